Source: an optimization exercise on an open RTL-to-GDS flow (aim: small area, a short achievable clock period and few clock cycles). Production flows keep margins and buffers that such runs may drop. Where RTL was checked, it was by simulation tests only, not by an equivalence proof against the original. Runs are listed by start time; runs that overlapped did not see each other's results, and the first one shown may already differ from the original design. Some runs may be left out. An edit can pass the tests and still lose a function that they never use. Function not checked in runs 5 to 8, 10, 14, 15, 17, 20, 24 to 26, 32, 34, 35, 37 and 40 to 46: the RTL went through the layout flow alone.

==> flow/design.v <==
module cpu(clk,reset,read_data,datapath_out,mem_cmd,mem_addr);
input clk, reset; 
input [15:0] read_data;
output [15:0] datapath_out;
reg load_ir;
output reg [1:0] mem_cmd;
output reg [8:0] mem_addr;
reg reset_pc;
reg load_pc;
reg addr_sel;
reg load_addr;
reg [2:0] nsel;
wire [2:0] opcode;
wire [1:0] op;
wire [1:0] ALUop;
wire [15:0] sximm5;
wire [15:0] sximm8;
wire [1:0] shift;
wire [2:0] readnum;
wire [2:0] writenum;
wire [15:0] mdata;
wire [8:0] next_pc;
reg [8:0] add;
wire [8:0] PC;
wire N,V,Z;
wire [8:0] data;
wire [15:0] instruct_out;
reg [4:0] present_state;
reg write, loada, loadb, asel, bsel, loadc, loads;
reg [1:0] vsel;
	assign mdata = read_data;
	vDFFE #(16) instruction_register(clk, load_ir, read_data, instruct_out);  
	instruction_decoder Dut(instruct_out, nsel, opcode, op, ALUop, sximm5, sximm8, shift, readnum, writenum);  
	always_ff @(posedge clk) begin
		if(reset) begin  
			present_state = 5'b11110;
		end
		else 
		case(present_state)
		5'b11110 : 		present_state = 5'b11111;
		5'b11111 : 		present_state = 5'b11101;
		5'b11101 :		present_state = 5'b11011;
		5'b11011 :	present_state = 5'b00001;
		5'b00001 : if(opcode == 3'b110 & op == 2'b10) begin  
			  present_state = 5'b00010;
			  end
			  else if(opcode == 3'b110 &op == 2'b00) begin   
			  present_state = 5'b00110;
			  end
			  else if( opcode == 3'b101 & op !== 2'b11) begin  
			  present_state = 5'b00100;
			  end
			  else if( opcode == 3'b101 & op == 2'b11) begin  
			  present_state = 5'b00110;
			  end
			  else if( opcode == 3'b011 | opcode == 3'b100) begin
			  present_state = 5'b10111;
			  end
			  else if( opcode == 3'b111) begin
			  present_state = 5'b00101;
			  end
			  else begin  
			  present_state = 5'b11111;
			  end
		5'b00010 : present_state = 5'b11111;  
		5'b00100 :	present_state = 5'b01000;  
		5'b10111 :	present_state = 5'b01111;
		5'b01111 :	present_state = 5'b10100;
		5'b10100 : 	present_state = 5'b10011;
		5'b10011 :	if(opcode == 3'b100) begin  
				present_state = 5'b01001;
				end
				else begin  
				present_state = 5'b00111;
				end
		5'b00111 :	present_state = 5'b10010;
		5'b01001 :		present_state = 5'b01010;
		5'b01010 :		present_state = 5'b01011;
		5'b01011 :		present_state = 5'b11111;
		5'b00110 :	present_state = 5'b01100;  
		5'b01100 :	present_state = 5'b11000;  
		5'b11000 : 	present_state = 5'b00011;  
		5'b01000 :	if(op == 2'b01) begin  
				present_state = 5'b11100;
				end
				else begin  
				present_state = 5'b10000;
				end
		5'b10000 : 	present_state = 5'b00011;  
		5'b11100 :		present_state = 5'b11111;  
		5'b00011 : 	present_state = 5'b11111;  
		5'b10010 : 		present_state = 5'b11111;
		5'b00101 :		present_state = 5'b00101;
		default : present_state = 5'b11110;
		endcase
		case(present_state)
		5'b11110	 :	begin  
				write <= 1'b0;
				loada <= 1'b0;
				loadb <= 1'b0;
				asel <= 1'b0;
				bsel <= 1'b0;
				loadc <= 1'b0;
				loads <= 1'b0;
				vsel <= 2'b10;
				nsel <= 3'b000;
				reset_pc <= 1'b1;
				load_pc <= 1'b1;
				addr_sel <= 1'b0;
				mem_cmd <= 2'b00;
				load_ir <= 1'b0;
				load_addr <= 1'b0;
				end
		5'b11111	 :	begin  
				write <= 1'b0;
				loada <= 1'b0;
				loadb <= 1'b0;
				asel <= 1'b0;
				bsel <= 1'b0;
				loadc <= 1'b0;
				loads <= 1'b0;
				vsel <= 2'b10;
				nsel <= 3'b000;
				reset_pc <= 1'b0;
				load_pc <= 1'b0;
				addr_sel <= 1'b1;
				mem_cmd <= 2'b01;
				load_ir <= 1'b0;
				load_addr <= 1'b0;
				end
		5'b11101	 :	begin  
				write <= 1'b0;
				loada <= 1'b0;
				loadb <= 1'b0;
				asel <= 1'b0;
				bsel <= 1'b0;
				loadc <= 1'b0;
				loads <= 1'b0;
				vsel <= 2'b10;
				nsel <= 3'b000;
				reset_pc <= 1'b0;
				load_pc <= 1'b0;
				addr_sel <= 1'b1;
				mem_cmd <= 2'b01;
				load_ir <= 1'b1;
				load_addr <= 1'b0;
				end
		5'b11011	 :	begin  
				write <= 1'b0;
				loada <= 1'b0;
				loadb <= 1'b0;
				asel <= 1'b0;
				bsel <= 1'b0;
				loadc <= 1'b0;
				loads <= 1'b0;
				vsel <= 2'b10;
				nsel <= 3'b000;
				reset_pc <= 1'b0;
				load_pc <= 1'b1;
				addr_sel <= 1'b0;
				mem_cmd <= 2'b00;
				load_ir <= 1'b0;
				load_addr <= 1'b0;
				end
		5'b00001 :	begin  
				write <= 1'b0;
				loada <= 1'b0;
				loadb <= 1'b0;
				asel <= 1'b0;
				bsel <= 1'b0;
				loadc <= 1'b0;
				loads <= 1'b0;
				vsel <= 2'b10;
				nsel <= 3'b000;
				reset_pc <= 1'b0;
				load_pc <= 1'b0;
				addr_sel <= 1'b0;
				mem_cmd <= 2'b00;
				load_ir <= 1'b0;
				load_addr <= 1'b0;
				end
		5'b00010 :	begin  
				write <= 1'b1;
				loada <= 1'b0;
				loadb <= 1'b0;
				asel <= 1'b0;
				bsel <= 1'b0;
				loadc <= 1'b0;
				loads <= 1'b0;
				vsel <= 2'b10;
				nsel <= 3'b001;
				reset_pc <= 1'b0;
				load_pc <= 1'b0;
				addr_sel <= 1'b0;
				mem_cmd <= 2'b00;
				load_ir <= 1'b0;
				load_addr <= 1'b0;
				end
		5'b00100 :	begin  
				write <= 1'b0;
				loada <= 1'b1;
				loadb <= 1'b0;
				asel <= 1'b0;
				bsel <= 1'b0;
				loadc <= 1'b0;
				loads <= 1'b0;
				vsel <= 2'b10;
				nsel <= 3'b001;
				reset_pc <= 1'b0;
				load_pc <= 1'b0;
				addr_sel <= 1'b0;
				mem_cmd <= 2'b00;
				load_ir <= 1'b0;
				load_addr <= 1'b0;
				end
		5'b00110 :	begin  
				write <= 1'b0;
				loada <= 1'b1;
				loadb <= 1'b0;
				asel <= 1'b1;
				bsel <= 1'b0;
				loadc <= 1'b0;
				loads <= 1'b0;
				vsel <= 2'b10;
				nsel <= 3'b001;
				reset_pc <= 1'b0;
				load_pc <= 1'b0;
				addr_sel <= 1'b0;
				mem_cmd <= 2'b00;
				load_ir <= 1'b0;
				load_addr <= 1'b0;
				end
		5'b10111 :	begin  
				write <= 1'b0;
				loada <= 1'b1;
				loadb <= 1'b0;
				asel <= 1'b0;
				bsel <= 1'b0;
				loadc <= 1'b0;
				loads <= 1'b0;
				vsel <= 2'b10;
				nsel <= 3'b001;
				reset_pc <= 1'b0;
				load_pc <= 1'b0;
				addr_sel <= 1'b0;
				mem_cmd <= 2'b00;
				load_ir <= 1'b0;
				load_addr <= 1'b0;
				end
		5'b01000 :	begin  
				write <= 1'b0;
				loada <= 1'b0;
				loadb <= 1'b1;
				asel <= 1'b0;
				bsel <= 1'b0;
				loadc <= 1'b0;
				loads <= 1'b0;
				vsel <= 2'b10;
				nsel <= 3'b010;
				reset_pc <= 1'b0;
				load_pc <= 1'b0;
				addr_sel <= 1'b0;
				mem_cmd <= 2'b00;
				load_ir <= 1'b0;
				load_addr <= 1'b0;
				end
		5'b01111 :	begin  
				write <= 1'b0;
				loada <= 1'b0;
				loadb <= 1'b1;
				asel <= 1'b0;
				bsel <= 1'b1;
				loadc <= 1'b0;
				loads <= 1'b0;
				vsel <= 2'b10;
				nsel <= 3'b010;
				reset_pc <= 1'b0;
				load_pc <= 1'b0;
				addr_sel <= 1'b0;
				mem_cmd <= 2'b00;
				load_ir <= 1'b0;
				load_addr <= 1'b0;
				end
		5'b01100 :	begin  
				write <= 1'b0;
				loada <= 1'b0;
				loadb <= 1'b1;
				asel <= 1'b1;
				bsel <= 1'b0;
				loadc <= 1'b0;
				loads <= 1'b0;
				vsel <= 2'b10;
				nsel <= 3'b010;
				reset_pc <= 1'b0;
				load_pc <= 1'b0;
				addr_sel <= 1'b0;
				mem_cmd <= 2'b00;
				load_ir <= 1'b0;
				load_addr <= 1'b0;
				end
		5'b10000 :		begin  
				write <= 1'b0;
				loada <= 1'b0;
				loadb <= 1'b0;
				asel <= 1'b0;
				bsel <= 1'b0;
				loadc <= 1'b1;
				loads <= 1'b0;
				vsel <= 2'b10;
				nsel <= 3'b000;
				reset_pc <= 1'b0;
				load_pc <= 1'b0;
				addr_sel <= 1'b0;
				mem_cmd <= 2'b00;
				load_ir <= 1'b0;
				load_addr <= 1'b0;
				end
		5'b11000 :		begin  
				write <= 1'b0;
				loada <= 1'b0;
				loadb <= 1'b0;
				asel <= 1'b1;
				bsel <= 1'b0;
				loadc <= 1'b1;
				loads <= 1'b0;
				vsel <= 2'b10;
				nsel <= 3'b000;
				reset_pc <= 1'b0;
				load_pc <= 1'b0;
				addr_sel <= 1'b0;
				mem_cmd <= 2'b00;
				load_ir <= 1'b0;
				load_addr <= 1'b0;
				end
		5'b11100 :		begin  
				write <= 1'b0;
				loada <= 1'b0;
				loadb <= 1'b0;
				asel <= 1'b0;
				bsel <= 1'b0;
				loadc <= 1'b1;
				loads <= 1'b1;
				vsel <= 2'b10;
				nsel <= 3'b000;
				reset_pc <= 1'b0;
				load_pc <= 1'b0;
				addr_sel <= 1'b0;
				mem_cmd <= 2'b00;
				load_ir <= 1'b0;
				load_addr <= 1'b0;
				end
		5'b10100 :		begin  
				write <= 1'b0;
				loada <= 1'b0;
				loadb <= 1'b0;
				asel <= 1'b0;
				bsel <= 1'b1;
				loadc <= 1'b1;
				loads <= 1'b0;
				vsel <= 2'b10;
				nsel <= 3'b000;
				reset_pc <= 1'b0;
				load_pc <= 1'b0;
				addr_sel <= 1'b0;
				mem_cmd <= 2'b00;
				load_ir <= 1'b0;
				load_addr <= 1'b0;
				end
		5'b10011 :		begin  
				write <= 1'b0;
				loada <= 1'b0;
				loadb <= 1'b0;
				asel <= 1'b0;
				bsel <= 1'b0;
				loadc <= 1'b0;
				loads <= 1'b0;
				vsel <= 2'b10;
				nsel <= 3'b100;
				reset_pc <= 1'b0;
				load_pc <= 1'b0;
				addr_sel <= 1'b0;
				mem_cmd <= 2'b00;
				load_ir <= 1'b0;
				load_addr <= 1'b1;
				end
		5'b10010 :		begin  
				write <= 1'b1;
				loada <= 1'b0;
				loadb <= 1'b0;
				asel <= 1'b0;
				bsel <= 1'b0;
				loadc <= 1'b0;
				loads <= 1'b0;
				vsel <= 2'b11;
				nsel <= 3'b100;
				reset_pc <= 1'b0;
				load_pc <= 1'b0;
				addr_sel <= 1'b0;
				mem_cmd <= 2'b01;
				load_ir <= 1'b0;
				load_addr <= 1'b0;
				end
		5'b00111 :	begin  
				write <= 1'b0;
				loada <= 1'b0;
				loadb <= 1'b0;
				asel <= 1'b0;
				bsel <= 1'b0;
				loadc <= 1'b0;
				loads <= 1'b0;
				vsel <= 2'b10;
				nsel <= 3'b100;
				reset_pc <= 1'b0;
				load_pc <= 1'b0;
				addr_sel <= 1'b0;
				mem_cmd <= 2'b01;
				load_ir <= 1'b0;
				load_addr <= 1'b0;
				end
		5'b01001 :	begin  
				write <= 1'b0;
				loada <= 1'b0;
				loadb <= 1'b1;
				asel <= 1'b0;
				bsel <= 1'b0;
				loadc <= 1'b0;
				loads <= 1'b0;
				vsel <= 2'b10;
				nsel <= 3'b100;
				reset_pc <= 1'b0;
				load_pc <= 1'b0;
				addr_sel <= 1'b0;
				mem_cmd <= 2'b00;
				load_ir <= 1'b0;
				load_addr <= 1'b0;
				end
		5'b01010 :	begin  
				write <= 1'b0;
				loada <= 1'b0;
				loadb <= 1'b0;
				asel <= 1'b1;
				bsel <= 1'b0;
				loadc <= 1'b1;
				loads <= 1'b0;
				vsel <= 2'b10;
				nsel <= 3'b000;
				reset_pc <= 1'b0;
				load_pc <= 1'b0;
				addr_sel <= 1'b0;
				mem_cmd <= 2'b00;
				load_ir <= 1'b0;
				load_addr <= 1'b0;
				end
		5'b01011 :	begin  
				write <= 1'b0;
				loada <= 1'b0;
				loadb <= 1'b0;
				asel <= 1'b0;
				bsel <= 1'b0;
				loadc <= 1'b0;
				loads <= 1'b0;
				vsel <= 2'b10;
				nsel <= 3'b000;
				reset_pc <= 1'b0;
				load_pc <= 1'b0;
				addr_sel <= 1'b0;
				mem_cmd <= 2'b10;
				load_ir <= 1'b0;
				load_addr <= 1'b0;
				end
		5'b00101 :	begin  
				write <= 1'b0;
				loada <= 1'b0;
				loadb <= 1'b0;
				asel <= 1'b0;
				bsel <= 1'b0;
				loadc <= 1'b0;
				loads <= 1'b0;
				vsel <= 2'b10;
				nsel <= 3'b000;
				reset_pc <= 1'b0;
				load_pc <= 1'b0;
				addr_sel <= 1'b0;
				mem_cmd <= 2'b00;
				load_ir <= 1'b0;
				load_addr <= 1'b0;
				end
		5'b00011 :	begin  
				write <= 1'b1;
				loada <= 1'b0;
				loadb <= 1'b0;
				asel <= 1'b0;
				bsel <= 1'b0;
				loadc <= 1'b0;
				loads <= 1'b0;
				vsel <= 2'b00;
				nsel <= 3'b100;
				reset_pc <= 1'b0;
				load_pc <= 1'b0;
				addr_sel <= 1'b0;
				mem_cmd <= 2'b00;
				load_ir <= 1'b0;
				load_addr <= 1'b0;
				end
		default :	begin  
				write <= 1'b0;
				loada <= 1'b0;
				loadb <= 1'b0;
				asel <= 1'b0;
				bsel <= 1'b0;
				loadc <= 1'b0;
				loads <= 1'b0;
				vsel <= 2'b00;
				nsel <= 3'b000;
				reset_pc <= 1'b1;
				load_pc <= 1'b0;
				addr_sel <= 1'b0;
				mem_cmd <= 2'b00;
				load_ir <= 1'b0;
				load_addr <= 1'b0;
				end
		endcase
	end
	datapath DP(clk, readnum, vsel, loada, loadb, shift, asel, bsel, ALUop, loadc, loads,
 	writenum, write, mdata, sximm8, sximm5, PC, datapath_out, N, V, Z );  
	assign next_pc = reset_pc ? 9'b000000000 : add;
	vDFFE_PC #(9) program_counter(clk,load_pc,next_pc,PC);
	always_comb begin
	add = PC + 1'b1;
	end
	assign mem_addr = addr_sel ? PC : data;
	vDFFE_DA #(9) data_address(clk, load_addr, datapath_out[8:0], data);
endmodule
module vDFFE(clk, en, in, out);  
	parameter n = 1;
	input clk, en;
	input [n-1:0] in;
	output reg [n-1:0] out;
	wire [n-1:0] next_state;
	assign next_state = en ? in : out;
	always @(posedge clk)
		out <= next_state;
endmodule
module vDFFE_PC(clk, en, in, out);  
	parameter n = 1;
	input clk, en;
	input [n-1:0] in;
	output reg [n-1:0] out;
	wire [n-1:0] next_state;
	assign next_state = en ? in : out;
	always @(posedge clk)
		out <= next_state;
endmodule
module vDFFE_DA(clk, en, in, out);  
	parameter n = 1;
	input clk, en;
	input [n-1:0] in;
	output reg [n-1:0] out;
	wire [n-1:0] next_state;
	assign next_state = en ? in : out;
	always @(posedge clk)
		out <= next_state;
endmodule
module datapath(clk, readnum, vsel, loada, loadb, shift, asel, bsel, ALUop, loadc, loads,
 	writenum, write, mdata, sximm8, sximm5, PC, C, N, V, Z );
	input write, loada, loadb, asel, bsel, loadc, loads, clk;
	input [1:0] vsel;
	input [2:0] readnum, writenum;
	input [1:0] shift, ALUop;
	input [15:0] mdata;
	input [15:0] sximm8;
	input [7:0] PC;
	input [15:0] sximm5;
	output [15:0] C;  
	output reg N,V,Z;
	reg [15:0] data_in;
	wire [15:0] data_out;
	reg oppsign;
	reg diff;
	wire [15:0] regA;
	wire [15:0] in;
	wire [15:0] sout;
	wire [15:0] Ain;
	wire [15:0] Bin;
	wire Z_in;
	wire [15:0] out;   
	always_comb begin
	case(vsel)
	2'b00 : data_in = C;
 	2'b01 : data_in = {8'b00000000,PC};
	2'b10 : data_in = sximm8;
	2'b11 : data_in = mdata;
	default : data_in = 16'b0000000000000000;
	endcase
	end
	regfile REGFILE(data_in,writenum,write,readnum,clk,data_out);  
	vDFFE1 #(16) A(clk,loada,data_out,regA);  
	vDFFE1 #(16) B(clk,loadb,data_out,in);    
	shifter U1(in,shift,sout);  
	assign Ain = asel ? 16'b0000000000000000 : regA;  
	assign Bin = bsel ? sximm5 : sout;  
	ALU U2(Ain,Bin,ALUop,out,Zin);  
	vDFFE1 #(16) D(clk,loadc,out,C);  
	vDFFE2 status(clk,loads,Zin,Z);  
	always @(posedge clk) begin
	if(ALUop == 2'b01 & loads == 1) begin
	if(out[15] == 1'b1) begin
	N = 1'b1;
	end 
	else begin
	N = 1'b0;
	end 
	if(Ain[15] != Bin[15])begin  
		oppsign = 1'b1;
    end else begin
		oppsign = 1'b0;
	end
	if(out[15] == Bin[15])begin  
		diff = 1'b1;
    end else begin
		diff = 1'b0;
	end
    if(oppsign && diff)begin  
		V = 1'b1;
    end else begin
		V = 1'b0;
	end
	end
	else begin
	end
	end
endmodule
module vDFFE1(clk, en, in, out);  
	parameter n = 1;
	input clk, en;
	input [n-1:0] in;
	output reg [n-1:0] out;
	wire [n-1:0] next_state;
	assign next_state = en ? in : out;
	always @(posedge clk)
		out <= next_state;
endmodule
module vDFFE2(clk, en, in, out);  
	parameter n = 1;
	input clk, en;
	input [n-1:0] in;
	output reg [n-1:0] out;
	wire [n-1:0] next_state;
	assign next_state = en ? in : out;
	always @(posedge clk)
		out <= next_state;
endmodule
module instruction_decoder(in, nsel, opcode, op, ALUop, sximm5, sximm8, shift, readnum, writenum);
input [15:0] in;
input [2:0] nsel;
output reg [2:0] opcode;
output reg [1:0] op;
output reg [1:0] ALUop;
output reg [15:0] sximm5;
output reg [15:0] sximm8;
output reg [1:0] shift;
output reg [2:0] readnum;
output reg [2:0] writenum;
reg [4:0] imm5;
reg [7:0] imm8;
reg [2:0] Rm;
reg [2:0] Rd;
reg [2:0] Rn;
always_comb begin
	imm5 = in[4:0];
	imm8 = in[7:0];
	Rm = in[2:0];
	Rd = in[7:5];
	Rn = in[10:8];
    	sximm5 = { {11{imm5[4]}}, imm5};
    	sximm8 = { {8{imm8[7]}}, imm8};
    	case(nsel)
    	3'b001: begin
		readnum = Rn;
		writenum = Rn;
		end
	3'b010: begin
		readnum = Rm;
		writenum = Rm;
		end
	3'b100: begin
		readnum = Rd;
		writenum = Rd;
		end
	default: begin
		readnum = 3'b000;
		writenum =3'b000;
		end
   	endcase
	ALUop = in[12:11];
	shift = (in[15:13] == 3'b100) ? 2'b00 : in[4:3];  
	opcode = in[15:13];
	op = in[12:11];
end
endmodule
module ALU(Ain,Bin,ALUop,out,Z);
input [15:0] Ain, Bin;  
input [1:0] ALUop;  
output reg [15:0] out;	 
output reg Z;	 
	always_comb begin
		if( ALUop == 2'b00 ) begin  
			out = Ain + Bin;
		end
		else if ( ALUop == 2'b01 ) begin    
			out = Ain - Bin;
		end
		else if ( ALUop == 2'b10 ) begin  
			out = Ain & Bin;
		end
		else begin
			out = ~Bin;  
		end
		if( out == 16'b0 ) begin  
			Z = 1'b1;
		end
		else begin
			Z = 1'b0;  
		end
	end
endmodule
module regfile(data_in,writenum,write,readnum,clk,data_out);
input [15:0] data_in;
input [2:0] writenum, readnum;
input write, clk;
output reg [15:0] data_out;
wire [7:0] decoder_1;
wire [7:0] decoder_2;
wire [7:0] regload;
reg [15:0] R0, R1, R2, R3, R4, R5, R6, R7;
	Dec3_8 dut_dec1(writenum, decoder_1);
	assign regload[0] = decoder_1[0] & write;
	assign regload[1] = decoder_1[1] & write;
	assign regload[2] = decoder_1[2] & write;
	assign regload[3] = decoder_1[3] & write;
	assign regload[4] = decoder_1[4] & write;
	assign regload[5] = decoder_1[5] & write;
	assign regload[6] = decoder_1[6] & write;
	assign regload[7] = decoder_1[7] & write;
	vDFFE_0 #(16) dut_0(clk, regload[0], data_in, R0);
	vDFFE_1 #(16) dut_1(clk, regload[1], data_in, R1);
	vDFFE_2 #(16) dut_2(clk, regload[2], data_in, R2);
	vDFFE_3 #(16) dut_3(clk, regload[3], data_in, R3);
	vDFFE_4 #(16) dut_4(clk, regload[4], data_in, R4);
	vDFFE_5 #(16) dut_5(clk, regload[5], data_in, R5);
	vDFFE_6 #(16) dut_6(clk, regload[6], data_in, R6);
	vDFFE_7 #(16) dut_7(clk, regload[7], data_in, R7);	
	Dec3_8 dut_dec2(readnum, decoder_2);
	always_comb begin
	case(decoder_2)
	8'b00000001 : data_out = R0;
	8'b00000010 : data_out = R1;
	8'b00000100 : data_out = R2;
	8'b00001000 : data_out = R3;
	8'b00010000 : data_out = R4;
	8'b00100000 : data_out = R5;
	8'b01000000 : data_out = R6;	
	8'b10000000 : data_out = R7;
	default : data_out = 16'b0000000000000000;
	endcase
	end
endmodule
module Dec3_8(in, out);  
	input [2:0] in;
	output [7:0] out;
	wire [7:0] out = 1 << in;
endmodule
module vDFFE_0(clk, en, in, out);  
	parameter n = 1;
	input clk, en;
	input [n-1:0] in;
	output reg [n-1:0] out;
	wire [n-1:0] next_state;
	assign next_state = en ? in : out;
	always @(posedge clk)
		out <= next_state;
endmodule
module vDFFE_1(clk, en, in, out);
	parameter n = 1;
	input clk, en;
	input [n-1:0] in;
	output reg [n-1:0] out;
	wire [n-1:0] next_state;
	assign next_state = en ? in : out;
	always @(posedge clk)
		out <= next_state;
endmodule
module vDFFE_2(clk, en, in, out);
	parameter n = 1;
	input clk, en;
	input [n-1:0] in;
	output reg [n-1:0] out;
	wire [n-1:0] next_state;
	assign next_state = en ? in : out;
	always @(posedge clk)
		out <= next_state;
endmodule
module vDFFE_3(clk, en, in, out);
	parameter n = 1;
	input clk, en;
	input [n-1:0] in;
	output reg [n-1:0] out;
	wire [n-1:0] next_state;
	assign next_state = en ? in : out;
	always @(posedge clk)
		out <= next_state;
endmodule
module vDFFE_4(clk, en, in, out);
	parameter n = 1;
	input clk, en;
	input [n-1:0] in;
	output reg [n-1:0] out;
	wire [n-1:0] next_state;
	assign next_state = en ? in : out;
	always @(posedge clk)
		out <= next_state;
endmodule
module vDFFE_5(clk, en, in, out);
	parameter n = 1;
	input clk, en;
	input [n-1:0] in;
	output reg [n-1:0] out;
	wire [n-1:0] next_state;
	assign next_state = en ? in : out;
	always @(posedge clk)
		out <= next_state;
endmodule
module vDFFE_6(clk, en, in, out);
	parameter n = 1;
	input clk, en;
	input [n-1:0] in;
	output reg [n-1:0] out;
	wire [n-1:0] next_state;
	assign next_state = en ? in : out;
	always @(posedge clk)
		out <= next_state;
endmodule
module vDFFE_7(clk, en, in, out);
	parameter n = 1;
	input clk, en;
	input [n-1:0] in;
	output reg [n-1:0] out;
	wire [n-1:0] next_state;
	assign next_state = en ? in : out;
	always @(posedge clk)
		out <= next_state;
endmodule
module shifter(in,shift,sout);
input [15:0] in;
input [1:0] shift;
output reg [15:0] sout;
	always_comb begin
		case(shift)  
	2'b00 : sout = in;  
	2'b01 : begin  
		sout = in << 1;
		sout[0] = 1'b0;
		end
	2'b10 : begin  
		sout = in >> 1;
		sout[15] = 1'b0;
		end
	2'b11 : begin	 
		sout = in >> 1;
		sout[15] = in[15];
		end
	default : sout = 16'b0000000000000000;
	endcase
	end
endmodule
==> flow/run.sh <==
#!/bin/bash
# synth_recipe.tcl (not shown) runs the flow's synth.tcl, then flattens the netlist and writes it again
# the make line also repeats each setting of config.mk as NAME=value (left out here)
make -C /OpenROAD-flow-scripts/flow DESIGN_CONFIG=/design/flow/config.mk WORK_HOME=/design/flow/orfs CLKGATE_MAP_FILE= SYNTH_SCRIPT=/design/flow/synth_recipe.tcl finish
==> flow/config.mk <==
export PLATFORM = sky130hd
export DESIGN_NAME = cpu
export DESIGN_NICKNAME = cpu
export VERILOG_FILES = /design/flow/design.v
export SDC_FILE = /design/flow/constraint.sdc
export NUM_CORES = 4
export LEC_CHECK = 0
export CAP_MARGIN = 20
export CORE_MARGIN = 2
export CORE_UTILIZATION = 40
export SLEW_MARGIN = 20
==> flow/constraint.sdc <==
create_clock -name core_clock -period 6.0 [get_ports {clk}]
set_input_delay 1.2000 -clock core_clock [delete_from_list [all_inputs] [get_ports {clk}]]
set_output_delay 1.2000 -clock core_clock [all_outputs]
set_load 0.01 [all_outputs]
==> out/qor.txt, run 1 <==
Run status -> no timing/DRC/antenna violations
Drt via density -> 5.84
Clk Latency, worst-skew pair -> 540 ps
R2R cell count -> 16
Clock sinks -> 233
Antenna violations before repair -> 0
Pins over their slew limit -> 0
TritonCTS clock tree -> yes
DRT Pass-1 Iters -> 5
Top delay family on crit path -> compound AO/OA/AOI/OAI gates
Crit Path Class -> reg2reg
Largest fanout on the critical path -> 30
Sequential cell area -> 6770 um2
Post-synthesis sequential element count -> 233
Setup TNS -> 0 ps
Antenna-violating nets left -> 0
Bufs and invs on worst path -> 2
Maximum clock rate -> 192 MHz
Max stage delay on crit path -> 710 ps
Final net count -> 1063
Die W -> 175 um
Routed via count -> 8210
Crit path depth -> 16
R2r endpoint -> DP.D.out[7]$_DFFE_PP_
Vias in the first global route -> 7823
DP HPWL -> 21.4 mm
Clk root buf -> clkbuf_16
Post-synth EDFFs -> 210
Final hold vios -> 0
Worst Hold End -> data_address.out[3]$_DFFE_PP_
Avg Inst Size Synth -> 12.1 um2
IO buf count -> 44
Largest net degree at the start of global routing -> 56
Clock slew at reported path FFs -> 70 ps
CTS Buf Count -> 25
Most common cell after layout, fill and taps aside -> edfxtp_1
Max Root-Sink Buffers -> 3
Crit path DAT -> 5480 ps
Post-synthesis sequential area ratio -> 57.7%
Grt total ovfl -> 0
Post-synth cell types -> 80
Hold Path Class -> reg2reg
FF-to-FF Start -> instruction_register.out[14]$_DFFE_PP_
Tcrit/Tclk final -> 86.7%
Total Routed Length -> 30.7 mm
Global-route usage over all layers -> 20.0%
# IOs -> 45
Element type at the critical path end -> register
Row cnt -> 62
Syn Inst Count -> 973
DIE HEIGHT -> 175 um
Post CTS Setup Buffer Count -> 0
First-pass GRT wire length -> 47.2 mm
Core Footprint -> 28800 um2
Final setup fails -> 0
Data required time at the worst endpoint -> 6280 ps
Yosys warns -> 22
Worst rel slew slack -> 26.0%
Setup Skew -> 14.4 ps
Drt initial violations -> 805
WL/cell -> 21.8 um
WHS Path Cells -> 0
Starting Density -> 40.7%
Post-synthesis async set-or-reset flop share -> 0%
Area of the multi-input gates -> 4560 um2
Hold wc startpoint -> DP.D.out[3]$_DFFE_PP_
GP Congestion -> 0.899
H-tree depth -> 1
Slowest cell on crit path -> ha_1
DRC errors left -> 0
CP Cell Sequence -> or3b_1, and2_1, inv_1, ha_1, nor2b_1, nor3_1, a21oi_1, inv_1, ha_1, o21bai_1, a211oi_1, nor2_1, o41a_1, a221oi_1, xnor2_1, mux2i_1
Most frequent cells in the layout -> 210 x edfxtp_1, 73 x nand2_1, 52 x nor2_1
RSZ-0062 raised after global routing -> no
Mapped cell area -> 11700 um2
Post-layout min period -> 5200 ps
Worst Setup Start Kind -> register
Share of layout cells above drive strength 1 -> 8.41%
Die area -> 30700 um2
Layout filler cell count -> 2560
Ys flop type -> edfxtp_1
Post-CTS sizing -> 0
# hold bufs at CTS -> 0
Mapped Nets -> 1033
Area growth from synthesis to layout -> 13.8%
MaxCap Viol Count -> 0
Worst Tran Pin Value -> 1110 ps
Reg2Reg Setup Slack -> 800 ps
cells in the mapped netlist (13+ instances only):
cell type / number / area, um2
nor2_1: 52 / 195
a221oi_1: 25 / 219
nor3_1: 18 / 90.1
clkbuf_1: 34 / 128
mux2_2: 15 / 169
xnor2_1: 14 / 123
and2_1: 14 / 87.6
ha_1: 40 / 500
nor2b_1: 39 / 244
mux2i_1: 16 / 160
dfxtp_1: 23 / 460
nand2_1: 73 / 274
edfxtp_1: 210 / 6310
inv_1: 46 / 173
a21oi_1: 47 / 235
a22o_1: 13 / 114
nand3_1: 26 / 130
a22oi_1: 32 / 240
o21ai_0: 29 / 145
cell families (layout without fill, tap and decap cells):
group | Yosys count | after routing | share of synthesized area [%]
compound gates | 246 | 246 | 15.0
xor+xnor | 19 | 19 | 1.42
fa+ha+maj | 42 | 42 | 4.61
buf+inv | 102 | 151 | 3.47
flops | 233 | 233 | 57.7
mux | 41 | 41 | 4.63
other cells | 0 | 1 | 0
simple gates | 290 | 290 | 13.1
metrics by stage:
stage / instances / setup slack (ps) / hold slack [ps] / util (%) / area, um2
final: 1407 / 798 / 501 / 46.4 / 13300
after CTS: 1406 / 817 / 505 / 46.4 / 13300
after floorplan: 973 / 1590 / 516 / - / 11700
after global routing: 1406 / 394 / 523 / 46.4 / 13300
after global placement: 1360 / 977 / 488 / 43.5 / 12500
after detailed placement: 1360 / 833 / 491 / 43.5 / 12500
worst reg2reg max path, stage by stage (launching register included):
cell,delay [ps]
edfxtp_1,470
or3b_1,480
and2_1,350
inv_1,200
ha_1,710
nor2b_1,220
nor3_1,60
a21oi_1,350
inv_1,140
ha_1,330
o21bai_1,100
a211oi_1,480
nor2_1,110
o41a_1,370
a221oi_1,340
xnor2_1,150
mux2i_1,80
layout make-up:
type,count,area share [%]
clock buffer,38,5.51
inverter,50,1.41
sequential,233,50.7
timing repair buffer,55,3.92
clock inverter,8,0.685
tap,384,3.60
antenna,1,0.0188
multi-input combinational,638,34.1
routing by layer:
metal  up-vias  global-route usage [%]  wire, um
met1      4114                    28.6     14000
met3        47                    3.18      1860
met5         -                       0         0
met2       264                    31.9     14200
li1       3785                       -         -
met4         0                    5.00       691
worst max-delay path by stage:
stage	start	end
2_1_floorplan	instruction_register.out[14]$_DFFE_PP_	DP.D.out[7]$_DFFE_PP_
3_3_place_gp	instruction_register.out[14]$_DFFE_PP_	DP.D.out[7]$_DFFE_PP_
3_5_place_dp	instruction_register.out[14]$_DFFE_PP_	DP.D.out[7]$_DFFE_PP_
4_1_cts	instruction_register.out[14]$_DFFE_PP_	DP.D.out[7]$_DFFE_PP_
5_1_grt	instruction_register.out[14]$_DFFE_PP_	DP.D.out[7]$_DFFE_PP_
6_report	instruction_register.out[14]$_DFFE_PP_	DP.D.out[7]$_DFFE_PP_
Testbench counts, summed over its fixed seeds: cycles 57,209.
Power of run 1 is not shown: the default activity estimate is doubtful for this run.
==> run 2: changes to the inputs <==
==> flow/design.v (replaced) <==
module cpu(clk, reset, read_data, datapath_out, mem_cmd, mem_addr);
  input clk, reset;
  input [15:0] read_data;
  output [15:0] datapath_out;
  output reg [1:0] mem_cmd;
  output reg [8:0] mem_addr;
  reg [15:0] R [0:7];
  reg [15:0] ir;
  reg        irv;       
  reg        inflight;  
  reg        ldwb;      
  reg [2:0]  ld_rd;
  reg        halted;
  reg [8:0]  pc;        
  wire [2:0] opcode = ir[15:13];
  wire [1:0] op     = ir[12:11];
  wire [2:0] rn     = ir[10:8];
  wire [2:0] rd     = ir[7:5];
  wire [1:0] sh     = ir[4:3];
  wire [2:0] rm     = ir[2:0];
  wire exec   = irv & ~ldwb & ~halted;
  wire is_ldr = opcode == 3'b011;
  wire is_str = opcode == 3'b100;
  wire is_hlt = opcode == 3'b111;
  wire memop  = exec & (is_ldr | is_str);
  wire [15:0] ra = R[rn];
  wire [15:0] rb = R[(ir[14] | ir[13]) ? rm : rd];
  reg [15:0] sb;
  always_comb begin
    case (sh)
      2'b00: sb = rb;
      2'b01: sb = {rb[14:0], 1'b0};
      2'b10: sb = {1'b0, rb[15:1]};
      default: sb = {rb[15], rb[15:1]};
    endcase
  end
  reg [15:0] res;
  reg        wr;
  reg [2:0]  wnum;
  always_comb begin
    res  = 16'b0;
    wr   = 1'b0;
    wnum = rd;
    if (opcode == 3'b110) begin
      if (op == 2'b10) begin
        res = {{8{ir[7]}}, ir[7:0]};
        wr = 1'b1;
        wnum = rn;
      end else if (op == 2'b00) begin
        res = sb;
        wr = 1'b1;
      end
    end else if (opcode == 3'b101) begin
      case (op)
        2'b00: begin res = ra + sb; wr = 1'b1; end
        2'b10: begin res = ra & sb; wr = 1'b1; end
        2'b11: begin res = ~sb;     wr = 1'b1; end
        default: ;
      endcase
    end
  end
  wire [8:0] addr = ra[8:0] + {{4{ir[4]}}, ir[4:0]};
  wire fetch = ~memop & ~halted & ~(pc[8] & (inflight | irv));
  assign datapath_out = rb;
  always_comb begin
    if (memop) begin
      mem_cmd  = is_str ? 2'b10 : 2'b01;
      mem_addr = addr;
    end else begin
      mem_cmd  = fetch ? 2'b01 : 2'b00;
      mem_addr = pc;
    end
  end
  wire        we    = ldwb | (exec & wr);
  wire [2:0]  waddr = ldwb ? ld_rd : wnum;
  wire [15:0] wdata = ldwb ? read_data : res;
  always_ff @(posedge clk) begin
    if (we) R[waddr] <= wdata;
  end
  always_ff @(posedge clk) begin
    if (~irv | exec) ir <= read_data;
    ld_rd <= rd;
  end
  always_ff @(posedge clk) begin
    if (reset) begin
      pc       <= 9'd0;
      irv      <= 1'b0;
      inflight <= 1'b0;
      ldwb     <= 1'b0;
      halted   <= 1'b0;
    end else begin
      if (fetch) pc <= pc + 9'd1;
      inflight <= fetch;
      if (~irv | exec) irv <= inflight;
      ldwb <= memop & is_ldr;
      if (exec & is_hlt) halted <= 1'b1;
    end
  end
endmodule
==> run 2 against run 1 <==
Compared with the run above:
- cell count is 15% lower
- setup slack worse by 480 ps
- die area is 18% lower
- non-clock buffer count is 20 higher
- via count is 12% lower
- utilization is 0.63 points higher
- global-route usage is 3.1 points higher
- sequential share of layout area is 8.2 points lower
- synthesized area is 18% lower
==> out/qor.txt, run 2 <==
Yosys warns -> 1 (-95%)
Cell taking the most area after synthesis -> edfxtp_1
Core Footprint -> 23500 um2 (-18%)
Drt via density -> 6.03 (+3.3%)
Reg2Reg Setup Slack -> 580 ps (-220 ps)
Worst Hold End -> irv$_SDFFE_PP0N_
Avg Inst Size Synth -> 11.6 um2 (-3.8%)
Synth top cells by count -> 144 x edfxtp_1, 55 x and3_1, 54 x nand2_1, 49 x a211oi_1, 49 x nor2_1
WL/cell -> 24.1 um (+10%)
Syn Inst Count -> 830 (-15%)
Antenna-violating nets left -> 0 (unchanged)
Area growth from synthesis to layout -> 15.0%
Die area -> 25300 um2 (-18%)
Routed via count -> 7231 (-12%)
Die W -> 159 um (-9.2%)
Clock sinks -> 163 (-30%)
Max Root-Sink Buffers -> 2 (-1)
Drt initial violations -> 699 (-13%)
RSZ-0062 raised after global routing -> no
Most frequent cells in the layout -> 144 x edfxtp_1, 55 x and3_1, 53 x nand2_1
Post-synthesis async set-or-reset flop share -> 0% (unchanged)
R2R cell count -> 17 (+1)
Final setup fails -> 0 (unchanged)
# hold bufs at CTS -> 0 (unchanged)
Hold Path Class -> reg2reg
TritonCTS clock tree -> yes
Setup Skew -> 11.0 ps (-3.38 ps)
Ys flop type -> edfxtp_1
Top Registers -> R (128), ir (16), pc (9)
Clk Latency, worst-skew pair -> 440 ps (-100 ps)
Hold wc startpoint -> inflight$_SDFF_PP0_
Worst Tran Pin Value -> 856 ps (-254 ps)
Post-synthesis sequential element count -> 163 (-30%)
MaxCap Viol Count -> 0 (unchanged)
DRT Pass-1 Iters -> 5 (unchanged)
Sequential cell area -> 4710 um2 (-30%)
CTS Buf Count -> 17 (-32%)
Crit Path Class -> reg2out
Starting Density -> 40.9% (+0.12 points)
Yosys top cell area share -> 44.9% (-8.8 points)
Row cnt -> 56 (-9.7%)
Worst rel slew slack -> 42.9% (+17 points)
Largest Register -> R
Post-CTS sizing -> 0 (unchanged)
Run status -> no timing/DRC/antenna violations
Count leader, synth -> edfxtp_1
Share of layout cells above drive strength 1 -> 15.3% (+6.9 points)
Mapped cell area -> 9620 um2 (-18%)
Post-synthesis sequential area ratio -> 48.9% (-8.8 points)
Antenna fix cells -> 0 (-1)
Antenna violations before repair -> 0 (unchanged)
Pins over their slew limit -> 0 (unchanged)
Post CTS Setup Buffer Count -> 0 (unchanged)
Post-synth cell types -> 67 (-16%)
Clk root buf -> clkbuf_16
Top cells by area, synth -> edfxtp_1 45%, mux4_2 8.0%, dfxtp_1 4.0%
Post-layout min period -> 5680 ps (+475 ps)
Post-synth EDFFs -> 144 (-31%)
Area of the multi-input gates -> 4590 um2 (+0.69%)
Crit path DAT -> 4480 ps (-1000 ps)
Total Routed Length -> 28.9 mm (-5.9%)
Final hold vios -> 0 (unchanged)
R2r endpoint -> R[0][12]$_DFFE_PP_
Largest net degree at the start of global routing -> 50 (-11%)
Final instance area -> 11100 um2 (-17%)
DRC errors left -> 0 (unchanged)
Tcrit/Tclk final -> 94.6% (+7.9 points)
IO buf count -> 44 (unchanged)
Maximum clock rate -> 176 MHz (-8.4%)
Setup TNS -> 0 ps (unchanged)
Final net count -> 913 (-14%)
DP HPWL -> 20.3 mm (-5.3%)
WHS Path Cells -> 2 (+2)
Global-route usage over all layers -> 23.1% (+3.1 points)
Layout filler cell count -> 2153 (-16%)
Mapped Nets -> 875 (-15%)
Largest fanout on the critical path -> 12 (-60%)
Most common cell after layout, fill and taps aside -> edfxtp_1
Element type at the critical path end -> output pin
Vias in the first global route -> 7091 (-9.4%)
FF-to-FF Start -> ir[14]$_DFFE_PN_
Clock slew at reported path FFs -> 70 ps (about the same)
# IOs -> 45 (unchanged)
First-pass GRT wire length -> 43.9 mm (-6.9%)
DIE HEIGHT -> 159 um (-9.2%)
DP Area -> 10500 um2 (-16%)
Data required time at the worst endpoint -> 4800 ps (-1480 ps)
GP Congestion -> 1.03 (+14%)
Grt total ovfl -> 0 (unchanged)
H-tree depth -> 4 (+3)
Max reg flops -> 128
Worst Setup Start Kind -> register
[run 2: cell count changes after synthesis, sizes merged, moves of 14 or more]
cell    previous run  this run
a22oi             32         4
nor2b             39         3
a221oi            26         4
and3               6        55
mux4               9        34
a211oi             9        49
ha                40        25
nand3             26         5
edfxtp           210       144
inv               48        34
nand2             73        54
[run 2: kinds of logic after synthesis]
family | count (synthesis) | synth area share (%)
simple gates | 223 | 12.0
compound gates | 218 | 15.6
flops | 163 | 48.9
buf+inv | 90 | 3.73
mux | 85 | 13.7
fa+ha+maj | 27 | 3.67
xor+xnor | 24 | 2.33
[run 2: per-layer routing]
layer / up-vias / GRT usage (%) / wire (um) / part of all wire, %
met4: 0 / 8.43 / 797 / 2.8
li1: 3317 / - / - / -
met1: 3568 / 31.4 / 12600 / 43
met5: - / 0 / 0 / 0
met2: 297 / 37.5 / 13600 / 47
met3: 49 / 3.91 / 1890 / 6.5
[run 2: layout make-up]
cell class,instances,area share (%)
well taps,319,3.61
clock buffers,17,3.85
repair buffers,75,6.08
multi-input cells,577,41.5
clock inverters,15,1.31
flip-flops and latches,163,42.5
inverters,34,1.15
[run 2: worst max path at each step]
stage	from	endpoint	cells after the start
final	register	mem_addr[7]	13
after global routing	register	mem_addr[7]	13
after CTS	register	mem_addr[7]	13
after detailed placement	ir[14]$_DFFE_PN_	R[0][12]$_DFFE_PP_	17
after global placement	ir[14]$_DFFE_PN_	R[0][12]$_DFFE_PP_	17
after floorplan	register	mem_addr[8]	16
[run 2: through the flow]
| stage | hold slack, ps | instances | utilization [%] | setup WS (ps) |
|---|---|---|---|---|
| 2_1_floorplan | 346 | 830 | - | 1200 |
| 3_3_place_gp | 436 | 1168 | 44.6 | 761 |
| 3_5_place_dp | 443 | 1168 | 44.6 | 641 |
| 4_1_cts | 445 | 1200 | 47.0 | 348 |
| 5_1_grt | 485 | 1200 | 47.0 | 60.7 |
| 6_report | 443 | 1200 | 47.0 | 322 |
[run 2: critical path, cell delays in order (launching register included)]
cell             delay (ps)
dfxtp_2                 600
mux4_2                  550
mux2i_1                 490
inv_1                   210
ha_1                    320
a21o_1                  180
a21oi_1                 220
o21bai_1                 90
a21oi_1                 220
o21bai_1                110
a21oi_1                 180
xor2_1                   90
o21ai_0                 200
clkdlybuf4s50_1         570
Testbench counts for the RTL of run 2, summed over its fixed seeds: cycles 9,740.
Power of run 2 is not shown: the default activity estimate is doubtful for this run.
==> run 3: changes to the inputs <==
--- a/flow/config.mk
+++ b/flow/config.mk
@@ -5,7 +5,9 @@
 export SDC_FILE = /design/flow/constraint.sdc
 export NUM_CORES = 4
 export LEC_CHECK = 0
+export ABC_CLOCK_PERIOD_IN_PS = 3000
 export CAP_MARGIN = 20
 export CORE_MARGIN = 2
 export CORE_UTILIZATION = 40
+export SETUP_SLACK_MARGIN = 2.0
 export SLEW_MARGIN = 20
==> run 3 against run 2 <==
Compared with the run above:
- fmax up 25%
- die area unchanged
- via count up 14%
==> out/qor.txt, run 3 <==
Run status -> no timing/DRC/antenna violations
Die W -> 159 um (unchanged)
Tcrit/Tclk final -> 75.9% (-19 points)
Top Registers -> R (128), ir (16), pc (9)
Final setup fails -> 0 (unchanged)
Share of layout cells above drive strength 1 -> 42.1% (+27 points)
Clock sinks -> 163 (unchanged)
Reg2Reg Setup Slack -> 1470 ps (+890 ps)
Crit Path Class -> reg2out
Syn Inst Count -> 830 (unchanged)
Setup TNS -> 0 ps (unchanged)
# IOs -> 45 (unchanged)
Most common cell after layout, fill and taps aside -> edfxtp_1
Grt total ovfl -> 0 (unchanged)
DP HPWL -> 20.2 mm (-0.25%)
Post-synthesis sequential element count -> 163 (unchanged)
DRT Pass-1 Iters -> 6 (+1)
Clk Latency, worst-skew pair -> 450 ps (about the same)
Largest Register -> R
First-pass GRT wire length -> 47.6 mm (+8.5%)
FF-to-FF Start -> ir[13]$_DFFE_PN_
Cell taking the most area after synthesis -> edfxtp_1
Row cnt -> 56 (unchanged)
Routed via count -> 8237 (+14%)
R2r endpoint -> R[4][14]$_DFFE_PP_
Most frequent cells in the layout -> 144 x edfxtp_1, 84 x buf_4, 53 x and3_1
Crit path DAT -> 3350 ps (-1130 ps)
Worst setup margin -> 1450 ps (+1120 ps)
Drt via density -> 6.27 (+4.0%)
DIE HEIGHT -> 159 um (unchanged)
Synth top cells by count -> 144 x edfxtp_1, 55 x and3_1, 54 x nand2_1, 49 x a211oi_1, 49 x nor2_1
WL/cell -> 25.6 um (+6.2%)
Worst Setup Start Kind -> register
MaxCap Viol Count -> 0 (unchanged)
Yosys warns -> 1 (unchanged)
Worst rel slew slack -> 41.0% (-1.9 points)
Drt initial violations -> 1168 (+67%)
IO buf count -> 44 (unchanged)
Final hold vios -> 0 (unchanged)
Worst Tran Pin Value -> 886 ps (+29.8 ps)
R2R cell count -> 18 (+1)
Post-layout min period -> 4550 ps (-1120 ps)
Total Routed Length -> 33.6 mm (+16%)
DRC errors left -> 0 (unchanged)
Ys flop type -> edfxtp_1
Avg Inst Size Synth -> 11.6 um2 (unchanged)
Post-synthesis sequential area ratio -> 48.9% (unchanged)
Antenna violations before repair -> 0 (unchanged)
Die area -> 25300 um2 (unchanged)
Data required time at the worst endpoint -> 4800 ps (about the same)
Post-synth cell types -> 67 (unchanged)
Hold wc startpoint -> inflight$_SDFF_PP0_
Clk root buf -> clkbuf_16
Setup Skew -> 12.9 ps (+1.92 ps)
Count leader, synth -> edfxtp_1
Element type at the critical path end -> output pin
Global-route usage over all layers -> 25.0% (+1.9 points)
WHS Path Cells -> 2 (unchanged)
Largest fanout on the critical path -> 16 (+4)
CTS Buf Count -> 17 (unchanged)
Post-synthesis async set-or-reset flop share -> 0% (unchanged)
Maximum clock rate -> 220 MHz (+25%)
Clock slew at reported path FFs -> 70 ps (about the same)
Max Root-Sink Buffers -> 2 (unchanged)
Worst Hold End -> irv$_SDFFE_PP0N_
Antenna-violating nets left -> 0 (unchanged)
Top cells by area, synth -> edfxtp_1 45%, mux4_2 8.0%, dfxtp_1 4.0%
H-tree depth -> 4 (unchanged)
Mapped Nets -> 875 (unchanged)
Post-synth EDFFs -> 144 (unchanged)
Max reg flops -> 128 (unchanged)
Antenna fix cells -> 0 (unchanged)
Pins over their slew limit -> 0 (unchanged)
DP Worst Slack -> 836 ps (+194 ps)
Hold Path Class -> reg2reg
Final net count -> 1027 (+12%)
# hold bufs at CTS -> 0 (unchanged)
Core Footprint -> 23500 um2 (unchanged)
Area growth from synthesis to layout -> 38.6%
GP Congestion -> 0.968 (-5.8%)
RSZ-0062 raised after global routing -> yes
Vias in the first global route -> 7654 (+7.9%)
TritonCTS clock tree -> yes
Mapped cell area -> 9620 um2 (unchanged)
Starting Density -> 40.9% (unchanged)
Yosys top cell area share -> 44.9% (unchanged)
Largest net degree at the start of global routing -> 30 (-40%)
==> run 3: cells by family after synthesis <==
| group | after synthesis | synth area share [%] |
|---|---|---|
| and+or+nand+nor | 223 | 12.0 |
| adders and majority gates | 27 | 3.67 |
| AOI/OAI and AO/OA | 218 | 15.6 |
| muxes | 85 | 13.7 |
| DFF | 163 | 48.9 |
| buffers and inverters | 90 | 3.73 |
| xor gates and xnor gates | 24 | 2.33 |
==> run 3: through the flow <==
stage | std cells | hold slack, ps | utilization (%) | cell area, um2
after detailed placement | 1162 | 437 | 45.0 | 10600
after CTS | 1271 | 456 | 53.6 | 12600
final | 1314 | 454 | 56.6 | 13300
after global routing | 1314 | 486 | 56.6 | 13300
after floorplan | 830 | 346 | - | 9890
after global placement | 1162 | 439 | 45.0 | 10600
==> run 3: worst max-delay path, stage by stage (launching register included) <==
cell	delay [ps]
dfxtp_4	390
buf_12	130
buf_12	100
buf_12	170
mux4_2	520
mux2_2	380
ha_1	350
a21o_1	180
a31oi_1	150
xnor3_1	260
o21ai_2	110
buf_2	130
==> run 3: what timing repair did <==
action | 4_1_cts | 5_1_grt
cloned | 5 | 4
setup buffers | 72 | 39
pin swaps | 74 | 57
hold endpoints to repair | 0 | 0
gates resized for setup | 233 | 89
endpoints found under the setup margin | 146 | 137
==> run 3: layout make-up <==
| type | instances | area (um2) |
|---|---|---|
| Clock inverter | 15 | 166 |
| Fill cell | 1897 | 10200 |
| Clock buffer | 17 | 425 |
| Tap cell | 319 | 399 |
| Multi-Input combinational cell | 582 | 5610 |
| Inverter | 34 | 138 |
| Timing Repair Buffer | 184 | 1880 |
| Sequential cell | 163 | 4710 |
==> run 3: worst max-delay path by stage <==
| stage | start | to | cells past startpoint |
|---|---|---|---|
| floorplan | ir[13]$_DFFE_PN_ | R[0][12]$_DFFE_PP_ | 19 |
| CTS | ir[13]$_DFFE_PN_ | R[3][15]$_DFFE_PP_ | 17 |
| global route | register | mem_addr[7] | 15 |
| global placement | ir[13]$_DFFE_PN_ | R[0][6]$_DFFE_PP_ | 17 |
| detailed placement | ir[13]$_DFFE_PN_ | R[0][15]$_DFFE_PP_ | 16 |
| finish | register | mem_addr[8] | 11 |
==> run 3: layer usage <==
layer / global-route usage [%] / wire length, um / share of wire [%] / vias up
met4: 9.59 / 1450 / 4.3 / 0
met2: 39.1 / 15400 / 46 / 509
li1: - / - / - / 3557
met1: 34.6 / 13700 / 41 / 4072
met5: 0 / 0 / 0 / -
met3: 4.69 / 3100 / 9.2 / 99
Power of run 3 is not shown: the default activity estimate is doubtful for this run.
==> run 4: changes to the inputs <==
--- a/flow/config.mk
+++ b/flow/config.mk
@@ -9,5 +9,4 @@
 export CAP_MARGIN = 20
 export CORE_MARGIN = 2
 export CORE_UTILIZATION = 40
-export SETUP_SLACK_MARGIN = 2.0
 export SLEW_MARGIN = 20
==> run 4 against run 3 <==
Compared with the run above:
- cell area fell by 17%
- synthesized area unchanged
- sequential share of layout area rose by 7.2 points
- still clean
- clock-buffer cell count unchanged
==> out/qor.txt, run 4 <==
H-tree depth -> 4 (unchanged)
Setup TNS -> 0 ps (unchanged)
Die area -> 25300 um2 (unchanged)
Post-layout min period -> 5680 ps (+1120 ps)
First-pass GRT wire length -> 43.9 mm (-7.8%)
Share of layout cells above drive strength 1 -> 15.3% (-27 points)
Maximum clock rate -> 176 MHz (-20%)
GP Congestion -> 1.03 (+6.2%)
Tcrit/Tclk final -> 94.6% (+19 points)
Avg Inst Size Synth -> 11.6 um2 (unchanged)
Most common cell after layout, fill and taps aside -> edfxtp_1
Area growth from synthesis to layout -> 15.0%
Post-CTS sizing -> 0 (-100%)
Final hold vios -> 0 (unchanged)
DP HPWL -> 20.3 mm (+0.25%)
Element type at the critical path end -> output pin
Critical Path Sink -> mem_addr[7]
Run status -> no timing/DRC/antenna violations
Worst rel slew slack -> 42.9% (+1.9 points)
# hold bufs at CTS -> 0 (unchanged)
Post-synthesis sequential area ratio -> 48.9% (unchanged)
Drt via density -> 6.03 (-3.9%)
TritonCTS clock tree -> yes
CP Cell Sequence -> mux4_2, mux2i_1, inv_1, ha_1, a21o_1, a21oi_1, o21bai_1, a21oi_1, o21bai_1, a21oi_1, xor2_1, o21ai_0, clkdlybuf4s50_1
Worst Setup Start Kind -> register
MaxCap Viol Count -> 0 (unchanged)
WL/cell -> 24.1 um (-5.9%)
Pins over their slew limit -> 0 (unchanged)
Vias in the first global route -> 7091 (-7.4%)
Routed via count -> 7231 (-12%)
DRT Pass-1 Iters -> 5 (-1)
Final net count -> 913 (-11%)
Post-synthesis sequential element count -> 163 (unchanged)
CTS Buf Count -> 17 (unchanged)
Post-synthesis async set-or-reset flop share -> 0% (unchanged)
Layout filler cell count -> 2153 (+13%)
Synth top cells by count -> 144 x edfxtp_1, 55 x and3_1, 54 x nand2_1, 49 x a211oi_1, 49 x nor2_1
Hold Path Class -> reg2reg
Slowest cell on crit path -> dfxtp_2
Count leader, synth -> edfxtp_1
Reg2Reg Setup Slack -> 580 ps (-890 ps)
Max Root-Sink Buffers -> 2 (unchanged)
R2r endpoint -> R[0][12]$_DFFE_PP_
Antenna fix cells -> 0 (unchanged)
# IOs -> 45 (unchanged)
Die W -> 159 um (unchanged)
Clock sinks -> 163 (unchanged)
Post CTS Setup Buffer Count -> 0 (-100%)
Largest Register -> R
Antenna-violating nets left -> 0 (unchanged)
Syn Inst Count -> 830 (unchanged)
R2R cell count -> 17 (-1)
Hold wc startpoint -> inflight$_SDFF_PP0_
Largest net degree at the start of global routing -> 50 (+67%)
Drt initial violations -> 699 (-40%)
Top Registers -> R (128), ir (16), pc (9)
Bufs and invs on worst path -> 2 (-2)
Most frequent cells in the layout -> 144 x edfxtp_1, 55 x and3_1, 53 x nand2_1
Crit path depth -> 13 (+2)
FF-to-FF Start -> ir[14]$_DFFE_PN_
Post-synth EDFFs -> 144 (unchanged)
Final setup fails -> 0 (unchanged)
Top cells by area, synth -> edfxtp_1 45%, mux4_2 8.0%, dfxtp_1 4.0%
CP dominant cell by count -> a21oi_1
Total Routed Length -> 28.9 mm (-14%)
Row cnt -> 56 (unchanged)
Global-route usage over all layers -> 23.1% (-1.9 points)
Yosys top cell area share -> 44.9% (unchanged)
Setup Skew -> 11.0 ps (-1.92 ps)
Cell taking the most area after synthesis -> edfxtp_1
Post-synth cell types -> 67 (unchanged)
Largest fanout on the critical path -> 12 (-4)
DRC errors left -> 0 (unchanged)
Grt total ovfl -> 0 (unchanged)
Clk Latency, worst-skew pair -> 440 ps (about the same)
Crit Path Class -> reg2out
Clk root buf -> clkbuf_16
IO buf count -> 44 (unchanged)
Clock slew at reported path FFs -> 70 ps (about the same)
Mapped cell area -> 9620 um2 (unchanged)
Core Footprint -> 23500 um2 (unchanged)
Worst Tran Pin Value -> 856 ps (-29.8 ps)
RSZ-0062 raised after global routing -> no
DIE HEIGHT -> 159 um (unchanged)
Crit path DAT -> 4480 ps (+1130 ps)
Max stage delay on crit path -> 600 ps (+80 ps)
Ys flop type -> edfxtp_1
Starting Density -> 40.9% (unchanged)
Antenna violations before repair -> 0 (unchanged)
Max reg flops -> 128 (unchanged)
Mapped Nets -> 875 (unchanged)
Top delay family on crit path -> compound AO/OA/AOI/OAI gates
Data required time at the worst endpoint -> 4800 ps (about the same)
Yosys warns -> 1 (unchanged)
==> run 4: cell counts after synthesis <==
No cell type changed its count.
==> run 4: how the worst min path moves through the flow <==
| stage | endpoint | slack, ps | cells past startpoint |
|---|---|---|---|
| after global placement | irv$_SDFFE_PP0N_ | 440 | 2 |
| after detailed placement | irv$_SDFFE_PP0N_ | 440 | 2 |
| final | irv$_SDFFE_PP0N_ | 440 | 2 |
| after global routing | irv$_SDFFE_PP0N_ | 480 | 2 |
| after floorplan | ld_rd[2]$_DFF_P_ | 350 | 0 |
| after CTS | irv$_SDFFE_PP0N_ | 450 | 2 |
==> run 4: metal layers <==
metal / GRT usage [%] / vias to the layer above / share of wire [%]
li1: - / 3317 / -
met1: 31.4 / 3568 / 43
met2: 37.5 / 297 / 47
met3: 3.91 / 49 / 6.5
met4: 8.43 / 0 / 2.8
met5: 0 / - / 0
==> run 4: kinds of logic after synthesis <==
group,after synthesis,synth area share (%)
buffers and inverters,90,3.73
AO/OA/AOI/OAI,218,15.6
AND/OR/NAND/NOR,223,12.0
adder cells (fa/ha/maj),27,3.67
multiplexers,85,13.7
XOR/XNOR,24,2.33
flip-flops,163,48.9
==> run 4: metrics by stage <==
| stage | utilization, % | cell area (um2) | setup WS (ps) | hold slack (ps) | std cells |
|---|---|---|---|---|---|
| 6_report | 47.0 | 11100 | 322 | 443 | 1200 |
| 5_1_grt | 47.0 | 11100 | 60.7 | 485 | 1200 |
| 4_1_cts | 47.0 | 11100 | 348 | 445 | 1200 |
| 3_5_place_dp | 44.6 | 10500 | 641 | 443 | 1168 |
| 3_3_place_gp | 44.6 | 10500 | 761 | 436 | 1168 |
| 2_1_floorplan | - | 9620 | 1200 | 346 | 830 |
==> run 4: worst reg2reg max path: stages (launching register included) <==
cell       delay [ps]
edfxtp_1          560
o21ai_2           690
buf_4             300
and3_1            170
a211oi_1           40
or4_1             730
nand2_1           130
o21ai_0           140
inv_1             120
ha_1              280
a211o_1           300
o221a_2           260
o31a_1            130
o21ai_0           280
xnor2_1           160
nand2_1            70
a221o_1           300
a2bb2oi_1         470
==> run 4: cell type report <==
class	count	area, um2	area share, %
repair buffers	75	673	6.08
flip-flops and latches	163	4710	42.5
clock inverters	15	145	1.31
well taps	319	399	3.61
multi-input cells	577	4590	41.5
clock buffers	17	425	3.85
inverters	34	128	1.15
Power of run 4 is not shown: the default activity estimate is doubtful for this run.
==> run 5: changes to the inputs <==
==> flow/design.v (replaced) <==
module cpu(clk, reset, read_data, datapath_out, mem_cmd, mem_addr);
  input clk, reset;
  input [15:0] read_data;
  output [15:0] datapath_out;
  output reg [1:0] mem_cmd;
  output reg [8:0] mem_addr;
  reg [15:0] R [0:7];
  reg [15:0] ir;
  reg [15:0] A, B;
  reg [8:0]  ma;
  reg        irv;       
  reg        inflight;  
  reg        ldwb;      
  reg [2:0]  ld_rd;
  reg        halted;
  reg [8:0]  pc;        
  wire [2:0] opcode = ir[15:13];
  wire [1:0] op     = ir[12:11];
  wire [1:0] sh     = ir[4:3];
  wire exec   = irv & ~ldwb & ~halted;
  wire is_ldr = opcode == 3'b011;
  wire is_str = opcode == 3'b100;
  wire is_hlt = opcode == 3'b111;
  wire memop  = exec & (is_ldr | is_str);
  reg [15:0] sb;
  always_comb begin
    case (sh)
      2'b00: sb = B;
      2'b01: sb = {B[14:0], 1'b0};
      2'b10: sb = {1'b0, B[15:1]};
      default: sb = {B[15], B[15:1]};
    endcase
  end
  wire [15:0] sum;
  pfx_add #(16) add16 (.a(A), .b(sb), .s(sum));
  reg [15:0] res;
  reg        wr;
  always_comb begin
    res = 16'b0;
    wr  = 1'b0;
    if (opcode == 3'b110) begin
      if (op == 2'b10) begin
        res = {{8{ir[7]}}, ir[7:0]};
        wr = 1'b1;
      end else if (op == 2'b00) begin
        res = sb;
        wr = 1'b1;
      end
    end else if (opcode == 3'b101) begin
      case (op)
        2'b00: begin res = sum;    wr = 1'b1; end
        2'b10: begin res = A & sb; wr = 1'b1; end
        2'b11: begin res = ~sb;    wr = 1'b1; end
        default: ;
      endcase
    end
  end
  wire [2:0] wnum = (opcode == 3'b110 && op == 2'b10) ? ir[10:8] : ir[7:5];
  wire        we    = ldwb | (exec & wr);
  wire [2:0]  waddr = ldwb ? ld_rd : wnum;
  wire [15:0] wdata = ldwb ? read_data : res;
  always_ff @(posedge clk) begin
    if (we) R[waddr] <= wdata;
  end
  wire fetch = ~memop & ~halted & ~(pc[8] & (inflight | irv));
  assign datapath_out = B;
  always_comb begin
    if (memop) begin
      mem_cmd  = is_str ? 2'b10 : 2'b01;
      mem_addr = ma;
    end else begin
      mem_cmd  = fetch ? 2'b01 : 2'b00;
      mem_addr = pc;
    end
  end
  wire load = ~irv | exec;
  wire [15:0] dw = load ? read_data : ir;
  wire [2:0] sela = dw[10:8];
  wire [2:0] selb = (dw[14] | dw[13]) ? dw[2:0] : dw[7:5];  
  wire [8:0] imm5 = {{4{dw[4]}}, dw[4:0]};
  wire hita = we & (waddr == sela);
  wire hitb = we & (waddr == selb);
  wire [15:0] ra = R[sela];
  wire [15:0] rb = R[selb];
  wire [8:0] ma_r, ma_w;
  pfx_add #(9) addr_r (.a(ra[8:0]),    .b(imm5), .s(ma_r));
  pfx_add #(9) addr_w (.a(wdata[8:0]), .b(imm5), .s(ma_w));
  always_ff @(posedge clk) begin
    ir    <= dw;
    A     <= hita ? wdata : ra;
    B     <= hitb ? wdata : rb;
    ma    <= hita ? ma_w : ma_r;
    ld_rd <= wnum;
  end
  always_ff @(posedge clk) begin
    if (reset) begin
      pc       <= 9'd0;
      irv      <= 1'b0;
      inflight <= 1'b0;
      ldwb     <= 1'b0;
      halted   <= 1'b0;
    end else begin
      if (fetch) pc <= pc + 9'd1;
      inflight <= fetch;
      if (load) irv <= inflight;
      ldwb <= memop & is_ldr;
      if (exec & is_hlt) halted <= 1'b1;
    end
  end
endmodule
module pfx_add #(parameter W = 16) (a, b, s);
  input  [W-1:0] a, b;
  output [W-1:0] s;
  localparam L = $clog2(W);
  wire [W-1:0] g [0:L];
  wire [W-1:0] p [0:L];
  assign g[0] = a & b;
  assign p[0] = a ^ b;
  genvar k, i;
  generate
    for (k = 0; k < L; k = k + 1) begin : lvl
      for (i = 0; i < W; i = i + 1) begin : bit_
        if (i >= (1 << k)) begin : c
          assign g[k+1][i] = g[k][i] | (p[k][i] & g[k][i-(1<<k)]);
          assign p[k+1][i] = p[k][i] & p[k][i-(1<<k)];
        end else begin : n
          assign g[k+1][i] = g[k][i];
          assign p[k+1][i] = p[k][i];
        end
      end
    end
  endgenerate
  assign s = p[0] ^ {g[L][W-2:0], 1'b0};
endmodule
--- a/flow/config.mk
+++ b/flow/config.mk
@@ -5,7 +5,6 @@
 export SDC_FILE = /design/flow/constraint.sdc
 export NUM_CORES = 4
 export LEC_CHECK = 0
-export ABC_CLOCK_PERIOD_IN_PS = 3000
 export CAP_MARGIN = 20
 export CORE_MARGIN = 2
 export CORE_UTILIZATION = 40
==> run 5 against run 4 <==
Compared with the run above:
- still clean
- sequential cell count grew 25
- sequential share of layout area shrank 0.49 points
- hold slack lost 0.98 ps
- non-clock buffer count is the same
- clock skew grew 1.0 ps
- first-iteration DRC count shrank 18%
- utilization shrank 0.53 points
- critical path type is now reg2reg
- critical endpoint is now ma[8]$_DFF_P_
==> out/qor.txt, run 5 <==
GRT met3 Usage -> 3.11% (-0.79 points)
WL/cell -> 22.0 um (-8.8%)
Pins over their slew limit -> 0 (unchanged)
Total Routed Length -> 27.8 mm (-3.6%)
Avg Inst Size Synth -> 12.1 um2 (+4.6%)
Worst Hold End -> irv$_SDFFE_PP0N_
First-pass GRT wire length -> 42.4 mm (-3.5%)
Crit Path Class -> reg2reg
Data required time at the worst endpoint -> 6370 ps (+1570 ps)
Syn Inst Count -> 872 (+5.1%)
Max reg flops -> 128 (unchanged)
Yosys warns -> 3 (+2)
MaxCap Viol Count -> 0 (unchanged)
Maximum clock rate -> 184 MHz (+4.6%)
Antenna violations before repair -> 0 (unchanged)
Largest fanout on the critical path -> 16 (+4)
Clk root buf -> clkbuf_16
GP Congestion -> 0.894 (-13%)
Post-synthesis sequential element count -> 188 (+15%)
WHS Path Cells -> 2 (unchanged)
Crit path DAT -> 5800 ps (+1320 ps)
Top delay family on crit path -> compound AO/OA/AOI/OAI gates
RSZ-0062 raised after global routing -> no
TritonCTS clock tree -> yes
DP HPWL -> 19.5 mm (-3.8%)
Largest Register -> R
IO buf count -> 44 (unchanged)
Final net count -> 974 (+6.7%)
DIE HEIGHT -> 167 um (+4.7%)
R2R cell count -> 18 (+1)
Post-layout min period -> 5430 ps (-252 ps)
Element type at the critical path end -> register
Clk Latency, worst-skew pair -> 430 ps (about the same)
Final setup fails -> 0 (unchanged)
Global routing's busiest layer -> met2
Share of layout cells above drive strength 1 -> 20.0% (+4.7 points)
Worst Setup Start Kind -> register
Antenna-violating nets left -> 0 (unchanged)
Row cnt -> 59 (+5.4%)
Mapped cell area -> 10600 um2 (+9.9%)
Area growth from synthesis to layout -> 14.2%
Mapped Nets -> 926 (+5.8%)
Bufs and invs on worst path -> 0 (-2)
Drt via density -> 5.83 (-3.2%)
R2r endpoint -> ma[8]$_DFF_P_
Largest net degree at the start of global routing -> 44 (-12%)
Post-synth EDFFs -> 131 (-9.0%)
Yosys top cell area share -> 37.2% (-7.7 points)
Most common cell after layout, fill and taps aside -> edfxtp_1
Setup TNS -> 0 ps (unchanged)
Routed via count -> 7396 (+2.3%)
Grt total ovfl -> 0 (unchanged)
Die area -> 27800 um2 (+9.7%)
Post-synthesis sequential area ratio -> 48.0% (-0.91 points)
Die W -> 167 um (+4.7%)
Antenna fix cells -> 0 (unchanged)
Hold wc startpoint -> inflight$_SDFF_PP0_
Worst Tran Pin Value -> 917 ps (+60.9 ps)
H-tree depth -> 4 (unchanged)
Cell taking the most area after synthesis -> edfxtp_1
# IOs -> 45 (unchanged)
DRT Pass-1 Iters -> 7 (+2)
Tcrit/Tclk final -> 90.4% (-4.2 points)
Reg2Reg Setup Slack -> 570 ps (about the same)
CTS Buf Count -> 17 (unchanged)
Clock slew at reported path FFs -> 80 ps (about the same)
Drt initial violations -> 574 (-18%)
Count leader, synth -> edfxtp_1
Post-CTS sizing -> 0 (unchanged)
Slowest cell on crit path -> dfxtp_2
CP dominant cell by count -> o21ai_0
Global-route usage over all layers -> 20.1% (-3.0 points)
Synth top cells by count -> 131 x edfxtp_1, 100 x nand2_1, 62 x mux4_2, 57 x dfxtp_1, 56 x a21oi_1
Worst rel slew slack -> 38.9% (-4.0 points)
Setup Skew -> 12.0 ps (+1.00 ps)
Clock sinks -> 188 (+15%)
CP Cell Sequence -> mux4_1, mux2_2, mux2i_1, o21ai_0, ha_1, a21o_1, a21oi_1, o21ai_0, and3_1, o31ai_1, a221o_1, a22o_1, ha_1, a21oi_1, o21ai_0, a2111oi_0, a31oi_1, nand4b_1
Post-synth cell types -> 71 (+6.0%)
GR Util met1 -> 28.8% (-2.6 points)
Final hold vios -> 0 (unchanged)
DRC errors left -> 0 (unchanged)
Hold Path Class -> reg2reg
# hold bufs at CTS -> 0 (unchanged)
Post CTS Setup Buffer Count -> 0 (unchanged)
Core Footprint -> 26000 um2 (+10%)
Starting Density -> 40.7% (-0.17 points)
GR Util met2 -> 31.3% (-6.1 points)
Max stage delay on crit path -> 670 ps (+70 ps)
Run status -> no timing/DRC/antenna violations
Post-synthesis async set-or-reset flop share -> 0% (unchanged)
Ys flop type -> edfxtp_1
Vias in the first global route -> 7064 (-0.38%)
Top cells by area, synth -> edfxtp_1 37%, mux4_2 13%, dfxtp_1 11%
Top Registers -> R (128), A (16), ir (16)
Most frequent cells in the layout -> 131 x edfxtp_1, 100 x nand2_1, 62 x mux4_2
Max Root-Sink Buffers -> 2 (unchanged)
run 5: changes by cell type in the layout (fill, tap and decap cells not counted), sizes merged, moves of 6 or more:
| cell | delta |
|---|---|
| and3 | -50 |
| nand2 | +46 |
| a211oi | -44 |
| dfxtp | +38 |
| mux4 | +30 |
| a21oi | +16 |
| mux2 | +15 |
| edfxtp | -13 |
| nor2b | +10 |
| or4 | -10 |
| ha | +8 |
| and2 | -7 |
| a21o | +6 |
| xnor2 | +6 |
run 5: layer usage:
layer	wire, um	share of wire (%)
met4	748	2.7
met2	12800	46
met5	0	0
met1	12700	45
met3	1650	5.9
run 5: final cells by class:
type,count,area (um2)
fill,2344,13900
timing repair buffer,75,686
inverter,35,131
clock inverter,15,160
tap,335,419
multi-input combinational,603,5180
sequential,188,5080
clock buffer,17,425
run 5: worst reg2reg max path, stage by stage (launching register included):
cell       delay, ps
dfxtp_2          670
mux4_1           620
mux2_2           320
mux2i_1          130
o21ai_0          230
ha_1             350
a21o_1           180
a21oi_1          250
o21ai_0          250
and3_1           270
o31ai_1          250
a221o_1          190
a22o_1           420
ha_1             350
a21oi_1          190
o21ai_0          140
a2111oi_0        370
a31oi_1           80
nand4b_1         120
run 5: metrics by stage:
stage / hold WS, ps / utilization [%] / worst slack, ps / std cells / area, um2
floorplan: 422 / - / 1080 / 872 / 10600
global placement: 433 / 44.2 / 689 / 1236 / 11500
detailed placement: 435 / 44.2 / 631 / 1236 / 11500
CTS: 444 / 46.5 / 613 / 1268 / 12100
global route: 465 / 46.5 / 263 / 1268 / 12100
finish: 442 / 46.5 / 575 / 1268 / 12100
run 5: how the worst max path moves through the flow:
stage	slack, ps	start	cells past startpoint	endpoint
after floorplan	1080	register	23	ma[8]$_DFF_P_
after global placement	690	register	18	ma[8]$_DFF_P_
after detailed placement	630	register	18	ma[8]$_DFF_P_
after CTS	610	register	18	ma[8]$_DFF_P_
after global routing	260	register	18	ma[8]$_DFF_P_
final	570	register	18	ma[8]$_DFF_P_
run 5: cells by family (layout without fill, tap and decap cells):
logic type / after synthesis / in the layout / synth area share [%]
adder cells (fa/ha/maj): 36 / 36 / 4.47
XOR/XNOR: 27 / 27 / 2.24
AND/OR/NAND/NOR: 219 / 219 / 9.54
AO/OA/AOI/OAI: 186 / 186 / 11.3
buffers and inverters: 81 / 142 / 3.51
flip-flops: 188 / 188 / 48.0
multiplexers: 135 / 135 / 20.9
Power of run 5 is not shown: the default activity estimate is doubtful for this run.
==> run 6: changes to the inputs <==
--- a/flow/config.mk
+++ b/flow/config.mk
@@ -8,4 +8,5 @@
 export CAP_MARGIN = 20
 export CORE_MARGIN = 2
 export CORE_UTILIZATION = 40
+export SETUP_SLACK_MARGIN = 3.0
 export SLEW_MARGIN = 20
==> run 6 against run 5 <==
Compared with the run above:
- clock-buffer cell count is the same
- highest routed layer unchanged
- critical endpoint unchanged
- sequential cell count is the same
- first-iteration DRC count grew 6.4%
- fmax grew 22%
- critical path type unchanged
- critical path depth grew 4
- still clean on timing, DRC and antenna
- hold slack gained 7.3 ps
- largest cell class unchanged
- via count grew 9.2%
- die area is the same
- clock skew grew 5.0 ps
- non-clock buffer count grew 117
- synthesized area is the same
- synthesized cell count is the same
==> out/qor.txt, run 6 <==
Run status -> no timing/DRC/antenna violations
Global-route usage over all layers -> 22.3% (+2.2 points)
Post-synthesis sequential area ratio -> 48.0% (unchanged)
WL/cell -> 22.5 um (+2.3%)
Clock slew at reported path FFs -> 70 ps (about the same)
Final hold vios -> 0 (unchanged)
WHS Path Cells -> 2 (unchanged)
Die area -> 27800 um2 (unchanged)
Ys flop type -> edfxtp_1
Starting Density -> 40.7% (unchanged)
Clk root buf -> clkbuf_16
Post-synthesis async set-or-reset flop share -> 0% (unchanged)
Worst Tran Pin Value -> 780 ps (-136 ps)
First-pass GRT wire length -> 47.1 mm (+11%)
Worst Hold End -> irv$_SDFFE_PP0N_
Finished Core Util -> 54.8% (+8.3 points)
Yosys warns -> 3 (unchanged)
Pins over their slew limit -> 0 (unchanged)
R2R cell count -> 22 (+4)
DIE HEIGHT -> 167 um (unchanged)
Antenna violations before repair -> 0 (unchanged)
Most common cell after layout, fill and taps aside -> edfxtp_1
Area growth from synthesis to layout -> 34.6%
Largest fanout on the critical path -> 7 (-9)
Hold Path Class -> reg2reg
RSZ-0062 raised after global routing -> yes
Crit Path Class -> reg2reg
Final net count -> 1091 (+12%)
Share of layout cells above drive strength 1 -> 41.8% (+22 points)
Vias in the first global route -> 7944 (+12%)
Total Routed Length -> 31.1 mm (+12%)
Antenna-violating nets left -> 0 (unchanged)
Clock sinks -> 188 (unchanged)
Syn Inst Count -> 872 (unchanged)
Clk Latency, worst-skew pair -> 450 ps (+20 ps)
CP Cell Sequence -> buf_12, mux4_2, mux2_4, mux2i_1, o21ai_2, ha_4, nor2b_4, o21a_1, nor2_1, xnor2_1, o31ai_1, o32a_1, o21ai_4, ha_4, inv_1, o21bai_2, a21oi_4, o21ai_2, buf_4, nor2_1, a31oi_1, nand4b_1
Slowest cell on crit path -> mux4_2
Row cnt -> 59 (unchanged)
Worst Setup Start Kind -> register
Reg2Reg Setup Slack -> 1550 ps (+970 ps)
Cell taking the most area after synthesis -> edfxtp_1
CTS Buf Count -> 17 (unchanged)
R2r endpoint -> ma[8]$_DFF_P_
Drt initial violations -> 611 (+6.4%)
Max Root-Sink Buffers -> 2 (unchanged)
DP HPWL -> 20.1 mm (+2.9%)
Core Footprint -> 26000 um2 (unchanged)
Post-layout min period -> 4450 ps (-975 ps)
Final setup fails -> 0 (unchanged)
Worst rel slew slack -> 47.6% (+8.7 points)
Maximum clock rate -> 225 MHz (+22%)
Tcrit/Tclk final -> 74.2% (-16 points)
Most frequent cells in the layout -> 131 x edfxtp_1, 96 x nand2_1, 83 x buf_4
Mapped cell area -> 10600 um2 (unchanged)
Setup TNS -> 0 ps (unchanged)
IO buf count -> 44 (unchanged)
Die W -> 167 um (unchanged)
Top cells by area, synth -> edfxtp_1 37%, mux4_2 13%, dfxtp_1 11%
Yosys top cell area share -> 37.2% (unchanged)
# IOs -> 45 (unchanged)
GP Congestion -> 0.813 (-9.0%)
Post-synthesis sequential element count -> 188 (unchanged)
Count leader, synth -> edfxtp_1
Post-synth cell types -> 71 (unchanged)
# hold bufs at CTS -> 0 (unchanged)
Max stage delay on crit path -> 490 ps (-180 ps)
MaxCap Viol Count -> 0 (unchanged)
Hold wc startpoint -> inflight$_SDFF_PP0_
Grt total ovfl -> 0 (unchanged)
Setup Skew -> 17.0 ps (+5.01 ps)
Routed via count -> 8074 (+9.2%)
DRT Pass-1 Iters -> 4 (-3)
Antenna fix cells -> 0 (unchanged)
Drt via density -> 5.83 (about the same)
Largest Register -> R
DRC errors left -> 0 (unchanged)
Hold slack -> 449 ps (+7.33 ps)
Element type at the critical path end -> register
Largest net degree at the start of global routing -> 37 (-16%)
Crit path DAT -> 4760 ps (-1040 ps)
Mapped Nets -> 926 (unchanged)
Avg Inst Size Synth -> 12.1 um2 (unchanged)
Max reg flops -> 128 (unchanged)
H-tree depth -> 4 (unchanged)
Post-synth EDFFs -> 131 (unchanged)
Synth top cells by count -> 131 x edfxtp_1, 100 x nand2_1, 62 x mux4_2, 57 x dfxtp_1, 56 x a21oi_1
TritonCTS clock tree -> yes
Data required time at the worst endpoint -> 6310 ps (-60 ps)
Top Registers -> R (128), A (16), ir (16)
[run 6: repair_timing]
action | CTS | global route
setup endpoints to repair | 306 | 215
resized for setup | 233 | 98
gates cloned | 2 | 0
pin swaps | 51 | 42
setup buffers | 85 | 32
[run 6: worst max path at each step]
stage                          to  cells past startpoint
global placement    ma[8]$_DFF_P_                     16
floorplan           ma[7]$_DFF_P_                     22
global route        ma[8]$_DFF_P_                     22
detailed placement  ma[8]$_DFF_P_                     16
finish              ma[8]$_DFF_P_                     22
CTS                 ma[8]$_DFF_P_                     21
[run 6: area by class of cell]
type,count,area [um2]
Inverter,35,136
Sequential cell,188,5100
Tap cell,335,419
Clock inverter,15,188
Fill cell,2106,11800
Clock buffer,17,425
Timing Repair Buffer,192,1950
Multi-Input combinational cell,603,6020
[run 6: critical path, delay by kind of cell, from the launching register on]
family                   cells  cell delay (ps)
flip-flops                   1              460
adder cells (fa/ha/maj)      2              600
buffers and inverters        3              330
AO/OA/AOI/OAI                9             1480
XOR/XNOR                     1              120
AND/OR/NAND/NOR              4              360
multiplexers                 3              990
[run 6: cells by family (layout without fill, tap and decap cells)]
| logic type | Yosys count | after routing | synth area share, % |
|---|---|---|---|
| buffers and inverters | 81 | 259 | 3.51 |
| xor gates and xnor gates | 27 | 27 | 2.24 |
| muxes | 135 | 135 | 20.9 |
| DFF | 188 | 188 | 48.0 |
| AOI/OAI and AO/OA | 186 | 186 | 11.3 |
| and+or+nand+nor | 219 | 219 | 9.54 |
| adders and majority gates | 36 | 36 | 4.47 |
[run 6: layer usage]
metal	vias to the layer above	track usage, %	routed length (um)
met4	0	6.15	617
met1	4104	30.5	13300
met2	271	36.3	15000
met5	-	0	0
met3	38	4.61	2130
li1	3661	-	-
[run 6: stage by stage]
step / instance area, um2 / instances / setup slack (ps)
6_report: 14200 / 1385 / 1550
5_1_grt: 14200 / 1385 / 1330
4_1_cts: 13600 / 1353 / 1550
3_5_place_dp: 11700 / 1234 / 879
3_3_place_gp: 11700 / 1234 / 944
2_1_floorplan: 10800 / 872 / 1640
Power of run 6 is not shown: the default activity estimate is doubtful for this run.
==> run 7: changes to the inputs <==
--- a/flow/design.v
+++ b/flow/design.v
@@ -14,12 +14,14 @@
   reg [2:0]  ld_rd;
   reg        halted;
   reg [8:0]  pc;        
+  reg [8:0]  pcm;       
+  reg        mab;       
   wire [2:0] opcode = ir[15:13];
   wire [1:0] op     = ir[12:11];
   wire [1:0] sh     = ir[4:3];
-  wire exec   = irv & ~ldwb & ~halted;
   wire is_ldr = opcode == 3'b011;
   wire is_str = opcode == 3'b100;
+  wire exec   = irv & ~ldwb & ~halted & ~(mab & (is_ldr | is_str));
   wire is_hlt = opcode == 3'b111;
   wire memop  = exec & (is_ldr | is_str);
   reg [15:0] sb;
@@ -62,34 +64,38 @@
   always_ff @(posedge clk) begin
     if (we) R[waddr] <= wdata;
   end
-  wire fetch = ~memop & ~halted & ~(pc[8] & (inflight | irv));
+  wire load = ~irv | exec;
+  wire refetch = inflight & ~load & ~halted;
+  wire fetch = ~memop & ~halted & ~refetch & ~(pc[8] & (inflight | irv));
   assign datapath_out = B;
   always_comb begin
     if (memop) begin
       mem_cmd  = is_str ? 2'b10 : 2'b01;
       mem_addr = ma;
     end else begin
-      mem_cmd  = fetch ? 2'b01 : 2'b00;
-      mem_addr = pc;
+      mem_cmd  = (fetch | refetch) ? 2'b01 : 2'b00;
+      mem_addr = refetch ? pcm : pc;
     end
   end
-  wire load = ~irv | exec;
   wire [15:0] dw = load ? read_data : ir;
   wire [2:0] sela = dw[10:8];
   wire [2:0] selb = (dw[14] | dw[13]) ? dw[2:0] : dw[7:5];  
   wire [8:0] imm5 = {{4{dw[4]}}, dw[4:0]};
   wire hita = we & (waddr == sela);
+  wire hitxa = exec & wr & (wnum == sela);
+  wire hitla = ldwb & (ld_rd == sela);
   wire hitb = we & (waddr == selb);
   wire [15:0] ra = R[sela];
   wire [15:0] rb = R[selb];
   wire [8:0] ma_r, ma_w;
   pfx_add #(9) addr_r (.a(ra[8:0]),    .b(imm5), .s(ma_r));
-  pfx_add #(9) addr_w (.a(wdata[8:0]), .b(imm5), .s(ma_w));
+  pfx_add #(9) addr_w (.a(read_data[8:0]), .b(imm5), .s(ma_w));
   always_ff @(posedge clk) begin
     ir    <= dw;
     A     <= hita ? wdata : ra;
     B     <= hitb ? wdata : rb;
-    ma    <= hita ? ma_w : ma_r;
+    ma    <= hitla ? ma_w : ma_r;
+    mab   <= hitxa;
     ld_rd <= wnum;
   end
   always_ff @(posedge clk) begin
@@ -100,8 +106,11 @@
       ldwb     <= 1'b0;
       halted   <= 1'b0;
     end else begin
-      if (fetch) pc <= pc + 9'd1;
-      inflight <= fetch;
+      if (fetch) begin
+        pc  <= pc + 9'd1;
+        pcm <= pc;
+      end
+      inflight <= fetch | refetch;
       if (load) irv <= inflight;
       ldwb <= memop & is_ldr;
       if (exec & is_hlt) halted <= 1'b1;
--- a/flow/config.mk
+++ b/flow/config.mk
@@ -8,5 +8,5 @@
 export CAP_MARGIN = 20
 export CORE_MARGIN = 2
 export CORE_UTILIZATION = 40
-export SETUP_SLACK_MARGIN = 3.0
+export SETUP_SLACK_MARGIN = 2.5
 export SLEW_MARGIN = 20
==> run 7 against run 6 <==
Compared with the run above:
- first-iteration DRC count is 25% higher
- non-clock buffer count down 25
- cell area rose by 3.2%
- global-route usage is 0.49 points higher
- critical endpoint is now A[13]$_DFF_P_
- highest routed layer unchanged
==> out/qor.txt, run 7 <==
Max reg flops -> 128 (unchanged)
Crit Path Class -> reg2reg
Avg Inst Size Synth -> 11.0 um2 (-9.2%)
R2R cell count -> 17 (-23%)
Final net count -> 1215 (+11%)
Count leader, synth -> edfxtp_1
Crit path DAT -> 4340 ps (-420 ps)
Largest fanout on the critical path -> 7 (unchanged)
Post-synthesis sequential area ratio -> 47.5% (-0.46 points)
Drt initial violations -> 766 (+25%)
Post-layout min period -> 4020 ps (-432 ps)
GR Util met1 -> 30.4% (-0.11 points)
DRT Pass-1 Iters -> 5 (+1)
Die area -> 29600 um2 (+6.6%)
Largest Register -> R
Post-synth cell types -> 68 (-4.2%)
Worst Tran Pin Value -> 1190 ps (+408 ps)
GP Congestion -> 0.909 (+12%)
Top cells by area, synth -> edfxtp_1 37%, dfxtp_1 10%, mux4_2 6.4%
DP Area -> 12300 um2 (+5.4%)
# IOs -> 45 (unchanged)
Met3 wire length -> 2.40 mm (+13%)
Largest net degree at the start of global routing -> 38 (+2.7%)
Post-synth EDFFs -> 140 (+6.9%)
Ys flop type -> edfxtp_1
Syn Inst Count -> 1025 (+18%)
Row cnt -> 61 (+3.4%)
Max Root-Sink Buffers -> 2 (unchanged)
Met2 wire length -> 16.4 mm (+9.1%)
Clk root buf -> clkbuf_16
Post-synthesis sequential element count -> 198 (+5.3%)
Data required time at the worst endpoint -> 6320 ps (about the same)
Top Registers -> R (128), A (16), ir (16)
Drt via density -> 5.78 (-0.78%)
Die W -> 172 um (+3.2%)
Core Footprint -> 27800 um2 (+6.9%)
Mapped Nets -> 1082 (+17%)
DIE HEIGHT -> 172 um (+3.2%)
RSZ-0062 raised after global routing -> yes
Antenna-violating nets left -> 0 (unchanged)
Setup TNS -> 0 ps (unchanged)
Cell taking the most area after synthesis -> edfxtp_1
Vias in the first global route -> 8419 (+6.0%)
Starting Density -> 40.6% (-0.065 points)
Clock sinks -> 198 (+5.3%)
M1 WL -> 14.6 mm (+9.6%)
Critical Path Sink -> A[13]$_DFF_P_
Total Routed Length -> 34.4 mm (+10%)
Yosys warns -> 3 (unchanged)
H-tree depth -> 4 (unchanged)
Worst Setup Start Kind -> register
Yosys top cell area share -> 37.2% (+0.044 points)
Share of layout cells above drive strength 1 -> 34.8% (-7.0 points)
Setup Skew -> 12.7 ps (-4.27 ps)
Routed via count -> 8965 (+11%)
CTS Buf Count -> 17 (unchanged)
Maximum clock rate -> 249 MHz (+11%)
Final hold vios -> 0 (unchanged)
Run status -> no timing/DRC/antenna violations
Global routing's busiest layer -> met2
Most common cell after layout, fill and taps aside -> edfxtp_1
DRC errors left -> 0 (unchanged)
First-pass GRT wire length -> 50.4 mm (+6.9%)
Clk Latency, worst-skew pair -> 440 ps (about the same)
Global-route usage over all layers -> 22.8% (+0.49 points)
Most frequent cells in the layout -> 140 x edfxtp_1, 133 x nand2_1, 71 x buf_4
Hold Path Class -> reg2reg
Post-synthesis async set-or-reset flop share -> 0% (unchanged)
GRT met3 Usage -> 4.33% (-0.28 points)
GR Util met2 -> 37.6% (+1.2 points)
MaxCap Viol Count -> 0 (unchanged)
Top Metal Used -> met4
R2r endpoint -> A[13]$_DFF_P_
WHS Path Cells -> 0 (-2)
Final instance area -> 14700 um2 (+3.2%)
DP HPWL -> 21.8 mm (+8.7%)
Reg2Reg Setup Slack -> 1980 ps (+430 ps)
Synth top cells by count -> 140 x edfxtp_1, 139 x nand2_1, 64 x o21ai_0, 58 x dfxtp_1, 58 x mux2i_1
Tcrit/Tclk final -> 67.0% (-7.2 points)
Element type at the critical path end -> register
TritonCTS clock tree -> yes
Final setup fails -> 0 (unchanged)
Worst rel slew slack -> 20.7% (-27 points)
Pins over their slew limit -> 0 (unchanged)
Layout filler cell count -> 2389 (+13%)
Antenna violations before repair -> 1 (+1)
# hold bufs at CTS -> 0 (unchanged)
Grt total ovfl -> 0 (unchanged)
Area growth from synthesis to layout -> 30.1%
Mapped cell area -> 11300 um2 (+6.7%)
Clock slew at reported path FFs -> 80 ps (about the same)
WL/cell -> 22.2 um (-1.3%)
IO buf count -> 44 (unchanged)
[run 7: changes by cell type after synthesis, moves of 11 or more]
cell,previous run,this run
nand3_1,8,51
nand2_1,100,139
mux4_2,62,32
mux2i_1,30,58
o21ai_0,39,64
a221oi_1,3,14
clkbuf_1,21,32
xnor2_1,17,28
[run 7: critical path, stage by stage, from the launching register on]
cell	delay, ps
dfxtp_4	420
buf_12	150
mux4_2	530
mux2i_4	230
inv_2	90
o21ai_2	130
o21a_1	160
inv_2	50
ha_4	240
a211oi_4	260
o211ai_1	220
a41oi_2	250
buf_6	160
buf_6	100
a211o_1	160
a21oi_4	70
o32a_4	440
a21o_1	220
[run 7: layout make-up]
cell class,instances,area (um2),area share [%]
Clock inverter,14,151,1.03
Timing Repair Buffer,167,1670,11.4
Multi-Input combinational cell,747,6450,44.0
Tap cell,378,473,3.22
Clock buffer,18,429,2.92
Sequential cell,198,5380,36.6
Inverter,27,123,0.835
Antenna cell,1,2.50,0.0170
[run 7: kinds of logic (layout without fill, tap and decap cells)]
family          Yosys count  count (layout)  synth area share [%]
other cells               0               1                     0
buf+inv                  83             226                  3.06
simple gates            307             308                  12.4
xor+xnor                 42              42                  3.26
fa+ha+maj                39              39                  4.52
flops                   198             198                  47.5
mux                     146             146                  17.2
compound gates          210             212                  12.0
[run 7: how the worst min path moves through the flow]
| stage | from | to | slack [ps] |
|---|---|---|---|
| finish | pc[5]$_SDFFE_PP0P_ | pcm[5]$_DFFE_PP_ | 520 |
| global route | pc[5]$_SDFFE_PP0P_ | pcm[5]$_DFFE_PP_ | 530 |
| CTS | pc[8]$_SDFFE_PP0P_ | pcm[8]$_DFFE_PP_ | 510 |
| detailed placement | inflight$_SDFF_PP0_ | irv$_SDFFE_PP0N_ | 470 |
| global placement | pc[8]$_SDFFE_PP0P_ | pcm[8]$_DFFE_PP_ | 490 |
| floorplan | inflight$_SDFF_PP0_ | irv$_SDFFE_PP0N_ | 450 |
[run 7: per-stage QoR]
step	instances	util (%)	setup WS (ps)	hold WS, ps
global placement	1420	44.4	1100	486
CTS	1508	49.7	2080	506
finish	1550	52.9	1980	517
global route	1549	52.8	1830	534
detailed placement	1420	44.4	968	475
floorplan	1025	-	1860	451
[run 7: timing repair]
item / CTS / global route
buffers inserted: 51 / 38
setup endpoints to repair: 172 / 161
gates resized for setup: 188 / 140
cloned: 5 / 3
pin swaps: 35 / 63
Power of run 7 is not shown: the default activity estimate is doubtful for this run.
==> run 8: changes to the inputs <==
--- a/flow/config.mk
+++ b/flow/config.mk
@@ -8,5 +8,4 @@
 export CAP_MARGIN = 20
 export CORE_MARGIN = 2
 export CORE_UTILIZATION = 40
-export SETUP_SLACK_MARGIN = 2.5
 export SLEW_MARGIN = 20
==> run 8 against run 7 <==
Compared with the run above:
- setup slack worse by 1100 ps
- via count is 7.4% lower
- sequential cell count stayed put
- non-clock buffer count is 94 lower
- sequential share of layout area is 5.2 points higher
- first-iteration DRC count is 10% lower
- synthesized area stayed put
- clock skew is 5.1 ps higher
- fmax is 22% lower
- critical path type unchanged
- largest cell class unchanged
- highest routed layer unchanged
==> out/qor.txt, run 8 <==
DP HPWL -> 21.5 mm (-1.7%)
Clk Latency, worst-skew pair -> 460 ps (+20 ps)
Final setup fails -> 0 (unchanged)
Post-synthesis async set-or-reset flop share -> 0% (unchanged)
Post-synth cell types -> 68 (unchanged)
Total Routed Length -> 31.2 mm (-9.1%)
Met2 wire length -> 14.4 mm (-12%)
Hold slack -> 488 ps (-29.0 ps)
Setup Skew -> 17.8 ps (+5.09 ps)
Core Footprint -> 27800 um2 (unchanged)
Tcrit/Tclk final -> 85.9% (+19 points)
Mapped Nets -> 1082 (unchanged)
Top cells by area, synth -> edfxtp_1 37%, dfxtp_1 10%, mux4_2 6.4%
Setup TNS -> 0 ps (unchanged)
Antenna violations before repair -> 0 (-1)
FF-to-FF Start -> ir[13]$_DFF_P_
IO buf count -> 44 (unchanged)
Die area -> 29600 um2 (unchanged)
Clock sinks -> 198 (unchanged)
Drt via density -> 5.72 (-1.1%)
Row cnt -> 61 (unchanged)
H-tree depth -> 4 (unchanged)
Data required time at the worst endpoint -> 6320 ps (about the same)
Post CTS Setup Buffer Count -> 0 (-100%)
Syn Inst Count -> 1025 (unchanged)
Worst Tran Pin Value -> 953 ps (-235 ps)
DIE HEIGHT -> 172 um (unchanged)
Global-route usage over all layers -> 21.6% (-1.2 points)
Final Non-Filler Cells -> 1452 (-6.3%)
Clock slew at reported path FFs -> 70 ps (about the same)
Sequential cell area -> 5370 um2 (-0.26%)
Run status -> no timing/DRC/antenna violations
Drt initial violations -> 686 (-10%)
Count leader, synth -> edfxtp_1
Post-synthesis sequential element count -> 198 (unchanged)
Critical Path Sink -> ma[8]$_DFF_P_
# hold bufs at CTS -> 0 (unchanged)
RSZ-0062 raised after global routing -> no
Largest fanout on the critical path -> 23 (+16)
Starting Density -> 40.6% (unchanged)
MaxCap Viol Count -> 0 (unchanged)
Share of layout cells above drive strength 1 -> 16.1% (-19 points)
Final net count -> 1118 (-8.0%)
Met3 wire length -> 1.71 mm (-29%)
Maximum clock rate -> 194 MHz (-22%)
Worst setup path startpoint -> ir[13]$_DFF_P_
Reg2Reg Setup Slack -> 850 ps (-1140 ps)
Post-synthesis sequential area ratio -> 47.5% (unchanged)
Ys flop type -> edfxtp_1
Largest Register -> R
Area of the multi-input gates -> 5630 um2 (-13%)
DRC errors left -> 0 (unchanged)
Die W -> 172 um (unchanged)
DRT Pass-1 Iters -> 5 (unchanged)
Hold Path Class -> reg2reg
Top Registers -> R (128), A (16), ir (16)
R2r endpoint -> ma[8]$_DFF_P_
Final hold vios -> 0 (unchanged)
Finished Core Util -> 46.2% (-6.7 points)
TritonCTS clock tree -> yes
Worst rel slew slack -> 36.1% (+15 points)
Antenna-violating nets left -> 0 (unchanged)
# IOs -> 45 (unchanged)
Routed via count -> 8302 (-7.4%)
Top Metal Used -> met4
Synth top cells by count -> 140 x edfxtp_1, 139 x nand2_1, 64 x o21ai_0, 58 x dfxtp_1, 58 x mux2i_1
Yosys top cell area share -> 37.2% (unchanged)
Antenna fix cells -> 0 (-1)
Most frequent cells in the layout -> 140 x edfxtp_1, 139 x nand2_1, 64 x o21ai_0
R2R cell count -> 18 (+1)
Area growth from synthesis to layout -> 13.6%
CTS Buf Count -> 17 (unchanged)
Grt total ovfl -> 0 (unchanged)
Largest net degree at the start of global routing -> 46 (+21%)
Vias in the first global route -> 7990 (-5.1%)
Layout filler cell count -> 2599 (+8.8%)
Crit path DAT -> 5470 ps (+1130 ps)
Post-synth EDFFs -> 140 (unchanged)
Mapped cell area -> 11300 um2 (unchanged)
Crit Path Class -> reg2reg
WL/cell -> 21.5 um (-3.0%)
Clk root buf -> clkbuf_16
Element type at the critical path end -> register
Most common cell after layout, fill and taps aside -> edfxtp_1
Post-CTS sizing -> 0 (-100%)
Worst Setup Start Kind -> register
GP Congestion -> 0.923 (+1.5%)
Cell taking the most area after synthesis -> edfxtp_1
Max reg flops -> 128 (unchanged)
Dpl cells -> 1420 (unchanged)
Pins over their slew limit -> 0 (unchanged)
Yosys warns -> 3 (unchanged)
Max Root-Sink Buffers -> 2 (unchanged)
First-pass GRT wire length -> 47.4 mm (-5.9%)
M1 WL -> 14.1 mm (-3.5%)
Post-layout min period -> 5150 ps (+1140 ps)
Avg Inst Size Synth -> 11.0 um2 (unchanged)
-- run 8: cell type report --
cell class | instances | share of cell area (%)
Clock buffer | 17 | 3.32
Clock inverter | 15 | 1.35
Inverter | 27 | 0.790
Multi-Input combinational cell | 744 | 43.9
Sequential cell | 198 | 41.8
Tap cell | 378 | 3.69
Timing Repair Buffer | 73 | 5.13
-- run 8: critical path, stage by stage, from the launching register on --
cell,delay [ps]
dfxtp_1,590
and4bb_1,310
o31ai_4,500
mux2i_2,600
inv_2,370
nand3_1,160
nand2_1,50
o21ai_0,320
ha_1,240
inv_1,60
fa_1,420
inv_1,70
a21oi_1,60
o21bai_1,190
nand3_1,120
a31oi_1,260
or3b_2,470
mux2i_1,130
a2111oi_0,80
-- run 8: how the worst min path moves through the flow --
stage | depth (start not counted) | to | slack [ps] | from
finish | 2 | irv$_SDFFE_PP0N_ | 490 | inflight$_SDFF_PP0_
global route | 2 | irv$_SDFFE_PP0N_ | 530 | inflight$_SDFF_PP0_
CTS | 2 | irv$_SDFFE_PP0N_ | 500 | inflight$_SDFF_PP0_
detailed placement | 2 | irv$_SDFFE_PP0N_ | 480 | inflight$_SDFF_PP0_
global placement | 2 | irv$_SDFFE_PP0N_ | 470 | inflight$_SDFF_PP0_
floorplan | 2 | irv$_SDFFE_PP0N_ | 450 | inflight$_SDFF_PP0_
-- run 8: cells by family (layout without fill, tap and decap cells) --
logic type,Yosys count,in the layout,share of synthesized area (%)
muxes,146,146,17.2
xor gates and xnor gates,42,42,3.26
and+or+nand+nor,307,307,12.4
buffers and inverters,83,132,3.06
AOI/OAI and AO/OA,210,210,12.0
adders and majority gates,39,39,4.52
DFF,198,198,47.5
-- run 8: metal layers --
metal | up-vias | track usage, %
met5 | - | 0
met4 | 0 | 8.00
met3 | 61 | 3.27
met2 | 306 | 34.8
met1 | 4033 | 29.7
li1 | 3902 | -
-- run 8: through the flow --
| step | setup WS (ps) | area [um2] |
|---|---|---|
| after floorplan | 1360 | 11300 |
| after global placement | 784 | 12200 |
| after detailed placement | 661 | 12200 |
| after CTS | 857 | 12800 |
| after global routing | 444 | 12800 |
| final | 845 | 12800 |
Power of run 8 is not shown: the default activity estimate is doubtful for this run.
==> run 9: changes to the inputs <==
--- a/flow/design.v
+++ b/flow/design.v
@@ -120,7 +120,7 @@
 module pfx_add #(parameter W = 16) (a, b, s);
   input  [W-1:0] a, b;
   output [W-1:0] s;
-  localparam L = $clog2(W);
+  parameter L = 4;  
   wire [W-1:0] g [0:L];
   wire [W-1:0] p [0:L];
   assign g[0] = a & b;
--- a/flow/config.mk
+++ b/flow/config.mk
@@ -8,4 +8,5 @@
 export CAP_MARGIN = 20
 export CORE_MARGIN = 2
 export CORE_UTILIZATION = 40
+export SETUP_SLACK_MARGIN = 2.5
 export SLEW_MARGIN = 20
==> run 9 against run 8 <==
Compared with the run above:
- via count is 8.0% higher
- wire length grew 10%
- fmax grew 28%
- cell count up 6.7%
- critical path depth down 1
- cell area up 14%
- sequential share of layout area down 5.2 points
- setup slack better by 1100 ps
- global-route usage increased by 1.2 points
==> out/qor.txt, run 9 <==
Run status -> no timing/DRC/antenna violations
Core Footprint -> 27800 um2 (unchanged)
Clk root buf -> clkbuf_16
Die area -> 29600 um2 (unchanged)
Mapped Nets -> 1082 (unchanged)
Compound-Gate Fraction of Synth Area -> 12.0% (unchanged)
Avg Inst Size Synth -> 11.0 um2 (unchanged)
TritonCTS clock tree -> yes
Post-synthesis simple-gate area fraction -> 12.4% (unchanged)
DP Worst Slack -> 968 ps (+307 ps)
Post-synth cell types -> 68 (unchanged)
Pins over their slew limit -> 0 (unchanged)
Cell taking the most area after synthesis -> edfxtp_1
Final setup fails -> 0 (unchanged)
Vias in the first global route -> 8419 (+5.4%)
Largest net degree at the start of global routing -> 38 (-17%)
Largest fanout on the critical path -> 7 (-70%)
Element type at the critical path end -> register
First-pass GRT wire length -> 50.4 mm (+6.3%)
Setup Skew -> 12.7 ps (-5.09 ps)
Worst Setup Start Kind -> register
Syn Inst Count -> 1025 (unchanged)
Grt total ovfl -> 0 (unchanged)
Layout filler cell count -> 2389 (-8.1%)
Adder-Cell Fraction of Synth Area -> 4.52% (unchanged)
Global-route usage over all layers -> 22.8% (+1.2 points)
Mapped cell area -> 11300 um2 (unchanged)
Total Routed Length -> 34.4 mm (+10%)
Worst rel slew slack -> 20.7% (-15 points)
Main combinational cell family by area after synthesis -> multiplexers
Max Root-Sink Buffers -> 2 (unchanged)
Proportion of synthesized area in mux cells -> 17.2% (unchanged)
Final net count -> 1215 (+8.7%)
Worst Tran Pin Value -> 1190 ps (+235 ps)
DP HPWL -> 21.8 mm (+1.7%)
IO buf count -> 44 (unchanged)
Sequential cell area -> 5380 um2 (+0.26%)
Xor and xnor fraction of the mapped netlist area -> 3.26% (unchanged)
Area of the multi-input gates -> 6450 um2 (+15%)
Maximum clock rate -> 249 MHz (+28%)
Reg2Reg Setup Slack -> 1980 ps (+1140 ps)
H-tree depth -> 4 (unchanged)
Setup TNS -> 0 ps (unchanged)
Drt initial violations -> 766 (+12%)
Yosys warns -> 3 (unchanged)
RSZ-0062 raised after global routing -> yes
Clock sinks -> 198 (unchanged)
Synth top cells by count -> 140 x edfxtp_1, 139 x nand2_1, 64 x o21ai_0, 58 x dfxtp_1, 58 x mux2i_1
Largest Register -> R
Antenna violations before repair -> 1 (+1)
Post-synthesis sequential element count -> 198 (unchanged)
Share of layout cells above drive strength 1 -> 34.8% (+19 points)
Hold Path Class -> reg2reg
Row cnt -> 61 (unchanged)
Antenna-violating nets left -> 0 (unchanged)
Final hold vios -> 0 (unchanged)
Most frequent cells in the layout -> 140 x edfxtp_1, 133 x nand2_1, 71 x buf_4
Starting Density -> 40.6% (unchanged)
Post-synthesis async set-or-reset flop share -> 0% (unchanged)
# hold bufs at CTS -> 0 (unchanged)
Yosys top cell area share -> 37.2% (unchanged)
DRT Pass-1 Iters -> 5 (unchanged)
Post-layout min period -> 4020 ps (-1140 ps)
GP Congestion -> 0.909 (-1.5%)
Worst setup margin -> 1980 ps (+1140 ps)
Die W -> 172 um (unchanged)
Area growth from synthesis to layout -> 30.1%
Clk Latency, worst-skew pair -> 440 ps (-20 ps)
Crit Path Class -> reg2reg
Top Registers -> R (128), A (16), ir (16)
Tcrit/Tclk final -> 67.0% (-19 points)
Ys flop type -> edfxtp_1
DIE HEIGHT -> 172 um (unchanged)
Post-synthesis sequential area ratio -> 47.5% (unchanged)
Data required time at the worst endpoint -> 6320 ps (about the same)
WL/cell -> 22.2 um (+3.1%)
MaxCap Viol Count -> 0 (unchanged)
Drt via density -> 5.78 (+1.2%)
Most common cell after layout, fill and taps aside -> edfxtp_1
Count leader, synth -> edfxtp_1
Crit path DAT -> 4340 ps (-1130 ps)
Top cells by area, synth -> edfxtp_1 37%, dfxtp_1 10%, mux4_2 6.4%
Post-synth EDFFs -> 140 (unchanged)
DRC errors left -> 0 (unchanged)
Max reg flops -> 128 (unchanged)
Clock slew at reported path FFs -> 80 ps (about the same)
Routed via count -> 8965 (+8.0%)
# IOs -> 45 (unchanged)
CTS Buf Count -> 17 (unchanged)
run 9: final timing paths:
kind,startpoint,end,cells past startpoint
setup / recovery,register,A[13]$_DFF_P_,17
setup reg to reg,register,A[13]$_DFF_P_,17
hold reg to reg,pc[5]$_SDFFE_PP0P_,pcm[5]$_DFFE_PP_,0
hold / removal,pc[5]$_SDFFE_PP0P_,pcm[5]$_DFFE_PP_,0
run 9: worst max-delay path, stage by stage (launching register included):
cell      delay, ps
dfxtp_4         420
buf_12          150
mux4_2          530
mux2i_4         230
inv_2            90
o21ai_2         130
o21a_1          160
inv_2            50
ha_4            240
a211oi_4        260
o211ai_1        220
a41oi_2         250
buf_6           160
buf_6           100
a211o_1         160
a21oi_4          70
o32a_4          440
a21o_1          220
run 9: stage by stage:
stage | instance area (um2) | utilization, % | std cells | hold WS [ps]
3_3_place_gp | 12300 | 44.4 | 1420 | 486
4_1_cts | 13800 | 49.7 | 1508 | 506
6_report | 14700 | 52.9 | 1550 | 517
5_1_grt | 14700 | 52.8 | 1549 | 534
2_1_floorplan | 11500 | - | 1025 | 451
3_5_place_dp | 12300 | 44.4 | 1420 | 475
run 9: cell families (layout without fill, tap and decap cells):
kind of cell / Yosys count / in the layout
simple gates: 307 / 308
compound gates: 210 / 212
flops: 198 / 198
mux: 146 / 146
buf+inv: 83 / 226
xor+xnor: 42 / 42
fa+ha+maj: 39 / 39
other cells: 0 / 1
run 9: cell type report:
class / count / share of cell area, %
inverter: 27 / 0.835
sequential: 198 / 36.6
timing repair buffer: 167 / 11.4
antenna: 1 / 0.0170
clock buffer: 18 / 2.92
clock inverter: 14 / 1.03
tap: 378 / 3.22
multi-input combinational: 747 / 44.0
run 9: layer usage:
| metal | GRT usage [%] | part of all wire, % |
|---|---|---|
| met5 | 0 | 0 |
| met4 | 7.60 | 2.7 |
| met3 | 4.33 | 7.0 |
| met2 | 37.6 | 48 |
| met1 | 30.4 | 43 |
run 9: repair_timing:
action | CTS | global route
setup endpoints to repair | 172 | 161
gates resized for setup | 188 | 140
pin swaps | 35 | 63
buffers inserted | 51 | 38
cloned | 5 | 3
Testbench counts for the RTL of run 9, summed over its fixed seeds: cycles 9,868.
Power of run 9 is not shown: the default activity estimate is doubtful for this run.
==> run 10: changes to the inputs <==
--- a/flow/design.v
+++ b/flow/design.v
@@ -5,24 +5,27 @@
   output reg [1:0] mem_cmd;
   output reg [8:0] mem_addr;
   reg [15:0] R [0:7];
+  reg [15:0] w1;        
+  reg [2:0]  w1b;       
+  reg        v1;        
   reg [15:0] ir;
+  reg        irv;       
   reg [15:0] A, B;
   reg [8:0]  ma;
-  reg        irv;       
+  reg        mab;       
   reg        inflight;  
   reg        ldwb;      
   reg [2:0]  ld_rd;
   reg        halted;
   reg [8:0]  pc;        
   reg [8:0]  pcm;       
-  reg        mab;       
   wire [2:0] opcode = ir[15:13];
   wire [1:0] op     = ir[12:11];
   wire [1:0] sh     = ir[4:3];
   wire is_ldr = opcode == 3'b011;
   wire is_str = opcode == 3'b100;
+  wire is_hlt = opcode == 3'b111;
   wire exec   = irv & ~ldwb & ~halted & ~(mab & (is_ldr | is_str));
-  wire is_hlt = opcode == 3'b111;
   wire memop  = exec & (is_ldr | is_str);
   reg [15:0] sb;
   always_comb begin
@@ -58,15 +61,17 @@
     end
   end
   wire [2:0] wnum = (opcode == 3'b110 && op == 2'b10) ? ir[10:8] : ir[7:5];
-  wire        we    = ldwb | (exec & wr);
+  wire        wx    = exec & wr;
+  wire        we    = ldwb | wx;
   wire [2:0]  waddr = ldwb ? ld_rd : wnum;
   wire [15:0] wdata = ldwb ? read_data : res;
   always_ff @(posedge clk) begin
     if (we) R[waddr] <= wdata;
   end
-  wire load = ~irv | exec;
-  wire refetch = inflight & ~load & ~halted;
-  wire fetch = ~memop & ~halted & ~refetch & ~(pc[8] & (inflight | irv));
+  wire adv  = ~irv | exec;    
+  wire take = ~v1 | adv;      
+  wire refetch = inflight & ~take & ~halted;
+  wire fetch = ~memop & ~halted & ~refetch & ~(pc[8] & (inflight | v1 | irv));
   assign datapath_out = B;
   always_comb begin
     if (memop) begin
@@ -77,30 +82,44 @@
       mem_addr = refetch ? pcm : pc;
     end
   end
-  wire [15:0] dw = load ? read_data : ir;
-  wire [2:0] sela = dw[10:8];
-  wire [2:0] selb = (dw[14] | dw[13]) ? dw[2:0] : dw[7:5];  
-  wire [8:0] imm5 = {{4{dw[4]}}, dw[4:0]};
-  wire hita = we & (waddr == sela);
-  wire hitxa = exec & wr & (wnum == sela);
+  wire [2:0] sela = w1[10:8];
+  wire [2:0] selb = w1b;
+  wire hitxa = wx & (wnum == sela);
+  wire hitxb = wx & (wnum == selb);
   wire hitla = ldwb & (ld_rd == sela);
-  wire hitb = we & (waddr == selb);
+  wire hitlb = ldwb & (ld_rd == selb);
   wire [15:0] ra = R[sela];
   wire [15:0] rb = R[selb];
-  wire [8:0] ma_r, ma_w;
-  pfx_add #(9) addr_r (.a(ra[8:0]),    .b(imm5), .s(ma_r));
-  pfx_add #(9) addr_w (.a(read_data[8:0]), .b(imm5), .s(ma_w));
+  wire [8:0] ma_r;
+  pfx_add #(9) addr_r (.a(ra[8:0]), .b({{4{w1[4]}}, w1[4:0]}), .s(ma_r));
+  wire [2:0] irb = (ir[14] | ir[13]) ? ir[2:0] : ir[7:5];
+  wire hla = ldwb & (ld_rd == ir[10:8]);
+  wire hlb = ldwb & (ld_rd == irb);
+  wire [8:0] ma_h;
+  pfx_add #(9) addr_h (.a(hla ? read_data[8:0] : A[8:0]), .b({{4{ir[4]}}, ir[4:0]}), .s(ma_h));
   always_ff @(posedge clk) begin
-    ir    <= dw;
-    A     <= hita ? wdata : ra;
-    B     <= hitb ? wdata : rb;
-    ma    <= hitla ? ma_w : ma_r;
-    mab   <= hitxa;
+    if (adv) begin
+      ir  <= w1;
+      A   <= hitxa ? res : (hitla ? read_data : ra);
+      B   <= hitxb ? res : (hitlb ? read_data : rb);
+      ma  <= ma_r;
+      mab <= hitxa | hitla;
+    end else begin
+      if (hla) A <= read_data;
+      if (hlb) B <= read_data;
+      if (hla | mab) ma <= ma_h;
+      mab <= 1'b0;
+    end
+    if (take) begin
+      w1  <= read_data;
+      w1b <= (read_data[14] | read_data[13]) ? read_data[2:0] : read_data[7:5];
+    end
     ld_rd <= wnum;
   end
   always_ff @(posedge clk) begin
     if (reset) begin
       pc       <= 9'd0;
+      v1       <= 1'b0;
       irv      <= 1'b0;
       inflight <= 1'b0;
       ldwb     <= 1'b0;
@@ -111,7 +130,8 @@
         pcm <= pc;
       end
       inflight <= fetch | refetch;
-      if (load) irv <= inflight;
+      if (take) v1 <= inflight;
+      if (adv) irv <= v1;
       ldwb <= memop & is_ldr;
       if (exec & is_hlt) halted <= 1'b1;
     end
--- a/flow/config.mk
+++ b/flow/config.mk
@@ -8,5 +8,4 @@
 export CAP_MARGIN = 20
 export CORE_MARGIN = 2
 export CORE_UTILIZATION = 40
-export SETUP_SLACK_MARGIN = 2.5
 export SLEW_MARGIN = 20
==> run 10 against run 9 <==
Compared with the run above:
- first-iteration DRC count down 3.8%
- non-clock buffer count down 101
- cell area up 5.1%
- synthesized area up 21%
- largest cell class is now sequential cells
- cell count up 1.5%
- die area up 20%
- critical path depth down 10
- clock-buffer cell count up 14
- sequential share of layout area up 7.9 points
- still clean
- utilization down 6.8 points
- fmax down 22%
==> out/qor.txt, run 10 <==
Run status -> no timing/DRC/antenna violations
DIE HEIGHT -> 189 um (+9.8%)
Cell taking the most area after synthesis -> edfxtp_1
Global-route usage over all layers -> 20.2% (-2.6 points)
Maximum clock rate -> 195 MHz (-22%)
Synth top cells by count -> 213 x edfxtp_1, 86 x nor2_1, 70 x a21oi_1, 68 x mux2i_1, 64 x mux4_2
Row cnt -> 67 (+9.8%)
Post-layout min period -> 5130 ps (+1110 ps)
Worst Tran Pin Value -> 1050 ps (-143 ps)
Core Footprint -> 33500 um2 (+21%)
Post-synthesis async set-or-reset flop share -> 0% (unchanged)
Mapped Nets -> 1131 (+4.5%)
Tcrit/Tclk final -> 85.4% (+18 points)
WL/cell -> 22.9 um (+3.1%)
Mapped cell area -> 13700 um2 (+21%)
Total Routed Length -> 36.0 mm (+4.7%)
GP Congestion -> 0.911 (+0.21%)
Post CTS Setup Buffer Count -> 0 (-100%)
Max reg flops -> 128 (unchanged)
Bufs and invs on worst path -> 1 (-4)
Post-synthesis sequential area ratio -> 50.4% (+2.8 points)
Slowest cell on crit path -> nand4_1
Worst rel slew slack -> 30.3% (+9.6 points)
Die area -> 35600 um2 (+20%)
Antenna violations before repair -> 0 (-1)
Post-synth EDFFs -> 213 (+52%)
Worst setup margin -> 874 ps (-1110 ps)
Final hold vios -> 0 (unchanged)
Layout filler cell count -> 3027 (+27%)
Post-synth cell types -> 81 (+19%)
# IOs -> 45 (unchanged)
Ys flop type -> edfxtp_1
FF-to-FF Start -> ir[3]$_DFFE_PN_
Largest fanout on the critical path -> 12 (+5)
Worst Hold End -> ir[6]$_DFFE_PN_
Clock slew at reported path FFs -> 60 ps (-20 ps)
DRT Pass-1 Iters -> 5 (unchanged)
Reg2Reg Setup Slack -> 1760 ps (-220 ps)
R2r endpoint -> R[5][14]$_DFFE_PP_
Clock sinks -> 237 (+20%)
Largest Register -> R
Final setup fails -> 0 (unchanged)
Drt initial violations -> 737 (-3.8%)
Routed via count -> 9243 (+3.1%)
Post-CTS sizing -> 0 (-100%)
Top delay family on crit path -> simple AND/OR/NAND/NOR gates
Area growth from synthesis to layout -> 13.0%
H-tree depth -> 1 (-3)
Yosys warns -> 3 (unchanged)
Share of layout cells above drive strength 1 -> 17.7% (-17 points)
Crit Path Class -> reg2out
Starting Density -> 40.7% (+0.089 points)
Yosys top cell area share -> 46.8% (+9.6 points)
Most frequent cells in the layout -> 213 x edfxtp_1, 86 x nor2_1, 70 x a21oi_1
Pins over their slew limit -> 0 (unchanged)
Crit path DAT -> 3930 ps (-410 ps)
Top cells by area, synth -> edfxtp_1 47%, mux4_2 11%, mux2i_1 5.0%
Clk Latency, worst-skew pair -> 550 ps (+110 ps)
Data required time at the worst endpoint -> 4800 ps (-1520 ps)
TritonCTS clock tree -> yes
First-pass GRT wire length -> 55.1 mm (+9.4%)
Hold Path Class -> reg2reg
Die W -> 189 um (+9.8%)
DP HPWL -> 25.3 mm (+16%)
CP Cell Sequence -> or3b_1, a21bo_2, a21boi_2, nand4_1, mux2i_1, a21oi_1, clkdlybuf4s50_1
Worst Setup Start Kind -> register
Max stage delay on crit path -> 690 ps (+160 ps)
Element type at the critical path end -> output pin
WHS Path Cells -> 0 (unchanged)
Antenna fix cells -> 0 (-1)
Finished Core Util -> 46.0% (-6.8 points)
CTS Buf Count -> 26 (+9)
Largest net degree at the start of global routing -> 37 (-2.6%)
DP Worst Slack -> 1420 ps (+451 ps)
IO buf count -> 44 (unchanged)
Max Root-Sink Buffers -> 3 (+1)
Clk root buf -> clkbuf_16
Setup Skew -> 16.1 ps (+3.33 ps)
R2R cell count -> 10 (-7)
Avg Inst Size Synth -> 12.7 um2 (+15%)
Count leader, synth -> edfxtp_1
RSZ-0062 raised after global routing -> no
Syn Inst Count -> 1075 (+4.9%)
Most common cell after layout, fill and taps aside -> edfxtp_1
DRC errors left -> 0 (unchanged)
Vias in the first global route -> 9085 (+7.9%)
Antenna-violating nets left -> 0 (unchanged)
Hold wc startpoint -> w1[6]$_DFFE_PP_
# hold bufs at CTS -> 0 (unchanged)
Drt via density -> 5.88 (+1.6%)
Setup TNS -> 0 ps (unchanged)
Final net count -> 1162 (-4.4%)
Grt total ovfl -> 0 (unchanged)
Post-synthesis sequential element count -> 237 (+20%)
MaxCap Viol Count -> 0 (unchanged)
[run 10: layout make-up]
type	instances	area (um2)	area share [%]
Sequential cell	237	6880	44.6
Multi-Input combinational cell	731	6320	41.0
Clock buffer	32	683	4.43
Timing Repair Buffer	66	606	3.92
Tap cell	448	561	3.63
Clock inverter	15	211	1.37
Inverter	44	165	1.07
[run 10: logic make-up (layout without fill, tap and decap cells)]
| logic type | Yosys count | in the layout | synth area share, % |
|---|---|---|---|
| simple gates | 250 | 250 | 9.03 |
| flops | 237 | 237 | 50.4 |
| compound gates | 234 | 234 | 12.4 |
| mux | 173 | 173 | 18.9 |
| buf+inv | 107 | 157 | 3.37 |
| fa+ha+maj | 38 | 38 | 3.65 |
| xor+xnor | 36 | 36 | 2.31 |
[run 10: stage by stage]
step,instances,hold slack (ps),instance area [um2]
after floorplan,1075,400,13700
after global placement,1526,405,14500
after detailed placement,1526,406,14500
after CTS,1573,422,15400
after global routing,1573,433,15400
final,1573,420,15400
[run 10: worst max-delay path by stage]
stage                      from           to  slack [ps]  cells past startpoint
2_1_floorplan  ir[14]$_DFFE_PN_  mem_addr[2]        2580                      9
3_3_place_gp   ir[13]$_DFFE_PN_  mem_addr[0]        1520                      7
3_5_place_dp   ir[13]$_DFFE_PN_  mem_addr[0]        1420                      7
4_1_cts        ir[13]$_DFFE_PN_  mem_addr[0]         850                      7
5_1_grt        ir[13]$_DFFE_PN_  mem_addr[0]         670                      7
6_report       ir[13]$_DFFE_PN_  mem_addr[0]         870                      7
[run 10: per-layer routing]
metal | GRT usage, % | vias up | wire, um
met5 | 0 | - | 0
met4 | 5.26 | 0 | 799
met3 | 2.98 | 53 | 2410
met2 | 33.0 | 337 | 16800
met1 | 28.4 | 4587 | 15900
li1 | - | 4266 | -
Power of run 10 is not shown: the default activity estimate is doubtful for this run.
==> run 11: changes to the inputs <==
--- a/flow/design.v
+++ b/flow/design.v
@@ -88,8 +88,18 @@
   wire hitxb = wx & (wnum == selb);
   wire hitla = ldwb & (ld_rd == sela);
   wire hitlb = ldwb & (ld_rd == selb);
-  wire [15:0] ra = R[sela];
-  wire [15:0] rb = R[selb];
+  wire [7:0] oha = 8'b1 << sela;
+  wire [7:0] ohb = 8'b1 << selb;
+  reg [15:0] ra, rb;
+  integer k;
+  always_comb begin
+    ra = 16'b0;
+    rb = 16'b0;
+    for (k = 0; k < 8; k = k + 1) begin
+      ra = ra | ({16{oha[k]}} & R[k]);
+      rb = rb | ({16{ohb[k]}} & R[k]);
+    end
+  end
   wire [8:0] ma_r;
   pfx_add #(9) addr_r (.a(ra[8:0]), .b({{4{w1[4]}}, w1[4:0]}), .s(ma_r));
   wire [2:0] irb = (ir[14] | ir[13]) ? ir[2:0] : ir[7:5];
--- a/flow/config.mk
+++ b/flow/config.mk
@@ -8,4 +8,5 @@
 export CAP_MARGIN = 20
 export CORE_MARGIN = 2
 export CORE_UTILIZATION = 40
+export SETUP_SLACK_MARGIN = 3.0
 export SLEW_MARGIN = 20
==> run 11 against run 10 <==
Compared with the run above:
- highest routed layer unchanged
- still clean on timing, DRC and antenna
- non-clock buffer count up 120
- synthesized cell count up 4.0%
- sequential cell count down 6
- cell area up 8.6%
- first-iteration DRC count up 58%
==> out/qor.txt, run 11 <==
Run status -> no timing/DRC/antenna violations
Bufs and invs on worst path -> 3 (+2)
Most common cell after layout, fill and taps aside -> edfxtp_1
Pins over their slew limit -> 0 (unchanged)
Largest net degree at the start of global routing -> 38 (+2.7%)
Worst rel slew slack -> 50.1% (+20 points)
DRC errors left -> 0 (unchanged)
GP Congestion -> 0.896 (-1.7%)
Grt total ovfl -> 0 (unchanged)
Maximum clock rate -> 287 MHz (+47%)
DRT Pass-1 Iters -> 6 (+1)
Area growth from synthesis to layout -> 28.7%
Hold Path Class -> reg2reg
Worst setup path startpoint -> ir[15]$_DFFE_PN_
CP Cell Sequence -> and3b_2, o21ai_4, a21oi_4, buf_12, buf_16, mux2i_1, o21ai_1, buf_2
Mapped Nets -> 1174 (+3.8%)
FF-to-FF Start -> ir[3]$_DFFE_PN_
Largest Register -> R
TritonCTS clock tree -> yes
Cell taking the most area after synthesis -> edfxtp_1
Hold slack -> 425 ps (+4.68 ps)
Die area -> 34000 um2 (-4.5%)
Post-synth EDFFs -> 213 (unchanged)
First-pass GRT wire length -> 62.5 mm (+13%)
DIE HEIGHT -> 184 um (-2.3%)
# hold bufs at CTS -> 0 (unchanged)
Worst Tran Pin Value -> 746 ps (-299 ps)
Post-layout min period -> 3480 ps (-1640 ps)
H-tree depth -> 1 (unchanged)
Finished Core Util -> 51.9% (+5.9 points)
Vias in the first global route -> 10000 (+10%)
Share of layout cells above drive strength 1 -> 31.9% (+14 points)
WL/cell -> 24.6 um (+7.4%)
Top cells by area, synth -> edfxtp_1 49%, mux2i_1 4.4%, mux4_2 4.2%
Post-synthesis async set-or-reset flop share -> 0% (unchanged)
Mapped cell area -> 13000 um2 (-4.6%)
Worst Setup Start Kind -> register
Die W -> 184 um (-2.3%)
Crit path DAT -> 2280 ps (-1650 ps)
Setup Skew -> 19.1 ps (+3.02 ps)
Global-route usage over all layers -> 24.5% (+4.3 points)
Starting Density -> 40.3% (-0.39 points)
Most frequent cells in the layout -> 213 x edfxtp_1, 104 x buf_4, 90 x nand2_1
Antenna fix cells -> 0 (unchanged)
Hold wc startpoint -> w1[15]$_DFFE_PP_
Ys flop type -> edfxtp_1
Synth top cells by count -> 213 x edfxtp_1, 101 x nor2_1, 95 x nand2_1, 77 x a21oi_1, 60 x o21ai_0
Largest fanout on the critical path -> 6 (-6)
Top delay family on crit path -> flip-flops
Antenna violations before repair -> 1 (+1)
Final setup fails -> 0 (unchanged)
Yosys warns -> 3 (unchanged)
Total Routed Length -> 42.5 mm (+18%)
Post-synth cell types -> 80 (-1.2%)
Max reg flops -> 128 (unchanged)
Syn Inst Count -> 1118 (+4.0%)
CTS Buf Count -> 26 (unchanged)
Max Root-Sink Buffers -> 3 (unchanged)
Final net count -> 1325 (+14%)
Antenna-violating nets left -> 0 (unchanged)
DP HPWL -> 27.1 mm (+6.9%)
Core Footprint -> 32300 um2 (-3.7%)
Final hold vios -> 0 (unchanged)
Element type at the critical path end -> output pin
Post-synthesis sequential area ratio -> 51.9% (+1.5 points)
Data required time at the worst endpoint -> 4800 ps (about the same)
Setup TNS -> 0 ps (unchanged)
Tcrit/Tclk final -> 58.1% (-27 points)
Clock slew at reported path FFs -> 60 ps (about the same)
IO buf count -> 44 (unchanged)
Row cnt -> 66 (-1.5%)
Clk root buf -> clkbuf_16
Post-synthesis sequential element count -> 231 (-2.5%)
RSZ-0062 raised after global routing -> yes
Clk Latency, worst-skew pair -> 540 ps (about the same)
# IOs -> 45 (unchanged)
Layout filler cell count -> 2732 (-9.7%)
Slowest cell on crit path -> edfxtp_1
Count leader, synth -> edfxtp_1
Yosys top cell area share -> 49.1% (+2.3 points)
Drt via density -> 6.06 (+3.1%)
Routed via count -> 10500 (+13%)
Clock sinks -> 231 (-2.5%)
Max stage delay on crit path -> 510 ps (-180 ps)
Crit Path Class -> reg2out
Drt initial violations -> 1167 (+58%)
Avg Inst Size Synth -> 11.6 um2 (-8.3%)
MaxCap Viol Count -> 0 (unchanged)
-- run 11: layout make-up --
type	count	area [um2]	share of cell area [%]
clock buffer	36	782	4.67
clock inverter	11	85.1	0.508
inverter	31	134	0.799
multi-input combinational	793	6680	39.9
sequential	231	6760	40.3
tap	442	553	3.30
timing repair buffer	186	1770	10.5
-- run 11: through the flow --
step / setup WS, ps / std cells / cell area [um2]
floorplan: 2940 / 1118 / 13100
global placement: 1980 / 1563 / 14000
detailed placement: 1940 / 1564 / 14000
CTS: 2510 / 1694 / 16200
global route: 2450 / 1730 / 16800
finish: 2520 / 1730 / 16800
-- run 11: cells by family (layout without fill, tap and decap cells) --
logic type                 after synthesis  count (layout)  synth area share, %
AOI/OAI and AO/OA                      304             304                 16.0
DFF                                    231             231                 51.9
and+or+nand+nor                        283             283                 9.94
muxes                                  120             120                 12.0
xor gates and xnor gates                48              48                 3.23
adders and majority gates               38              38                 3.82
buffers and inverters                   94             264                 3.15
-- run 11: worst paths after layout --
check	to	slack, ps	cells past startpoint
worst max-delay path	mem_addr[0]	2520	8
worst min-delay path	ir[15]$_DFFE_PN_	420	0
worst max register to register	R[0][14]$_DFFE_PP_	2680	14
worst min register to register	ir[15]$_DFFE_PN_	420	0
-- run 11: routing by layer --
metal	vias to the layer above	global-route usage [%]	wire length, um
li1	4646	-	-
met1	5107	31.9	16600
met2	594	40.9	19900
met3	137	4.64	4100
met4	0	8.67	1820
met5	-	0	0
-- run 11: what timing repair did --
action | 4_1_cts | 5_1_grt
gates resized for setup | 224 | 66
pin swaps | 53 | 50
gates cloned | 4 | 0
setup buffers | 79 | 36
setup endpoints to repair | 246 | 272
Testbench counts for the RTL of run 11, summed over its fixed seeds: cycles 9,896.
Power of run 11 is not shown: the default activity estimate is doubtful for this run.
==> run 12: changes to the inputs <==
--- a/flow/config.mk
+++ b/flow/config.mk
@@ -8,5 +8,7 @@
 export CAP_MARGIN = 20
 export CORE_MARGIN = 2
 export CORE_UTILIZATION = 40
-export SETUP_SLACK_MARGIN = 3.0
+export CTS_BUF_LIST = sky130_fd_sc_hd__clkbuf_8
+export CTS_CLUSTER_SIZE = 40
+export SETUP_SLACK_MARGIN = 2.5
 export SLEW_MARGIN = 20
==> run 12 against run 11 <==
Compared with the run above:
- non-clock buffer count shrank 58
- cell count shrank 2.0%
- utilization shrank 3.9 points
- sequential cell count is the same
- fmax shrank 1.5%
- cell area shrank 7.4%
- sequential share of layout area grew 3.2 points
- register-to-register slack lost 120 ps
- critical path depth grew 1
==> out/qor.txt, run 12 <==
Run status -> no timing/DRC/antenna violations
Largest Register -> R
WL/cell -> 24.4 um (-0.58%)
Final setup fails -> 0 (unchanged)
Yosys top cell area share -> 49.1% (unchanged)
GP Congestion -> 0.918 (+2.5%)
DIE HEIGHT -> 184 um (unchanged)
Post-layout min period -> 3540 ps (+51.3 ps)
Post-synth EDFFs -> 213 (unchanged)
RSZ-0062 raised after global routing -> yes
Clock slew at reported path FFs -> 70 ps (about the same)
TritonCTS clock tree -> yes
Mapped Nets -> 1174 (unchanged)
Setup TNS -> 0 ps (unchanged)
Mapped cell area -> 13000 um2 (unchanged)
Final hold vios -> 0 (unchanged)
DP Worst Slack -> 1760 ps (-182 ps)
Ys flop type -> edfxtp_1
Post-synth cell types -> 80 (unchanged)
Synth top cells by count -> 213 x edfxtp_1, 101 x nor2_1, 95 x nand2_1, 77 x a21oi_1, 60 x o21ai_0
Count leader, synth -> edfxtp_1
Adder-Cell Fraction of Synth Area -> 3.82% (unchanged)
Maximum clock rate -> 283 MHz (-1.5%)
Main combinational cell family by area after synthesis -> compound AO/OA/AOI/OAI gates
Slowest cell on crit path -> edfxtp_1
Bufs and invs on worst path -> 4 (+1)
Top delay family on crit path -> buffers and inverters
First-pass GRT wire length -> 61.6 mm (-1.3%)
Tcrit/Tclk final -> 58.9% (+0.86 points)
Clk root buf -> clkbuf_8
Final net count -> 1281 (-3.3%)
Worst setup margin -> 2460 ps (-51.3 ps)
DRC errors left -> 0 (unchanged)
Starting Density -> 40.3% (unchanged)
CTS Buf Count -> 39 (+50%)
Crit path DAT -> 2340 ps (+60 ps)
Post-synthesis sequential element count -> 231 (unchanged)
Data required time at the worst endpoint -> 4800 ps (about the same)
Clk Latency, worst-skew pair -> 560 ps (+20 ps)
Max reg flops -> 128 (unchanged)
Largest net degree at the start of global routing -> 43 (+13%)
Post-synthesis simple-gate area fraction -> 9.94% (unchanged)
Row cnt -> 66 (unchanged)
Avg Inst Size Synth -> 11.6 um2 (unchanged)
Most common cell after layout, fill and taps aside -> edfxtp_1
Antenna violations before repair -> 0 (-1)
Largest fanout on the critical path -> 7 (+1)
Die W -> 184 um (unchanged)
CP Cell Sequence -> nor3b_4, buf_4, nor2_4, nor3_4, buf_6, buf_12, nand2_1, o21ai_1, clkbuf_2
Share of layout cells above drive strength 1 -> 22.5% (-9.4 points)
Antenna-violating nets left -> 0 (unchanged)
Grt total ovfl -> 0 (unchanged)
Post-synthesis async set-or-reset flop share -> 0% (unchanged)
Area growth from synthesis to layout -> 19.2%
Syn Inst Count -> 1118 (unchanged)
Total Routed Length -> 41.4 mm (-2.5%)
Cell taking the most area after synthesis -> edfxtp_1
# IOs -> 45 (unchanged)
Drt via density -> 6.12 (+0.97%)
# hold bufs at CTS -> 0 (unchanged)
Most frequent cells in the layout -> 213 x edfxtp_1, 95 x nand2_1, 93 x nor2_1
Xor and xnor fraction of the mapped netlist area -> 3.23% (unchanged)
Top cells by area, synth -> edfxtp_1 49%, mux2i_1 4.4%, mux4_2 4.2%
Vias in the first global route -> 9997 (-0.35%)
MaxCap Viol Count -> 0 (unchanged)
Hold Path Class -> reg2reg
IO buf count -> 44 (unchanged)
Global-route usage over all layers -> 24.2% (-0.31 points)
DP HPWL -> 27.8 mm (+2.7%)
Core Footprint -> 32300 um2 (unchanged)
Element type at the critical path end -> output pin
Drt initial violations -> 1242 (+6.4%)
Pins over their slew limit -> 0 (unchanged)
Setup Skew -> 34.5 ps (+15.4 ps)
DRT Pass-1 Iters -> 5 (-1)
Crit Path Class -> reg2out
Worst Setup Start Kind -> register
Routed via count -> 10400 (-1.0%)
Worst Tran Pin Value -> 1030 ps (+285 ps)
Max stage delay on crit path -> 530 ps (+20 ps)
Post-synthesis sequential area ratio -> 51.9% (unchanged)
Clock sinks -> 231 (unchanged)
Max Root-Sink Buffers -> 3 (unchanged)
Compound-Gate Fraction of Synth Area -> 16.0% (unchanged)
Proportion of synthesized area in mux cells -> 12.0% (unchanged)
H-tree depth -> 2 (+1)
Yosys warns -> 3 (unchanged)
Die area -> 34000 um2 (unchanged)
Worst rel slew slack -> 30.5% (-20 points)
[run 12: per-layer routing]
| layer | track usage, % | wire length (um) |
|---|---|---|
| met1 | 31.3 | 16500 |
| met2 | 39.5 | 19500 |
| met3 | 4.66 | 3660 |
| met4 | 10.6 | 1780 |
| met5 | 0 | 0 |
[run 12: timing repair]
item / in CTS / in global routing
pin swaps: 10 / 11
endpoints found under the hold margin: 0 / 0
endpoints found under the setup margin: 145 / 111
resized for setup: 75 / 67
setup buffers: 40 / 17
gates cloned: 1 / 2
[run 12: final timing paths]
kind,startpoint,endpoint,slack (ps),depth (start not counted)
min reg2reg,w1[11]$_DFFE_PP_,ir[11]$_DFFE_PN_,400,0
max,ir[13]$_DFFE_PN_,mem_addr[7],2460,9
min,w1[11]$_DFFE_PP_,ir[11]$_DFFE_PN_,400,0
max reg2reg,w1[9]$_DFFE_PP_,ma[7]$_DFFE_PP_,2560,12
[run 12: cell type report]
| class | instances | area [um2] |
|---|---|---|
| well taps | 442 | 553 |
| inverters | 31 | 120 |
| multi-input cells | 794 | 6230 |
| repair buffers | 128 | 1120 |
| flip-flops and latches | 231 | 6760 |
| clock inverters | 28 | 166 |
| fillers | 2893 | 16800 |
| diodes | 1 | 2.50 |
| clock buffers | 41 | 564 |
[run 12: cells by family (layout without fill, tap and decap cells)]
family / Yosys count / after routing
AO/OA/AOI/OAI: 304 / 305
AND/OR/NAND/NOR: 283 / 283
flip-flops: 231 / 231
multiplexers: 120 / 120
buffers and inverters: 94 / 228
XOR/XNOR: 48 / 48
adder cells (fa/ha/maj): 38 / 38
other: 0 / 1
[run 12: worst register-to-register path: cells and delay by family (launching register included)]
family,cells,cell delay (ps)
muxes,1,260
adders and majority gates,1,350
AOI/OAI and AO/OA,3,630
and+or+nand+nor,4,960
DFF,1,490
xor gates and xnor gates,1,130
buffers and inverters,2,390
[run 12: through the flow]
step	instance area [um2]	hold slack, ps	instances	util (%)
detailed placement	13900	405	1566	43.1
CTS	15100	411	1676	46.8
global route	15500	421	1695	48.0
finish	15500	402	1696	48.1
floorplan	13000	400	1118	-
global placement	13900	403	1566	43.1
Power of run 12 is not shown: the default activity estimate is doubtful for this run.
==> run 13: changes to the inputs <==
--- a/flow/config.mk
+++ b/flow/config.mk
@@ -8,7 +8,5 @@
 export CAP_MARGIN = 20
 export CORE_MARGIN = 2
 export CORE_UTILIZATION = 40
-export CTS_BUF_LIST = sky130_fd_sc_hd__clkbuf_8
-export CTS_CLUSTER_SIZE = 40
-export SETUP_SLACK_MARGIN = 2.5
+export SETUP_SLACK_MARGIN = 2.2
 export SLEW_MARGIN = 20
==> run 13 against run 12 <==
Compared with the run above:
- still clean
- sequential cell count did not move
- sequential share of layout area rose by 0.76 points
- utilization fell by 0.83 points
- cell count fell by 2.5%
- synthesized area did not move
- first-iteration DRC count fell by 11%
- register-to-register slack got worse by 270 ps
- critical path depth rose by 3
- fmax fell by 4.6%
- global-route usage fell by 0.34 points
- critical endpoint is now R[2][6]$_DFFE_PP_
==> out/qor.txt, run 13 <==
Run status -> no timing/DRC/antenna violations
H-tree depth -> 1 (-1)
Drt initial violations -> 1109 (-11%)
Element type at the critical path end -> register
Final setup fails -> 0 (unchanged)
Pins over their slew limit -> 0 (unchanged)
MaxCap Viol Count -> 0 (unchanged)
DRT Pass-1 Iters -> 5 (unchanged)
Max reg flops -> 128 (unchanged)
Hold Path Class -> reg2reg
Hold wc startpoint -> w1[13]$_DFFE_PP_
Worst setup path startpoint -> ir[3]$_DFFE_PN_
Worst rel slew slack -> 32.1% (+1.5 points)
CTS Buf Count -> 26 (-33%)
Clk Latency, worst-skew pair -> 550 ps (about the same)
Avg Inst Size Synth -> 11.6 um2 (unchanged)
Post-synthesis async set-or-reset flop share -> 0% (unchanged)
Clock slew at reported path FFs -> 70 ps (about the same)
Post-layout min period -> 3710 ps (+171 ps)
Antenna fix cells -> 0 (-1)
Global-route usage over all layers -> 23.8% (-0.34 points)
Layout filler cell count -> 2906 (+0.45%)
RSZ-0062 raised after global routing -> yes
Syn Inst Count -> 1118 (unchanged)
Largest net degree at the start of global routing -> 43 (unchanged)
Cell taking the most area after synthesis -> edfxtp_1
Post-synth EDFFs -> 213 (unchanged)
TritonCTS clock tree -> yes
Die area -> 34000 um2 (unchanged)
Share of layout cells above drive strength 1 -> 17.6% (-4.9 points)
First-pass GRT wire length -> 61.0 mm (-1.1%)
Data required time at the worst endpoint -> 6360 ps (+1560 ps)
Final hold vios -> 0 (unchanged)
Ys flop type -> edfxtp_1
Top cells by area, synth -> edfxtp_1 49%, mux2i_1 4.4%, mux4_2 4.2%
Worst Tran Pin Value -> 1010 ps (-22.8 ps)
Core Footprint -> 32300 um2 (unchanged)
DP HPWL -> 27.8 mm (unchanged)
WL/cell -> 24.6 um (+0.62%)
Most common cell after layout, fill and taps aside -> edfxtp_1
Worst Setup Start Kind -> register
Crit path DAT -> 4070 ps (+1730 ps)
Post-synth cell types -> 80 (unchanged)
Largest Register -> R
Clock sinks -> 231 (unchanged)
Antenna violations before repair -> 0 (unchanged)
Final net count -> 1248 (-2.6%)
Clk root buf -> clkbuf_16
Routed via count -> 10200 (-2.0%)
Maximum clock rate -> 270 MHz (-4.6%)
Antenna-violating nets left -> 0 (unchanged)
# hold bufs at CTS -> 0 (unchanged)
IO buf count -> 44 (unchanged)
Post-synthesis sequential element count -> 231 (unchanged)
Setup Skew -> 23.2 ps (-11.3 ps)
DIE HEIGHT -> 184 um (unchanged)
Max Root-Sink Buffers -> 3 (unchanged)
Total Routed Length -> 40.6 mm (-1.9%)
Sequential cell area -> 6760 um2 (unchanged)
FF-to-FF Start -> ir[3]$_DFFE_PN_
Largest fanout on the critical path -> 8 (+1)
Post-synthesis sequential area ratio -> 51.9% (unchanged)
Setup TNS -> 0 ps (unchanged)
GP Congestion -> 0.918 (unchanged)
Starting Density -> 40.3% (unchanged)
DRC errors left -> 0 (unchanged)
Drt via density -> 6.15 (+0.45%)
Die W -> 184 um (unchanged)
# IOs -> 45 (unchanged)
Crit Path Class -> reg2reg
Yosys warns -> 3 (unchanged)
Grt total ovfl -> 0 (unchanged)
Synth top cells by count -> 213 x edfxtp_1, 101 x nor2_1, 95 x nand2_1, 77 x a21oi_1, 60 x o21ai_0
Mapped Nets -> 1174 (unchanged)
Vias in the first global route -> 9766 (-2.3%)
Row cnt -> 66 (unchanged)
Count leader, synth -> edfxtp_1
Area of the multi-input gates -> 6020 um2 (-3.4%)
Tcrit/Tclk final -> 61.8% (+2.8 points)
Mapped cell area -> 13000 um2 (unchanged)
Area growth from synthesis to layout -> 17.1%
Most frequent cells in the layout -> 213 x edfxtp_1, 96 x nor2_1, 95 x nand2_1
Yosys top cell area share -> 49.1% (unchanged)
run 13: worst paths after layout:
kind                            end  slack (ps)  depth (start not counted)
setup / recovery  R[2][6]$_DFFE_PP_        2290                         12
hold / removal     ir[13]$_DFFE_PN_         410                          0
setup reg to reg  R[2][6]$_DFFE_PP_        2290                         12
hold reg to reg    ir[13]$_DFFE_PN_         410                          0
run 13: area by class of cell:
class / instances / area share, %
sequential: 231 / 44.3
multi-input combinational: 794 / 39.5
timing repair buffer: 108 / 6.29
clock buffer: 31 / 4.39
tap: 442 / 3.63
clock inverter: 17 / 1.13
inverter: 31 / 0.788
run 13: metrics by stage:
| stage | util, % | area [um2] | hold WS [ps] | instances | setup slack, ps |
|---|---|---|---|---|---|
| finish | 47.2 | 15200 | 407 | 1654 | 2290 |
| global route | 47.2 | 15200 | 427 | 1654 | 2190 |
| CTS | 46.6 | 15100 | 411 | 1642 | 2080 |
| detailed placement | 43.1 | 13900 | 405 | 1566 | 1760 |
| global placement | 43.1 | 13900 | 403 | 1566 | 1820 |
| floorplan | - | 13000 | 400 | 1118 | 2630 |
run 13: layer usage:
layer,track usage [%],routed length [um]
met1,31.1,16200
met2,39.8,19400
met4,8.83,1520
met3,4.27,3500
met5,0,0
run 13: what timing repair did:
action,4_1_cts,5_1_grt
gates cloned,1,0
buffers inserted,27,12
resized for setup,15,28
pin swaps,4,6
setup endpoints to repair,109,96
run 13: cell families (layout without fill, tap and decap cells):
| family | Yosys count | after routing | share of synthesized area [%] |
|---|---|---|---|
| AOI/OAI and AO/OA | 304 | 305 | 16.0 |
| and+or+nand+nor | 283 | 283 | 9.94 |
| DFF | 231 | 231 | 51.9 |
| muxes | 120 | 120 | 12.0 |
| buffers and inverters | 94 | 187 | 3.15 |
| xor gates and xnor gates | 48 | 48 | 3.23 |
| adders and majority gates | 38 | 38 | 3.82 |
run 13: worst max-delay path, stage by stage, from the launching register on:
cell	delay [ps]
edfxtp_1	500
buf_4	210
nor2_1	150
a22o_1	200
ha_1	210
inv_1	70
fa_1	440
nand3b_1	200
nand2_1	120
a31oi_1	110
xor2_1	160
o21ai_0	730
mux2_2	410
Power of run 13 is not shown: the default activity estimate is doubtful for this run.
==> run 14: changes to the inputs <==
==> flow/design.v (replaced) <==
module cpu(clk, reset, read_data, datapath_out, mem_cmd, mem_addr);
  input clk, reset;
  input [15:0] read_data;
  output [15:0] datapath_out;
  output reg [1:0] mem_cmd;
  output [8:0] mem_addr;
  reg [15:0] R [0:7];
  reg [15:0] w1;        
  reg [2:0]  w1b;       
  reg        v1;        
  reg [15:0] ir;
  reg        irv;       
  reg [15:0] A, B;
  reg [8:0]  ma;
  reg        mab;       
  reg        inflight;  
  reg        ldwb;      
  reg [2:0]  ld_rd;
  reg        halted;
  reg [8:0]  pc;        
  reg [8:0]  pcm;       
  reg        ex;        
  reg        mo;        
  reg        fe;        
  reg        rf;        
  wire [2:0] opcode = ir[15:13];
  wire [1:0] op     = ir[12:11];
  wire [1:0] sh     = ir[4:3];
  wire is_ldr = opcode == 3'b011;
  wire is_str = opcode == 3'b100;
  wire is_hlt = opcode == 3'b111;
  reg [15:0] sb;
  always_comb begin
    case (sh)
      2'b00: sb = B;
      2'b01: sb = {B[14:0], 1'b0};
      2'b10: sb = {1'b0, B[15:1]};
      default: sb = {B[15], B[15:1]};
    endcase
  end
  wire [15:0] sum;
  pfx_add #(16) add16 (.a(A), .b(sb), .s(sum));
  reg [15:0] res;
  always_comb begin
    res = 16'b0;
    if (opcode == 3'b110) begin
      if (op == 2'b10) res = {{8{ir[7]}}, ir[7:0]};
      else             res = sb;
    end else begin
      case (op)
        2'b00:   res = sum;
        2'b10:   res = A & sb;
        default: res = ~sb;
      endcase
    end
  end
  function automatic writes(input [15:0] w);
    writes = (w[15:13] == 3'b110 && (w[12:11] == 2'b10 || w[12:11] == 2'b00)) ||
             (w[15:13] == 3'b101 && w[12:11] != 2'b01);
  endfunction
  function automatic [2:0] wreg(input [15:0] w);
    wreg = (w[15:13] == 3'b110 && w[12:11] == 2'b10) ? w[10:8] : w[7:5];
  endfunction
  function automatic is_mem(input [15:0] w);
    is_mem = w[15:13] == 3'b011 || w[15:13] == 3'b100;
  endfunction
  wire [2:0]  wnum  = wreg(ir);
  wire        wx    = ex & writes(ir);
  wire [15:0] wdata = ldwb ? read_data : res;
  wire       we    = ldwb | wx;
  wire [2:0] waddr = ldwb ? ld_rd : wnum;
  always_ff @(posedge clk) begin
    if (we) R[waddr] <= wdata;
  end
  assign datapath_out = B;
  assign mem_addr = mo ? ma : (rf ? pcm : pc);
  wire adv  = ~irv | ex;      
  wire take = ~v1 | adv;      
  wire [2:0] sela = w1[10:8];
  wire [2:0] selb = w1b;
  wire hitxa = wx & (wnum == sela);
  wire hitxb = wx & (wnum == selb);
  wire hitla = ldwb & (ld_rd == sela);
  wire hitlb = ldwb & (ld_rd == selb);
  wire [7:0] oha = 8'b1 << sela;
  wire [7:0] ohb = 8'b1 << selb;
  reg [15:0] ra, rb;
  integer j;
  always_comb begin
    ra = 16'b0;
    rb = 16'b0;
    for (j = 0; j < 8; j = j + 1) begin
      ra = ra | ({16{oha[j]}} & R[j]);
      rb = rb | ({16{ohb[j]}} & R[j]);
    end
  end
  wire [8:0] ma_r, ma_h;
  pfx_add #(9) addr_r (.a(ra[8:0]), .b({{4{w1[4]}}, w1[4:0]}), .s(ma_r));
  pfx_add #(9) addr_h (.a(A[8:0]),  .b({{4{ir[4]}}, ir[4:0]}), .s(ma_h));
  wire [2:0] irb = (ir[14] | ir[13]) ? ir[2:0] : ir[7:5];
  wire hla = ldwb & (ld_rd == ir[10:8]);
  wire hlb = ldwb & (ld_rd == irb);
  always_ff @(posedge clk) begin
    if (adv) begin
      ir <= w1;
      A  <= hitxa ? res : (hitla ? read_data : ra);
      B  <= hitxb ? res : (hitlb ? read_data : rb);
      ma <= ma_r;
    end else begin
      if (hla) A <= read_data;
      if (hlb) B <= read_data;
      if (mab) ma <= ma_h;
    end
    if (take) begin
      w1  <= read_data;
      w1b <= (read_data[14] | read_data[13]) ? read_data[2:0] : read_data[7:5];
    end
    ld_rd <= wnum;
  end
  wire [15:0] ir_n   = adv ? w1 : ir;
  wire irv_n    = adv ? v1 : irv;
  wire v1_n     = take ? inflight : v1;
  wire inf_n    = fe | rf;
  wire ldwb_n   = mo & is_ldr;
  wire halted_n = halted | (ex & is_hlt);
  wire mab_n    = adv ? (hitxa | hitla) : hla;
  wire mem_n    = is_mem(ir_n);
  wire ex_n     = irv_n & ~ldwb_n & ~halted_n & ~(mab_n & mem_n);
  wire mo_n     = ex_n & mem_n;
  wire [8:0] pc_n  = fe ? pc + 9'd1 : pc;
  wire take_n   = ~v1_n | ~irv_n | ex_n;
  wire rf_n     = inf_n & ~take_n & ~halted_n;
  wire fe_n     = ~mo_n & ~halted_n & ~rf_n & ~(pc_n[8] & (inf_n | v1_n | irv_n));
  always_ff @(posedge clk) begin
    mab <= mab_n;
    if (reset) begin
      pc       <= 9'd0;
      v1       <= 1'b0;
      irv      <= 1'b0;
      inflight <= 1'b0;
      ldwb     <= 1'b0;
      halted   <= 1'b0;
      ex       <= 1'b0;
      mo       <= 1'b0;
      fe       <= 1'b1;
      rf       <= 1'b0;
      mem_cmd  <= 2'b01;
    end else begin
      if (fe) begin
        pc  <= pc + 9'd1;
        pcm <= pc;
      end
      v1       <= v1_n;
      irv      <= irv_n;
      inflight <= inf_n;
      ldwb     <= ldwb_n;
      halted   <= halted_n;
      ex       <= ex_n;
      mo       <= mo_n;
      fe       <= fe_n;
      rf       <= rf_n;
      mem_cmd  <= mo_n ? (str_op(ir_n) ? 2'b10 : 2'b01) : ((fe_n | rf_n) ? 2'b01 : 2'b00);
    end
  end
  function automatic str_op(input [15:0] w);
    str_op = w[15:13] == 3'b100;
  endfunction
endmodule
module pfx_add #(parameter W = 16) (a, b, s);
  input  [W-1:0] a, b;
  output [W-1:0] s;
  parameter L = 4;  
  wire [W-1:0] g [0:L];
  wire [W-1:0] p [0:L];
  assign g[0] = a & b;
  assign p[0] = a ^ b;
  genvar k, i;
  generate
    for (k = 0; k < L; k = k + 1) begin : lvl
      for (i = 0; i < W; i = i + 1) begin : bit_
        if (i >= (1 << k)) begin : c
          assign g[k+1][i] = g[k][i] | (p[k][i] & g[k][i-(1<<k)]);
          assign p[k+1][i] = p[k][i] & p[k][i-(1<<k)];
        end else begin : n
          assign g[k+1][i] = g[k][i];
          assign p[k+1][i] = p[k][i];
        end
      end
    end
  endgenerate
  assign s = p[0] ^ {g[L][W-2:0], 1'b0};
endmodule
--- a/flow/config.mk
+++ b/flow/config.mk
@@ -8,5 +8,5 @@
 export CAP_MARGIN = 20
 export CORE_MARGIN = 2
 export CORE_UTILIZATION = 40
-export SETUP_SLACK_MARGIN = 2.2
+export SETUP_SLACK_MARGIN = 2.5
 export SLEW_MARGIN = 20
==> run 14 against run 13 <==
Compared with the run above:
- fmax increased by 5.3%
- non-clock buffer count decreased by 6
- setup slack improved by 190 ps
- largest cell class unchanged
- clock skew decreased by 4.3 ps
- still clean on timing, DRC and antenna
- wire length decreased by 2.1%
==> out/qor.txt, run 14 <==
Run status -> no timing/DRC/antenna violations
Core Footprint -> 34300 um2 (+6.2%)
WL/cell -> 22.9 um (-6.9%)
Yosys warns -> 3 (unchanged)
WHS Path Cells -> 0 (unchanged)
Worst rel slew slack -> 40.5% (+8.4 points)
Top cells by area, synth -> edfxtp_1 46%, mux2i_1 4.6%, mux4_2 4.2%
Post-synthesis sequential element count -> 237 (+2.6%)
MaxCap Viol Count -> 0 (unchanged)
Drt initial violations -> 1215 (+9.6%)
Die W -> 190 um (+3.0%)
# hold bufs at CTS -> 0 (unchanged)
Crit Path Class -> reg2reg
Drt via density -> 5.98 (-2.8%)
Post-layout min period -> 3520 ps (-188 ps)
Most frequent cells in the layout -> 210 x edfxtp_1, 96 x nand2_1, 87 x nor2_1
Crit path DAT -> 3850 ps (-220 ps)
Bufs and invs on worst path -> 4 (+2)
Antenna violations before repair -> 0 (unchanged)
Antenna fix cells -> 0 (unchanged)
Row cnt -> 68 (+3.0%)
Tcrit/Tclk final -> 58.6% (-3.1 points)
Hold Path Class -> reg2reg
First-pass GRT wire length -> 60.2 mm (-1.2%)
Die area -> 36100 um2 (+6.0%)
Area growth from synthesis to layout -> 17.4%
Avg Inst Size Synth -> 11.4 um2 (-2.2%)
Starting Density -> 40.3% (about the same)
DP HPWL -> 27.5 mm (-1.0%)
Worst Setup Start Kind -> register
H-tree depth -> 1 (unchanged)
Top delay family on crit path -> simple AND/OR/NAND/NOR gates
Total Routed Length -> 39.8 mm (-2.1%)
Clk Latency, worst-skew pair -> 540 ps (about the same)
Final setup fails -> 0 (unchanged)
R2R cell count -> 15 (+3)
GP Congestion -> 0.928 (+1.0%)
Mapped cell area -> 13800 um2 (+6.1%)
Routed via count -> 10400 (+2.3%)
Clk root buf -> clkbuf_16
Cell taking the most area after synthesis -> edfxtp_1
Post-synthesis sequential area ratio -> 49.5% (-2.3 points)
Vias in the first global route -> 9952 (+1.9%)
Data required time at the worst endpoint -> 6330 ps (-30 ps)
CTS Buf Count -> 27 (+3.8%)
Yosys top cell area share -> 45.6% (-3.5 points)
Element type at the critical path end -> register
Slowest cell on crit path -> or4b_1
Share of layout cells above drive strength 1 -> 19.0% (+1.4 points)
Crit path depth -> 15 (+3)
Max Root-Sink Buffers -> 3 (unchanged)
CP Cell Sequence -> buf_12, buf_4, buf_4, mux2i_1, nor2_1, a21oi_2, inv_1, ha_2, or4b_1, a2111oi_2, and4_1, nor4_1, o211ai_1, nand2_2, a221oi_1
# IOs -> 45 (unchanged)
Largest Register -> R
Final net count -> 1321 (+5.8%)
CP dominant cell by count -> buf_4
RSZ-0062 raised after global routing -> yes
Mapped Nets -> 1269 (+8.1%)
TritonCTS clock tree -> yes
Maximum clock rate -> 284 MHz (+5.3%)
Largest fanout on the critical path -> 9 (+1)
Clock slew at reported path FFs -> 60 ps (about the same)
Post-synth EDFFs -> 210 (-1.4%)
Global-route usage over all layers -> 21.7% (-2.2 points)
Ys flop type -> edfxtp_1
Grt total ovfl -> 0 (unchanged)
Final hold vios -> 0 (unchanged)
Max stage delay on crit path -> 570 ps (-160 ps)
Synth top cells by count -> 210 x edfxtp_1, 97 x nand2_1, 89 x nor2_1, 73 x a21oi_1, 66 x o21ai_0
Post-synth cell types -> 85 (+6.3%)
Pins over their slew limit -> 0 (unchanged)
Clock sinks -> 237 (+2.6%)
Setup Skew -> 18.9 ps (-4.32 ps)
Largest net degree at the start of global routing -> 50 (+16%)
Max reg flops -> 128 (unchanged)
Most common cell after layout, fill and taps aside -> edfxtp_1
Worst Tran Pin Value -> 890 ps (-119 ps)
Setup TNS -> 0 ps (unchanged)
Antenna-violating nets left -> 0 (unchanged)
DRC errors left -> 0 (unchanged)
DRT Pass-1 Iters -> 5 (unchanged)
Count leader, synth -> edfxtp_1
IO buf count -> 44 (unchanged)
Syn Inst Count -> 1213 (+8.5%)
DIE HEIGHT -> 190 um (+3.0%)
Post-synthesis async set-or-reset flop share -> 0% (unchanged)
==> run 14: cell count changes in the layout (fill, tap and decap cells not counted), moves of 10 or more <==
| cell | previous run | this run |
|---|---|---|
| xnor2_1 | 27 | 40 |
| nor2b_1 | 7 | 20 |
| o21ai_0 | 58 | 46 |
| nand3_1 | 11 | 23 |
| buf_4 | 61 | 47 |
| o21ai_1 | 3 | 15 |
| clkdlybuf4s50_1 | 34 | 44 |
| a221oi_1 | 33 | 16 |
==> run 14: per-layer routing <==
layer  global-route usage (%)  vias to the layer above  share of wire, %
met5                        0                        -                 0
met4                     7.51                        0               3.5
met3                     3.01                       83               7.0
met2                     35.9                      458                47
met1                     29.2                     5093                43
li1                         -                     4767                 -
==> run 14: path summary, 6_finish.rpt <==
path | startpoint | end | slack (ps)
worst max register to register | ir[3]$_DFFE_PN_ | A[13]$_DFFE_PP_ | 2480
worst min register to register | w1[6]$_DFFE_PN_ | ir[6]$_DFFE_PN_ | 410
worst min-delay path | w1[6]$_DFFE_PN_ | ir[6]$_DFFE_PN_ | 410
worst max-delay path | ir[3]$_DFFE_PN_ | A[13]$_DFFE_PP_ | 2480
==> run 14: repair_timing <==
| item | CTS | global route |
|---|---|---|
| setup buffers | 20 | 13 |
| gates resized for setup | 37 | 49 |
| endpoints found under the setup margin | 157 | 139 |
| pin swaps | 9 | 24 |
==> run 14: area by class of cell <==
cell class,count,area (um2)
multi-input combinational,862,6730
clock inverter,20,289
tap,455,569
sequential,237,6850
inverter,35,135
fill,3067,18100
clock buffer,29,683
timing repair buffer,102,971
==> run 14: kinds of logic after synthesis <==
family | count (synthesis) | share of synthesized area [%]
muxes | 129 | 12.1
AOI/OAI and AO/OA | 315 | 15.8
adders and majority gates | 39 | 3.68
buffers and inverters | 114 | 3.69
xor gates and xnor gates | 57 | 3.61
and+or+nand+nor | 322 | 11.6
DFF | 237 | 49.5
==> run 14: through the flow <==
step / cell area [um2] / util [%] / hold slack (ps) / worst slack, ps / std cells
floorplan: 13800 / - / 400 / 2530 / 1213
detailed placement: 14700 / 42.9 / 405 / 1570 / 1658
global placement: 14700 / 42.8 / 401 / 1760 / 1656
CTS: 16000 / 46.6 / 413 / 2460 / 1727
global route: 16200 / 47.3 / 426 / 2330 / 1740
finish: 16200 / 47.3 / 412 / 2480 / 1740
Power of run 14 is not shown: the default activity estimate is doubtful for this run.
==> run 15: changes to the inputs <==
--- a/flow/design.v
+++ b/flow/design.v
@@ -23,6 +23,8 @@
   reg        mo;        
   reg        fe;        
   reg        rf;        
+  reg [8:0]  fa;        
+  reg [7:0]  wen;       
   wire [2:0] opcode = ir[15:13];
   wire [1:0] op     = ir[12:11];
   wire [1:0] sh     = ir[4:3];
@@ -67,13 +69,13 @@
   wire [2:0]  wnum  = wreg(ir);
   wire        wx    = ex & writes(ir);
   wire [15:0] wdata = ldwb ? read_data : res;
-  wire       we    = ldwb | wx;
-  wire [2:0] waddr = ldwb ? ld_rd : wnum;
+  integer k;
   always_ff @(posedge clk) begin
-    if (we) R[waddr] <= wdata;
+    for (k = 0; k < 8; k = k + 1)
+      if (wen[k]) R[k] <= wdata;
   end
   assign datapath_out = B;
-  assign mem_addr = mo ? ma : (rf ? pcm : pc);
+  assign mem_addr = mo ? ma : fa;
   wire adv  = ~irv | ex;      
   wire take = ~v1 | adv;      
   wire [2:0] sela = w1[10:8];
@@ -128,9 +130,12 @@
   wire ex_n     = irv_n & ~ldwb_n & ~halted_n & ~(mab_n & mem_n);
   wire mo_n     = ex_n & mem_n;
   wire [8:0] pc_n  = fe ? pc + 9'd1 : pc;
+  wire [8:0] pcm_n = fe ? pc : pcm;
   wire take_n   = ~v1_n | ~irv_n | ex_n;
   wire rf_n     = inf_n & ~take_n & ~halted_n;
   wire fe_n     = ~mo_n & ~halted_n & ~rf_n & ~(pc_n[8] & (inf_n | v1_n | irv_n));
+  wire [2:0] wnum_n = wreg(ir_n);
+  wire wx_n     = ex_n & writes(ir_n);
   always_ff @(posedge clk) begin
     mab <= mab_n;
     if (reset) begin
@@ -144,12 +149,12 @@
       mo       <= 1'b0;
       fe       <= 1'b1;
       rf       <= 1'b0;
+      fa       <= 9'd0;
       mem_cmd  <= 2'b01;
+      wen      <= 8'b0;
     end else begin
-      if (fe) begin
-        pc  <= pc + 9'd1;
-        pcm <= pc;
-      end
+      pc       <= pc_n;
+      pcm      <= pcm_n;
       v1       <= v1_n;
       irv      <= irv_n;
       inflight <= inf_n;
@@ -159,7 +164,10 @@
       mo       <= mo_n;
       fe       <= fe_n;
       rf       <= rf_n;
+      fa       <= rf_n ? pcm_n : pc_n;
       mem_cmd  <= mo_n ? (str_op(ir_n) ? 2'b10 : 2'b01) : ((fe_n | rf_n) ? 2'b01 : 2'b00);
+      for (k = 0; k < 8; k = k + 1)
+        wen[k] <= (wx_n & (wnum_n == k)) | (ldwb_n & (wnum == k));
     end
   end
   function automatic str_op(input [15:0] w);
==> run 15 against run 14 <==
Compared with the run above:
- wire length up 12%
- global-route usage up 2.2 points
- setup slack worse by 27 ps
- hold slack better by 52 ps
- utilization up 0.85 points
- first-iteration DRC count down 1.5%
- synthesized cell count up 6.3%
- still clean
- via count up 7.9%
- clock skew down 6.7 ps
==> out/qor.txt, run 15 <==
Critical Path Sink -> R[4][15]$_DFFE_PP_
Most frequent cells in the layout -> 202 x edfxtp_1, 107 x nand2_1, 83 x nor2_1
Pins over their slew limit -> 0 (unchanged)
Largest net degree at the start of global routing -> 51 (+2.0%)
RSZ-0062 raised after global routing -> yes
CTS Buf Count -> 29 (+7.4%)
First-pass GRT wire length -> 66.7 mm (+11%)
Tcrit/Tclk final -> 59.1% (+0.45 points)
Largest Register -> R
Hold Path Class -> reg2reg
Antenna violations before repair -> 1 (+1)
Final instance area -> 16700 um2 (+3.1%)
Post-synth cell types -> 86 (+1.2%)
Largest fanout on the critical path -> 8 (-1)
Run status -> no timing/DRC/antenna violations
Top delay family on crit path -> compound AO/OA/AOI/OAI gates
Max reg flops -> 128 (unchanged)
Clock slew at reported path FFs -> 60 ps (about the same)
Routed via count -> 11200 (+7.9%)
# IOs -> 45 (unchanged)
Drt via density -> 6.16 (+3.1%)
DRT Pass-1 Iters -> 6 (+1)
Post-layout min period -> 3550 ps (+26.8 ps)
Post-synthesis sequential element count -> 254 (+7.2%)
R2r endpoint -> R[4][15]$_DFFE_PP_
Total Routed Length -> 44.6 mm (+12%)
Max stage delay on crit path -> 530 ps (-40 ps)
Die area -> 37000 um2 (+2.6%)
Cell taking the most area after synthesis -> edfxtp_1
MaxCap Viol Count -> 0 (unchanged)
Synth top cells by count -> 202 x edfxtp_1, 108 x nand2_1, 89 x a21oi_1, 89 x nor2_1, 66 x o21ai_0
Setup TNS -> 0 ps (unchanged)
Yosys top cell area share -> 42.7% (-2.9 points)
Ys flop type -> edfxtp_1
Drt initial violations -> 1197 (-1.5%)
Vias in the first global route -> 10800 (+8.7%)
Mapped cell area -> 14200 um2 (+2.7%)
DRC errors left -> 0 (unchanged)
Final net count -> 1400 (+6.0%)
CP Cell Sequence -> buf_12, buf_6, mux2i_1, o21ai_2, ha_1, a211oi_2, o211ai_1, nand4_1, a21oi_2, or4_4, a221oi_4, o31ai_4
Count leader, synth -> edfxtp_1
Setup Skew -> 12.2 ps (-6.74 ps)
Yosys warns -> 4 (+1)
Worst Setup Start Kind -> register
Final hold vios -> 0 (unchanged)
Slowest cell on crit path -> edfxtp_1
Most common cell after layout, fill and taps aside -> edfxtp_1
Final setup fails -> 0 (unchanged)
Area growth from synthesis to layout -> 17.8%
Post-synthesis async set-or-reset flop share -> 0% (unchanged)
Antenna-violating nets left -> 0 (unchanged)
Avg Inst Size Synth -> 11.0 um2 (-3.4%)
Worst Tran Pin Value -> 1180 ps (+286 ps)
Data required time at the worst endpoint -> 6270 ps (-60 ps)
DP HPWL -> 29.7 mm (+7.8%)
Crit path depth -> 12 (-3)
Clock sinks -> 254 (+7.2%)
GP Congestion -> 0.941 (+1.5%)
Element type at the critical path end -> register
Clk Latency, worst-skew pair -> 560 ps (+20 ps)
Syn Inst Count -> 1290 (+6.3%)
R2R cell count -> 12 (-3)
Antenna fix cells -> 0 (unchanged)
Bufs and invs on worst path -> 2 (-2)
Crit path DAT -> 3820 ps (-30 ps)
DIE HEIGHT -> 192 um (+1.3%)
Max Root-Sink Buffers -> 3 (unchanged)
Mapped Nets -> 1346 (+6.1%)
Die W -> 192 um (+1.3%)
Worst rel slew slack -> 21.5% (-19 points)
Top cells by area, synth -> edfxtp_1 43%, dfxtp_1 7.3%, mux2_2 3.8%
Post-synthesis sequential area ratio -> 50.1% (+0.54 points)
WL/cell -> 24.5 um (+7.2%)
Post-synth EDFFs -> 202 (-3.8%)
IO buf count -> 44 (unchanged)
H-tree depth -> 1 (unchanged)
Global-route usage over all layers -> 23.9% (+2.2 points)
Starting Density -> 40.9% (+0.58 points)
Grt total ovfl -> 0 (unchanged)
TritonCTS clock tree -> yes
Share of layout cells above drive strength 1 -> 18.9% (-0.11 points)
Worst setup path startpoint -> ir[3]$_DFFE_PN_
FF-to-FF Start -> ir[3]$_DFFE_PN_
Core Footprint -> 34700 um2 (+1.2%)
Row cnt -> 68 (unchanged)
Crit Path Class -> reg2reg
DP Area -> 15100 um2 (+2.3%)
Clk root buf -> clkbuf_16
Maximum clock rate -> 282 MHz (-0.76%)
Reg2Reg Setup Slack -> 2450 ps (-30 ps)
==> run 15: cell types whose count changed in the layout (fill, tap and decap cells not counted), moves of 12 or more <==
cell      change
nand3_1      +12
dfxtp_1      +25
mux2i_1      -12
a221oi_1     +16
a31o_2       +12
a21oi_1      +15
==> run 15: worst min path at each step <==
stage          depth (start not counted)             endpoint  slack, ps       startpoint
3_5_place_dp                           0      ir[0]$_DFFE_PN_        450  w1[0]$_DFFE_PN_
4_1_cts                                0      ir[0]$_DFFE_PN_        460  w1[0]$_DFFE_PN_
6_report                               0      ir[0]$_DFFE_PN_        460  w1[0]$_DFFE_PN_
5_1_grt                                0      ir[0]$_DFFE_PN_        490  w1[0]$_DFFE_PN_
2_1_floorplan                          2        ir[7]$_DFF_P_        430  w1[7]$_DFFE_PN_
3_3_place_gp                           2  inflight$_SDFF_PP0_        450    rf$_SDFF_PP0_
==> run 15: per-stage QoR <==
step / setup WS (ps) / std cells / util (%) / hold WS (ps)
finish: 2450 / 1822 / 48.2 / 464
global route: 2380 / 1822 / 48.2 / 490
CTS: 2440 / 1802 / 47.0 / 457
detailed placement: 1420 / 1733 / 43.4 / 445
global placement: 1600 / 1733 / 43.4 / 446
floorplan: 2530 / 1290 / - / 425
==> run 15: cell families after synthesis <==
group	after synthesis	synth area share [%]
flops	254	50.1
compound gates	362	17.4
buf+inv	126	3.62
mux	120	10.7
fa+ha+maj	39	3.58
simple gates	332	11.1
xor+xnor	57	3.52
==> run 15: final cells by class <==
| type | instances | area, um2 |
|---|---|---|
| Clock inverter | 18 | 190 |
| Sequential cell | 254 | 7110 |
| Tap cell | 455 | 569 |
| Inverter | 45 | 178 |
| Fill cell | 3189 | 18000 |
| Multi-Input combinational cell | 910 | 6930 |
| Clock buffer | 36 | 762 |
| Timing Repair Buffer | 104 | 982 |
==> run 15: timing repair <==
item / CTS / global route
pin swaps: 7 / 20
gates cloned: 1 / 0
setup endpoints to repair: 142 / 115
resized for setup: 51 / 62
hold buffers: 0 / 0
buffers inserted: 14 / 20
==> run 15: routing by layer <==
layer  GRT usage, %  vias to the layer above  routed length, um
li1               -                     5073                  -
met5              0                        -                  0
met1           31.7                     5511              18200
met3           4.04                      110               3750
met4           9.37                        0               1950
met2           39.1                      532              20700
Power of run 15 is not shown: the default activity estimate is doubtful for this run.
==> run 16: changes to the inputs <==
==> flow/design.v: back to that of run 11 <==
==> run 16 against run 15 <==
Compared with the run above:
- synthesized area shrank 8.3%
- hold slack lost 56 ps
- non-clock buffer count grew 12
- utilization shrank 0.32 points
- highest routed layer unchanged
- global-route usage grew 0.10 points
- synthesized cell count shrank 13%
- die area shrank 8.1%
- still clean
- sequential cell count shrank 23
- clock skew grew 7.4 ps
- critical path depth shrank 5
==> out/qor.txt, run 16 <==
Post-layout min period -> 3460 ps (-80.8 ps)
Tcrit/Tclk final -> 57.7% (-1.3 points)
Clk Latency, worst-skew pair -> 540 ps (-20 ps)
Post-synth EDFFs -> 213 (+5.4%)
Setup TNS -> 0 ps (unchanged)
Yosys warns -> 3 (-1)
DP Area -> 13900 um2 (-7.5%)
Cell taking the most area after synthesis -> edfxtp_1
Run status -> no timing/DRC/antenna violations
Count leader, synth -> edfxtp_1
Clock sinks -> 231 (-9.1%)
Share of layout cells above drive strength 1 -> 21.2% (+2.4 points)
Largest fanout on the critical path -> 7 (-1)
Finished Core Util -> 47.8% (-0.32 points)
Post-synthesis simple-gate area fraction -> 9.94% (-1.1 points)
GR Util met1 -> 31.4% (-0.29 points)
Data required time at the worst endpoint -> 4800 ps (-1470 ps)
Worst rel slew slack -> 32.7% (+11 points)
Setup Skew -> 19.6 ps (+7.44 ps)
DRT Pass-1 Iters -> 5 (-1)
Largest net degree at the start of global routing -> 43 (-16%)
Total Routed Length -> 40.8 mm (-8.5%)
Largest Register -> R
DRC errors left -> 0 (unchanged)
CP Cell Sequence -> and3b_2, o21ai_4, a21oi_4, buf_12, mux2i_1, o21ai_1, buf_2
WL/cell -> 24.6 um (+0.33%)
Pins over their slew limit -> 0 (unchanged)
Most common cell after layout, fill and taps aside -> edfxtp_1
Compound-Gate Fraction of Synth Area -> 16.0% (-1.4 points)
Die W -> 184 um (-4.1%)
Drt via density -> 6.10 (-1.0%)
Synth top cells by count -> 213 x edfxtp_1, 101 x nor2_1, 95 x nand2_1, 77 x a21oi_1, 60 x o21ai_0
# IOs -> 45 (unchanged)
RSZ-0062 raised after global routing -> yes
Antenna fix cells -> 0 (unchanged)
Post-synthesis async set-or-reset flop share -> 0% (unchanged)
GP Congestion -> 0.918 (-2.4%)
Row cnt -> 66 (-2.9%)
Adder-Cell Fraction of Synth Area -> 3.82% (+0.25 points)
Crit path DAT -> 2260 ps (-1560 ps)
Main combinational cell family by area after synthesis -> compound AO/OA/AOI/OAI gates
WHS Path Cells -> 0 (unchanged)
Proportion of synthesized area in mux cells -> 12.0% (+1.2 points)
Max Root-Sink Buffers -> 3 (unchanged)
Worst Hold End -> ir[14]$_DFFE_PN_
Drt initial violations -> 1224 (+2.3%)
Final Non-Filler Cells -> 1662 (-8.8%)
R2R cell count -> 15 (+3)
Top cells by area, synth -> edfxtp_1 49%, mux2i_1 4.4%, mux4_2 4.2%
Worst Setup Start Kind -> register
Most frequent cells in the layout -> 213 x edfxtp_1, 95 x nand2_1, 92 x nor2_1
Final setup fails -> 0 (unchanged)
Area growth from synthesis to layout -> 18.7%
TritonCTS clock tree -> yes
Grt total ovfl -> 0 (unchanged)
Post-synth cell types -> 80 (-7.0%)
Hold Path Class -> reg2reg
Vias in the first global route -> 9858 (-8.9%)
IO buf count -> 44 (unchanged)
Mapped Nets -> 1174 (-13%)
Final hold vios -> 0 (unchanged)
Global routing's busiest layer -> met2
GR Util met2 -> 39.5% (+0.48 points)
Max stage delay on crit path -> 530 ps (about the same)
First-pass GRT wire length -> 61.2 mm (-8.3%)
Crit Path Class -> reg2out
Final net count -> 1256 (-10%)
CTS Buf Count -> 26 (-10%)
Mapped cell area -> 13000 um2 (-8.3%)
Syn Inst Count -> 1118 (-13%)
Maximum clock rate -> 289 MHz (+2.3%)
Die area -> 34000 um2 (-8.1%)
Final instance area -> 15400 um2 (-7.6%)
Worst Tran Pin Value -> 999 ps (-176 ps)
Clock slew at reported path FFs -> 60 ps (about the same)
Post-synthesis sequential area ratio -> 51.9% (+1.8 points)
Antenna violations before repair -> 0 (-1)
Avg Inst Size Synth -> 11.6 um2 (+5.9%)
Core Footprint -> 32300 um2 (-7.0%)
DIE HEIGHT -> 184 um (-4.1%)
FF-to-FF Start -> w1[10]$_DFFE_PP_
Antenna-violating nets left -> 0 (unchanged)
Clk root buf -> clkbuf_16
Dpl cells -> 1566 (-9.6%)
# hold bufs at CTS -> 0 (unchanged)
H-tree depth -> 1 (unchanged)
Yosys top cell area share -> 49.1% (+6.4 points)
Element type at the critical path end -> output pin
Hold wc startpoint -> w1[14]$_DFFE_PP_
Global-route usage over all layers -> 24.0% (+0.10 points)
Routed via count -> 10100 (-9.7%)
DP HPWL -> 27.8 mm (-6.3%)
Slowest cell on crit path -> edfxtp_1
Ys flop type -> edfxtp_1
Reg2Reg Setup Slack -> 2540 ps (+80 ps)
Max reg flops -> 128 (unchanged)
R2r endpoint -> ma[8]$_DFFE_PP_
Starting Density -> 40.3% (-0.56 points)
Xor and xnor fraction of the mapped netlist area -> 3.23% (-0.29 points)
MaxCap Viol Count -> 0 (unchanged)
GRT met3 Usage -> 4.27% (+0.23 points)
Post-synthesis sequential element count -> 231 (-9.1%)
run 16: what timing repair did:
item,in CTS,in global routing
gates cloned,1,0
pin swaps,9,11
gates resized for setup,70,59
endpoints found under the setup margin,146,116
buffers inserted,38,9
run 16: final cells by class:
class,instances,area [um2]
Clock buffer,31,669
Clock inverter,17,173
Fill cell,2888,16800
Inverter,31,120
Multi-Input combinational cell,794,6190
Sequential cell,231,6760
Tap cell,442,553
Timing Repair Buffer,116,985
run 16: worst max path at each step:
| stage | start | to | slack [ps] | cells past startpoint |
|---|---|---|---|---|
| 4_1_cts | ir[13]$_DFFE_PN_ | mem_addr[7] | 2330 | 7 |
| 5_1_grt | w1[10]$_DFFE_PP_ | ma[6]$_DFFE_PP_ | 2390 | 15 |
| 3_3_place_gp | ir[3]$_DFFE_PN_ | R[3][9]$_DFFE_PP_ | 1820 | 12 |
| 3_5_place_dp | ir[3]$_DFFE_PN_ | R[3][9]$_DFFE_PP_ | 1760 | 12 |
| 2_1_floorplan | ldwb$_SDFF_PP0_ | B[0]$_DFFE_PP_ | 2630 | 4 |
| 6_report | ir[13]$_DFFE_PN_ | mem_addr[7] | 2540 | 7 |
run 16: worst max-delay path: cells and delay by family (launching register included):
family,cells,cell delay [ps]
flip-flops,1,530
buffers and inverters,2,310
AO/OA/AOI/OAI,3,460
AND/OR/NAND/NOR,1,300
multiplexers,1,110
run 16: per-layer routing:
layer	vias up	part of all wire [%]
li1	4512	-
met1	5024	41
met2	484	47
met3	115	8.4
met4	0	3.9
met5	-	0
run 16: kinds of logic after synthesis:
kind of cell             count (synthesis)
AO/OA/AOI/OAI                          304
XOR/XNOR                                48
adder cells (fa/ha/maj)                 38
buffers and inverters                   94
flip-flops                             231
multiplexers                           120
AND/OR/NAND/NOR                        283
run 16: metrics by stage:
stage / setup WS [ps] / hold WS [ps]
after floorplan: 2630 / 400
after global placement: 1820 / 403
after detailed placement: 1760 / 405
after CTS: 2330 / 411
after global routing: 2390 / 427
final: 2540 / 408
Testbench counts for the RTL of run 16, summed over its fixed seeds: cycles 9,896.
Power of run 16 is not shown: the default activity estimate is doubtful for this run.
==> run 17: changes to the inputs <==
--- a/flow/design.v
+++ b/flow/design.v
@@ -18,7 +18,6 @@
   reg [2:0]  ld_rd;
   reg        halted;
   reg [8:0]  pc;        
-  reg [8:0]  pcm;       
   wire [2:0] opcode = ir[15:13];
   wire [1:0] op     = ir[12:11];
   wire [1:0] sh     = ir[4:3];
@@ -70,21 +69,22 @@
   end
   wire adv  = ~irv | exec;    
   wire take = ~v1 | adv;      
-  wire refetch = inflight & ~take & ~halted;
-  wire fetch = ~memop & ~halted & ~refetch & ~(pc[8] & (inflight | v1 | irv));
+  wire stall_n;
+  wire fetch = ~memop & ~halted & ~stall_n & ~(pc[8] & (inflight | v1 | irv));
   assign datapath_out = B;
   always_comb begin
     if (memop) begin
       mem_cmd  = is_str ? 2'b10 : 2'b01;
       mem_addr = ma;
     end else begin
-      mem_cmd  = (fetch | refetch) ? 2'b01 : 2'b00;
-      mem_addr = refetch ? pcm : pc;
+      mem_cmd  = fetch ? 2'b01 : 2'b00;
+      mem_addr = pc;
     end
   end
   wire [2:0] sela = w1[10:8];
   wire [2:0] selb = w1b;
   wire hitxa = wx & (wnum == sela);
+  assign stall_n = v1 & inflight & hitxa & (w1[15:13] == 3'b011 || w1[15:13] == 3'b100);
   wire hitxb = wx & (wnum == selb);
   wire hitla = ldwb & (ld_rd == sela);
   wire hitlb = ldwb & (ld_rd == selb);
@@ -135,11 +135,8 @@
       ldwb     <= 1'b0;
       halted   <= 1'b0;
     end else begin
-      if (fetch) begin
-        pc  <= pc + 9'd1;
-        pcm <= pc;
-      end
-      inflight <= fetch | refetch;
+      if (fetch) pc <= pc + 9'd1;
+      inflight <= fetch;
       if (take) v1 <= inflight;
       if (adv) irv <= v1;
       ldwb <= memop & is_ldr;
==> run 17 against run 16 <==
Compared with the run above:
- clock skew fell by 7.2 ps
- first-iteration DRC count fell by 2.6%
- synthesized area rose by 0.86%
- critical path type unchanged
- highest routed layer unchanged
- wire length rose by 3.2%
- hold slack improved by 12 ps
- via count rose by 2.5%
- setup slack got worse by 150 ps
- register-to-register slack got worse by 70 ps
- fmax fell by 4.2%
- sequential cell count fell by 9
==> out/qor.txt, run 17 <==
Hold Path Class -> reg2reg
DRC errors left -> 0 (unchanged)
# hold bufs at CTS -> 0 (unchanged)
RSZ-0062 raised after global routing -> yes
WL/cell -> 25.2 um (+2.6%)
Grt total ovfl -> 0 (unchanged)
Clock sinks -> 222 (-3.9%)
Post-synthesis sequential area ratio -> 49.4% (-2.5 points)
Most common cell after layout, fill and taps aside -> edfxtp_1
Post-layout min period -> 3620 ps (+153 ps)
Starting Density -> 40.5% (+0.14 points)
Maximum clock rate -> 276 MHz (-4.2%)
Post-synthesis sequential element count -> 222 (-3.9%)
Largest net degree at the start of global routing -> 45 (+4.7%)
Element type at the critical path end -> output pin
Largest Register -> R
Global-route usage over all layers -> 24.3% (+0.34 points)
Clk Latency, worst-skew pair -> 540 ps (about the same)
GP Congestion -> 0.894 (-2.7%)
Yosys top cell area share -> 46.6% (-2.5 points)
DRT Pass-1 Iters -> 6 (+1)
Crit path DAT -> 2420 ps (+160 ps)
Final setup fails -> 0 (unchanged)
Setup Skew -> 12.4 ps (-7.23 ps)
Clock slew at reported path FFs -> 60 ps (about the same)
Mapped Nets -> 1207 (+2.8%)
Synth top cells by count -> 204 x edfxtp_1, 103 x nor2_1, 70 x mux2_2, 70 x nand2_1, 63 x o21ai_0
Bufs and invs on worst path -> 2 (unchanged)
Syn Inst Count -> 1151 (+3.0%)
Post-synth EDFFs -> 204 (-4.2%)
Setup TNS -> 0 ps (unchanged)
Routed via count -> 10400 (+2.5%)
Data required time at the worst endpoint -> 4800 ps (about the same)
Top delay family on crit path -> simple AND/OR/NAND/NOR gates
Ys flop type -> edfxtp_1
Final net count -> 1269 (+1.0%)
Core Footprint -> 32500 um2 (+0.51%)
Dpl cells -> 1597 (+2.0%)
Share of layout cells above drive strength 1 -> 19.4% (-1.8 points)
Max reg flops -> 128 (unchanged)
Max Root-Sink Buffers -> 3 (unchanged)
Antenna fix cells -> 0 (unchanged)
Pins over their slew limit -> 0 (unchanged)
Yosys warns -> 3 (unchanged)
Most frequent cells in the layout -> 204 x edfxtp_1, 98 x nor2_1, 70 x mux2_2
Count leader, synth -> edfxtp_1
Antenna violations before repair -> 0 (unchanged)
Worst rel slew slack -> 22.0% (-11 points)
Clk root buf -> clkbuf_16
CTS Buf Count -> 25 (-3.8%)
Slowest cell on crit path -> edfxtp_1
Run status -> no timing/DRC/antenna violations
MaxCap Viol Count -> 0 (unchanged)
TritonCTS clock tree -> yes
Row cnt -> 66 (unchanged)
Antenna-violating nets left -> 0 (unchanged)
# IOs -> 45 (unchanged)
Worst Tran Pin Value -> 1170 ps (+166 ps)
Area growth from synthesis to layout -> 17.0%
Avg Inst Size Synth -> 11.4 um2 (-2.0%)
DIE HEIGHT -> 185 um (+0.42%)
Final hold vios -> 0 (unchanged)
Vias in the first global route -> 10000 (+1.5%)
Drt initial violations -> 1192 (-2.6%)
Die area -> 34300 um2 (+0.85%)
Tcrit/Tclk final -> 60.3% (+2.5 points)
Mapped cell area -> 13100 um2 (+0.86%)
Largest fanout on the critical path -> 4 (-3)
Final instance area -> 15400 um2 (-0.57%)
Post-synthesis async set-or-reset flop share -> 0% (unchanged)
Die W -> 185 um (+0.42%)
Final Non-Filler Cells -> 1672 (+0.60%)
Cell taking the most area after synthesis -> edfxtp_1
Worst Setup Start Kind -> register
DP HPWL -> 28.8 mm (+3.7%)
First-pass GRT wire length -> 62.1 mm (+1.5%)
IO buf count -> 44 (unchanged)
H-tree depth -> 1 (unchanged)
Drt via density -> 6.21 (+1.9%)
Total Routed Length -> 42.2 mm (+3.2%)
Post-synth cell types -> 81 (+1.3%)
Max stage delay on crit path -> 430 ps (-100 ps)
CP Cell Sequence -> buf_6, nand3b_4, nor2_4, mux2i_2, nand4_1, o21ai_2, nand2_1, clkbuf_2
DP Area -> 14000 um2 (+0.73%)
Crit Path Class -> reg2out
Top cells by area, synth -> edfxtp_1 47%, mux2_2 6.0%, mux2i_1 3.9%
-- run 17: cell types whose count changed in the layout (fill, tap and decap cells not counted), moves of 10 or more --
cell | before | now
nand2_1 | 95 | 69
a21oi_1 | 65 | 52
a221o_1 | 5 | 16
mux2_2 | 36 | 70
mux4_2 | 24 | 12
and2_1 | 2 | 14
buf_4 | 64 | 47
a221oi_1 | 30 | 44
o21ai_0 | 43 | 53
-- run 17: worst register-to-register path, stage by stage (launching register included) --
cell	delay [ps]
edfxtp_1	460
buf_6	220
buf_4	240
inv_1	120
nor2_1	350
a221oi_1	170
o22ai_1	590
ha_1	390
nor2_1	100
o21bai_1	230
o41ai_2	130
xnor2_1	140
mux2i_1	90
-- run 17: what timing repair did --
item | in CTS | in global routing
gates resized for setup | 41 | 36
cloned | 0 | 1
buffers inserted | 26 | 4
endpoints found under the setup margin | 157 | 126
pin swaps | 6 | 6
-- run 17: path summary, 6_finish.rpt --
path | cells after the start | end | slack [ps] | from
max | 8 | mem_cmd[0] | 2380 | ir[13]$_DFFE_PN_
min | 0 | ir[5]$_DFFE_PN_ | 420 | w1[5]$_DFFE_PP_
max reg2reg | 12 | ma[8]$_DFFE_PP_ | 2470 | w1[10]$_DFFE_PP_
min reg2reg | 0 | ir[5]$_DFFE_PN_ | 420 | w1[5]$_DFFE_PP_
-- run 17: area by class of cell --
class | count | area, um2
timing repair buffer | 102 | 917
multi-input combinational | 826 | 6390
tap | 442 | 553
sequential | 222 | 6490
clock buffer | 25 | 626
clock inverter | 19 | 254
inverter | 36 | 136
fill | 2916 | 17100
-- run 17: logic make-up after synthesis --
family | count (synthesis) | synth area share, %
xor gates and xnor gates | 39 | 2.60
AOI/OAI and AO/OA | 326 | 17.9
buffers and inverters | 103 | 3.43
DFF | 222 | 49.4
adders and majority gates | 38 | 3.79
muxes | 136 | 12.3
and+or+nand+nor | 287 | 10.6
-- run 17: metal layers --
metal | vias up | part of all wire (%) | wire length (um) | GRT usage (%)
met1 | 5081 | 42 | 17500 | 33.4
li1 | 4633 | - | - | -
met2 | 557 | 45 | 19000 | 38.6
met4 | 0 | 4.6 | 1950 | 10.8
met5 | - | 0 | 0 | 0
met3 | 119 | 8.8 | 3690 | 3.11
-- run 17: stage by stage --
step           utilization (%)  setup WS [ps]  hold WS [ps]
2_1_floorplan                -           2660           400
3_3_place_gp              43.2           1940           403
3_5_place_dp              43.2           1870           408
4_1_cts                   46.9           2360           423
5_1_grt                   47.3           2320           427
6_report                  47.3           2380           420
Power of run 17 is not shown: the default activity estimate is doubtful for this run.
==> run 18: changes to the inputs <==
--- a/flow/design.v
+++ b/flow/design.v
@@ -9,6 +9,9 @@
   reg [2:0]  w1b;       
   reg        v1;        
   reg [15:0] ir;
+  reg        wd;        
+  reg [2:0]  wn;        
+  reg        mo;        
   reg        irv;       
   reg [15:0] A, B;
   reg [8:0]  ma;
@@ -25,7 +28,7 @@
   wire is_str = opcode == 3'b100;
   wire is_hlt = opcode == 3'b111;
   wire exec   = irv & ~ldwb & ~halted & ~(mab & (is_ldr | is_str));
-  wire memop  = exec & (is_ldr | is_str);
+  wire memop  = mo;
   reg [15:0] sb;
   always_comb begin
     case (sh)
@@ -38,28 +41,18 @@
   wire [15:0] sum;
   pfx_add #(16) add16 (.a(A), .b(sb), .s(sum));
   reg [15:0] res;
-  reg        wr;
   always_comb begin
-    res = 16'b0;
-    wr  = 1'b0;
-    if (opcode == 3'b110) begin
-      if (op == 2'b10) begin
-        res = {{8{ir[7]}}, ir[7:0]};
-        wr = 1'b1;
-      end else if (op == 2'b00) begin
-        res = sb;
-        wr = 1'b1;
-      end
-    end else if (opcode == 3'b101) begin
+    if (opcode == 3'b110)
+      res = (op == 2'b10) ? {{8{ir[7]}}, ir[7:0]} : sb;
+    else
       case (op)
-        2'b00: begin res = sum;    wr = 1'b1; end
-        2'b10: begin res = A & sb; wr = 1'b1; end
-        2'b11: begin res = ~sb;    wr = 1'b1; end
-        default: ;
+        2'b00:   res = sum;
+        2'b10:   res = A & sb;
+        default: res = ~sb;
       endcase
-    end
   end
-  wire [2:0] wnum = (opcode == 3'b110 && op == 2'b10) ? ir[10:8] : ir[7:5];
+  wire       wr   = wd;
+  wire [2:0] wnum = wn;
   wire        wx    = exec & wr;
   wire        we    = ldwb | wx;
   wire [2:0]  waddr = ldwb ? ld_rd : wnum;
@@ -110,6 +103,9 @@
   always_ff @(posedge clk) begin
     if (adv) begin
       ir  <= w1;
+      wd  <= (w1[15:13] == 3'b110 && (w1[12:11] == 2'b10 || w1[12:11] == 2'b00)) ||
+             (w1[15:13] == 3'b101 && w1[12:11] != 2'b01);
+      wn  <= (w1[15:13] == 3'b110 && w1[12:11] == 2'b10) ? w1[10:8] : w1[7:5];
       A   <= hitxa ? res : (hitla ? read_data : ra);
       B   <= hitxb ? res : (hitlb ? read_data : rb);
       ma  <= ma_r;
@@ -134,7 +130,11 @@
       inflight <= 1'b0;
       ldwb     <= 1'b0;
       halted   <= 1'b0;
+      mo       <= 1'b0;
     end else begin
+      mo <= (adv ? v1 : irv) & ~(memop & is_ldr) & ~(halted | (exec & is_hlt)) &
+            ~(adv & (hitxa | hitla)) &
+            (adv ? (w1[15:13] == 3'b011 || w1[15:13] == 3'b100) : (is_ldr | is_str));
       if (fetch) pc <= pc + 9'd1;
       inflight <= fetch;
       if (take) v1 <= inflight;
==> run 18 against run 17 <==
Compared with the run above:
- still clean
- synthesized area rose by 0.91%
- highest routed layer unchanged
- wire length fell by 8.6%
- fmax rose by 3.5%
- cell count fell by 1.4%
==> out/qor.txt, run 18 <==
Largest net degree at the start of global routing -> 53 (+18%)
Post-synthesis async set-or-reset flop share -> 0% (unchanged)
Final net count -> 1245 (-1.9%)
Routed via count -> 9963 (-4.1%)
Yosys warns -> 3 (unchanged)
Grt total ovfl -> 0 (unchanged)
Final hold vios -> 0 (unchanged)
Mapped cell area -> 13300 um2 (+0.91%)
RSZ-0062 raised after global routing -> yes
Die area -> 34600 um2 (+0.89%)
Count leader, synth -> edfxtp_1
MaxCap Viol Count -> 0 (unchanged)
Global-route usage over all layers -> 22.2% (-2.2 points)
Top delay family on crit path -> compound AO/OA/AOI/OAI gates
IO buf count -> 44 (unchanged)
Worst Tran Pin Value -> 974 ps (-192 ps)
Post-layout min period -> 3500 ps (-121 ps)
Run status -> no timing/DRC/antenna violations
CP Cell Sequence -> buf_4, mux2i_1, nor2_1, a21oi_2, inv_1, ha_1, a21o_1, a221o_1, a21o_1, a311oi_4, mux2i_4, o31ai_4, buf_6
Vias in the first global route -> 9603 (-4.0%)
Drt initial violations -> 1055 (-11%)
TritonCTS clock tree -> yes
Row cnt -> 66 (unchanged)
FF-to-FF Start -> ir[3]$_DFFE_PN_
GP Congestion -> 0.872 (-2.5%)
Cell taking the most area after synthesis -> edfxtp_1
Bufs and invs on worst path -> 3 (+1)
DRC errors left -> 0 (unchanged)
Max Root-Sink Buffers -> 3 (unchanged)
Post-synthesis sequential element count -> 227 (+2.3%)
Antenna fix cells -> 0 (unchanged)
Tcrit/Tclk final -> 58.3% (-2.0 points)
Setup TNS -> 0 ps (unchanged)
Syn Inst Count -> 1127 (-2.1%)
Core Footprint -> 32600 um2 (+0.51%)
Area of the multi-input gates -> 6630 um2 (+3.8%)
Data required time at the worst endpoint -> 6270 ps (+1470 ps)
Setup Skew -> 13.1 ps (+0.709 ps)
Max stage delay on crit path -> 440 ps (about the same)
Antenna-violating nets left -> 0 (unchanged)
Most common cell after layout, fill and taps aside -> edfxtp_1
DIE HEIGHT -> 186 um (+0.45%)
# IOs -> 45 (unchanged)
Layout filler cell count -> 2867 (-1.7%)
Largest fanout on the critical path -> 8 (+4)
Avg Inst Size Synth -> 11.8 um2 (+3.1%)
Max reg flops -> 128 (unchanged)
Slowest cell on crit path -> a311oi_4
Mapped Nets -> 1183 (-2.0%)
DRT Pass-1 Iters -> 5 (-1)
Top cells by area, synth -> edfxtp_1 47%, mux4_2 5.1%, mux2_2 4.8%
Worst Setup Start Kind -> register
Synth top cells by count -> 208 x edfxtp_1, 88 x nand2_1, 86 x nor2_1, 61 x a21oi_1, 58 x mux2i_1
Crit path DAT -> 3770 ps (+1350 ps)
Worst rel slew slack -> 34.9% (+13 points)
Area growth from synthesis to layout -> 19.1%
Post-synth EDFFs -> 208 (+2.0%)
Final setup fails -> 0 (unchanged)
Pins over their slew limit -> 0 (unchanged)
Worst setup path startpoint -> ir[3]$_DFFE_PN_
Total Routed Length -> 38.5 mm (-8.6%)
Starting Density -> 40.6% (+0.16 points)
CTS Buf Count -> 25 (unchanged)
Hold slack -> 449 ps (+28.6 ps)
Largest Register -> R
WL/cell -> 23.4 um (-7.4%)
Antenna violations before repair -> 0 (unchanged)
First-pass GRT wire length -> 57.6 mm (-7.1%)
Hold wc startpoint -> w1[6]$_DFFE_PP_
Most frequent cells in the layout -> 208 x edfxtp_1, 88 x nand2_1, 77 x nor2_1
Share of layout cells above drive strength 1 -> 20.6% (+1.2 points)
Finished Core Util -> 48.4% (+1.0 points)
Clk root buf -> clkbuf_16
Clock slew at reported path FFs -> 60 ps (about the same)
CP dominant cell by count -> a21o_1
Clk Latency, worst-skew pair -> 530 ps (about the same)
Yosys top cell area share -> 47.1% (+0.48 points)
Crit Path Class -> reg2reg
Clock sinks -> 227 (+2.3%)
Drt via density -> 6.04 (-2.8%)
Sequential cell area -> 6630 um2 (+2.2%)
Post-synthesis sequential area ratio -> 50.0% (+0.61 points)
Maximum clock rate -> 286 MHz (+3.5%)
DP HPWL -> 26.8 mm (-7.2%)
Element type at the critical path end -> register
H-tree depth -> 1 (unchanged)
Post-synth cell types -> 78 (-3.7%)
Ys flop type -> edfxtp_1
Die W -> 186 um (+0.45%)
# hold bufs at CTS -> 0 (unchanged)
Hold Path Class -> reg2reg
[run 18: changes by cell type after synthesis, sizes merged, moves of 6 or more]
cell    before  now
a221oi      45    9
mux2        72   56
inv         35   27
mux2i       52   58
xor2        14   22
mux4        12   30
xnor2       25   38
a21oi       55   61
nor2       103   86
nand2       70   88
clkbuf      31   37
o21ai       65   54
[run 18: cell type report]
type	count	area share, %
Multi-Input combinational cell	804	42.0
Inverter	28	0.666
Sequential cell	227	42.0
Clock inverter	16	1.46
Tap cell	442	3.50
Timing Repair Buffer	103	6.30
Clock buffer	29	4.06
[run 18: repair_timing]
item / CTS / global route
resized for setup: 45 / 51
cloned: 0 / 1
buffers inserted: 26 / 9
pin swaps: 8 / 4
setup endpoints to repair: 142 / 101
[run 18: per-layer routing]
layer | track usage, % | vias to the layer above | share of wire [%]
li1 | - | 4500 | -
met1 | 30.1 | 4951 | 42
met2 | 36.8 | 425 | 47
met3 | 2.76 | 87 | 7.1
met4 | 7.72 | 0 | 3.8
met5 | 0 | - | 0
[run 18: worst paths after layout]
| path | end | slack, ps | depth (start not counted) |
|---|---|---|---|
| worst max-delay path | R[6][15]$_DFFE_PP_ | 2500 | 13 |
| worst min-delay path | ir[6]$_DFFE_PN_ | 450 | 0 |
| worst max register to register | R[6][15]$_DFFE_PP_ | 2500 | 13 |
| worst min register to register | ir[6]$_DFFE_PN_ | 450 | 0 |
[run 18: cell families after synthesis]
kind of cell	count (synthesis)	share of synthesized area [%]
mux	144	14.2
simple gates	278	9.92
compound gates	283	15.1
flops	227	50.0
xor+xnor	61	4.13
fa+ha+maj	38	3.76
buf+inv	96	2.88
[run 18: metrics by stage]
| stage | std cells | instance area (um2) | worst slack, ps |
|---|---|---|---|
| 2_1_floorplan | 1127 | 13300 | 2510 |
| 4_1_cts | 1639 | 15500 | 2360 |
| 5_1_grt | 1649 | 15800 | 2390 |
| 3_5_place_dp | 1568 | 14200 | 1570 |
| 3_3_place_gp | 1567 | 14200 | 1650 |
| 6_report | 1649 | 15800 | 2500 |
Testbench counts for the RTL of run 18, summed over its fixed seeds: cycles 9,896.
Power of run 18 is not shown: the default activity estimate is doubtful for this run.
==> run 19: changes to the inputs <==
==> flow/design.v: back to that of run 11 <==
--- a/flow/config.mk
+++ b/flow/config.mk
@@ -8,5 +8,8 @@
 export CAP_MARGIN = 20
 export CORE_MARGIN = 2
 export CORE_UTILIZATION = 40
+export CTS_CLUSTER_DIAMETER = 150
+export CTS_CLUSTER_SIZE = 22
 export SETUP_SLACK_MARGIN = 2.5
 export SLEW_MARGIN = 20
+export TNS_END_PERCENT = 10
==> run 19 against run 18 <==
Compared with the run above:
- critical path depth fell by 6
- sequential share of layout area rose by 3.3 points
- fmax fell by 4.5%
- highest routed layer unchanged
- synthesized cell count fell by 0.80%
- setup slack got worse by 170 ps
- clock skew rose by 23 ps
- hold slack got worse by 33 ps
- synthesized area fell by 1.8%
- cell area fell by 5.5%
- register-to-register slack got worse by 130 ps
- utilization fell by 2.2 points
- first-iteration DRC count rose by 21%
- critical endpoint is now mem_addr[7]
==> out/qor.txt, run 19 <==
Maximum clock rate -> 273 MHz (-4.5%)
R2r endpoint -> R[6][7]$_DFFE_PP_
Global-route usage over all layers -> 23.7% (+1.5 points)
Hold wc startpoint -> w1[13]$_DFFE_PP_
FF-to-FF Start -> ir[3]$_DFFE_PN_
First-pass GRT wire length -> 60.5 mm (+5.0%)
Clk root buf -> clkbuf_16
Share of layout cells above drive strength 1 -> 18.3% (-2.4 points)
MaxCap Viol Count -> 0 (unchanged)
Starting Density -> 40.3% (-0.31 points)
Largest Register -> R
Setup Skew -> 36.1 ps (+23.0 ps)
Final setup fails -> 0 (unchanged)
Routed via count -> 10000 (+0.52%)
Ys flop type -> edfxtp_1
Most frequent cells in the layout -> 213 x edfxtp_1, 95 x nand2_1, 93 x nor2_1
CP Cell Sequence -> and3b_2, o21ai_4, a21oi_4, buf_12, mux2i_1, o21ai_0, dlygate4sd2_1
Clock slew at reported path FFs -> 100 ps (+40 ps)
DIE HEIGHT -> 184 um (-0.86%)
Post-synth cell types -> 80 (+2.6%)
CTS Buf Count -> 14 (-44%)
WHS Path Cells -> 0 (unchanged)
Count leader, synth -> edfxtp_1
Worst rel slew slack -> 30.8% (-4.2 points)
Worst Hold End -> ir[13]$_DFFE_PN_
Pins over their slew limit -> 0 (unchanged)
# hold bufs at CTS -> 0 (unchanged)
Clock sinks -> 231 (+1.8%)
Worst Tran Pin Value -> 1030 ps (+54.0 ps)
Bufs and invs on worst path -> 2 (-1)
Run status -> no timing/DRC/antenna violations
Antenna fix cells -> 0 (unchanged)
Drt initial violations -> 1273 (+21%)
Crit path DAT -> 2460 ps (-1310 ps)
Max stage delay on crit path -> 550 ps (+110 ps)
Yosys top cell area share -> 49.1% (+2.0 points)
Clk Latency, worst-skew pair -> 500 ps (-30 ps)
DRC errors left -> 0 (unchanged)
Mapped cell area -> 13000 um2 (-1.8%)
Post-synthesis async set-or-reset flop share -> 0% (unchanged)
Crit Path Class -> reg2out
Post-synthesis sequential element count -> 231 (+1.8%)
Largest fanout on the critical path -> 7 (-1)
Tcrit/Tclk final -> 61.0% (+2.8 points)
Antenna-violating nets left -> 0 (unchanged)
Largest net degree at the start of global routing -> 43 (-19%)
Post-layout min period -> 3660 ps (+166 ps)
Final net count -> 1241 (-0.32%)
Slowest cell on crit path -> edfxtp_1
Element type at the critical path end -> output pin
Die W -> 184 um (-0.86%)
Final hold vios -> 0 (unchanged)
Crit path depth -> 7 (-6)
Post-synthesis sequential area ratio -> 51.9% (+1.9 points)
Max Root-Sink Buffers -> 3 (unchanged)
DP HPWL -> 27.8 mm (+3.8%)
Drt via density -> 6.14 (+1.7%)
# IOs -> 45 (unchanged)
Cell taking the most area after synthesis -> edfxtp_1
Vias in the first global route -> 9686 (+0.86%)
Total Routed Length -> 40.4 mm (+4.9%)
Data required time at the worst endpoint -> 4800 ps (-1470 ps)
Dpl cells -> 1566 (-0.13%)
Reg2Reg Setup Slack -> 2370 ps (-130 ps)
Core Footprint -> 32300 um2 (-1.0%)
Synth top cells by count -> 213 x edfxtp_1, 101 x nor2_1, 95 x nand2_1, 77 x a21oi_1, 60 x o21ai_0
Grt total ovfl -> 0 (unchanged)
Top delay family on crit path -> flip-flops
Worst Setup Start Kind -> register
H-tree depth -> 1 (unchanged)
Yosys warns -> 3 (unchanged)
Top cells by area, synth -> edfxtp_1 49%, mux2i_1 4.4%, mux4_2 4.2%
Post-synth EDFFs -> 213 (+2.4%)
Die area -> 34000 um2 (-1.7%)
Setup TNS -> 0 ps (unchanged)
TritonCTS clock tree -> yes
Hold Path Class -> reg2reg
Most common cell after layout, fill and taps aside -> edfxtp_1
Antenna violations before repair -> 0 (unchanged)
WL/cell -> 24.8 um (+6.1%)
Row cnt -> 66 (unchanged)
Final Non-Filler Cells -> 1630 (-1.2%)
Max reg flops -> 128 (unchanged)
Syn Inst Count -> 1118 (-0.80%)
RSZ-0062 raised after global routing -> yes
Layout filler cell count -> 2914 (+1.6%)
Area growth from synthesis to layout -> 14.5%
Avg Inst Size Synth -> 11.6 um2 (-0.97%)
GP Congestion -> 0.918 (+5.3%)
R2R cell count -> 12 (-1)
IO buf count -> 44 (unchanged)
Mapped Nets -> 1174 (-0.76%)
DRT Pass-1 Iters -> 5 (unchanged)
-- run 19: cell types whose count changed after synthesis, sizes merged, moves of 7 or more --
| cell | delta |
|---|---|
| o21ai | +8 |
| a211oi | -8 |
| a2bb2oi | -7 |
| nor2 | +17 |
| clkbuf | -9 |
| mux2 | -18 |
| nand2 | +9 |
| a21oi | +17 |
| xnor2 | -11 |
| a221o | -10 |
| a221oi | +25 |
-- run 19: layout make-up --
| cell class | instances | area [um2] | share of cell area [%] |
|---|---|---|---|
| tap | 442 | 553 | 3.71 |
| timing repair buffer | 113 | 953 | 6.39 |
| clock inverter | 1 | 16.3 | 0.109 |
| sequential | 231 | 6760 | 45.3 |
| clock buffer | 18 | 387 | 2.59 |
| inverter | 31 | 123 | 0.822 |
| multi-input combinational | 794 | 6120 | 41.1 |
-- run 19: per-stage QoR --
step / setup slack [ps] / instance area [um2] / utilization (%) / hold slack (ps)
2_1_floorplan: 2630 / 13000 / - / 400
3_3_place_gp: 1820 / 13900 / 43.1 / 403
3_5_place_dp: 1760 / 13900 / 43.1 / 405
4_1_cts: 2280 / 14600 / 45.3 / 418
5_1_grt: 2280 / 14900 / 46.2 / 434
6_report: 2340 / 14900 / 46.2 / 415
-- run 19: metal layers --
metal / routed length (um) / vias to the layer above / track usage, % / share of wire [%]
met3: 3360 / 119 / 3.69 / 8.3
met4: 1690 / 0 / 9.31 / 4.2
met2: 19100 / 489 / 39.1 / 47
met5: 0 / - / 0 / 0
li1: - / 4461 / - / -
met1: 16300 / 4946 / 31.2 / 40
-- run 19: kinds of logic after synthesis --
group	after synthesis	share of synthesized area, %
AND/OR/NAND/NOR	283	9.94
XOR/XNOR	48	3.23
adder cells (fa/ha/maj)	38	3.82
flip-flops	231	51.9
multiplexers	120	12.0
buffers and inverters	94	3.15
AO/OA/AOI/OAI	304	16.0
-- run 19: worst max path at each step --
stage                          start                 end  slack [ps]
floorplan            ldwb$_SDFF_PP0_      B[0]$_DFFE_PP_        2630
global placement     ir[3]$_DFFE_PN_   R[3][9]$_DFFE_PP_        1820
detailed placement   ir[3]$_DFFE_PN_   R[3][9]$_DFFE_PP_        1760
CTS                  ir[3]$_DFFE_PN_  R[2][12]$_DFFE_PP_        2280
global route        ir[14]$_DFFE_PN_         mem_addr[7]        2280
finish              ir[14]$_DFFE_PN_         mem_addr[7]        2340
-- run 19: timing repair --
item | in CTS | in global routing
buffers inserted | 31 | 13
setup endpoints to repair | 147 | 131
hold endpoints to repair | 0 | 0
cloned | 1 | 0
pin swaps | 7 | 4
gates resized for setup | 55 | 49
Testbench counts for the RTL of run 19, summed over its fixed seeds: cycles 9,896.
Power of run 19 is not shown: the default activity estimate is doubtful for this run.
==> run 20: changes to the inputs <==
--- a/flow/design.v
+++ b/flow/design.v
@@ -18,24 +18,14 @@
   reg [2:0]  ld_rd;
   reg        halted;
   reg [8:0]  pc;        
-  reg [8:0]  pcm;       
   wire [2:0] opcode = ir[15:13];
   wire [1:0] op     = ir[12:11];
-  wire [1:0] sh     = ir[4:3];
   wire is_ldr = opcode == 3'b011;
   wire is_str = opcode == 3'b100;
   wire is_hlt = opcode == 3'b111;
   wire exec   = irv & ~ldwb & ~halted & ~(mab & (is_ldr | is_str));
   wire memop  = exec & (is_ldr | is_str);
-  reg [15:0] sb;
-  always_comb begin
-    case (sh)
-      2'b00: sb = B;
-      2'b01: sb = {B[14:0], 1'b0};
-      2'b10: sb = {1'b0, B[15:1]};
-      default: sb = {B[15], B[15:1]};
-    endcase
-  end
+  wire [15:0] sb = B;
   wire [15:0] sum;
   pfx_add #(16) add16 (.a(A), .b(sb), .s(sum));
   reg [15:0] res;
@@ -70,21 +60,22 @@
   end
   wire adv  = ~irv | exec;    
   wire take = ~v1 | adv;      
-  wire refetch = inflight & ~take & ~halted;
-  wire fetch = ~memop & ~halted & ~refetch & ~(pc[8] & (inflight | v1 | irv));
+  wire stall_n;
+  wire fetch = ~memop & ~halted & ~stall_n & ~(pc[8] & (inflight | v1 | irv));
   assign datapath_out = B;
   always_comb begin
     if (memop) begin
       mem_cmd  = is_str ? 2'b10 : 2'b01;
       mem_addr = ma;
     end else begin
-      mem_cmd  = (fetch | refetch) ? 2'b01 : 2'b00;
-      mem_addr = refetch ? pcm : pc;
+      mem_cmd  = fetch ? 2'b01 : 2'b00;
+      mem_addr = pc;
     end
   end
   wire [2:0] sela = w1[10:8];
   wire [2:0] selb = w1b;
   wire hitxa = wx & (wnum == sela);
+  assign stall_n = v1 & inflight & hitxa & (w1[15:13] == 3'b011 || w1[15:13] == 3'b100);
   wire hitxb = wx & (wnum == selb);
   wire hitla = ldwb & (ld_rd == sela);
   wire hitlb = ldwb & (ld_rd == selb);
@@ -107,16 +98,18 @@
   wire hlb = ldwb & (ld_rd == irb);
   wire [8:0] ma_h;
   pfx_add #(9) addr_h (.a(hla ? read_data[8:0] : A[8:0]), .b({{4{ir[4]}}, ir[4:0]}), .s(ma_h));
+  wire [1:0] shd = (w1[15:13] == 3'b100) ? 2'b00 : w1[4:3];
+  wire [1:0] shx = (ir[15:13] == 3'b100) ? 2'b00 : ir[4:3];
   always_ff @(posedge clk) begin
     if (adv) begin
       ir  <= w1;
       A   <= hitxa ? res : (hitla ? read_data : ra);
-      B   <= hitxb ? res : (hitlb ? read_data : rb);
+      B   <= hitxb ? shf(res, shd) : (hitlb ? shf(read_data, shd) : shf(rb, shd));
       ma  <= ma_r;
       mab <= hitxa | hitla;
     end else begin
       if (hla) A <= read_data;
-      if (hlb) B <= read_data;
+      if (hlb) B <= shf(read_data, shx);
       if (hla | mab) ma <= ma_h;
       mab <= 1'b0;
     end
@@ -135,17 +128,22 @@
       ldwb     <= 1'b0;
       halted   <= 1'b0;
     end else begin
-      if (fetch) begin
-        pc  <= pc + 9'd1;
-        pcm <= pc;
-      end
-      inflight <= fetch | refetch;
+      if (fetch) pc <= pc + 9'd1;
+      inflight <= fetch;
       if (take) v1 <= inflight;
       if (adv) irv <= v1;
       ldwb <= memop & is_ldr;
       if (exec & is_hlt) halted <= 1'b1;
     end
   end
+  function automatic [15:0] shf(input [15:0] v, input [1:0] s);
+    case (s)
+      2'b00:   shf = v;
+      2'b01:   shf = {v[14:0], 1'b0};
+      2'b10:   shf = {1'b0, v[15:1]};
+      default: shf = {v[15], v[15:1]};
+    endcase
+  endfunction
 endmodule
 module pfx_add #(parameter W = 16) (a, b, s);
   input  [W-1:0] a, b;
--- a/flow/config.mk
+++ b/flow/config.mk
@@ -8,8 +8,5 @@
 export CAP_MARGIN = 20
 export CORE_MARGIN = 2
 export CORE_UTILIZATION = 40
-export CTS_CLUSTER_DIAMETER = 150
-export CTS_CLUSTER_SIZE = 22
 export SETUP_SLACK_MARGIN = 2.5
 export SLEW_MARGIN = 20
-export TNS_END_PERCENT = 10
==> run 20 against run 19 <==
Compared with the run above:
- setup slack got worse by 98 ps
- highest routed layer unchanged
- wire length increased by 22%
- clock skew decreased by 9.4 ps
==> out/qor.txt, run 20 <==
Vias in the first global route -> 11600 (+19%)
Tcrit/Tclk final -> 62.7% (+1.6 points)
Post-synthesis sequential area ratio -> 45.4% (-6.5 points)
H-tree depth -> 1 (unchanged)
Hold Path Class -> reg2reg
Post-synth EDFFs -> 204 (-4.2%)
Mapped Nets -> 1385 (+18%)
WHS Path Cells -> 0 (unchanged)
Clk root buf -> clkbuf_16
Hold wc startpoint -> w1[7]$_DFFE_PP_
Synth top cells by count -> 204 x edfxtp_1, 107 x nor2_1, 87 x nand2_1, 85 x a21oi_1, 65 x clkbuf_1
DP HPWL -> 33.5 mm (+20%)
Crit Path Class -> reg2out
Antenna-violating nets left -> 0 (unchanged)
FF-to-FF Start -> ir[13]$_DFFE_PN_
Pins over their slew limit -> 0 (unchanged)
CTS Buf Count -> 26 (+12)
Core Footprint -> 35400 um2 (+9.6%)
Bufs and invs on worst path -> 3 (+1)
Die area -> 37200 um2 (+9.5%)
DRC errors left -> 0 (unchanged)
Share of layout cells above drive strength 1 -> 18.7% (+0.39 points)
RSZ-0062 raised after global routing -> yes
Post-synthesis sequential element count -> 222 (-3.9%)
Most frequent cells in the layout -> 204 x edfxtp_1, 104 x nor2_1, 84 x nand2_1
Largest fanout on the critical path -> 4 (-3)
Post-layout min period -> 3760 ps (+98.3 ps)
Clock sinks -> 222 (-3.9%)
First-pass GRT wire length -> 72.6 mm (+20%)
DP Worst Slack -> 1670 ps (-91.2 ps)
Syn Inst Count -> 1331 (+19%)
Largest Register -> R
Largest net degree at the start of global routing -> 48 (+12%)
Post-synth cell types -> 91 (+14%)
Post-synthesis async set-or-reset flop share -> 0% (unchanged)
Starting Density -> 40.4% (about the same)
Run status -> no timing/DRC/antenna violations
WL/cell -> 26.6 um (+7.5%)
Top delay family on crit path -> compound AO/OA/AOI/OAI gates
Cell taking the most area after synthesis -> edfxtp_1
Max Root-Sink Buffers -> 3 (unchanged)
Drt initial violations -> 1323 (+3.9%)
CP Cell Sequence -> buf_6, and4bb_4, buf_6, nand3_2, a21o_1, o2111a_2, a31oi_4, o21bai_1, buf_2
Worst Setup Start Kind -> register
IO buf count -> 44 (unchanged)
# hold bufs at CTS -> 0 (unchanged)
Most common cell after layout, fill and taps aside -> edfxtp_1
Global-route usage over all layers -> 26.0% (+2.4 points)
Data required time at the worst endpoint -> 4800 ps (about the same)
Yosys warns -> 3 (unchanged)
GP Congestion -> 0.964 (+5.0%)
Total Routed Length -> 49.2 mm (+22%)
Final setup fails -> 0 (unchanged)
DRT Pass-1 Iters -> 5 (unchanged)
Antenna fix cells -> 0 (unchanged)
Ys flop type -> edfxtp_1
Worst Tran Pin Value -> 1140 ps (+108 ps)
Worst Hold End -> ir[7]$_DFFE_PN_
Grt total ovfl -> 0 (unchanged)
Clk Latency, worst-skew pair -> 550 ps (+50 ps)
Max stage delay on crit path -> 480 ps (-70 ps)
Max reg flops -> 128 (unchanged)
Antenna violations before repair -> 0 (unchanged)
Routed via count -> 12200 (+22%)
Finished Core Util -> 46.6% (+0.41 points)
Row cnt -> 69 (+4.5%)
Top cells by area, synth -> edfxtp_1 43%, mux2_2 4.4%, mux4_2 3.3%
Final hold vios -> 0 (unchanged)
Area growth from synthesis to layout -> 15.4%
Worst rel slew slack -> 24.1% (-6.6 points)
Count leader, synth -> edfxtp_1
Crit path DAT -> 2560 ps (+100 ps)
MaxCap Viol Count -> 0 (unchanged)
Die W -> 193 um (+4.6%)
Drt via density -> 6.59 (+7.2%)
# IOs -> 45 (unchanged)
Slowest cell on crit path -> edfxtp_1
R2r endpoint -> B[10]$_DFFE_PP_
Setup Skew -> 26.6 ps (-9.45 ps)
TritonCTS clock tree -> yes
Maximum clock rate -> 266 MHz (-2.6%)
CP dominant cell by count -> buf_6
Reg2Reg Setup Slack -> 2510 ps (+140 ps)
Element type at the critical path end -> output pin
Avg Inst Size Synth -> 10.7 um2 (-7.8%)
Final net count -> 1422 (+15%)
Setup TNS -> 0 ps (unchanged)
R2R cell count -> 10 (-2)
Yosys top cell area share -> 42.9% (-6.2 points)
DIE HEIGHT -> 193 um (+4.6%)
Clock slew at reported path FFs -> 70 ps (-30 ps)
Mapped cell area -> 14300 um2 (+9.7%)
Worst setup margin -> 2240 ps (-98.3 ps)
run 20: cell types whose count changed in the layout (fill, tap and decap cells not counted), moves of 12 or more:
cell	change
a211oi_1	+27
a221oi_1	+15
nand3_1	+17
mux2_2	+12
nor2b_1	+14
a21oi_1	+15
buf_6	+19
clkbuf_16	+14
mux2i_1	-19
run 20: cell type report:
type / instances / area [um2]
clock buffers: 34 / 733
multi-input cells: 972 / 7390
flip-flops and latches: 222 / 6490
repair buffers: 117 / 1100
fillers: 3242 / 18900
clock inverters: 14 / 95.1
inverters: 29 / 113
well taps: 461 / 577
run 20: worst max path at each step:
stage,startpoint,endpoint,cells after the start
6_report,ir[13]$_DFFE_PN_,mem_cmd[0],9
5_1_grt,ir[13]$_DFFE_PN_,mem_cmd[0],9
4_1_cts,ir[13]$_DFFE_PN_,mem_cmd[0],9
3_5_place_dp,ir[11]$_DFFE_PN_,mem_cmd[0],9
3_3_place_gp,ir[11]$_DFFE_PN_,mem_cmd[0],9
2_1_floorplan,w1[10]$_DFFE_PP_,ma[8]$_DFFE_PP_,16
run 20: cell families after synthesis:
logic type	Yosys count	share of synthesized area (%)
AOI/OAI and AO/OA	437	22.2
xor gates and xnor gates	34	2.14
adders and majority gates	36	3.31
buffers and inverters	137	4.15
DFF	222	45.4
muxes	120	10.8
and+or+nand+nor	345	12.0
run 20: worst reg2reg max path: stages (launching register included):
cell	delay (ps)
edfxtp_1	480
or3b_4	440
buf_4	160
a21boi_4	180
buf_4	150
o31a_2	440
buf_4	370
nor2_1	120
and3_1	160
a2111oi_0	600
a31oi_1	100
run 20: repair_timing:
action                     CTS  global route
resized for setup           92            37
pin swaps                    9             8
setup endpoints to repair   69            41
gates cloned                 2             1
setup buffers               36             4
run 20: metrics by stage:
step,hold slack [ps],instances,area [um2]
floorplan,400,1331,14300
global placement,406,1758,15000
detailed placement,405,1758,15000
CTS,421,1844,16300
global route,428,1849,16500
finish,420,1849,16500
run 20: routing by layer:
layer	GRT usage, %	part of all wire, %
met1	34.8	41
met2	41.8	46
met3	5.68	10
met4	9.44	3.9
met5	0	0
Power of run 20 is not shown: the default activity estimate is doubtful for this run.
==> run 21: changes to the inputs <==
==> flow/design.v: back to that of run 11 <==
--- a/flow/config.mk
+++ b/flow/config.mk
@@ -8,5 +8,7 @@
 export CAP_MARGIN = 20
 export CORE_MARGIN = 2
 export CORE_UTILIZATION = 40
+export CTS_CLUSTER_DIAMETER = 150
+export CTS_CLUSTER_SIZE = 22
 export SETUP_SLACK_MARGIN = 2.5
 export SLEW_MARGIN = 20
==> run 21 against run 20 <==
Compared with the run above:
- still clean
- clock skew increased by 6.2 ps
- critical path depth unchanged
- utilization rose by 0.41 points
- synthesized cell count fell by 16%
- fmax is 7.3% higher
- first-iteration DRC count is 6.9% lower
- largest cell class is now sequential cells
==> out/qor.txt, run 21 <==
Vias in the first global route -> 9740 (-16%)
FF-to-FF Start -> w1[10]$_DFFE_PP_
Largest fanout on the critical path -> 7 (+3)
Die W -> 184 um (-4.4%)
Final setup fails -> 0 (unchanged)
R2R cell count -> 15 (+5)
H-tree depth -> 1 (unchanged)
DIE HEIGHT -> 184 um (-4.4%)
Final net count -> 1251 (-12%)
Mapped cell area -> 13000 um2 (-8.9%)
Avg Inst Size Synth -> 11.6 um2 (+8.5%)
Post-synth cell types -> 80 (-12%)
Die area -> 34000 um2 (-8.7%)
Worst Setup Start Kind -> register
Reg2Reg Setup Slack -> 2500 ps (about the same)
Synth top cells by count -> 213 x edfxtp_1, 101 x nor2_1, 95 x nand2_1, 77 x a21oi_1, 60 x o21ai_0
GP Congestion -> 0.918 (-4.7%)
Global-route usage over all layers -> 23.8% (-2.3 points)
Element type at the critical path end -> output pin
Post-synthesis sequential area ratio -> 51.9% (+6.5 points)
Count leader, synth -> edfxtp_1
IO buf count -> 44 (unchanged)
Drt via density -> 6.18 (-6.1%)
Pins over their slew limit -> 0 (unchanged)
Clock sinks -> 231 (+4.1%)
Layout filler cell count -> 2877 (-11%)
Worst setup path startpoint -> ir[14]$_DFFE_PN_
Max reg flops -> 128 (unchanged)
First-pass GRT wire length -> 60.8 mm (-16%)
R2r endpoint -> ma[7]$_DFFE_PP_
Largest Register -> R
Clock slew at reported path FFs -> 100 ps (+30 ps)
Run status -> no timing/DRC/antenna violations
Area growth from synthesis to layout -> 16.5%
Setup TNS -> 0 ps (unchanged)
Post-layout min period -> 3500 ps (-257 ps)
Worst Tran Pin Value -> 977 ps (-158 ps)
Data required time at the worst endpoint -> 4800 ps (about the same)
Antenna fix cells -> 0 (unchanged)
DP HPWL -> 27.8 mm (-17%)
Drt initial violations -> 1232 (-6.9%)
Grt total ovfl -> 0 (unchanged)
Clk root buf -> clkbuf_16
Mapped Nets -> 1174 (-15%)
DRT Pass-1 Iters -> 5 (unchanged)
# IOs -> 45 (unchanged)
Critical Path Sink -> mem_addr[3]
Post-synth EDFFs -> 213 (+4.4%)
Antenna-violating nets left -> 0 (unchanged)
Core Footprint -> 32300 um2 (-8.8%)
Top cells by area, synth -> edfxtp_1 49%, mux2i_1 4.4%, mux4_2 4.2%
# hold bufs at CTS -> 0 (unchanged)
Ys flop type -> edfxtp_1
Cell taking the most area after synthesis -> edfxtp_1
RSZ-0062 raised after global routing -> yes
Most frequent cells in the layout -> 213 x edfxtp_1, 92 x nor2_1, 88 x nand2_1
Final hold vios -> 0 (unchanged)
Total Routed Length -> 40.8 mm (-17%)
CTS Buf Count -> 14 (-46%)
Tcrit/Tclk final -> 58.4% (-4.3 points)
Share of layout cells above drive strength 1 -> 21.0% (+2.3 points)
DRC errors left -> 0 (unchanged)
Post-synthesis async set-or-reset flop share -> 0% (unchanged)
Row cnt -> 66 (-4.3%)
Clk Latency, worst-skew pair -> 490 ps (-60 ps)
Crit path DAT -> 2300 ps (-260 ps)
Antenna violations before repair -> 0 (unchanged)
Crit Path Class -> reg2out
Routed via count -> 10100 (-17%)
Maximum clock rate -> 285 MHz (+7.3%)
WL/cell -> 24.9 um (-6.6%)
Syn Inst Count -> 1118 (-16%)
Setup Skew -> 32.8 ps (+6.20 ps)
Starting Density -> 40.3% (about the same)
Yosys warns -> 3 (unchanged)
TritonCTS clock tree -> yes
MaxCap Viol Count -> 0 (unchanged)
Hold Path Class -> reg2reg
Post-synthesis sequential element count -> 231 (+4.1%)
Largest net degree at the start of global routing -> 43 (-10%)
Max Root-Sink Buffers -> 3 (unchanged)
Most common cell after layout, fill and taps aside -> edfxtp_1
Worst rel slew slack -> 34.2% (+10 points)
Yosys top cell area share -> 49.1% (+6.2 points)
run 21: cell count changes after synthesis, sizes merged, moves of 11 or more:
cell,previous run,this run
a211oi,32,3
a221o,16,5
a221oi,46,34
clkbuf,65,28
mux2,61,38
mux2i,38,58
nand3,30,11
nor2b,22,8
run 21: through the flow:
step           setup slack (ps)  utilization [%]  cells  cell area, um2  hold slack [ps]
2_1_floorplan              2630                -   1118           13000              400
3_3_place_gp               1820             43.1   1566           13900              403
3_5_place_dp               1760             43.1   1566           13900              405
4_1_cts                    2380             45.6   1618           14700              418
5_1_grt                    2360             47.0   1640           15200              434
6_report                   2500             47.0   1640           15200              419
run 21: layout make-up:
cell class	count	area, um2	share of cell area [%]
Sequential cell	231	6760	44.5
Multi-Input combinational cell	794	6250	41.2
Timing Repair Buffer	123	1090	7.16
Tap cell	442	553	3.64
Clock buffer	18	387	2.55
Inverter	31	121	0.800
Clock inverter	1	16.3	0.107
run 21: timing repair:
item / 4_1_cts / 5_1_grt
setup buffers: 32 / 20
setup endpoints to repair: 147 / 124
gates cloned: 1 / 2
gates resized for setup: 73 / 79
pin swaps: 7 / 15
hold endpoints to repair: 0 / 0
run 21: worst max-delay path, cell delays in order, from the launching register on:
cell and delay, ps:
edfxtp_1 540, nor3b_4 310, buf_4 170, nor2_4 40, nor3_4 200, buf_6 160
buf_12 140, nand2_2 60, o21ai_0 50, buf_2 140
run 21: metal layers:
layer | routed length, um | GRT usage, % | part of all wire (%) | vias up
met5 | 0 | 0 | 0 | -
met4 | 1660 | 9.50 | 4.1 | 0
met3 | 3510 | 3.46 | 8.6 | 113
met2 | 19400 | 39.1 | 47 | 515
met1 | 16300 | 31.6 | 40 | 5031
li1 | - | - | - | 4480
run 21: worst min-delay path by stage:
stage	from	end	slack (ps)	cells past startpoint
after floorplan	w1[11]$_DFFE_PP_	ir[11]$_DFFE_PN_	400	0
after global placement	w1[7]$_DFFE_PP_	ir[7]$_DFFE_PN_	400	0
after detailed placement	w1[13]$_DFFE_PP_	ir[13]$_DFFE_PN_	400	0
after CTS	w1[13]$_DFFE_PP_	ir[13]$_DFFE_PN_	420	0
after global routing	w1[14]$_DFFE_PP_	ir[14]$_DFFE_PN_	430	0
final	w1[13]$_DFFE_PP_	ir[13]$_DFFE_PN_	420	0
run 21: logic make-up after synthesis:
group / Yosys count / synth area share [%]
compound gates: 304 / 16.0
flops: 231 / 51.9
simple gates: 283 / 9.94
xor+xnor: 48 / 3.23
fa+ha+maj: 38 / 3.82
buf+inv: 94 / 3.15
mux: 120 / 12.0
Testbench counts for the RTL of run 21, summed over its fixed seeds: cycles 9,896.
Power of run 21 is not shown: the default activity estimate is doubtful for this run.
==> run 22: changes to the inputs <==
--- a/flow/config.mk
+++ b/flow/config.mk
@@ -7,7 +7,7 @@
 export LEC_CHECK = 0
 export CAP_MARGIN = 20
 export CORE_MARGIN = 2
-export CORE_UTILIZATION = 40
+export CORE_UTILIZATION = 60
 export CTS_CLUSTER_DIAMETER = 150
 export CTS_CLUSTER_SIZE = 22
 export SETUP_SLACK_MARGIN = 2.5
==> run 22 against run 21 <==
Compared with the run above:
- clock-buffer cell count up 4
- setup slack got worse by 160 ps
- utilization increased by 23 points
- wire length fell by 5.9%
- hold slack hardly changed
- fmax decreased by 4.3%
- still clean
- largest cell class unchanged
- highest routed layer unchanged
- first-iteration DRC count increased by 0.65%
- non-clock buffer count fell by 2
- via count fell by 1.4%
- cell area is 2.1% lower
- cell count decreased by 10%
==> out/qor.txt, run 22 <==
CTS Buf Count -> 14 (unchanged)
Most common cell after layout, fill and taps aside -> edfxtp_1
Setup Skew -> 28.4 ps (-4.45 ps)
Element type at the critical path end -> output pin
Largest Register -> R
Top cells by area, synth -> edfxtp_1 49%, mux2i_1 4.4%, mux4_2 4.2%
DP Worst Slack -> 1790 ps (+33.4 ps)
Yosys warns -> 3 (unchanged)
Drt initial violations -> 1240 (+0.65%)
Clk Latency, worst-skew pair -> 500 ps (about the same)
Clock sinks -> 231 (unchanged)
Tcrit/Tclk final -> 61.0% (+2.6 points)
Slowest cell on crit path -> edfxtp_1
Data required time at the worst endpoint -> 4800 ps (about the same)
Max reg flops -> 128 (unchanged)
Post-synth cell types -> 80 (unchanged)
Run status -> no timing/DRC/antenna violations
DP HPWL -> 26.5 mm (-4.6%)
Cell taking the most area after synthesis -> edfxtp_1
Ys flop type -> edfxtp_1
Maximum clock rate -> 273 MHz (-4.3%)
TritonCTS clock tree -> yes
Max Root-Sink Buffers -> 3 (unchanged)
GP Congestion -> 0.968 (+5.4%)
Largest fanout on the critical path -> 12 (+5)
WL/cell -> 26.0 um (+4.5%)
Yosys top cell area share -> 49.1% (unchanged)
Final setup fails -> 0 (unchanged)
H-tree depth -> 1 (unchanged)
Most frequent cells in the layout -> 213 x edfxtp_1, 96 x nor2_1, 95 x nand2_1
Vias in the first global route -> 9512 (-2.3%)
DIE HEIGHT -> 151 um (-18%)
CP dominant cell by count -> buf_4
Post-layout min period -> 3660 ps (+156 ps)
Avg Inst Size Synth -> 11.6 um2 (unchanged)
GRT met3 Usage -> 4.82% (+1.4 points)
Synth top cells by count -> 213 x edfxtp_1, 101 x nor2_1, 95 x nand2_1, 77 x a21oi_1, 60 x o21ai_0
Crit path DAT -> 2460 ps (+160 ps)
Area growth from synthesis to layout -> 14.1%
Pins over their slew limit -> 0 (unchanged)
DRT Pass-1 Iters -> 6 (+1)
Die W -> 151 um (-18%)
Hold Path Class -> reg2reg
Hold slack -> 419 ps (-0.234 ps)
RSZ-0062 raised after global routing -> yes
Final net count -> 1249 (-0.16%)
Max stage delay on crit path -> 540 ps (about the same)
Mapped cell area -> 13000 um2 (unchanged)
Worst rel slew slack -> 31.1% (-3.0 points)
Starting Density -> 61.6% (+21 points)
# IOs -> 45 (unchanged)
Post-synthesis sequential element count -> 231 (unchanged)
Clk root buf -> clkbuf_16
Layout filler cell count -> 1552 (-46%)
Final hold vios -> 0 (unchanged)
Antenna violations before repair -> 0 (unchanged)
Post-synthesis async set-or-reset flop share -> 0% (unchanged)
Mapped Nets -> 1174 (unchanged)
Syn Inst Count -> 1118 (unchanged)
Count leader, synth -> edfxtp_1
Worst setup margin -> 2340 ps (-156 ps)
Clock slew at reported path FFs -> 100 ps (about the same)
Worst Tran Pin Value -> 1030 ps (+49.4 ps)
MaxCap Viol Count -> 0 (unchanged)
Dpl cells -> 1396 (-11%)
Global routing's busiest layer -> met2
Total Routed Length -> 38.4 mm (-5.9%)
IO buf count -> 44 (unchanged)
Routed via count -> 10000 (-1.4%)
Die area -> 22900 um2 (-33%)
Global-route usage over all layers -> 33.9% (+10 points)
Worst Setup Start Kind -> register
First-pass GRT wire length -> 57.2 mm (-5.9%)
Largest net degree at the start of global routing -> 40 (-7.0%)
Setup TNS -> 0 ps (unchanged)
GR Util met1 -> 48.2% (+17 points)
GR Util met2 -> 53.3% (+14 points)
Crit Path Class -> reg2out
Antenna-violating nets left -> 0 (unchanged)
Row cnt -> 53 (-20%)
Drt via density -> 6.78 (+9.6%)
Grt total ovfl -> 0 (unchanged)
Final Non-Filler Cells -> 1476 (-10%)
Core Footprint -> 21200 um2 (-34%)
DRC errors left -> 0 (unchanged)
Share of layout cells above drive strength 1 -> 19.2% (-1.7 points)
Antenna fix cells -> 0 (unchanged)
Post-synthesis sequential area ratio -> 51.9% (unchanged)
CP Cell Sequence -> and3b_2, nor2_1, nor3_1, buf_4, buf_4, o21ai_0, dlygate4sd2_1
Post-synth EDFFs -> 213 (unchanged)
==> run 22: cell types whose count changed in the layout (fill, tap and decap cells not counted), sizes merged <==
cell	previous run	this run
clkinv	5	6
buf	86	85
clkdlybuf4s50	33	32
dlymetal6s2s	1	2
dlygate4sd2	0	1
clkbuf	21	23
==> run 22: critical path, delay by kind of cell, from the launching register on <==
family	cells	cell delay (ps)
DFF	1	540
and+or+nand+nor	3	560
AOI/OAI and AO/OA	1	220
buffers and inverters	3	650
==> run 22: metal layers <==
layer	vias to the layer above	share of wire, %
li1	4472	-
met3	113	10
met4	0	4.3
met2	580	46
met1	4837	40
met5	-	0
==> run 22: area by class of cell <==
cell class	instances	area (um2)	area share, %
sequential	231	6760	45.5
multi-input combinational	794	6140	41.3
timing repair buffer	121	1080	7.29
clock buffer	22	380	2.56
tap	275	344	2.32
inverter	31	124	0.833
clock inverter	2	32.5	0.219
==> run 22: final timing paths <==
check              startpoint               end  slack, ps  cells after the start
min          w1[14]$_DFFE_PP_  ir[14]$_DFFE_PN_        420                      0
min reg2reg  w1[14]$_DFFE_PP_  ir[14]$_DFFE_PN_        420                      0
max reg2reg   w1[8]$_DFFE_PP_   ma[8]$_DFFE_PP_       2570                     13
max          ir[13]$_DFFE_PN_       mem_addr[7]       2340                      7
==> run 22: cell families after synthesis <==
family                   Yosys count  share of synthesized area (%)
XOR/XNOR                          48                           3.23
buffers and inverters             94                           3.15
multiplexers                     120                           12.0
adder cells (fa/ha/maj)           38                           3.82
AND/OR/NAND/NOR                  283                           9.94
AO/OA/AOI/OAI                    304                           16.0
flip-flops                       231                           51.9
==> run 22: per-stage QoR <==
stage / area, um2 / utilization, %
finish: 14900 / 70.3
global placement: 13700 / 64.7
detailed placement: 13700 / 64.7
CTS: 14500 / 68.6
global route: 14900 / 70.3
floorplan: 13000 / -
==> run 22: repair_timing <==
item,4_1_cts,5_1_grt
endpoints found under the setup margin,156,127
gates resized for setup,77,53
hold buffers,0,0
gates cloned,1,0
pin swaps,11,10
buffers inserted,34,21
Power of run 22 is not shown: the default activity estimate is doubtful for this run.
==> run 23: changes to the inputs <==
--- a/flow/config.mk
+++ b/flow/config.mk
@@ -5,9 +5,10 @@
 export SDC_FILE = /design/flow/constraint.sdc
 export NUM_CORES = 4
 export LEC_CHECK = 0
+export ABC_AREA = 1
 export CAP_MARGIN = 20
 export CORE_MARGIN = 2
-export CORE_UTILIZATION = 60
+export CORE_UTILIZATION = 40
 export CTS_CLUSTER_DIAMETER = 150
 export CTS_CLUSTER_SIZE = 22
 export SETUP_SLACK_MARGIN = 2.5
==> run 23 against run 22 <==
Compared with the run above:
- still clean on timing, DRC and antenna
- clock-buffer cell count down 4
- hold slack better by 11 ps
- sequential share of layout area is 1.4 points lower
==> out/qor.txt, run 23 <==
Post-synthesis async set-or-reset flop share -> 0% (unchanged)
Hold Path Class -> reg2reg
Element type at the critical path end -> output pin
FF-to-FF Start -> w1[10]$_DFFE_PP_
Area growth from synthesis to layout -> 12.6%
First-pass GRT wire length -> 66.7 mm (+17%)
Routed via count -> 12200 (+22%)
Share of layout cells above drive strength 1 -> 7.95% (-11 points)
Cell taking the most area after synthesis -> edfxtp_1
Xor and xnor fraction of the mapped netlist area -> 0.642% (-2.6 points)
Post-synth EDFFs -> 213 (unchanged)
RSZ-0062 raised after global routing -> yes
Crit Path Class -> reg2out
Setup TNS -> 0 ps (unchanged)
DP Area -> 14500 um2 (+5.9%)
Final net count -> 1776 (+42%)
Tcrit/Tclk final -> 57.1% (-3.9 points)
# IOs -> 45 (unchanged)
Final setup fails -> 0 (unchanged)
Maximum clock rate -> 292 MHz (+6.7%)
Layout filler cell count -> 3248 (+110%)
Most frequent cells in the layout -> 445 x nand2_1, 226 x inv_1, 213 x edfxtp_1
Final instance area -> 15300 um2 (+3.3%)
H-tree depth -> 1 (unchanged)
Post-synthesis sequential element count -> 231 (unchanged)
Main combinational cell family by area after synthesis -> simple AND/OR/NAND/NOR gates
Clk Latency, worst-skew pair -> 490 ps (about the same)
R2R cell count -> 12 (-1)
Core Footprint -> 33500 um2 (+59%)
Yosys warns -> 3 (unchanged)
R2r endpoint -> ma[8]$_DFFE_PP_
Mapped Nets -> 1728 (+47%)
Yosys top cell area share -> 46.9% (-2.2 points)
Worst Hold End -> ir[14]$_DFFE_PN_
GP Congestion -> 0.946 (-2.2%)
Grt total ovfl -> 0 (unchanged)
Avg Inst Size Synth -> 8.15 um2 (-30%)
Drt initial violations -> 1509 (+22%)
Drt via density -> 5.60 (-17%)
Die W -> 189 um (+25%)
Worst rel slew slack -> 16.6% (-15 points)
Final hold vios -> 0 (unchanged)
Max reg flops -> 128 (unchanged)
Syn Inst Count -> 1672 (+50%)
DRT Pass-1 Iters -> 5 (-1)
Post-synth cell types -> 46 (-43%)
Antenna fix cells -> 0 (unchanged)
Final Non-Filler Cells -> 2171 (+47%)
Clock slew at reported path FFs -> 90 ps (about the same)
Mapped cell area -> 13600 um2 (+4.7%)
Crit path DAT -> 2230 ps (-230 ps)
DRC errors left -> 0 (unchanged)
Pins over their slew limit -> 0 (unchanged)
Worst setup margin -> 2570 ps (+231 ps)
Largest net degree at the start of global routing -> 54 (+35%)
Clock sinks -> 231 (unchanged)
Run status -> no timing/DRC/antenna violations
CTS Buf Count -> 14 (unchanged)
Max Root-Sink Buffers -> 3 (unchanged)
Antenna violations before repair -> 0 (unchanged)
DIE HEIGHT -> 189 um (+25%)
Most common cell after layout, fill and taps aside -> nand2_1
DP HPWL -> 30.7 mm (+16%)
Adder-Cell Fraction of Synth Area -> 3.65% (-0.17 points)
Total Routed Length -> 44.3 mm (+15%)
Compound-Gate Fraction of Synth Area -> 13.9% (-2.1 points)
Data required time at the worst endpoint -> 4800 ps (about the same)
Post-layout min period -> 3430 ps (-231 ps)
Ys flop type -> edfxtp_1
Dpl cells -> 2128 (+52%)
# hold bufs at CTS -> 0 (unchanged)
TritonCTS clock tree -> yes
Clk root buf -> clkbuf_16
Hold wc startpoint -> w1[14]$_DFFE_PP_
Largest fanout on the critical path -> 9 (-3)
DP Worst Slack -> 1940 ps (+143 ps)
Antenna-violating nets left -> 0 (unchanged)
Vias in the first global route -> 11300 (+19%)
Count leader, synth -> nand2_1
Setup Skew -> 25.5 ps (-2.87 ps)
Row cnt -> 67 (+26%)
Global-route usage over all layers -> 24.3% (-9.6 points)
Post-synthesis sequential area ratio -> 49.6% (-2.3 points)
IO buf count -> 44 (unchanged)
Worst Setup Start Kind -> register
MaxCap Viol Count -> 0 (unchanged)
Reg2Reg Setup Slack -> 2670 ps (+100 ps)
Die area -> 35600 um2 (+55%)
WL/cell -> 20.4 um (-22%)
Top cells by area, synth -> edfxtp_1 47%, nand2_1 12%, inv_1 6.3%
Starting Density -> 40.7% (-21 points)
Proportion of synthesized area in mux cells -> 0.0826% (-12 points)
Largest Register -> R
WHS Path Cells -> 0 (unchanged)
Synth top cells by count -> 454 x nand2_1, 228 x inv_1, 213 x edfxtp_1, 146 x nor2_1, 109 x nand3_1
Post-synthesis simple-gate area fraction -> 23.5% (+14 points)
Worst Tran Pin Value -> 1240 ps (+217 ps)
[run 23: cell count changes in the layout (fill, tap and decap cells not counted), sizes merged, moves of 50 or more]
cell / before / now
inv: 26 / 238
mux2i: 58 / 0
nand2: 97 / 461
nand3: 11 / 112
nor2: 103 / 153
o22ai: 15 / 88
[run 23: how the worst max path moves through the flow]
| stage | start | cells after the start | slack, ps | endpoint |
|---|---|---|---|---|
| finish | ir[13]$_DFFE_PN_ | 13 | 2570 | mem_addr[2] |
| global route | ir[14]$_DFFE_PN_ | 14 | 2390 | mem_cmd[0] |
| CTS | ir[4]$_DFFE_PN_ | 15 | 2370 | R[0][5]$_DFFE_PP_ |
| detailed placement | ir[4]$_DFFE_PN_ | 13 | 1940 | R[7][4]$_DFFE_PP_ |
| global placement | ir[4]$_DFFE_PN_ | 12 | 2110 | R[1][2]$_DFFE_PP_ |
| floorplan | read_data[0] | 16 | 2950 | ma[6]$_DFFE_PP_ |
[run 23: per-layer routing]
metal	vias to the layer above	routed length, um	GRT usage, %
li1	5735	-	-
met1	5655	18100	32.6
met2	650	20400	40.1
met3	122	4080	3.28
met4	0	1680	9.34
met5	-	0	0
[run 23: metrics by stage]
step           utilization, %  hold WS, ps
2_1_floorplan               -          400
3_3_place_gp             43.3          401
3_5_place_dp             43.3          406
4_1_cts                  44.9          429
5_1_grt                  45.8          442
6_report                 45.8          429
[run 23: final cells by class]
class / instances / area (um2) / share of cell area [%]
Sequential cell: 231 / 6760 / 44.0
Multi-Input combinational cell: 1146 / 5970 / 38.9
Inverter: 241 / 920 / 5.99
Timing Repair Buffer: 85 / 723 / 4.71
Tap cell: 448 / 561 / 3.65
Clock buffer: 18 / 387 / 2.52
Clock inverter: 1 / 16.3 / 0.106
Timing Repair inverter: 1 / 6.26 / 0.0408
[run 23: timing repair]
action,in CTS,in global routing
setup endpoints to repair,153,146
hold endpoints to repair,0,0
gates cloned,1,0
pin swaps,3,6
setup buffers,9,14
resized for setup,67,37
[run 23: worst max-delay path: stages, from the launching register on]
cell	delay [ps]
edfxtp_1	450
nand2_1	110
clkinv_1	90
nand2_2	100
nand2_2	60
nand2_2	70
nand2_4	60
clkinv_4	90
nor2_8	50
nand4_4	110
buf_12	140
nand2_1	50
a31oi_1	180
buf_2	160
[run 23: cell families (layout without fill, tap and decap cells)]
kind of cell | count (synthesis) | in the layout
and+or+nand+nor | 764 | 764
AOI/OAI and AO/OA | 333 | 333
buffers and inverters | 295 | 346
DFF | 231 | 231
adders and majority gates | 38 | 38
xor gates and xnor gates | 10 | 10
muxes | 1 | 1
Power of run 23 is not shown: the default activity estimate is doubtful for this run.
==> run 24: changes to the inputs <==
--- a/flow/design.v
+++ b/flow/design.v
@@ -18,7 +18,6 @@
   reg [2:0]  ld_rd;
   reg        halted;
   reg [8:0]  pc;        
-  reg [8:0]  pcm;       
   wire [2:0] opcode = ir[15:13];
   wire [1:0] op     = ir[12:11];
   wire [1:0] sh     = ir[4:3];
@@ -70,21 +69,22 @@
   end
   wire adv  = ~irv | exec;    
   wire take = ~v1 | adv;      
-  wire refetch = inflight & ~take & ~halted;
-  wire fetch = ~memop & ~halted & ~refetch & ~(pc[8] & (inflight | v1 | irv));
+  wire stall_n;
+  wire fetch = ~memop & ~halted & ~stall_n & ~(pc[8] & (inflight | v1 | irv));
   assign datapath_out = B;
   always_comb begin
     if (memop) begin
       mem_cmd  = is_str ? 2'b10 : 2'b01;
       mem_addr = ma;
     end else begin
-      mem_cmd  = (fetch | refetch) ? 2'b01 : 2'b00;
-      mem_addr = refetch ? pcm : pc;
+      mem_cmd  = fetch ? 2'b01 : 2'b00;
+      mem_addr = pc;
     end
   end
   wire [2:0] sela = w1[10:8];
   wire [2:0] selb = w1b;
   wire hitxa = wx & (wnum == sela);
+  assign stall_n = v1 & inflight & hitxa & (w1[15:13] == 3'b011 || w1[15:13] == 3'b100);
   wire hitxb = wx & (wnum == selb);
   wire hitla = ldwb & (ld_rd == sela);
   wire hitlb = ldwb & (ld_rd == selb);
@@ -135,11 +135,8 @@
       ldwb     <= 1'b0;
       halted   <= 1'b0;
     end else begin
-      if (fetch) begin
-        pc  <= pc + 9'd1;
-        pcm <= pc;
-      end
-      inflight <= fetch | refetch;
+      if (fetch) pc <= pc + 9'd1;
+      inflight <= fetch;
       if (take) v1 <= inflight;
       if (adv) irv <= v1;
       ldwb <= memop & is_ldr;
--- a/flow/config.mk
+++ b/flow/config.mk
@@ -5,7 +5,6 @@
 export SDC_FILE = /design/flow/constraint.sdc
 export NUM_CORES = 4
 export LEC_CHECK = 0
-export ABC_AREA = 1
 export CAP_MARGIN = 20
 export CORE_MARGIN = 2
 export CORE_UTILIZATION = 40
==> run 24 against run 23 <==
Compared with the run above:
- register-to-register slack worse by 130 ps
- die area down 3.6%
- wire length down 5.8%
- clock skew up 2.9 ps
- fmax down 4.7%
- clock-buffer cell count up 1
- cell count down 24%
- utilization up 0.14 points
- hold slack better by 2.1 ps
- critical path depth down 5
- critical path type unchanged
- sequential cell count down 9
==> out/qor.txt, run 24 <==
Run status -> no timing/DRC/antenna violations
Pins over their slew limit -> 0 (unchanged)
Clock slew at reported path FFs -> 100 ps (about the same)
H-tree depth -> 1 (unchanged)
Global-route usage over all layers -> 24.2% (-0.11 points)
Hold Path Class -> reg2reg
Mapped cell area -> 13100 um2 (-3.7%)
Clk Latency, worst-skew pair -> 510 ps (+20 ps)
Post-layout min period -> 3600 ps (+170 ps)
DRT Pass-1 Iters -> 5 (unchanged)
Drt via density -> 6.23 (+11%)
First-pass GRT wire length -> 61.7 mm (-7.6%)
Worst Hold End -> ir[5]$_DFFE_PN_
Setup Skew -> 28.4 ps (+2.88 ps)
Post-synth EDFFs -> 204 (-4.2%)
Die W -> 185 um (-1.8%)
Avg Inst Size Synth -> 11.4 um2 (+40%)
R2R cell count -> 12 (unchanged)
Yosys top cell area share -> 46.6% (-0.27 points)
Total Routed Length -> 41.7 mm (-5.8%)
Hold wc startpoint -> w1[5]$_DFFE_PP_
Largest fanout on the critical path -> 4 (-5)
Finished Core Util -> 45.9% (+0.14 points)
# IOs -> 45 (unchanged)
# hold bufs at CTS -> 0 (unchanged)
DIE HEIGHT -> 185 um (-1.8%)
Largest Register -> R
Clock sinks -> 222 (-3.9%)
RSZ-0062 raised after global routing -> yes
TritonCTS clock tree -> yes
Area growth from synthesis to layout -> 13.5%
GP Congestion -> 0.894 (-5.6%)
Max reg flops -> 128 (unchanged)
Worst rel slew slack -> 25.5% (+8.9 points)
FF-to-FF Start -> w1[10]$_DFFE_PP_
Max Root-Sink Buffers -> 3 (unchanged)
Ys flop type -> edfxtp_1
Starting Density -> 40.5% (-0.19 points)
Vias in the first global route -> 9952 (-12%)
Antenna-violating nets left -> 0 (unchanged)
Worst Setup Start Kind -> register
DRC errors left -> 0 (unchanged)
IO buf count -> 44 (unchanged)
Most common cell after layout, fill and taps aside -> edfxtp_1
R2r endpoint -> ma[8]$_DFFE_PP_
Setup TNS -> 0 ps (unchanged)
Final setup fails -> 0 (unchanged)
Mapped Nets -> 1207 (-30%)
Worst Tran Pin Value -> 1110 ps (-131 ps)
Maximum clock rate -> 278 MHz (-4.7%)
Top cells by area, synth -> edfxtp_1 47%, mux2_2 6.0%, mux2i_1 3.9%
Post-synthesis async set-or-reset flop share -> 0% (unchanged)
MaxCap Viol Count -> 0 (unchanged)
Die area -> 34300 um2 (-3.6%)
Count leader, synth -> edfxtp_1
Tcrit/Tclk final -> 60.0% (+2.8 points)
Post-synthesis sequential area ratio -> 49.4% (-0.17 points)
Largest net degree at the start of global routing -> 45 (-17%)
Crit path DAT -> 2400 ps (+170 ps)
Core Footprint -> 32500 um2 (-3.2%)
WL/cell -> 25.3 um (+24%)
Routed via count -> 10300 (-16%)
Layout filler cell count -> 2939 (-9.5%)
Grt total ovfl -> 0 (unchanged)
DP HPWL -> 28.8 mm (-6.2%)
Reg2Reg Setup Slack -> 2540 ps (-130 ps)
WHS Path Cells -> 0 (unchanged)
Drt initial violations -> 1048 (-31%)
Final hold vios -> 0 (unchanged)
Most frequent cells in the layout -> 204 x edfxtp_1, 99 x nor2_1, 70 x mux2_2
Final net count -> 1259 (-29%)
Yosys warns -> 3 (unchanged)
Data required time at the worst endpoint -> 4800 ps (about the same)
Synth top cells by count -> 204 x edfxtp_1, 103 x nor2_1, 70 x mux2_2, 70 x nand2_1, 63 x o21ai_0
Antenna fix cells -> 0 (unchanged)
Post-synth cell types -> 81 (+76%)
Cell taking the most area after synthesis -> edfxtp_1
Row cnt -> 66 (-1.5%)
Post-synthesis sequential element count -> 222 (-3.9%)
Crit Path Class -> reg2out
Clk root buf -> clkbuf_16
Share of layout cells above drive strength 1 -> 18.1% (+10 points)
Hold slack -> 431 ps (+2.10 ps)
CTS Buf Count -> 14 (unchanged)
Element type at the critical path end -> output pin
Syn Inst Count -> 1151 (-31%)
Antenna violations before repair -> 0 (unchanged)
[run 24: worst max path at each step]
stage	from	endpoint	slack (ps)	cells after the start
after floorplan	w1[10]$_DFFE_PP_	ma[7]$_DFFE_PP_	2660	13
after global placement	ir[13]$_DFFE_PN_	mem_cmd[0]	1940	7
after detailed placement	ir[13]$_DFFE_PN_	mem_cmd[0]	1870	7
after CTS	ir[13]$_DFFE_PN_	mem_cmd[0]	2380	8
after global routing	ir[13]$_DFFE_PN_	mem_cmd[0]	2330	8
final	ir[13]$_DFFE_PN_	mem_cmd[0]	2400	8
[run 24: metrics by stage]
stage                     cell area [um2]  setup WS, ps  instances
after detailed placement            14000          1870       1597
final                               14900          2400       1649
after floorplan                     13100          2660       1151
after global placement              14000          1940       1597
after CTS                           14700          2380       1643
after global routing                14900          2330       1649
[run 24: final cells by class]
type,count,area (um2),share of cell area (%)
clock buffers,19,390,2.62
clock inverters,1,20.0,0.134
inverters,36,136,0.915
multi-input cells,826,6400,43.0
flip-flops and latches,222,6490,43.5
well taps,442,553,3.71
repair buffers,103,915,6.14
[run 24: routing by layer]
metal | vias up | global-route usage, % | wire [um]
met2 | 560 | 38.4 | 19000
met1 | 5018 | 32.8 | 17100
met5 | - | 0 | 0
met3 | 107 | 3.64 | 3740
met4 | 0 | 10.9 | 1800
li1 | 4582 | - | -
[run 24: worst max-delay path, stage by stage, from the launching register on]
cell	delay, ps
edfxtp_1	430
buf_6	150
nand3b_4	190
nor2_4	170
mux2i_2	280
nand4_1	270
o21ai_2	220
nand2_1	60
clkbuf_2	120
[run 24: what timing repair did]
| action | 4_1_cts | 5_1_grt |
|---|---|---|
| gates cloned | 0 | 1 |
| pin swaps | 5 | 7 |
| buffers inserted | 26 | 5 |
| setup endpoints to repair | 189 | 128 |
| resized for setup | 42 | 46 |
[run 24: logic make-up (layout without fill, tap and decap cells)]
group                      Yosys count  after routing  synth area share [%]
DFF                                222            222                  49.4
and+or+nand+nor                    287            287                  10.6
xor gates and xnor gates            39             39                  2.60
muxes                              136            136                  12.3
adders and majority gates           38             38                  3.79
buffers and inverters              103            159                  3.43
AOI/OAI and AO/OA                  326            326                  17.9
Power of run 24 is not shown: the default activity estimate is doubtful for this run.
==> run 25: changes to the inputs <==
--- a/flow/config.mk
+++ b/flow/config.mk
@@ -5,10 +5,11 @@
 export SDC_FILE = /design/flow/constraint.sdc
 export NUM_CORES = 4
 export LEC_CHECK = 0
+export ABC_AREA = 1
 export CAP_MARGIN = 20
 export CORE_MARGIN = 2
 export CORE_UTILIZATION = 40
 export CTS_CLUSTER_DIAMETER = 150
 export CTS_CLUSTER_SIZE = 22
-export SETUP_SLACK_MARGIN = 2.5
+export SETUP_SLACK_MARGIN = 2.7
 export SLEW_MARGIN = 20
==> run 25 against run 24 <==
Compared with the run above:
- register-to-register slack improved by 130 ps
- sequential cell count unchanged
- clock-buffer cell count decreased by 2
- synthesized cell count increased by 44%
- critical endpoint is now mem_addr[8]
- via count increased by 19%
- wire length increased by 6.8%
- setup slack improved by 62 ps
- largest cell class unchanged
- cell area increased by 4.1%
- first-iteration DRC count increased by 30%
- utilization increased by 1.6 points
- critical path depth increased by 3
- synthesized area increased by 1.4%
==> out/qor.txt, run 25 <==
Run status -> no timing/DRC/antenna violations
DRC errors left -> 0 (unchanged)
Global-route usage over all layers -> 24.8% (+0.57 points)
Mapped cell area -> 13300 um2 (+1.4%)
Yosys top cell area share -> 46.0% (-0.64 points)
Worst setup path startpoint -> ir[14]$_DFFE_PN_
Starting Density -> 40.8% (+0.35 points)
R2r endpoint -> ma[8]$_DFFE_PP_
Core Footprint -> 32600 um2 (+0.51%)
FF-to-FF Start -> w1[8]$_DFFE_PP_
Syn Inst Count -> 1663 (+44%)
Max reg flops -> 128 (unchanged)
Post-synth cell types -> 47 (-42%)
Hold slack -> 424 ps (-7.70 ps)
Worst rel slew slack -> 29.2% (+3.7 points)
First-pass GRT wire length -> 66.7 mm (+8.2%)
Post-synthesis sequential area ratio -> 48.7% (-0.67 points)
Row cnt -> 66 (unchanged)
Clk root buf -> clkbuf_16
Tcrit/Tclk final -> 58.9% (-1.0 points)
Avg Inst Size Synth -> 8.01 um2 (-30%)
CTS Buf Count -> 14 (unchanged)
Worst Setup Start Kind -> register
Die W -> 186 um (+0.67%)
Final setup fails -> 0 (unchanged)
Area growth from synthesis to layout -> 16.5%
GP Congestion -> 0.942 (+5.4%)
Die area -> 34800 um2 (+1.3%)
Data required time at the worst endpoint -> 4800 ps (about the same)
MaxCap Viol Count -> 0 (unchanged)
Crit path DAT -> 2340 ps (-60 ps)
Element type at the critical path end -> output pin
Reg2Reg Setup Slack -> 2670 ps (+130 ps)
Antenna fix cells -> 0 (unchanged)
WL/cell -> 20.2 um (-20%)
Mapped Nets -> 1719 (+42%)
Crit Path Class -> reg2out
Drt via density -> 5.57 (-11%)
# hold bufs at CTS -> 0 (unchanged)
Largest fanout on the critical path -> 5 (+1)
Synth top cells by count -> 498 x nand2_1, 204 x edfxtp_1, 203 x inv_1, 141 x nor2_1, 140 x nand3_1
Cell taking the most area after synthesis -> edfxtp_1
Setup Skew -> 31.5 ps (+3.14 ps)
Final net count -> 1812 (+44%)
Clock slew at reported path FFs -> 110 ps (about the same)
Post-synthesis sequential element count -> 222 (unchanged)
IO buf count -> 44 (unchanged)
Critical Path Sink -> mem_addr[8]
Setup TNS -> 0 ps (unchanged)
DRT Pass-1 Iters -> 5 (unchanged)
Drt initial violations -> 1360 (+30%)
Post-layout min period -> 3540 ps (-62.5 ps)
Clk Latency, worst-skew pair -> 510 ps (about the same)
Dpl cells -> 2120 (+33%)
Antenna violations before repair -> 1 (+1)
Largest Register -> R
Largest net degree at the start of global routing -> 46 (+2.2%)
R2R cell count -> 14 (+2)
Yosys warns -> 3 (unchanged)
Worst Tran Pin Value -> 1060 ps (-53.5 ps)
Maximum clock rate -> 283 MHz (+1.8%)
DP HPWL -> 31.1 mm (+7.8%)
Routed via count -> 12300 (+19%)
Post-synthesis async set-or-reset flop share -> 0% (unchanged)
Max Root-Sink Buffers -> 3 (unchanged)
Share of layout cells above drive strength 1 -> 12.0% (-6.1 points)
Vias in the first global route -> 11200 (+13%)
Grt total ovfl -> 0 (unchanged)
Clock sinks -> 222 (unchanged)
Antenna-violating nets left -> 0 (unchanged)
Post-synth EDFFs -> 204 (unchanged)
TritonCTS clock tree -> yes
Pins over their slew limit -> 0 (unchanged)
# IOs -> 45 (unchanged)
Final Non-Filler Cells -> 2201 (+33%)
Finished Core Util -> 47.5% (+1.6 points)
Final hold vios -> 0 (unchanged)
Top cells by area, synth -> edfxtp_1 46%, nand2_1 14%, inv_1 5.7%
Count leader, synth -> nand2_1
Hold Path Class -> reg2reg
Most frequent cells in the layout -> 479 x nand2_1, 204 x edfxtp_1, 196 x inv_1
RSZ-0062 raised after global routing -> yes
DIE HEIGHT -> 186 um (+0.67%)
Total Routed Length -> 44.6 mm (+6.8%)
Most common cell after layout, fill and taps aside -> nand2_1
H-tree depth -> 1 (unchanged)
Ys flop type -> edfxtp_1
run 25: worst min-delay path by stage:
stage / endpoint / cells past startpoint / startpoint / slack (ps)
after floorplan: ir[11]$_DFFE_PN_ / 0 / w1[11]$_DFFE_PP_ / 400
after global placement: ir[7]$_DFFE_PN_ / 0 / w1[7]$_DFFE_PP_ / 400
after detailed placement: ir[7]$_DFFE_PN_ / 0 / w1[7]$_DFFE_PP_ / 410
after CTS: ir[6]$_DFFE_PN_ / 0 / w1[6]$_DFFE_PP_ / 430
after global routing: ir[6]$_DFFE_PN_ / 0 / w1[6]$_DFFE_PP_ / 440
final: ir[7]$_DFFE_PN_ / 0 / w1[7]$_DFFE_PP_ / 420
run 25: metal layers:
| layer | global-route usage (%) | share of wire (%) |
|---|---|---|
| met1 | 34.6 | 43 |
| met2 | 40.3 | 45 |
| met3 | 2.58 | 8.2 |
| met4 | 8.58 | 3.5 |
| met5 | 0 | 0 |
run 25: worst max-delay path: stages (launching register included):
cell and delay (ps):
edfxtp_1 440, buf_4 160, buf_6 110, nor2_4 110
nand2_2 80, nand2_4 90, buf_6 110, nand2_4 60
buf_4 150, buf_6 110, mux2_4 300, buf_6 120
run 25: repair_timing:
item / CTS / global route
resized for setup: 100 / 52
buffers inserted: 41 / 19
pin swaps: 13 / 14
setup endpoints to repair: 152 / 155
cloned: 2 / 0
run 25: kinds of logic after synthesis:
family | Yosys count | share of synthesized area (%)
flip-flops | 222 | 48.7
AND/OR/NAND/NOR | 836 | 26.3
multiplexers | 6 | 0.507
XOR/XNOR | 14 | 0.921
buffers and inverters | 262 | 7.79
adder cells (fa/ha/maj) | 38 | 3.74
AO/OA/AOI/OAI | 285 | 12.1
run 25: area by class of cell:
cell class	instances	area, um2
multi-input combinational	1180	6170
clock buffer	17	362
clock inverter	2	36.3
timing repair buffer	123	1070
inverter	215	831
sequential	222	6490
fill	3136	17100
tap	442	553
run 25: stage by stage:
stage | setup WS, ps | cell area, um2
2_1_floorplan | 2860 | 13300
3_3_place_gp | 2030 | 14200
3_5_place_dp | 1960 | 14200
4_1_cts | 2460 | 15200
5_1_grt | 2370 | 15500
6_report | 2460 | 15500
Power of run 25 is not shown: the default activity estimate is doubtful for this run.
==> run 26: changes to the inputs <==
--- a/flow/config.mk
+++ b/flow/config.mk
@@ -11,5 +11,5 @@
 export CORE_UTILIZATION = 40
 export CTS_CLUSTER_DIAMETER = 150
 export CTS_CLUSTER_SIZE = 22
-export SETUP_SLACK_MARGIN = 2.7
+export SETUP_SLACK_MARGIN = 2.5
 export SLEW_MARGIN = 20
==> run 26 against run 25 <==
Compared with the run above:
- still clean on timing, DRC and antenna
- clock skew is 3.6 ps lower
- highest routed layer unchanged
- die area stayed put
- via count is 1.5% lower
- wire length is 1.5% lower
- non-clock buffer count is 21 lower
- synthesized cell count stayed put
- clock-buffer cell count stayed put
- fmax hardly changed
- hold slack better by 5.7 ps
==> out/qor.txt, run 26 <==
Run status -> no timing/DRC/antenna violations
TritonCTS clock tree -> yes
Die area -> 34800 um2 (unchanged)
Max Root-Sink Buffers -> 3 (unchanged)
Crit path DAT -> 2340 ps (about the same)
Most frequent cells in the layout -> 481 x nand2_1, 204 x edfxtp_1, 198 x inv_1
WL/cell -> 20.1 um (-0.55%)
Setup TNS -> 0 ps (unchanged)
Largest Register -> R
Cell taking the most area after synthesis -> edfxtp_1
Setup Skew -> 28.0 ps (-3.57 ps)
Total Routed Length -> 43.9 mm (-1.5%)
Tcrit/Tclk final -> 59.0% (about the same)
Yosys warns -> 3 (unchanged)
Count leader, synth -> nand2_1
Clock sinks -> 222 (unchanged)
Crit Path Class -> reg2out
Max reg flops -> 128 (unchanged)
Clk Latency, worst-skew pair -> 500 ps (about the same)
Antenna-violating nets left -> 0 (unchanged)
Worst Setup Start Kind -> register
Core Footprint -> 32600 um2 (unchanged)
Final Non-Filler Cells -> 2181 (-0.91%)
Post-layout min period -> 3540 ps (+3.17 ps)
Post-synth EDFFs -> 204 (unchanged)
Routed via count -> 12100 (-1.5%)
Post-synthesis sequential element count -> 222 (unchanged)
Final setup fails -> 0 (unchanged)
Global-route usage over all layers -> 24.5% (-0.28 points)
Starting Density -> 40.8% (unchanged)
Hold slack -> 429 ps (+5.67 ps)
Largest fanout on the critical path -> 5 (unchanged)
Layout filler cell count -> 3166 (+0.96%)
Share of layout cells above drive strength 1 -> 9.43% (-2.6 points)
Vias in the first global route -> 11100 (-1.3%)
Synth top cells by count -> 498 x nand2_1, 204 x edfxtp_1, 203 x inv_1, 141 x nor2_1, 140 x nand3_1
GP Congestion -> 0.942 (unchanged)
Final net count -> 1792 (-1.1%)
Clock slew at reported path FFs -> 100 ps (about the same)
Worst Tran Pin Value -> 1060 ps (+2.19 ps)
Post-synth cell types -> 47 (unchanged)
Worst rel slew slack -> 29.0% (-0.15 points)
Ys flop type -> edfxtp_1
DIE HEIGHT -> 186 um (unchanged)
Antenna fix cells -> 0 (unchanged)
Avg Inst Size Synth -> 8.01 um2 (unchanged)
MaxCap Viol Count -> 0 (unchanged)
Max stage delay on crit path -> 410 ps (-30 ps)
CTS Buf Count -> 14 (unchanged)
Drt initial violations -> 1379 (+1.4%)
Post-synthesis async set-or-reset flop share -> 0% (unchanged)
DRT Pass-1 Iters -> 5 (unchanged)
Data required time at the worst endpoint -> 4800 ps (about the same)
Area growth from synthesis to layout -> 14.6%
Drt via density -> 5.53 (-0.65%)
Syn Inst Count -> 1663 (unchanged)
# IOs -> 45 (unchanged)
Top cells by area, synth -> edfxtp_1 46%, nand2_1 14%, inv_1 5.7%
Dpl cells -> 2120 (unchanged)
Die W -> 186 um (unchanged)
Most common cell after layout, fill and taps aside -> nand2_1
Mapped cell area -> 13300 um2 (unchanged)
CP Cell Sequence -> buf_4, buf_4, nor2_4, nand2_2, nand2_4, a21oi_4, nand2_4, mux2_2, dlygate4sd2_1
IO buf count -> 44 (unchanged)
RSZ-0062 raised after global routing -> yes
First-pass GRT wire length -> 65.9 mm (-1.2%)
Grt total ovfl -> 0 (unchanged)
Row cnt -> 66 (unchanged)
Post-synthesis sequential area ratio -> 48.7% (unchanged)
Yosys top cell area share -> 46.0% (unchanged)
Largest net degree at the start of global routing -> 46 (unchanged)
H-tree depth -> 1 (unchanged)
Final hold vios -> 0 (unchanged)
Maximum clock rate -> 283 MHz (about the same)
DRC errors left -> 0 (unchanged)
Mapped Nets -> 1719 (unchanged)
Clk root buf -> clkbuf_16
Hold Path Class -> reg2reg
Element type at the critical path end -> output pin
Antenna violations before repair -> 1 (unchanged)
DP HPWL -> 31.1 mm (unchanged)
Slowest cell on crit path -> edfxtp_1
Pins over their slew limit -> 0 (unchanged)
==> run 26: stage by stage <==
stage	worst slack (ps)	area [um2]	util (%)
3_5_place_dp	1960	14200	43.6
3_3_place_gp	2030	14200	43.6
6_report	2460	15300	46.8
2_1_floorplan	2860	13300	-
5_1_grt	2370	15300	46.8
4_1_cts	2300	14900	45.8
==> run 26: path summary, 6_finish.rpt <==
path                     from              end  slack [ps]  cells past startpoint
max          ir[14]$_DFFE_PN_      mem_addr[8]        2460                      9
min           w1[7]$_DFFE_PP_  ir[7]$_DFFE_PN_         430                      0
max reg2reg   w1[8]$_DFFE_PP_  ma[7]$_DFFE_PP_        2650                     12
min reg2reg   w1[7]$_DFFE_PP_  ir[7]$_DFFE_PN_         430                      0
==> run 26: per-layer routing <==
| layer | share of wire (%) | up-vias | GRT usage [%] | routed length (um) |
|---|---|---|---|---|
| met5 | 0 | - | 0 | 0 |
| met4 | 3.5 | 0 | 8.18 | 1540 |
| met3 | 8.8 | 108 | 2.69 | 3850 |
| met2 | 45 | 602 | 39.7 | 19800 |
| li1 | - | 5738 | - | - |
| met1 | 43 | 5621 | 34.3 | 18700 |
==> run 26: final cells by class <==
type	count	area (um2)	area share, %
inverters	215	827	5.42
multi-input cells	1181	6090	39.9
flip-flops and latches	222	6490	42.5
repair buffers	102	902	5.91
well taps	442	553	3.62
clock inverters	2	36.3	0.238
clock buffers	17	362	2.37
==> run 26: what timing repair did <==
item	4_1_cts	5_1_grt
gates cloned	2	1
pin swaps	7	12
hold buffers	0	0
endpoints found under the setup margin	125	126
gates resized for setup	49	43
buffers inserted	18	21
==> run 26: critical path, delay by kind of cell, from the launching register on <==
kind / cells / cell delay, ps
buffers and inverters: 3 / 560
multiplexers: 1 / 350
AND/OR/NAND/NOR: 4 / 410
AO/OA/AOI/OAI: 1 / 100
flip-flops: 1 / 410
==> run 26: cell families after synthesis <==
family,share of synthesized area [%]
simple gates,26.3
compound gates,12.1
fa+ha+maj,3.74
flops,48.7
mux,0.507
xor+xnor,0.921
buf+inv,7.79
Power of run 26 is not shown: the default activity estimate is doubtful for this run.
==> run 27: changes to the inputs <==
==> flow/design.v: back to that of run 18 <==
==> run 27 against run 26 <==
Compared with the run above:
- still clean
- clock skew increased by 6.2 ps
- synthesized area is 1.1% higher
- clock-buffer cell count up 2
- non-clock buffer count fell by 1
- global-route usage grew 0.55 points
- cell count fell by 2.1%
- setup slack better by 120 ps
- die area rose by 1.1%
- first-iteration DRC count decreased by 6.2%
- critical path type is now reg2reg
==> out/qor.txt, run 27 <==
Area growth from synthesis to layout -> 13.4%
Largest net degree at the start of global routing -> 42 (-8.7%)
Max stage delay on crit path -> 490 ps (+80 ps)
Die W -> 187 um (+0.53%)
Antenna violations before repair -> 0 (-1)
Drt initial violations -> 1293 (-6.2%)
Largest Register -> R
Post-synthesis sequential element count -> 227 (+2.3%)
CP Cell Sequence -> buf_4, nand2_1, buf_4, nor2_1, a221oi_1, nand3_2, ha_2, nand3_1, nand2_1, a21oi_1, inv_1, a21oi_1, or2_2, nand3_1, o21ai_1
Global routing's busiest layer -> met2
Run status -> no timing/DRC/antenna violations
Hold slack -> 477 ps (+48.1 ps)
Most frequent cells in the layout -> 445 x nand2_1, 213 x inv_1, 208 x edfxtp_1
R2r endpoint -> ma[5]$_DFFE_PP_
Vias in the first global route -> 11200 (+1.3%)
Area of the multi-input gates -> 5890 um2 (-3.3%)
Synth top cells by count -> 448 x nand2_1, 222 x inv_1, 208 x edfxtp_1, 124 x nor2_1, 97 x o21ai_0
Bufs and invs on worst path -> 3 (unchanged)
Post-synthesis async set-or-reset flop share -> 0% (unchanged)
Yosys warns -> 3 (unchanged)
R2R cell count -> 15 (+3)
FF-to-FF Start -> w1[10]$_DFFE_PP_
Drt via density -> 5.66 (+2.3%)
Worst Setup Start Kind -> register
Avg Inst Size Synth -> 8.33 um2 (+4.1%)
GR Util met2 -> 40.3% (+0.62 points)
Hold Path Class -> reg2reg
TritonCTS clock tree -> yes
GP Congestion -> 0.917 (-2.7%)
Crit Path Class -> reg2reg
Syn Inst Count -> 1615 (-2.9%)
Most common cell after layout, fill and taps aside -> nand2_1
Mapped Nets -> 1671 (-2.8%)
Max reg flops -> 128 (unchanged)
Share of layout cells above drive strength 1 -> 9.42% (-0.011 points)
Final hold vios -> 0 (unchanged)
Final net count -> 1740 (-2.9%)
Worst rel slew slack -> 33.0% (+4.0 points)
Clock slew at reported path FFs -> 110 ps (about the same)
Top delay family on crit path -> simple AND/OR/NAND/NOR gates
Routed via count -> 12100 (+0.21%)
Max Root-Sink Buffers -> 3 (unchanged)
GR Util met1 -> 33.4% (-0.90 points)
WL/cell -> 21.2 um (+5.2%)
Antenna fix cells -> 0 (unchanged)
Layout filler cell count -> 3288 (+3.9%)
CTS Buf Count -> 14 (unchanged)
Slowest cell on crit path -> edfxtp_1
IO buf count -> 44 (unchanged)
GRT met3 Usage -> 2.83% (+0.14 points)
Post-synth cell types -> 52 (+11%)
Count leader, synth -> nand2_1
Post-layout min period -> 3420 ps (-118 ps)
Clock sinks -> 227 (+2.3%)
Crit path DAT -> 3690 ps (+1350 ps)
Finished Core Util -> 45.8% (-1.0 points)
Pins over their slew limit -> 0 (unchanged)
Core Footprint -> 33400 um2 (+2.3%)
Final setup fails -> 0 (unchanged)
Ys flop type -> edfxtp_1
Top Metal Used -> met4
Tcrit/Tclk final -> 57.0% (-2.0 points)
Setup TNS -> 0 ps (unchanged)
Met3 wire length -> 4.73 mm (+23%)
Reg2Reg Setup Slack -> 2580 ps (-70 ps)
Post-synth EDFFs -> 208 (+2.0%)
First-pass GRT wire length -> 66.7 mm (+1.2%)
Starting Density -> 40.3% (-0.48 points)
Antenna-violating nets left -> 0 (unchanged)
Grt total ovfl -> 0 (unchanged)
Met2 wire length -> 20.4 mm (+2.9%)
MaxCap Viol Count -> 0 (unchanged)
# IOs -> 45 (unchanged)
Top cells by area, synth -> edfxtp_1 46%, nand2_1 12%, inv_1 6.2%
Row cnt -> 67 (+1.5%)
DIE HEIGHT -> 187 um (+0.53%)
Largest fanout on the critical path -> 8 (+3)
Die area -> 35100 um2 (+1.1%)
Data required time at the worst endpoint -> 6270 ps (+1470 ps)
Cell taking the most area after synthesis -> edfxtp_1
Yosys top cell area share -> 46.4% (+0.40 points)
DP HPWL -> 31.1 mm (+0.12%)
# hold bufs at CTS -> 0 (unchanged)
DRT Pass-1 Iters -> 6 (+1)
Hold wc startpoint -> pc[7]$_SDFFE_PP0P_
WHS Path Cells -> 2 (+2)
Setup Skew -> 34.2 ps (+6.21 ps)
Total Routed Length -> 45.2 mm (+3.0%)
Worst Tran Pin Value -> 1000 ps (-59.8 ps)
Sequential cell area -> 6630 um2 (+2.1%)
DRC errors left -> 0 (unchanged)
H-tree depth -> 1 (unchanged)
RSZ-0062 raised after global routing -> yes
Worst Hold End -> pc[7]$_SDFFE_PP0P_
M1 WL -> 17.7 mm (-5.6%)
Post-synthesis sequential area ratio -> 49.2% (+0.52 points)
Mapped cell area -> 13500 um2 (+1.1%)
Global-route usage over all layers -> 25.0% (+0.55 points)
Maximum clock rate -> 292 MHz (+3.5%)
Clk root buf -> clkbuf_16
Element type at the critical path end -> register
Clk Latency, worst-skew pair -> 500 ps (about the same)
-- run 27: changes by cell type in the layout (fill, tap and decap cells not counted), moves of 14 or more --
cell / previous run / this run
nor2_1: 137 / 123
inv_1: 198 / 213
nand2_1: 481 / 445
o22ai_1: 53 / 80
nand3_1: 134 / 71
a21oi_1: 105 / 89
-- run 27: worst reg2reg max path, cell delays in order, from the launching register on --
cell and delay (ps):
edfxtp_1 490, buf_4 230, nand2_1 300, buf_4 280, nor2_1 60, a221oi_1 280, nand3_2 240, ha_2 450
nand3_1 90, nand2_1 150, a21oi_1 80, inv_1 50, a21oi_1 70, or2_2 280, nand3_1 70, o21ai_1 70
-- run 27: stage by stage --
stage          setup WS, ps  std cells  cell area [um2]
3_5_place_dp           1770       2080            14300
6_report               2580       2136            15300
5_1_grt                2400       2136            15300
4_1_cts                2160       2118            14900
3_3_place_gp           1800       2080            14300
2_1_floorplan          2960       1615            13500
-- run 27: kinds of logic (layout without fill, tap and decap cells) --
family | Yosys count | in the layout | synth area share [%]
fa+ha+maj | 38 | 38 | 3.70
mux | 5 | 5 | 0.409
simple gates | 713 | 714 | 22.4
xor+xnor | 15 | 15 | 0.976
compound gates | 338 | 338 | 14.8
buf+inv | 279 | 351 | 8.49
flops | 227 | 227 | 49.2
-- run 27: worst max-delay path by stage --
| stage | to | slack, ps | startpoint | depth (start not counted) |
|---|---|---|---|---|
| 2_1_floorplan | ma[6]$_DFFE_PP_ | 2960 | read_data[0] | 14 |
| 3_3_place_gp | ma[6]$_DFFE_PP_ | 1800 | read_data[0] | 15 |
| 3_5_place_dp | R[0][6]$_DFFE_PP_ | 1770 | ir[4]$_DFFE_PN_ | 15 |
| 4_1_cts | mem_cmd[0] | 2160 | ldwb$_SDFF_PP0_ | 10 |
| 5_1_grt | ma[5]$_DFFE_PP_ | 2400 | w1[10]$_DFFE_PP_ | 15 |
| 6_report | ma[5]$_DFFE_PP_ | 2580 | w1[10]$_DFFE_PP_ | 15 |
-- run 27: what timing repair did --
action / in CTS / in global routing
endpoints found under the setup margin: 139 / 122
buffers inserted: 17 / 17
gates resized for setup: 26 / 39
gates cloned: 1 / 1
pin swaps: 2 / 7
-- run 27: cell type report --
class | count | share of cell area (%)
Clock buffer | 19 | 2.56
Clock inverter | 1 | 0.107
Inverter | 230 | 5.80
Multi-Input combinational cell | 1110 | 38.5
Sequential cell | 227 | 43.4
Tap cell | 448 | 3.67
Timing Repair Buffer | 101 | 5.91
Testbench counts for the RTL of run 27, summed over its fixed seeds: cycles 9,896.
Power of run 27 is not shown: the default activity estimate is doubtful for this run.
==> run 28: changes to the inputs <==
--- a/flow/design.v
+++ b/flow/design.v
@@ -7,10 +7,12 @@
   reg [15:0] R [0:7];
   reg [15:0] w1;        
   reg [2:0]  w1b;       
+  reg [7:0]  w1a;       
   reg        v1;        
   reg [15:0] ir;
   reg        wd;        
   reg [2:0]  wn;        
+  reg        ex;        
   reg        mo;        
   reg        irv;       
   reg [15:0] A, B;
@@ -27,7 +29,7 @@
   wire is_ldr = opcode == 3'b011;
   wire is_str = opcode == 3'b100;
   wire is_hlt = opcode == 3'b111;
-  wire exec   = irv & ~ldwb & ~halted & ~(mab & (is_ldr | is_str));
+  wire exec   = ex;
   wire memop  = mo;
   reg [15:0] sb;
   always_comb begin
@@ -77,11 +79,12 @@
   wire [2:0] sela = w1[10:8];
   wire [2:0] selb = w1b;
   wire hitxa = wx & (wnum == sela);
-  assign stall_n = v1 & inflight & hitxa & (w1[15:13] == 3'b011 || w1[15:13] == 3'b100);
+  assign stall_n = (v1 & inflight & hitxa & (w1[15:13] == 3'b011 || w1[15:13] == 3'b100)) |
+                   (v1 & hla & (is_ldr | is_str));
   wire hitxb = wx & (wnum == selb);
   wire hitla = ldwb & (ld_rd == sela);
   wire hitlb = ldwb & (ld_rd == selb);
-  wire [7:0] oha = 8'b1 << sela;
+  wire [7:0] oha = w1a;
   wire [7:0] ohb = 8'b1 << selb;
   reg [15:0] ra, rb;
   integer k;
@@ -99,7 +102,7 @@
   wire hla = ldwb & (ld_rd == ir[10:8]);
   wire hlb = ldwb & (ld_rd == irb);
   wire [8:0] ma_h;
-  pfx_add #(9) addr_h (.a(hla ? read_data[8:0] : A[8:0]), .b({{4{ir[4]}}, ir[4:0]}), .s(ma_h));
+  pfx_add #(9) addr_h (.a(A[8:0]), .b({{4{ir[4]}}, ir[4:0]}), .s(ma_h));
   always_ff @(posedge clk) begin
     if (adv) begin
       ir  <= w1;
@@ -113,15 +116,18 @@
     end else begin
       if (hla) A <= read_data;
       if (hlb) B <= read_data;
-      if (hla | mab) ma <= ma_h;
-      mab <= 1'b0;
+      if (mab) ma <= ma_h;
+      mab <= hla;
     end
     if (take) begin
       w1  <= read_data;
       w1b <= (read_data[14] | read_data[13]) ? read_data[2:0] : read_data[7:5];
+      w1a <= 8'b1 << read_data[10:8];
     end
     ld_rd <= wnum;
   end
+  wire mab_n = adv ? (hitxa | hitla) : hla;
+  wire mem_n = adv ? (w1[15:13] == 3'b011 || w1[15:13] == 3'b100) : (is_ldr | is_str);
   always_ff @(posedge clk) begin
     if (reset) begin
       pc       <= 9'd0;
@@ -130,11 +136,13 @@
       inflight <= 1'b0;
       ldwb     <= 1'b0;
       halted   <= 1'b0;
+      ex       <= 1'b0;
       mo       <= 1'b0;
     end else begin
+      ex <= (adv ? v1 : irv) & ~(memop & is_ldr) & ~(halted | (exec & is_hlt)) &
+            ~(mab_n & mem_n);
       mo <= (adv ? v1 : irv) & ~(memop & is_ldr) & ~(halted | (exec & is_hlt)) &
-            ~(adv & (hitxa | hitla)) &
-            (adv ? (w1[15:13] == 3'b011 || w1[15:13] == 3'b100) : (is_ldr | is_str));
+            ~mab_n & mem_n;
       if (fetch) pc <= pc + 9'd1;
       inflight <= fetch;
       if (take) v1 <= inflight;
==> run 28 against run 27 <==
Compared with the run above:
- non-clock buffer count decreased by 14
- register-to-register slack improved by 100 ps
- clock skew decreased by 19 ps
- fmax increased by 2.9%
- utilization decreased by 0.54 points
- clock-buffer cell count unchanged
- still clean
- largest cell class unchanged
- highest routed layer is now met5
- first-iteration DRC count increased by 21%
==> out/qor.txt, run 28 <==
Post-layout min period -> 3330 ps (-95.4 ps)
Ys flop type -> edfxtp_1
Data required time at the worst endpoint -> 4800 ps (-1470 ps)
WHS Path Cells -> 0 (-2)
Element type at the critical path end -> output pin
Share of layout cells above drive strength 1 -> 6.69% (-2.7 points)
Most frequent cells in the layout -> 521 x nand2_1, 216 x edfxtp_1, 183 x inv_1
Post-synth cell types -> 52 (unchanged)
Reg2Reg Setup Slack -> 2680 ps (+100 ps)
Syn Inst Count -> 1600 (-0.93%)
DIE HEIGHT -> 187 um (about the same)
Avg Inst Size Synth -> 8.41 um2 (+0.87%)
Final hold vios -> 0 (unchanged)
First-pass GRT wire length -> 65.5 mm (-1.8%)
Setup Skew -> 14.8 ps (-19.3 ps)
Post-synthesis sequential element count -> 236 (+4.0%)
Core Footprint -> 33400 um2 (unchanged)
Max Root-Sink Buffers -> 3 (unchanged)
Setup TNS -> 0 ps (unchanged)
Die area -> 35100 um2 (about the same)
Crit Path Class -> reg2out
Max stage delay on crit path -> 710 ps (+220 ps)
Antenna fix cells -> 0 (unchanged)
# IOs -> 45 (unchanged)
Worst Tran Pin Value -> 764 ps (-238 ps)
Post-synth EDFFs -> 216 (+3.8%)
Worst rel slew slack -> 48.7% (+16 points)
RSZ-0062 raised after global routing -> no
TritonCTS clock tree -> yes
Clock slew at reported path FFs -> 90 ps (-20 ps)
Worst Hold End -> ld_rd[1]$_DFF_P_
Antenna violations before repair -> 1 (+1)
Mapped Nets -> 1656 (-0.90%)
DRC errors left -> 0 (unchanged)
Area growth from synthesis to layout -> 12.2%
H-tree depth -> 1 (unchanged)
Total Routed Length -> 43.5 mm (-3.8%)
WL/cell -> 20.7 um (-2.4%)
Vias in the first global route -> 10900 (-3.2%)
Clk root buf -> clkbuf_16
Final setup fails -> 0 (unchanged)
Most common cell after layout, fill and taps aside -> nand2_1
Max reg flops -> 128 (unchanged)
Crit path DAT -> 2130 ps (-1560 ps)
Hold Path Class -> reg2reg
Run status -> no timing/DRC/antenna violations
Yosys warns -> 3 (unchanged)
Clk Latency, worst-skew pair -> 500 ps (about the same)
Drt initial violations -> 1564 (+21%)
CP Cell Sequence -> inv_1, nor2_1, clkdlybuf4s50_1
Grt total ovfl -> 0 (unchanged)
Starting Density -> 40.3% (about the same)
Drt via density -> 5.54 (-2.1%)
Clock sinks -> 236 (+4.0%)
Post-synthesis sequential area ratio -> 51.2% (+2.0 points)
Largest fanout on the critical path -> 19 (+11)
IO buf count -> 44 (unchanged)
Largest Register -> R
R2r endpoint -> R[1][8]$_DFFE_PP_
Row cnt -> 67 (unchanged)
Pins over their slew limit -> 0 (unchanged)
MaxCap Viol Count -> 0 (unchanged)
Largest net degree at the start of global routing -> 39 (-7.1%)
Mapped cell area -> 13500 um2 (about the same)
Worst Setup Start Kind -> register
Post-synthesis async set-or-reset flop share -> 0% (unchanged)
DP HPWL -> 30.6 mm (-1.7%)
R2R cell count -> 13 (-2)
GP Congestion -> 0.964 (+5.1%)
Global-route usage over all layers -> 24.3% (-0.76 points)
Count leader, synth -> nand2_1
FF-to-FF Start -> ir[3]$_DFFE_PN_
Yosys top cell area share -> 48.2% (+1.8 points)
Antenna-violating nets left -> 0 (unchanged)
Top cells by area, synth -> edfxtp_1 48%, nand2_1 15%, inv_1 5.1%
Slowest cell on crit path -> dfxtp_1
Maximum clock rate -> 301 MHz (+2.9%)
Final net count -> 1710 (-1.7%)
Cell taking the most area after synthesis -> edfxtp_1
CTS Buf Count -> 14 (unchanged)
DRT Pass-1 Iters -> 6 (unchanged)
Routed via count -> 11700 (-3.5%)
Hold wc startpoint -> wn[1]$_DFFE_PN_
Die W -> 187 um (about the same)
Synth top cells by count -> 521 x nand2_1, 216 x edfxtp_1, 184 x inv_1, 106 x o21ai_0, 92 x nor2_1
Tcrit/Tclk final -> 55.4% (-1.6 points)
-- run 28: cell count changes in the layout (fill, tap and decap cells not counted), moves of 7 or more --
cell and change:
edfxtp_1 +8, a22o_1 +7, a21oi_2 -7, o21ai_0 +7
a221oi_1 +8, buf_4 -13, xor2_1 +7, nand2_2 -9
inv_1 -30, nor2_1 -32, o22ai_1 -53, o2bb2ai_1 -7
nand2_1 +76, nand4_1 +13
-- run 28: what timing repair did --
action,4_1_cts,5_1_grt
hold buffers,0,0
setup endpoints to repair,126,117
gates cloned,0,0
resized for setup,18,21
pin swaps,4,1
setup buffers,13,8
-- run 28: logic make-up (layout without fill, tap and decap cells) --
kind of cell / after synthesis / after routing / share of synthesized area [%]
flops: 236 / 236 / 51.2
mux: 4 / 4 / 0.326
fa+ha+maj: 38 / 38 / 3.70
simple gates: 762 / 762 / 23.6
compound gates: 292 / 292 / 12.7
xor+xnor: 19 / 19 / 1.24
buf+inv: 249 / 307 / 7.31
-- run 28: area by class of cell --
| cell class | count | area, um2 |
|---|---|---|
| fill | 3299 | 18300 |
| sequential | 236 | 6890 |
| multi-input combinational | 1115 | 5690 |
| tap | 448 | 561 |
| clock inverter | 1 | 3.75 |
| inverter | 200 | 763 |
| timing repair buffer | 87 | 773 |
| clock buffer | 19 | 412 |
-- run 28: per-layer routing --
layer | global-route usage [%] | wire, um
met1 | 33.0 | 18300
met2 | 40.0 | 20200
met3 | 3.15 | 3600
met4 | 8.72 | 1420
met5 | 0 | 10
-- run 28: worst max path at each step --
stage,startpoint,to,slack (ps),cells past startpoint
detailed placement,ir[4]$_DFFE_PN_,R[1][6]$_DFFE_PP_,1880,15
finish,mo$_SDFF_PP0_,mem_cmd[1],2670,3
global placement,ir[4]$_DFFE_PN_,R[1][6]$_DFFE_PP_,1950,15
floorplan,ir[14]$_DFFE_PN_,B[0]$_DFFE_PP_,2870,4
global route,ir[3]$_DFFE_PN_,R[0][8]$_DFFE_PP_,2510,13
CTS,wn[1]$_DFFE_PN_,mem_cmd[0],2500,9
-- run 28: critical path: cells and delay by family, from the launching register on --
family,cells,cell delay (ps)
and+or+nand+nor,1,150
buffers and inverters,2,770
DFF,1,710
-- run 28: metrics by stage --
stage               setup WS, ps  area, um2  util (%)  hold slack (ps)  cells
CTS                         2500      15000      44.9              435   2098
detailed placement          1880      14400      43.2              445   2065
global route                2510      15100      45.2              468   2106
floorplan                   2870      13500         -              410   1600
finish                      2670      15100      45.2              448   2106
global placement            1950      14400      43.2              439   2065
Testbench counts for the RTL of run 28, summed over its fixed seeds: cycles 9,929.
Power of run 28 is not shown: the default activity estimate is doubtful for this run.
==> run 29: changes to the inputs <==
==> flow/design.v: back to that of run 18 <==
--- a/flow/config.mk
+++ b/flow/config.mk
@@ -11,5 +11,5 @@
 export CORE_UTILIZATION = 40
 export CTS_CLUSTER_DIAMETER = 150
 export CTS_CLUSTER_SIZE = 22
-export SETUP_SLACK_MARGIN = 2.5
+export SETUP_SLACK_MARGIN = 3.1
 export SLEW_MARGIN = 20
==> run 29 against run 28 <==
Compared with the run above:
- via count grew 9.0%
- cell area grew 15%
- cell count grew 7.0%
- critical endpoint is now mem_cmd[0]
- sequential share of layout area shrank 7.5 points
- synthesized cell count grew 0.94%
- utilization grew 6.9 points
- die area is essentially flat
- still clean
- synthesized area is essentially flat
==> out/qor.txt, run 29 <==
Max reg flops -> 128 (unchanged)
# IOs -> 45 (unchanged)
Crit Path Class -> reg2out
CTS Buf Count -> 14 (unchanged)
Routed via count -> 12700 (+9.0%)
Synth top cells by count -> 448 x nand2_1, 222 x inv_1, 208 x edfxtp_1, 124 x nor2_1, 97 x o21ai_0
Post-synth cell types -> 52 (unchanged)
Die area -> 35100 um2 (about the same)
Final hold vios -> 0 (unchanged)
Tcrit/Tclk final -> 51.7% (-3.7 points)
Hold Path Class -> reg2reg
Worst setup margin -> 2900 ps (+221 ps)
Clk Latency, worst-skew pair -> 500 ps (about the same)
Drt initial violations -> 1399 (-11%)
Data required time at the worst endpoint -> 4800 ps (about the same)
Most frequent cells in the layout -> 388 x nand2_1, 208 x edfxtp_1, 189 x inv_1
Final instance area -> 17400 um2 (+15%)
Crit path DAT -> 1900 ps (-230 ps)
Mapped Nets -> 1671 (+0.91%)
DP Area -> 14300 um2 (-0.78%)
Avg Inst Size Synth -> 8.33 um2 (-0.86%)
Starting Density -> 40.3% (about the same)
Sequential cell area -> 6640 um2 (-3.7%)
H-tree depth -> 1 (unchanged)
Worst rel slew slack -> 41.8% (-7.0 points)
GP Congestion -> 0.934 (-3.1%)
WL/cell -> 21.4 um (+3.7%)
Largest fanout on the critical path -> 4 (-15)
Top delay family on crit path -> simple AND/OR/NAND/NOR gates
DP HPWL -> 30.3 mm (-0.91%)
Main combinational cell family by area after synthesis -> simple AND/OR/NAND/NOR gates
DRT Pass-1 Iters -> 6 (unchanged)
Area growth from synthesis to layout -> 29.2%
Clock sinks -> 227 (-3.8%)
Crit path depth -> 9 (+6)
Hold wc startpoint -> w1[7]$_DFFE_PP_
Yosys top cell area share -> 46.4% (-1.8 points)
Bufs and invs on worst path -> 1 (-1)
Area of the multi-input gates -> 6860 um2 (+21%)
Worst Tran Pin Value -> 871 ps (+107 ps)
Mapped cell area -> 13500 um2 (about the same)
Share of layout cells above drive strength 1 -> 26.1% (+19 points)
Post-synthesis async set-or-reset flop share -> 0% (unchanged)
DIE HEIGHT -> 187 um (about the same)
Setup TNS -> 0 ps (unchanged)
Antenna fix cells -> 0 (unchanged)
Largest Register -> R
Post-layout min period -> 3100 ps (-221 ps)
Clock slew at reported path FFs -> 90 ps (about the same)
Drt via density -> 5.65 (+1.9%)
RSZ-0062 raised after global routing -> yes
TritonCTS clock tree -> yes
Slowest cell on crit path -> edfxtp_1
Post-synthesis sequential area ratio -> 49.2% (-2.0 points)
Antenna violations before repair -> 1 (unchanged)
Max Root-Sink Buffers -> 3 (unchanged)
Xor and xnor fraction of the mapped netlist area -> 0.976% (-0.26 points)
Vias in the first global route -> 12000 (+10%)
Proportion of synthesized area in mux cells -> 0.409% (+0.083 points)
Clk root buf -> clkbuf_16
CP Cell Sequence -> nand2_2, o21ai_4, a21oi_4, nand2_4, nor2_8, nand2_4, nand2_8, nand2_4, buf_6
Layout filler cell count -> 3068 (-7.0%)
DRC errors left -> 0 (unchanged)
Run status -> no timing/DRC/antenna violations
Core Footprint -> 33400 um2 (unchanged)
Total Routed Length -> 48.3 mm (+11%)
WHS Path Cells -> 0 (unchanged)
Top cells by area, synth -> edfxtp_1 46%, nand2_1 12%, inv_1 6.2%
Most common cell after layout, fill and taps aside -> nand2_1
Post-synthesis sequential element count -> 227 (-3.8%)
FF-to-FF Start -> w1[8]$_DFFE_PP_
Post-synth EDFFs -> 208 (-3.7%)
Worst setup path startpoint -> ir[14]$_DFFE_PN_
Worst Setup Start Kind -> register
R2R cell count -> 16 (+3)
MaxCap Viol Count -> 0 (unchanged)
Global-route usage over all layers -> 26.5% (+2.3 points)
Element type at the critical path end -> output pin
Row cnt -> 67 (unchanged)
Setup Skew -> 33.6 ps (+18.7 ps)
DP Worst Slack -> 1890 ps (+11.8 ps)
Final net count -> 1857 (+8.6%)
First-pass GRT wire length -> 71.3 mm (+8.9%)
Ys flop type -> edfxtp_1
Antenna-violating nets left -> 0 (unchanged)
Final setup fails -> 0 (unchanged)
Post-synthesis simple-gate area fraction -> 22.4% (-1.2 points)
IO buf count -> 44 (unchanged)
Die W -> 187 um (about the same)
Adder-Cell Fraction of Synth Area -> 3.70% (about the same)
Syn Inst Count -> 1615 (+0.94%)
Grt total ovfl -> 0 (unchanged)
Pins over their slew limit -> 0 (unchanged)
CP dominant cell by count -> nand2_4
Maximum clock rate -> 322 MHz (+7.1%)
Yosys warns -> 3 (unchanged)
Compound-Gate Fraction of Synth Area -> 14.8% (+2.1 points)
Largest net degree at the start of global routing -> 53 (+36%)
Cell taking the most area after synthesis -> edfxtp_1
Max stage delay on crit path -> 500 ps (-210 ps)
Count leader, synth -> nand2_1
==> run 29: repair_timing <==
action | in CTS | in global routing
pin swaps | 65 | 113
hold buffers | 0 | 0
setup endpoints to repair | 241 | 211
setup buffers | 115 | 42
gates cloned | 4 | 1
gates resized for setup | 204 | 193
==> run 29: routing by layer <==
layer | GRT usage [%] | vias up | part of all wire [%]
met2 | 44.5 | 690 | 47
met5 | 0 | - | 0
met4 | 12.5 | 0 | 5.2
met3 | 4.45 | 162 | 9.6
li1 | - | 5852 | -
met1 | 33.5 | 6019 | 38
==> run 29: stage by stage <==
stage                     hold WS, ps  std cells  utilization (%)
after floorplan                   419       1615                -
after global placement            442       2071             42.8
after detailed placement          446       2071             42.8
after CTS                         468       2210             49.1
after global routing              484       2253             52.1
final                             468       2253             52.1
==> run 29: cell type report <==
class | count | area share [%]
multi-input cells | 1111 | 39.4
flip-flops and latches | 227 | 38.2
repair buffers | 216 | 11.6
inverters | 230 | 5.22
well taps | 448 | 3.22
clock buffers | 19 | 2.24
clock inverters | 1 | 0.0935
repair inverters | 1 | 0.0432
==> run 29: final timing paths <==
path         slack [ps]               to
max                2900       mem_cmd[0]
min                 470  ir[7]$_DFFE_PN_
max reg2reg        2920  ma[8]$_DFFE_PP_
min reg2reg         470  ir[7]$_DFFE_PN_
==> run 29: cell families after synthesis <==
logic type | Yosys count
buffers and inverters | 279
flip-flops | 227
multiplexers | 5
adder cells (fa/ha/maj) | 38
AO/OA/AOI/OAI | 338
XOR/XNOR | 15
AND/OR/NAND/NOR | 713
Testbench counts for the RTL of run 29, summed over its fixed seeds: cycles 9,896.
Power of run 29 is not shown: the default activity estimate is doubtful for this run.
==> run 30: changes to the inputs <==
--- a/flow/config.mk
+++ b/flow/config.mk
@@ -11,5 +11,5 @@
 export CORE_UTILIZATION = 40
 export CTS_CLUSTER_DIAMETER = 150
 export CTS_CLUSTER_SIZE = 22
-export SETUP_SLACK_MARGIN = 3.1
+export SETUP_SLACK_MARGIN = 2.8
 export SLEW_MARGIN = 20
==> run 30 against run 29 <==
Compared with the run above:
- non-clock buffer count decreased by 71
- clock skew decreased by 1.1 ps
- sequential share of layout area rose by 3.4 points
- hold slack improved by 12 ps
- fmax is 1.7% lower
- sequential cell count unchanged
- setup slack got worse by 54 ps
- register-to-register slack worse by 20 ps
- synthesized area stayed put
- global-route usage shrank 0.98 points
- highest routed layer unchanged
- synthesized cell count is the same
- via count is 3.1% lower
==> out/qor.txt, run 30 <==
Run status -> no timing/DRC/antenna violations
Vias in the first global route -> 11400 (-4.7%)
Clk root buf -> clkbuf_16
Antenna-violating nets left -> 0 (unchanged)
Post-synth cell types -> 52 (unchanged)
Final setup fails -> 0 (unchanged)
GP Congestion -> 0.917 (-1.8%)
Post-layout min period -> 3160 ps (+53.6 ps)
Yosys warns -> 3 (unchanged)
Hold Path Class -> reg2reg
Antenna fix cells -> 0 (unchanged)
Count leader, synth -> nand2_1
Starting Density -> 40.3% (unchanged)
H-tree depth -> 1 (unchanged)
Row cnt -> 67 (unchanged)
Core Footprint -> 33400 um2 (unchanged)
TritonCTS clock tree -> yes
Final net count -> 1785 (-3.9%)
Largest Register -> R
Share of layout cells above drive strength 1 -> 14.8% (-11 points)
Drt initial violations -> 1516 (+8.4%)
Post-synth EDFFs -> 208 (unchanged)
Avg Inst Size Synth -> 8.33 um2 (unchanged)
Max Root-Sink Buffers -> 3 (unchanged)
Antenna violations before repair -> 0 (-1)
Die W -> 187 um (unchanged)
DRT Pass-1 Iters -> 8 (+2)
Worst Setup Start Kind -> input pin
Post-synthesis async set-or-reset flop share -> 0% (unchanged)
Element type at the critical path end -> register
Worst Tran Pin Value -> 1030 ps (+158 ps)
# IOs -> 45 (unchanged)
Setup Skew -> 32.4 ps (-1.12 ps)
Clock sinks -> 227 (unchanged)
Mapped Nets -> 1671 (unchanged)
RSZ-0062 raised after global routing -> yes
Pins over their slew limit -> 0 (unchanged)
Synth top cells by count -> 448 x nand2_1, 222 x inv_1, 208 x edfxtp_1, 124 x nor2_1, 97 x o21ai_0
DRC errors left -> 0 (unchanged)
Final hold vios -> 0 (unchanged)
Tcrit/Tclk final -> 52.6% (+0.89 points)
Mapped cell area -> 13500 um2 (unchanged)
CP dominant cell by count -> nand3_1
Slowest cell on crit path -> clkdlybuf4s50_1
CTS Buf Count -> 14 (unchanged)
Maximum clock rate -> 317 MHz (-1.7%)
First-pass GRT wire length -> 68.2 mm (-4.5%)
Die area -> 35100 um2 (unchanged)
Global-route usage over all layers -> 25.6% (-0.98 points)
Max reg flops -> 128 (unchanged)
Grt total ovfl -> 0 (unchanged)
Most frequent cells in the layout -> 436 x nand2_1, 208 x edfxtp_1, 207 x inv_1
Top cells by area, synth -> edfxtp_1 46%, nand2_1 12%, inv_1 6.2%
Drt via density -> 5.65 (+0.13%)
Ys flop type -> edfxtp_1
Crit path DAT -> 3410 ps (+1510 ps)
Largest net degree at the start of global routing -> 42 (-21%)
DP HPWL -> 31.1 mm (+2.6%)
WL/cell -> 21.3 um (-0.73%)
Most common cell after layout, fill and taps aside -> nand2_1
Max stage delay on crit path -> 660 ps (+160 ps)
Clk Latency, worst-skew pair -> 500 ps (about the same)
Worst rel slew slack -> 31.2% (-11 points)
Cell taking the most area after synthesis -> edfxtp_1
Clock slew at reported path FFs -> 90 ps (about the same)
Post-synthesis sequential element count -> 227 (unchanged)
IO buf count -> 44 (unchanged)
Yosys top cell area share -> 46.4% (unchanged)
Layout filler cell count -> 3221 (+5.0%)
Routed via count -> 12300 (-3.1%)
Syn Inst Count -> 1615 (unchanged)
Dpl cells -> 2080 (+0.43%)
Post-synthesis sequential area ratio -> 49.2% (unchanged)
Total Routed Length -> 46.4 mm (-3.9%)
Top delay family on crit path -> buffers and inverters
Bufs and invs on worst path -> 1 (unchanged)
Final Non-Filler Cells -> 2181 (-3.2%)
Setup TNS -> 0 ps (unchanged)
# hold bufs at CTS -> 0 (unchanged)
Crit Path Class -> in2reg
CP Cell Sequence -> clkdlybuf4s50_1, mux2_2, ha_1, a21oi_1, o21ai_0, a31oi_1, nand3_1, nand3_1, nand2_1
DIE HEIGHT -> 187 um (unchanged)
Data required time at the worst endpoint -> 6250 ps (+1450 ps)
Area growth from synthesis to layout -> 18.6%
MaxCap Viol Count -> 0 (unchanged)
Largest fanout on the critical path -> 7 (+3)
## run 30: cell counts after synthesis
Identical to the previous run, type by type.
## run 30: tightest hold or removal path: cells and delay by family (launching register included)
family          cells  cell delay, ps
compound gates      1              50
flops               1             330
simple gates        1              70
## run 30: through the flow
step	utilization (%)	hold WS, ps	cell area, um2	worst slack, ps
after floorplan	-	419	13500	2960
after global placement	43.0	439	14300	1800
after detailed placement	43.0	442	14300	1770
after CTS	45.8	473	15300	2630
after global routing	47.8	495	16000	2730
final	47.8	480	16000	2840
## run 30: logic make-up after synthesis
group                      Yosys count  synth area share [%]
buffers and inverters              279                  8.49
xor gates and xnor gates            15                 0.976
adders and majority gates           38                  3.70
and+or+nand+nor                    713                  22.4
AOI/OAI and AO/OA                  338                  14.8
DFF                                227                  49.2
muxes                                5                 0.409
## run 30: area by class of cell
type	count	area, um2	area share (%)
clock inverters	1	16.3	0.102
multi-input cells	1110	6190	38.8
well taps	448	561	3.51
repair buffers	145	1270	7.95
inverters	230	893	5.60
clock buffers	19	390	2.45
flip-flops and latches	227	6640	41.6
repair inverters	1	7.51	0.0470
## run 30: per-layer routing
metal | routed length (um) | up-vias | part of all wire [%] | GRT usage [%]
met5 | 0 | - | 0 | 0
met2 | 20900 | 701 | 45 | 41.1
met1 | 18300 | 5783 | 39 | 34.0
met4 | 2530 | 0 | 5.5 | 13.3
met3 | 4680 | 145 | 10 | 3.15
li1 | - | 5703 | - | -
## run 30: path summary, 6_finish.rpt
check / start / to / slack (ps) / depth (start not counted)
min reg2reg: pc[7]$_SDFFE_PP0P_ / pc[7]$_SDFFE_PP0P_ / 480 / 2
max: read_data[7] / ma[8]$_DFFE_PP_ / 2840 / 9
max reg2reg: w1[10]$_DFFE_PP_ / ma[8]$_DFFE_PP_ / 2900 / 18
min: pc[7]$_SDFFE_PP0P_ / pc[7]$_SDFFE_PP0P_ / 480 / 2
## run 30: what timing repair did
action | in CTS | in global routing
setup buffers | 36 | 41
pin swaps | 6 | 34
endpoints found under the setup margin | 155 | 156
gates cloned | 2 | 2
endpoints found under the hold margin | 0 | 0
resized for setup | 75 | 79
Power of run 30 is not shown: the default activity estimate is doubtful for this run.
==> run 31: changes to the inputs <==
==> flow/design.v: back to that of run 28 <==
--- a/flow/config.mk
+++ b/flow/config.mk
@@ -11,5 +11,5 @@
 export CORE_UTILIZATION = 40
 export CTS_CLUSTER_DIAMETER = 150
 export CTS_CLUSTER_SIZE = 22
-export SETUP_SLACK_MARGIN = 2.8
+export SETUP_SLACK_MARGIN = 3.1
 export SLEW_MARGIN = 20
==> run 31 against run 30 <==
Compared with the run above:
- still clean on timing, DRC and antenna
- synthesized cell count decreased by 0.93%
- register-to-register slack better by 160 ps
- utilization grew 0.92 points
==> out/qor.txt, run 31 <==
Core Footprint -> 33400 um2 (unchanged)
Met3 wire length -> 4.26 mm (-9.0%)
Vias in the first global route -> 11500 (+0.78%)
Met2 wire length -> 21.6 mm (+3.3%)
# hold bufs at CTS -> 0 (unchanged)
Die area -> 35100 um2 (about the same)
DRT Pass-1 Iters -> 6 (-2)
Largest net degree at the start of global routing -> 42 (unchanged)
Area growth from synthesis to layout -> 20.9%
Final setup fails -> 0 (unchanged)
WHS Path Cells -> 2 (unchanged)
Final net count -> 1760 (-1.4%)
Clk Latency, worst-skew pair -> 520 ps (+20 ps)
Worst Hold End -> pc[8]$_SDFFE_PP0P_
Top Metal Used -> met4
Antenna-violating nets left -> 0 (unchanged)
Dpl cells -> 2062 (-0.87%)
Routed via count -> 12300 (-0.53%)
Crit Path Class -> reg2out
Die W -> 187 um (about the same)
Run status -> no timing/DRC/antenna violations
Hold Path Class -> reg2reg
Top cells by area, synth -> edfxtp_1 48%, nand2_1 15%, inv_1 5.1%
Ys flop type -> edfxtp_1
Worst Setup Start Kind -> register
R2r endpoint -> ma[6]$_DFFE_PP_
Hold wc startpoint -> pc[8]$_SDFFE_PP0P_
FF-to-FF Start -> w1a[2]$_SDFFCE_PP0P_
Largest Register -> R
Total Routed Length -> 46.8 mm (+0.81%)
Most common cell after layout, fill and taps aside -> nand2_1
Syn Inst Count -> 1600 (-0.93%)
Post-synth cell types -> 52 (unchanged)
Post-synth EDFFs -> 216 (+3.8%)
Drt initial violations -> 1421 (-6.3%)
First-pass GRT wire length -> 68.8 mm (+0.94%)
Avg Inst Size Synth -> 8.41 um2 (+0.87%)
IO buf count -> 44 (unchanged)
Reg2Reg Setup Slack -> 3060 ps (+160 ps)
Cell taking the most area after synthesis -> edfxtp_1
Worst rel slew slack -> 38.3% (+7.1 points)
Largest fanout on the critical path -> 3 (-4)
Most frequent cells in the layout -> 469 x nand2_1, 216 x edfxtp_1, 166 x inv_1
Pins over their slew limit -> 0 (unchanged)
DIE HEIGHT -> 187 um (about the same)
Share of layout cells above drive strength 1 -> 17.2% (+2.5 points)
DP HPWL -> 31.2 mm (+0.15%)
Mapped Nets -> 1656 (-0.90%)
Final instance area -> 16300 um2 (+1.9%)
Post-synthesis sequential element count -> 236 (+4.0%)
Antenna violations before repair -> 0 (unchanged)
CTS Buf Count -> 14 (unchanged)
Yosys top cell area share -> 48.2% (+1.8 points)
Final hold vios -> 0 (unchanged)
Clock slew at reported path FFs -> 90 ps (about the same)
RSZ-0062 raised after global routing -> yes
Mapped cell area -> 13500 um2 (about the same)
Synth top cells by count -> 521 x nand2_1, 216 x edfxtp_1, 184 x inv_1, 106 x o21ai_0, 92 x nor2_1
DRC errors left -> 0 (unchanged)
TritonCTS clock tree -> yes
Starting Density -> 40.3% (about the same)
WL/cell -> 21.7 um (+2.0%)
Setup Skew -> 45.4 ps (+13.0 ps)
MaxCap Viol Count -> 0 (unchanged)
Clock sinks -> 236 (+4.0%)
GP Congestion -> 1.01 (+9.9%)
Final Non-Filler Cells -> 2156 (-1.1%)
H-tree depth -> 1 (unchanged)
Post-synthesis async set-or-reset flop share -> 0% (unchanged)
Grt total ovfl -> 0 (unchanged)
Setup TNS -> 0 ps (unchanged)
M1 WL -> 18.8 mm (+2.8%)
Max reg flops -> 128 (unchanged)
Post-synthesis sequential area ratio -> 51.2% (+2.0 points)
Clk root buf -> clkbuf_16
DP Area -> 14400 um2 (+0.27%)
Count leader, synth -> nand2_1
Drt via density -> 5.69 (+0.63%)
Maximum clock rate -> 327 MHz (+3.2%)
Data required time at the worst endpoint -> 4800 ps (-1450 ps)
Worst Tran Pin Value -> 925 ps (-105 ps)
Tcrit/Tclk final -> 51.0% (-1.6 points)
Crit path DAT -> 1860 ps (-1550 ps)
Yosys warns -> 3 (unchanged)
Max Root-Sink Buffers -> 3 (unchanged)
# IOs -> 45 (unchanged)
Element type at the critical path end -> output pin
Global-route usage over all layers -> 25.5% (-0.026 points)
Row cnt -> 67 (unchanged)
Post-layout min period -> 3060 ps (-98.5 ps)
R2R cell count -> 17 (-1)
## run 31: area by class of cell
type                       count  area (um2)
timing repair buffer         137        1210
sequential                   236        6900
multi-input combinational   1115        6410
clock inverter                 2        25.0
antenna                        1        2.50
clock buffer                  17         362
fill                        3156       17100
inverter                     200         795
tap                          448         561
## run 31: cell families (layout without fill, tap and decap cells)
kind of cell             Yosys count  in the layout  synth area share [%]
AND/OR/NAND/NOR                  762            762                  23.6
AO/OA/AOI/OAI                    292            292                  12.7
buffers and inverters            249            356                  7.31
flip-flops                       236            236                  51.2
adder cells (fa/ha/maj)           38             38                  3.70
XOR/XNOR                          19             19                  1.24
multiplexers                       4              4                 0.326
other                              0              1                     0
## run 31: worst max path at each step
stage                               start                  to  cells past startpoint
after floorplan           ir[4]$_DFFE_PN_  R[0][10]$_DFFE_PP_                     15
after global placement    ir[4]$_DFFE_PN_   R[2][6]$_DFFE_PP_                     15
after detailed placement  ir[4]$_DFFE_PN_   R[3][6]$_DFFE_PP_                     15
after CTS                 w1[9]$_DFFE_PP_          mem_cmd[0]                      9
after global routing      wn[1]$_DFFE_PN_          mem_cmd[0]                      9
final                     wn[1]$_DFFE_PN_          mem_cmd[0]                      9
## run 31: metal layers
| layer | track usage [%] | vias up |
|---|---|---|
| met5 | 0 | - |
| met4 | 9.87 | 0 |
| met3 | 3.94 | 143 |
| met2 | 42.1 | 687 |
| met1 | 34.0 | 5800 |
| li1 | - | 5637 |
## run 31: repair_timing
action	in CTS	in global routing
resized for setup	97	145
pin swaps	26	65
buffers inserted	50	23
endpoints found under the setup margin	178	160
cloned	1	0
## run 31: through the flow
step	util, %	hold slack (ps)	setup slack (ps)
floorplan	-	410	3120
global placement	43.1	451	2110
detailed placement	43.1	445	1900
CTS	46.4	469	2920
global route	48.7	490	2860
finish	48.8	469	2940
## run 31: critical path, cell delays in order, from the launching register on
cell	delay, ps
edfxtp_1	450
nand2_2	110
nand2_2	70
nor3_4	210
nand2_4	100
clkinv_8	60
nand4_4	80
nand3_4	90
nand2_1	40
buf_2	130
Testbench counts for the RTL of run 31, summed over its fixed seeds: cycles 9,929.
Power of run 31 is not shown: the default activity estimate is doubtful for this run.
==> run 32: changes to the inputs <==
--- a/flow/design.v
+++ b/flow/design.v
@@ -2,7 +2,7 @@
   input clk, reset;
   input [15:0] read_data;
   output [15:0] datapath_out;
-  output reg [1:0] mem_cmd;
+  output reg [1:0] mem_cmd;   
   output reg [8:0] mem_addr;
   reg [15:0] R [0:7];
   reg [15:0] w1;        
@@ -14,6 +14,7 @@
   reg [2:0]  wn;        
   reg        ex;        
   reg        mo;        
+  reg        fe;        
   reg        irv;       
   reg [15:0] A, B;
   reg [8:0]  ma;
@@ -64,23 +65,12 @@
   end
   wire adv  = ~irv | exec;    
   wire take = ~v1 | adv;      
-  wire stall_n;
-  wire fetch = ~memop & ~halted & ~stall_n & ~(pc[8] & (inflight | v1 | irv));
+  wire fetch = fe;
   assign datapath_out = B;
-  always_comb begin
-    if (memop) begin
-      mem_cmd  = is_str ? 2'b10 : 2'b01;
-      mem_addr = ma;
-    end else begin
-      mem_cmd  = fetch ? 2'b01 : 2'b00;
-      mem_addr = pc;
-    end
-  end
+  always_comb mem_addr = memop ? ma : pc;
   wire [2:0] sela = w1[10:8];
   wire [2:0] selb = w1b;
   wire hitxa = wx & (wnum == sela);
-  assign stall_n = (v1 & inflight & hitxa & (w1[15:13] == 3'b011 || w1[15:13] == 3'b100)) |
-                   (v1 & hla & (is_ldr | is_str));
   wire hitxb = wx & (wnum == selb);
   wire hitla = ldwb & (ld_rd == sela);
   wire hitlb = ldwb & (ld_rd == selb);
@@ -128,6 +118,22 @@
   end
   wire mab_n = adv ? (hitxa | hitla) : hla;
   wire mem_n = adv ? (w1[15:13] == 3'b011 || w1[15:13] == 3'b100) : (is_ldr | is_str);
+  wire [15:0] ir_n = adv ? w1 : ir;
+  wire [15:0] w1_n = take ? read_data : w1;
+  wire irv_n    = adv ? v1 : irv;
+  wire v1_n     = take ? inflight : v1;
+  wire ldwb_n   = memop & is_ldr;
+  wire halted_n = halted | (exec & is_hlt);
+  wire ex_n     = irv_n & ~ldwb_n & ~halted_n & ~(mab_n & mem_n);
+  wire mo_n     = irv_n & ~ldwb_n & ~halted_n & ~mab_n & mem_n;
+  wire wd_n     = adv ? ((w1[15:13] == 3'b110 && (w1[12:11] == 2'b10 || w1[12:11] == 2'b00)) ||
+                         (w1[15:13] == 3'b101 && w1[12:11] != 2'b01)) : wd;
+  wire [2:0] wn_n = adv ? ((w1[15:13] == 3'b110 && w1[12:11] == 2'b10) ? w1[10:8] : w1[7:5]) : wn;
+  wire [8:0] pc_n = fetch ? pc + 9'd1 : pc;
+  wire stall_n  = (v1_n & fetch & ex_n & wd_n & (wn_n == w1_n[10:8]) &
+                   (w1_n[15:13] == 3'b011 || w1_n[15:13] == 3'b100)) |
+                  (v1_n & ldwb_n & (wn == ir_n[10:8]) & (ir_n[15:13] == 3'b011 || ir_n[15:13] == 3'b100));
+  wire fe_n     = ~mo_n & ~halted_n & ~stall_n & ~(pc_n[8] & (fetch | v1_n | irv_n));
   always_ff @(posedge clk) begin
     if (reset) begin
       pc       <= 9'd0;
@@ -138,11 +144,13 @@
       halted   <= 1'b0;
       ex       <= 1'b0;
       mo       <= 1'b0;
+      fe       <= 1'b1;
+      mem_cmd  <= 2'b01;
     end else begin
-      ex <= (adv ? v1 : irv) & ~(memop & is_ldr) & ~(halted | (exec & is_hlt)) &
-            ~(mab_n & mem_n);
-      mo <= (adv ? v1 : irv) & ~(memop & is_ldr) & ~(halted | (exec & is_hlt)) &
-            ~mab_n & mem_n;
+      fe       <= fe_n;
+      mem_cmd  <= mo_n ? ((ir_n[15:13] == 3'b100) ? 2'b10 : 2'b01) : (fe_n ? 2'b01 : 2'b00);
+      ex <= ex_n;
+      mo <= mo_n;
       if (fetch) pc <= pc + 9'd1;
       inflight <= fetch;
       if (take) v1 <= inflight;
--- a/flow/config.mk
+++ b/flow/config.mk
@@ -11,5 +11,5 @@
 export CORE_UTILIZATION = 40
 export CTS_CLUSTER_DIAMETER = 150
 export CTS_CLUSTER_SIZE = 22
-export SETUP_SLACK_MARGIN = 3.1
+export SETUP_SLACK_MARGIN = 2.9
 export SLEW_MARGIN = 20
==> run 32 against run 31 <==
Compared with the run above:
- die area grew 3.9%
- first-iteration DRC count decreased by 16%
- clock-buffer cell count up 1
- highest routed layer unchanged
- critical path type is now reg2reg
- critical path depth increased by 4
==> out/qor.txt, run 32 <==
IO buf count -> 44 (unchanged)
RSZ-0062 raised after global routing -> yes
Count leader, synth -> nand2_1
Drt initial violations -> 1192 (-16%)
Largest fanout on the critical path -> 8 (+5)
Largest Register -> R
Dpl cells -> 2244 (+8.8%)
Yosys top cell area share -> 43.0% (-5.3 points)
Routed via count -> 12700 (+3.8%)
CP Cell Sequence -> inv_2, nor2_4, nand2_1, o21ai_0, inv_1, o21ai_2, inv_1, fa_1, nand2_1, nand3_1, o2111ai_1, nand2_1, o21ai_1
Post-synthesis sequential element count -> 239 (+1.3%)
Core Footprint -> 34500 um2 (+3.3%)
Largest net degree at the start of global routing -> 58 (+38%)
DRC errors left -> 0 (unchanged)
Cell taking the most area after synthesis -> edfxtp_1
Clk root buf -> clkbuf_16
Bufs and invs on worst path -> 3 (+1)
Clock sinks -> 239 (+1.3%)
# IOs -> 45 (unchanged)
Element type at the critical path end -> register
DP HPWL -> 32.0 mm (+2.7%)
Drt via density -> 5.52 (-3.0%)
Mapped Nets -> 1842 (+11%)
Pins over their slew limit -> 0 (unchanged)
DRT Pass-1 Iters -> 5 (-1)
Setup Skew -> 20.4 ps (-25.0 ps)
H-tree depth -> 1 (unchanged)
First-pass GRT wire length -> 69.3 mm (+0.75%)
Top delay family on crit path -> compound AO/OA/AOI/OAI gates
Antenna fix cells -> 0 (-1)
Slowest cell on crit path -> o21ai_1
Area growth from synthesis to layout -> 13.3%
Hold slack -> 405 ps (-64.2 ps)
Max reg flops -> 128 (unchanged)
Run status -> no timing/DRC/antenna violations
Final Non-Filler Cells -> 2307 (+7.0%)
Max stage delay on crit path -> 610 ps (+160 ps)
Total Routed Length -> 46.1 mm (-1.4%)
Global-route usage over all layers -> 24.9% (-0.60 points)
Grt total ovfl -> 0 (unchanged)
Hold Path Class -> reg2reg
Antenna violations before repair -> 0 (unchanged)
Final hold vios -> 0 (unchanged)
Maximum clock rate -> 333 MHz (+1.9%)
Clock slew at reported path FFs -> 90 ps (about the same)
Worst Tran Pin Value -> 899 ps (-26.1 ps)
Row cnt -> 68 (+1.5%)
Most frequent cells in the layout -> 647 x nand2_1, 200 x edfxtp_1, 193 x inv_1
Tcrit/Tclk final -> 50.1% (-0.93 points)
Syn Inst Count -> 1786 (+12%)
Share of layout cells above drive strength 1 -> 8.80% (-8.4 points)
Vias in the first global route -> 11800 (+3.0%)
Final net count -> 1905 (+8.2%)
Top cells by area, synth -> edfxtp_1 43%, nand2_1 18%, dfxtp_1 5.6%
Mapped cell area -> 14000 um2 (+3.9%)
Final setup fails -> 0 (unchanged)
Post-synthesis async set-or-reset flop share -> 0% (unchanged)
Data required time at the worst endpoint -> 6200 ps (+1400 ps)
Die area -> 36500 um2 (+3.9%)
CP dominant cell by count -> nand2_1
Crit path DAT -> 3200 ps (+1340 ps)
Starting Density -> 40.6% (+0.26 points)
Post-synth EDFFs -> 200 (-7.4%)
Max Root-Sink Buffers -> 3 (unchanged)
Post-synthesis sequential area ratio -> 48.5% (-2.7 points)
Post-layout min period -> 3000 ps (-55.7 ps)
Yosys warns -> 3 (unchanged)
Avg Inst Size Synth -> 7.83 um2 (-6.9%)
TritonCTS clock tree -> yes
Worst Setup Start Kind -> register
Ys flop type -> edfxtp_1
DIE HEIGHT -> 191 um (+1.9%)
Worst rel slew slack -> 40.0% (+1.7 points)
Clk Latency, worst-skew pair -> 500 ps (-20 ps)
Post-synth cell types -> 48 (-7.7%)
Antenna-violating nets left -> 0 (unchanged)
CTS Buf Count -> 14 (unchanged)
Most common cell after layout, fill and taps aside -> nand2_1
Crit Path Class -> reg2reg
GP Congestion -> 0.919 (-8.7%)
WL/cell -> 20.0 um (-7.8%)
Setup TNS -> 0 ps (unchanged)
Die W -> 191 um (+1.9%)
Synth top cells by count -> 659 x nand2_1, 200 x edfxtp_1, 199 x inv_1, 121 x nor2_1, 95 x o21ai_0
MaxCap Viol Count -> 0 (unchanged)
run 32: changes by cell type after synthesis, moves of 6 or more:
cell      before  now
xor2_1        17    6
edfxtp_1     216  200
nor2_1        92  121
o21ai_1        5   16
a31oi_1        6    0
o21ai_0      106   95
dfxtp_1       20   39
inv_1        184  199
buf_4          3    9
nand2_1      521  659
a21oi_1       83   66
nand3_1       74   92
a22o_1         7    0
run 32: kinds of logic (layout without fill, tap and decap cells):
group | count (synthesis) | count (layout) | share of synthesized area (%)
buf+inv | 277 | 342 | 8.06
compound gates | 265 | 265 | 11.0
xor+xnor | 6 | 6 | 0.376
flops | 239 | 239 | 48.5
mux | 2 | 2 | 0.152
fa+ha+maj | 38 | 38 | 3.56
simple gates | 959 | 960 | 28.3
run 32: worst paths after layout:
| kind | start | to | cells past startpoint | slack (ps) |
|---|---|---|---|---|
| max | ir[3]$_DFFE_PN_ | R[2][2]$_DFFE_PP_ | 13 | 3000 |
| min | wn[0]$_DFF_P_ | ld_rd[0]$_DFF_P_ | 0 | 410 |
| max reg2reg | ir[3]$_DFFE_PN_ | R[2][2]$_DFFE_PP_ | 13 | 3000 |
| min reg2reg | wn[0]$_DFF_P_ | ld_rd[0]$_DFF_P_ | 0 | 410 |
run 32: timing repair:
item                       in CTS  in global routing
buffers inserted               26                 16
hold buffers                    0                  0
gates resized for setup        39                 39
gates cloned                    0                  2
setup endpoints to repair     171                159
pin swaps                       2                 11
hold endpoints to repair        0                  0
run 32: metal layers:
metal / global-route usage [%] / routed length, um
met3: 4.04 / 3890
met1: 33.1 / 19300
met5: 0 / 0
met2: 40.8 / 21100
met4: 9.78 / 1820
run 32: layout make-up:
type,count,area (um2)
fillers,3391,18600
flip-flops and latches,239,6790
multi-input cells,1271,6350
repair buffers,102,892
inverters,220,841
well taps,455,569
clock buffers,18,387
clock inverters,1,5.00
repair inverters,1,5.00
run 32: stage by stage:
| stage | utilization, % | setup WS (ps) | area, um2 |
|---|---|---|---|
| finish | 46.0 | 3000 | 15800 |
| CTS | 45.0 | 2900 | 15500 |
| detailed placement | 43.0 | 1840 | 14800 |
| floorplan | - | 3070 | 14000 |
| global placement | 43.0 | 1960 | 14800 |
| global route | 46.0 | 2830 | 15800 |
run 32: worst reg2reg max path: cells and delay by family, from the launching register on:
family                     cells  cell delay (ps)
buffers and inverters          3              270
adders and majority gates      1              400
AOI/OAI and AO/OA              4              900
and+or+nand+nor                5              640
DFF                            1              520
Power of run 32 is not shown: the default activity estimate is doubtful for this run.
==> run 33: changes to the inputs <==
==> flow/design.v: back to that of run 28 <==
==> run 33 against run 32 <==
Compared with the run above:
- critical path depth fell by 4
- clock-buffer cell count is 1 higher
- sequential share of layout area grew 1.2 points
- utilization is 0.99 points higher
- highest routed layer unchanged
==> out/qor.txt, run 33 <==
Layout filler cell count -> 3222 (-5.0%)
Area growth from synthesis to layout -> 16.5%
Max stage delay on crit path -> 450 ps (-160 ps)
Drt initial violations -> 1524 (+28%)
Yosys warns -> 3 (unchanged)
Drt via density -> 5.59 (+1.3%)
RSZ-0062 raised after global routing -> yes
GP Congestion -> 0.967 (+5.1%)
CP Cell Sequence -> nand2_2, nand2_2, nor3_4, nand2_4, clkinv_8, nand4_4, nand3_4, nand2_1, clkbuf_2
Count leader, synth -> nand2_1
Max reg flops -> 128 (unchanged)
Data required time at the worst endpoint -> 4800 ps (-1400 ps)
Run status -> no timing/DRC/antenna violations
Tcrit/Tclk final -> 51.2% (+1.1 points)
# IOs -> 45 (unchanged)
Hold Path Class -> reg2reg
Worst Setup Start Kind -> register
Maximum clock rate -> 326 MHz (-2.1%)
Largest fanout on the critical path -> 3 (-5)
Top cells by area, synth -> edfxtp_1 48%, nand2_1 15%, inv_1 5.1%
Worst rel slew slack -> 33.2% (-6.8 points)
WHS Path Cells -> 0 (unchanged)
DP Area -> 14400 um2 (-3.0%)
IO buf count -> 44 (unchanged)
Core Footprint -> 33400 um2 (-3.2%)
Post-synthesis async set-or-reset flop share -> 0% (unchanged)
Slowest cell on crit path -> edfxtp_1
Avg Inst Size Synth -> 8.41 um2 (+7.4%)
Post-synth EDFFs -> 216 (+8.0%)
DIE HEIGHT -> 187 um (-1.9%)
Final Non-Filler Cells -> 2143 (-7.1%)
Grt total ovfl -> 0 (unchanged)
DRC errors left -> 0 (unchanged)
Setup TNS -> 0 ps (unchanged)
Post-synthesis sequential element count -> 236 (-1.3%)
Ys flop type -> edfxtp_1
Synth top cells by count -> 521 x nand2_1, 216 x edfxtp_1, 184 x inv_1, 106 x o21ai_0, 92 x nor2_1
Final hold vios -> 0 (unchanged)
R2R cell count -> 17 (+4)
Reg2Reg Setup Slack -> 2960 ps (-40 ps)
Final net count -> 1747 (-8.3%)
Hold wc startpoint -> w1[2]$_DFFE_PP_
Clk root buf -> clkbuf_16
Clock slew at reported path FFs -> 90 ps (about the same)
DRT Pass-1 Iters -> 6 (+1)
WL/cell -> 20.9 um (+4.4%)
Share of layout cells above drive strength 1 -> 11.1% (+2.3 points)
Routed via count -> 12000 (-5.9%)
Yosys top cell area share -> 48.2% (+5.3 points)
Post-synthesis sequential area ratio -> 51.2% (+2.7 points)
Post-synth cell types -> 52 (+8.3%)
Sequential cell area -> 6900 um2 (+1.6%)
Row cnt -> 67 (-1.5%)
Mapped cell area -> 13500 um2 (-3.8%)
Starting Density -> 40.3% (-0.26 points)
Antenna fix cells -> 0 (unchanged)
Clk Latency, worst-skew pair -> 500 ps (about the same)
Antenna violations before repair -> 0 (unchanged)
Setup Skew -> 14.0 ps (-6.44 ps)
Mapped Nets -> 1656 (-10%)
Die W -> 187 um (-1.9%)
Cell taking the most area after synthesis -> edfxtp_1
FF-to-FF Start -> w1a[2]$_SDFFCE_PP0P_
First-pass GRT wire length -> 67.4 mm (-2.8%)
Worst Hold End -> ir[2]$_DFFE_PN_
Final setup fails -> 0 (unchanged)
Most common cell after layout, fill and taps aside -> nand2_1
Pins over their slew limit -> 0 (unchanged)
Vias in the first global route -> 11300 (-4.9%)
Global-route usage over all layers -> 25.0% (+0.029 points)
Worst Tran Pin Value -> 999 ps (+101 ps)
Dpl cells -> 2061 (-8.2%)
# hold bufs at CTS -> 0 (unchanged)
Post-layout min period -> 3070 ps (+65.5 ps)
DP HPWL -> 30.5 mm (-4.6%)
Die area -> 35100 um2 (-3.7%)
Most frequent cells in the layout -> 512 x nand2_1, 216 x edfxtp_1, 179 x inv_1
TritonCTS clock tree -> yes
CTS Buf Count -> 14 (unchanged)
Crit Path Class -> reg2out
Largest Register -> R
MaxCap Viol Count -> 0 (unchanged)
Max Root-Sink Buffers -> 3 (unchanged)
Area of the multi-input gates -> 5940 um2 (-6.5%)
Crit path DAT -> 1870 ps (-1330 ps)
Largest net degree at the start of global routing -> 41 (-29%)
Syn Inst Count -> 1600 (-10%)
R2r endpoint -> ma[6]$_DFFE_PP_
CP dominant cell by count -> nand2_2
H-tree depth -> 1 (unchanged)
Element type at the critical path end -> output pin
Finished Core Util -> 47.0% (+0.99 points)
Final instance area -> 15700 um2 (-1.1%)
Antenna-violating nets left -> 0 (unchanged)
Total Routed Length -> 44.7 mm (-3.1%)
Clock sinks -> 236 (-1.3%)
[run 33: cell type report]
cell class | count | area share [%]
Clock buffer | 19 | 2.49
Inverter | 200 | 4.97
Multi-Input combinational cell | 1115 | 37.9
Sequential cell | 236 | 44.0
Timing Repair Buffer | 124 | 6.95
Clock inverter | 1 | 0.0559
Tap cell | 448 | 3.58
[run 33: repair_timing]
| item | 4_1_cts | 5_1_grt |
|---|---|---|
| setup buffers | 33 | 28 |
| gates cloned | 1 | 0 |
| setup endpoints to repair | 169 | 162 |
| pin swaps | 6 | 20 |
| resized for setup | 55 | 56 |
[run 33: through the flow]
stage	setup WS (ps)	hold WS, ps
floorplan	2980	410
finish	2930	473
CTS	2780	472
global route	2740	498
global placement	2030	444
detailed placement	1910	447
[run 33: critical path, delay by kind of cell, from the launching register on]
| family | cells | cell delay, ps |
|---|---|---|
| flip-flops | 1 | 450 |
| buffers and inverters | 2 | 190 |
| AND/OR/NAND/NOR | 7 | 760 |
[run 33: kinds of logic (layout without fill, tap and decap cells)]
logic type | after synthesis | in the layout | share of synthesized area (%)
XOR/XNOR | 19 | 19 | 1.24
flip-flops | 236 | 236 | 51.2
AND/OR/NAND/NOR | 762 | 762 | 23.6
AO/OA/AOI/OAI | 292 | 292 | 12.7
multiplexers | 4 | 4 | 0.326
adder cells (fa/ha/maj) | 38 | 38 | 3.70
buffers and inverters | 249 | 344 | 7.31
[run 33: worst max path at each step]
stage / from / end / slack (ps)
CTS: ldwb$_SDFF_PP0_ / mem_cmd[0] / 2780
global route: w1a[5]$_SDFFCE_PN0P_ / ma[6]$_DFFE_PP_ / 2740
global placement: ir[4]$_DFFE_PN_ / R[6][12]$_DFFE_PP_ / 2030
detailed placement: ir[4]$_DFFE_PN_ / R[3][8]$_DFFE_PP_ / 1910
floorplan: ir[4]$_DFFE_PN_ / R[0][12]$_DFFE_PP_ / 2980
finish: wn[1]$_DFFE_PN_ / mem_cmd[0] / 2930
[run 33: per-layer routing]
metal  vias up  routed length [um]  track usage, %
li1       5620                   -               -
met1      5686               18600            33.6
met2       577               20900            41.3
met3        99                3870            4.17
met4         0                1350            7.63
met5         -                   0               0
Testbench counts for the RTL of run 33, summed over its fixed seeds: cycles 9,929.
Power of run 33 is not shown: the default activity estimate is doubtful for this run.
==> run 34: changes to the inputs <==
==> flow/design.v: back to that of run 32 <==
--- a/flow/config.mk
+++ b/flow/config.mk
@@ -11,5 +11,5 @@
 export CORE_UTILIZATION = 40
 export CTS_CLUSTER_DIAMETER = 150
 export CTS_CLUSTER_SIZE = 22
-export SETUP_SLACK_MARGIN = 2.9
+export SETUP_SLACK_MARGIN = 3.2
 export SLEW_MARGIN = 20
==> run 34 against run 33 <==
Compared with the run above:
- register-to-register slack gained 60 ps
- die area grew 3.9%
- critical endpoint is now R[0][15]$_DFFE_PP_
- wire length grew 7.5%
- cell count grew 10%
- setup slack gained 92 ps
- non-clock buffer count grew 38
- utilization grew 3.0 points
- largest cell class is now multi-input combinational cells
- fmax grew 3.1%
- critical path depth grew 9
- sequential share of layout area shrank 4.6 points
==> out/qor.txt, run 34 <==
Synth top cells by count -> 659 x nand2_1, 200 x edfxtp_1, 199 x inv_1, 121 x nor2_1, 95 x o21ai_0
Cell taking the most area after synthesis -> edfxtp_1
Worst rel slew slack -> 47.4% (+14 points)
Mapped Nets -> 1842 (+11%)
Hold Path Class -> reg2reg
Post-synthesis sequential element count -> 239 (+1.3%)
Yosys top cell area share -> 43.0% (-5.3 points)
RSZ-0062 raised after global routing -> yes
Clock sinks -> 239 (+1.3%)
CTS Buf Count -> 14 (unchanged)
Total Routed Length -> 48.0 mm (+7.5%)
Met2 wire length -> 22.2 mm (+6.2%)
Largest Register -> R
Run status -> no timing/DRC/antenna violations
Row cnt -> 68 (+1.5%)
Worst Setup Start Kind -> register
Core Footprint -> 34500 um2 (+3.3%)
Data required time at the worst endpoint -> 6270 ps (+1470 ps)
Final setup fails -> 0 (unchanged)
Post-synth cell types -> 48 (-7.7%)
Most frequent cells in the layout -> 574 x nand2_1, 200 x edfxtp_1, 177 x inv_1
Clk Latency, worst-skew pair -> 490 ps (about the same)
DIE HEIGHT -> 191 um (+1.9%)
M1 WL -> 19.3 mm (+4.0%)
Drt via density -> 5.53 (-1.1%)
Yosys warns -> 3 (unchanged)
DRT Pass-1 Iters -> 7 (+1)
Post-synthesis sequential area ratio -> 48.5% (-2.7 points)
Antenna violations before repair -> 0 (unchanged)
Crit Path Class -> reg2reg
Syn Inst Count -> 1786 (+12%)
Mapped cell area -> 14000 um2 (+3.9%)
GP Congestion -> 0.956 (-1.1%)
GR Util met1 -> 33.7% (+0.098 points)
Post-synthesis async set-or-reset flop share -> 0% (unchanged)
Routed via count -> 13100 (+9.2%)
Max reg flops -> 128 (unchanged)
Starting Density -> 40.6% (+0.26 points)
Maximum clock rate -> 336 MHz (+3.1%)
Global routing's busiest layer -> met2
Share of layout cells above drive strength 1 -> 19.8% (+8.7 points)
Largest net degree at the start of global routing -> 58 (+41%)
Top cells by area, synth -> edfxtp_1 43%, nand2_1 18%, dfxtp_1 5.6%
DP HPWL -> 31.7 mm (+3.7%)
Element type at the critical path end -> register
Global-route usage over all layers -> 25.4% (+0.48 points)
# IOs -> 45 (unchanged)
Setup Skew -> 21.2 ps (+7.19 ps)
Area growth from synthesis to layout -> 23.2%
GRT met3 Usage -> 3.54% (-0.62 points)
GR Util met2 -> 41.7% (+0.36 points)
Vias in the first global route -> 12000 (+6.6%)
Antenna-violating nets left -> 0 (unchanged)
Clk root buf -> clkbuf_16
Avg Inst Size Synth -> 7.83 um2 (-6.9%)
Antenna fix cells -> 0 (unchanged)
TritonCTS clock tree -> yes
Clock slew at reported path FFs -> 100 ps (about the same)
Worst Tran Pin Value -> 788 ps (-212 ps)
Final hold vios -> 0 (unchanged)
Die W -> 191 um (+1.9%)
DRC errors left -> 0 (unchanged)
Pins over their slew limit -> 0 (unchanged)
MaxCap Viol Count -> 0 (unchanged)
Met3 wire length -> 4.22 mm (+9.2%)
Count leader, synth -> nand2_1
Most common cell after layout, fill and taps aside -> nand2_1
Drt initial violations -> 1547 (+1.5%)
Crit path DAT -> 3250 ps (+1380 ps)
Setup TNS -> 0 ps (unchanged)
IO buf count -> 44 (unchanged)
Post-layout min period -> 2980 ps (-92.0 ps)
Max Root-Sink Buffers -> 3 (unchanged)
Tcrit/Tclk final -> 49.6% (-1.5 points)
H-tree depth -> 1 (unchanged)
Largest fanout on the critical path -> 8 (+5)
Die area -> 36500 um2 (+3.9%)
Top Metal Used -> met4
Ys flop type -> edfxtp_1
WL/cell -> 20.3 um (-2.7%)
Grt total ovfl -> 0 (unchanged)
Final net count -> 1964 (+12%)
First-pass GRT wire length -> 70.8 mm (+5.0%)
Post-synth EDFFs -> 200 (-7.4%)
run 34: cell count changes in the layout (fill, tap and decap cells not counted), moves of 14 or more:
cell,before,now
a21oi_1,76,57
buf_4,76,99
dfxtp_1,17,38
edfxtp_1,216,200
ha_1,29,15
ha_4,3,18
inv_2,14,32
nand2_1,512,574
nand2_2,10,64
nand2_4,2,24
nand3_2,2,22
nor2_1,88,112
o21ai_0,88,71
run 34: area by class of cell:
| type | count | area [um2] |
|---|---|---|
| fill | 3245 | 17200 |
| multi-input combinational | 1270 | 7160 |
| sequential | 239 | 6790 |
| timing repair buffer | 162 | 1460 |
| inverter | 220 | 853 |
| tap | 455 | 569 |
| clock buffer | 19 | 390 |
| clock inverter | 1 | 5.00 |
| timing repair inverter | 1 | 5.00 |
run 34: cells by family (layout without fill, tap and decap cells):
kind of cell | Yosys count | count (layout) | synth area share [%]
AOI/OAI and AO/OA | 265 | 265 | 11.0
DFF | 239 | 239 | 48.5
xor gates and xnor gates | 6 | 6 | 0.376
adders and majority gates | 38 | 38 | 3.56
and+or+nand+nor | 959 | 959 | 28.3
buffers and inverters | 277 | 403 | 8.06
muxes | 2 | 2 | 0.152
run 34: stage by stage:
step                      util, %  hold slack (ps)  std cells  setup slack [ps]  area, um2
after floorplan                 -              326       1786              3220      14000
after global placement       43.0              397       2242              1970      14800
after detailed placement     43.0              395       2242              1870      14800
after CTS                    47.4              409       2326              3060      16300
after global routing         50.0              421       2367              2930      17200
final                        50.0              405       2367              3020      17200
run 34: worst paths after layout:
path	from	to	slack [ps]	cells after the start
worst min register to register	wn[0]$_DFF_P_	ld_rd[0]$_DFF_P_	410	0
worst max register to register	ir[4]$_DFFE_PN_	R[0][15]$_DFFE_PP_	3020	18
worst max-delay path	ir[4]$_DFFE_PN_	R[0][15]$_DFFE_PP_	3020	18
worst min-delay path	wn[0]$_DFF_P_	ld_rd[0]$_DFF_P_	410	0
run 34: critical path: stages, from the launching register on:
cell      delay, ps
edfxtp_1        550
buf_6           190
nor2_4          160
buf_12          130
nand2_4          30
o211ai_1        180
ha_1            340
buf_4           150
nand2_2          90
inv_2            40
nand2_2          40
nand2_1          50
a21oi_2         120
nand2_1          70
nand2_1          70
nand3_2          80
nand2_2          90
nand2_4          70
o21ai_4         290
run 34: what timing repair did:
action | 4_1_cts | 5_1_grt
pin swaps | 41 | 79
resized for setup | 142 | 170
setup endpoints to repair | 172 | 172
gates cloned | 3 | 0
setup buffers | 61 | 41
hold buffers | 0 | 0
Power of run 34 is not shown: the default activity estimate is doubtful for this run.
==> run 35: changes to the inputs <==
--- a/flow/config.mk
+++ b/flow/config.mk
@@ -11,5 +11,6 @@
 export CORE_UTILIZATION = 40
 export CTS_CLUSTER_DIAMETER = 150
 export CTS_CLUSTER_SIZE = 22
-export SETUP_SLACK_MARGIN = 3.2
+export PLACE_DENSITY = 0.75
+export SETUP_SLACK_MARGIN = 3.0
 export SLEW_MARGIN = 20
==> run 35 against run 34 <==
Compared with the run above:
- non-clock buffer count decreased by 52
- cell count decreased by 2.2%
- die area unchanged
- utilization decreased by 3.4 points
- sequential cell count unchanged
- fmax increased by 0.22%
- wire length decreased by 7.3%
- setup slack improved by 6.7 ps
==> out/qor.txt, run 35 <==
Main combinational cell family by area after synthesis -> simple AND/OR/NAND/NOR gates
Largest net degree at the start of global routing -> 58 (unchanged)
Final setup fails -> 0 (unchanged)
Antenna violations before repair -> 0 (unchanged)
MaxCap Viol Count -> 0 (unchanged)
Antenna-violating nets left -> 0 (unchanged)
Crit Path Class -> reg2reg
Post-synthesis sequential element count -> 239 (unchanged)
Total Routed Length -> 44.5 mm (-7.3%)
WHS Path Cells -> 0 (unchanged)
Layout filler cell count -> 3275 (+0.92%)
Element type at the critical path end -> register
Post-layout min period -> 2970 ps (-6.68 ps)
Hold wc startpoint -> wn[0]$_DFF_P_
Grt total ovfl -> 0 (unchanged)
Final hold vios -> 0 (unchanged)
Drt initial violations -> 1332 (-14%)
DIE HEIGHT -> 191 um (unchanged)
Share of layout cells above drive strength 1 -> 10.3% (-9.5 points)
Proportion of synthesized area in mux cells -> 0.152% (unchanged)
Top cells by area, synth -> edfxtp_1 43%, nand2_1 18%, dfxtp_1 5.6%
IO buf count -> 44 (unchanged)
Crit path DAT -> 3220 ps (-30 ps)
Row cnt -> 68 (unchanged)
Area growth from synthesis to layout -> 14.8%
Clk Latency, worst-skew pair -> 510 ps (+20 ps)
Compound-Gate Fraction of Synth Area -> 11.0% (unchanged)
DRT Pass-1 Iters -> 6 (-1)
DRC errors left -> 0 (unchanged)
Core Footprint -> 34500 um2 (unchanged)
Reg2Reg Setup Slack -> 3030 ps (about the same)
First-pass GRT wire length -> 67.9 mm (-4.1%)
Adder-Cell Fraction of Synth Area -> 3.56% (unchanged)
Worst Tran Pin Value -> 876 ps (+88.3 ps)
Count leader, synth -> nand2_1
Data required time at the worst endpoint -> 6240 ps (-30 ps)
# IOs -> 45 (unchanged)
Tcrit/Tclk final -> 49.5% (-0.11 points)
Setup TNS -> 0 ps (unchanged)
Synth top cells by count -> 659 x nand2_1, 200 x edfxtp_1, 199 x inv_1, 121 x nor2_1, 95 x o21ai_0
Largest Register -> R
Starting Density -> 40.6% (unchanged)
CTS Buf Count -> 14 (unchanged)
Max Root-Sink Buffers -> 3 (unchanged)
Run status -> no timing/DRC/antenna violations
Final net count -> 1912 (-2.6%)
Worst Setup Start Kind -> register
Setup Skew -> 42.0 ps (+20.8 ps)
# hold bufs at CTS -> 0 (unchanged)
Post-synthesis simple-gate area fraction -> 28.3% (unchanged)
Clk root buf -> clkbuf_16
Largest fanout on the critical path -> 7 (-1)
Yosys warns -> 3 (unchanged)
Most frequent cells in the layout -> 640 x nand2_1, 200 x edfxtp_1, 193 x inv_1
R2R cell count -> 14 (-4)
Mapped cell area -> 14000 um2 (unchanged)
Worst rel slew slack -> 41.5% (-5.8 points)
Pins over their slew limit -> 0 (unchanged)
Hold Path Class -> reg2reg
Avg Inst Size Synth -> 7.83 um2 (unchanged)
Area of the multi-input gates -> 6470 um2 (-9.7%)
Max reg flops -> 128 (unchanged)
GP Congestion -> 0.971 (+1.6%)
Global-route usage over all layers -> 24.1% (-1.3 points)
Post-synth EDFFs -> 200 (unchanged)
Clock slew at reported path FFs -> 90 ps (about the same)
Post-synthesis async set-or-reset flop share -> 0% (unchanged)
Post-synth cell types -> 48 (unchanged)
Worst setup path startpoint -> w1a[1]$_SDFFCE_PP0N_
Antenna fix cells -> 0 (unchanged)
Sequential cell area -> 6790 um2 (unchanged)
FF-to-FF Start -> w1a[1]$_SDFFCE_PP0N_
Ys flop type -> edfxtp_1
TritonCTS clock tree -> yes
Die area -> 36500 um2 (unchanged)
H-tree depth -> 1 (unchanged)
Drt via density -> 5.54 (+0.32%)
Finished Core Util -> 46.6% (-3.4 points)
Vias in the first global route -> 12100 (+1.1%)
WL/cell -> 19.2 um (-5.2%)
Cell taking the most area after synthesis -> edfxtp_1
Yosys top cell area share -> 43.0% (unchanged)
Xor and xnor fraction of the mapped netlist area -> 0.376% (unchanged)
Routed via count -> 12800 (-1.9%)
RSZ-0062 raised after global routing -> yes
Post-synthesis sequential area ratio -> 48.5% (unchanged)
Most common cell after layout, fill and taps aside -> nand2_1
Die W -> 191 um (unchanged)
DP HPWL -> 31.4 mm (-0.95%)
Mapped Nets -> 1842 (unchanged)
Syn Inst Count -> 1786 (unchanged)
Maximum clock rate -> 337 MHz (+0.22%)
Clock sinks -> 239 (unchanged)
-- run 35: cell counts after synthesis --
No cell type changed its count.
-- run 35: what timing repair did --
action                     4_1_cts  5_1_grt
pin swaps                        3       21
gates cloned                     1        0
resized for setup               47       58
setup buffers                   30       21
setup endpoints to repair      170      154
-- run 35: final cells by class --
type / count / share of cell area, %
inverter: 220 / 5.24
clock buffer: 19 / 2.43
sequential: 239 / 42.3
multi-input combinational: 1270 / 40.3
tap: 455 / 3.55
clock inverter: 1 / 0.0312
timing repair inverter: 1 / 0.0312
timing repair buffer: 110 / 6.09
-- run 35: worst paths after layout --
path                                          to
worst min register to register  ld_rd[0]$_DFF_P_
worst min-delay path            ld_rd[0]$_DFF_P_
worst max-delay path             ma[8]$_DFFE_PP_
worst max register to register   ma[8]$_DFFE_PP_
-- run 35: cells by family after synthesis --
kind of cell,count (synthesis)
compound gates,265
buf+inv,277
fa+ha+maj,38
flops,239
xor+xnor,6
simple gates,959
mux,2
-- run 35: metal layers --
metal	GRT usage, %	vias up	part of all wire (%)
met5	0	-	0
met4	13.7	0	5.8
met3	3.84	163	9.9
met2	39.7	691	46
met1	30.2	5937	38
li1	-	6045	-
-- run 35: critical path, cell delays in order, from the launching register on --
cell	delay (ps)
edfxtp_1	550
clkinvlp_4	320
buf_6	190
o22ai_1	160
a21oi_1	70
o211ai_1	240
ha_1	360
nand2_1	110
nand2_1	70
nand2_2	80
nand2_1	70
a21o_1	190
o21bai_1	150
nand3_1	80
nand2_2	80
-- run 35: per-stage QoR --
stage,worst slack (ps),cell area (um2),hold slack (ps),instances
finish,3030,16000,412,2315
detailed placement,1880,14800,394,2242
CTS,3010,15600,406,2293
global placement,2030,14800,387,2242
global route,2950,16000,412,2315
floorplan,3070,14000,326,1786
Power of run 35 is not shown: the default activity estimate is doubtful for this run.
==> run 36: changes to the inputs <==
==> flow/design.v: back to that of run 28 <==
--- a/flow/config.mk
+++ b/flow/config.mk
@@ -11,6 +11,6 @@
 export CORE_UTILIZATION = 40
 export CTS_CLUSTER_DIAMETER = 150
 export CTS_CLUSTER_SIZE = 22
-export PLACE_DENSITY = 0.75
-export SETUP_SLACK_MARGIN = 3.0
+export SETUP_SLACK_MARGIN = 2.9
 export SLEW_MARGIN = 20
+export TNS_END_PERCENT = 30
==> run 36 against run 35 <==
Compared with the run above:
- via count fell by 6.9%
- cell area fell by 2.4%
- utilization rose by 0.36 points
- wire length fell by 0.68%
- sequential share of layout area rose by 1.7 points
- fmax fell by 4.4%
- critical path depth rose by 5
- non-clock buffer count rose by 15
==> out/qor.txt, run 36 <==
Run status -> no timing/DRC/antenna violations
CTS Buf Count -> 14 (unchanged)
Clk Latency, worst-skew pair -> 500 ps (about the same)
Worst rel slew slack -> 34.4% (-7.2 points)
Hold Path Class -> reg2reg
DRT Pass-1 Iters -> 6 (unchanged)
Yosys top cell area share -> 48.2% (+5.3 points)
Vias in the first global route -> 11100 (-8.6%)
WL/cell -> 20.6 um (+7.2%)
Data required time at the worst endpoint -> 6240 ps (about the same)
Worst Setup Start Kind -> register
Adder-Cell Fraction of Synth Area -> 3.70% (+0.14 points)
Element type at the critical path end -> register
Yosys warns -> 3 (unchanged)
Synth top cells by count -> 521 x nand2_1, 216 x edfxtp_1, 184 x inv_1, 106 x o21ai_0, 92 x nor2_1
Ys flop type -> edfxtp_1
Drt initial violations -> 1463 (+9.8%)
Post-synth EDFFs -> 216 (+8.0%)
Final net count -> 1748 (-8.6%)
DP HPWL -> 30.5 mm (-2.7%)
Antenna fix cells -> 0 (unchanged)
Post CTS Setup Buffer Count -> 16 (-47%)
Die W -> 187 um (-1.9%)
Post-synth cell types -> 52 (+8.3%)
Mapped cell area -> 13500 um2 (-3.8%)
Proportion of synthesized area in mux cells -> 0.326% (+0.17 points)
Global-route usage over all layers -> 24.6% (+0.46 points)
Post-layout min period -> 3110 ps (+136 ps)
Clock sinks -> 236 (-1.3%)
Final hold vios -> 0 (unchanged)
Count leader, synth -> nand2_1
Cell taking the most area after synthesis -> edfxtp_1
IO buf count -> 44 (unchanged)
Max reg flops -> 128 (unchanged)
Crit Path Class -> reg2reg
Xor and xnor fraction of the mapped netlist area -> 1.24% (+0.86 points)
Area growth from synthesis to layout -> 16.4%
Main combinational cell family by area after synthesis -> simple AND/OR/NAND/NOR gates
Antenna violations before repair -> 0 (unchanged)
Post-synthesis sequential area ratio -> 51.2% (+2.7 points)
Most frequent cells in the layout -> 513 x nand2_1, 216 x edfxtp_1, 178 x inv_1
TritonCTS clock tree -> yes
Antenna-violating nets left -> 0 (unchanged)
Die area -> 35100 um2 (-3.7%)
Core Footprint -> 33400 um2 (-3.2%)
Layout filler cell count -> 3237 (-1.2%)
Post-CTS sizing -> 44 (-6.4%)
Most common cell after layout, fill and taps aside -> nand2_1
Post-synthesis sequential element count -> 236 (-1.3%)
Pins over their slew limit -> 0 (unchanged)
Syn Inst Count -> 1600 (-10%)
Tcrit/Tclk final -> 51.8% (+2.3 points)
# hold bufs at CTS -> 0 (unchanged)
Setup TNS -> 0 ps (unchanged)
Setup Skew -> 11.4 ps (-30.6 ps)
Clock slew at reported path FFs -> 100 ps (about the same)
H-tree depth -> 1 (unchanged)
Crit path DAT -> 3340 ps (+120 ps)
Grt total ovfl -> 0 (unchanged)
Post-synthesis async set-or-reset flop share -> 0% (unchanged)
Routed via count -> 11900 (-6.9%)
Worst Tran Pin Value -> 982 ps (+106 ps)
Mapped Nets -> 1656 (-10%)
GP Congestion -> 0.967 (-0.49%)
RSZ-0062 raised after global routing -> yes
Avg Inst Size Synth -> 8.41 um2 (+7.4%)
Max Root-Sink Buffers -> 3 (unchanged)
Largest Register -> R
Clk root buf -> clkbuf_16
Share of layout cells above drive strength 1 -> 11.0% (+0.76 points)
Largest fanout on the critical path -> 8 (+1)
Top cells by area, synth -> edfxtp_1 48%, nand2_1 15%, inv_1 5.1%
Final setup fails -> 0 (unchanged)
Post-synthesis simple-gate area fraction -> 23.6% (-4.8 points)
Total Routed Length -> 44.2 mm (-0.68%)
Compound-Gate Fraction of Synth Area -> 12.7% (+1.7 points)
# IOs -> 45 (unchanged)
Maximum clock rate -> 322 MHz (-4.4%)
Drt via density -> 5.57 (+0.49%)
Row cnt -> 67 (-1.5%)
Largest net degree at the start of global routing -> 41 (-29%)
DRC errors left -> 0 (unchanged)
First-pass GRT wire length -> 66.5 mm (-2.0%)
MaxCap Viol Count -> 0 (unchanged)
DIE HEIGHT -> 187 um (-1.9%)
Starting Density -> 40.3% (-0.26 points)
==> run 36: changes by cell type after synthesis, sizes merged, moves of 19 or more <==
cell   change
nand2    -137
nor2      -29
dfxtp     -19
inv       -20
nand3     -22
==> run 36: per-layer routing <==
layer	track usage (%)	vias to the layer above	share of wire, %
met3	3.98	98	8.9
met4	7.87	0	3.2
met2	40.5	570	47
met5	0	-	0
li1	-	5618	-
met1	33.2	5660	41
==> run 36: layout make-up <==
| class | count | area [um2] | share of cell area [%] |
|---|---|---|---|
| Timing Repair Buffer | 125 | 1100 | 7.01 |
| Multi-Input combinational cell | 1115 | 5930 | 37.9 |
| Sequential cell | 236 | 6900 | 44.0 |
| Clock buffer | 19 | 390 | 2.49 |
| Clock inverter | 1 | 8.76 | 0.0559 |
| Inverter | 200 | 774 | 4.95 |
| Tap cell | 448 | 561 | 3.58 |
==> run 36: metrics by stage <==
stage | instance area [um2] | hold WS, ps | util, % | setup WS, ps | cells
after floorplan | 13500 | 410 | - | 2980 | 1600
after global placement | 14400 | 444 | 43.1 | 2030 | 2061
after detailed placement | 14400 | 447 | 43.1 | 1910 | 2061
after CTS | 15100 | 472 | 45.1 | 2690 | 2098
after global routing | 15700 | 498 | 46.9 | 2720 | 2144
final | 15700 | 473 | 46.9 | 2890 | 2144
==> run 36: cells by family (layout without fill, tap and decap cells) <==
group                      after synthesis  count (layout)
and+or+nand+nor                        762             762
AOI/OAI and AO/OA                      292             292
buffers and inverters                  249             345
DFF                                    236             236
adders and majority gates               38              38
xor gates and xnor gates                19              19
muxes                                    4               4
==> run 36: worst paths after layout <==
check | depth (start not counted) | end | start | slack, ps
worst max-delay path | 19 | R[6][14]$_DFFE_PP_ | ir[4]$_DFFE_PN_ | 2890
worst min-delay path | 0 | ir[2]$_DFFE_PN_ | w1[2]$_DFFE_PP_ | 470
worst max register to register | 19 | R[6][14]$_DFFE_PP_ | ir[4]$_DFFE_PN_ | 2890
worst min register to register | 0 | ir[2]$_DFFE_PN_ | w1[2]$_DFFE_PP_ | 470
==> run 36: critical path, cell delays in order, from the launching register on <==
cell and delay [ps]:
edfxtp_1 480, buf_6 170, nor2_4 170, buf_12 130, nand2_1 40, o211ai_1 220
ha_1 370, nand2_1 140, inv_1 50, nand2_1 60, nand2_1 60, a21oi_1 170
nand2_1 70, nand2_1 60, nand3_1 120, nand2_1 90, nand2_1 90, nand2_1 100
nand2_1 70, o21ai_2 200
Testbench counts for the RTL of run 36, summed over its fixed seeds: cycles 9,929.
Power of run 36 is not shown: the default activity estimate is doubtful for this run.
==> run 37: changes to the inputs <==
--- a/flow/design.v
+++ b/flow/design.v
@@ -2,7 +2,7 @@
   input clk, reset;
   input [15:0] read_data;
   output [15:0] datapath_out;
-  output reg [1:0] mem_cmd;
+  output reg [1:0] mem_cmd;   
   output reg [8:0] mem_addr;
   reg [15:0] R [0:7];
   reg [15:0] w1;        
@@ -10,10 +10,12 @@
   reg [7:0]  w1a;       
   reg        v1;        
   reg [15:0] ir;
+  reg [2:0]  irb;       
   reg        wd;        
   reg [2:0]  wn;        
   reg        ex;        
   reg        mo;        
+  reg        fe;        
   reg        irv;       
   reg [15:0] A, B;
   reg [8:0]  ma;
@@ -64,23 +66,12 @@
   end
   wire adv  = ~irv | exec;    
   wire take = ~v1 | adv;      
-  wire stall_n;
-  wire fetch = ~memop & ~halted & ~stall_n & ~(pc[8] & (inflight | v1 | irv));
+  wire fetch = fe;
   assign datapath_out = B;
-  always_comb begin
-    if (memop) begin
-      mem_cmd  = is_str ? 2'b10 : 2'b01;
-      mem_addr = ma;
-    end else begin
-      mem_cmd  = fetch ? 2'b01 : 2'b00;
-      mem_addr = pc;
-    end
-  end
+  always_comb mem_addr = memop ? ma : pc;
   wire [2:0] sela = w1[10:8];
   wire [2:0] selb = w1b;
   wire hitxa = wx & (wnum == sela);
-  assign stall_n = (v1 & inflight & hitxa & (w1[15:13] == 3'b011 || w1[15:13] == 3'b100)) |
-                   (v1 & hla & (is_ldr | is_str));
   wire hitxb = wx & (wnum == selb);
   wire hitla = ldwb & (ld_rd == sela);
   wire hitlb = ldwb & (ld_rd == selb);
@@ -98,7 +89,6 @@
   end
   wire [8:0] ma_r;
   pfx_add #(9) addr_r (.a(ra[8:0]), .b({{4{w1[4]}}, w1[4:0]}), .s(ma_r));
-  wire [2:0] irb = (ir[14] | ir[13]) ? ir[2:0] : ir[7:5];
   wire hla = ldwb & (ld_rd == ir[10:8]);
   wire hlb = ldwb & (ld_rd == irb);
   wire [8:0] ma_h;
@@ -106,6 +96,7 @@
   always_ff @(posedge clk) begin
     if (adv) begin
       ir  <= w1;
+      irb <= w1b;
       wd  <= (w1[15:13] == 3'b110 && (w1[12:11] == 2'b10 || w1[12:11] == 2'b00)) ||
              (w1[15:13] == 3'b101 && w1[12:11] != 2'b01);
       wn  <= (w1[15:13] == 3'b110 && w1[12:11] == 2'b10) ? w1[10:8] : w1[7:5];
@@ -128,6 +119,22 @@
   end
   wire mab_n = adv ? (hitxa | hitla) : hla;
   wire mem_n = adv ? (w1[15:13] == 3'b011 || w1[15:13] == 3'b100) : (is_ldr | is_str);
+  wire [15:0] ir_n = adv ? w1 : ir;
+  wire [15:0] w1_n = take ? read_data : w1;
+  wire irv_n    = adv ? v1 : irv;
+  wire v1_n     = take ? inflight : v1;
+  wire ldwb_n   = memop & is_ldr;
+  wire halted_n = halted | (exec & is_hlt);
+  wire ex_n     = irv_n & ~ldwb_n & ~halted_n & ~(mab_n & mem_n);
+  wire mo_n     = irv_n & ~ldwb_n & ~halted_n & ~mab_n & mem_n;
+  wire wd_n     = adv ? ((w1[15:13] == 3'b110 && (w1[12:11] == 2'b10 || w1[12:11] == 2'b00)) ||
+                         (w1[15:13] == 3'b101 && w1[12:11] != 2'b01)) : wd;
+  wire [2:0] wn_n = adv ? ((w1[15:13] == 3'b110 && w1[12:11] == 2'b10) ? w1[10:8] : w1[7:5]) : wn;
+  wire [8:0] pc_n = fetch ? pc + 9'd1 : pc;
+  wire stall_n  = (v1_n & fetch & ex_n & wd_n & (wn_n == w1_n[10:8]) &
+                   (w1_n[15:13] == 3'b011 || w1_n[15:13] == 3'b100)) |
+                  (v1_n & ldwb_n & (wn == ir_n[10:8]) & (ir_n[15:13] == 3'b011 || ir_n[15:13] == 3'b100));
+  wire fe_n     = ~mo_n & ~halted_n & ~stall_n & ~(pc_n[8] & (fetch | v1_n | irv_n));
   always_ff @(posedge clk) begin
     if (reset) begin
       pc       <= 9'd0;
@@ -138,11 +145,13 @@
       halted   <= 1'b0;
       ex       <= 1'b0;
       mo       <= 1'b0;
+      fe       <= 1'b1;
+      mem_cmd  <= 2'b01;
     end else begin
-      ex <= (adv ? v1 : irv) & ~(memop & is_ldr) & ~(halted | (exec & is_hlt)) &
-            ~(mab_n & mem_n);
-      mo <= (adv ? v1 : irv) & ~(memop & is_ldr) & ~(halted | (exec & is_hlt)) &
-            ~mab_n & mem_n;
+      fe       <= fe_n;
+      mem_cmd  <= mo_n ? ((ir_n[15:13] == 3'b100) ? 2'b10 : 2'b01) : (fe_n ? 2'b01 : 2'b00);
+      ex <= ex_n;
+      mo <= mo_n;
       if (fetch) pc <= pc + 9'd1;
       inflight <= fetch;
       if (take) v1 <= inflight;
--- a/flow/config.mk
+++ b/flow/config.mk
@@ -13,4 +13,3 @@
 export CTS_CLUSTER_SIZE = 22
 export SETUP_SLACK_MARGIN = 2.9
 export SLEW_MARGIN = 20
-export TNS_END_PERCENT = 30
==> run 37 against run 36 <==
Compared with the run above:
- sequential cell count increased by 6
- synthesized area grew 2.7%
- clock skew grew 8.7 ps
- register-to-register slack better by 50 ps
- via count up 5.5%
- largest cell class unchanged
==> out/qor.txt, run 37 <==
Run status -> no timing/DRC/antenna violations
RSZ-0062 raised after global routing -> yes
Post-synth EDFFs -> 203 (-6.0%)
Total Routed Length -> 45.1 mm (+2.0%)
Yosys top cell area share -> 44.1% (-4.1 points)
Vias in the first global route -> 11600 (+4.1%)
Hold wc startpoint -> wn[2]$_DFF_P_
Share of layout cells above drive strength 1 -> 11.3% (+0.30 points)
Top cells by area, synth -> edfxtp_1 44%, nand2_1 15%, dfxtp_1 5.7%
R2R cell count -> 18 (-1)
WL/cell -> 20.1 um (-2.7%)
Finished Core Util -> 46.4% (-0.52 points)
Routed via count -> 12600 (+5.5%)
Data required time at the worst endpoint -> 6310 ps (+70 ps)
Bufs and invs on worst path -> 6 (+3)
Clk root buf -> clkbuf_16
Area growth from synthesis to layout -> 15.2%
DP Area -> 14700 um2 (+2.1%)
Worst Hold End -> ld_rd[2]$_DFF_P_
FF-to-FF Start -> ir[4]$_DFFE_PN_
IO buf count -> 44 (unchanged)
TritonCTS clock tree -> yes
Max Root-Sink Buffers -> 3 (unchanged)
Die area -> 36000 um2 (+2.6%)
Worst Tran Pin Value -> 984 ps (+1.58 ps)
Post-synth cell types -> 49 (-5.8%)
Most frequent cells in the layout -> 534 x nand2_1, 203 x edfxtp_1, 188 x inv_1
First-pass GRT wire length -> 67.7 mm (+1.8%)
Grt total ovfl -> 0 (unchanged)
Global-route usage over all layers -> 24.6% (about the same)
CP dominant cell by count -> buf_6
Count leader, synth -> nand2_1
Tcrit/Tclk final -> 50.9% (-0.88 points)
H-tree depth -> 1 (unchanged)
Starting Density -> 40.3% (about the same)
Clk Latency, worst-skew pair -> 500 ps (about the same)
Crit path DAT -> 3360 ps (+20 ps)
Hold Path Class -> reg2reg
Setup TNS -> 0 ps (unchanged)
Antenna violations before repair -> 0 (unchanged)
DRC errors left -> 0 (unchanged)
Drt via density -> 5.61 (+0.71%)
Slowest cell on crit path -> edfxtp_1
Drt initial violations -> 1255 (-14%)
Crit Path Class -> reg2reg
Post-synthesis async set-or-reset flop share -> 0% (unchanged)
Maximum clock rate -> 327 MHz (+1.7%)
Post-synthesis sequential area ratio -> 49.8% (-1.4 points)
Clock slew at reported path FFs -> 100 ps (about the same)
Yosys warns -> 3 (unchanged)
Cell taking the most area after synthesis -> edfxtp_1
Max reg flops -> 128 (unchanged)
CTS Buf Count -> 14 (unchanged)
Final net count -> 1844 (+5.5%)
DRT Pass-1 Iters -> 5 (-1)
Setup Skew -> 20.1 ps (+8.69 ps)
Mapped cell area -> 13800 um2 (+2.7%)
Post-synthesis sequential element count -> 242 (+2.5%)
Final setup fails -> 0 (unchanged)
Pins over their slew limit -> 0 (unchanged)
DIE HEIGHT -> 190 um (+1.3%)
Final instance area -> 15900 um2 (+1.6%)
Die W -> 190 um (+1.3%)
Antenna fix cells -> 0 (unchanged)
Largest Register -> R
R2r endpoint -> R[1][14]$_DFFE_PP_
Final hold vios -> 0 (unchanged)
Hold slack -> 432 ps (-41.5 ps)
CP Cell Sequence -> buf_6, nor2_4, buf_6, buf_6, nand2_2, o211ai_1, ha_2, buf_6, inv_4, nor3_4, buf_6, a21oi_4, nand2_1, nand2_1, nand3_1, nand2_1, nand2_2, o21ai_4
DP HPWL -> 30.9 mm (+1.1%)
Element type at the critical path end -> register
Most common cell after layout, fill and taps aside -> nand2_1
Avg Inst Size Synth -> 8.04 um2 (-4.3%)
Mapped Nets -> 1774 (+7.1%)
MaxCap Viol Count -> 0 (unchanged)
Clock sinks -> 242 (+2.5%)
Core Footprint -> 34300 um2 (+2.8%)
Worst Setup Start Kind -> register
Row cnt -> 68 (+1.5%)
Largest fanout on the critical path -> 8 (unchanged)
GP Congestion -> 0.941 (-2.7%)
WHS Path Cells -> 0 (unchanged)
Post-layout min period -> 3050 ps (-52.7 ps)
Synth top cells by count -> 567 x nand2_1, 203 x edfxtp_1, 198 x inv_1, 133 x nor2_1, 115 x o21ai_0
Reg2Reg Setup Slack -> 2950 ps (+50 ps)
Ys flop type -> edfxtp_1
Top delay family on crit path -> buffers and inverters
Largest net degree at the start of global routing -> 52 (+27%)
Worst rel slew slack -> 34.2% (-0.10 points)
Antenna-violating nets left -> 0 (unchanged)
# IOs -> 45 (unchanged)
Syn Inst Count -> 1718 (+7.4%)
Max stage delay on crit path -> 510 ps (+30 ps)
==> run 37: how the worst max path moves through the flow <==
| stage | from | to | slack, ps | cells after the start |
|---|---|---|---|---|
| 3_3_place_gp | ir[4]$_DFFE_PN_ | R[0][6]$_DFFE_PP_ | 1850 | 15 |
| 6_report | ir[4]$_DFFE_PN_ | R[1][14]$_DFFE_PP_ | 2950 | 18 |
| 3_5_place_dp | ir[4]$_DFFE_PN_ | R[7][6]$_DFFE_PP_ | 1740 | 15 |
| 2_1_floorplan | ir[4]$_DFFE_PN_ | R[0][14]$_DFFE_PP_ | 2960 | 19 |
| 4_1_cts | ir[4]$_DFFE_PN_ | R[7][12]$_DFFE_PP_ | 2910 | 16 |
| 5_1_grt | ir[4]$_DFFE_PN_ | B[15]$_DFFE_PP_ | 2830 | 17 |
==> run 37: per-layer routing <==
layer	global-route usage [%]	vias up	share of wire [%]
met5	0	-	0
met4	8.74	0	3.8
met3	2.95	117	9.2
met2	40.9	679	47
met1	33.1	5922	40
li1	-	5891	-
==> run 37: area by class of cell <==
class                   count  area (um2)
flip-flops and latches    242        6880
clock buffers              20         394
repair buffers            106         940
fillers                  3303       18400
well taps                 455         569
inverters                 212         812
multi-input cells        1212        6320
==> run 37: logic make-up (layout without fill, tap and decap cells) <==
kind of cell / count (synthesis) / count (layout) / synth area share (%)
and+or+nand+nor: 874 / 874 / 26.2
muxes: 2 / 2 / 0.154
AOI/OAI and AO/OA: 291 / 291 / 12.0
xor gates and xnor gates: 7 / 7 / 0.444
buffers and inverters: 264 / 338 / 7.80
DFF: 242 / 242 / 49.8
adders and majority gates: 38 / 38 / 3.60
==> run 37: through the flow <==
stage,setup slack [ps],instances
6_report,2950,2247
5_1_grt,2830,2247
4_1_cts,2910,2224
3_5_place_dp,1740,2183
3_3_place_gp,1850,2183
2_1_floorplan,2960,1718
==> run 37: what timing repair did <==
item	4_1_cts	5_1_grt
hold buffers	0	0
setup buffers	21	23
endpoints found under the setup margin	169	153
resized for setup	43	110
pin swaps	3	57
Power of run 37 is not shown: the default activity estimate is doubtful for this run.
==> run 38: changes to the inputs <==
--- a/flow/design.v
+++ b/flow/design.v
@@ -11,6 +11,7 @@
   reg        v1;        
   reg [15:0] ir;
   reg [2:0]  irb;       
+  reg        sn, sl, sr, sa;  
   reg        wd;        
   reg [2:0]  wn;        
   reg        ex;        
@@ -33,15 +34,8 @@
   wire is_hlt = opcode == 3'b111;
   wire exec   = ex;
   wire memop  = mo;
-  reg [15:0] sb;
-  always_comb begin
-    case (sh)
-      2'b00: sb = B;
-      2'b01: sb = {B[14:0], 1'b0};
-      2'b10: sb = {1'b0, B[15:1]};
-      default: sb = {B[15], B[15:1]};
-    endcase
-  end
+  wire [15:0] sb = ({16{sn}} & B) | ({16{sl}} & {B[14:0], 1'b0}) |
+                   ({16{sr | sa}} & {1'b0, B[15:1]}) | {sa & B[15], 15'b0};
   wire [15:0] sum;
   pfx_add #(16) add16 (.a(A), .b(sb), .s(sum));
   reg [15:0] res;
@@ -97,6 +91,10 @@
     if (adv) begin
       ir  <= w1;
       irb <= w1b;
+      sn  <= w1[4:3] == 2'b00;
+      sl  <= w1[4:3] == 2'b01;
+      sr  <= w1[4:3] == 2'b10;
+      sa  <= w1[4:3] == 2'b11;
       wd  <= (w1[15:13] == 3'b110 && (w1[12:11] == 2'b10 || w1[12:11] == 2'b00)) ||
              (w1[15:13] == 3'b101 && w1[12:11] != 2'b01);
       wn  <= (w1[15:13] == 3'b110 && w1[12:11] == 2'b10) ? w1[10:8] : w1[7:5];
--- a/flow/config.mk
+++ b/flow/config.mk
@@ -11,5 +11,5 @@
 export CORE_UTILIZATION = 40
 export CTS_CLUSTER_DIAMETER = 150
 export CTS_CLUSTER_SIZE = 22
-export SETUP_SLACK_MARGIN = 2.9
+export SETUP_SLACK_MARGIN = 3.2
 export SLEW_MARGIN = 20
==> run 38 against run 37 <==
Compared with the run above:
- die area increased by 1.8%
- hold slack improved by 10 ps
- cell count increased by 2.8%
- wire length increased by 2.8%
- setup slack improved by 110 ps
- sequential cell count increased by 4
- clock skew increased by 3.4 ps
- cell area increased by 7.9%
- clock-buffer cell count decreased by 1
- via count increased by 0.34%
==> out/qor.txt, run 38 <==
Final hold vios -> 0 (unchanged)
Worst rel slew slack -> 46.3% (+12 points)
Cell taking the most area after synthesis -> edfxtp_1
RSZ-0062 raised after global routing -> yes
Avg Inst Size Synth -> 7.99 um2 (-0.64%)
Layout filler cell count -> 3256 (-1.4%)
Post-synthesis sequential element count -> 246 (+1.7%)
Setup Skew -> 23.5 ps (+3.40 ps)
TritonCTS clock tree -> yes
Yosys warns -> 3 (unchanged)
Maximum clock rate -> 339 MHz (+3.6%)
DIE HEIGHT -> 192 um (+0.90%)
Antenna fix cells -> 0 (unchanged)
Largest fanout on the critical path -> 7 (-1)
H-tree depth -> 1 (unchanged)
Largest net degree at the start of global routing -> 65 (+25%)
Max reg flops -> 128 (unchanged)
DP HPWL -> 31.4 mm (+1.7%)
Final instance area -> 17200 um2 (+7.9%)
# IOs -> 45 (unchanged)
Crit path DAT -> 3200 ps (-160 ps)
DP Area -> 14900 um2 (+1.7%)
Syn Inst Count -> 1761 (+2.5%)
Most common cell after layout, fill and taps aside -> nand2_1
Post-synth EDFFs -> 207 (+2.0%)
Dpl cells -> 2223 (+1.8%)
Run status -> no timing/DRC/antenna violations
Hold Path Class -> reg2reg
Clock sinks -> 246 (+1.7%)
Row cnt -> 68 (unchanged)
Tcrit/Tclk final -> 49.1% (-1.8 points)
Antenna violations before repair -> 0 (unchanged)
IO buf count -> 44 (unchanged)
# hold bufs at CTS -> 0 (unchanged)
Drt via density -> 5.48 (-2.4%)
Routed via count -> 12700 (+0.34%)
Area growth from synthesis to layout -> 22.0%
Clk Latency, worst-skew pair -> 500 ps (about the same)
Final net count -> 1907 (+3.4%)
Worst Setup Start Kind -> register
Mapped cell area -> 14100 um2 (+1.8%)
Top cells by area, synth -> edfxtp_1 44%, nand2_1 16%, inv_1 6.2%
Post-synth cell types -> 50 (+2.0%)
Drt initial violations -> 1115 (-11%)
Post-layout min period -> 2950 ps (-107 ps)
Ys flop type -> edfxtp_1
Count leader, synth -> nand2_1
Pins over their slew limit -> 0 (unchanged)
First-pass GRT wire length -> 68.0 mm (+0.45%)
WL/cell -> 20.1 um (about the same)
Data required time at the worst endpoint -> 6260 ps (-50 ps)
Post-synthesis sequential area ratio -> 49.7% (about the same)
Clk root buf -> clkbuf_16
Grt total ovfl -> 0 (unchanged)
Post-synthesis async set-or-reset flop share -> 0% (unchanged)
Max Root-Sink Buffers -> 3 (unchanged)
Sequential cell area -> 7000 um2 (+1.8%)
Worst Tran Pin Value -> 804 ps (-180 ps)
Mapped Nets -> 1817 (+2.4%)
Final setup fails -> 0 (unchanged)
Final Non-Filler Cells -> 2309 (+2.8%)
Yosys top cell area share -> 44.2% (+0.053 points)
Vias in the first global route -> 11600 (+0.73%)
Core Footprint -> 34600 um2 (+0.99%)
Total Routed Length -> 46.4 mm (+2.8%)
DP Worst Slack -> 2290 ps (+551 ps)
Crit Path Class -> reg2reg
CTS Buf Count -> 15 (+1)
MaxCap Viol Count -> 0 (unchanged)
GP Congestion -> 0.903 (-4.1%)
Area of the multi-input gates -> 7090 um2 (+12%)
Setup TNS -> 0 ps (unchanged)
Antenna-violating nets left -> 0 (unchanged)
Global-route usage over all layers -> 24.4% (-0.18 points)
Die area -> 36700 um2 (+1.8%)
Element type at the critical path end -> register
Largest Register -> R
DRT Pass-1 Iters -> 6 (+1)
DRC errors left -> 0 (unchanged)
Starting Density -> 40.6% (+0.34 points)
Worst setup margin -> 3050 ps (+107 ps)
Synth top cells by count -> 588 x nand2_1, 232 x inv_1, 207 x edfxtp_1, 115 x nor2_1, 109 x o21ai_0
Share of layout cells above drive strength 1 -> 19.2% (+7.9 points)
Clock slew at reported path FFs -> 100 ps (about the same)
Most frequent cells in the layout -> 511 x nand2_1, 207 x edfxtp_1, 200 x inv_1
Die W -> 192 um (+0.90%)
run 38: final timing paths:
path,from,end,slack [ps],cells after the start
worst min-delay path,wn[1]$_DFF_P_,ld_rd[1]$_DFF_P_,440,0
worst min register to register,wn[1]$_DFF_P_,ld_rd[1]$_DFF_P_,440,0
worst max-delay path,w1a[1]$_SDFFCE_PP0N_,ma[8]$_DFFE_PP_,3050,20
worst max register to register,w1a[1]$_SDFFCE_PP0N_,ma[8]$_DFFE_PP_,3050,20
run 38: final cells by class:
| cell class | instances | area share (%) |
|---|---|---|
| Multi-Input combinational cell | 1217 | 41.3 |
| Inverter | 240 | 5.39 |
| Clock inverter | 1 | 0.117 |
| Clock buffer | 19 | 2.27 |
| Tap cell | 455 | 3.32 |
| Sequential cell | 246 | 40.8 |
| Timing Repair Buffer | 131 | 6.85 |
run 38: stage by stage:
step / util (%) / hold slack [ps]
6_report: 49.6 / 442
5_1_grt: 49.6 / 451
4_1_cts: 46.4 / 436
3_5_place_dp: 43.1 / 422
3_3_place_gp: 43.1 / 434
2_1_floorplan: - / 383
run 38: metal layers:
metal | vias up | GRT usage (%) | wire length [um]
met5 | - | 0 | 0
met4 | 0 | 9.38 | 1860
met3 | 122 | 3.05 | 3380
met2 | 513 | 41.0 | 21900
met1 | 5980 | 32.0 | 19300
li1 | 6037 | - | -
run 38: cells by family (layout without fill, tap and decap cells):
family                     count (synthesis)  after routing  share of synthesized area, %
buffers and inverters                    298            391                          8.65
AOI/OAI and AO/OA                        280            280                          11.5
DFF                                      246            246                          49.7
xor gates and xnor gates                   6              6                         0.373
adders and majority gates                 38             38                          3.54
muxes                                      1              1                        0.0711
and+or+nand+nor                          892            892                          26.2
run 38: timing repair:
action                     4_1_cts  5_1_grt
setup endpoints to repair      171      168
pin swaps                       37       75
buffers inserted                30       35
gates resized for setup        131      201
gates cloned                     0        1
run 38: critical path: stages, from the launching register on:
cell	delay [ps]
edfxtp_1	530
clkinvlp_4	160
buf_4	110
buf_6	140
o22ai_2	90
nor3b_2	210
nand2_2	180
inv_2	100
fa_2	210
inv_2	40
nand2_2	60
nand2_2	50
nand2_2	60
nand2_2	60
buf_4	130
buf_6	110
a31o_4	210
inv_1	50
nand2_1	40
nand3_1	70
nand2_1	80
Testbench counts for the RTL of run 38, summed over its fixed seeds: cycles 9,929.
Power of run 38 is not shown: the default activity estimate is doubtful for this run.
==> run 39: changes to the inputs <==
--- a/flow/config.mk
+++ b/flow/config.mk
@@ -11,5 +11,5 @@
 export CORE_UTILIZATION = 40
 export CTS_CLUSTER_DIAMETER = 150
 export CTS_CLUSTER_SIZE = 22
-export SETUP_SLACK_MARGIN = 3.2
+export SETUP_SLACK_MARGIN = 3.0
 export SLEW_MARGIN = 20
==> run 39 against run 38 <==
Compared with the run above:
- global-route usage is 0.24 points lower
- utilization is 3.1 points lower
- hold slack gained 28 ps
- clock-buffer cell count is the same
- synthesized area did not move
- synthesized cell count is the same
- largest cell class is now sequential cells
- fmax up 1.9%
- clock skew grew 5.2 ps
- die area unchanged
==> out/qor.txt, run 39 <==
Grt total ovfl -> 0 (unchanged)
Yosys top cell area share -> 44.2% (unchanged)
Post-synthesis sequential area ratio -> 49.7% (unchanged)
Max Root-Sink Buffers -> 3 (unchanged)
IO buf count -> 44 (unchanged)
Total Routed Length -> 44.9 mm (-3.2%)
Mapped Nets -> 1817 (unchanged)
Starting Density -> 40.6% (unchanged)
Final setup fails -> 0 (unchanged)
Post-synthesis sequential element count -> 246 (unchanged)
Max stage delay on crit path -> 450 ps (-80 ps)
Ys flop type -> edfxtp_1
DP Area -> 14900 um2 (-0.13%)
Data required time at the worst endpoint -> 6250 ps (about the same)
Element type at the critical path end -> register
Mapped cell area -> 14100 um2 (unchanged)
CTS Buf Count -> 15 (unchanged)
TritonCTS clock tree -> yes
Vias in the first global route -> 11700 (+0.30%)
Post-synthesis async set-or-reset flop share -> 0% (unchanged)
Maximum clock rate -> 346 MHz (+1.9%)
Crit path DAT -> 3140 ps (-60 ps)
Worst Tran Pin Value -> 832 ps (+28.1 ps)
Post-synth EDFFs -> 207 (unchanged)
Dpl cells -> 2220 (-0.13%)
DP HPWL -> 31.4 mm (+0.22%)
Worst rel slew slack -> 44.4% (-1.9 points)
Antenna violations before repair -> 0 (unchanged)
First-pass GRT wire length -> 67.7 mm (-0.38%)
GP Congestion -> 0.906 (+0.41%)
Area of the multi-input gates -> 6370 um2 (-10%)
Routed via count -> 12500 (-1.0%)
DIE HEIGHT -> 192 um (unchanged)
Pins over their slew limit -> 0 (unchanged)
Row cnt -> 68 (unchanged)
Reg2Reg Setup Slack -> 3110 ps (+60 ps)
Yosys warns -> 3 (unchanged)
Largest net degree at the start of global routing -> 65 (unchanged)
Sequential cell area -> 7000 um2 (about the same)
Most common cell after layout, fill and taps aside -> nand2_1
Antenna-violating nets left -> 0 (unchanged)
Setup TNS -> 0 ps (unchanged)
DRC errors left -> 0 (unchanged)
Synth top cells by count -> 588 x nand2_1, 232 x inv_1, 207 x edfxtp_1, 115 x nor2_1, 109 x o21ai_0
Final net count -> 1869 (-2.0%)
Slowest cell on crit path -> edfxtp_1
Die W -> 192 um (unchanged)
Global-route usage over all layers -> 24.1% (-0.24 points)
Top cells by area, synth -> edfxtp_1 44%, nand2_1 16%, inv_1 6.2%
Setup Skew -> 28.6 ps (+5.17 ps)
Tcrit/Tclk final -> 48.2% (-0.93 points)
DP Worst Slack -> 2260 ps (-29.0 ps)
H-tree depth -> 1 (unchanged)
RSZ-0062 raised after global routing -> yes
Core Footprint -> 34600 um2 (unchanged)
Syn Inst Count -> 1761 (unchanged)
Run status -> no timing/DRC/antenna violations
Top delay family on crit path -> simple AND/OR/NAND/NOR gates
Avg Inst Size Synth -> 7.99 um2 (unchanged)
Clk root buf -> clkbuf_16
CP Cell Sequence -> clkinvlp_4, buf_4, o22ai_1, nor3b_1, nand2_1, inv_1, fa_2, inv_2, nand2_2, nand2_1, nand2_1, nand2_2, nand2_2, inv_2, nor2_2, nor2_2, nor2_1, o21ai_1, o21ai_1
Max reg flops -> 128 (unchanged)
Bufs and invs on worst path -> 5 (-3)
Area growth from synthesis to layout -> 14.4%
DRT Pass-1 Iters -> 8 (+2)
Largest Register -> R
Worst Setup Start Kind -> register
Worst Hold End -> ir[7]$_DFFE_PN_
Cell taking the most area after synthesis -> edfxtp_1
Die area -> 36700 um2 (unchanged)
Clk Latency, worst-skew pair -> 490 ps (about the same)
Final Non-Filler Cells -> 2272 (-1.6%)
WL/cell -> 19.8 um (-1.6%)
Drt initial violations -> 1195 (+7.2%)
Hold Path Class -> reg2reg
Layout filler cell count -> 3284 (+0.86%)
# hold bufs at CTS -> 0 (unchanged)
Post-synth cell types -> 50 (unchanged)
R2R cell count -> 19 (-5.0%)
WHS Path Cells -> 0 (unchanged)
Final instance area -> 16100 um2 (-6.2%)
Most frequent cells in the layout -> 567 x nand2_1, 221 x inv_1, 207 x edfxtp_1
Crit Path Class -> reg2reg
Clock sinks -> 246 (unchanged)
R2r endpoint -> ma[6]$_DFFE_PP_
Clock slew at reported path FFs -> 100 ps (about the same)
Count leader, synth -> nand2_1
MaxCap Viol Count -> 0 (unchanged)
Largest fanout on the critical path -> 3 (-4)
Final hold vios -> 0 (unchanged)
FF-to-FF Start -> w1a[0]$_SDFFCE_PP0N_
Hold wc startpoint -> w1[7]$_DFFE_PN_
Post-layout min period -> 2890 ps (-55.9 ps)
Share of layout cells above drive strength 1 -> 10.2% (-9.0 points)
Drt via density -> 5.51 (+0.57%)
# IOs -> 45 (unchanged)
Worst setup margin -> 3110 ps (+55.9 ps)
run 39: cell counts after synthesis:
Identical to the previous run, type by type.
run 39: through the flow:
stage	utilization [%]	hold slack, ps
after floorplan	-	383
after global placement	43.0	446
after detailed placement	43.0	444
after CTS	45.0	458
after global routing	46.5	477
final	46.5	469
run 39: area by class of cell:
type | count | share of cell area [%]
Sequential cell | 246 | 43.5
Multi-Input combinational cell | 1217 | 39.6
Inverter | 240 | 5.70
Timing Repair Buffer | 92 | 5.09
Tap cell | 455 | 3.54
Clock buffer | 19 | 2.42
Clock inverter | 1 | 0.124
Timing Repair inverter | 1 | 0.0466
Antenna cell | 1 | 0.0155
run 39: worst max-delay path by stage:
stage / startpoint / end / slack [ps] / cells after the start
after CTS: sn$_DFFE_PN_ / A[7]$_DFFE_PP_ / 3000 / 17
final: w1a[0]$_SDFFCE_PP0N_ / ma[6]$_DFFE_PP_ / 3110 / 19
after global routing: sl$_DFFE_PN_ / R[2][13]$_DFFE_PP_ / 2960 / 17
after floorplan: sn$_DFFE_PN_ / R[0][8]$_DFFE_PP_ / 3140 / 17
after detailed placement: sn$_DFFE_PN_ / R[6][6]$_DFFE_PP_ / 2260 / 14
after global placement: sn$_DFFE_PN_ / R[1][8]$_DFFE_PP_ / 2290 / 16
run 39: cells by family (layout without fill, tap and decap cells):
family	after synthesis	count (layout)	synth area share, %
buf+inv	298	353	8.65
other cells	0	1	0
flops	246	246	49.7
mux	1	1	0.0711
simple gates	892	892	26.2
fa+ha+maj	38	38	3.54
compound gates	280	280	11.5
xor+xnor	6	6	0.373
run 39: routing by layer:
layer,share of wire (%),global-route usage (%),up-vias
li1,-,-,5961
met1,41,31.8,5869
met2,46,39.5,562
met3,8.4,3.30,128
met4,4.5,10.9,0
met5,0,0,-
run 39: repair_timing:
item | 4_1_cts | 5_1_grt
gates cloned | 0 | 1
resized for setup | 51 | 89
pin swaps | 3 | 31
endpoints found under the hold margin | 0 | 0
setup endpoints to repair | 155 | 163
setup buffers | 14 | 16
Power of run 39 is not shown: the default activity estimate is doubtful for this run.
==> run 40: changes to the inputs <==
--- a/flow/design.v
+++ b/flow/design.v
@@ -12,6 +12,7 @@
   reg [15:0] ir;
   reg [2:0]  irb;       
   reg        sn, sl, sr, sa;  
+  reg        oi, om, oa, on, ov;  
   reg        wd;        
   reg [2:0]  wn;        
   reg        ex;        
@@ -39,16 +40,9 @@
   wire [15:0] sum;
   pfx_add #(16) add16 (.a(A), .b(sb), .s(sum));
   reg [15:0] res;
-  always_comb begin
-    if (opcode == 3'b110)
-      res = (op == 2'b10) ? {{8{ir[7]}}, ir[7:0]} : sb;
-    else
-      case (op)
-        2'b00:   res = sum;
-        2'b10:   res = A & sb;
-        default: res = ~sb;
-      endcase
-  end
+  always_comb
+    res = ({16{oi}} & {{8{ir[7]}}, ir[7:0]}) | ({16{om}} & sb) | ({16{oa}} & sum) |
+          ({16{on}} & (A & sb)) | ({16{ov}} & ~sb);
   wire       wr   = wd;
   wire [2:0] wnum = wn;
   wire        wx    = exec & wr;
@@ -95,6 +89,11 @@
       sl  <= w1[4:3] == 2'b01;
       sr  <= w1[4:3] == 2'b10;
       sa  <= w1[4:3] == 2'b11;
+      oi  <= w1[15:13] == 3'b110 && w1[12:11] == 2'b10;
+      om  <= w1[15:13] == 3'b110 && w1[12:11] != 2'b10;
+      oa  <= w1[15:13] != 3'b110 && w1[12:11] == 2'b00;
+      on  <= w1[15:13] != 3'b110 && w1[12:11] == 2'b10;
+      ov  <= w1[15:13] != 3'b110 && w1[11];
       wd  <= (w1[15:13] == 3'b110 && (w1[12:11] == 2'b10 || w1[12:11] == 2'b00)) ||
              (w1[15:13] == 3'b101 && w1[12:11] != 2'b01);
       wn  <= (w1[15:13] == 3'b110 && w1[12:11] == 2'b10) ? w1[10:8] : w1[7:5];
--- a/flow/config.mk
+++ b/flow/config.mk
@@ -11,5 +11,5 @@
 export CORE_UTILIZATION = 40
 export CTS_CLUSTER_DIAMETER = 150
 export CTS_CLUSTER_SIZE = 22
-export SETUP_SLACK_MARGIN = 3.0
+export SETUP_SLACK_MARGIN = 3.1
 export SLEW_MARGIN = 20
==> run 40 against run 39 <==
Compared with the run above:
- register-to-register slack improved by 40 ps
- utilization up 0.82 points
- cell area grew 2.0%
- fmax rose by 1.1%
- synthesized area grew 0.62%
- wire length up 4.3%
- clock skew barely moved
- cell count up 1.3%
- non-clock buffer count is 13 higher
- still clean on timing, DRC and antenna
- global-route usage is 0.79 points higher
- critical path depth is 14 lower
- highest routed layer unchanged
- die area is 0.61% higher
==> out/qor.txt, run 40 <==
Run status -> no timing/DRC/antenna violations
Total Routed Length -> 46.8 mm (+4.3%)
DP Area -> 15000 um2 (+0.44%)
WL/cell -> 20.3 um (+2.9%)
Final instance area -> 16400 um2 (+2.0%)
Global-route usage over all layers -> 24.9% (+0.79 points)
Pins over their slew limit -> 0 (unchanged)
Grt total ovfl -> 0 (unchanged)
FF-to-FF Start -> sr$_DFFE_PN_
Area growth from synthesis to layout -> 16.0%
Routed via count -> 12600 (+0.95%)
Yosys warns -> 3 (unchanged)
Share of layout cells above drive strength 1 -> 12.5% (+2.3 points)
IO buf count -> 44 (unchanged)
Most frequent cells in the layout -> 575 x nand2_1, 210 x edfxtp_1, 181 x inv_1
RSZ-0062 raised after global routing -> yes
Synth top cells by count -> 610 x nand2_1, 210 x edfxtp_1, 195 x inv_1, 136 x nor2_1, 126 x nand3_1
Mapped cell area -> 14200 um2 (+0.62%)
Most common cell after layout, fill and taps aside -> nand2_1
Final hold vios -> 0 (unchanged)
WHS Path Cells -> 0 (unchanged)
Core Footprint -> 34700 um2 (+0.25%)
Tcrit/Tclk final -> 47.7% (-0.53 points)
Worst rel slew slack -> 33.8% (-11 points)
Crit Path Class -> reg2out
DRC errors left -> 0 (unchanged)
Antenna-violating nets left -> 0 (unchanged)
Post-synth EDFFs -> 210 (+1.4%)
Worst setup path startpoint -> mo$_SDFF_PP0_
Post-synthesis sequential area ratio -> 50.1% (+0.33 points)
Post-layout min period -> 2860 ps (-31.6 ps)
Starting Density -> 40.8% (+0.15 points)
Setup Skew -> 28.4 ps (-0.274 ps)
Die W -> 192 um (+0.31%)
Area of the multi-input gates -> 6590 um2 (+3.5%)
TritonCTS clock tree -> yes
Vias in the first global route -> 11700 (+0.0086%)
Max reg flops -> 128 (unchanged)
# hold bufs at CTS -> 0 (unchanged)
Hold wc startpoint -> wn[0]$_DFF_P_
MaxCap Viol Count -> 0 (unchanged)
Largest net degree at the start of global routing -> 49 (-25%)
R2R cell count -> 14 (-5)
Largest Register -> R
Syn Inst Count -> 1780 (+1.1%)
DIE HEIGHT -> 192 um (+0.31%)
Layout filler cell count -> 3368 (+2.6%)
Post-synthesis simple-gate area fraction -> 27.6% (+1.5 points)
Cell taking the most area after synthesis -> edfxtp_1
Die area -> 36900 um2 (+0.61%)
Antenna violations before repair -> 0 (unchanged)
Post-synthesis sequential element count -> 249 (+1.2%)
Top cells by area, synth -> edfxtp_1 45%, nand2_1 16%, dfxtp_1 5.5%
Final setup fails -> 0 (unchanged)
Drt initial violations -> 1211 (+1.3%)
Count leader, synth -> nand2_1
Dpl cells -> 2233 (+0.59%)
Max Root-Sink Buffers -> 3 (unchanged)
Xor and xnor fraction of the mapped netlist area -> 0.495% (+0.12 points)
Post-synthesis async set-or-reset flop share -> 0% (unchanged)
Worst Tran Pin Value -> 987 ps (+155 ps)
GP Congestion -> 0.932 (+2.8%)
Yosys top cell area share -> 44.5% (+0.36 points)
Final net count -> 1900 (+1.7%)
Hold slack -> 430 ps (-39.7 ps)
Largest fanout on the critical path -> 9 (+6)
Clock slew at reported path FFs -> 100 ps (about the same)
Avg Inst Size Synth -> 7.95 um2 (-0.45%)
Element type at the critical path end -> output pin
Crit path DAT -> 1660 ps (-1480 ps)
Sequential cell area -> 7090 um2 (+1.3%)
Clk root buf -> clkbuf_16
Proportion of synthesized area in mux cells -> 0.0707% (-0.00044 points)
Compound-Gate Fraction of Synth Area -> 10.5% (-0.95 points)
Worst Setup Start Kind -> register
H-tree depth -> 1 (unchanged)
Maximum clock rate -> 350 MHz (+1.1%)
Clk Latency, worst-skew pair -> 510 ps (+20 ps)
Setup TNS -> 0 ps (unchanged)
Antenna fix cells -> 0 (-1)
First-pass GRT wire length -> 69.4 mm (+2.4%)
Post-synth cell types -> 48 (-4.0%)
Clock sinks -> 249 (+1.2%)
# IOs -> 45 (unchanged)
Drt via density -> 5.49 (-0.37%)
Final Non-Filler Cells -> 2302 (+1.3%)
Adder-Cell Fraction of Synth Area -> 3.52% (-0.022 points)
Ys flop type -> edfxtp_1
Mapped Nets -> 1836 (+1.0%)
Data required time at the worst endpoint -> 4800 ps (-1450 ps)
CTS Buf Count -> 15 (unchanged)
DP HPWL -> 32.4 mm (+3.2%)
Main combinational cell family by area after synthesis -> simple AND/OR/NAND/NOR gates
DRT Pass-1 Iters -> 6 (-2)
Row cnt -> 68 (unchanged)
Hold Path Class -> reg2reg
run 40: cell types whose count changed in the layout (fill, tap and decap cells not counted), sizes merged, moves of 5 or more:
cell / previous run / this run
buf: 48 / 60
nand4: 32 / 23
o22ai: 40 / 33
nand3: 105 / 129
a22oi: 6 / 1
nand2: 592 / 615
nor2: 118 / 139
o21ai: 113 / 118
o2111ai: 10 / 1
a31oi: 2 / 7
inv: 235 / 204
run 40: cell type report:
class	instances	share of cell area (%)
repair inverters	1	0.0305
flip-flops and latches	249	43.2
repair buffers	105	5.70
well taps	455	3.47
multi-input cells	1261	40.2
clock inverters	1	0.0991
inverters	211	4.99
clock buffers	19	2.38
run 40: metal layers:
layer | vias to the layer above | wire length (um) | global-route usage (%)
li1 | 6034 | - | -
met5 | - | 0 | 0
met3 | 88 | 3720 | 3.53
met2 | 535 | 21700 | 41.4
met1 | 5982 | 20000 | 33.8
met4 | 0 | 1510 | 7.43
run 40: cell families after synthesis:
logic type,after synthesis
multiplexers,1
AO/OA/AOI/OAI,266
buffers and inverters,270
AND/OR/NAND/NOR,948
adder cells (fa/ha/maj),38
flip-flops,249
XOR/XNOR,8
run 40: repair_timing:
action	in CTS	in global routing
gates resized for setup	43	130
pin swaps	4	44
gates cloned	0	1
setup endpoints to repair	170	147
buffers inserted	21	27
run 40: critical path, cell delays in order, from the launching register on:
cell,delay (ps)
dfxtp_4,410
clkbuf_4,210
buf_4,120
nand2_1,40
o21ai_0,80
dlygate4sd2_1,290
run 40: final timing paths:
path	to	slack, ps
setup / recovery	mem_addr[8]	3140
hold / removal	ld_rd[0]$_DFF_P_	430
setup reg to reg	R[0][15]$_DFFE_PP_	3150
hold reg to reg	ld_rd[0]$_DFF_P_	430
run 40: metrics by stage:
step,utilization [%],setup WS (ps)
3_5_place_dp,43.1,2390
4_1_cts,45.2,3050
6_report,47.3,3140
2_1_floorplan,-,3290
3_3_place_gp,43.1,2420
5_1_grt,47.3,2980
Power of run 40 is not shown: the default activity estimate is doubtful for this run.
==> run 41: changes to the inputs <==
--- a/flow/config.mk
+++ b/flow/config.mk
@@ -11,5 +11,5 @@
 export CORE_UTILIZATION = 40
 export CTS_CLUSTER_DIAMETER = 150
 export CTS_CLUSTER_SIZE = 22
-export SETUP_SLACK_MARGIN = 3.1
+export SETUP_SLACK_MARGIN = 3.0
 export SLEW_MARGIN = 20
==> run 41 against run 40 <==
Compared with the run above:
- hold slack better by 1.4 ps
- clock-buffer cell count stayed put
- non-clock buffer count is 18 lower
- largest cell class unchanged
- synthesized cell count stayed put
- die area stayed put
- first-iteration DRC count is 6.8% higher
- still clean
==> out/qor.txt, run 41 <==
Antenna-violating nets left -> 0 (unchanged)
Syn Inst Count -> 1780 (unchanged)
RSZ-0062 raised after global routing -> yes
DRT Pass-1 Iters -> 6 (unchanged)
Worst Hold End -> ld_rd[0]$_DFF_P_
Post-synthesis async set-or-reset flop share -> 0% (unchanged)
Grt total ovfl -> 0 (unchanged)
Row cnt -> 68 (unchanged)
DP HPWL -> 32.4 mm (unchanged)
Top cells by area, synth -> edfxtp_1 45%, nand2_1 16%, dfxtp_1 5.5%
Post-synth cell types -> 48 (unchanged)
Ys flop type -> edfxtp_1
Adder-Cell Fraction of Synth Area -> 3.52% (unchanged)
CP Cell Sequence -> nor2_4, clkinvlp_4, buf_12, a21oi_2, inv_1, ha_4, nand2_1, inv_1, nand3_1, nor2_1, nand2_1, nand2_1, nand2_1, nand3_1, nand2_1, nand2_1, o21ai_4
MaxCap Viol Count -> 0 (unchanged)
H-tree depth -> 1 (unchanged)
# IOs -> 45 (unchanged)
First-pass GRT wire length -> 69.1 mm (-0.34%)
Top delay family on crit path -> simple AND/OR/NAND/NOR gates
Area growth from synthesis to layout -> 12.7%
Final net count -> 1881 (-1.0%)
Antenna fix cells -> 0 (unchanged)
Pins over their slew limit -> 0 (unchanged)
Most common cell after layout, fill and taps aside -> nand2_1
Crit path DAT -> 3120 ps (+1460 ps)
Main combinational cell family by area after synthesis -> simple AND/OR/NAND/NOR gates
Core Footprint -> 34700 um2 (unchanged)
TritonCTS clock tree -> yes
Die W -> 192 um (unchanged)
Starting Density -> 40.8% (unchanged)
Total Routed Length -> 46.2 mm (-1.4%)
Post-synth EDFFs -> 210 (unchanged)
Slowest cell on crit path -> edfxtp_1
Die area -> 36900 um2 (unchanged)
Bufs and invs on worst path -> 4 (+1)
Routed via count -> 12500 (-1.3%)
Clock sinks -> 249 (unchanged)
WHS Path Cells -> 0 (unchanged)
Max reg flops -> 128 (unchanged)
CTS Buf Count -> 15 (unchanged)
Avg Inst Size Synth -> 7.95 um2 (unchanged)
Tcrit/Tclk final -> 48.6% (+0.93 points)
Vias in the first global route -> 11600 (-0.45%)
Yosys warns -> 3 (unchanged)
Proportion of synthesized area in mux cells -> 0.0707% (unchanged)
Maximum clock rate -> 343 MHz (-1.9%)
FF-to-FF Start -> sa$_DFFE_PN_
Final hold vios -> 0 (unchanged)
Worst Setup Start Kind -> register
Post-synthesis sequential element count -> 249 (unchanged)
Final setup fails -> 0 (unchanged)
Largest net degree at the start of global routing -> 49 (unchanged)
R2R cell count -> 17 (+3)
Xor and xnor fraction of the mapped netlist area -> 0.495% (unchanged)
Most frequent cells in the layout -> 603 x nand2_1, 210 x edfxtp_1, 191 x inv_1
Max stage delay on crit path -> 440 ps (+30 ps)
Layout filler cell count -> 3389 (+0.62%)
Final Non-Filler Cells -> 2283 (-0.83%)
Max Root-Sink Buffers -> 3 (unchanged)
Antenna violations before repair -> 0 (unchanged)
IO buf count -> 44 (unchanged)
WL/cell -> 20.2 um (-0.59%)
Hold Path Class -> reg2reg
Setup Skew -> 30.0 ps (+1.66 ps)
Largest fanout on the critical path -> 8 (-1)
Worst Tran Pin Value -> 1090 ps (+102 ps)
DRC errors left -> 0 (unchanged)
Clk Latency, worst-skew pair -> 510 ps (about the same)
Mapped Nets -> 1836 (unchanged)
GP Congestion -> 0.932 (unchanged)
Count leader, synth -> nand2_1
Hold wc startpoint -> wn[0]$_DFF_P_
R2r endpoint -> R[5][13]$_DFFE_PP_
Worst rel slew slack -> 26.6% (-7.2 points)
Drt via density -> 5.46 (-0.52%)
Setup TNS -> 0 ps (unchanged)
Crit Path Class -> reg2reg
Drt initial violations -> 1293 (+6.8%)
Dpl cells -> 2233 (unchanged)
DIE HEIGHT -> 192 um (unchanged)
Mapped cell area -> 14200 um2 (unchanged)
Post-layout min period -> 2920 ps (+56.0 ps)
Reg2Reg Setup Slack -> 3080 ps (-70 ps)
Synth top cells by count -> 610 x nand2_1, 210 x edfxtp_1, 195 x inv_1, 136 x nor2_1, 126 x nand3_1
CP dominant cell by count -> nand2_1
Data required time at the worst endpoint -> 6200 ps (+1400 ps)
Post-synthesis sequential area ratio -> 50.1% (unchanged)
Cell taking the most area after synthesis -> edfxtp_1
Post-synthesis simple-gate area fraction -> 27.6% (unchanged)
Clock slew at reported path FFs -> 110 ps (about the same)
Run status -> no timing/DRC/antenna violations
Largest Register -> R
Yosys top cell area share -> 44.5% (unchanged)
Compound-Gate Fraction of Synth Area -> 10.5% (unchanged)
Share of layout cells above drive strength 1 -> 7.88% (-4.6 points)
Global-route usage over all layers -> 24.8% (-0.11 points)
Clk root buf -> clkbuf_16
Element type at the critical path end -> register
# hold bufs at CTS -> 0 (unchanged)
## run 41: kinds of logic after synthesis
group,after synthesis
fa+ha+maj,38
simple gates,948
xor+xnor,8
buf+inv,270
compound gates,266
flops,249
mux,1
## run 41: how the worst max path moves through the flow
stage,from,to,slack (ps),cells after the start
after floorplan,sn$_DFFE_PN_,R[0][14]$_DFFE_PP_,3290,18
after global placement,sa$_DFFE_PN_,R[1][10]$_DFFE_PP_,2420,11
after detailed placement,sa$_DFFE_PN_,R[1][10]$_DFFE_PP_,2390,11
after CTS,sr$_DFFE_PN_,R[1][10]$_DFFE_PP_,2910,11
after global routing,sa$_DFFE_PN_,R[6][13]$_DFFE_PP_,2920,17
final,sa$_DFFE_PN_,R[5][13]$_DFFE_PP_,3080,17
## run 41: repair_timing
item	CTS	global route
buffers inserted	18	12
resized for setup	23	54
pin swaps	0	16
endpoints found under the setup margin	154	142
## run 41: metal layers
layer | vias up | track usage (%) | share of wire [%]
li1 | 6005 | - | -
met1 | 5861 | 33.9 | 43
met3 | 81 | 3.51 | 8.0
met4 | 0 | 7.72 | 2.7
met2 | 522 | 40.8 | 46
met5 | - | 0 | 0
## run 41: metrics by stage
step / setup slack, ps / cell area (um2) / utilization (%) / hold slack, ps
after floorplan: 3290 / 14200 / - / 384
after global placement: 2420 / 15000 / 43.1 / 420
after detailed placement: 2390 / 15000 / 43.1 / 414
after CTS: 2910 / 15600 / 44.9 / 429
after global routing: 2920 / 16000 / 46.0 / 441
final: 3080 / 16000 / 46.0 / 431
## run 41: final cells by class
| type | instances | area, um2 | share of cell area (%) |
|---|---|---|---|
| clock buffer | 19 | 390 | 2.45 |
| timing repair buffer | 87 | 778 | 4.88 |
| tap | 455 | 569 | 3.57 |
| inverter | 211 | 807 | 5.06 |
| clock inverter | 1 | 16.3 | 0.102 |
| sequential | 249 | 7090 | 44.4 |
| multi-input combinational | 1261 | 6310 | 39.5 |
Power of run 41 is not shown: the default activity estimate is doubtful for this run.
==> run 42: changes to the inputs <==
--- a/flow/config.mk
+++ b/flow/config.mk
@@ -11,5 +11,5 @@
 export CORE_UTILIZATION = 40
 export CTS_CLUSTER_DIAMETER = 150
 export CTS_CLUSTER_SIZE = 22
-export SETUP_SLACK_MARGIN = 3.0
+export SETUP_SLACK_MARGIN = 3.3
 export SLEW_MARGIN = 20
==> run 42 against run 41 <==
Compared with the run above:
- still clean
- setup slack better by 46 ps
- first-iteration DRC count is 12% higher
- die area stayed put
- hold slack worse by 39 ps
- non-clock buffer count is 68 higher
- sequential share of layout area is 3.3 points lower
- critical path depth is 1 lower
- utilization is 3.7 points higher
- global-route usage is 0.62 points higher
- synthesized cell count stayed put
- sequential cell count stayed put
- fmax is 1.6% higher
- critical path type unchanged
==> out/qor.txt, run 42 <==
Worst rel slew slack -> 32.9% (+6.2 points)
DRC errors left -> 0 (unchanged)
Most frequent cells in the layout -> 561 x nand2_1, 210 x edfxtp_1, 170 x inv_1
Reg2Reg Setup Slack -> 3130 ps (+50 ps)
Global-route usage over all layers -> 25.4% (+0.62 points)
Clock slew at reported path FFs -> 110 ps (about the same)
IO buf count -> 44 (unchanged)
Mapped Nets -> 1836 (unchanged)
First-pass GRT wire length -> 71.0 mm (+2.7%)
DP HPWL -> 32.4 mm (-0.11%)
Final instance area -> 17300 um2 (+8.1%)
Cell taking the most area after synthesis -> edfxtp_1
Data required time at the worst endpoint -> 6290 ps (+90 ps)
Clk Latency, worst-skew pair -> 530 ps (+20 ps)
Element type at the critical path end -> register
Finished Core Util -> 49.7% (+3.7 points)
Routed via count -> 13100 (+5.1%)
Most common cell after layout, fill and taps aside -> nand2_1
Synth top cells by count -> 610 x nand2_1, 210 x edfxtp_1, 195 x inv_1, 136 x nor2_1, 126 x nand3_1
Setup Skew -> 39.0 ps (+8.99 ps)
Top cells by area, synth -> edfxtp_1 45%, nand2_1 16%, dfxtp_1 5.5%
Vias in the first global route -> 12000 (+2.9%)
Worst Setup Start Kind -> register
Largest Register -> R
Grt total ovfl -> 0 (unchanged)
Crit path DAT -> 3160 ps (+40 ps)
Antenna-violating nets left -> 0 (unchanged)
Dpl cells -> 2234 (+0.045%)
WL/cell -> 20.5 um (+1.1%)
DP Area -> 15000 um2 (about the same)
Pins over their slew limit -> 0 (unchanged)
Clock sinks -> 249 (unchanged)
MaxCap Viol Count -> 0 (unchanged)
Final setup fails -> 0 (unchanged)
Drt via density -> 5.57 (+2.0%)
RSZ-0062 raised after global routing -> yes
Post-synthesis sequential element count -> 249 (unchanged)
Final Non-Filler Cells -> 2353 (+3.1%)
DIE HEIGHT -> 192 um (unchanged)
Post-synthesis async set-or-reset flop share -> 0% (unchanged)
Starting Density -> 40.8% (unchanged)
Antenna violations before repair -> 0 (unchanged)
Yosys top cell area share -> 44.5% (unchanged)
Share of layout cells above drive strength 1 -> 18.1% (+10 points)
H-tree depth -> 1 (unchanged)
Core Footprint -> 34700 um2 (unchanged)
Hold slack -> 392 ps (-39.2 ps)
# IOs -> 45 (unchanged)
Ys flop type -> edfxtp_1
Worst setup margin -> 3130 ps (+45.8 ps)
Avg Inst Size Synth -> 7.95 um2 (unchanged)
Crit Path Class -> reg2reg
Run status -> no timing/DRC/antenna violations
Hold Path Class -> reg2reg
Yosys warns -> 3 (unchanged)
Post-layout min period -> 2870 ps (-45.8 ps)
DRT Pass-1 Iters -> 7 (+1)
Clk root buf -> clkbuf_16
Largest net degree at the start of global routing -> 48 (-2.0%)
Largest fanout on the critical path -> 8 (unchanged)
TritonCTS clock tree -> yes
Post-synth cell types -> 48 (unchanged)
Setup TNS -> 0 ps (unchanged)
Antenna fix cells -> 0 (unchanged)
Max Root-Sink Buffers -> 3 (unchanged)
Tcrit/Tclk final -> 47.8% (-0.76 points)
Sequential cell area -> 7090 um2 (unchanged)
Post-synth EDFFs -> 210 (unchanged)
Total Routed Length -> 48.1 mm (+4.2%)
Die W -> 192 um (unchanged)
Count leader, synth -> nand2_1
Mapped cell area -> 14200 um2 (unchanged)
# hold bufs at CTS -> 0 (unchanged)
Die area -> 36900 um2 (unchanged)
GP Congestion -> 0.960 (+3.0%)
Syn Inst Count -> 1780 (unchanged)
Layout filler cell count -> 3255 (-4.0%)
Max reg flops -> 128 (unchanged)
Maximum clock rate -> 348 MHz (+1.6%)
Final net count -> 1950 (+3.7%)
Row cnt -> 68 (unchanged)
Post-synthesis sequential area ratio -> 50.1% (unchanged)
Area growth from synthesis to layout -> 21.8%
Final hold vios -> 0 (unchanged)
Drt initial violations -> 1443 (+12%)
DP Worst Slack -> 2380 ps (-11.8 ps)
Area of the multi-input gates -> 6960 um2 (+10%)
CTS Buf Count -> 15 (unchanged)
Worst Tran Pin Value -> 1000 ps (-87.9 ps)
## run 42: changes by cell type in the layout (fill, tap and decap cells not counted), moves of 9 or more
cell	delta
nand2_2	+33
nand3_1	-26
inv_2	+17
buf_4	+50
nand2_4	+9
ha_4	+11
clkdlybuf4s50_1	-11
buf_6	+13
inv_1	-21
a21oi_1	-9
o21ai_0	-12
nand3_2	+21
ha_1	-11
nand2_1	-42
## run 42: cell type report
| cell class | instances | area share, % |
|---|---|---|
| repair buffers | 155 | 8.06 |
| flip-flops and latches | 249 | 41.1 |
| multi-input cells | 1261 | 40.3 |
| repair inverters | 1 | 0.0435 |
| clock buffers | 19 | 2.26 |
| inverters | 211 | 4.76 |
| well taps | 455 | 3.30 |
| clock inverters | 2 | 0.145 |
## run 42: routing by layer
metal  global-route usage [%]  wire length (um)  vias up
met2                     41.9             22000      654
met1                     35.2             20300     6206
met4                     7.72              1580        0
li1                         -                 -     6143
met3                     2.89              4180      102
met5                        0                 0        -
## run 42: final timing paths
check | start | endpoint | cells past startpoint
worst min-delay path | wn[0]$_DFF_P_ | ld_rd[0]$_DFF_P_ | 0
worst max-delay path | sr$_DFFE_PN_ | R[7][13]$_DFFE_PP_ | 16
worst max register to register | sr$_DFFE_PN_ | R[7][13]$_DFFE_PP_ | 16
worst min register to register | wn[0]$_DFF_P_ | ld_rd[0]$_DFF_P_ | 0
## run 42: worst max-delay path: stages (launching register included)
cell	delay [ps]
edfxtp_1	430
nor2_4	220
buf_6	140
buf_6	90
o211ai_1	160
ha_1	390
nand2_1	90
nand2_2	80
a21oi_2	190
nor2_1	80
nor2_1	150
nand2_1	80
nand2_1	80
nand3_2	90
nand2_2	140
nand2_2	70
o21ai_4	150
## run 42: cells by family after synthesis
group                    count (synthesis)  synth area share [%]
AO/OA/AOI/OAI                          266                  10.5
buffers and inverters                  270                  7.71
XOR/XNOR                                 8                 0.495
adder cells (fa/ha/maj)                 38                  3.52
AND/OR/NAND/NOR                        948                  27.6
multiplexers                             1                0.0707
flip-flops                             249                  50.1
## run 42: timing repair
| item | 4_1_cts | 5_1_grt |
|---|---|---|
| gates cloned | 1 | 0 |
| pin swaps | 36 | 59 |
| resized for setup | 110 | 175 |
| buffers inserted | 69 | 27 |
| setup endpoints to repair | 182 | 179 |
Power of run 42 is not shown: the default activity estimate is doubtful for this run.
==> run 43: changes to the inputs <==
--- a/flow/config.mk
+++ b/flow/config.mk
@@ -8,8 +8,9 @@
 export ABC_AREA = 1
 export CAP_MARGIN = 20
 export CORE_MARGIN = 2
-export CORE_UTILIZATION = 40
+export CORE_UTILIZATION = 50
 export CTS_CLUSTER_DIAMETER = 150
 export CTS_CLUSTER_SIZE = 22
-export SETUP_SLACK_MARGIN = 3.3
+export PLACE_DENSITY = 0.7
+export SETUP_SLACK_MARGIN = 3.0
 export SLEW_MARGIN = 20
==> run 43 against run 42 <==
Compared with the run above:
- highest routed layer unchanged
- cell count fell by 6.1%
- cell area shrank 8.2%
- hold slack better by 38 ps
- global-route usage grew 4.0 points
- synthesized cell count stayed put
- non-clock buffer count shrank 66
- utilization is 7.1 points higher
- critical path depth shrank 1
- register-to-register slack worse by 80 ps
- clock-buffer cell count unchanged
- first-iteration DRC count up 14%
- critical endpoint is now B[6]$_DFFE_PP_
==> out/qor.txt, run 43 <==
Worst setup path startpoint -> sa$_DFFE_PN_
Mapped Nets -> 1836 (unchanged)
DP Area -> 14900 um2 (-0.69%)
Yosys top cell area share -> 44.5% (unchanged)
Layout filler cell count -> 2528 (-22%)
Most common cell after layout, fill and taps aside -> nand2_1
Synth top cells by count -> 610 x nand2_1, 210 x edfxtp_1, 195 x inv_1, 136 x nor2_1, 126 x nand3_1
Die area -> 29700 um2 (-20%)
Row cnt -> 61 (-10%)
Starting Density -> 50.8% (+10 points)
Tcrit/Tclk final -> 49.1% (+1.3 points)
Post-synth EDFFs -> 210 (unchanged)
Core Footprint -> 27900 um2 (-20%)
Post-layout min period -> 2950 ps (+76.1 ps)
Avg Inst Size Synth -> 7.95 um2 (unchanged)
Area growth from synthesis to layout -> 11.8%
Crit path DAT -> 3210 ps (+50 ps)
Worst Setup Start Kind -> register
Max reg flops -> 128 (unchanged)
Post-synthesis sequential element count -> 249 (unchanged)
Post-synthesis sequential area ratio -> 50.1% (unchanged)
Yosys warns -> 3 (unchanged)
Critical Path Sink -> B[6]$_DFFE_PP_
Die W -> 172 um (-10%)
Routed via count -> 12600 (-3.7%)
CP Cell Sequence -> nor2_4, clkinvlp_4, buf_4, nand2_2, nand2_2, ha_1, nand2_1, nand2_1, inv_1, nand2_1, or2_2, nand3_1, nand3_1, nand3_1, nand2_1
Final net count -> 1884 (-3.4%)
Ys flop type -> edfxtp_1
Data required time at the worst endpoint -> 6260 ps (-30 ps)
Hold Path Class -> reg2reg
FF-to-FF Start -> sa$_DFFE_PN_
Vias in the first global route -> 11500 (-4.1%)
R2R cell count -> 15 (-1)
Run status -> no timing/DRC/antenna violations
Antenna fix cells -> 0 (unchanged)
Drt initial violations -> 1642 (+14%)
Worst rel slew slack -> 28.0% (-4.9 points)
Final instance area -> 15800 um2 (-8.2%)
Final setup fails -> 0 (unchanged)
Total Routed Length -> 43.8 mm (-9.0%)
Setup Skew -> 34.1 ps (-4.89 ps)
Reg2Reg Setup Slack -> 3050 ps (-80 ps)
Antenna-violating nets left -> 0 (unchanged)
Share of layout cells above drive strength 1 -> 8.03% (-10 points)
CP dominant cell by count -> nand2_1
Max Root-Sink Buffers -> 3 (unchanged)
R2r endpoint -> B[6]$_DFFE_PP_
Hold slack -> 430 ps (+38.4 ps)
Largest net degree at the start of global routing -> 49 (+2.1%)
Setup TNS -> 0 ps (unchanged)
H-tree depth -> 1 (unchanged)
Count leader, synth -> nand2_1
Most frequent cells in the layout -> 603 x nand2_1, 210 x edfxtp_1, 191 x inv_1
Pins over their slew limit -> 0 (unchanged)
Largest Register -> R
Antenna violations before repair -> 0 (unchanged)
Syn Inst Count -> 1780 (unchanged)
# hold bufs at CTS -> 0 (unchanged)
DP HPWL -> 30.7 mm (-5.2%)
WL/cell -> 19.8 um (-3.1%)
Maximum clock rate -> 339 MHz (-2.6%)
First-pass GRT wire length -> 65.8 mm (-7.2%)
Clock slew at reported path FFs -> 100 ps (about the same)
DIE HEIGHT -> 172 um (-10%)
Clock sinks -> 249 (unchanged)
DRC errors left -> 0 (unchanged)
Mapped cell area -> 14200 um2 (unchanged)
Post-synth cell types -> 48 (unchanged)
DRT Pass-1 Iters -> 6 (-1)
CTS Buf Count -> 15 (unchanged)
Final hold vios -> 0 (unchanged)
Slowest cell on crit path -> edfxtp_1
GP Congestion -> 0.945 (-1.5%)
Post-synthesis async set-or-reset flop share -> 0% (unchanged)
Clk Latency, worst-skew pair -> 500 ps (-30 ps)
Global-route usage over all layers -> 29.5% (+4.0 points)
Top cells by area, synth -> edfxtp_1 45%, nand2_1 16%, dfxtp_1 5.5%
Finished Core Util -> 56.8% (+7.1 points)
Worst Tran Pin Value -> 1070 ps (+68.0 ps)
Drt via density -> 5.71 (+2.6%)
Grt total ovfl -> 0 (unchanged)
Largest fanout on the critical path -> 8 (unchanged)
IO buf count -> 44 (unchanged)
Max stage delay on crit path -> 450 ps (+20 ps)
# IOs -> 45 (unchanged)
Element type at the critical path end -> register
Cell taking the most area after synthesis -> edfxtp_1
TritonCTS clock tree -> yes
Crit Path Class -> reg2reg
RSZ-0062 raised after global routing -> yes
Clk root buf -> clkbuf_16
MaxCap Viol Count -> 0 (unchanged)
[run 43: cell counts after synthesis]
Identical to the previous run, type by type.
[run 43: kinds of logic after synthesis]
logic type | synth area share [%]
adders and majority gates | 3.52
xor gates and xnor gates | 0.495
AOI/OAI and AO/OA | 10.5
and+or+nand+nor | 27.6
DFF | 50.1
muxes | 0.0707
buffers and inverters | 7.71
[run 43: area by class of cell]
| class | count | area (um2) | share of cell area (%) |
|---|---|---|---|
| clock buffer | 19 | 390 | 2.47 |
| clock inverter | 1 | 16.3 | 0.103 |
| inverter | 211 | 807 | 5.10 |
| multi-input combinational | 1262 | 6270 | 39.6 |
| sequential | 249 | 7090 | 44.8 |
| tap | 378 | 473 | 2.99 |
| timing repair buffer | 89 | 791 | 4.99 |
[run 43: timing repair]
| action | in CTS | in global routing |
|---|---|---|
| setup buffers | 4 | 28 |
| gates cloned | 0 | 1 |
| pin swaps | 0 | 9 |
| endpoints found under the setup margin | 154 | 155 |
| resized for setup | 22 | 50 |
[run 43: per-layer routing]
| metal | wire (um) | GRT usage, % | part of all wire [%] |
|---|---|---|---|
| met3 | 4200 | 4.69 | 9.6 |
| met5 | 0 | 0 | 0 |
| met4 | 1410 | 10.3 | 3.2 |
| met2 | 20300 | 47.5 | 46 |
| met1 | 17900 | 40.6 | 41 |
[run 43: how the worst min path moves through the flow]
stage / cells past startpoint / to / startpoint
2_1_floorplan: 0 / ld_rd[0]$_DFF_P_ / wn[0]$_DFF_P_
3_3_place_gp: 0 / ld_rd[0]$_DFF_P_ / wn[0]$_DFF_P_
3_5_place_dp: 0 / ld_rd[0]$_DFF_P_ / wn[0]$_DFF_P_
4_1_cts: 0 / ld_rd[0]$_DFF_P_ / wn[0]$_DFF_P_
5_1_grt: 0 / ld_rd[0]$_DFF_P_ / wn[0]$_DFF_P_
6_report: 0 / ld_rd[0]$_DFF_P_ / wn[0]$_DFF_P_
[run 43: stage by stage]
step	cells	setup slack, ps
finish	2209	3050
global route	2209	2900
global placement	2156	2510
detailed placement	2156	2420
floorplan	1780	3290
CTS	2180	3000
[run 43: worst max-delay path: cells and delay by family, from the launching register on]
family | cells | cell delay [ps]
fa+ha+maj | 1 | 330
flops | 1 | 450
simple gates | 11 | 1390
buf+inv | 3 | 550
Power of run 43 is not shown: the default activity estimate is doubtful for this run.
==> run 44: changes to the inputs <==
==> flow/config.mk (replaced) <==
export PLATFORM = sky130hd
export DESIGN_NAME = cpu
export DESIGN_NICKNAME = cpu
export VERILOG_FILES = /design/flow/design.v
export SDC_FILE = /design/flow/constraint.sdc
export NUM_CORES = 4
export LEC_CHECK = 0
export ABC_AREA = 1
export CAP_MARGIN = 5
export CORE_MARGIN = 2
export CORE_UTILIZATION = 40
export CTS_CLUSTER_DIAMETER = 150
export CTS_CLUSTER_SIZE = 22
export SETUP_SLACK_MARGIN = 3.0
export SLEW_MARGIN = 5
==> run 44 against run 43 <==
Compared with the run above:
- sequential cell count did not move
- critical path depth fell by 1
- wire length rose by 5.9%
- cell area rose by 2.2%
- first-iteration DRC count fell by 27%
- utilization fell by 10 points
- setup slack got worse by 49 ps
- fmax fell by 1.6%
- clock-buffer cell count did not move
- hold slack got worse by 1.3 ps
- critical path type unchanged
- critical endpoint is now R[0][15]$_DFFE_PP_
==> out/qor.txt, run 44 <==
Post-synth EDFFs -> 210 (unchanged)
Largest fanout on the critical path -> 8 (unchanged)
Post-synthesis sequential area ratio -> 50.1% (unchanged)
GP Congestion -> 0.932 (-1.4%)
Max stage delay on crit path -> 440 ps (about the same)
Final hold vios -> 0 (unchanged)
Dpl cells -> 2233 (+3.6%)
Setup Skew -> 31.4 ps (-2.75 ps)
Crit path DAT -> 3290 ps (+80 ps)
Crit Path Class -> reg2reg
CP Cell Sequence -> nor2_4, clkinvlp_4, buf_12, buf_12, nand2_4, o221ai_4, ha_4, nand2_2, nor3_2, and2_1, nand2_1, nand3b_1, nand3_4, a31oi_4
Worst Setup Start Kind -> register
Maximum clock rate -> 334 MHz (-1.6%)
Grt total ovfl -> 0 (unchanged)
Total Routed Length -> 46.4 mm (+5.9%)
Max reg flops -> 128 (unchanged)
Largest Register -> R
Yosys top cell area share -> 44.5% (unchanged)
WL/cell -> 20.2 um (+1.8%)
Data required time at the worst endpoint -> 6300 ps (+40 ps)
Cell taking the most area after synthesis -> edfxtp_1
Count leader, synth -> nand2_1
CTS Buf Count -> 15 (unchanged)
Avg Inst Size Synth -> 7.95 um2 (unchanged)
Final instance area -> 16200 um2 (+2.2%)
Worst rel slew slack -> 7.94% (-20 points)
Drt initial violations -> 1194 (-27%)
Vias in the first global route -> 11600 (+1.4%)
Max Root-Sink Buffers -> 3 (unchanged)
IO buf count -> 44 (unchanged)
Worst Tran Pin Value -> 1380 ps (+310 ps)
Routed via count -> 12600 (-0.39%)
Post-synth cell types -> 48 (unchanged)
R2r endpoint -> R[0][15]$_DFFE_PP_
Hold Path Class -> reg2reg
R2R cell count -> 14 (-1)
Post-synthesis sequential element count -> 249 (unchanged)
Row cnt -> 68 (+11%)
Final Non-Filler Cells -> 2299 (+4.1%)
Layout filler cell count -> 3384 (+34%)
Most frequent cells in the layout -> 593 x nand2_1, 210 x edfxtp_1, 188 x inv_1
H-tree depth -> 1 (unchanged)
Worst setup path startpoint -> sa$_DFFE_PN_
Die W -> 192 um (+12%)
Top cells by area, synth -> edfxtp_1 45%, nand2_1 16%, dfxtp_1 5.5%
Critical Path Sink -> R[0][15]$_DFFE_PP_
Antenna-violating nets left -> 0 (unchanged)
Antenna fix cells -> 0 (unchanged)
Clk root buf -> clkbuf_16
Clk Latency, worst-skew pair -> 510 ps (about the same)
DRC errors left -> 0 (unchanged)
Tcrit/Tclk final -> 49.9% (+0.81 points)
Setup TNS -> 0 ps (unchanged)
Share of layout cells above drive strength 1 -> 10.0% (+2.0 points)
FF-to-FF Start -> sa$_DFFE_PN_
Drt via density -> 5.47 (-4.3%)
DP Area -> 15000 um2 (+0.65%)
Run status -> no timing/DRC/antenna violations
DIE HEIGHT -> 192 um (+12%)
# IOs -> 45 (unchanged)
Core Footprint -> 34700 um2 (+25%)
MaxCap Viol Count -> 0 (unchanged)
Syn Inst Count -> 1780 (unchanged)
Reg2Reg Setup Slack -> 3000 ps (-50 ps)
Clock slew at reported path FFs -> 110 ps (about the same)
Most common cell after layout, fill and taps aside -> nand2_1
RSZ-0062 raised after global routing -> yes
Global-route usage over all layers -> 24.8% (-4.7 points)
TritonCTS clock tree -> yes
Yosys warns -> 3 (unchanged)
CP dominant cell by count -> buf_12
Mapped cell area -> 14200 um2 (unchanged)
Final setup fails -> 0 (unchanged)
Mapped Nets -> 1836 (unchanged)
Clock sinks -> 249 (unchanged)
Finished Core Util -> 46.6% (-10 points)
Antenna violations before repair -> 0 (unchanged)
DP HPWL -> 32.4 mm (+5.6%)
Slowest cell on crit path -> edfxtp_1
Final net count -> 1897 (+0.69%)
Synth top cells by count -> 610 x nand2_1, 210 x edfxtp_1, 195 x inv_1, 136 x nor2_1, 126 x nand3_1
Element type at the critical path end -> register
DRT Pass-1 Iters -> 8 (+2)
Post-synthesis async set-or-reset flop share -> 0% (unchanged)
Starting Density -> 40.8% (-10 points)
Ys flop type -> edfxtp_1
Pins over their slew limit -> 0 (unchanged)
First-pass GRT wire length -> 69.1 mm (+5.0%)
Area growth from synthesis to layout -> 14.3%
Post-layout min period -> 3000 ps (+48.9 ps)
Largest net degree at the start of global routing -> 49 (unchanged)
Die area -> 36900 um2 (+24%)
==> run 44: cell counts after synthesis <==
Identical to the previous run, type by type.
==> run 44: worst min-delay path by stage <==
stage	endpoint	slack [ps]	startpoint	cells after the start
floorplan	ld_rd[0]$_DFF_P_	380	wn[0]$_DFF_P_	0
global placement	ld_rd[0]$_DFF_P_	420	wn[0]$_DFF_P_	0
detailed placement	ld_rd[0]$_DFF_P_	410	wn[0]$_DFF_P_	0
CTS	ld_rd[0]$_DFF_P_	430	wn[0]$_DFF_P_	0
global route	ld_rd[0]$_DFF_P_	440	wn[0]$_DFF_P_	0
finish	ld_rd[0]$_DFF_P_	430	wn[0]$_DFF_P_	0
==> run 44: routing by layer <==
layer | wire, um | up-vias | GRT usage (%)
li1 | - | 6037 | -
met1 | 19700 | 5892 | 33.9
met2 | 21500 | 562 | 40.8
met3 | 3900 | 83 | 3.51
met4 | 1320 | 0 | 7.72
met5 | 0 | - | 0
==> run 44: critical path: cells and delay by family, from the launching register on <==
family,cells,cell delay (ps)
buffers and inverters,3,490
adder cells (fa/ha/maj),1,340
AO/OA/AOI/OAI,2,440
AND/OR/NAND/NOR,8,1080
flip-flops,1,440
==> run 44: kinds of logic after synthesis <==
logic type	after synthesis	synth area share (%)
adder cells (fa/ha/maj)	38	3.52
multiplexers	1	0.0707
AND/OR/NAND/NOR	948	27.6
AO/OA/AOI/OAI	266	10.5
buffers and inverters	270	7.71
flip-flops	249	50.1
XOR/XNOR	8	0.495
==> run 44: what timing repair did <==
item                                    4_1_cts  5_1_grt
gates resized for setup                      23       86
endpoints found under the setup margin      154      148
pin swaps                                     0       31
hold buffers                                  0        0
setup buffers                                18       28
cloned                                        0        0
==> run 44: layout make-up <==
type / instances / area, um2 / area share [%]
flip-flops and latches: 249 / 7090 / 43.8
repair buffers: 103 / 911 / 5.63
inverters: 211 / 810 / 5.00
multi-input cells: 1261 / 6400 / 39.5
clock buffers: 19 / 390 / 2.41
clock inverters: 1 / 16.3 / 0.100
well taps: 455 / 569 / 3.52
==> run 44: stage by stage <==
stage	hold slack (ps)	worst slack (ps)
after floorplan	384	3290
after global placement	420	2420
after detailed placement	414	2390
after CTS	429	2910
after global routing	441	2870
final	429	3000
Power of run 44 is not shown: the default activity estimate is doubtful for this run.
==> run 45: changes to the inputs <==
--- a/flow/design.v
+++ b/flow/design.v
@@ -40,15 +40,17 @@
   wire [15:0] sum;
   pfx_add #(16) add16 (.a(A), .b(sb), .s(sum));
   reg [15:0] res;
+  wire nl = ~ldwb;
   always_comb
-    res = ({16{oi}} & {{8{ir[7]}}, ir[7:0]}) | ({16{om}} & sb) | ({16{oa}} & sum) |
-          ({16{on}} & (A & sb)) | ({16{ov}} & ~sb);
+    res = ({16{oi & nl}} & {{8{ir[7]}}, ir[7:0]}) | ({16{om & nl}} & sb) |
+          ({16{oa & nl}} & sum) | ({16{on & nl}} & (A & sb)) | ({16{ov & nl}} & ~sb) |
+          ({16{ldwb}} & read_data);
   wire       wr   = wd;
   wire [2:0] wnum = wn;
   wire        wx    = exec & wr;
   wire        we    = ldwb | wx;
   wire [2:0]  waddr = ldwb ? ld_rd : wnum;
-  wire [15:0] wdata = ldwb ? read_data : res;
+  wire [15:0] wdata = res;
   always_ff @(posedge clk) begin
     if (we) R[waddr] <= wdata;
   end
@@ -97,8 +99,8 @@
       wd  <= (w1[15:13] == 3'b110 && (w1[12:11] == 2'b10 || w1[12:11] == 2'b00)) ||
              (w1[15:13] == 3'b101 && w1[12:11] != 2'b01);
       wn  <= (w1[15:13] == 3'b110 && w1[12:11] == 2'b10) ? w1[10:8] : w1[7:5];
-      A   <= hitxa ? res : (hitla ? read_data : ra);
-      B   <= hitxb ? res : (hitlb ? read_data : rb);
+      A   <= (hitxa | hitla) ? res : ra;
+      B   <= (hitxb | hitlb) ? res : rb;
       ma  <= ma_r;
       mab <= hitxa | hitla;
     end else begin
--- a/flow/config.mk
+++ b/flow/config.mk
@@ -6,10 +6,10 @@
 export NUM_CORES = 4
 export LEC_CHECK = 0
 export ABC_AREA = 1
-export CAP_MARGIN = 5
+export CAP_MARGIN = 20
 export CORE_MARGIN = 2
 export CORE_UTILIZATION = 40
 export CTS_CLUSTER_DIAMETER = 150
 export CTS_CLUSTER_SIZE = 22
 export SETUP_SLACK_MARGIN = 3.0
-export SLEW_MARGIN = 5
+export SLEW_MARGIN = 20
==> run 45 against run 44 <==
Compared with the run above:
- utilization shrank 0.69 points
- critical path type unchanged
- fmax shrank 0.11%
- cell count decreased by 7.7%
- wire length fell by 1.9%
- highest routed layer unchanged
- first-iteration DRC count increased by 12%
- register-to-register slack barely moved
- still clean
==> out/qor.txt, run 45 <==
WHS Path Cells -> 1 (+1)
Final hold vios -> 0 (unchanged)
# IOs -> 45 (unchanged)
R2R cell count -> 9 (-5)
Global-route usage over all layers -> 24.9% (+0.072 points)
# hold bufs at CTS -> 0 (unchanged)
Post-layout min period -> 3000 ps (+3.44 ps)
Mapped cell area -> 13600 um2 (-3.7%)
Largest Register -> R
Avg Inst Size Synth -> 8.48 um2 (+6.6%)
Pins over their slew limit -> 0 (unchanged)
Total Routed Length -> 45.5 mm (-1.9%)
Ys flop type -> edfxtp_1
DRC errors left -> 0 (unchanged)
Area of the multi-input gates -> 5700 um2 (-11%)
Final net count -> 1726 (-9.0%)
Row cnt -> 67 (-1.5%)
Mapped Nets -> 1664 (-9.4%)
Synth top cells by count -> 454 x nand2_1, 215 x inv_1, 210 x edfxtp_1, 140 x nor2_1, 94 x nand3_1
Setup Skew -> 50.9 ps (+19.5 ps)
Starting Density -> 40.6% (-0.14 points)
Hold Path Class -> reg2reg
Worst Tran Pin Value -> 1010 ps (-366 ps)
Yosys top cell area share -> 46.3% (+1.7 points)
Clk Latency, worst-skew pair -> 530 ps (+20 ps)
Post-synth cell types -> 50 (+4.2%)
Crit Path Class -> reg2reg
Largest fanout on the critical path -> 12 (+4)
DIE HEIGHT -> 189 um (-1.8%)
Worst Setup Start Kind -> register
Post-synthesis sequential element count -> 249 (unchanged)
Largest net degree at the start of global routing -> 62 (+27%)
H-tree depth -> 1 (unchanged)
Grt total ovfl -> 0 (unchanged)
Antenna-violating nets left -> 0 (unchanged)
Max Root-Sink Buffers -> 3 (unchanged)
Max reg flops -> 128 (unchanged)
CTS Buf Count -> 15 (unchanged)
WL/cell -> 21.5 um (+6.3%)
DP HPWL -> 31.6 mm (-2.5%)
Cell taking the most area after synthesis -> edfxtp_1
Worst Hold End -> pc[7]$_SDFFE_PP0P_
Worst rel slew slack -> 32.3% (+24 points)
MaxCap Viol Count -> 0 (unchanged)
GP Congestion -> 1.01 (+8.2%)
Core Footprint -> 33500 um2 (-3.4%)
Routed via count -> 12000 (-4.9%)
Die area -> 35600 um2 (-3.7%)
Area growth from synthesis to layout -> 13.0%
Yosys warns -> 3 (unchanged)
Antenna fix cells -> 0 (unchanged)
TritonCTS clock tree -> yes
Drt via density -> 5.63 (+3.0%)
Setup TNS -> 0 ps (unchanged)
Post-synthesis async set-or-reset flop share -> 0% (unchanged)
Vias in the first global route -> 11100 (-4.9%)
FF-to-FF Start -> w1b[2]$_DFFE_PN_
Data required time at the worst endpoint -> 6370 ps (+70 ps)
Top cells by area, synth -> edfxtp_1 46%, nand2_1 13%, inv_1 5.9%
Syn Inst Count -> 1607 (-9.7%)
Reg2Reg Setup Slack -> 3000 ps (about the same)
Maximum clock rate -> 333 MHz (-0.11%)
Crit path DAT -> 3370 ps (+80 ps)
Most frequent cells in the layout -> 443 x nand2_1, 210 x edfxtp_1, 208 x inv_1
Share of layout cells above drive strength 1 -> 8.18% (-1.8 points)
Hold wc startpoint -> pc[7]$_SDFFE_PP0P_
R2r endpoint -> B[11]$_DFFE_PP_
Tcrit/Tclk final -> 50.0% (+0.057 points)
First-pass GRT wire length -> 67.2 mm (-2.8%)
Count leader, synth -> nand2_1
Final setup fails -> 0 (unchanged)
Sequential cell area -> 7090 um2 (about the same)
Run status -> no timing/DRC/antenna violations
Layout filler cell count -> 3334 (-1.5%)
Post-synthesis sequential area ratio -> 52.0% (+1.9 points)
Drt initial violations -> 1334 (+12%)
Element type at the critical path end -> register
Die W -> 189 um (-1.8%)
Antenna violations before repair -> 1 (+1)
Post-synth EDFFs -> 210 (unchanged)
Clock sinks -> 249 (unchanged)
RSZ-0062 raised after global routing -> no
Clock slew at reported path FFs -> 100 ps (about the same)
Most common cell after layout, fill and taps aside -> nand2_1
IO buf count -> 44 (unchanged)
DRT Pass-1 Iters -> 6 (-2)
Clk root buf -> clkbuf_16
-- run 45: changes by cell type after synthesis, sizes merged, moves of 8 or more --
cell / before / now
a21oi: 72 / 80
a221oi: 2 / 20
clkbuf: 22 / 10
inv: 209 / 223
nand2: 615 / 457
nand3: 129 / 98
nand4: 23 / 12
o21ai: 118 / 95
o221ai: 1 / 10
-- run 45: final cells by class --
class / count / area share, %
inverters: 223 / 5.51
well taps: 448 / 3.64
repair buffers: 89 / 5.09
multi-input cells: 1091 / 37.0
clock inverters: 2 / 0.162
clock buffers: 20 / 2.56
flip-flops and latches: 249 / 46.0
-- run 45: through the flow --
step	cell area (um2)	util (%)	std cells	hold slack, ps	setup WS [ps]
floorplan	13600	-	1607	326	3020
global placement	14500	43.2	2069	442	2650
detailed placement	14500	43.2	2069	448	2640
CTS	15100	45.0	2108	470	2990
global route	15400	45.9	2122	494	2990
finish	15400	45.9	2122	463	3000
-- run 45: cell families (layout without fill, tap and decap cells) --
kind of cell | after synthesis | after routing | synth area share [%]
AND/OR/NAND/NOR | 753 | 753 | 23.0
adder cells (fa/ha/maj) | 39 | 39 | 3.75
buffers and inverters | 267 | 334 | 7.93
XOR/XNOR | 10 | 10 | 0.643
multiplexers | 1 | 1 | 0.0734
flip-flops | 249 | 249 | 52.0
AO/OA/AOI/OAI | 288 | 288 | 12.6
-- run 45: worst max path at each step --
stage	startpoint	cells after the start	to
4_1_cts	sn$_DFFE_PN_	15	A[12]$_DFFE_PP_
3_3_place_gp	read_data[10]	8	A[10]$_DFFE_PP_
5_1_grt	sn$_DFFE_PN_	13	A[7]$_DFFE_PP_
3_5_place_dp	read_data[10]	8	A[10]$_DFFE_PP_
6_report	w1b[2]$_DFFE_PN_	9	B[11]$_DFFE_PP_
2_1_floorplan	ldwb$_SDFF_PP0_	4	B[0]$_DFFE_PP_
-- run 45: worst max-delay path: stages (launching register included) --
cell	delay, ps
edfxtp_1	570
inv_2	330
nand3_1	430
inv_1	660
nand2_1	100
nand2_1	110
nor2_1	40
a31oi_1	380
nand2_1	120
nand2_1	100
-- run 45: repair_timing --
action                     4_1_cts  5_1_grt
pin swaps                        1        5
setup endpoints to repair      113      130
gates resized for setup         20       46
buffers inserted                17       14
cloned                           0        0
-- run 45: per-layer routing --
metal / vias up / part of all wire (%) / GRT usage, %
met5: - / 0 / 0
met1: 5588 / 40 / 33.5
met3: 125 / 10 / 4.06
met4: 0 / 4.5 / 10.2
li1: 5561 / - / -
met2: 681 / 45 / 40.1
Power of run 45 is not shown: the default activity estimate is doubtful for this run.
==> run 46: changes to the inputs <==
--- a/flow/config.mk
+++ b/flow/config.mk
@@ -11,5 +11,5 @@
 export CORE_UTILIZATION = 40
 export CTS_CLUSTER_DIAMETER = 150
 export CTS_CLUSTER_SIZE = 22
-export SETUP_SLACK_MARGIN = 3.0
+export SETUP_SLACK_MARGIN = 2.8
 export SLEW_MARGIN = 20
==> run 46 against run 45 <==
Compared with the run above:
- still clean on timing, DRC and antenna
- synthesized area is the same
- global-route usage fell by 0.41 points
- cell count down 0.19%
- wire length shrank 2.0%
- critical path depth rose by 1
- die area unchanged
- synthesized cell count is the same
==> out/qor.txt, run 46 <==
Final Non-Filler Cells -> 2118 (-0.19%)
Worst Tran Pin Value -> 1030 ps (+15.6 ps)
Yosys top cell area share -> 46.3% (unchanged)
Post-synthesis sequential element count -> 249 (unchanged)
TritonCTS clock tree -> yes
Dpl cells -> 2069 (unchanged)
Mapped cell area -> 13600 um2 (unchanged)
Core Footprint -> 33500 um2 (unchanged)
Clk root buf -> clkbuf_16
GP Congestion -> 1.01 (unchanged)
Element type at the critical path end -> register
Setup TNS -> 0 ps (unchanged)
Syn Inst Count -> 1607 (unchanged)
Final net count -> 1722 (-0.23%)
Post-synth EDFFs -> 210 (unchanged)
Final setup fails -> 0 (unchanged)
Most frequent cells in the layout -> 445 x nand2_1, 210 x edfxtp_1, 210 x inv_1
Pins over their slew limit -> 0 (unchanged)
DP HPWL -> 31.6 mm (unchanged)
Hold Path Class -> reg2reg
Share of layout cells above drive strength 1 -> 6.35% (-1.8 points)
Setup Skew -> 49.6 ps (-1.26 ps)
Global-route usage over all layers -> 24.5% (-0.41 points)
Clock sinks -> 249 (unchanged)
Antenna-violating nets left -> 0 (unchanged)
Run status -> no timing/DRC/antenna violations
Row cnt -> 67 (unchanged)
Drt via density -> 5.56 (-1.4%)
CTS Buf Count -> 15 (unchanged)
H-tree depth -> 1 (unchanged)
Antenna violations before repair -> 0 (-1)
Die area -> 35600 um2 (unchanged)
DRC errors left -> 0 (unchanged)
MaxCap Viol Count -> 0 (unchanged)
Mapped Nets -> 1664 (unchanged)
Crit Path Class -> reg2reg
Final hold vios -> 0 (unchanged)
Antenna fix cells -> 0 (unchanged)
Max Root-Sink Buffers -> 3 (unchanged)
Grt total ovfl -> 0 (unchanged)
Most common cell after layout, fill and taps aside -> nand2_1
First-pass GRT wire length -> 66.2 mm (-1.4%)
Starting Density -> 40.6% (unchanged)
Avg Inst Size Synth -> 8.48 um2 (unchanged)
Data required time at the worst endpoint -> 6270 ps (-100 ps)
Cell taking the most area after synthesis -> edfxtp_1
Worst rel slew slack -> 31.2% (-1.0 points)
DRT Pass-1 Iters -> 5 (-1)
Largest net degree at the start of global routing -> 62 (unchanged)
Worst Setup Start Kind -> register
Area growth from synthesis to layout -> 11.7%
Yosys warns -> 3 (unchanged)
RSZ-0062 raised after global routing -> yes
Drt initial violations -> 1432 (+7.3%)
Tcrit/Tclk final -> 52.4% (+2.4 points)
Post-layout min period -> 3140 ps (+144 ps)
Vias in the first global route -> 11000 (-0.97%)
Count leader, synth -> nand2_1
Max reg flops -> 128 (unchanged)
Largest Register -> R
Die W -> 189 um (unchanged)
Crit path DAT -> 3410 ps (+40 ps)
Clk Latency, worst-skew pair -> 530 ps (about the same)
# IOs -> 45 (unchanged)
IO buf count -> 44 (unchanged)
Synth top cells by count -> 454 x nand2_1, 215 x inv_1, 210 x edfxtp_1, 140 x nor2_1, 94 x nand3_1
Post-synthesis sequential area ratio -> 52.0% (unchanged)
Total Routed Length -> 44.6 mm (-2.0%)
DIE HEIGHT -> 189 um (unchanged)
Largest fanout on the critical path -> 13 (+1)
Maximum clock rate -> 318 MHz (-4.6%)
Post-synth cell types -> 50 (unchanged)
WL/cell -> 21.1 um (-1.8%)
Post-synthesis async set-or-reset flop share -> 0% (unchanged)
Top cells by area, synth -> edfxtp_1 46%, nand2_1 13%, inv_1 5.9%
Ys flop type -> edfxtp_1
Routed via count -> 11800 (-1.5%)
Clock slew at reported path FFs -> 110 ps (about the same)
run 46: cell counts after synthesis:
No cell type changed its count.
run 46: critical path, cell delays in order, from the launching register on:
cell and delay, ps:
edfxtp_1 860, inv_1 250, o2111ai_1 610, ha_1 400, a21oi_1 140, nand2_1 110
nand2_1 90, nand2_1 50, a21oi_1 150, xor2_1 170, o22ai_1 80
run 46: kinds of logic after synthesis:
group / count (synthesis) / share of synthesized area, %
AND/OR/NAND/NOR: 753 / 23.0
AO/OA/AOI/OAI: 288 / 12.6
buffers and inverters: 267 / 7.93
flip-flops: 249 / 52.0
adder cells (fa/ha/maj): 39 / 3.75
XOR/XNOR: 10 / 0.643
multiplexers: 1 / 0.0734
run 46: routing by layer:
layer	vias to the layer above	global-route usage (%)	routed length, um
li1	5554	-	-
met5	-	0	0
met1	5518	32.6	17900
met3	106	4.47	4430
met2	592	39.4	20400
met4	0	10.2	1820
run 46: path summary, 6_finish.rpt:
check	startpoint	to	cells past startpoint	slack, ps
worst max-delay path	w1a[2]$_SDFFCE_PP0N_	ma[6]$_DFFE_PP_	10	2860
worst min-delay path	pc[7]$_SDFFE_PP0P_	pc[7]$_SDFFE_PP0P_	1	470
worst max register to register	w1a[2]$_SDFFCE_PP0N_	ma[6]$_DFFE_PP_	10	2860
worst min register to register	pc[7]$_SDFFE_PP0P_	pc[7]$_SDFFE_PP0P_	1	470
run 46: layout make-up:
type,count,area (um2)
Clock buffer,20,394
Clock inverter,2,25.0
Fill cell,3339,18300
Inverter,223,852
Multi-Input combinational cell,1091,5530
Sequential cell,249,7090
Tap cell,448,561
Timing Repair Buffer,85,773
run 46: what timing repair did:
| item | 4_1_cts | 5_1_grt |
|---|---|---|
| cloned | 0 | 0 |
| hold buffers | 0 | 0 |
| buffers inserted | 0 | 27 |
| gates resized for setup | 6 | 20 |
| endpoints found under the setup margin | 12 | 137 |
run 46: per-stage QoR:
| stage | utilization (%) | setup slack (ps) | cell area (um2) | hold slack (ps) |
|---|---|---|---|---|
| after floorplan | - | 3020 | 13600 | 326 |
| after global placement | 43.2 | 2650 | 14500 | 442 |
| after detailed placement | 43.2 | 2640 | 14500 | 448 |
| after CTS | 44.5 | 2810 | 14900 | 470 |
| after global routing | 45.4 | 2740 | 15200 | 495 |
| final | 45.4 | 2860 | 15200 | 466 |
Power of run 46 is not shown: the default activity estimate is doubtful for this run.
==> run 47: changes to the inputs <==
--- a/flow/design.v
+++ b/flow/design.v
@@ -8,6 +8,7 @@
   reg [15:0] w1;        
   reg [2:0]  w1b;       
   reg [7:0]  w1a;       
+  reg [7:0]  w1o;       
   reg        v1;        
   reg [15:0] ir;
   reg [2:0]  irb;       
@@ -66,7 +67,7 @@
   wire hitla = ldwb & (ld_rd == sela);
   wire hitlb = ldwb & (ld_rd == selb);
   wire [7:0] oha = w1a;
-  wire [7:0] ohb = 8'b1 << selb;
+  wire [7:0] ohb = w1o;
   reg [15:0] ra, rb;
   integer k;
   always_comb begin
@@ -113,6 +114,7 @@
       w1  <= read_data;
       w1b <= (read_data[14] | read_data[13]) ? read_data[2:0] : read_data[7:5];
       w1a <= 8'b1 << read_data[10:8];
+      w1o <= 8'b1 << ((read_data[14] | read_data[13]) ? read_data[2:0] : read_data[7:5]);
     end
     ld_rd <= wnum;
   end
--- a/flow/config.mk
+++ b/flow/config.mk
@@ -11,5 +11,5 @@
 export CORE_UTILIZATION = 40
 export CTS_CLUSTER_DIAMETER = 150
 export CTS_CLUSTER_SIZE = 22
-export SETUP_SLACK_MARGIN = 2.8
+export SETUP_SLACK_MARGIN = 3.0
 export SLEW_MARGIN = 20
==> run 47 against run 46 <==
Compared with the run above:
- still clean
- sequential share of layout area is 1.3 points higher
- hold slack worse by 2.1 ps
- fmax is 6.2% higher
- synthesized cell count is 1.7% lower
- non-clock buffer count is 2 lower
- first-iteration DRC count is 26% lower
- setup slack better by 180 ps
- highest routed layer is now met5
==> out/qor.txt, run 47 <==
DP Worst Slack -> 2740 ps (+105 ps)
R2r endpoint -> A[14]$_DFFE_PP_
Share of layout cells above drive strength 1 -> 7.48% (+1.1 points)
Setup Skew -> 30.0 ps (-19.7 ps)
Yosys warns -> 3 (unchanged)
GP Congestion -> 0.968 (-4.1%)
Most common cell after layout, fill and taps aside -> nand2_1
Post-synthesis sequential element count -> 257 (+3.2%)
Synth top cells by count -> 528 x nand2_1, 218 x edfxtp_1, 165 x inv_1, 115 x nor2_1, 77 x a21oi_1
Largest Register -> R
Xor and xnor fraction of the mapped netlist area -> 0.641% (-0.0015 points)
DRC errors left -> 0 (unchanged)
Avg Inst Size Synth -> 8.65 um2 (+2.0%)
Layout filler cell count -> 3233 (-3.2%)
RSZ-0062 raised after global routing -> yes
DRT Pass-1 Iters -> 8 (+3)
Clock sinks -> 257 (+3.2%)
TritonCTS clock tree -> yes
Worst Tran Pin Value -> 1020 ps (-7.22 ps)
Worst rel slew slack -> 31.9% (+0.65 points)
Clock slew at reported path FFs -> 110 ps (about the same)
Post-synth EDFFs -> 218 (+3.8%)
Final net count -> 1683 (-2.3%)
Syn Inst Count -> 1579 (-1.7%)
Final setup fails -> 0 (unchanged)
Count leader, synth -> nand2_1
Post-synth cell types -> 48 (-4.0%)
CTS Buf Count -> 15 (unchanged)
Routed via count -> 11600 (-1.6%)
Vias in the first global route -> 10900 (-0.54%)
Mapped cell area -> 13700 um2 (+0.23%)
Worst setup margin -> 3040 ps (+184 ps)
Main combinational cell family by area after synthesis -> simple AND/OR/NAND/NOR gates
Data required time at the worst endpoint -> 6280 ps (about the same)
Top delay family on crit path -> compound AO/OA/AOI/OAI gates
Post-layout min period -> 2960 ps (-184 ps)
Slowest cell on crit path -> edfxtp_1
Starting Density -> 40.6% (about the same)
Final hold vios -> 0 (unchanged)
# hold bufs at CTS -> 0 (unchanged)
Worst Setup Start Kind -> register
Setup TNS -> 0 ps (unchanged)
Ys flop type -> edfxtp_1
Crit Path Class -> reg2reg
Compound-Gate Fraction of Synth Area -> 11.4% (-1.2 points)
Area growth from synthesis to layout -> 12.1%
Adder-Cell Fraction of Synth Area -> 3.74% (-0.0086 points)
H-tree depth -> 1 (unchanged)
Worst setup path startpoint -> sl$_DFFE_PN_
DIE HEIGHT -> 189 um (+0.11%)
Worst Hold End -> ld_rd[1]$_DFF_P_
Most frequent cells in the layout -> 513 x nand2_1, 218 x edfxtp_1, 162 x inv_1
Largest fanout on the critical path -> 15 (+2)
CP Cell Sequence -> clkinvlp_4, buf_4, o221ai_2, ha_1, a21oi_1, nand2_1, a21oi_1, nand3b_1, nand3_1, nand2_2, nand2_1, nand2_1
Crit path DAT -> 3240 ps (-170 ps)
Die area -> 35600 um2 (+0.22%)
Post-synthesis simple-gate area fraction -> 23.9% (+0.86 points)
Die W -> 189 um (+0.11%)
Global-route usage over all layers -> 24.3% (-0.21 points)
Bufs and invs on worst path -> 2 (+1)
# IOs -> 45 (unchanged)
First-pass GRT wire length -> 65.2 mm (-1.6%)
Antenna violations before repair -> 1 (+1)
Proportion of synthesized area in mux cells -> 0.0733% (-0.00017 points)
Total Routed Length -> 44.5 mm (-0.21%)
Hold wc startpoint -> wn[1]$_DFF_P_
CP dominant cell by count -> nand2_1
Pins over their slew limit -> 0 (unchanged)
Row cnt -> 67 (unchanged)
Top cells by area, synth -> edfxtp_1 48%, nand2_1 15%, dfxtp_1 5.7%
Hold Path Class -> reg2reg
Yosys top cell area share -> 47.9% (+1.7 points)
Antenna fix cells -> 0 (unchanged)
Max stage delay on crit path -> 400 ps (-460 ps)
Maximum clock rate -> 338 MHz (+6.2%)
MaxCap Viol Count -> 0 (unchanged)
Largest net degree at the start of global routing -> 53 (-15%)
Post-synthesis sequential area ratio -> 53.6% (+1.6 points)
Drt initial violations -> 1064 (-26%)
Max reg flops -> 128 (unchanged)
Cell taking the most area after synthesis -> edfxtp_1
R2R cell count -> 12 (+2)
Reg2Reg Setup Slack -> 3040 ps (+180 ps)
Clk root buf -> clkbuf_16
Tcrit/Tclk final -> 49.3% (-3.1 points)
Grt total ovfl -> 0 (unchanged)
Element type at the critical path end -> register
Clk Latency, worst-skew pair -> 520 ps (about the same)
Max Root-Sink Buffers -> 3 (unchanged)
Run status -> no timing/DRC/antenna violations
Post-synthesis async set-or-reset flop share -> 0% (unchanged)
WHS Path Cells -> 0 (-1)
Antenna-violating nets left -> 0 (unchanged)
DP HPWL -> 29.8 mm (-5.8%)
IO buf count -> 44 (unchanged)
Mapped Nets -> 1636 (-1.7%)
Core Footprint -> 33600 um2 (+0.25%)
Drt via density -> 5.58 (+0.32%)
WL/cell -> 21.4 um (+1.7%)
FF-to-FF Start -> sl$_DFFE_PN_
## run 47: kinds of logic (layout without fill, tap and decap cells)
family,count (synthesis),in the layout
AND/OR/NAND/NOR,795,796
flip-flops,257,257
AO/OA/AOI/OAI,249,249
buffers and inverters,228,278
adder cells (fa/ha/maj),39,39
XOR/XNOR,10,10
multiplexers,1,1
## run 47: area by class of cell
type | instances | area (um2) | share of cell area [%]
flip-flops and latches | 257 | 7330 | 47.9
multi-input cells | 1095 | 5620 | 36.7
repair buffers | 83 | 741 | 4.84
inverters | 173 | 657 | 4.29
well taps | 448 | 561 | 3.66
clock buffers | 20 | 394 | 2.57
clock inverters | 1 | 8.76 | 0.0572
repair inverters | 1 | 7.51 | 0.0490
## run 47: per-stage QoR
step | utilization [%] | instances | hold WS [ps] | instance area (um2)
detailed placement | 43.3 | 2033 | 449 | 14500
global placement | 43.3 | 2033 | 444 | 14500
CTS | 44.8 | 2063 | 464 | 15100
floorplan | - | 1579 | 326 | 13700
finish | 45.6 | 2078 | 463 | 15300
global route | 45.6 | 2078 | 485 | 15300
## run 47: repair_timing
action | 4_1_cts | 5_1_grt
cloned | 0 | 2
buffers inserted | 9 | 13
setup endpoints to repair | 115 | 101
pin swaps | 2 | 5
resized for setup | 14 | 40
## run 47: worst max-delay path by stage
stage | cells after the start | slack (ps) | endpoint
after floorplan | 3 | 3070 | B[0]$_DFFE_PP_
after global placement | 9 | 2760 | A[10]$_DFFE_PP_
after detailed placement | 9 | 2740 | A[10]$_DFFE_PP_
after CTS | 18 | 2980 | A[10]$_DFFE_PP_
after global routing | 20 | 2860 | ma[6]$_DFFE_PP_
final | 12 | 3040 | A[14]$_DFFE_PP_
## run 47: layer usage
layer	part of all wire (%)	routed length (um)	vias up	GRT usage, %
met5	0.027	12	-	0
met4	4.3	1900	2	10.5
met3	9.0	4030	126	4.73
met2	47	20800	552	39.6
met1	40	17800	5464	31.5
li1	-	-	5441	-
Testbench counts for the RTL of run 47, summed over its fixed seeds: cycles 9,929.
Power of run 47 is not shown: the default activity estimate is doubtful for this run.
==> run 48: changes to the inputs <==
--- a/flow/config.mk
+++ b/flow/config.mk
@@ -11,5 +11,5 @@
 export CORE_UTILIZATION = 40
 export CTS_CLUSTER_DIAMETER = 150
 export CTS_CLUSTER_SIZE = 22
-export SETUP_SLACK_MARGIN = 3.0
+export SETUP_SLACK_MARGIN = 3.1
 export SLEW_MARGIN = 20
==> run 48 against run 47 <==
Compared with the run above:
- register-to-register slack better by 110 ps
- critical path depth rose by 2
- clock-buffer cell count increased by 4
- cell count grew 0.48%
- synthesized area unchanged
- sequential share of layout area decreased by 0.89 points
- cell area rose by 1.9%
- sequential cell count unchanged
- first-iteration DRC count rose by 13%
- non-clock buffer count increased by 6
- global-route usage is 0.20 points higher
- critical path type unchanged
==> out/qor.txt, run 48 <==
Clk Latency, worst-skew pair -> 520 ps (about the same)
Clock slew at reported path FFs -> 100 ps (about the same)
Syn Inst Count -> 1579 (unchanged)
Worst Tran Pin Value -> 1090 ps (+72.8 ps)
Drt via density -> 5.57 (-0.18%)
Top delay family on crit path -> compound AO/OA/AOI/OAI gates
Hold Path Class -> reg2reg
Final setup fails -> 0 (unchanged)
Hold wc startpoint -> wn[1]$_DFF_P_
Largest fanout on the critical path -> 8 (-7)
# hold bufs at CTS -> 0 (unchanged)
Max Root-Sink Buffers -> 3 (unchanged)
Global-route usage over all layers -> 24.5% (+0.20 points)
DRT Pass-1 Iters -> 6 (-2)
Max stage delay on crit path -> 400 ps (about the same)
TritonCTS clock tree -> yes
CTS Buf Count -> 15 (unchanged)
Top cells by area, synth -> edfxtp_1 48%, nand2_1 15%, dfxtp_1 5.7%
Tcrit/Tclk final -> 47.6% (-1.8 points)
Antenna fix cells -> 0 (unchanged)
Core Footprint -> 33600 um2 (unchanged)
Routed via count -> 11600 (+0.30%)
Element type at the critical path end -> register
Run status -> no timing/DRC/antenna violations
Worst rel slew slack -> 27.0% (-4.9 points)
DRC errors left -> 0 (unchanged)
Post-synthesis sequential element count -> 257 (unchanged)
Data required time at the worst endpoint -> 6250 ps (-30 ps)
Area of the multi-input gates -> 5730 um2 (+2.0%)
Post-synthesis sequential area ratio -> 53.6% (unchanged)
Clk root buf -> clkbuf_16
DP HPWL -> 29.9 mm (+0.14%)
Ys flop type -> edfxtp_1
DIE HEIGHT -> 189 um (unchanged)
GP Congestion -> 0.981 (+1.4%)
Layout filler cell count -> 3185 (-1.5%)
Die area -> 35600 um2 (unchanged)
Cell taking the most area after synthesis -> edfxtp_1
Setup Skew -> 33.5 ps (+3.51 ps)
WL/cell -> 21.6 um (+0.61%)
CP Cell Sequence -> buf_8, buf_12, nand2_1, nand3_2, a221oi_4, o2111ai_4, ha_4, nand2_1, nand3_1, nand2_1, nand2_1, a21oi_1, xor2_1, o22ai_1
Maximum clock rate -> 350 MHz (+3.7%)
Post-synth EDFFs -> 218 (unchanged)
Crit Path Class -> reg2reg
Clock sinks -> 257 (unchanged)
Count leader, synth -> nand2_1
Share of layout cells above drive strength 1 -> 8.60% (+1.1 points)
MaxCap Viol Count -> 0 (unchanged)
IO buf count -> 44 (unchanged)
Area growth from synthesis to layout -> 14.2%
Most frequent cells in the layout -> 510 x nand2_1, 218 x edfxtp_1, 161 x inv_1
Worst Setup Start Kind -> register
RSZ-0062 raised after global routing -> yes
Antenna-violating nets left -> 0 (unchanged)
Sequential cell area -> 7330 um2 (unchanged)
Avg Inst Size Synth -> 8.65 um2 (unchanged)
Most common cell after layout, fill and taps aside -> nand2_1
Worst setup path startpoint -> w1a[0]$_SDFFCE_PP0N_
Slowest cell on crit path -> edfxtp_1
Row cnt -> 67 (unchanged)
Yosys top cell area share -> 47.9% (unchanged)
Vias in the first global route -> 10700 (-2.0%)
Grt total ovfl -> 0 (unchanged)
Max reg flops -> 128 (unchanged)
Final hold vios -> 0 (unchanged)
Largest Register -> R
Yosys warns -> 3 (unchanged)
Setup TNS -> 0 ps (unchanged)
First-pass GRT wire length -> 65.5 mm (+0.44%)
Starting Density -> 40.6% (unchanged)
Post-synth cell types -> 48 (unchanged)
Bufs and invs on worst path -> 2 (unchanged)
Largest net degree at the start of global routing -> 84 (+58%)
Drt initial violations -> 1205 (+13%)
Antenna violations before repair -> 2 (+1)
H-tree depth -> 1 (unchanged)
Die W -> 189 um (unchanged)
Mapped cell area -> 13700 um2 (unchanged)
# IOs -> 45 (unchanged)
Final net count -> 1688 (+0.30%)
Post-layout min period -> 2850 ps (-105 ps)
FF-to-FF Start -> w1a[0]$_SDFFCE_PP0N_
Mapped Nets -> 1636 (unchanged)
Crit path DAT -> 3110 ps (-130 ps)
Synth top cells by count -> 528 x nand2_1, 218 x edfxtp_1, 165 x inv_1, 115 x nor2_1, 77 x a21oi_1
CP dominant cell by count -> nand2_1
Total Routed Length -> 45.0 mm (+1.1%)
Pins over their slew limit -> 0 (unchanged)
Post-synthesis async set-or-reset flop share -> 0% (unchanged)
-- run 48: cell count changes in the layout (fill, tap and decap cells not counted), moves of 4 or more --
cell	delta
dlygate4sd2_1	+5
buf_4	-4
clkbuf_1	+4
buf_12	+8
clkdlybuf4s50_1	-8
-- run 48: final timing paths --
kind	to	slack [ps]	depth (start not counted)
max	ma[5]$_DFFE_PP_	3150	14
min	ld_rd[1]$_DFF_P_	470	0
max reg2reg	ma[5]$_DFFE_PP_	3150	14
min reg2reg	ld_rd[1]$_DFF_P_	470	0
-- run 48: layout make-up --
class                      count  area share [%]
inverter                     173            4.25
clock inverter                 2           0.112
multi-input combinational   1095            36.7
timing repair buffer          89            5.72
sequential                   257            47.0
tap                          448            3.59
clock buffer                  24            2.62
-- run 48: per-layer routing --
| metal | share of wire, % | GRT usage (%) | wire length, um | vias to the layer above |
|---|---|---|---|---|
| li1 | - | - | - | 5457 |
| met1 | 39 | 31.5 | 17700 | 5438 |
| met2 | 47 | 41.2 | 21200 | 599 |
| met3 | 9.3 | 4.15 | 4200 | 122 |
| met4 | 4.2 | 9.44 | 1870 | 4 |
| met5 | 0.060 | 0 | 27 | - |
-- run 48: worst reg2reg max path: cells and delay by family, from the launching register on --
| kind | cells | cell delay, ps |
|---|---|---|
| flip-flops | 1 | 400 |
| AO/OA/AOI/OAI | 4 | 780 |
| buffers and inverters | 2 | 300 |
| AND/OR/NAND/NOR | 6 | 590 |
| XOR/XNOR | 1 | 200 |
| adder cells (fa/ha/maj) | 1 | 320 |
-- run 48: cells by family after synthesis --
| group | after synthesis | synth area share, % |
|---|---|---|
| xor gates and xnor gates | 10 | 0.641 |
| adders and majority gates | 39 | 3.74 |
| DFF | 257 | 53.6 |
| buffers and inverters | 228 | 6.69 |
| and+or+nand+nor | 795 | 23.9 |
| AOI/OAI and AO/OA | 249 | 11.4 |
| muxes | 1 | 0.0733 |
-- run 48: timing repair --
item | 4_1_cts | 5_1_grt
resized for setup | 24 | 61
endpoints found under the hold margin | 0 | 0
buffers inserted | 6 | 20
gates cloned | 1 | 0
pin swaps | 4 | 13
endpoints found under the setup margin | 99 | 168
-- run 48: metrics by stage --
step	utilization [%]	std cells	cell area (um2)	hold slack, ps	setup slack (ps)
floorplan	-	1579	13700	326	3360
global placement	43.3	2035	14600	435	2810
detailed placement	43.3	2035	14600	441	2780
CTS	44.9	2068	15100	466	2990
global route	46.4	2088	15600	477	3020
finish	46.4	2088	15600	467	3150
Power of run 48 is not shown: the default activity estimate is doubtful for this run.
==> run 49: changes to the inputs <==
--- a/flow/config.mk
+++ b/flow/config.mk
@@ -11,5 +11,5 @@
 export CORE_UTILIZATION = 40
 export CTS_CLUSTER_DIAMETER = 150
 export CTS_CLUSTER_SIZE = 22
-export SETUP_SLACK_MARGIN = 3.1
+export SETUP_SLACK_MARGIN = 3.3
 export SLEW_MARGIN = 20
==> run 49 against run 48 <==
Compared with the run above:
- non-clock buffer count is 52 higher
- setup slack better by 150 ps
- still clean on timing, DRC and antenna
- fmax is 5.6% higher
- sequential share of layout area is 3.1 points lower
- cell area is 7.1% higher
- sequential cell count stayed put
- critical path type unchanged
- clock skew is 1.5 ps higher
- cell count is 2.6% higher
- global-route usage is 0.50 points higher
- via count is 4.0% higher
- die area stayed put
==> out/qor.txt, run 49 <==
Max Root-Sink Buffers -> 3 (unchanged)
DRT Pass-1 Iters -> 5 (-1)
Cell taking the most area after synthesis -> edfxtp_1
Vias in the first global route -> 11000 (+3.2%)
Mapped Nets -> 1636 (unchanged)
Dpl cells -> 2035 (unchanged)
Largest fanout on the critical path -> 8 (unchanged)
Post-synth EDFFs -> 218 (unchanged)
Max reg flops -> 128 (unchanged)
R2r endpoint -> ma[8]$_DFFE_PP_
Final setup fails -> 0 (unchanged)
H-tree depth -> 1 (unchanged)
Setup Skew -> 35.0 ps (+1.55 ps)
Yosys top cell area share -> 47.9% (unchanged)
Post-layout min period -> 2700 ps (-151 ps)
Most common cell after layout, fill and taps aside -> nand2_1
Ys flop type -> edfxtp_1
Drt via density -> 5.64 (+1.3%)
Antenna-violating nets left -> 0 (unchanged)
Layout filler cell count -> 3056 (-4.1%)
Routed via count -> 12100 (+4.0%)
Setup TNS -> 0 ps (unchanged)
Total Routed Length -> 47.3 mm (+5.1%)
WL/cell -> 22.1 um (+2.4%)
Largest Register -> R
Global-route usage over all layers -> 25.0% (+0.50 points)
Share of layout cells above drive strength 1 -> 16.7% (+8.1 points)
Grt total ovfl -> 0 (unchanged)
Maximum clock rate -> 370 MHz (+5.6%)
Most frequent cells in the layout -> 489 x nand2_1, 218 x edfxtp_1, 152 x inv_1
GP Congestion -> 0.981 (unchanged)
Post-synthesis sequential area ratio -> 53.6% (unchanged)
MaxCap Viol Count -> 0 (unchanged)
Count leader, synth -> nand2_1
Clock slew at reported path FFs -> 100 ps (about the same)
Slowest cell on crit path -> nor3_1
Die W -> 189 um (unchanged)
Clock sinks -> 257 (unchanged)
Tcrit/Tclk final -> 45.0% (-2.5 points)
Row cnt -> 67 (unchanged)
Antenna violations before repair -> 3 (+1)
Mapped cell area -> 13700 um2 (unchanged)
IO buf count -> 44 (unchanged)
FF-to-FF Start -> w1a[0]$_SDFFCE_PP0N_
Data required time at the worst endpoint -> 6250 ps (about the same)
Worst setup path startpoint -> w1a[0]$_SDFFCE_PP0N_
CTS Buf Count -> 15 (unchanged)
Yosys warns -> 3 (unchanged)
Critical Path Sink -> ma[8]$_DFFE_PP_
Clk Latency, worst-skew pair -> 530 ps (about the same)
DIE HEIGHT -> 189 um (unchanged)
Final net count -> 1743 (+3.3%)
Worst Tran Pin Value -> 1100 ps (+6.44 ps)
Crit path DAT -> 2950 ps (-160 ps)
Final hold vios -> 0 (unchanged)
Antenna fix cells -> 0 (unchanged)
CP Cell Sequence -> buf_8, buf_12, buf_4, inv_1, o21ai_0, nor3_1, inv_1, nand2_1, nand3_1, nand2_1, o22ai_2
Max stage delay on crit path -> 700 ps (+300 ps)
Synth top cells by count -> 528 x nand2_1, 218 x edfxtp_1, 165 x inv_1, 115 x nor2_1, 77 x a21oi_1
RSZ-0062 raised after global routing -> yes
R2R cell count -> 11 (-3)
Worst rel slew slack -> 26.6% (-0.43 points)
Pins over their slew limit -> 0 (unchanged)
Post-synth cell types -> 48 (unchanged)
DP HPWL -> 29.9 mm (unchanged)
DP Area -> 14600 um2 (unchanged)
Run status -> no timing/DRC/antenna violations
Top cells by area, synth -> edfxtp_1 48%, nand2_1 15%, dfxtp_1 5.7%
Die area -> 35600 um2 (unchanged)
Crit Path Class -> reg2reg
Starting Density -> 40.6% (unchanged)
Core Footprint -> 33600 um2 (unchanged)
Clk root buf -> clkbuf_16
Avg Inst Size Synth -> 8.65 um2 (unchanged)
Hold Path Class -> reg2reg
TritonCTS clock tree -> yes
First-pass GRT wire length -> 66.8 mm (+2.0%)
# IOs -> 45 (unchanged)
Area growth from synthesis to layout -> 22.4%
Post-synthesis sequential element count -> 257 (unchanged)
Syn Inst Count -> 1579 (unchanged)
DRC errors left -> 0 (unchanged)
Final instance area -> 16700 um2 (+7.1%)
Post-synthesis async set-or-reset flop share -> 0% (unchanged)
Element type at the critical path end -> register
Largest net degree at the start of global routing -> 84 (unchanged)
Worst Setup Start Kind -> register
Drt initial violations -> 1128 (-6.4%)
Final Non-Filler Cells -> 2143 (+2.6%)
Reg2Reg Setup Slack -> 3300 ps (+150 ps)
## run 49: cell counts after synthesis
No cell type changed its count.
## run 49: stage by stage
| stage | utilization, % | worst slack, ps | hold slack [ps] |
|---|---|---|---|
| 2_1_floorplan | - | 3360 | 326 |
| 3_3_place_gp | 43.3 | 2810 | 435 |
| 3_5_place_dp | 43.3 | 2780 | 441 |
| 4_1_cts | 46.4 | 3070 | 466 |
| 5_1_grt | 49.7 | 3210 | 477 |
| 6_report | 49.7 | 3300 | 460 |
## run 49: what timing repair did
item                                    4_1_cts  5_1_grt
cloned                                        2        3
endpoints found under the hold margin         0        0
setup buffers                                38       39
pin swaps                                    14       48
endpoints found under the setup margin      189      162
hold buffers                                  0        0
gates resized for setup                      80      157
## run 49: metal layers
| metal | part of all wire [%] | wire length [um] | track usage, % |
|---|---|---|---|
| met1 | 39 | 18300 | 31.9 |
| met2 | 47 | 22100 | 41.6 |
| met3 | 9.5 | 4480 | 4.41 |
| met4 | 5.1 | 2420 | 10.9 |
| met5 | 0.053 | 25 | 0 |
## run 49: logic make-up after synthesis
family                     Yosys count  share of synthesized area [%]
muxes                                1                         0.0733
adders and majority gates           39                           3.74
DFF                                257                           53.6
and+or+nand+nor                    795                           23.9
AOI/OAI and AO/OA                  249                           11.4
buffers and inverters              228                           6.69
xor gates and xnor gates            10                          0.641
## run 49: how the worst min path moves through the flow
stage                  startpoint               end  slack [ps]  depth (start not counted)
finish              wn[1]$_DFF_P_  ld_rd[1]$_DFF_P_         460                          0
global route        wn[1]$_DFF_P_  ld_rd[1]$_DFF_P_         480                          0
CTS                 wn[1]$_DFF_P_  ld_rd[1]$_DFF_P_         470                          0
detailed placement  wn[1]$_DFF_P_  ld_rd[1]$_DFF_P_         440                          0
global placement    wn[1]$_DFF_P_  ld_rd[1]$_DFF_P_         430                          0
floorplan           wn[0]$_DFF_P_  ld_rd[0]$_DFF_P_         330                          0
## run 49: cell type report
cell class / instances / area, um2 / share of cell area (%)
Sequential cell: 257 / 7330 / 43.8
Timing Repair inverter: 1 / 7.51 / 0.0449
Clock inverter: 2 / 17.5 / 0.105
Timing Repair Buffer: 141 / 1370 / 8.18
Multi-Input combinational cell: 1097 / 6350 / 38.0
Tap cell: 448 / 561 / 3.35
Clock buffer: 24 / 409 / 2.45
Inverter: 173 / 674 / 4.03
## run 49: critical path, delay by kind of cell (launching register included)
family | cells | cell delay [ps]
DFF | 1 | 400
AOI/OAI and AO/OA | 2 | 210
and+or+nand+nor | 4 | 1040
buffers and inverters | 5 | 770
Power of run 49 is not shown: the default activity estimate is doubtful for this run.

separate check: timing with driven ports:
In the flow no input, the clock included, has a driving cell. The finished layouts below were timed again as built, in two steps.
Step 1, drivers: a clkbuf_16 drives clk and a buf_2 each remaining input, both assumed.
Step 2 also shifts input and output timing later by t, the mid clock arrival at the registers, as if the neighbouring blocks saw the same clock.
Three values: ideal ports, drivers, drivers and shift; two values: the first two.
| run | shift t [ns] | slack for setup (ns) | clock arrival spread, ns | pins driven straight from the clock port |
|---|---|---|---|---|
| run 1 | 0.582 | 0.798 / 0.798 / 0.798 | 0.015 / 0.014 | 1 |
| run 2 | 0.484 | 0.322 / 0.275 / 0.580 | 0.011 / 0.011 | 1 |
| run 3 | 0.482 | 1.447 / 1.405 / 1.472 | 0.013 / 0.013 | 1 |
| run 4 | 0.484 | 0.322 / 0.275 / 0.580 | 0.011 / 0.011 | 1 |
| run 5 | 0.475 | 0.575 / 0.575 / 0.575 | 0.012 / 0.012 | 1 |
| run 6 | 0.487 | 1.549 / 1.549 / 1.544 | 0.017 / 0.017 | 1 |
| run 7 | 0.486 | 1.981 / 1.981 / 1.579 | 0.013 / 0.013 | 1 |
| run 8 | 0.499 | 0.845 / 0.845 / 0.556 | 0.018 / 0.017 | 1 |
| run 9 | 0.486 | 1.981 / 1.981 / 1.579 | 0.013 / 0.013 | 1 |
| run 10 | 0.589 | 0.874 / 0.826 / 1.415 | 0.017 / 0.017 | 1 |
| run 11 | 0.590 | 2.516 / 2.462 / 2.438 | 0.020 / 0.020 | 1 |
| run 12 | 0.593 | 2.464 / 2.415 / 2.009 | 0.037 / 0.037 | 1 |
| run 13 | 0.590 | 2.293 / 2.254 / 1.876 | 0.025 / 0.024 | 1 |
| run 14 | 0.585 | 2.481 / 2.481 / 2.481 | 0.019 / 0.018 | 1 |
| run 15 | 0.607 | 2.455 / 2.455 / 2.455 | 0.012 / 0.012 | 1 |
| run 16 | 0.587 | 2.536 / 2.483 / 2.036 | 0.021 / 0.021 | 1 |
| run 17 | 0.582 | 2.383 / 2.333 / 2.104 | 0.013 / 0.014 | 1 |
| run 18 | 0.571 | 2.504 / 2.504 / 2.177 | 0.013 / 0.013 | 1 |
| run 19 | 0.534 | 2.337 / 2.284 / 1.884 | 0.036 / 0.037 | 1 |
| run 20 | 0.587 | 2.239 / 2.191 / 2.106 | 0.027 / 0.027 | 1 |
| run 21 | 0.530 | 2.496 / 2.442 / 2.126 | 0.033 / 0.033 | 1 |
| run 22 | 0.534 | 2.340 / 2.292 / 2.188 | 0.029 / 0.029 | 1 |
| run 23 | 0.536 | 2.571 / 2.519 / 2.192 | 0.028 / 0.028 | 1 |
| run 24 | 0.548 | 2.401 / 2.350 / 2.137 | 0.029 / 0.029 | 1 |
| run 25 | 0.541 | 2.464 / 2.412 / 2.316 | 0.032 / 0.032 | 1 |
| run 26 | 0.540 | 2.460 / 2.408 / 2.190 | 0.029 / 0.029 | 1 |
| run 27 | 0.539 | 2.579 / 2.541 / 2.111 | 0.034 / 0.034 | 1 |
| run 28 | 0.540 | 2.674 / 2.623 / 2.684 | 0.014 / 0.014 | 1 |
| run 29 | 0.536 | 2.896 / 2.844 / 2.585 | 0.034 / 0.034 | 1 |
| run 30 | 0.540 | 2.842 / 2.792 / 2.326 | 0.032 / 0.033 | 1 |
| run 31 | 0.551 | 2.940 / 2.891 / 3.058 | 0.047 / 0.046 | 1 |
| run 32 | 0.542 | 2.996 / 2.996 / 2.888 | 0.021 / 0.021 | 1 |
| run 33 | 0.534 | 2.931 / 2.885 / 2.963 | 0.015 / 0.015 | 1 |
| run 34 | 0.536 | 3.023 / 3.023 / 2.990 | 0.022 / 0.022 | 1 |
| run 35 | 0.538 | 3.029 / 3.029 / 2.861 | 0.042 / 0.042 | 1 |
| run 36 | 0.536 | 2.893 / 2.882 / 2.893 | 0.012 / 0.013 | 1 |
| run 37 | 0.546 | 2.946 / 2.946 / 2.946 | 0.021 / 0.020 | 1 |
| run 38 | 0.547 | 3.052 / 3.052 / 2.831 | 0.024 / 0.024 | 1 |
| run 39 | 0.532 | 3.108 / 3.077 / 2.901 | 0.030 / 0.030 | 1 |
| run 40 | 0.547 | 3.140 / 3.087 / 2.930 | 0.029 / 0.028 | 1 |
| run 41 | 0.545 | 3.084 / 3.042 / 2.851 | 0.031 / 0.030 | 1 |
| run 42 | 0.559 | 3.130 / 3.130 / 2.990 | 0.039 / 0.040 | 1 |
| run 43 | 0.536 | 3.054 / 3.054 / 2.831 | 0.034 / 0.034 | 1 |
| run 44 | 0.546 | 3.005 / 3.005 / 2.723 | 0.032 / 0.031 | 1 |
| run 45 | 0.556 | 3.001 / 3.001 / 2.755 | 0.051 / 0.051 | 1 |
| run 46 | 0.556 | 2.857 / 2.857 / 2.642 | 0.049 / 0.049 | 1 |
| run 47 | 0.552 | 3.041 / 3.040 / 2.700 | 0.030 / 0.030 | 1 |
| run 48 | 0.554 | 3.147 / 3.133 / 2.760 | 0.035 / 0.034 | 1 |
| run 49 | 0.556 | 3.298 / 3.298 / 2.834 | 0.036 / 0.036 | 1 |
After both steps every run listed still meets setup and hold. The setup slack of run 30, which loses most, moves by -0.050 ns with the drivers and by -0.516 ns with both steps.
